Source: an optimization exercise on an open RTL-to-GDS flow (aim: small area and a short achievable clock period). Production flows keep margins and buffers that such runs may drop. Where RTL was checked, it was by simulation tests only, not by an equivalence proof against the original. Order is by start time. A run may have started before the one above it ended, and the first run may already hold edits. Not every run is shown, and edits may drop behaviour that the tests do not exercise. No functional check of the RTL was part of runs 2 to 9, 11 to 15, 17, 20 and 27. No activity file was given, so power comes from the tool's default toggle rates.

--- flow/design.v ---
module Decoder_Unit(
    input wire [3:2] ALU_FUN,
    input CLK, RST,
    output reg Arith_Enable,
    output reg Logic_Enable,
    output reg CMP_Enable,
    output reg Shift_Enable
);
    always @(posedge CLK or negedge RST) begin
        if (!RST) begin         
            Arith_Enable <= 1'b0;
            Logic_Enable <= 1'b0;
            CMP_Enable <= 1'b0;
            Shift_Enable <= 1'b0; 
        end
        else begin
            case (ALU_FUN)
                2'b00: begin         
                    Arith_Enable <= 1'b1;
                    Logic_Enable <= 1'b0;
                    CMP_Enable <= 1'b0;
                    Shift_Enable <= 1'b0; 
                end
                2'b01: begin         
                    Arith_Enable <= 1'b0;
                    Logic_Enable <= 1'b1;
                    CMP_Enable <= 1'b0;
                    Shift_Enable <= 1'b0; 
                end
                2'b10: begin         
                    Arith_Enable <= 1'b0;
                    Logic_Enable <= 1'b0;
                    CMP_Enable <= 1'b1;
                    Shift_Enable <= 1'b0; 
                end
                2'b11: begin         
                    Arith_Enable <= 1'b0;
                    Logic_Enable <= 1'b0;
                    CMP_Enable <= 1'b0;
                    Shift_Enable <= 1'b1; 
                end
                default: begin
                    Arith_Enable <= 1'b0;
                    Logic_Enable <= 1'b0;
                    CMP_Enable <= 1'b0;
                    Shift_Enable <= 1'b0; 
                end
            endcase
        end
    end
endmodule
module ARITHMETIC_UNIT#(parameter inWidth=7,
                        parameter outWidth=15)
(
                input wire [inWidth:0] A,
                input wire [inWidth:0] B,
                input wire [1:0] ALU_FUN,
                input CLK,RST,
                input wire Arith_Enable,
                output reg [outWidth:0] Arith_OUT,
                output reg Carry_OUT,
                output reg Arith_Flag  
);
    wire [inWidth+1:0] Sum = A + B;
    always @(posedge CLK or negedge RST) begin
        if (!RST) begin
            Arith_OUT<= 16'd0;
            Carry_OUT<=1'b0;
            Arith_Flag<=1'b0;
        end
        else if (Arith_Enable==1'b1) begin
            case (ALU_FUN)
            2'b00: begin
                Arith_OUT<= A + B;
                Carry_OUT<= Sum[inWidth+1];
                Arith_Flag<=1;
             end
            2'b01:begin
                Arith_OUT<= A - B;
                Carry_OUT<= 1'b0;
                Arith_Flag<=1'b1;
            end
            2'b10:begin
                Arith_OUT<= A * B;
                Carry_OUT<= 1'b0;
                Arith_Flag<=1'b1;
            end
            2'b11: begin
                Arith_OUT<= (B == 0) ? 16'hFFFF : A / B;
                Carry_OUT<= 1'b0;
                Arith_Flag<=1'b1; 
            end
                default: begin
                    Arith_OUT<= 16'b0;
                    Carry_OUT<= 1'b0;
                    Arith_Flag<=1'b0;
                end
            endcase
        end
        else
                Arith_Flag<=1'b0; 
    end
endmodule
module LOGIC_UNIT#(parameter inWidth=7,
                   parameter outWidth=15)(
                input wire [inWidth:0] A,
                input wire [inWidth:0] B,
                input wire [1:0] ALU_FUN,
                input CLK,RST,
                input wire Logic_Enable,
                output reg [outWidth:0] Logic_OUT,
                output reg Logic_Flag  
);
    always @(posedge CLK or negedge RST) begin
        if (!RST) begin
            Logic_OUT<= 16'd0;
            Logic_Flag<=1'b0;
        end
        else if (Logic_Enable==1'b1) begin
            case (ALU_FUN)
            2'b00: begin
                Logic_OUT<= (A & B);
                Logic_Flag<=1'b1;
             end
            2'b01:begin
                Logic_OUT<= (A | B);
                Logic_Flag<=1'b1;
            end
            2'b10:begin
                Logic_OUT<= ~(A & B);
                Logic_Flag<=1'b1;
            end
            2'b11: begin
                Logic_OUT<= ~(A | B);
                Logic_Flag<=1'b1; 
            end
                default: begin
                    Logic_OUT<= 16'b0;
                    Logic_Flag<=1'b0;
                end
            endcase
        end
        else
            Logic_Flag<=1'b0; 
    end
endmodule
module CMP_UNIT#(parameter inWidth=7,
                 parameter outWidth=15)(
                input wire [inWidth:0] A,
                input wire [inWidth:0] B,
                input wire [1:0] ALU_FUN,
                input CLK,RST,
                input wire CMP_Enable,
                output reg [3 : 0] CMP_OUT,
                output reg CMP_Flag  
);
    always @(posedge CLK or negedge RST) begin
        if (!RST) begin
            CMP_OUT<= 16'd0;
            CMP_Flag<=1'b0;
        end
        else if (CMP_Enable==1'b1) begin
            case (ALU_FUN)
            2'b00: begin
                CMP_OUT<= 4'd0;
                CMP_Flag<=1'b1;
             end
            2'b01:begin
                CMP_Flag<=1'b1;
                CMP_OUT<=(A == B)? 4'd1 : 4'd0;
            end
            2'b10:begin
                CMP_Flag<=1'b1;
                CMP_OUT<=(A > B)? 4'd2 : 4'd0;
            end
            2'b11: begin
                CMP_Flag<=1'b1;
                CMP_OUT<=(A < B)? 4'd3 : 4'd0; 
            end
                default: begin
                    CMP_OUT<= 4'd0;
                    CMP_Flag<=1'b0;
                end
            endcase
        end
        else
            CMP_Flag<= 1'b0; 
    end
endmodule
module SHIFT_UNIT#(parameter Width=7,
                   parameter outWidth=15)(
                input wire [Width:0] A,
                input wire [Width:0] B,
                input wire [1:0] ALU_FUN,
                input CLK,RST,
                input wire Shift_Enable,
                output reg [outWidth:0] SHIFT_OUT,
                output reg SHIFT_Flag  
);
    always @(posedge CLK or negedge RST) begin
        if (!RST) begin
            SHIFT_OUT<= 16'd0;
            SHIFT_Flag<=1'b0;
        end
        else if (Shift_Enable==1'b1) begin
            case (ALU_FUN)
            2'b00: begin
                SHIFT_OUT<= (A >> 1);
                SHIFT_Flag<=1'b1;
             end
            2'b01:begin
                SHIFT_OUT<= (A << 1);
                SHIFT_Flag<=1'b1;
            end
            2'b10:begin
                SHIFT_OUT<= (B >> 1);
                SHIFT_Flag<=1'b1;
            end
            2'b11: begin
                SHIFT_OUT<= (B << 1);
                SHIFT_Flag<=1'b1; 
            end
                default: begin
                    SHIFT_OUT<= 16'd0;
                    SHIFT_Flag<=1'b0;
                end
            endcase
        end
        else
            SHIFT_Flag<=1'b0;
    end
endmodule
module ALU_TOP#(parameter inWidth = 8,
                parameter outWidth = 16)
(
    input wire [inWidth-1 : 0] A,B,
    input wire [3:0] ALU_FUN,
    input CLK, RST,
    output wire Arith_Enable,Logic_Enable,CMP_Enable,Shift_Enable,
    output wire [outWidth-1:0] Arith_OUT,
    output wire Carry_OUT,Arith_Flag,
    output wire [outWidth-1:0] Logic_OUT,
    output wire Logic_Flag,
    output wire [4-1:0] CMP_OUT,
    output wire CMP_Flag,
    output wire [outWidth-1:0] SHIFT_OUT,
    output wire SHIFT_Flag
);
Decoder_Unit u0 (
    .ALU_FUN(ALU_FUN[3:2]),
    .CLK(CLK),.RST(RST),
    .Arith_Enable(Arith_Enable),
    .Logic_Enable(Logic_Enable),
    .CMP_Enable(CMP_Enable),
    .Shift_Enable(Shift_Enable)
);
ARITHMETIC_UNIT u1 (
    .A(A), .B(B),
    .ALU_FUN(ALU_FUN [1:0]),
    .CLK(CLK),.RST(RST),
    .Arith_Enable(Arith_Enable),
    .Arith_OUT(Arith_OUT),
    .Carry_OUT (Carry_OUT),
    .Arith_Flag (Arith_Flag)
);
LOGIC_UNIT u2 (
    .A(A), .B(B),
    .ALU_FUN(ALU_FUN [1:0]),
    .CLK(CLK),.RST(RST),
    .Logic_Enable(Logic_Enable),
    .Logic_OUT(Logic_OUT),
    .Logic_Flag (Logic_Flag)
);
CMP_UNIT u3 (
    .A(A), .B(B),
    .ALU_FUN(ALU_FUN [1:0]),
    .CLK(CLK),.RST(RST),
    .CMP_Enable(CMP_Enable),
    .CMP_OUT(CMP_OUT),
    .CMP_Flag (CMP_Flag)
);
SHIFT_UNIT u4 (
    .A(A), .B(B),
    .ALU_FUN(ALU_FUN [1:0]),
    .CLK(CLK),.RST(RST),
    .Shift_Enable(Shift_Enable),
    .SHIFT_OUT(SHIFT_OUT),
    .SHIFT_Flag (SHIFT_Flag)
);
endmodule
--- flow/run.sh ---
#!/bin/bash
# synth_recipe.tcl (not shown) runs the flow's synth.tcl, then flattens the netlist and writes it again
# the make line also repeats each setting of config.mk as NAME=value (left out here)
make -C /OpenROAD-flow-scripts/flow DESIGN_CONFIG=/design/flow/config.mk WORK_HOME=/design/flow/orfs CLKGATE_MAP_FILE= SYNTH_SCRIPT=/design/flow/synth_recipe.tcl finish
--- flow/config.mk ---
export PLATFORM = sky130hd
export DESIGN_NAME = ALU_TOP
export DESIGN_NICKNAME = ALU_TOP
export VERILOG_FILES = /design/flow/design.v
export SDC_FILE = /design/flow/constraint.sdc
export NUM_CORES = 4
export LEC_CHECK = 0
export CAP_MARGIN = 20
export CORE_AREA = 10 10 170 170
export DIE_AREA = 0 0 180 180
export SLEW_MARGIN = 20
--- flow/constraint.sdc ---
create_clock -name core_clock -period 32.0 [get_ports {CLK}]
set_input_delay 6.4000 -clock core_clock [delete_from_list [all_inputs] [get_ports {CLK}]]
set_output_delay 6.4000 -clock core_clock [all_outputs]
set_load 0.01 [all_outputs]
==> summary.md, run 1 <==
| Metric | Value |
|---|---|
| Outcome | finished clean |
| Port Buf Inserts | 73 |
| Hold_ws | around 0.5 ns |
| Via Count | between 10000 and 15000 |
| Router iterations before antenna repair | 5 |
| DRT Wirelength | between 30000 and 40000 µm |
| Data arrival, critical path | just over 30 ns |
| Crit-path most repeated cell | o21a_1 |
| H-tree depth | 2 |
| Clock Latency Late Sink | about 0.29 ns |
| Yosys warns | 5 |
| Critical R2R Capture | u1.Arith_OUT[0] |
| M1 GR Usage | 0.2736 |
| WL per Instance | roughly 19 µm |
| Slowest CP cell | or4_1 |
| Post-route ant nets | 0 |
| Net switching power figure | roughly 0.65 mW |
| Launch point of the worst path | B[7] |
| Most used DFF post-synth | dfrtp_1 |
| Crit path launch type | input port |
| Share of the synthesized area in the top cell type | 0.1909 |
| CORE AREA | between 0.02 and 0.03 mm² |
| DRC viols | 0 |
| Yosys top cell by area | ha_1 |
| First-pass GRT wire length | approximately 54000 µm |
| GR Util All Layers | 0.2004 |
| Post-synth EDFFs | 0 |
| Tmin final | approximately 30 ns |
| Initial DRC count | ~690 |
| Clock Sinks | 45 |
| Largest net degree at the start of global routing | 55 |
| RD Place Congestion | 0.9592 |
| Final period utilization | 0.9507 |
| Clock transition at path regs | 0.06 ns |
| Area contributors post-synth | ha_1, dfrtp_1, fa_1, nor2_1, a21oi_1 |
| Max Buffers Root-to-Sink | 2 |
| Min-Delay Path Class | flop to flop |
| WP data required | 32.16 ns |
| Mean number of vias per cell | about 5.8 |
| Root buf cell | clkbuf_16 |
| Cells after synthesis | 1349 |
| Internal power | ~0.62 mW |
| CP endpoint kind | flop |
| Reg2reg setup slack | approximately 30 ns |
| Die X-Extent | 180 µm |
| Max Clk Rate | between 30 and 40 MHz |
| Total chip power | around 1.3 mW |
| Avg Inst Size Synth | slightly below 8 µm² |
| Most frequent cell after synthesis | ha_1 |
| Final instance area | between 0.01 and 0.015 mm² |
| Worst reg2reg path depth | 6 |
| Vias in the first global route | between 10000 and 15000 |
| Reg-to-reg startpoint | u0.Arith_Enable |
| Crit path kind | input port to flop |
| Total Nets Final | 1700 |
| Final Slew Violations | 0 |
| Final Hold Fails | 0 |
| IO Count | 83 |
| Worst Tran Pin Value | a little under 0.9 ns |
| Placed cells | around 1800 |
| Antenna violations before repair | 0 |
| Register area share after synthesis | 0.1054 |
| Die height | roughly 180 µm |
| Num CTS Buffers | 5 |
| Synth async-reset ratio | 1.000 |
| Total grt overflow | 0 |
| Yosys reg bits | 45 |
| Slew HR | 0.4069 |
| Final setup fails | 0 |
| Area growth, synth to finish | 19.37% |
| Initial Util | 0.4242 |
| Net Sw Frac | 0.5088 |
| Worst-path fanout max | 14 |
| Synthesized area | 0.01068 mm² |
| CTS tree | done |
| CTS Hold Buffers Added | 0 |
| # Max-Cap Violations | 0 |
| Sequential share of power | 0.058 |
| GRT Max-Usage Layer | met2 |
| Count of different cell masters after synthesis | 96 |
| Ant diodes | 0 |
| Power per Cell Area | ~100 mW/mm² |
| Post-Layout Cell Count | ~1800 |
| Fraction of layout cells with a size suffix above 1 | 0.1590 |
| Setup TNS Final | 0 ns |
| Row Count | a little under 60 |
| Clk_skew | about 0.005 ns |
| Peak supply drop | 0.1345 mV |
| Post-synth top cells | ha_1, nor2_1, inv_1 |
| Leak pwr | about 6 nW |
| GRT met3 Usage | 0.02149 |
| DIE AREA | around 0.032 mm² |
| Detailed Place HPWL | between 20000 and 30000 µm |
| Logic pwr share | 0.894 |
| Met2 Use GR | 0.3263 |
| Worst stage delay on the critical path | just over 0.6 ns |
| Timing endpoint of the critical path | u1.Arith_OUT[0] |
| Placed inst area | roughly 0.012 mm² |
| Clk network pwr share | 0.048 |
[power by group through the flow]
stage	Clock, mW	Sequential, mW	Combinational, mW
finish	0.0610	0.0741	1.14
CTS	0.0621	0.0743	1.04
floorplan	0	0.0789	0.793
detailed placement	0	0.0752	1.02
global route	0.0641	0.0755	1.26
global placement	0	0.0749	1.02
[layer usage]
layer / share of wire / vias up
met5: 0 / -
met4: 0.025 / 0
met3: 0.064 / 53
met2: 0.45 / 348
met1: 0.46 / 4928
li1: - / 5127
[kinds of logic (layout without fill, tap and decap cells)]
family,count (synthesis),in the layout,share of synthesized area
flops,45,45,0.1054
buf+inv,160,273,0.06465
compound gates,386,386,0.2402
simple gates,415,415,0.1880
other cells,1,17,0.0003510
fa+ha+maj,203,203,0.2640
mux,76,76,0.08573
xor+xnor,63,63,0.05165
[worst max-delay path, delay by kind of cell]
| family | cells | cell delay, ns |
|---|---|---|
| AOI/OAI and AO/OA | 66 | 11.54 |
| and+or+nand+nor | 33 | 5.04 |
| adders and majority gates | 13 | 3.68 |
| muxes | 9 | 2.54 |
| buffers and inverters | 7 | 1.34 |
[state kept, by name (all words and copies together), names as in the netlist]
name	count
u0.Arith_Enable	1
u0.CMP_Enable	1
u0.Logic_Enable	1
u0.Shift_Enable	1
u1.Arith_Flag	1
u1.Arith_OUT	16
u1.Carry_OUT	1
u2.Logic_Flag	1
u2.Logic_OUT	9
u3.CMP_Flag	1
u3.CMP_OUT	2
u4.SHIFT_Flag	1
u4.SHIFT_OUT	9
[what timing repair did]
| action | 4_1_cts | 5_1_grt |
|---|---|---|
| pin swaps | 0 | 18 |
| hold endpoints to repair | 0 | 0 |
| resized for setup | 8 | 65 |
| endpoints found under the setup margin | 1 | 2 |
| setup buffers | 1 | 21 |
[final cells by class]
| type | count | area (µm²) |
|---|---|---|
| clock buffer | 6 | 138.9 |
| clock inverter | 2 | 37.54 |
| fill | 2443 | 12430 |
| inverter | 105 | 397.9 |
| multi-input combinational | 1160 | 9251 |
| sequential | 45 | 1126 |
| tap | 330 | 412.9 |
| timing repair buffer | 160 | 1388 |
[layout by cell type, fill, tap and decap left out, types with 12 or more instances in the layout]
cell type	netlist	routed
mux2i_1	29	27
o21a_1	52	51
nand4_1	13	13
or2_2	13	12
nand2_1	96	94
or3_1	13	13
conb_1	1	17
buf_4	17	86
a21oi_1	94	85
dfrtp_1	45	45
nand2b_1	15	15
xnor2_1	46	46
ha_1	163	159
nor3_1	48	46
mux2_2	37	37
nor2_1	138	128
a21o_1	29	29
o21ai_0	82	73
clkdlybuf4s50_1	0	67
o211ai_1	21	21
xor2_1	17	17
inv_1	102	101
fa_1	38	38
[through the flow]
stage                       util  setup slack [ns]
after global placement    0.4812           -0.3250
after global routing      0.5064           -0.1421
after detailed placement  0.4812           -0.9105
after CTS                 0.4894           0.06024
after floorplan                -            0.1234
final                     0.5064             1.578
[how the worst min path moves through the flow]
stage / startpoint / cells past startpoint / endpoint / slack (ns)
after floorplan: u0.Arith_Enable / 0 / u1.Arith_Flag / 0.43
after global placement: u1.Arith_OUT[8] / 2 / u1.Arith_OUT[8] / 0.49
after CTS: u4.SHIFT_OUT[4] / 1 / u4.SHIFT_OUT[4] / 0.51
after global routing: u4.SHIFT_OUT[1] / 1 / u4.SHIFT_OUT[1] / 0.53
after detailed placement: u4.SHIFT_OUT[4] / 1 / u4.SHIFT_OUT[4] / 0.50
final: u4.SHIFT_OUT[4] / 1 / u4.SHIFT_OUT[4] / 0.51
==> inputs of run 2 (changes only) <==
==> flow/design.v (replaced) <==
module ALU_TOP #(parameter inWidth = 8,
                 parameter outWidth = 16)
(
    input wire [inWidth-1 : 0] A,B,
    input wire [3:0] ALU_FUN,
    input CLK, RST,
    output reg Arith_Enable,Logic_Enable,CMP_Enable,Shift_Enable,
    output wire [outWidth-1:0] Arith_OUT,
    output reg Carry_OUT,Arith_Flag,
    output wire [outWidth-1:0] Logic_OUT,
    output reg Logic_Flag,
    output wire [4-1:0] CMP_OUT,
    output reg CMP_Flag,
    output wire [outWidth-1:0] SHIFT_OUT,
    output reg SHIFT_Flag
);
    wire [1:0] op = ALU_FUN[1:0];
    wire       sub = op[0];
    wire [8:0] s   = {1'b0, A} + {1'b0, B ^ {8{sub}}} + {8'd0, sub};
    wire       borrow = ~s[8];
    wire [15:0] prod = A * B;
    wire [7:0] quo;
    wire [7:0] rem [0:8];
    assign rem[8] = A;
    genvar i;
    generate
        for (i = 7; i >= 0; i = i - 1) begin : div
            wire [8-i:0] d = {1'b0, rem[i+1][7:i]} - {1'b0, B[7-i:0]};
            wire bhz;
            if (i == 0) begin : top0
                assign bhz = 1'b1;
            end else begin : topn
                assign bhz = ~|B[7:8-i];
            end
            assign quo[i] = bhz & ~d[8-i];
            if (i == 0) begin : r0
                assign rem[i] = quo[i] ? d[7:0] : rem[i+1];
            end else begin : rn
                assign rem[i] = quo[i] ? {d[7-i:0], rem[i+1][i-1:0]} : rem[i+1];
            end
        end
    endgenerate
    wire bz = ~|B;
    reg [8:0] arith_lo;    
    reg [6:0] arith_hi;    
    always @* begin
        case (op)
            2'b00: begin arith_lo = s;               arith_hi = 7'd0;         end
            2'b01: begin arith_lo = {borrow, s[7:0]}; arith_hi = {7{borrow}}; end
            2'b10: begin arith_lo = prod[8:0];       arith_hi = prod[15:9];   end
            default: begin arith_lo = {bz, quo};     arith_hi = {7{bz}};      end
        endcase
    end
    reg [15:0] arith_q;
    always @(posedge CLK or negedge RST) begin
        if (!RST) begin
            arith_q   <= 16'd0;
            Carry_OUT <= 1'b0;
        end else if (Arith_Enable) begin
            arith_q   <= {arith_hi, arith_lo};
            Carry_OUT <= (op == 2'b00) & s[8];
        end
    end
    assign Arith_OUT = arith_q;
    reg [7:0] logic_lo;
    reg       logic_hi;
    wire [7:0] lres = (op[0] ? (A | B) : (A & B)) ^ {8{op[1]}};
    always @(posedge CLK or negedge RST) begin
        if (!RST) begin
            logic_lo <= 8'd0;
            logic_hi <= 1'b0;
        end else if (Logic_Enable) begin
            logic_lo <= lres;
            logic_hi <= op[1];
        end
    end
    assign Logic_OUT = {{8{logic_hi}}, logic_lo};
    reg [1:0] cmp_q;
    wire eq = (A == B);
    wire gt = (A > B);
    wire lt = ~eq & ~gt;
    always @(posedge CLK or negedge RST) begin
        if (!RST)
            cmp_q <= 2'd0;
        else if (CMP_Enable) begin
            cmp_q[0] <= (op == 2'b01) ? eq : (op == 2'b11) ? lt : 1'b0;
            cmp_q[1] <= (op == 2'b10) ? gt : (op == 2'b11) ? lt : 1'b0;
        end
    end
    assign CMP_OUT = {2'b00, cmp_q};
    reg  [8:0] shift_q;
    wire [7:0] sx = op[1] ? B : A;
    always @(posedge CLK or negedge RST) begin
        if (!RST)
            shift_q <= 9'd0;
        else if (Shift_Enable)
            shift_q <= op[0] ? {sx, 1'b0} : {2'b00, sx[7:1]};
    end
    assign SHIFT_OUT = {7'd0, shift_q};
    always @(posedge CLK or negedge RST) begin
        if (!RST) begin
            Arith_Enable <= 1'b0;
            Logic_Enable <= 1'b0;
            CMP_Enable   <= 1'b0;
            Shift_Enable <= 1'b0;
            Arith_Flag   <= 1'b0;
            Logic_Flag   <= 1'b0;
            CMP_Flag     <= 1'b0;
            SHIFT_Flag   <= 1'b0;
        end else begin
            Arith_Enable <= (ALU_FUN[3:2] == 2'b00);
            Logic_Enable <= (ALU_FUN[3:2] == 2'b01);
            CMP_Enable   <= (ALU_FUN[3:2] == 2'b10);
            Shift_Enable <= (ALU_FUN[3:2] == 2'b11);
            Arith_Flag   <= Arith_Enable;
            Logic_Flag   <= Logic_Enable;
            CMP_Flag     <= CMP_Enable;
            SHIFT_Flag   <= Shift_Enable;
        end
    end
endmodule
==> summary.md, run 2 <==
| Metric | Value |
|---|---|
| Avg Inst Size Synth | 8.865 µm² (+12%) |
| Reg2reg setup slack | 30.34 ns (-0.20 ns) |
| WP data required | 32.23 ns (+0.07 ns) |
| Cells after synthesis | 762 (-44%) |
| Launch point of the worst path | B[7] |
| DIE AREA | 0.03240 mm² (unchanged) |
| PostCTS Resize Cnt | 0 (-8) |
| Post-Layout Cell Count | 1148 (-37%) |
| DRT Wirelength | 19040 µm (-44%) |
| RD Place Congestion | 0.9043 (-5.7%) |
| Hold path cells | 0 (-1) |
| Min-Delay Path Class | flop to flop |
| Vias in the first global route | 5612 (-44%) |
| Post-synth top cells | ha_1, inv_1, nor2_1 |
| Max Clk Rate | 53.39 MHz (+62%) |
| Die height | 180 µm (unchanged) |
| GR Util All Layers | 0.1133 (-0.08705) |
| # Max-Cap Violations | 0 (unchanged) |
| Area contributors post-synth | ha_1, dfrtp_1, fa_1, inv_1, nor2_1 |
| Antenna violations before repair | 1 (+1) |
| Router iterations before antenna repair | 5 (unchanged) |
| Num CTS Buffers | 5 (unchanged) |
| Hold Path End | CMP_Flag |
| Initial Util | 0.2683 (-0.1560) |
| Clock transition at path regs | 0.07 ns (about the same) |
| First-pass GRT wire length | 30500 µm (-44%) |
| Worst Tran Pin Value | 0.6844 ns (-0.2052 ns) |
| Mean number of vias per cell | 4.834 (-16%) |
| Fraction of layout cells with a size suffix above 1 | 0.07099 (-0.08801) |
| Clk_skew | 0.003108 ns (-0.001906 ns) |
| Reg-to-reg startpoint | Arith_Enable |
| Crit-path most repeated cell | ha_1 |
| Peak supply drop | 0.02781 mV (-79%) |
| Largest registers | arith_q x16, shift_q x9, logic_lo x8 |
| Final setup fails | 0 (unchanged) |
| Slowest CP cell | clkdlybuf4s50_1 |
| Post-synth EDFFs | 0 (unchanged) |
| Power per Cell Area | 42.62 mW/mm² (-57%) |
| RSZ-0062 raised after global routing | false |
| Data arrival, critical path | 18.96 ns (-11.63 ns) |
| CTS tree | done |
| Clock Sinks | 45 (unchanged) |
| Critical R2R Capture | arith_q[15] |
| Worst setup margin | 13.27 ns (+11.69 ns) |
| Fillers | 2614 (+7.0%) |
| Largest delay contributor family on the critical path | compound AO/OA/AOI/OAI gates |
| Placed cells | 1138 (-36%) |
| Clock Latency Late Sink | 0.29 ns (about the same) |
| Yosys top cell by area | ha_1 |
| Synth async-reset ratio | 1.000 (unchanged) |
| Die X-Extent | 180 µm (unchanged) |
| Initial DRC count | 352 (-49%) |
| Port Buf Inserts | 73 (unchanged) |
| Largest net degree at the start of global routing | 52 (-5.5%) |
| Biggest register | arith_q |
| Final period utilization | 0.5854 (-0.3653) |
| CTS Hold Buffers Added | 0 (unchanged) |
| Fin util | 0.3134 (-0.1930) |
| Row Count | 58 (unchanged) |
| WL per Instance | 16.59 µm (-12%) |
| DRC viols | 0 (unchanged) |
| Yosys reg bits | 45 (unchanged) |
| Setup TNS Final | 0 ns (unchanged) |
| H-tree depth | 2 (unchanged) |
| Commonest non-fill, non-tap cell in the layout | ha_1 |
| Post-route ant nets | 0 (unchanged) |
| Final Slew Violations | 0 (unchanged) |
| Area growth, synth to finish | 16.84% |
| Max Buffers Root-to-Sink | 2 (unchanged) |
| Via Count | 5550 (-47%) |
| Hold_ws | 0.4967 ns (-0.009528 ns) |
| Total grt overflow | 0 (unchanged) |
| Register area share after synthesis | 0.1667 (+0.06129) |
| Worst reg2reg path depth | 4 (-2) |
| Slew HR | 0.5380 (+0.1310) |
| # Post-CTS Setup Buffers | 0 (-1) |
| IO Count | 83 (unchanged) |
| Root buf cell | clkbuf_16 |
| Count of different cell masters after synthesis | 72 (-25%) |
| Synthesized area | 0.006755 mm² (-37%) |
| Most frequent cells in the layout | ha_1, inv_1, nor2_1 |
| Max reg flops | 16 (unchanged) |
| Pre-CTS WS | 12.78 ns (+13.69 ns) |
| CP endpoint kind | flop |
| Worst-path fanout max | 13 (-1) |
| Crit path launch type | input port |
| Leak pwr | 3.699 nW (-38%) |
| WP buf/inv | 3 (-4) |
| Detailed Place HPWL | 15070 µm (-43%) |
| Crit path kind | input port to flop |
| Most used DFF post-synth | dfrtp_1 |
| Share of the synthesized area in the top cell type | 0.2000 (+0.009126) |
| Yosys warns | 1 (-4) |
| Total Nets Final | 989 (-42%) |
| CORE AREA | 0.02518 mm² (unchanged) |
| Most frequent cell after synthesis | ha_1 |
| Hold path startpoint | CMP_Enable |
| Outcome | finished clean |
| Final Hold Fails | 0 (unchanged) |
| Worst stage delay on the critical path | 0.71 ns (+0.10 ns) |
| Tmin final | 18.73 ns (-11.69 ns) |
[run 2: cell count changes after synthesis, moves of 38 or more]
cell,delta
ha_1,-55
a21oi_1,-61
o21ai_0,-58
nor3_1,-38
o21a_1,-41
nor2_1,-58
nand2_1,-40
[run 2: area by class of cell]
class	instances	area [µm²]	area share
multi-input cells	587	5065	0.6417
flip-flops and latches	45	1126	0.1427
repair buffers	79	768.2	0.09734
well taps	330	412.9	0.05231
inverters	98	367.9	0.04661
clock buffers	5	125.1	0.01585
clock inverters	3	25.02	0.003171
diodes	1	2.502	0.0003171
[run 2: where the power goes]
group | total (mW) | internal (mW) | switching, mW
Combinational | 0.210 | 0.0955 | 0.114
Sequential | 0.0743 | 0.0675 | 0.00677
Clock | 0.0525 | 0.0293 | 0.0231
[run 2: worst max path at each step]
| stage | endpoint | slack (ns) | cells past startpoint |
|---|---|---|---|
| 2_1_floorplan | arith_q[0] | 14.92 | 45 |
| 3_3_place_gp | arith_q[0] | 13.15 | 42 |
| 3_5_place_dp | arith_q[0] | 12.78 | 43 |
| 4_1_cts | arith_q[0] | 13.08 | 43 |
| 5_1_grt | arith_q[0] | 12.45 | 42 |
| 6_report | arith_q[0] | 13.27 | 42 |
[run 2: cell families after synthesis]
group,after synthesis,share of synthesized area
buf+inv,138,0.08798
flops,45,0.1667
fa+ha+maj,151,0.3275
mux,45,0.08428
xor+xnor,32,0.04149
simple gates,206,0.1419
other cells,1,0.0005551
compound gates,144,0.1497
[run 2: metal layers]
metal	up-vias	track usage	routed length, µm
li1	2695	-	-
met1	2664	0.1510	8742
met2	170	0.1836	8781
met3	21	0.02169	1254
met4	0	0.02911	264
met5	-	0	0
[run 2: metrics by stage]
step	total power [mW]	area, µm²
3_5_place_dp	0.2847	7730
3_3_place_gp	0.2823	7730
4_1_cts	0.3391	7880
6_report	0.3364	7893
2_1_floorplan	0.2166	6785
5_1_grt	0.3659	7890
==> inputs of run 3 (changes only) <==
--- a/flow/design.v
+++ b/flow/design.v
@@ -17,6 +17,46 @@
     wire [1:0] op = ALU_FUN[1:0];
-    wire       sub = op[0];
-    wire [8:0] s   = {1'b0, A} + {1'b0, B ^ {8{sub}}} + {8'd0, sub};
-    wire       borrow = ~s[8];
-    wire [15:0] prod = A * B;
+    wire       sub = ~Arith_Enable | op[0];
+    wire [7:0] bx  = B ^ {8{sub}};
+    wire [8:0] ac;
+    wire [8:0] s;
+    assign ac[0] = sub;
+    genvar i, j;
+    generate
+        for (i = 0; i < 8; i = i + 1) begin : addsub
+            assign s[i]    = A[i] ^ bx[i] ^ ac[i];
+            assign ac[i+1] = (A[i] & bx[i]) | (A[i] & ac[i]) | (bx[i] & ac[i]);
+        end
+    endgenerate
+    assign s[8] = ac[8];
+    wire borrow = ~s[8];
+    wire [15:0] nprod;
+    wire [7:0] ms [0:7];    
+    wire [7:0] mc [0:7];    
+    generate
+        for (j = 0; j < 8; j = j + 1) begin : mrow0
+            assign ms[0][j] = ~(A[j] & B[0]);
+            assign mc[0][j] = 1'b1;
+        end
+        for (i = 1; i < 8; i = i + 1) begin : mrow
+            for (j = 0; j < 8; j = j + 1) begin : mcell
+                wire a = ~(A[j] & B[i]);
+                wire b = (j == 7) ? 1'b1 : ms[i-1][(j == 7) ? 0 : j+1];
+                wire c = mc[i-1][j];
+                assign ms[i][j] = a ^ b ^ c;
+                assign mc[i][j] = (a & b) | (a & c) | (b & c);
+            end
+        end
+        for (i = 0; i < 8; i = i + 1) begin : mlow
+            assign nprod[i] = ms[i][0];
+        end
+        wire [8:0] fc;
+        assign fc[0] = 1'b1;
+        for (j = 0; j < 8; j = j + 1) begin : mfinal
+            wire x = (j == 7) ? 1'b1 : ms[7][(j == 7) ? 0 : j+1];
+            wire y = mc[7][j];
+            assign nprod[8+j] = x ^ y ^ fc[j];
+            assign fc[j+1]    = (x & y) | (x & fc[j]) | (y & fc[j]);
+        end
+    endgenerate
+    wire [15:0] prod = ~nprod;
     wire [7:0] quo;
@@ -24,3 +64,2 @@
     assign rem[8] = A;
-    genvar i;
     generate
@@ -78,5 +117,6 @@
     reg [1:0] cmp_q;
-    wire eq = (A == B);
-    wire gt = (A > B);
-    wire lt = ~eq & ~gt;
+    wire ge = s[8];
+    wire eq = ~|s[7:0];
+    wire gt = ge & ~eq;
+    wire lt = ~ge;
     always @(posedge CLK or negedge RST) begin
--- a/flow/config.mk
+++ b/flow/config.mk
@@ -7,2 +7,3 @@
 export LEC_CHECK = 0
+export ABC_AREA = 1
 export CAP_MARGIN = 20
==> summary.md, run 3 <==
| Metric | Value |
|---|---|
| Power per Cell Area | 41.46 mW/mm² (-2.7%) |
| Row Count | 58 (unchanged) |
| Post-route ant nets | 0 (unchanged) |
| Total grt overflow | 0 (unchanged) |
| DRC viols | 0 (unchanged) |
| Clock Sinks | 45 (unchanged) |
| Initial Util | 0.2292 (-0.03910) |
| Post-synth EDFFs | 0 (unchanged) |
| DIE AREA | 0.03240 mm² (unchanged) |
| Crit path kind | input port to flop |
| Max reg flops | 16 (unchanged) |
| # Post-CTS Setup Buffers | 0 (unchanged) |
| Post-synthesis mux area share | 0 (-0.08427) |
| Router iterations before antenna repair | 5 (unchanged) |
| Fraction of layout cells with a size suffix above 1 | 0.07206 (+0.001069) |
| Yosys warns | 1 (unchanged) |
| Clk_skew | 0.005283 ns (+0.002175 ns) |
| Most frequent cell after synthesis | nand2_1 |
| IO Count | 83 (unchanged) |
| Fin util | 0.2756 (-0.03786) |
| Yosys reg bits | 45 (unchanged) |
| Data arrival, critical path | 15.72 ns (-3.24 ns) |
| DRT Wirelength | 16690 µm (-12%) |
| Reg-to-reg startpoint | Arith_Enable |
| Register area share after synthesis | 0.1951 (+0.02845) |
| Antenna violations before repair | 0 (-1) |
| Vias in the first global route | 4929 (-12%) |
| WP buf/inv | 8 (+5) |
| Max Clk Rate | 64.32 MHz (+20%) |
| Die X-Extent | 180 µm (unchanged) |
| Peak supply drop | 0.02167 mV (-22%) |
| H-tree depth | 2 (unchanged) |
| Worst reg2reg path depth | 13 (+9) |
| Yosys top cell by area | fa_1 |
| Post-synthesis adder-cell area fraction | 0.3244 (-0.003097) |
| Detailed Place HPWL | 13320 µm (-12%) |
| Synth Area in Compound Gates | 0.1130 (-0.03669) |
| Synthesized area | 0.005771 mm² (-15%) |
| CP endpoint kind | flop |
| Final Hold Fails | 0 (unchanged) |
| Setup TNS Final | 0 ns (unchanged) |
| WL per Instance | 14.89 µm (-10%) |
| Die height | 180 µm (unchanged) |
| Largest delay contributor family on the critical path | simple AND/OR/NAND/NOR gates |
| Total Nets Final | 925 (-6.5%) |
| Hold path startpoint | Logic_Enable |
| Most frequent cells in the layout | nand2_1, inv_1, clkdlybuf4s50_1 |
| Worst-path fanout max | 12 (-1) |
| Pre-CTS WS | 16.17 ns (+3.393 ns) |
| Area share of and/or/nand/nor cells after synthesis | 0.2079 (+0.06606) |
| CTS tree | done |
| GR Util All Layers | 0.1008 (-0.01253) |
| Worst stage delay on the critical path | 0.76 ns (+0.05 ns) |
| Slowest CP cell | clkdlybuf4s50_1 |
| Synth async-reset ratio | 1.000 (unchanged) |
| Root buf cell | clkbuf_16 |
| Crit path launch type | input port |
| Worst setup margin | 16.45 ns (+3.183 ns) |
| Area contributors post-synth | fa_1, dfrtp_1, ha_1, nand2_1, inv_1 |
| Xor/xnor share of the synthesized area | 0.02884 (-0.01265) |
| # Max-Cap Violations | 0 (unchanged) |
| Port Buf Inserts | 73 (unchanged) |
| Leak pwr | 3.548 nW (-4.1%) |
| Outcome | finished clean |
| Mean number of vias per cell | 4.315 (-11%) |
| Hold Path End | Logic_Flag |
| Min-Delay Path Class | flop to flop |
| Cells after synthesis | 733 (-3.8%) |
| Reg2reg setup slack | 27.20 ns (-3.14 ns) |
| Avg Inst Size Synth | 7.872 µm² (-11%) |
| Max Buffers Root-to-Sink | 2 (unchanged) |
| PostCTS Resize Cnt | 0 (unchanged) |
| Largest net degree at the start of global routing | 46 (-12%) |
| Commonest non-fill, non-tap cell in the layout | nand2_1 |
| Share of the synthesized area in the top cell type | 0.2116 (+0.01158) |
| Final period utilization | 0.4859 (-0.09948) |
| Clock transition at path regs | 0.07 ns (about the same) |
| Count of different cell masters after synthesis | 46 (-36%) |
| Largest registers | arith_q x16, shift_q x9, logic_lo x8 |
| RSZ-0062 raised after global routing | false |
| Hold_ws | 0.4532 ns (-0.04344 ns) |
| Largest family of logic cells by synthesized area | adder cells |
| Ant diodes | 0 (-1) |
| Most used DFF post-synth | dfrtp_1 |
| Worst Tran Pin Value | 0.9342 ns (+0.2498 ns) |
| Slew HR | 0.3743 (-0.1636) |
| Hold path cells | 0 (unchanged) |
| CORE AREA | 0.02518 mm² (unchanged) |
| Num CTS Buffers | 5 (unchanged) |
| First-pass GRT wire length | 26860 µm (-12%) |
| Post-synth top cells | nand2_1, inv_1, fa_1 |
| CTS Hold Buffers Added | 0 (unchanged) |
| RD Place Congestion | 0.8837 (-2.3%) |
| WP data required | 32.17 ns (-0.06 ns) |
| Final Slew Violations | 0 (unchanged) |
| Crit-path most repeated cell | nand2_1 |
| Tmin final | 15.55 ns (-3.183 ns) |
| Via Count | 4837 (-13%) |
| Initial DRC count | 303 (-14%) |
| Critical R2R Capture | arith_q[8] |
| Biggest register | arith_q |
| Final setup fails | 0 (unchanged) |
| Clock Latency Late Sink | 0.29 ns (about the same) |
| Area growth, synth to finish | 20.25% |
## run 3: changes by cell type after synthesis, sizes merged, moves of 10 or more
cell	change
mux2	-19
ha	-56
nor2b	-16
nand3	+19
nor2	-37
inv	+40
fa	+18
o21ai	+10
xnor2	-11
mux2i	-20
nand2	+123
## run 3: per-layer routing
metal  vias up  track usage  wire length (µm)  part of all wire
met5         -            0                 0                 0
met4         0      0.02481               269             0.016
met3        22     0.009639               581             0.035
met2       103       0.1805              8617              0.52
met1      2352       0.1265              7221              0.43
li1       2360            -                 -                 -
## run 3: cells by family after synthesis
logic type,after synthesis
other,1
AOI/OAI and AO/OA,107
and+or+nand+nor,267
xor gates and xnor gates,19
buffers and inverters,181
adders and majority gates,113
DFF,45
## run 3: area by class of cell
cell class,count,area [µm²]
Clock buffer,6,138.9
Clock inverter,2,16.27
Fill cell,2707,18240
Inverter,142,533.0
Multi-Input combinational cell,515,3924
Sequential cell,45,1126
Tap cell,330,412.9
Timing Repair Buffer,81,788.3
## run 3: per-stage QoR
stage               instance area [µm²]  std cells  total power [mW]
finish                             6939       1121            0.2877
global route                       6939       1121            0.3163
CTS                                6937       1121            0.2918
detailed placement                 6782       1113            0.2345
global placement                   6782       1113            0.2314
floorplan                          5801        741            0.1794
## run 3: where the power goes
| part | switching (mW) | leakage (nW) | internal [mW] | total [mW] |
|---|---|---|---|---|
| clock network | 0.0248 | 0.0735 | 0.0315 | 0.0563 |
| logic | 0.0871 | 2.93 | 0.0708 | 0.158 |
| registers | 0.00719 | 0.548 | 0.0663 | 0.0735 |
| total | 0.119 | 3.55 | 0.169 | 0.288 |
## run 3: worst max path at each step
stage          startpoint          to  slack, ns  cells after the start
3_5_place_dp         B[4]  arith_q[0]      16.17                     55
3_3_place_gp         B[4]  arith_q[0]      16.41                     55
5_1_grt              B[4]  arith_q[0]      15.74                     57
4_1_cts              B[4]  arith_q[0]      16.45                     55
6_report             B[4]  arith_q[0]      16.45                     55
2_1_floorplan        A[7]  arith_q[0]      17.53                     58
==> inputs of run 4 (changes only) <==
--- a/flow/config.mk
+++ b/flow/config.mk
@@ -9,4 +9,4 @@
 export CAP_MARGIN = 20
-export CORE_AREA = 10 10 170 170
-export DIE_AREA = 0 0 180 180
+export CORE_MARGIN = 2
+export CORE_UTILIZATION = 60
 export SLEW_MARGIN = 20
==> summary.md, run 4 <==
| Metric | Value |
|---|---|
| Tmin final | 15.76 ns (+0.2087 ns) |
| Clock transition at path regs | 0.09 ns (+0.02 ns) |
| Total chip power | 0.2775 mW (-3.6%) |
| Net switching power figure | 0.1144 mW (-4.0%) |
| Max Clk Rate | 63.46 MHz (-1.3%) |
| Worst-path fanout max | 12 (unchanged) |
| Total Nets Final | 921 (-0.43%) |
| Final Slew Violations | 0 (unchanged) |
| Setup TNS Final | 0 ns (unchanged) |
| Worst setup margin | 16.24 ns (-0.2087 ns) |
| Num CTS Buffers | 5 (unchanged) |
| Yosys warns | 1 (unchanged) |
| Hold_ws | 0.4488 ns (-0.004440 ns) |
| Fillers | 783 (-71%) |
| Fraction of layout cells with a size suffix above 1 | 0.06734 (-0.004716) |
| RSZ-0062 raised after global routing | false |
| Placed cells | 908 (-18%) |
| Crit path launch type | input port |
| Router iterations before antenna repair | 5 (unchanged) |
| Net Sw Frac | 0.4122 (-0.001916) |
| Data arrival, critical path | 15.95 ns (+0.23 ns) |
| Most frequent cells in the layout | nand2_1, inv_1, clkdlybuf4s50_1 |
| Worst reg2reg path depth | 13 (unchanged) |
| Mean number of vias per cell | 5.349 (+24%) |
| Peak supply drop | 0.02674 mV (+23%) |
| WP data required | 32.19 ns (+0.02 ns) |
| Die height | 102.1 µm (-43%) |
| Synth async-reset ratio | 1.000 (unchanged) |
| First-pass GRT wire length | 23580 µm (-12%) |
| Internal power | 0.1631 mW (-3.2%) |
| CTS tree | done |
| Largest registers | arith_q x16, shift_q x9, logic_lo x8 |
| Initial Util | 0.6216 (+0.3924) |
| Clock Latency Late Sink | 0.30 ns (about the same) |
| Levels on crit path | 57 (+3.6%) |
| WP buf/inv | 8 (unchanged) |
| Yosys reg bits | 45 (unchanged) |
| Register area share after synthesis | 0.1951 (unchanged) |
| H-tree depth | 2 (unchanged) |
| Final period utilization | 0.4924 (+0.006522) |
| Synthesized area | 0.005771 mm² (unchanged) |
| Biggest register | arith_q |
| Worst Tran Pin Value | 0.8588 ns (-0.07538 ns) |
| Largest net degree at the start of global routing | 46 (unchanged) |
| Avg Inst Size Synth | 7.872 µm² (unchanged) |
| Die X-Extent | 102.1 µm (-43%) |
| Area growth, synth to finish | 14.77% |
| Detailed Place HPWL | 11210 µm (-16%) |
| Min-Delay Path Class | flop to flop |
| Post-synth EDFFs | 0 (unchanged) |
| Placed inst area | 0.006500 mm² (-4.2%) |
| DRT Wirelength | 14220 µm (-15%) |
| Post-synth top cells | nand2_1, inv_1, fa_1 |
| Critical R2R Capture | cmp_q[0] |
| Worst stage delay on the critical path | 0.84 ns (+0.08 ns) |
| CP endpoint kind | flop |
| Clock Sinks | 45 (unchanged) |
| Outcome | finished clean |
| Vias in the first global route | 4831 (-2.0%) |
| Leak pwr | 3.512 nW (-1.0%) |
| Commonest non-fill, non-tap cell in the layout | nand2_1 |
| Final instance area | 0.006623 mm² (-4.6%) |
| IO Count | 83 (unchanged) |
| Count of different cell masters after synthesis | 46 (unchanged) |
| Reg-to-reg startpoint | Arith_Enable |
| Slew HR | 0.4248 (+0.05049) |
| Final setup fails | 0 (unchanged) |
| Cells after synthesis | 733 (unchanged) |
| Hold path startpoint | Logic_Enable |
| Sequential share of power | 0.261 (+0.005) |
| Yosys top cell by area | fa_1 |
| Initial DRC count | 289 (-4.6%) |
| Ant diodes | 0 (unchanged) |
| Max reg flops | 16 (unchanged) |
| PostCTS Resize Cnt | 0 (unchanged) |
| Total grt overflow | 0 (unchanged) |
| CORE AREA | 0.009284 mm² (-63%) |
| Crit-path most repeated cell | nand2_1 |
| GR Util All Layers | 0.2911 (+0.1903) |
| Fin util | 0.7133 (+0.4378) |
| # Max-Cap Violations | 0 (unchanged) |
| Area contributors post-synth | fa_1, dfrtp_1, ha_1, nand2_1, inv_1 |
| Slowest CP cell | clkdlybuf4s50_1 |
| Post-Layout Cell Count | 916 (-18%) |
| Max Buffers Root-to-Sink | 2 (unchanged) |
| Root buf cell | clkbuf_8 |
| Share of the synthesized area in the top cell type | 0.2116 (unchanged) |
| Power per Cell Area | 41.90 mW/mm² (+1.1%) |
| CTS Hold Buffers Added | 0 (unchanged) |
| Port Buf Inserts | 73 (unchanged) |
| # Post-CTS Setup Buffers | 0 (unchanged) |
| Antenna violations before repair | 0 (unchanged) |
| Most frequent cell after synthesis | nand2_1 |
| Via Count | 4900 (+1.3%) |
| RD Place Congestion | 0.8932 (+1.1%) |
| DIE AREA | 0.01042 mm² (-68%) |
| Most used DFF post-synth | dfrtp_1 |
| Crit path kind | input port to flop |
| DRC viols | 0 (unchanged) |
| Logic pwr share | 0.571 (+0.022) |
| Pre-CTS WS | 16.04 ns (-0.1307 ns) |
| Final Hold Fails | 0 (unchanged) |
| WL per Instance | 15.52 µm (+4.2%) |
| Clk_skew | 0.005066 ns (-0.0002165 ns) |
| Clk network pwr share | 0.168 (-0.028) |
| Post-route ant nets | 0 (unchanged) |
| Reg2reg setup slack | 26.77 ns (-0.43 ns) |
| Largest delay contributor family on the critical path | simple AND/OR/NAND/NOR gates |
| Row Count | 35 (-40%) |
| Hold Path End | Logic_Flag |
| Hold path cells | 0 (unchanged) |
[run 4: final cells by class]
class / count / area (µm²) / area share
clock buffers: 6 / 82.58 / 0.01247
clock inverters: 2 / 37.54 / 0.005668
inverters: 142 / 533.0 / 0.08048
multi-input cells: 515 / 3924 / 0.5925
flip-flops and latches: 45 / 1126 / 0.1700
well taps: 129 / 161.4 / 0.02437
repair buffers: 77 / 758.2 / 0.1145
[run 4: kinds of logic after synthesis]
family,after synthesis,share of synthesized area
and+or+nand+nor,267,0.2079
buffers and inverters,181,0.1301
adders and majority gates,113,0.3244
AOI/OAI and AO/OA,107,0.1130
DFF,45,0.1951
xor gates and xnor gates,19,0.02884
other,1,0.0006499
[run 4: metal layers]
layer | track usage | vias to the layer above | share of wire
met1 | 0.4250 | 2326 | 0.47
met5 | 0 | - | 0
met2 | 0.4641 | 202 | 0.45
met4 | 0.08718 | 0 | 0.024
met3 | 0.02873 | 30 | 0.063
li1 | - | 2342 | -
[run 4: power by group through the flow]
stage | clock [mW] | sequential (mW) | combinational (mW)
floorplan | 0 | 0.0771 | 0.102
global placement | 0 | 0.0733 | 0.153
detailed placement | 0 | 0.0735 | 0.158
CTS | 0.0472 | 0.0724 | 0.159
global route | 0.0491 | 0.0735 | 0.180
finish | 0.0467 | 0.0724 | 0.158
[run 4: how the worst max path moves through the flow]
stage / slack [ns] / endpoint / startpoint
floorplan: 17.53 / arith_q[0] / A[7]
global placement: 16.54 / arith_q[0] / A[7]
CTS: 16.34 / arith_q[0] / A[7]
global route: 15.41 / arith_q[0] / A[7]
finish: 16.24 / arith_q[0] / A[7]
detailed placement: 16.04 / arith_q[0] / A[7]
[run 4: worst reg2reg max path: stages, from the launching register on]
cell and delay (ns):
dfrtp_1 0.84, nand2_1 0.45, xor2_1 0.27, fa_1 0.43, fa_1 0.39, fa_1 0.40
fa_1 0.41, fa_1 0.40, fa_1 0.40, fa_1 0.45, nor4_1 0.23, nand3_1 0.17
o21ai_0 0.18, o21a_1 0.14
==> inputs of run 5 (changes only) <==
==> flow/flow/run.sh (new file) <==
#!/bin/bash
# The standard layout, with the port buffers made of the smallest buffer cell
set -euo pipefail
bash standard.sh "BUFFER_PORTS_ARGS=-buffer_cell sky130_fd_sc_hd__buf_1" finish > flow_make.log 2>&1
==> flow/standard.sh (new file) <==
#!/bin/bash
# synth_recipe.tcl (not shown) runs the flow's synth.tcl, then flattens the netlist and writes it again
# the make line also repeats each setting of config.mk as NAME=value (left out here)
make -C /OpenROAD-flow-scripts/flow DESIGN_CONFIG=/design/flow/config.mk WORK_HOME=/design/flow/orfs CLKGATE_MAP_FILE= SYNTH_SCRIPT=/design/flow/synth_recipe.tcl "${@:-finish}"
--- a/flow/config.mk
+++ b/flow/config.mk
@@ -9,4 +9,4 @@
 export CAP_MARGIN = 20
-export CORE_MARGIN = 2
-export CORE_UTILIZATION = 60
+export CORE_AREA = 10 10 170 170
+export DIE_AREA = 0 0 180 180
 export SLEW_MARGIN = 20
removed: flow/run.sh
==> summary.md, run 5 <==
| Metric | Value |
|---|---|
| Tmin final | 15.20 ns (-0.5618 ns) |
| Slew HR | 0.3584 (-0.06642) |
| Largest net degree at the start of global routing | 46 (unchanged) |
| Worst Tran Pin Value | 0.9579 ns (+0.09916 ns) |
| Detailed Place HPWL | 13360 µm (+19%) |
| Final period utilization | 0.4748 (-0.01756) |
| First-pass GRT wire length | 26700 µm (+13%) |
| Post-route ant nets | 0 (unchanged) |
| Clock Latency Late Sink | 0.30 ns (about the same) |
| CTS Hold Buffers Added | 0 (unchanged) |
| WP data required | 32.18 ns (about the same) |
| CORE AREA | 0.02518 mm² (+170%) |
| Hold_ws | 0.4844 ns (+0.03564 ns) |
| RSZ-0062 raised after global routing | false |
| Post-synth EDFFs | 0 (unchanged) |
| Peak supply drop | 0.02759 mV (+3.2%) |
| Initial DRC count | 314 (+8.7%) |
| Fraction of layout cells with a size suffix above 1 | 0.07673 (+0.009385) |
| CTS tree | done |
| Router iterations before antenna repair | 5 (unchanged) |
| CP endpoint kind | flop |
| Reg2reg setup slack | 27.10 ns (+0.33 ns) |
| Vias in the first global route | 5095 (+5.5%) |
| Fin util | 0.2595 (-0.4539) |
| Pre-CTS WS | 16.54 ns (+0.4954 ns) |
| Largest registers | arith_q x16, shift_q x9, logic_lo x8 |
| Area growth, synth to finish | 13.23% |
| WL per Instance | 14.68 µm (-5.4%) |
| Final Slew Violations | 0 (unchanged) |
| Placed inst area | 0.006361 mm² (-2.1%) |
| Clk_skew | 0.01441 ns (+0.009348 ns) |
| Biggest register | arith_q |
| Critical R2R Capture | cmp_q[0] |
| Ant diodes | 0 (unchanged) |
| Area contributors post-synth | fa_1, dfrtp_1, ha_1, nand2_1, inv_1 |
| RD Place Congestion | 0.8902 (-0.34%) |
| Total chip power | 0.2794 mW (+0.70%) |
| Placed cells | 1117 (+23%) |
| H-tree depth | 2 (unchanged) |
| Worst stage delay on the critical path | 0.57 ns (-0.27 ns) |
| Worst-path fanout max | 12 (unchanged) |
| Crit path kind | input port to flop |
| Max reg flops | 16 (unchanged) |
| Initial Util | 0.2292 (-0.3924) |
| Outcome | finished clean |
| Port Buf Inserts | 73 (unchanged) |
| Synth async-reset ratio | 1.000 (unchanged) |
| Yosys top cell by area | fa_1 |
| Leak pwr | 3.387 nW (-3.6%) |
| Num CTS Buffers | 5 (unchanged) |
| Clock transition at path regs | 0.08 ns (about the same) |
| Hold path startpoint | Logic_Enable |
| Antenna violations before repair | 0 (unchanged) |
| Most used DFF post-synth | dfrtp_1 |
| DRC viols | 0 (unchanged) |
| Share of the synthesized area in the top cell type | 0.2116 (unchanged) |
| IO Count | 83 (unchanged) |
| Yosys warns | 1 (unchanged) |
| Max Buffers Root-to-Sink | 2 (unchanged) |
| Max Clk Rate | 65.81 MHz (+3.7%) |
| Power per Cell Area | 42.76 mW/mm² (+2.1%) |
| Worst reg2reg path depth | 14 (+1) |
| Die X-Extent | 180 µm (+76%) |
| Total Nets Final | 929 (+0.87%) |
| # Max-Cap Violations | 0 (unchanged) |
| Total grt overflow | 0 (unchanged) |
| Commonest non-fill, non-tap cell in the layout | nand2_1 |
| PostCTS Resize Cnt | 0 (unchanged) |
| Most frequent cells in the layout | nand2_1, inv_1, buf_1 |
| Via Count | 4849 (-1.0%) |
| Final setup fails | 0 (unchanged) |
| Cells after synthesis | 733 (unchanged) |
| Most frequent cell after synthesis | nand2_1 |
| Mean number of vias per cell | 4.310 (-19%) |
| Data arrival, critical path | 15.38 ns (-0.57 ns) |
| Row Count | 58 (+66%) |
| Crit path launch type | input port |
| Post-synth top cells | nand2_1, inv_1, fa_1 |
| Reg-to-reg startpoint | Arith_Enable |
| Crit-path most repeated cell | nand2_1 |
| GR Util All Layers | 0.09970 (-0.1914) |
| DRT Wirelength | 16510 µm (+16%) |
| Worst setup margin | 16.81 ns (+0.5618 ns) |
| Slowest CP cell | buf_1 |
| DIE AREA | 0.03240 mm² (+210%) |
| Yosys reg bits | 45 (unchanged) |
| Die height | 180 µm (+76%) |
| # Post-CTS Setup Buffers | 0 (unchanged) |
| Final Hold Fails | 0 (unchanged) |
| Post-Layout Cell Count | 1125 (+23%) |
| Min-Delay Path Class | flop to flop |
| Setup TNS Final | 0 ns (unchanged) |
| Synthesized area | 0.005771 mm² (unchanged) |
| Hold path cells | 0 (unchanged) |
| Final instance area | 0.006534 mm² (-1.3%) |
| Count of different cell masters after synthesis | 46 (unchanged) |
| Avg Inst Size Synth | 7.872 µm² (unchanged) |
| Register area share after synthesis | 0.1951 (unchanged) |
| Hold Path End | Logic_Flag |
| Root buf cell | clkbuf_16 |
| Clock Sinks | 45 (unchanged) |
## run 5: logic make-up after synthesis
family	share of synthesized area
AOI/OAI and AO/OA	0.1130
xor gates and xnor gates	0.02884
adders and majority gates	0.3244
and+or+nand+nor	0.2079
buffers and inverters	0.1301
DFF	0.1951
other	0.0006499
## run 5: worst max-delay path by stage
stage,from,slack (ns),depth (start not counted),endpoint
6_report,B[4],16.81,56,arith_q[0]
5_1_grt,B[3],16.01,57,arith_q[0]
4_1_cts,B[4],16.87,56,arith_q[0]
3_5_place_dp,B[4],16.54,56,arith_q[0]
3_3_place_gp,B[4],16.84,54,arith_q[0]
2_1_floorplan,A[7],17.53,58,arith_q[0]
## run 5: report_power, final
group / internal (mW) / total (mW) / switching, mW
clock: 0.0375 / 0.0631 / 0.0256
combinational: 0.0561 / 0.144 / 0.0877
sequential: 0.0663 / 0.0725 / 0.00620
## run 5: critical path, delay by kind of cell
family	cells	cell delay (ns)
adders and majority gates	7	2.35
AOI/OAI and AO/OA	16	2.26
and+or+nand+nor	26	2.94
buffers and inverters	7	1.38
## run 5: area by class of cell
| type | count | area (µm²) |
|---|---|---|
| Fill cell | 2718 | 18650 |
| Multi-Input combinational cell | 515 | 3924 |
| Sequential cell | 45 | 1126 |
| Inverter | 142 | 533.0 |
| Tap cell | 330 | 412.9 |
| Timing Repair Buffer | 85 | 365.4 |
| Clock buffer | 5 | 125.1 |
| Clock inverter | 3 | 47.55 |
## run 5: metal layers
layer	global-route usage	part of all wire	vias to the layer above
met5	0	0	-
li1	-	-	2375
met1	0.1185	0.42	2348
met3	0.01165	0.032	22
met2	0.1845	0.53	104
met4	0.02580	0.019	0
==> inputs of run 6 (changes only) <==
==> flow/run.sh (new file) <==
#!/bin/bash
# synth_recipe.tcl (not shown) runs the flow's synth.tcl, then flattens the netlist and writes it again
# the make line also repeats each setting of config.mk as NAME=value (left out here)
make -C /OpenROAD-flow-scripts/flow DESIGN_CONFIG=/design/flow/config.mk WORK_HOME=/design/flow/orfs CLKGATE_MAP_FILE= SYNTH_SCRIPT=/design/flow/synth_recipe.tcl finish
--- a/flow/config.mk
+++ b/flow/config.mk
@@ -10,2 +10,3 @@
 export CORE_AREA = 10 10 170 170
+export CTS_BUF_LIST = sky130_fd_sc_hd__clkbuf_2 sky130_fd_sc_hd__clkbuf_4 sky130_fd_sc_hd__clkbuf_8
 export DIE_AREA = 0 0 180 180
removed: flow/flow/run.sh
removed: flow/standard.sh
==> summary.md, run 6 <==
| Metric | Value |
|---|---|
| Final setup fails | 0 (unchanged) |
| First-pass GRT wire length | 26920 µm (+0.82%) |
| Detailed Place HPWL | 13320 µm (-0.24%) |
| Largest registers | arith_q x16, shift_q x9, logic_lo x8 |
| H-tree depth | 2 (unchanged) |
| Register area | 0.001126 mm² (unchanged) |
| Max Clk Rate | 64.44 MHz (-2.1%) |
| Root buf cell | clkbuf_8 |
| Fraction of layout cells with a size suffix above 1 | 0.07206 (-0.004669) |
| Total Nets Final | 925 (-0.43%) |
| Net Sw Frac | 0.4304 (+0.002876) |
| Clock transition at path regs | 0.10 ns (+0.02 ns) |
| Area contributors post-synth | fa_1, dfrtp_1, ha_1, nand2_1, inv_1 |
| # Post-CTS Setup Buffers | 0 (unchanged) |
| Ant diodes | 0 (unchanged) |
| Setup TNS Final | 0 ns (unchanged) |
| Data arrival, critical path | 15.71 ns (+0.33 ns) |
| Row Count | 58 (unchanged) |
| Crit path kind | input port to flop |
| CP endpoint kind | flop |
| Outcome | finished clean |
| PostCTS Resize Cnt | 0 (unchanged) |
| Clock Latency Late Sink | 0.31 ns (about the same) |
| Yosys reg bits | 45 (unchanged) |
| DIE AREA | 0.03240 mm² (unchanged) |
| WP data required | 32.19 ns (about the same) |
| Final Slew Violations | 0 (unchanged) |
| Min-Delay Path Class | flop to flop |
| Power per Cell Area | 39.50 mW/mm² (-7.6%) |
| CTS Hold Buffers Added | 0 (unchanged) |
| Vias in the first global route | 4907 (-3.7%) |
| Worst stage delay on the critical path | 0.77 ns (+0.20 ns) |
| Via Count | 4864 (+0.31%) |
| DRC viols | 0 (unchanged) |
| Count of different cell masters after synthesis | 46 (unchanged) |
| Crit path launch type | input port |
| Antenna violations before repair | 0 (unchanged) |
| Sequential share of power | 0.270 (+0.010) |
| Tmin final | 15.52 ns (+0.3223 ns) |
| DRT Wirelength | 16650 µm (+0.82%) |
| Area of the multi-input gates | 0.003924 mm² (unchanged) |
| Clock Sinks | 45 (unchanged) |
| # Max-Cap Violations | 0 (unchanged) |
| Register area share after synthesis | 0.1951 (unchanged) |
| WP buf/inv | 8 (+1) |
| Critical R2R Capture | cmp_q[0] |
| Final Hold Fails | 0 (unchanged) |
| Die height | 180 µm (unchanged) |
| Port Buf Inserts | 73 (unchanged) |
| Hold Path End | Logic_Flag |
| Clk_skew | 0.003914 ns (-0.01050 ns) |
| Post-route ant nets | 0 (unchanged) |
| IO Count | 83 (unchanged) |
| Largest delay contributor family on the critical path | simple AND/OR/NAND/NOR gates |
| Area growth, synth to finish | 19.28% |
| Total grt overflow | 0 (unchanged) |
| RSZ-0062 raised after global routing | false |
| Initial Util | 0.2292 (unchanged) |
| CORE AREA | 0.02518 mm² (unchanged) |
| Router iterations before antenna repair | 5 (unchanged) |
| Num CTS Buffers | 5 (unchanged) |
| Final period utilization | 0.4849 (+0.01007) |
| Reg-to-reg startpoint | Arith_Enable |
| GR Util All Layers | 0.1010 (+0.001266) |
| Fin util | 0.2733 (+0.01386) |
| Most frequent cells in the layout | nand2_1, inv_1, clkdlybuf4s50_1 |
| Net switching power figure | 0.1170 mW (-2.0%) |
| Reg2reg setup slack | 27.17 ns (+0.07 ns) |
| Logic pwr share | 0.580 (+0.065) |
| Placed cells | 1113 (-0.36%) |
| Mean number of vias per cell | 4.339 (+0.67%) |
| Crit-path most repeated cell | nand2_1 |
| Die X-Extent | 180 µm (unchanged) |
| RD Place Congestion | 0.8837 (-0.73%) |
| Hold path cells | 0 (unchanged) |
| Worst-path fanout max | 12 (unchanged) |
| Fillers | 2716 (-0.074%) |
| Avg Inst Size Synth | 7.872 µm² (unchanged) |
| Peak supply drop | 0.01919 mV (-30%) |
| Clk network pwr share | 0.150 (-0.076) |
| Most used DFF post-synth | dfrtp_1 |
| Slowest CP cell | clkdlybuf4s50_1 |
| Worst Tran Pin Value | 0.9535 ns (-0.004396 ns) |
| Biggest register | arith_q |
| Yosys warns | 1 (unchanged) |
| Post-Layout Cell Count | 1121 (-0.36%) |
| Internal power | 0.1549 mW (-3.2%) |
| Initial DRC count | 278 (-11%) |
| Post-synth EDFFs | 0 (unchanged) |
| Largest net degree at the start of global routing | 46 (unchanged) |
| Synthesized area | 0.005771 mm² (unchanged) |
| CTS tree | done |
| Synth async-reset ratio | 1.000 (unchanged) |
| Hold path startpoint | Logic_Enable |
| Commonest non-fill, non-tap cell in the layout | nand2_1 |
| Max reg flops | 16 (unchanged) |
| Yosys top cell by area | fa_1 |
| Slew HR | 0.3613 (+0.002944) |
| Max Buffers Root-to-Sink | 2 (unchanged) |
| Worst reg2reg path depth | 14 (unchanged) |
| Share of the synthesized area in the top cell type | 0.2116 (unchanged) |
| Most frequent cell after synthesis | nand2_1 |
| Leak pwr | 3.522 nW (+4.0%) |
| WL per Instance | 14.85 µm (+1.2%) |
| Cells after synthesis | 733 (unchanged) |
| Post-synth top cells | nand2_1, inv_1, fa_1 |
[run 6: cells by family (layout without fill, tap and decap cells)]
group,Yosys count,after routing,share of synthesized area
fa+ha+maj,113,113,0.3244
xor+xnor,19,19,0.02884
buf+inv,181,231,0.1301
simple gates,267,267,0.2079
compound gates,107,107,0.1130
other cells,1,9,0.0006499
flops,45,45,0.1951
[run 6: power by group through the flow]
stage	clock, mW	sequential, mW	combinational [mW]
3_3_place_gp	0	0.0746	0.157
3_5_place_dp	0	0.0747	0.160
6_report	0.0408	0.0734	0.158
5_1_grt	0.0439	0.0745	0.183
2_1_floorplan	0	0.0771	0.102
4_1_cts	0.0420	0.0737	0.161
[run 6: layout make-up]
type | count | area share
Multi-Input combinational cell | 515 | 0.5701
Sequential cell | 45 | 0.1636
Timing Repair Buffer | 81 | 0.1145
Inverter | 142 | 0.07744
Tap cell | 330 | 0.05999
Clock buffer | 6 | 0.01200
Clock inverter | 2 | 0.002363
[run 6: worst max path at each step]
stage	start	slack, ns	to	cells past startpoint
6_report	B[4]	16.48	arith_q[0]	55
5_1_grt	B[4]	15.77	arith_q[0]	57
4_1_cts	B[4]	16.47	arith_q[0]	55
2_1_floorplan	A[7]	17.53	arith_q[0]	58
3_3_place_gp	B[4]	16.41	arith_q[0]	55
3_5_place_dp	B[4]	16.17	arith_q[0]	55
[run 6: through the flow]
stage	cell area, µm²	total power [mW]	worst slack (ns)	hold slack (ns)
detailed placement	6782	0.2345	16.17	0.4390
CTS	6880	0.2764	16.47	0.4613
global placement	6782	0.2314	16.41	0.4374
floorplan	5801	0.1794	17.53	0.4330
global route	6883	0.3010	15.77	0.4838
finish	6883	0.2719	16.48	0.4658
[run 6: routing by layer]
metal,share of wire,vias up,GRT usage
met5,0,-,0
met4,0.017,0,0.02316
met3,0.041,20,0.01024
met2,0.52,130,0.1814
met1,0.42,2357,0.1265
li1,-,2357,-
==> inputs of run 7 (changes only) <==
==> flow/flow/run.sh (new file) <==
#!/bin/bash
# The standard layout, with the port buffers made of the smallest buffer
# cell, and timing repair asked for extra setup margin
set -euo pipefail
bash standard.sh "BUFFER_PORTS_ARGS=-buffer_cell sky130_fd_sc_hd__buf_1" SETUP_SLACK_MARGIN=19 finish > flow_make.log 2>&1
==> flow/standard.sh (new file) <==
#!/bin/bash
# synth_recipe.tcl (not shown) runs the flow's synth.tcl, then flattens the netlist and writes it again
# the make line also repeats each setting of config.mk as NAME=value (left out here)
make -C /OpenROAD-flow-scripts/flow DESIGN_CONFIG=/design/flow/config.mk WORK_HOME=/design/flow/orfs CLKGATE_MAP_FILE= SYNTH_SCRIPT=/design/flow/synth_recipe.tcl "${@:-finish}"
removed: flow/run.sh
==> summary.md, run 7 <==
| Metric | Value |
|---|---|
| Most frequent cell after synthesis | nand2_1 |
| Peak supply drop | 0.01963 mV (+2.3%) |
| Outcome | finished clean |
| # Max-Cap Violations | 0 (unchanged) |
| Clk_skew | 0.006869 ns (+0.002956 ns) |
| Crit path kind | input port to flop |
| DIE AREA | 0.03240 mm² (unchanged) |
| Yosys warns | 1 (unchanged) |
| Most used DFF post-synth | dfrtp_1 |
| Synth async-reset ratio | 1.000 (unchanged) |
| Die height | 180 µm (unchanged) |
| Final period utilization | 0.4311 (-0.05382) |
| Die X-Extent | 180 µm (unchanged) |
| Router iterations before antenna repair | 5 (unchanged) |
| Via Count | 5165 (+6.2%) |
| Post-Layout Cell Count | 1176 (+4.9%) |
| Clock Latency Late Sink | 0.32 ns (about the same) |
| Max Clk Rate | 72.49 MHz (+12%) |
| Slew HR | 0.4323 (+0.07096) |
| Total Nets Final | 980 (+5.9%) |
| Worst-path fanout max | 8 (-4) |
| Mean number of vias per cell | 4.392 (+1.2%) |
| Yosys reg bits | 45 (unchanged) |
| Worst stage delay on the critical path | 0.53 ns (-0.24 ns) |
| Row Count | 58 (unchanged) |
| Crit-path most repeated cell | nand2_1 |
| Count of different cell masters after synthesis | 46 (unchanged) |
| CP endpoint kind | flop |
| Final setup fails | 0 (unchanged) |
| Post-synth top cells | nand2_1, inv_1, fa_1 |
| Yosys top cell by area | fa_1 |
| Most frequent cells in the layout | nand2_1, inv_1, buf_1 |
| IO Count | 83 (unchanged) |
| Leak pwr | 3.649 nW (+3.6%) |
| WP buf/inv | 8 (unchanged) |
| CTS tree | done |
| Fraction of layout cells with a size suffix above 1 | 0.2293 (+0.1573) |
| Post-route ant nets | 0 (unchanged) |
| Total grt overflow | 0 (unchanged) |
| Root buf cell | clkbuf_8 |
| First-pass GRT wire length | 28510 µm (+5.9%) |
| Slowest CP cell | fa_2 |
| Initial Util | 0.2292 (unchanged) |
| Clock Sinks | 45 (unchanged) |
| Tmin final | 13.80 ns (-1.722 ns) |
| Max reg flops | 16 (unchanged) |
| Placed cells | 1115 (+0.18%) |
| CORE AREA | 0.02518 mm² (unchanged) |
| Area growth, synth to finish | 26.86% |
| GR Util All Layers | 0.1083 (+0.007365) |
| Power per Cell Area | 38.07 mW/mm² (-3.6%) |
| Final Slew Violations | 0 (unchanged) |
| Area contributors post-synth | fa_1, dfrtp_1, ha_1, nand2_1, inv_1 |
| Vias in the first global route | 5252 (+7.0%) |
| Ant diodes | 0 (unchanged) |
| Share of the synthesized area in the top cell type | 0.2116 (unchanged) |
| Post-synth EDFFs | 0 (unchanged) |
| Fillers | 2683 (-1.2%) |
| Worst Tran Pin Value | 0.8515 ns (-0.1020 ns) |
| Final Hold Fails | 0 (unchanged) |
| Synthesized area | 0.005771 mm² (unchanged) |
| Commonest non-fill, non-tap cell in the layout | nand2_1 |
| Antenna violations before repair | 0 (unchanged) |
| Avg Inst Size Synth | 7.872 µm² (unchanged) |
| Biggest register | arith_q |
| H-tree depth | 2 (unchanged) |
| Min-Delay Path Class | flop to flop |
| Largest registers | arith_q x16, shift_q x9, logic_lo x8 |
| Crit path launch type | input port |
| Largest net degree at the start of global routing | 46 (unchanged) |
| Cells after synthesis | 733 (unchanged) |
| DRT Wirelength | 18260 µm (+9.7%) |
| Register area share after synthesis | 0.1951 (unchanged) |
| Worst setup margin | 18.20 ns (+1.722 ns) |
| Port Buf Inserts | 73 (unchanged) |
| Largest delay contributor family on the critical path | simple AND/OR/NAND/NOR gates |
| Num CTS Buffers | 5 (unchanged) |
| Max Buffers Root-to-Sink | 2 (unchanged) |
| Detailed Place HPWL | 13420 µm (+0.73%) |
| DRC viols | 0 (unchanged) |
| Setup TNS Final | 0 ns (unchanged) |
| Data arrival, critical path | 14.01 ns (-1.70 ns) |
| WL per Instance | 15.53 µm (+4.5%) |
| WP data required | 32.21 ns (+0.02 ns) |
| RSZ-0062 raised after global routing | true |
| Initial DRC count | 352 (+27%) |
| RD Place Congestion | 0.8742 (-1.1%) |
| Pre-CTS WS | 17.00 ns (+0.8269 ns) |
| Clock transition at path regs | 0.10 ns (about the same) |
-- run 7: cell counts after synthesis --
No cell type changed its count.
-- run 7: routing by layer --
metal | global-route usage | part of all wire | vias to the layer above
met2 | 0.1885 | 0.50 | 129
met5 | 0 | 0 | -
li1 | - | - | 2476
met3 | 0.02550 | 0.062 | 19
met4 | 0.02316 | 0.013 | 0
met1 | 0.1326 | 0.42 | 2541
-- run 7: worst register-to-register path, stage by stage (launching register included) --
cell	delay, ns
dfrtp_1	0.89
nand2_1	0.48
xor2_1	0.28
fa_1	0.43
fa_1	0.41
fa_1	0.40
fa_1	0.39
fa_1	0.40
fa_1	0.40
fa_1	0.43
o21ai_0	0.22
a31oi_1	0.19
a21oi_1	0.26
-- run 7: final cells by class --
class / count / area (µm²) / share of cell area
Timing Repair inverter: 1 / 3.754 / 0.0005127
Clock buffer: 6 / 82.58 / 0.01128
Timing Repair Buffer: 135 / 793.3 / 0.1084
Inverter: 142 / 566.8 / 0.07742
Tap cell: 330 / 412.9 / 0.05640
Clock inverter: 2 / 16.27 / 0.002222
Sequential cell: 45 / 1126 / 0.1538
Multi-Input combinational cell: 515 / 4319 / 0.5900
-- run 7: cell families (layout without fill, tap and decap cells) --
family	Yosys count	count (layout)	share of synthesized area
flops	45	45	0.1951
xor+xnor	19	19	0.02884
fa+ha+maj	113	113	0.3244
buf+inv	181	286	0.1301
simple gates	267	267	0.2079
compound gates	107	107	0.1130
other cells	1	9	0.0006499
-- run 7: through the flow --
step           total power, mW  instance area (µm²)    util  hold WS (ns)
4_1_cts                 0.2754                 7206  0.2861        0.4577
3_3_place_gp            0.2209                 6538  0.2596        0.4286
6_report                0.2787                 7321  0.2907        0.4553
3_5_place_dp            0.2236                 6538  0.2596        0.4355
2_1_floorplan           0.1845                 6008       -        0.4330
5_1_grt                 0.3071                 7321  0.2907        0.4874
-- run 7: what timing repair did --
action,CTS,global route
pin swaps,52,12
setup endpoints to repair,2,4
resized for setup,61,22
cloned,1,0
buffers inserted,47,5
hold buffers,0,0
-- run 7: power by group --
group / internal, mW / switching, mW
registers: 0.0663 / 0.00681
logic: 0.0694 / 0.0952
clock network: 0.0178 / 0.0231
total: 0.154 / 0.125
-- run 7: worst paths after layout --
kind	cells past startpoint	end	start	slack [ns]
worst max-delay path	56	arith_q[0]	A[7]	18.20
worst min register to register	0	Logic_Flag	Logic_Enable	0.46
max in group asynchronous	2	shift_q[5]	RST	25.43
worst max register to register	12	arith_q[14]	Arith_Enable	26.76
min in group asynchronous	2	logic_lo[6]	RST	6.16
worst min-delay path	0	Logic_Flag	Logic_Enable	0.46
==> inputs of run 8 (changes only) <==
==> flow/flow/run.sh (replaced) <==
#!/bin/bash
# The standard layout, with the port buffers made of the smallest buffer
# cell, and timing repair asked for extra setup margin
set -euo pipefail
bash standard.sh "BUFFER_PORTS_ARGS=-buffer_cell sky130_fd_sc_hd__buf_1" SETUP_SLACK_MARGIN=17.5 finish > flow_make.log 2>&1
==> summary.md, run 8 <==
| Metric | Value |
|---|---|
| Die height | 180 µm (unchanged) |
| Final Hold Fails | 0 (unchanged) |
| Post-synth EDFFs | 0 (unchanged) |
| Final setup fails | 0 (unchanged) |
| Clock transition at path regs | 0.11 ns (about the same) |
| Min-Delay Path Class | flop to flop |
| Post-route ant nets | 0 (unchanged) |
| Root buf cell | clkbuf_8 |
| Ant diodes | 0 (unchanged) |
| Final Slew Violations | 0 (unchanged) |
| Reg-to-reg startpoint | Arith_Enable |
| Register area share after synthesis | 0.1951 (unchanged) |
| RD Place Congestion | 0.8902 (+1.8%) |
| GR Util All Layers | 0.1005 (-0.007821) |
| Share of the synthesized area in the top cell type | 0.2116 (unchanged) |
| Peak supply drop | 0.02364 mV (+20%) |
| Biggest register | arith_q |
| CP endpoint kind | flop |
| Largest net degree at the start of global routing | 46 (unchanged) |
| Num CTS Buffers | 5 (unchanged) |
| Synthesized area | 0.005771 mm² (unchanged) |
| Setup TNS Final | 0 ns (unchanged) |
| Synth async-reset ratio | 1.000 (unchanged) |
| Power per Cell Area | 38.70 mW/mm² (+1.7%) |
| Fraction of layout cells with a size suffix above 1 | 0.2064 (-0.02291) |
| Max Buffers Root-to-Sink | 2 (unchanged) |
| Port Buf Inserts | 73 (unchanged) |
| Hold_ws | 0.4825 ns (+0.02713 ns) |
| Row Count | 58 (unchanged) |
| WL per Instance | 15.18 µm (-2.3%) |
| Via Count | 5101 (-1.2%) |
| Post-synth top cells | nand2_1, inv_1, fa_1 |
| CTS Hold Buffers Added | 0 (unchanged) |
| Worst Tran Pin Value | 0.9657 ns (+0.1142 ns) |
| Router iterations before antenna repair | 5 (unchanged) |
| Area contributors post-synth | fa_1, dfrtp_1, ha_1, nand2_1, inv_1 |
| Commonest non-fill, non-tap cell in the layout | nand2_1 |
| Reg2reg setup slack | 27.11 ns (+0.35 ns) |
| DRC viols | 0 (unchanged) |
| Slowest CP cell | fa_2 |
| Vias in the first global route | 5096 (-3.0%) |
| H-tree depth | 2 (unchanged) |
| Fillers | 2645 (-1.4%) |
| # Max-Cap Violations | 0 (unchanged) |
| Largest delay contributor family on the critical path | compound AO/OA/AOI/OAI gates |
| Crit path launch type | input port |
| Worst setup margin | 17.82 ns (-0.3868 ns) |
| Initial DRC count | 324 (-8.0%) |
| Slew HR | 0.3532 (-0.07912) |
| Hold path startpoint | CMP_Enable |
| Antenna violations before repair | 0 (unchanged) |
| Die X-Extent | 180 µm (unchanged) |
| WP data required | 32.25 ns (+0.04 ns) |
| Crit path kind | input port to flop |
| DRT Wirelength | 17800 µm (-2.5%) |
| Clk_skew | 0.02473 ns (+0.01786 ns) |
| Pre-CTS WS | 16.54 ns (-0.4622 ns) |
| Final period utilization | 0.4432 (+0.01209) |
| Area growth, synth to finish | 26.02% |
| Yosys reg bits | 45 (unchanged) |
| CORE AREA | 0.02518 mm² (unchanged) |
| IO Count | 83 (unchanged) |
| Worst reg2reg path depth | 14 (+2) |
| Most frequent cell after synthesis | nand2_1 |
| Max reg flops | 16 (unchanged) |
| Data arrival, critical path | 14.43 ns (+0.42 ns) |
| Crit-path most repeated cell | nand2_1 |
| Leak pwr | 3.655 nW (+0.18%) |
| Hold path cells | 0 (unchanged) |
| Yosys top cell by area | fa_1 |
| Most frequent cells in the layout | nand2_1, inv_1, buf_1 |
| Clock Sinks | 45 (unchanged) |
| Clock Latency Late Sink | 0.32 ns (about the same) |
| Mean number of vias per cell | 4.349 (-0.99%) |
| Worst stage delay on the critical path | 0.35 ns (-0.18 ns) |
| Count of different cell masters after synthesis | 46 (unchanged) |
| WP buf/inv | 10 (+2) |
| First-pass GRT wire length | 26860 µm (-5.8%) |
| Max Clk Rate | 70.51 MHz (-2.7%) |
| Outcome | finished clean |
| Tmin final | 14.18 ns (+0.3868 ns) |
| Critical R2R Capture | cmp_q[0] |
| Most used DFF post-synth | dfrtp_1 |
| Yosys warns | 1 (unchanged) |
| Total Nets Final | 977 (-0.31%) |
| Cells after synthesis | 733 (unchanged) |
| Total grt overflow | 0 (unchanged) |
| CTS tree | done |
| Detailed Place HPWL | 13360 µm (-0.48%) |
| DIE AREA | 0.03240 mm² (unchanged) |
| RSZ-0062 raised after global routing | true |
| Worst-path fanout max | 14 (+6) |
| Hold Path End | CMP_Flag |
| Largest registers | arith_q x16, shift_q x9, logic_lo x8 |
| Initial Util | 0.2292 (unchanged) |
| Avg Inst Size Synth | 7.872 µm² (unchanged) |
-- run 8: cell types whose count changed in the layout (fill, tap and decap cells not counted), moves of 2 or more --
cell,before,now
ha_2,2,0
inv_1,120,122
fa_2,13,4
buf_4,57,53
ha_1,39,41
fa_1,48,57
a21oi_2,5,7
buf_6,5,7
inv_2,11,9
nand2_1,151,157
nand2_2,21,15
-- run 8: final cells by class --
type	count	area [µm²]	area share
clock inverter	3	47.55	0.006538
inverter	142	561.8	0.07725
timing repair buffer	133	773.2	0.1063
tap	330	412.9	0.05678
multi-input combinational	515	4282	0.5888
clock buffer	5	68.82	0.009463
sequential	45	1126	0.1549
-- run 8: logic make-up after synthesis --
| kind of cell | after synthesis | synth area share |
|---|---|---|
| other cells | 1 | 0.0006499 |
| simple gates | 267 | 0.2079 |
| buf+inv | 181 | 0.1301 |
| flops | 45 | 0.1951 |
| fa+ha+maj | 113 | 0.3244 |
| xor+xnor | 19 | 0.02884 |
| compound gates | 107 | 0.1130 |
-- run 8: worst register-to-register path: cells and delay by family (launching register included) --
kind            cells  cell delay [ns]
flops               1             0.35
xor+xnor            1             0.27
compound gates      2             0.33
buf+inv             1             0.29
simple gates        3             0.73
fa+ha+maj           7             2.88
-- run 8: how the worst max path moves through the flow --
stage / startpoint / end / slack (ns) / cells after the start
floorplan: A[7] / arith_q[0] / 17.53 / 58
finish: B[0] / arith_q[0] / 17.82 / 57
global placement: B[4] / arith_q[0] / 16.84 / 54
detailed placement: B[4] / arith_q[0] / 16.54 / 56
global route: A[7] / arith_q[0] / 17.35 / 59
CTS: A[7] / arith_q[0] / 17.52 / 59
-- run 8: timing repair --
action                                  in CTS  in global routing
pin swaps                                    5                 59
buffers inserted                             4                 44
endpoints found under the setup margin       1                  1
gates resized for setup                     19                 89
-- run 8: power by group --
group | internal (mW) | total (mW) | switching, mW
clock | 0.0239 | 0.0480 | 0.0241
combinational | 0.0663 | 0.161 | 0.0945
sequential | 0.0663 | 0.0726 | 0.00627
-- run 8: per-layer routing --
| layer | vias to the layer above | GRT usage | wire length, µm |
|---|---|---|---|
| li1 | 2464 | - | - |
| met3 | 15 | 0.01506 | 763 |
| met1 | 2506 | 0.1183 | 7292 |
| met5 | - | 0 | 0 |
| met4 | 0 | 0.02481 | 270 |
| met2 | 116 | 0.1856 | 9475 |
-- run 8: through the flow --
step	total power, mW	utilization	cells	instance area (µm²)
after CTS	0.2701	0.2602	1129	6551
after detailed placement	0.2198	0.2526	1117	6361
after global routing	0.3088	0.2888	1173	7272
after global placement	0.2166	0.2526	1117	6361
final	0.2814	0.2888	1173	7272
after floorplan	0.1794	-	741	5801
==> inputs of run 9 (changes only) <==
==> flow/flow/run.sh (replaced) <==
#!/bin/bash
# The standard layout (standard.sh, unchanged synthesis), with the port
# buffers made of the smallest buffer cell instead of a delay cell.
set -euo pipefail
bash standard.sh "BUFFER_PORTS_ARGS=-buffer_cell sky130_fd_sc_hd__buf_1" finish > flow_make.log 2>&1
==> summary.md, run 9 <==
| Metric | Value |
|---|---|
| Max reg flops | 16 (unchanged) |
| Final setup fails | 0 (unchanged) |
| Commonest non-fill, non-tap cell in the layout | nand2_1 |
| DRC viols | 0 (unchanged) |
| Clock transition at path regs | 0.11 ns (about the same) |
| Total grt overflow | 0 (unchanged) |
| Most used DFF post-synth | dfrtp_1 |
| Share of the synthesized area in the top cell type | 0.2116 (unchanged) |
| Fin util | 0.2572 (-0.03155) |
| Final period utilization | 0.4735 (+0.03035) |
| Largest registers | arith_q x16, shift_q x9, logic_lo x8 |
| Crit path kind | input port to flop |
| CTS Hold Buffers Added | 0 (unchanged) |
| Die height | 180 µm (unchanged) |
| H-tree depth | 2 (unchanged) |
| Outcome | finished clean |
| CTS tree | done |
| Yosys top cell by area | fa_1 |
| Detailed Place HPWL | 13360 µm (unchanged) |
| Router iterations before antenna repair | 5 (unchanged) |
| RD Place Congestion | 0.8902 (unchanged) |
| Most frequent cell after synthesis | nand2_1 |
| Yosys warns | 1 (unchanged) |
| Synth async-reset ratio | 1.000 (unchanged) |
| Yosys reg bits | 45 (unchanged) |
| Placed inst area | 0.006361 mm² (unchanged) |
| Slew HR | 0.3695 (+0.01635) |
| Num CTS Buffers | 5 (unchanged) |
| Pre-CTS WS | 16.54 ns (unchanged) |
| Row Count | 58 (unchanged) |
| Initial Util | 0.2292 (unchanged) |
| IO Count | 83 (unchanged) |
| Ant diodes | 0 (unchanged) |
| Net Sw Frac | 0.4458 (+0.002024) |
| Post-Layout Cell Count | 1125 (-4.1%) |
| Tmin final | 15.15 ns (+0.9713 ns) |
| Logic pwr share | 0.544 (-0.028) |
| # Max-Cap Violations | 0 (unchanged) |
| Total Nets Final | 929 (-4.9%) |
| WP data required | 32.21 ns (-0.04 ns) |
| Clock Latency Late Sink | 0.32 ns (about the same) |
| Slowest CP cell | buf_1 |
| Data arrival, critical path | 15.36 ns (+0.93 ns) |
| Clock Sinks | 45 (unchanged) |
| Crit path launch type | input port |
| First-pass GRT wire length | 26610 µm (-0.92%) |
| Worst Tran Pin Value | 0.9413 ns (-0.02441 ns) |
| Clk network pwr share | 0.181 (+0.011) |
| Antenna violations before repair | 0 (unchanged) |
| Clk_skew | 0.02459 ns (-0.0001446 ns) |
| RSZ-0062 raised after global routing | false |
| Synthesized area | 0.005771 mm² (unchanged) |
| # Post-CTS Setup Buffers | 0 (-4) |
| Biggest register | arith_q |
| Register area share after synthesis | 0.1951 (unchanged) |
| Min-Delay Path Class | flop to flop |
| Final Slew Violations | 0 (unchanged) |
| Worst-path fanout max | 12 (-2) |
| GR Util All Layers | 0.09941 (-0.001097) |
| Die X-Extent | 180 µm (unchanged) |
| DIE AREA | 0.03240 mm² (unchanged) |
| DRT Wirelength | 16450 µm (-7.6%) |
| Leak pwr | 3.361 nW (-8.0%) |
| Net switching power figure | 0.1176 mW (-5.8%) |
| Post-synth EDFFs | 0 (unchanged) |
| Sequential share of power | 0.275 (+0.017) |
| Area growth, synth to finish | 12.25% |
| Worst setup margin | 16.85 ns (-0.9713 ns) |
| Avg Inst Size Synth | 7.872 µm² (unchanged) |
| Root buf cell | clkbuf_8 |
| Max Clk Rate | 65.99 MHz (-6.4%) |
| Setup TNS Final | 0 ns (unchanged) |
| Mean number of vias per cell | 4.318 (-0.70%) |
| Post-route ant nets | 0 (unchanged) |
| Peak supply drop | 0.02287 mV (-3.2%) |
| Fraction of layout cells with a size suffix above 1 | 0.07673 (-0.1297) |
| Count of different cell masters after synthesis | 46 (unchanged) |
| Final instance area | 0.006477 mm² (-11%) |
| Placed cells | 1117 (unchanged) |
| CORE AREA | 0.02518 mm² (unchanged) |
| Worst stage delay on the critical path | 0.56 ns (+0.21 ns) |
| Port Buf Inserts | 73 (unchanged) |
| CP endpoint kind | flop |
| Crit-path most repeated cell | nand2_1 |
| Largest net degree at the start of global routing | 46 (unchanged) |
| Via Count | 4858 (-4.8%) |
| Final Hold Fails | 0 (unchanged) |
| Max Buffers Root-to-Sink | 2 (unchanged) |
| PostCTS Resize Cnt | 0 (-19) |
| Post-synth top cells | nand2_1, inv_1, fa_1 |
| Cells after synthesis | 733 (unchanged) |
| Initial DRC count | 286 (-12%) |
| Internal power | 0.1462 mW (-6.6%) |
| WL per Instance | 14.63 µm (-3.6%) |
| Most frequent cells in the layout | nand2_1, inv_1, buf_1 |
| Vias in the first global route | 5062 (-0.67%) |
| Power per Cell Area | 40.74 mW/mm² (+5.3%) |
| Area contributors post-synth | fa_1, dfrtp_1, ha_1, nand2_1, inv_1 |
[run 9: changes by cell type in the layout (fill, tap and decap cells not counted), sizes merged]
cell / previous run / this run
inv: 138 / 139
clkbuf: 7 / 6
buf: 131 / 84
clkinvlp: 1 / 0
[run 9: final timing paths]
path / startpoint / to / slack [ns] / cells past startpoint
max: B[4] / arith_q[0] / 16.85 / 56
min: CMP_Enable / CMP_Flag / 0.49 / 0
max reg2reg: Arith_Enable / cmp_q[0] / 27.11 / 14
min reg2reg: CMP_Enable / CMP_Flag / 0.49 / 0
max in group asynchronous: RST / shift_q[1] / 25.39 / 2
min in group asynchronous: RST / arith_q[13] / 6.16 / 2
[run 9: stage by stage]
step           hold WS (ns)  power (mW)
6_report             0.4874      0.2639
5_1_grt              0.5049      0.2920
4_1_cts              0.4874      0.2686
3_5_place_dp         0.4541      0.2198
3_3_place_gp         0.4413      0.2166
2_1_floorplan        0.4330      0.1794
[run 9: layer usage]
metal	global-route usage	vias to the layer above	part of all wire
li1	-	2377	-
met1	0.1187	2353	0.43
met2	0.1830	108	0.52
met3	0.01265	20	0.032
met4	0.02481	0	0.017
met5	0	-	0
[run 9: area by class of cell]
| class | instances | area (µm²) |
|---|---|---|
| Fill cell | 2726 | 18700 |
| Clock inverter | 3 | 47.55 |
| Multi-Input combinational cell | 515 | 3924 |
| Timing Repair Buffer | 85 | 365.4 |
| Clock buffer | 5 | 68.82 |
| Inverter | 142 | 533.0 |
| Sequential cell | 45 | 1126 |
| Tap cell | 330 | 412.9 |
[run 9: critical path, delay by kind of cell]
family,cells,cell delay [ns]
fa+ha+maj,7,2.35
compound gates,16,2.25
buf+inv,7,1.37
simple gates,26,2.94
[run 9: logic make-up after synthesis]
kind of cell	Yosys count	share of synthesized area
xor+xnor	19	0.02884
buf+inv	181	0.1301
fa+ha+maj	113	0.3244
compound gates	107	0.1130
simple gates	267	0.2079
flops	45	0.1951
other cells	1	0.0006499
[run 9: power groups by stage]
stage	registers [mW]	logic (mW)	clock network, mW
6_report	0.0725	0.144	0.0477
5_1_grt	0.0741	0.167	0.0512
4_1_cts	0.0727	0.147	0.0492
3_5_place_dp	0.0738	0.146	0
3_3_place_gp	0.0737	0.143	0
2_1_floorplan	0.0771	0.102	0
==> inputs of run 10 (changes only) <==
--- a/flow/design.v
+++ b/flow/design.v
@@ -1 +1,98 @@
+module FA (
+    input  wire a, b, c,
+    output wire s, co
+);
+    assign s  = a ^ b ^ c;
+    assign co = (a & b) | (a & c) | (b & c);
+endmodule
+module ADDSUB8 (
+    input  wire [7:0] A, B,
+    input  wire       sub,
+    output wire [8:0] s
+);
+    wire [7:0] bx = B ^ {8{sub}};
+    wire [8:0] c;
+    assign c[0] = sub;
+    genvar i;
+    generate
+        for (i = 0; i < 8; i = i + 1) begin : g
+            FA fa (.a(A[i]), .b(bx[i]), .c(c[i]), .s(s[i]), .co(c[i+1]));
+        end
+    endgenerate
+    assign s[8] = c[8];
+endmodule
+module MUL8 (
+    input  wire [7:0]  A, B,
+    output wire [15:0] P
+);
+    wire [15:0] np;
+    wire [7:0] ms [0:7];    
+    wire [7:0] mc [0:7];    
+    genvar i, j;
+    generate
+        for (j = 0; j < 8; j = j + 1) begin : r0
+            assign ms[0][j] = ~(A[j] & B[0]);
+            assign mc[0][j] = 1'b1;
+        end
+        for (i = 1; i < 8; i = i + 1) begin : r
+            for (j = 0; j < 8; j = j + 1) begin : c
+                wire a = ~(A[j] & B[i]);
+                if (j == 7) begin : ed
+                    assign ms[i][j] = ~(a ^ mc[i-1][j]);
+                    assign mc[i][j] = a | mc[i-1][j];
+                end else if (i == 1) begin : top
+                    assign ms[i][j] = ~(a ^ ms[i-1][j+1]);
+                    assign mc[i][j] = a | ms[i-1][j+1];
+                end else begin : full
+                    FA fa (.a(a), .b(ms[i-1][j+1]), .c(mc[i-1][j]), .s(ms[i][j]), .co(mc[i][j]));
+                end
+            end
+        end
+        for (i = 0; i < 8; i = i + 1) begin : lo
+            assign np[i] = ms[i][0];
+        end
+        wire [8:0] fc;
+        assign fc[0] = 1'b1;
+        for (j = 0; j < 8; j = j + 1) begin : f
+            if (j == 7) begin : last
+                assign np[15] = ~(mc[7][j] ^ fc[j]);
+            end else begin : mid
+                FA fa (.a(ms[7][j+1]), .b(mc[7][j]), .c(fc[j]), .s(np[8+j]), .co(fc[j+1]));
+            end
+        end
+    endgenerate
+    assign P = ~np;
+endmodule
+module DIV8 (
+    input  wire [7:0] A, B,
+    output wire [7:0] Q
+);
+    wire [9:0] b1 = {2'b00, B};
+    wire [9:0] b2 = {1'b0, B, 1'b0};
+    wire [9:0] b3 = b1 + b2;
+    wire [7:0] rem [0:4];
+    assign rem[4] = A;
+    genvar m;
+    generate
+        for (m = 3; m >= 0; m = m - 1) begin : s
+            localparam W = 8 - 2*m;            
+            wire [W-1:0] x = rem[m+1][7:2*m];
+            wire [W:0] d1 = {1'b0, x} - {1'b0, b1[W-1:0]};
+            wire [W:0] d2 = {1'b0, x} - {1'b0, b2[W-1:0]};
+            wire [W:0] d3 = {1'b0, x} - {1'b0, b3[W-1:0]};
+            wire c1, c2, c3;
+            if (W < 10) begin : hz
+                assign c1 = ~|b1[9:W] & ~d1[W];
+                assign c2 = ~|b2[9:W] & ~d2[W];
+                assign c3 = ~|b3[9:W] & ~d3[W];
+            end
+            assign Q[2*m+1] = c2;
+            assign Q[2*m]   = c3 | (c1 & ~c2);
+            if (m != 0) begin : r
+                wire [W-1:0] nx = c3 ? d3[W-1:0] : c2 ? d2[W-1:0] : c1 ? d1[W-1:0] : x;
+                assign rem[m] = {nx, rem[m+1][2*m-1:0]};
+            end
+        end
+    endgenerate
+endmodule
 module ALU_TOP #(parameter inWidth = 8,
@@ -18,65 +115,9 @@
     wire       sub = ~Arith_Enable | op[0];
-    wire [7:0] bx  = B ^ {8{sub}};
-    wire [8:0] ac;
     wire [8:0] s;
-    assign ac[0] = sub;
-    genvar i, j;
-    generate
-        for (i = 0; i < 8; i = i + 1) begin : addsub
-            assign s[i]    = A[i] ^ bx[i] ^ ac[i];
-            assign ac[i+1] = (A[i] & bx[i]) | (A[i] & ac[i]) | (bx[i] & ac[i]);
-        end
-    endgenerate
-    assign s[8] = ac[8];
+    ADDSUB8 u_addsub (.A(A), .B(B), .sub(sub), .s(s));
     wire borrow = ~s[8];
-    wire [15:0] nprod;
-    wire [7:0] ms [0:7];    
-    wire [7:0] mc [0:7];    
-    generate
-        for (j = 0; j < 8; j = j + 1) begin : mrow0
-            assign ms[0][j] = ~(A[j] & B[0]);
-            assign mc[0][j] = 1'b1;
-        end
-        for (i = 1; i < 8; i = i + 1) begin : mrow
-            for (j = 0; j < 8; j = j + 1) begin : mcell
-                wire a = ~(A[j] & B[i]);
-                wire b = (j == 7) ? 1'b1 : ms[i-1][(j == 7) ? 0 : j+1];
-                wire c = mc[i-1][j];
-                assign ms[i][j] = a ^ b ^ c;
-                assign mc[i][j] = (a & b) | (a & c) | (b & c);
-            end
-        end
-        for (i = 0; i < 8; i = i + 1) begin : mlow
-            assign nprod[i] = ms[i][0];
-        end
-        wire [8:0] fc;
-        assign fc[0] = 1'b1;
-        for (j = 0; j < 8; j = j + 1) begin : mfinal
-            wire x = (j == 7) ? 1'b1 : ms[7][(j == 7) ? 0 : j+1];
-            wire y = mc[7][j];
-            assign nprod[8+j] = x ^ y ^ fc[j];
-            assign fc[j+1]    = (x & y) | (x & fc[j]) | (y & fc[j]);
-        end
-    endgenerate
-    wire [15:0] prod = ~nprod;
+    wire [15:0] prod;
+    MUL8 u_mul (.A(A), .B(B), .P(prod));
     wire [7:0] quo;
-    wire [7:0] rem [0:8];
-    assign rem[8] = A;
-    generate
-        for (i = 7; i >= 0; i = i - 1) begin : div
-            wire [8-i:0] d = {1'b0, rem[i+1][7:i]} - {1'b0, B[7-i:0]};
-            wire bhz;
-            if (i == 0) begin : top0
-                assign bhz = 1'b1;
-            end else begin : topn
-                assign bhz = ~|B[7:8-i];
-            end
-            assign quo[i] = bhz & ~d[8-i];
-            if (i == 0) begin : r0
-                assign rem[i] = quo[i] ? d[7:0] : rem[i+1];
-            end else begin : rn
-                assign rem[i] = quo[i] ? {d[7-i:0], rem[i+1][i-1:0]} : rem[i+1];
-            end
-        end
-    endgenerate
+    DIV8 u_div (.A(A), .B(B), .Q(quo));
     wire bz = ~|B;
==> summary.md, run 10 <==
| Metric | Value |
|---|---|
| Outcome | finished clean |
| Worst setup margin | 18.80 ns (+1.952 ns) |
| Placed inst area | 0.007147 mm² (+12%) |
| Row Count | 58 (unchanged) |
| Vias in the first global route | 5784 (+14%) |
| Most frequent cell after synthesis | nand2_1 |
| Avg Inst Size Synth | 7.613 µm² (-3.3%) |
| Max Buffers Root-to-Sink | 2 (unchanged) |
| Setup TNS Final | 0 ns (unchanged) |
| Clk_skew | 0.01279 ns (-0.01180 ns) |
| GR Util All Layers | 0.1151 (+0.01570) |
| CORE AREA | 0.02518 mm² (unchanged) |
| WP data required | 32.21 ns (about the same) |
| Cells after synthesis | 864 (+18%) |
| Detailed Place HPWL | 15470 µm (+16%) |
| Initial Util | 0.2612 (+0.03205) |
| DIE AREA | 0.03240 mm² (unchanged) |
| CTS tree | done |
| Final instance area | 0.007246 mm² (+12%) |
| Router iterations before antenna repair | 5 (unchanged) |
| # Max-Cap Violations | 0 (unchanged) |
| Crit path launch type | input port |
| H-tree depth | 2 (unchanged) |
| Leak pwr | 3.867 nW (+15%) |
| Crit path kind | input port to flop |
| Post-route ant nets | 0 (unchanged) |
| Min-Delay Path Class | flop to flop |
| Synthesized area | 0.006578 mm² (+14%) |
| # Post-CTS Setup Buffers | 0 (unchanged) |
| Total chip power | 0.2747 mW (+4.1%) |
| Via Count | 5671 (+17%) |
| First-pass GRT wire length | 31140 µm (+17%) |
| Post-synth EDFFs | 0 (unchanged) |
| Yosys reg bits | 45 (unchanged) |
| Power per Cell Area | 37.91 mW/mm² (-6.9%) |
| Initial DRC count | 323 (+13%) |
| Die X-Extent | 180 µm (unchanged) |
| Post-synth top cells | nand2_1, inv_1, ha_1 |
| Worst-path fanout max | 16 (+4) |
| Clock Latency Late Sink | 0.32 ns (about the same) |
| Total grt overflow | 0 (unchanged) |
| Most used DFF post-synth | dfrtp_1 |
| DRC viols | 0 (unchanged) |
| Antenna violations before repair | 4 (+4) |
| WL per Instance | 15.02 µm (+2.7%) |
| Final Hold Fails | 0 (unchanged) |
| Largest registers | arith_q x16, shift_q x9, logic_lo x8 |
| Share of the synthesized area in the top cell type | 0.1917 (-0.01988) |
| Yosys top cell by area | fa_1 |
| Port Buf Inserts | 73 (unchanged) |
| Crit-path most repeated cell | nand2_1 |
| Yosys warns | 3 (+2) |
| Pre-CTS WS | 18.43 ns (+1.894 ns) |
| IO Count | 83 (unchanged) |
| Synth async-reset ratio | 1.000 (unchanged) |
| Commonest non-fill, non-tap cell in the layout | nand2_1 |
| Num CTS Buffers | 5 (unchanged) |
| Biggest register | arith_q |
| CP endpoint kind | flop |
| Peak supply drop | 0.02759 mV (+21%) |
| RSZ-0062 raised after global routing | false |
| DRT Wirelength | 18850 µm (+15%) |
| Fraction of layout cells with a size suffix above 1 | 0.03900 (-0.03773) |
| Most frequent cells in the layout | nand2_1, inv_1, ha_1 |
| Slew HR | 0.4038 (+0.03432) |
| Worst Tran Pin Value | 0.8942 ns (-0.04708 ns) |
| Count of different cell masters after synthesis | 44 (-4.3%) |
| Mean number of vias per cell | 4.519 (+4.6%) |
| Area contributors post-synth | fa_1, dfrtp_1, ha_1, nand2_1, inv_1 |
| Die height | 180 µm (unchanged) |
| Worst stage delay on the critical path | 0.65 ns (+0.09 ns) |
| Clock transition at path regs | 0.11 ns (about the same) |
| Data arrival, critical path | 13.41 ns (-1.95 ns) |
| RD Place Congestion | 0.9003 (+1.1%) |
| Tmin final | 13.20 ns (-1.952 ns) |
| Slowest CP cell | buf_1 |
| Final setup fails | 0 (unchanged) |
| Root buf cell | clkbuf_8 |
| CTS Hold Buffers Added | 0 (unchanged) |
| Largest net degree at the start of global routing | 46 (unchanged) |
| Register area share after synthesis | 0.1712 (-0.02394) |
| Total Nets Final | 1095 (+18%) |
| Area growth, synth to finish | 10.16% |
| Clock Sinks | 45 (unchanged) |
| Final Slew Violations | 0 (unchanged) |
| Max Clk Rate | 75.75 MHz (+15%) |
| Final period utilization | 0.4126 (-0.06099) |
| Max reg flops | 16 (unchanged) |
| PostCTS Resize Cnt | 0 (unchanged) |
run 10: cell count changes after synthesis, sizes merged, moves of 4 or more:
cell / previous run / this run
o21ai: 35 / 58
buf: 25 / 18
a21oi: 41 / 54
clkbuf: 14 / 19
and2: 6 / 2
or2: 9 / 2
ha: 52 / 88
inv: 137 / 163
nand2: 179 / 207
nor2: 43 / 50
nand3: 25 / 21
run 10: stage by stage:
| step | hold WS, ns | std cells | utilization |
|---|---|---|---|
| 2_1_floorplan | 0.4330 | 872 | - |
| 3_3_place_gp | 0.4225 | 1245 | 0.2837 |
| 3_5_place_dp | 0.4356 | 1245 | 0.2838 |
| 4_1_cts | 0.4659 | 1253 | 0.2875 |
| 5_1_grt | 0.4824 | 1253 | 0.2875 |
| 6_report | 0.4634 | 1255 | 0.2877 |
run 10: worst paths after layout:
path,from,cells past startpoint,end,slack (ns)
max,B[7],43,arith_q[0],18.80
min,Logic_Enable,0,Logic_Flag,0.46
max reg2reg,Arith_Enable,14,cmp_q[1],26.26
min reg2reg,Logic_Enable,0,Logic_Flag,0.46
max in group asynchronous,RST,1,arith_q[12],25.44
min in group asynchronous,RST,1,shift_q[5],6.11
run 10: cell type report:
class	instances	area (µm²)
inverter	169	635.6
timing repair buffer	80	330.3
fill	2761	17940
tap	330	412.9
antenna	2	5.005
clock inverter	3	25.02
sequential	45	1126
clock buffer	5	68.82
multi-input combinational	621	4642
run 10: report_power, final:
part	internal [mW]	switching, mW
Combinational	0.0629	0.101
Clock	0.0158	0.0223
Sequential	0.0664	0.00676
run 10: cell families after synthesis:
group,count (synthesis),synth area share
xor gates and xnor gates,22,0.03044
other,1,0.0005701
buffers and inverters,206,0.1276
AOI/OAI and AO/OA,148,0.1286
adders and majority gates,151,0.3591
DFF,45,0.1712
and+or+nand+nor,291,0.1824
run 10: critical path: cells and delay by family:
| family | cells | cell delay [ns] |
|---|---|---|
| buf+inv | 6 | 1.33 |
| compound gates | 20 | 2.75 |
| simple gates | 13 | 1.54 |
| fa+ha+maj | 4 | 1.37 |
run 10: per-layer routing:
| layer | routed length, µm | GRT usage | vias to the layer above |
|---|---|---|---|
| met4 | 308 | 0.02746 | 4 |
| li1 | - | - | 2806 |
| met2 | 8124 | 0.1801 | 161 |
| met5 | 16 | 0 | - |
| met1 | 8937 | 0.1551 | 2678 |
| met3 | 1465 | 0.02912 | 22 |
==> inputs of run 11 (changes only) <==
--- a/flow/design.v
+++ b/flow/design.v
@@ -27,39 +27,161 @@
 );
-    wire [15:0] np;
-    wire [7:0] ms [0:7];    
-    wire [7:0] mc [0:7];    
-    genvar i, j;
-    generate
-        for (j = 0; j < 8; j = j + 1) begin : r0
-            assign ms[0][j] = ~(A[j] & B[0]);
-            assign mc[0][j] = 1'b1;
-        end
-        for (i = 1; i < 8; i = i + 1) begin : r
-            for (j = 0; j < 8; j = j + 1) begin : c
-                wire a = ~(A[j] & B[i]);
-                if (j == 7) begin : ed
-                    assign ms[i][j] = ~(a ^ mc[i-1][j]);
-                    assign mc[i][j] = a | mc[i-1][j];
-                end else if (i == 1) begin : top
-                    assign ms[i][j] = ~(a ^ ms[i-1][j+1]);
-                    assign mc[i][j] = a | ms[i-1][j+1];
-                end else begin : full
-                    FA fa (.a(a), .b(ms[i-1][j+1]), .c(mc[i-1][j]), .s(ms[i][j]), .co(mc[i][j]));
-                end
-            end
-        end
-        for (i = 0; i < 8; i = i + 1) begin : lo
-            assign np[i] = ms[i][0];
-        end
-        wire [8:0] fc;
-        assign fc[0] = 1'b1;
-        for (j = 0; j < 8; j = j + 1) begin : f
-            if (j == 7) begin : last
-                assign np[15] = ~(mc[7][j] ^ fc[j]);
-            end else begin : mid
-                FA fa (.a(ms[7][j+1]), .b(mc[7][j]), .c(fc[j]), .s(np[8+j]), .co(fc[j+1]));
-            end
-        end
-    endgenerate
-    assign P = ~np;
+    wire pp0_0 = ~(A[0] & B[0]);
+    wire pp0_1 = ~(A[1] & B[0]);
+    wire pp0_2 = ~(A[2] & B[0]);
+    wire pp0_3 = ~(A[3] & B[0]);
+    wire pp0_4 = ~(A[4] & B[0]);
+    wire pp0_5 = ~(A[5] & B[0]);
+    wire pp0_6 = ~(A[6] & B[0]);
+    wire pp0_7 = ~(A[7] & B[0]);
+    wire pp1_0 = ~(A[0] & B[1]);
+    wire pp1_1 = ~(A[1] & B[1]);
+    wire pp1_2 = ~(A[2] & B[1]);
+    wire pp1_3 = ~(A[3] & B[1]);
+    wire pp1_4 = ~(A[4] & B[1]);
+    wire pp1_5 = ~(A[5] & B[1]);
+    wire pp1_6 = ~(A[6] & B[1]);
+    wire pp1_7 = ~(A[7] & B[1]);
+    wire pp2_0 = ~(A[0] & B[2]);
+    wire pp2_1 = ~(A[1] & B[2]);
+    wire pp2_2 = ~(A[2] & B[2]);
+    wire pp2_3 = ~(A[3] & B[2]);
+    wire pp2_4 = ~(A[4] & B[2]);
+    wire pp2_5 = ~(A[5] & B[2]);
+    wire pp2_6 = ~(A[6] & B[2]);
+    wire pp2_7 = ~(A[7] & B[2]);
+    wire pp3_0 = ~(A[0] & B[3]);
+    wire pp3_1 = ~(A[1] & B[3]);
+    wire pp3_2 = ~(A[2] & B[3]);
+    wire pp3_3 = ~(A[3] & B[3]);
+    wire pp3_4 = ~(A[4] & B[3]);
+    wire pp3_5 = ~(A[5] & B[3]);
+    wire pp3_6 = ~(A[6] & B[3]);
+    wire pp3_7 = ~(A[7] & B[3]);
+    wire pp4_0 = ~(A[0] & B[4]);
+    wire pp4_1 = ~(A[1] & B[4]);
+    wire pp4_2 = ~(A[2] & B[4]);
+    wire pp4_3 = ~(A[3] & B[4]);
+    wire pp4_4 = ~(A[4] & B[4]);
+    wire pp4_5 = ~(A[5] & B[4]);
+    wire pp4_6 = ~(A[6] & B[4]);
+    wire pp4_7 = ~(A[7] & B[4]);
+    wire pp5_0 = ~(A[0] & B[5]);
+    wire pp5_1 = ~(A[1] & B[5]);
+    wire pp5_2 = ~(A[2] & B[5]);
+    wire pp5_3 = ~(A[3] & B[5]);
+    wire pp5_4 = ~(A[4] & B[5]);
+    wire pp5_5 = ~(A[5] & B[5]);
+    wire pp5_6 = ~(A[6] & B[5]);
+    wire pp5_7 = ~(A[7] & B[5]);
+    wire pp6_0 = ~(A[0] & B[6]);
+    wire pp6_1 = ~(A[1] & B[6]);
+    wire pp6_2 = ~(A[2] & B[6]);
+    wire pp6_3 = ~(A[3] & B[6]);
+    wire pp6_4 = ~(A[4] & B[6]);
+    wire pp6_5 = ~(A[5] & B[6]);
+    wire pp6_6 = ~(A[6] & B[6]);
+    wire pp6_7 = ~(A[7] & B[6]);
+    wire pp7_0 = ~(A[0] & B[7]);
+    wire pp7_1 = ~(A[1] & B[7]);
+    wire pp7_2 = ~(A[2] & B[7]);
+    wire pp7_3 = ~(A[3] & B[7]);
+    wire pp7_4 = ~(A[4] & B[7]);
+    wire pp7_5 = ~(A[5] & B[7]);
+    wire pp7_6 = ~(A[6] & B[7]);
+    wire pp7_7 = ~(A[7] & B[7]);
+    wire s1, c2;
+    wire s3, c4;
+    wire s6, c7;
+    wire s8, c9;
+    wire s11, c12;
+    wire s13, c14;
+    wire s16, c17;
+    wire s18, c19;
+    wire s21, c22;
+    wire s23, c24;
+    wire s26, c27;
+    wire s29, c30;
+    wire s32, c33;
+    wire s35, c36;
+    wire s38, c39;
+    wire s41, c42;
+    wire s44, c45;
+    wire s47, c48;
+    wire s50, c51;
+    wire s53, c54;
+    wire s56, c57;
+    wire s58, c59;
+    wire s61, c62;
+    wire s64, c65;
+    wire s67, c68;
+    wire s70, c71;
+    wire s73, c74;
+    wire s76, c77;
+    wire s79, c80;
+    wire s82, c83;
+    wire s85, c86;
+    wire s87, c88;
+    wire s90, c91;
+    wire s93, c94;
+    wire s96, c97;
+    wire s99, c100;
+    wire s102, c103;
+    wire s105, c106;
+    wire s108, c109;
+    wire s111, c112;
+    wire s114, c115;
+    wire s117, c118;
+    assign s1 = ~(pp0_6 ^ pp1_5);
+    assign c2 = pp0_6 | pp1_5;
+    FA u5 (.a(pp0_7), .b(pp1_6), .c(pp2_5), .s(s3), .co(c4));
+    assign s6 = ~(pp3_4 ^ pp4_3);
+    assign c7 = pp3_4 | pp4_3;
+    FA u10 (.a(pp1_7), .b(pp2_6), .c(pp3_5), .s(s8), .co(c9));
+    assign s11 = ~(pp4_4 ^ pp5_3);
+    assign c12 = pp4_4 | pp5_3;
+    FA u15 (.a(pp2_7), .b(pp3_6), .c(pp4_5), .s(s13), .co(c14));
+    assign s16 = ~(pp0_4 ^ pp1_3);
+    assign c17 = pp0_4 | pp1_3;
+    FA u20 (.a(pp0_5), .b(pp1_4), .c(pp2_3), .s(s18), .co(c19));
+    assign s21 = ~(pp3_2 ^ pp4_1);
+    assign c22 = pp3_2 | pp4_1;
+    FA u25 (.a(s1), .b(pp2_4), .c(pp3_3), .s(s23), .co(c24));
+    FA u28 (.a(pp4_2), .b(pp5_1), .c(pp6_0), .s(s26), .co(c27));
+    FA u31 (.a(c2), .b(s3), .c(s6), .s(s29), .co(c30));
+    FA u34 (.a(pp5_2), .b(pp6_1), .c(pp7_0), .s(s32), .co(c33));
+    FA u37 (.a(c4), .b(c7), .c(s8), .s(s35), .co(c36));
+    FA u40 (.a(s11), .b(pp6_2), .c(pp7_1), .s(s38), .co(c39));
+    FA u43 (.a(c9), .b(c12), .c(s13), .s(s41), .co(c42));
+    FA u46 (.a(pp5_4), .b(pp6_3), .c(pp7_2), .s(s44), .co(c45));
+    FA u49 (.a(c14), .b(pp3_7), .c(pp4_6), .s(s47), .co(c48));
+    FA u52 (.a(pp5_5), .b(pp6_4), .c(pp7_3), .s(s50), .co(c51));
+    FA u55 (.a(pp4_7), .b(pp5_6), .c(pp6_5), .s(s53), .co(c54));
+    assign s56 = ~(pp0_3 ^ pp1_2);
+    assign c57 = pp0_3 | pp1_2;
+    FA u60 (.a(s16), .b(pp2_2), .c(pp3_1), .s(s58), .co(c59));
+    FA u63 (.a(c17), .b(s18), .c(s21), .s(s61), .co(c62));
+    FA u66 (.a(c19), .b(c22), .c(s23), .s(s64), .co(c65));
+    FA u69 (.a(c24), .b(c27), .c(s29), .s(s67), .co(c68));
+    FA u72 (.a(c30), .b(c33), .c(s35), .s(s70), .co(c71));
+    FA u75 (.a(c36), .b(c39), .c(s41), .s(s73), .co(c74));
+    FA u78 (.a(c42), .b(c45), .c(s47), .s(s76), .co(c77));
+    FA u81 (.a(c48), .b(c51), .c(s53), .s(s79), .co(c80));
+    FA u84 (.a(c54), .b(pp5_7), .c(pp6_6), .s(s82), .co(c83));
+    assign s85 = ~(pp0_2 ^ pp1_1);
+    assign c86 = pp0_2 | pp1_1;
+    FA u89 (.a(s56), .b(pp2_1), .c(pp3_0), .s(s87), .co(c88));
+    FA u92 (.a(c57), .b(s58), .c(pp4_0), .s(s90), .co(c91));
+    FA u95 (.a(c59), .b(s61), .c(pp5_0), .s(s93), .co(c94));
+    FA u98 (.a(c62), .b(s64), .c(s26), .s(s96), .co(c97));
+    FA u101 (.a(c65), .b(s67), .c(s32), .s(s99), .co(c100));
+    FA u104 (.a(c68), .b(s70), .c(s38), .s(s102), .co(c103));
+    FA u107 (.a(c71), .b(s73), .c(s44), .s(s105), .co(c106));
+    FA u110 (.a(c74), .b(s76), .c(s50), .s(s108), .co(c109));
+    FA u113 (.a(c77), .b(s79), .c(pp7_4), .s(s111), .co(c112));
+    FA u116 (.a(c80), .b(s82), .c(pp7_5), .s(s114), .co(c115));
+    FA u119 (.a(c83), .b(pp6_7), .c(pp7_6), .s(s117), .co(c118));
+    wire [15:0] x = {1'b1, c118, c115, c112, c109, c106, c103, c100, c97, c94, c91, c88, c86, s85, pp0_1, pp0_0};
+    wire [15:0] y = {1'b1, pp7_7, s117, s114, s111, s108, s105, s102, s99, s96, s93, s90, s87, pp2_0, pp1_0, 1'b1};
+    wire [16:0] t = {x, 1'b1} + {y, 1'b1};
+    assign P = ~t[16:1];
 endmodule
==> summary.md, run 11 <==
| Metric | Value |
|---|---|
| Clk_skew | 0.02205 ns (+0.009258 ns) |
| Row Count | 58 (unchanged) |
| Crit path launch type | input port |
| CORE AREA | 0.02518 mm² (unchanged) |
| Data arrival, critical path | 12.85 ns (-0.56 ns) |
| Largest net degree at the start of global routing | 46 (unchanged) |
| Register area share after synthesis | 0.1643 (-0.006877) |
| Antenna violations before repair | 2 (-2) |
| CTS Hold Buffers Added | 0 (unchanged) |
| Fin util | 0.3008 (+0.01307) |
| # Post-CTS Setup Buffers | 0 (unchanged) |
| Worst stage delay on the critical path | 0.57 ns (-0.08 ns) |
| Synthesized area | 0.006853 mm² (+4.2%) |
| Max reg flops | 16 (unchanged) |
| Power per Cell Area | 41.42 mW/mm² (+9.3%) |
| Port Buf Inserts | 73 (unchanged) |
| Total Nets Final | 1173 (+7.1%) |
| Yosys reg bits | 45 (unchanged) |
| Area growth, synth to finish | 10.53% |
| DIE AREA | 0.03240 mm² (unchanged) |
| Leak pwr | 3.975 nW (+2.8%) |
| Clock transition at path regs | 0.12 ns (about the same) |
| Clock Sinks | 45 (unchanged) |
| Tmin final | 12.63 ns (-0.5693 ns) |
| Share of the synthesized area in the top cell type | 0.1808 (-0.01099) |
| RD Place Congestion | 0.9204 (+2.2%) |
| Yosys top cell by area | ha_1 |
| # Max-Cap Violations | 0 (unchanged) |
| Largest registers | arith_q x16, shift_q x9, logic_lo x8 |
| DRT Wirelength | 20620 µm (+9.4%) |
| Initial DRC count | 436 (+35%) |
| Detailed Place HPWL | 16530 µm (+6.8%) |
| Min-Delay Path Class | flop to flop |
| CTS tree | done |
| Synth async-reset ratio | 1.000 (unchanged) |
| Most frequent cells in the layout | nand2_1, inv_1, ha_1 |
| Most used DFF post-synth | dfrtp_1 |
| PostCTS Resize Cnt | 0 (unchanged) |
| First-pass GRT wire length | 32690 µm (+5.0%) |
| Via Count | 6217 (+9.6%) |
| Final Slew Violations | 0 (unchanged) |
| Max Clk Rate | 79.16 MHz (+4.5%) |
| Cells after synthesis | 935 (+8.2%) |
| Router iterations before antenna repair | 5 (unchanged) |
| Post-route ant nets | 0 (unchanged) |
| Count of different cell masters after synthesis | 50 (+14%) |
| Num CTS Buffers | 5 (unchanged) |
| Largest delay contributor family on the critical path | compound AO/OA/AOI/OAI gates |
| Mean number of vias per cell | 4.664 (+3.2%) |
| Post-Layout Cell Count | 1333 (+6.2%) |
| Most frequent cell after synthesis | nand2_1 |
| Worst-path fanout max | 15 (-1) |
| Final Hold Fails | 0 (unchanged) |
| Total grt overflow | 0 (unchanged) |
| Final period utilization | 0.3948 (-0.01779) |
| GR Util All Layers | 0.1220 (+0.006874) |
| DRC viols | 0 (unchanged) |
| Die X-Extent | 180 µm (unchanged) |
| RSZ-0062 raised after global routing | false |
| Crit-path most repeated cell | nand2_1 |
| Post-synth top cells | nand2_1, inv_1, ha_1 |
| Area contributors post-synth | ha_1, dfrtp_1, fa_1, nand2_1, inv_1 |
| Worst setup margin | 19.37 ns (+0.5693 ns) |
| Setup TNS Final | 0 ns (unchanged) |
| Initial Util | 0.2721 (+0.01093) |
| Worst Tran Pin Value | 1.010 ns (+0.1156 ns) |
| Die height | 180 µm (unchanged) |
| WL per Instance | 15.47 µm (+3.0%) |
| IO Count | 83 (unchanged) |
| Fraction of layout cells with a size suffix above 1 | 0.04595 (+0.006951) |
| CP endpoint kind | flop |
| Fillers | 2728 (-1.2%) |
| H-tree depth | 2 (unchanged) |
| Commonest non-fill, non-tap cell in the layout | nand2_1 |
| Crit path kind | input port to flop |
| Slowest CP cell | fa_1 |
| WP buf/inv | 7 (+1) |
| WP data required | 32.22 ns (about the same) |
| Root buf cell | clkbuf_8 |
| Post-synth EDFFs | 0 (unchanged) |
| Max Buffers Root-to-Sink | 2 (unchanged) |
| Peak supply drop | 0.02602 mV (-5.7%) |
| Pre-CTS WS | 19.06 ns (+0.6308 ns) |
| Clock Latency Late Sink | 0.33 ns (about the same) |
| Avg Inst Size Synth | 7.329 µm² (-3.7%) |
| Final setup fails | 0 (unchanged) |
| Yosys warns | 2 (-1) |
| Slew HR | 0.3243 (-0.07956) |
| Placed cells | 1323 (+6.3%) |
| Biggest register | arith_q |
| Outcome | finished clean |
| Vias in the first global route | 6015 (+4.0%) |
[run 11: changes by cell type in the layout (fill, tap and decap cells not counted), sizes merged, moves of 8 or more]
| cell | previous run | this run |
|---|---|---|
| nand2 | 207 | 228 |
| nand3 | 21 | 42 |
| o21ai | 58 | 40 |
| nor2 | 50 | 62 |
| fa | 63 | 52 |
| ha | 88 | 99 |
| buf | 79 | 87 |
[run 11: power by group]
group          internal [mW]  switching, mW  leakage [nW]
logic                 0.0765          0.125          3.38
registers             0.0661        0.00630         0.549
clock network         0.0158         0.0238        0.0448
[run 11: path summary, 6_finish.rpt]
check                      cells after the start          from  slack (ns)          end
min reg2reg                                    0    CMP_Enable        0.49     CMP_Flag
max in group asynchronous                      2           RST       25.40   shift_q[6]
min                                            0    CMP_Enable        0.49     CMP_Flag
max                                           41          B[1]       19.37   arith_q[0]
max reg2reg                                   12  Arith_Enable       26.62  arith_q[12]
min in group asynchronous                      2           RST        6.15  arith_q[12]
[run 11: cell type report]
class | count | area, µm² | share of cell area
multi-input combinational | 688 | 4903 | 0.6473
clock inverter | 3 | 25.02 | 0.003304
inverter | 172 | 645.6 | 0.08523
sequential | 45 | 1126 | 0.1487
tap | 330 | 412.9 | 0.05451
clock buffer | 5 | 68.82 | 0.009085
timing repair buffer | 88 | 387.9 | 0.05121
antenna | 2 | 5.005 | 0.0006607
[run 11: stage by stage]
stage                     power [mW]  instance area (µm²)  hold WS (ns)
after floorplan               0.2219                 6883        0.4330
after global placement        0.2731                 7476        0.4469
after detailed placement      0.2751                 7476        0.4683
after CTS                     0.3158                 7570        0.4941
after global routing          0.3462                 7570        0.5136
final                         0.3137                 7575        0.4885
[run 11: logic make-up after synthesis]
logic type | Yosys count | share of synthesized area
AND/OR/NAND/NOR | 354 | 0.2186
other | 1 | 0.0005472
XOR/XNOR | 23 | 0.02940
flip-flops | 45 | 0.1643
buffers and inverters | 210 | 0.1245
adder cells (fa/ha/maj) | 151 | 0.3327
AO/OA/AOI/OAI | 151 | 0.1300
[run 11: routing by layer]
layer | routed length, µm | GRT usage
met2 | 9520 | 0.2022
met5 | 0 | 0
met3 | 1499 | 0.02390
met4 | 322 | 0.02646
met1 | 9274 | 0.1602
==> inputs of run 12 (changes only) <==
--- a/flow/config.mk
+++ b/flow/config.mk
@@ -13 +13,3 @@
 export SLEW_MARGIN = 20
+export SYNTH_HIERARCHICAL = 1
+export SYNTH_MINIMUM_KEEP_SIZE = 0
==> summary.md, run 12 <==
| Metric | Value |
|---|---|
| Outcome | finished clean |
| Total Nets Final | 1237 (+5.5%) |
| Internal power | 0.1745 mW (+10%) |
| Clock Latency Late Sink | 0.31 ns (-0.02 ns) |
| DRC viols | 0 (unchanged) |
| Die X-Extent | 180 µm (unchanged) |
| Net switching power figure | 0.1697 mW (+9.2%) |
| Most frequent cell after synthesis | nand2_1 |
| # Max-Cap Violations | 0 (unchanged) |
| Fin util | 0.3111 (+0.01028) |
| Clk_skew | 0.005674 ns (-0.01637 ns) |
| Post-synth top cells | nand2_1, inv_1, ha_1 |
| Biggest register | arith_q |
| RSZ-0062 raised after global routing | false |
| Clk network pwr share | 0.134 (+0.008) |
| Fraction of layout cells with a size suffix above 1 | 0.06395 (+0.01799) |
| CORE AREA | 0.02518 mm² (unchanged) |
| Leak pwr | 3.983 nW (+0.21%) |
| WP data required | 32.20 ns (-0.02 ns) |
| Yosys warns | 8 (+6) |
| Port Buf Inserts | 73 (unchanged) |
| Detailed Place HPWL | 15990 µm (-3.2%) |
| Max Clk Rate | 76.21 MHz (-3.7%) |
| Most used DFF post-synth | dfrtp_1 |
| Critical R2R Capture | cmp_q[1] |
| GR Util All Layers | 0.1254 (+0.003378) |
| Post-route ant nets | 0 (unchanged) |
| Hold path startpoint | CMP_Enable |
| Final Slew Violations | 0 (unchanged) |
| Initial Util | 0.2858 (+0.01371) |
| Peak supply drop | 0.01825 mV (-30%) |
| Power per Cell Area | 43.93 mW/mm² (+6.1%) |
| Area contributors post-synth | nand2_1, dfrtp_1, fa_1, ha_1, inv_1 |
| DIE AREA | 0.03240 mm² (unchanged) |
| Mean number of vias per cell | 4.700 (+0.78%) |
| Initial DRC count | 433 (-0.69%) |
| Reg-to-reg startpoint | Arith_Enable |
| DRT Wirelength | 20540 µm (-0.37%) |
| Final Hold Fails | 0 (unchanged) |
| PostCTS Resize Cnt | 0 (unchanged) |
| First-pass GRT wire length | 34420 µm (+5.3%) |
| Max reg flops | 16 (unchanged) |
| Worst reg2reg path depth | 17 (+5) |
| IO Count | 83 (unchanged) |
| Tmin final | 13.12 ns (+0.4896 ns) |
| Cells after synthesis | 1024 (+9.5%) |
| Count of different cell masters after synthesis | 52 (+4.0%) |
| # Post-CTS Setup Buffers | 0 (unchanged) |
| Die height | 180 µm (unchanged) |
| Commonest non-fill, non-tap cell in the layout | nand2_1 |
| Total grt overflow | 0 (unchanged) |
| Vias in the first global route | 6712 (+12%) |
| RD Place Congestion | 0.9167 (-0.40%) |
| Area growth, synth to finish | 8.830% |
| Sequential share of power | 0.210 (-0.021) |
| CP endpoint kind | flop |
| Net Sw Frac | 0.4930 (-0.002077) |
| Post-synth EDFFs | 0 (unchanged) |
| Row Count | 58 (unchanged) |
| Largest net degree at the start of global routing | 46 (unchanged) |
| Clock Sinks | 45 (unchanged) |
| Worst-path fanout max | 18 (+3) |
| Largest delay contributor family on the critical path | compound AO/OA/AOI/OAI gates |
| Clock transition at path regs | 0.10 ns (-0.02 ns) |
| Final period utilization | 0.4101 (+0.01530) |
| Worst stage delay on the critical path | 0.73 ns (+0.16 ns) |
| Share of the synthesized area in the top cell type | 0.1627 (-0.01806) |
| Final setup fails | 0 (unchanged) |
| Hold path cells | 0 (unchanged) |
| Root buf cell | clkbuf_8 |
| Min-Delay Path Class | flop to flop |
| CTS Hold Buffers Added | 0 (unchanged) |
| Pre-CTS WS | 18.64 ns (-0.4169 ns) |
| Via Count | 6623 (+6.5%) |
| Worst Tran Pin Value | 1.018 ns (+0.008605 ns) |
| Crit-path most repeated cell | nand2_1 |
| Router iterations before antenna repair | 5 (unchanged) |
| Yosys top cell by area | nand2_1 |
| Largest registers | arith_q x16, shift_q x9, logic_lo x8 |
| Synthesized area | 0.007198 mm² (+5.0%) |
| Num CTS Buffers | 5 (unchanged) |
| Most frequent cells in the layout | nand2_1, inv_1, ha_1 |
| Synth async-reset ratio | 1.000 (unchanged) |
| WL per Instance | 14.58 µm (-5.7%) |
| Setup TNS Final | 0 ns (unchanged) |
| Worst setup margin | 18.88 ns (-0.4896 ns) |
| WP buf/inv | 5 (-2) |
| Slowest CP cell | buf_1 |
| Hold Path End | CMP_Flag |
| Crit path kind | input port to flop |
| Logic pwr share | 0.656 (+0.013) |
| Antenna violations before repair | 0 (-2) |
| Slew HR | 0.3210 (-0.003249) |
| Ant diodes | 0 (-2) |
| Yosys reg bits | 45 (unchanged) |
| Max Buffers Root-to-Sink | 2 (unchanged) |
| Reg2reg setup slack | 26.85 ns (+0.23 ns) |
| Crit path launch type | input port |
| Data arrival, critical path | 13.32 ns (+0.47 ns) |
| Avg Inst Size Synth | 7.029 µm² (-4.1%) |
| CTS tree | done |
| Register area share after synthesis | 0.1564 (-0.007883) |
| H-tree depth | 2 (unchanged) |
==> run 12: cell types whose count changed after synthesis, sizes merged, moves of 3 or more <==
cell,previous run,this run
a21boi,1,8
a21oi,60,50
buf,19,31
ha,99,84
inv,167,150
nand2,228,327
nand3,42,55
nor2,62,88
o211ai,14,7
o21bai,4,7
or2,6,2
xor2,17,14
==> run 12: worst max-delay path by stage <==
stage          startpoint         end  slack (ns)  depth (start not counted)
4_1_cts              B[6]  arith_q[0]       18.96                         38
3_5_place_dp         B[6]  arith_q[0]       18.64                         38
2_1_floorplan        B[1]  arith_q[0]       20.20                         38
5_1_grt              B[6]  arith_q[0]       17.93                         40
3_3_place_gp         B[6]  arith_q[0]       18.87                         40
6_report             B[6]  arith_q[0]       18.88                         38
==> run 12: per-layer routing <==
metal | wire, µm | GRT usage | vias up
met5 | 0 | 0 | -
met2 | 9862 | 0.2159 | 153
li1 | - | - | 3299
met4 | 345 | 0.03109 | 0
met3 | 849 | 0.01225 | 26
met1 | 9483 | 0.1640 | 3145
==> run 12: power by group through the flow <==
stage	Combinational (mW)	Clock [mW]	Sequential, mW
after CTS	0.227	0.0468	0.0724
after detailed placement	0.226	0	0.0735
after floorplan	0.167	0	0.0770
after global placement	0.223	0	0.0734
final	0.226	0.0459	0.0724
after global routing	0.262	0.0486	0.0736
==> run 12: Yosys stat by module (local to each module, per instance) <==
module,flops+latches,times used,cells inside
ADDSUB8,0,1,35
ALU_TOP,45,1,314
FA,0,43,1
DIV8,0,1,363
MUL8,0,1,269
==> run 12: cell families after synthesis <==
logic type                 synth area share
buffers and inverters                0.1231
and+or+nand+nor                      0.2915
adders and majority gates            0.2934
DFF                                  0.1564
AOI/OAI and AO/OA                    0.1073
other                             0.0005210
xor gates and xnor gates            0.02781
==> run 12: worst reg2reg max path: stages, from the launching register on <==
cell	delay (ns)
dfrtp_1	0.40
buf_4	0.25
nand2_1	0.35
inv_2	0.15
nand2_1	0.09
nand2_1	0.07
fa_1	0.42
fa_1	0.40
fa_1	0.41
fa_1	0.41
fa_1	0.40
fa_1	0.39
fa_1	0.40
fa_1	0.46
nor2_1	0.10
nand2_1	0.08
o21ai_0	0.18
a21oi_1	0.09
==> run 12: layout make-up <==
type	count	area [µm²]
clock buffers	6	76.32
repair buffers	87	380.4
fillers	2736	17350
well taps	330	412.9
clock inverters	2	38.79
flip-flops and latches	45	1126
multi-input cells	786	5216
inverters	153	583.1
==> run 12: stage by stage <==
stage          power, mW  area (µm²)  hold WS (ns)  instances
3_3_place_gp      0.2967        7719        0.4389       1401
4_1_cts           0.3464        7834        0.4604       1409
5_1_grt           0.3840        7834        0.4873       1409
2_1_floorplan     0.2442        7228        0.4330       1032
3_5_place_dp      0.2993        7719        0.4410       1401
6_report          0.3442        7834        0.4586       1409
==> inputs of run 13 (changes only) <==
==> flow/flow/run.sh (replaced) <==
#!/bin/bash
set -euo pipefail
bash standard.sh "BUFFER_PORTS_ARGS=-buffer_cell sky130_fd_sc_hd__buf_1" SETUP_SLACK_MARGIN=19.6 SETUP_MOVE_SEQUENCE=sizeup,swap finish > flow_make.log 2>&1
--- a/flow/config.mk
+++ b/flow/config.mk
@@ -13,3 +13 @@
 export SLEW_MARGIN = 20
-export SYNTH_HIERARCHICAL = 1
-export SYNTH_MINIMUM_KEEP_SIZE = 0
==> summary.md, run 13 <==
| Metric | Value |
|---|---|
| RD Place Congestion | 0.9204 (+0.40%) |
| Internal power | 0.1627 mW (-6.8%) |
| Yosys warns | 2 (-6) |
| Worst stage delay on the critical path | 0.53 ns (-0.20 ns) |
| Hold Path End | cmp_q[0] |
| Met2 Use GR | 0.2012 (-0.01473) |
| Final Slew Violations | 0 (unchanged) |
| Post-synth top cells | nand2_1, inv_1, ha_1 |
| Slew HR | 0.3388 (+0.01775) |
| Root buf cell | clkbuf_8 |
| Reg2reg setup slack | 26.59 ns (-0.26 ns) |
| Clk network pwr share | 0.123 (-0.011) |
| Max Buffers Root-to-Sink | 2 (unchanged) |
| Area share of and/or/nand/nor cells after synthesis | 0.2186 (-0.07295) |
| Antenna violations before repair | 2 (+2) |
| Num CTS Buffers | 5 (unchanged) |
| Synth async-reset ratio | 1.000 (unchanged) |
| Clock Sinks | 45 (unchanged) |
| Clock transition at path regs | 0.11 ns (about the same) |
| Synthesized area | 0.006853 mm² (-4.8%) |
| Worst reg2reg path depth | 12 (-5) |
| Clk_skew | 0.02044 ns (+0.01476 ns) |
| Die X-Extent | 180 µm (unchanged) |
| Die height | 180 µm (unchanged) |
| Leak pwr | 3.991 nW (+0.20%) |
| Hold path cells | 1 (+1) |
| Router iterations before antenna repair | 4 (-1) |
| Detailed Place HPWL | 16530 µm (+3.3%) |
| Outcome | finished clean |
| Most frequent cells in the layout | nand2_1, inv_1, ha_1 |
| Min-Delay Path Class | flop to flop |
| Post-synthesis mux area share | 0 (unchanged) |
| IO Count | 83 (unchanged) |
| DRC viols | 0 (unchanged) |
| Largest registers | arith_q x16, shift_q x9, logic_lo x8 |
| Data arrival, critical path | 12.35 ns (-0.97 ns) |
| DIE AREA | 0.03240 mm² (unchanged) |
| Crit path launch type | input port |
| Worst-path fanout max | 14 (-4) |
| GRT Max-Usage Layer | met2 |
| Final Hold Fails | 0 (unchanged) |
| Total grt overflow | 0 (unchanged) |
| WL per Instance | 15.74 µm (+8.0%) |
| CP endpoint kind | flop |
| Clock Latency Late Sink | 0.33 ns (+0.02 ns) |
| Avg Inst Size Synth | 7.329 µm² (+4.3%) |
| Area growth, synth to finish | 15.06% |
| Worst Tran Pin Value | 0.9882 ns (-0.03028 ns) |
| Post-Layout Cell Count | 1333 (-5.4%) |
| Largest delay contributor family on the critical path | compound AO/OA/AOI/OAI gates |
| Largest net degree at the start of global routing | 46 (unchanged) |
| Total Nets Final | 1173 (-5.2%) |
| WP data required | 32.21 ns (about the same) |
| # Max-Cap Violations | 0 (unchanged) |
| Net Sw Frac | 0.4939 (+0.0009613) |
| H-tree depth | 2 (unchanged) |
| Fraction of layout cells with a size suffix above 1 | 0.08991 (+0.02596) |
| RSZ-0062 raised after global routing | true |
| Logic pwr share | 0.652 (-0.004) |
| Post-route ant nets | 0 (unchanged) |
| WP buf/inv | 7 (+2) |
| DRT Wirelength | 20980 µm (+2.1%) |
| Largest family of logic cells by synthesized area | adder cells |
| Peak supply drop | 0.02606 mV (+43%) |
| Yosys top cell by area | ha_1 |
| Sequential share of power | 0.225 (+0.015) |
| Via Count | 6233 (-5.9%) |
| M1 GR Usage | 0.1603 (-0.003693) |
| Biggest register | arith_q |
| First-pass GRT wire length | 32640 µm (-5.2%) |
| Net switching power figure | 0.1588 mW (-6.4%) |
| Final setup fails | 0 (unchanged) |
| Critical R2R Capture | arith_q[12] |
| Crit-path most repeated cell | nand2_1 |
| CORE AREA | 0.02518 mm² (unchanged) |
| Row Count | 58 (unchanged) |
| Initial Util | 0.2721 (-0.01371) |
| Power per Cell Area | 40.78 mW/mm² (-7.2%) |
| Crit path kind | input port to flop |
| Register area share after synthesis | 0.1643 (+0.007883) |
| Yosys reg bits | 45 (unchanged) |
| Share of the synthesized area in the top cell type | 0.1808 (+0.01806) |
| Vias in the first global route | 6012 (-10%) |
| Synth Area in Compound Gates | 0.1300 (+0.02275) |
| Max Clk Rate | 82.39 MHz (+8.1%) |
| Tmin final | 12.14 ns (-0.9848 ns) |
| Final period utilization | 0.3793 (-0.03077) |
| Slowest CP cell | fa_2 |
| Most used DFF post-synth | dfrtp_1 |
| CTS Hold Buffers Added | 0 (unchanged) |
| Most frequent cell after synthesis | nand2_1 |
| Reg-to-reg startpoint | Arith_Enable |
| Initial DRC count | 467 (+7.9%) |
| Commonest non-fill, non-tap cell in the layout | nand2_1 |
| Area contributors post-synth | ha_1, dfrtp_1, fa_1, nand2_1, inv_1 |
| Port Buf Inserts | 73 (unchanged) |
| GR Util All Layers | 0.1219 (-0.003504) |
| Post-synth EDFFs | 0 (unchanged) |
| Count of different cell masters after synthesis | 50 (-3.8%) |
| # Post-CTS Setup Buffers | 0 (unchanged) |
| Xor/xnor share of the synthesized area | 0.02940 (+0.001584) |
| Setup TNS Final | 0 ns (unchanged) |
| GRT met3 Usage | 0.02390 (+0.01165) |
| Placed cells | 1323 (-5.6%) |
| Max reg flops | 16 (unchanged) |
| Hold path startpoint | cmp_q[0] |
| CTS tree | done |
| Cells after synthesis | 935 (-8.7%) |
| Post-synthesis adder-cell area fraction | 0.3327 (+0.03925) |
| Mean number of vias per cell | 4.676 (-0.52%) |
==> run 13: cell types whose count changed in the layout (fill, tap and decap cells not counted), sizes merged, moves of 7 or more <==
cell    change
a21oi      +10
nand2      -99
ha         +15
nor2       -26
o211ai      +7
inv        +15
a21boi      -7
nand3      -13
==> run 13: final cells by class <==
type | instances | area [µm²]
antenna | 2 | 5.005
clock buffer | 5 | 68.82
clock inverter | 3 | 25.02
fill | 2695 | 17300
inverter | 172 | 659.4
multi-input combinational | 688 | 5189
sequential | 45 | 1126
tap | 330 | 412.9
timing repair buffer | 88 | 399.1
==> run 13: what timing repair did <==
action / CTS / global route
gates resized for setup: 7 / 49
pin swaps: 0 / 14
endpoints found under the setup margin: 2 / 2
==> run 13: through the flow <==
stage               hold WS, ns  instance area [µm²]  setup slack, ns  power [mW]  utilization
global route             0.5136                 7880            19.41      0.3545       0.3129
floorplan                0.4330                 6883            20.05      0.2219            -
detailed placement       0.4683                 7476            19.06      0.2751       0.2969
CTS                      0.4941                 7595            19.60      0.3163       0.3016
finish                   0.4937                 7885            19.86      0.3215       0.3131
global placement         0.4469                 7476            19.22      0.2731       0.2969
==> run 13: routing by layer <==
layer  share of wire  vias to the layer above
li1                -                     3082
met1            0.45                     2944
met2            0.47                      182
met3           0.067                       25
met4           0.017                        0
met5               0                        -
==> run 13: cell families (layout without fill, tap and decap cells) <==
kind of cell | Yosys count | count (layout)
and+or+nand+nor | 354 | 354
buffers and inverters | 210 | 268
adders and majority gates | 151 | 151
AOI/OAI and AO/OA | 151 | 151
DFF | 45 | 45
xor gates and xnor gates | 23 | 23
other | 1 | 11
==> run 13: power groups by stage <==
stage	Clock (mW)	Sequential, mW	Combinational (mW)
CTS	0.0409	0.0725	0.203
finish	0.0396	0.0724	0.210
detailed placement	0	0.0735	0.202
global route	0.0430	0.0736	0.238
global placement	0	0.0735	0.200
floorplan	0	0.0767	0.145
==> run 13: how the worst max path moves through the flow <==
stage	startpoint	endpoint	slack, ns	cells past startpoint
detailed placement	B[1]	arith_q[0]	19.06	40
global placement	B[1]	arith_q[0]	19.22	40
global route	B[2]	arith_q[0]	19.41	44
CTS	B[1]	arith_q[0]	19.60	40
floorplan	B[1]	arith_q[0]	20.05	37
finish	B[2]	arith_q[0]	19.86	40
==> inputs of run 14 (changes only) <==
==> flow/flow/run.sh (replaced) <==
#!/bin/bash
set -euo pipefail
bash standard.sh "BUFFER_PORTS_ARGS=-buffer_cell sky130_fd_sc_hd__buf_1" SETUP_SLACK_MARGIN=20.5 SETUP_MOVE_SEQUENCE=sizeup,swap finish > flow_make.log 2>&1
==> summary.md, run 14 <==
| Metric | Value |
|---|---|
| Yosys top cell by area | ha_1 |
| Leak pwr | 4.051 nW (+1.5%) |
| Total Nets Final | 1171 (-0.17%) |
| Vias in the first global route | 6188 (+2.9%) |
| GRT met3 Usage | 0.01667 (-0.007229) |
| Port Buf Inserts | 73 (unchanged) |
| Register area share after synthesis | 0.1643 (unchanged) |
| Worst-path fanout max | 15 (+1) |
| Power per Cell Area | 41.57 mW/mm² (+2.0%) |
| Yosys reg bits | 45 (unchanged) |
| Crit path kind | input port to flop |
| # Max-Cap Violations | 0 (unchanged) |
| Worst Tran Pin Value | 0.7746 ns (-0.2136 ns) |
| Crit-path most repeated cell | nand2_2 |
| GRT Max-Usage Layer | met2 |
| Post-synth top cells | nand2_1, inv_1, ha_1 |
| Row Count | 58 (unchanged) |
| Initial Util | 0.2721 (unchanged) |
| Peak supply drop | 0.02166 mV (-17%) |
| Post-synthesis mux area share | 0 (unchanged) |
| Data arrival, critical path | 12.06 ns (-0.29 ns) |
| Router iterations before antenna repair | 8 (+4) |
| Most frequent cells in the layout | nand2_1, inv_1, ha_1 |
| Area of the multi-input gates | 0.005413 mm² (+4.3%) |
| Largest family of logic cells by synthesized area | adder cells |
| Clock Sinks | 45 (unchanged) |
| CTS Hold Buffers Added | 0 (unchanged) |
| Area contributors post-synth | ha_1, dfrtp_1, fa_1, nand2_1, inv_1 |
| Clock Latency Late Sink | 0.32 ns (about the same) |
| WP data required | 32.19 ns (-0.02 ns) |
| Biggest register | arith_q |
| Clock transition at path regs | 0.10 ns (about the same) |
| Largest net degree at the start of global routing | 46 (unchanged) |
| Max reg flops | 16 (unchanged) |
| Fillers | 2661 (-1.3%) |
| Fraction of layout cells with a size suffix above 1 | 0.1311 (+0.04122) |
| Final Hold Fails | 0 (unchanged) |
| Largest registers | arith_q x16, shift_q x9, logic_lo x8 |
| Post-synthesis adder-cell area fraction | 0.3327 (unchanged) |
| Area growth, synth to finish | 19.57% |
| Setup TNS Final | 0 ns (unchanged) |
| Min-Delay Path Class | flop to flop |
| Most frequent cell after synthesis | nand2_1 |
| GR Util All Layers | 0.1300 (+0.008184) |
| Yosys warns | 2 (unchanged) |
| Post-synth EDFFs | 0 (unchanged) |
| Die height | 180 µm (unchanged) |
| Mean number of vias per cell | 4.732 (+1.2%) |
| Total grt overflow | 0 (unchanged) |
| Met2 Use GR | 0.2058 (+0.004613) |
| Initial DRC count | 487 (+4.3%) |
| Register area | 0.001126 mm² (unchanged) |
| Hold path cells | 0 (-1) |
| Xor/xnor share of the synthesized area | 0.02940 (unchanged) |
| Synth Area in Compound Gates | 0.1300 (unchanged) |
| CTS tree | done |
| WL per Instance | 16.29 µm (+3.5%) |
| Synthesized area | 0.006853 mm² (unchanged) |
| Clk_skew | 0.01245 ns (-0.007985 ns) |
| Final Slew Violations | 0 (unchanged) |
| Synth async-reset ratio | 1.000 (unchanged) |
| Tmin final | 11.87 ns (-0.2654 ns) |
| First-pass GRT wire length | 34620 µm (+6.1%) |
| Antenna violations before repair | 0 (-2) |
| Final period utilization | 0.3710 (-0.008294) |
| IO Count | 83 (unchanged) |
| Via Count | 6289 (+0.90%) |
| Ant diodes | 0 (-2) |
| Post-route ant nets | 0 (unchanged) |
| Area share of and/or/nand/nor cells after synthesis | 0.2186 (unchanged) |
| Slowest CP cell | fa_1 |
| Most used DFF post-synth | dfrtp_1 |
| Avg Inst Size Synth | 7.329 µm² (unchanged) |
| CP endpoint kind | flop |
| DRT Wirelength | 21640 µm (+3.2%) |
| Root buf cell | clkbuf_8 |
| Count of different cell masters after synthesis | 50 (unchanged) |
| Die X-Extent | 180 µm (unchanged) |
| Final setup fails | 0 (unchanged) |
| RSZ-0062 raised after global routing | true |
| Slew HR | 0.4836 (+0.1448) |
| H-tree depth | 2 (unchanged) |
| Max Buffers Root-to-Sink | 2 (unchanged) |
| Num CTS Buffers | 5 (unchanged) |
| Max Clk Rate | 84.23 MHz (+2.2%) |
| Detailed Place HPWL | 17110 µm (+3.5%) |
| Crit path launch type | input port |
| Fin util | 0.3254 (+0.01227) |
| Outcome | finished clean |
| Cells after synthesis | 935 (unchanged) |
| Worst reg2reg path depth | 12 (unchanged) |
| M1 GR Usage | 0.1832 (+0.02291) |
| Share of the synthesized area in the top cell type | 0.1808 (unchanged) |
| Commonest non-fill, non-tap cell in the layout | nand2_1 |
| RD Place Congestion | 0.9210 (about the same) |
| # Post-CTS Setup Buffers | 0 (unchanged) |
| DRC viols | 0 (unchanged) |
| Worst stage delay on the critical path | 0.46 ns (-0.07 ns) |
| CORE AREA | 0.02518 mm² (unchanged) |
| DIE AREA | 0.03240 mm² (unchanged) |
[run 14: cell counts after synthesis]
Identical to the previous run, type by type.
[run 14: worst paths after layout]
path / start / slack, ns / endpoint
worst max-delay path: B[1] / 20.13 / arith_q[0]
worst min-delay path: Logic_Enable / 0.47 / Logic_Flag
worst max register to register: Arith_Enable / 26.75 / arith_q[9]
worst min register to register: Logic_Enable / 0.47 / Logic_Flag
max in group asynchronous: RST / 25.41 / logic_hi
min in group asynchronous: RST / 6.16 / arith_q[8]
[run 14: metal layers]
layer,vias to the layer above,part of all wire
met5,-,0
met4,0,0.015
met3,19,0.064
met2,204,0.45
met1,2981,0.47
li1,3085,-
[run 14: cell type report]
class / count / area share
clock buffers: 6 / 0.009314
multi-input cells: 688 / 0.6606
well taps: 330 / 0.05039
repair buffers: 86 / 0.05589
clock inverters: 2 / 0.004734
inverters: 172 / 0.08169
flip-flops and latches: 45 / 0.1374
[run 14: repair_timing]
action                                  in CTS  in global routing
pin swaps                                   26                 28
endpoints found under the setup margin       2                  2
resized for setup                           69                 49
[run 14: worst max-delay path, delay by kind of cell]
family                   cells  cell delay (ns)
AO/OA/AOI/OAI               14             1.90
adder cells (fa/ha/maj)      5             1.66
buffers and inverters        6             0.74
AND/OR/NAND/NOR             10             1.35
[run 14: where the power goes]
group | switching, mW | leakage, nW | internal (mW)
Combinational | 0.135 | 3.44 | 0.0869
Sequential | 0.00634 | 0.549 | 0.0661
Clock | 0.0220 | 0.0588 | 0.0243
Total | 0.163 | 4.05 | 0.177
[run 14: through the flow]
stage / instances / instance area, µm² / total power [mW] / hold WS [ns] / setup slack, ns
4_1_cts: 1329 / 7990 / 0.3356 / 0.4755 / 20.16
2_1_floorplan: 943 / 6989 / 0.2242 / 0.4330 / 20.52
6_report: 1329 / 8194 / 0.3407 / 0.4685 / 20.13
5_1_grt: 1329 / 8194 / 0.3763 / 0.4994 / 19.76
3_3_place_gp: 1321 / 7555 / 0.2766 / 0.4471 / 19.21
3_5_place_dp: 1321 / 7555 / 0.2793 / 0.4549 / 19.00
[run 14: cells by family (layout without fill, tap and decap cells)]
kind of cell / count (synthesis) / count (layout)
xor+xnor: 23 / 23
other cells: 1 / 9
flops: 45 / 45
simple gates: 354 / 354
buf+inv: 210 / 266
fa+ha+maj: 151 / 151
compound gates: 151 / 151
==> inputs of run 15 (changes only) <==
==> flow/design.v (replaced) <==
module ALU_TOP #(parameter inWidth = 8,
                 parameter outWidth = 16)
(
    input wire [inWidth-1 : 0] A,B,
    input wire [3:0] ALU_FUN,
    input CLK, RST,
    output reg Arith_Enable,Logic_Enable,CMP_Enable,Shift_Enable,
    output wire [outWidth-1:0] Arith_OUT,
    output reg Carry_OUT,Arith_Flag,
    output wire [outWidth-1:0] Logic_OUT,
    output reg Logic_Flag,
    output wire [4-1:0] CMP_OUT,
    output reg CMP_Flag,
    output wire [outWidth-1:0] SHIFT_OUT,
    output reg SHIFT_Flag
);
    wire [1:0] op = ALU_FUN[1:0];
    wire       sub = ~Arith_Enable | op[0];
    wire [7:0] bx  = B ^ {8{sub}};
    wire [8:0] ac;
    wire [8:0] s;
    assign ac[0] = sub;
    genvar i, j;
    generate
        for (i = 0; i < 8; i = i + 1) begin : addsub
            assign s[i]    = A[i] ^ bx[i] ^ ac[i];
            assign ac[i+1] = (A[i] & bx[i]) | (A[i] & ac[i]) | (bx[i] & ac[i]);
        end
    endgenerate
    assign s[8] = ac[8];
    wire borrow = ~s[8];
    wire [15:0] nprod;
    wire [7:0] ms [0:7];    
    wire [7:0] mc [0:7];    
    generate
        for (j = 0; j < 8; j = j + 1) begin : mrow0
            assign ms[0][j] = ~(A[j] & B[0]);
            assign mc[0][j] = 1'b1;
        end
        for (i = 1; i < 8; i = i + 1) begin : mrow
            for (j = 0; j < 8; j = j + 1) begin : mcell
                wire a = ~(A[j] & B[i]);
                wire b = (j == 7) ? 1'b1 : ms[i-1][(j == 7) ? 0 : j+1];
                wire c = mc[i-1][j];
                assign ms[i][j] = a ^ b ^ c;
                assign mc[i][j] = (a & b) | (a & c) | (b & c);
            end
        end
        for (i = 0; i < 8; i = i + 1) begin : mlow
            assign nprod[i] = ms[i][0];
        end
        wire [8:0] fc;
        assign fc[0] = 1'b1;
        for (j = 0; j < 8; j = j + 1) begin : mfinal
            wire x = (j == 7) ? 1'b1 : ms[7][(j == 7) ? 0 : j+1];
            wire y = mc[7][j];
            assign nprod[8+j] = x ^ y ^ fc[j];
            assign fc[j+1]    = (x & y) | (x & fc[j]) | (y & fc[j]);
        end
    endgenerate
    wire [15:0] prod = ~nprod;
    wire [7:0] quo;
    wire [7:0] rem [1:8];
    assign rem[8] = A;
    generate
        for (i = 7; i >= 0; i = i - 1) begin : div
            localparam W = 8 - i;
            wire [W-1:0] x = rem[i+1][7:i];
            wire [W-1:0] y = ~B[W-1:0];
            wire [W:0]   c;
            wire [W-1:0] d;
            assign c[0] = 1'b1;
            for (j = 0; j < W; j = j + 1) begin : dbit
                assign d[j]   = x[j] ^ y[j] ^ c[j];
                assign c[j+1] = (x[j] & y[j]) | (x[j] & c[j]) | (y[j] & c[j]);
            end
            if (i == 0) begin : last
                assign quo[0] = c[W];
            end else begin : mid
                assign quo[i] = c[W] & ~|B[7:W];
                assign rem[i] = {quo[i] ? d : x, rem[i+1][i-1:0]};
            end
        end
    endgenerate
    wire bz = ~|B;
    reg [8:0] arith_lo;    
    reg [6:0] arith_hi;    
    always @* begin
        case (op)
            2'b00: begin arith_lo = s;               arith_hi = 7'd0;         end
            2'b01: begin arith_lo = {borrow, s[7:0]}; arith_hi = {7{borrow}}; end
            2'b10: begin arith_lo = prod[8:0];       arith_hi = prod[15:9];   end
            default: begin arith_lo = {bz, quo};     arith_hi = {7{bz}};      end
        endcase
    end
    reg [15:0] arith_q;
    always @(posedge CLK or negedge RST) begin
        if (!RST) begin
            arith_q   <= 16'd0;
            Carry_OUT <= 1'b0;
        end else if (Arith_Enable) begin
            arith_q   <= {arith_hi, arith_lo};
            Carry_OUT <= (op == 2'b00) & s[8];
        end
    end
    assign Arith_OUT = arith_q;
    reg [7:0] logic_lo;
    reg       logic_hi;
    wire [7:0] lres = (op[0] ? (A | B) : (A & B)) ^ {8{op[1]}};
    always @(posedge CLK or negedge RST) begin
        if (!RST) begin
            logic_lo <= 8'd0;
            logic_hi <= 1'b0;
        end else if (Logic_Enable) begin
            logic_lo <= lres;
            logic_hi <= op[1];
        end
    end
    assign Logic_OUT = {{8{logic_hi}}, logic_lo};
    reg [1:0] cmp_q;
    wire ge = s[8];
    wire eq = ~|s[7:0];
    wire gt = ge & ~eq;
    wire lt = ~ge;
    always @(posedge CLK or negedge RST) begin
        if (!RST)
            cmp_q <= 2'd0;
        else if (CMP_Enable) begin
            cmp_q[0] <= (op == 2'b01) ? eq : (op == 2'b11) ? lt : 1'b0;
            cmp_q[1] <= (op == 2'b10) ? gt : (op == 2'b11) ? lt : 1'b0;
        end
    end
    assign CMP_OUT = {2'b00, cmp_q};
    reg  [8:0] shift_q;
    wire [7:0] sx = op[1] ? B : A;
    always @(posedge CLK or negedge RST) begin
        if (!RST)
            shift_q <= 9'd0;
        else if (Shift_Enable)
            shift_q <= op[0] ? {sx, 1'b0} : {2'b00, sx[7:1]};
    end
    assign SHIFT_OUT = {7'd0, shift_q};
    always @(posedge CLK or negedge RST) begin
        if (!RST) begin
            Arith_Enable <= 1'b0;
            Logic_Enable <= 1'b0;
            CMP_Enable   <= 1'b0;
            Shift_Enable <= 1'b0;
            Arith_Flag   <= 1'b0;
            Logic_Flag   <= 1'b0;
            CMP_Flag     <= 1'b0;
            SHIFT_Flag   <= 1'b0;
        end else begin
            Arith_Enable <= (ALU_FUN[3:2] == 2'b00);
            Logic_Enable <= (ALU_FUN[3:2] == 2'b01);
            CMP_Enable   <= (ALU_FUN[3:2] == 2'b10);
            Shift_Enable <= (ALU_FUN[3:2] == 2'b11);
            Arith_Flag   <= Arith_Enable;
            Logic_Flag   <= Logic_Enable;
            CMP_Flag     <= CMP_Enable;
            SHIFT_Flag   <= Shift_Enable;
        end
    end
endmodule
==> flow/flow/run.sh (replaced) <==
#!/bin/bash
# The standard layout (standard.sh) with two changes:
#  - synthesis leaves adders to ABC instead of mapping them to the library's
#    full/half-adder cells (ADDER_MAP_FILE empty); registers are unchanged;
#  - the port buffers are the smallest buffer cell instead of a delay cell.
# Each tool's full output is in flow_make.log and orfs/logs/.
set -euo pipefail
bash standard.sh ADDER_MAP_FILE= "BUFFER_PORTS_ARGS=-buffer_cell sky130_fd_sc_hd__buf_1" finish > flow_make.log 2>&1
==> summary.md, run 15 <==
| Metric | Value |
|---|---|
| Outcome | finished clean |
| Leak pwr | 3.207 nW (-21%) |
| Clock transition at path regs | 0.09 ns (about the same) |
| Setup TNS Final | 0 ns (unchanged) |
| Peak supply drop | 0.02469 mV (+14%) |
| Detailed Place HPWL | 15110 µm (-12%) |
| Router iterations before antenna repair | 5 (-3) |
| Crit path kind | input port to flop |
| Placed inst area | 0.006296 mm² (-17%) |
| Avg Inst Size Synth | 5.899 µm² (-20%) |
| Final period utilization | 0.3812 (+0.01021) |
| Min-Delay Path Class | flop to flop |
| Slew HR | 0.2708 (-0.2128) |
| Largest registers | arith_q x16, shift_q x9, logic_lo x8 |
| Via Count | 6167 (-1.9%) |
| Most frequent cells in the layout | nand2_1, inv_1, nor2_1 |
| Yosys warns | 1 (-1) |
| Largest net degree at the start of global routing | 46 (unchanged) |
| DIE AREA | 0.03240 mm² (unchanged) |
| Slowest CP cell | buf_1 |
| RSZ-0062 raised after global routing | false |
| Antenna violations before repair | 1 (+1) |
| Fin util | 0.2537 (-0.07175) |
| Crit-path most repeated cell | nand2_2 |
| Worst Tran Pin Value | 1.094 ns (+0.3192 ns) |
| H-tree depth | 2 (unchanged) |
| DRT Wirelength | 19170 µm (-11%) |
| Final Slew Violations | 0 (unchanged) |
| Hold path startpoint | Logic_Enable |
| Ant diodes | 0 (unchanged) |
| CTS tree | done |
| Reg-to-reg startpoint | Arith_Enable |
| WP buf/inv | 5 (-1) |
| Worst stage delay on the critical path | 0.79 ns (+0.33 ns) |
| Yosys reg bits | 45 (unchanged) |
| Share of the synthesized area in the top cell type | 0.2271 (+0.04635) |
| Fraction of layout cells with a size suffix above 1 | 0.09188 (-0.03925) |
| Total Nets Final | 1055 (-9.9%) |
| Cells after synthesis | 989 (+5.8%) |
| Hold Path End | Logic_Flag |
| Clock Sinks | 45 (unchanged) |
| Num CTS Buffers | 5 (unchanged) |
| Reg2reg setup slack | 28.55 ns (+1.80 ns) |
| Synth async-reset ratio | 1.000 (unchanged) |
| WP data required | 32.24 ns (+0.05 ns) |
| CP endpoint kind | flop |
| Crit path launch type | input port |
| IO Count | 83 (unchanged) |
| Data arrival, critical path | 12.44 ns (+0.38 ns) |
| Die X-Extent | 180 µm (unchanged) |
| GR Util All Layers | 0.1153 (-0.01470) |
| RD Place Congestion | 0.9314 (+1.1%) |
| Initial DRC count | 470 (-3.5%) |
| Area contributors post-synth | nand2_1, dfrtp_1, inv_1, xor2_1, nand3_1 |
| # Max-Cap Violations | 0 (unchanged) |
| CORE AREA | 0.02518 mm² (unchanged) |
| Final setup fails | 0 (unchanged) |
| Biggest register | arith_q |
| Port Buf Inserts | 73 (unchanged) |
| Commonest non-fill, non-tap cell in the layout | nand2_1 |
| Worst-path fanout max | 16 (+1) |
| Synthesized area | 0.005834 mm² (-15%) |
| Die height | 180 µm (unchanged) |
| Post-route ant nets | 0 (unchanged) |
| Mean number of vias per cell | 4.521 (-4.5%) |
| First-pass GRT wire length | 31150 µm (-10%) |
| Most used DFF post-synth | dfrtp_1 |
| Hold path cells | 0 (unchanged) |
| Vias in the first global route | 5875 (-5.1%) |
| Initial Util | 0.2317 (-0.04045) |
| Clock Latency Late Sink | 0.30 ns (-0.02 ns) |
| Tmin final | 12.20 ns (+0.3268 ns) |
| Fillers | 2864 (+7.6%) |
| PostCTS Resize Cnt | 0 (-100%) |
| Final instance area | 0.006387 mm² (-22%) |
| Root buf cell | clkbuf_8 |
| Row Count | 58 (unchanged) |
| WL per Instance | 14.06 µm (-14%) |
| Count of different cell masters after synthesis | 54 (+8.0%) |
| Area growth, synth to finish | 9.479% |
| Max Clk Rate | 81.98 MHz (-2.7%) |
| Most frequent cell after synthesis | nand2_1 |
| Register area share after synthesis | 0.1930 (+0.02869) |
| # Post-CTS Setup Buffers | 0 (unchanged) |
| Max Buffers Root-to-Sink | 2 (unchanged) |
| Total grt overflow | 0 (unchanged) |
| Critical R2R Capture | arith_q[8] |
| Post-synth top cells | nand2_1, inv_1, nor2_1 |
| Clk_skew | 0.007996 ns (-0.004458 ns) |
| Largest delay contributor family on the critical path | simple AND/OR/NAND/NOR gates |
| DRC viols | 0 (unchanged) |
| Worst reg2reg path depth | 21 (+9) |
| Power per Cell Area | 39.37 mW/mm² (-5.3%) |
| Yosys top cell by area | nand2_1 |
| Final Hold Fails | 0 (unchanged) |
| CTS Hold Buffers Added | 0 (unchanged) |
| Max reg flops | 16 (unchanged) |
| Post-synth EDFFs | 0 (unchanged) |
## run 15: worst max-delay path by stage
stage | start | slack, ns | end | cells past startpoint
global placement | B[7] | 19.68 | arith_q[0] | 61
detailed placement | B[7] | 19.54 | arith_q[0] | 61
CTS | B[7] | 19.85 | arith_q[0] | 61
finish | B[7] | 19.80 | arith_q[0] | 59
global route | B[7] | 19.08 | arith_q[0] | 61
floorplan | B[4] | 21.02 | arith_q[0] | 59
## run 15: where the power goes
part           switching (mW)  total [mW]  internal, mW
Clock                  0.0203      0.0366        0.0163
Combinational          0.0934       0.144        0.0508
Sequential            0.00526      0.0707        0.0654
Total                   0.119       0.251         0.132
## run 15: routing by layer
layer / wire, µm / share of wire / vias up / track usage
met5: 13 / 0.00068 / - / 0
met4: 172 / 0.0090 / 2 / 0.02117
met3: 1323 / 0.069 / 10 / 0.02169
met2: 8133 / 0.42 / 186 / 0.1799
met1: 9529 / 0.50 / 2755 / 0.1620
li1: - / - / 3214 / -
## run 15: cell type report
type                       count  area [µm²]  area share
clock inverter                 2       15.01    0.002351
multi-input combinational    789        3985      0.6239
timing repair buffer          83       350.3     0.05485
sequential                    45        1126      0.1763
tap                          330       412.9     0.06464
inverter                     109       421.7     0.06601
clock buffer                   6       76.32     0.01195
## run 15: metrics by stage
step	instances	setup slack, ns	hold WS, ns	total power, mW
floorplan	997	21.02	0.4330	0.1847
global placement	1356	19.68	0.4168	0.2143
detailed placement	1356	19.54	0.4347	0.2160
CTS	1364	19.85	0.4551	0.2523
global route	1364	19.08	0.4652	0.2783
finish	1364	19.80	0.4439	0.2515
## run 15: logic make-up after synthesis
logic type / synth area share
xor gates and xnor gates: 0.09457
and+or+nand+nor: 0.4210
buffers and inverters: 0.1291
muxes: 0.001716
DFF: 0.1930
AOI/OAI and AO/OA: 0.1600
other: 0.0006427
==> inputs of run 16 (changes only) <==
--- a/flow/design.v
+++ b/flow/design.v
@@ -1 +1,228 @@
+module FA (
+    input  wire a, b, c,
+    output wire s, co
+);
+    assign s  = a ^ b ^ c;
+    assign co = (a & b) | (a & c) | (b & c);
+endmodule
+module ADDSUB8 (
+    input  wire [7:0] A, B,
+    input  wire       sub,
+    output wire [8:0] s
+);
+    wire [7:0] bx = B ^ {8{sub}};
+    wire [8:0] c;
+    assign c[0] = sub;
+    genvar i;
+    generate
+        for (i = 0; i < 8; i = i + 1) begin : g
+            FA fa (.a(A[i]), .b(bx[i]), .c(c[i]), .s(s[i]), .co(c[i+1]));
+        end
+    endgenerate
+    assign s[8] = c[8];
+endmodule
+module MUL8 (
+    input  wire [7:0]  A, B,
+    output wire [15:0] P
+);
+    wire pp0_0 = ~(A[0] & B[0]);
+    wire pp0_1 = ~(A[1] & B[0]);
+    wire pp0_2 = ~(A[2] & B[0]);
+    wire pp0_3 = ~(A[3] & B[0]);
+    wire pp0_4 = ~(A[4] & B[0]);
+    wire pp0_5 = ~(A[5] & B[0]);
+    wire pp0_6 = ~(A[6] & B[0]);
+    wire pp0_7 = ~(A[7] & B[0]);
+    wire pp1_0 = ~(A[0] & B[1]);
+    wire pp1_1 = ~(A[1] & B[1]);
+    wire pp1_2 = ~(A[2] & B[1]);
+    wire pp1_3 = ~(A[3] & B[1]);
+    wire pp1_4 = ~(A[4] & B[1]);
+    wire pp1_5 = ~(A[5] & B[1]);
+    wire pp1_6 = ~(A[6] & B[1]);
+    wire pp1_7 = ~(A[7] & B[1]);
+    wire pp2_0 = ~(A[0] & B[2]);
+    wire pp2_1 = ~(A[1] & B[2]);
+    wire pp2_2 = ~(A[2] & B[2]);
+    wire pp2_3 = ~(A[3] & B[2]);
+    wire pp2_4 = ~(A[4] & B[2]);
+    wire pp2_5 = ~(A[5] & B[2]);
+    wire pp2_6 = ~(A[6] & B[2]);
+    wire pp2_7 = ~(A[7] & B[2]);
+    wire pp3_0 = ~(A[0] & B[3]);
+    wire pp3_1 = ~(A[1] & B[3]);
+    wire pp3_2 = ~(A[2] & B[3]);
+    wire pp3_3 = ~(A[3] & B[3]);
+    wire pp3_4 = ~(A[4] & B[3]);
+    wire pp3_5 = ~(A[5] & B[3]);
+    wire pp3_6 = ~(A[6] & B[3]);
+    wire pp3_7 = ~(A[7] & B[3]);
+    wire pp4_0 = ~(A[0] & B[4]);
+    wire pp4_1 = ~(A[1] & B[4]);
+    wire pp4_2 = ~(A[2] & B[4]);
+    wire pp4_3 = ~(A[3] & B[4]);
+    wire pp4_4 = ~(A[4] & B[4]);
+    wire pp4_5 = ~(A[5] & B[4]);
+    wire pp4_6 = ~(A[6] & B[4]);
+    wire pp4_7 = ~(A[7] & B[4]);
+    wire pp5_0 = ~(A[0] & B[5]);
+    wire pp5_1 = ~(A[1] & B[5]);
+    wire pp5_2 = ~(A[2] & B[5]);
+    wire pp5_3 = ~(A[3] & B[5]);
+    wire pp5_4 = ~(A[4] & B[5]);
+    wire pp5_5 = ~(A[5] & B[5]);
+    wire pp5_6 = ~(A[6] & B[5]);
+    wire pp5_7 = ~(A[7] & B[5]);
+    wire pp6_0 = ~(A[0] & B[6]);
+    wire pp6_1 = ~(A[1] & B[6]);
+    wire pp6_2 = ~(A[2] & B[6]);
+    wire pp6_3 = ~(A[3] & B[6]);
+    wire pp6_4 = ~(A[4] & B[6]);
+    wire pp6_5 = ~(A[5] & B[6]);
+    wire pp6_6 = ~(A[6] & B[6]);
+    wire pp6_7 = ~(A[7] & B[6]);
+    wire pp7_0 = ~(A[0] & B[7]);
+    wire pp7_1 = ~(A[1] & B[7]);
+    wire pp7_2 = ~(A[2] & B[7]);
+    wire pp7_3 = ~(A[3] & B[7]);
+    wire pp7_4 = ~(A[4] & B[7]);
+    wire pp7_5 = ~(A[5] & B[7]);
+    wire pp7_6 = ~(A[6] & B[7]);
+    wire pp7_7 = ~(A[7] & B[7]);
+    wire s1, c2;
+    wire s3, c4;
+    wire s6, c7;
+    wire s8, c9;
+    wire s11, c12;
+    wire s13, c14;
+    wire s16, c17;
+    wire s18, c19;
+    wire s21, c22;
+    wire s23, c24;
+    wire s26, c27;
+    wire s29, c30;
+    wire s32, c33;
+    wire s35, c36;
+    wire s38, c39;
+    wire s41, c42;
+    wire s44, c45;
+    wire s47, c48;
+    wire s50, c51;
+    wire s53, c54;
+    wire s56, c57;
+    wire s58, c59;
+    wire s61, c62;
+    wire s64, c65;
+    wire s67, c68;
+    wire s70, c71;
+    wire s73, c74;
+    wire s76, c77;
+    wire s79, c80;
+    wire s82, c83;
+    wire s85, c86;
+    wire s87, c88;
+    wire s90, c91;
+    wire s93, c94;
+    wire s96, c97;
+    wire s99, c100;
+    wire s102, c103;
+    wire s105, c106;
+    wire s108, c109;
+    wire s111, c112;
+    wire s114, c115;
+    wire s117, c118;
+    assign s1 = ~(pp0_6 ^ pp1_5);
+    assign c2 = pp0_6 | pp1_5;
+    FA u5 (.a(pp0_7), .b(pp1_6), .c(pp2_5), .s(s3), .co(c4));
+    assign s6 = ~(pp3_4 ^ pp4_3);
+    assign c7 = pp3_4 | pp4_3;
+    FA u10 (.a(pp1_7), .b(pp2_6), .c(pp3_5), .s(s8), .co(c9));
+    assign s11 = ~(pp4_4 ^ pp5_3);
+    assign c12 = pp4_4 | pp5_3;
+    FA u15 (.a(pp2_7), .b(pp3_6), .c(pp4_5), .s(s13), .co(c14));
+    assign s16 = ~(pp0_4 ^ pp1_3);
+    assign c17 = pp0_4 | pp1_3;
+    FA u20 (.a(pp0_5), .b(pp1_4), .c(pp2_3), .s(s18), .co(c19));
+    assign s21 = ~(pp3_2 ^ pp4_1);
+    assign c22 = pp3_2 | pp4_1;
+    FA u25 (.a(s1), .b(pp2_4), .c(pp3_3), .s(s23), .co(c24));
+    FA u28 (.a(pp4_2), .b(pp5_1), .c(pp6_0), .s(s26), .co(c27));
+    FA u31 (.a(c2), .b(s3), .c(s6), .s(s29), .co(c30));
+    FA u34 (.a(pp5_2), .b(pp6_1), .c(pp7_0), .s(s32), .co(c33));
+    FA u37 (.a(c4), .b(c7), .c(s8), .s(s35), .co(c36));
+    FA u40 (.a(s11), .b(pp6_2), .c(pp7_1), .s(s38), .co(c39));
+    FA u43 (.a(c9), .b(c12), .c(s13), .s(s41), .co(c42));
+    FA u46 (.a(pp5_4), .b(pp6_3), .c(pp7_2), .s(s44), .co(c45));
+    FA u49 (.a(c14), .b(pp3_7), .c(pp4_6), .s(s47), .co(c48));
+    FA u52 (.a(pp5_5), .b(pp6_4), .c(pp7_3), .s(s50), .co(c51));
+    FA u55 (.a(pp4_7), .b(pp5_6), .c(pp6_5), .s(s53), .co(c54));
+    assign s56 = ~(pp0_3 ^ pp1_2);
+    assign c57 = pp0_3 | pp1_2;
+    FA u60 (.a(s16), .b(pp2_2), .c(pp3_1), .s(s58), .co(c59));
+    FA u63 (.a(c17), .b(s18), .c(s21), .s(s61), .co(c62));
+    FA u66 (.a(c19), .b(c22), .c(s23), .s(s64), .co(c65));
+    FA u69 (.a(c24), .b(c27), .c(s29), .s(s67), .co(c68));
+    FA u72 (.a(c30), .b(c33), .c(s35), .s(s70), .co(c71));
+    FA u75 (.a(c36), .b(c39), .c(s41), .s(s73), .co(c74));
+    FA u78 (.a(c42), .b(c45), .c(s47), .s(s76), .co(c77));
+    FA u81 (.a(c48), .b(c51), .c(s53), .s(s79), .co(c80));
+    FA u84 (.a(c54), .b(pp5_7), .c(pp6_6), .s(s82), .co(c83));
+    assign s85 = ~(pp0_2 ^ pp1_1);
+    assign c86 = pp0_2 | pp1_1;
+    FA u89 (.a(s56), .b(pp2_1), .c(pp3_0), .s(s87), .co(c88));
+    FA u92 (.a(c57), .b(s58), .c(pp4_0), .s(s90), .co(c91));
+    FA u95 (.a(c59), .b(s61), .c(pp5_0), .s(s93), .co(c94));
+    FA u98 (.a(c62), .b(s64), .c(s26), .s(s96), .co(c97));
+    FA u101 (.a(c65), .b(s67), .c(s32), .s(s99), .co(c100));
+    FA u104 (.a(c68), .b(s70), .c(s38), .s(s102), .co(c103));
+    FA u107 (.a(c71), .b(s73), .c(s44), .s(s105), .co(c106));
+    FA u110 (.a(c74), .b(s76), .c(s50), .s(s108), .co(c109));
+    FA u113 (.a(c77), .b(s79), .c(pp7_4), .s(s111), .co(c112));
+    FA u116 (.a(c80), .b(s82), .c(pp7_5), .s(s114), .co(c115));
+    FA u119 (.a(c83), .b(pp6_7), .c(pp7_6), .s(s117), .co(c118));
+    wire [15:0] x = {1'b1, c118, c115, c112, c109, c106, c103, c100, c97, c94, c91, c88, c86, s85, pp0_1, pp0_0};
+    wire [15:0] y = {1'b1, pp7_7, s117, s114, s111, s108, s105, s102, s99, s96, s93, s90, s87, pp2_0, pp1_0, 1'b1};
+    wire [16:0] fc;
+    wire [15:0] ns;
+    assign fc[0] = 1'b1;
+    genvar k;
+    generate
+        for (k = 0; k < 16; k = k + 1) begin : cpa
+            FA fa (.a(x[k]), .b(y[k]), .c(fc[k]), .s(ns[k]), .co(fc[k+1]));
+        end
+    endgenerate
+    assign P = ~ns;
+endmodule
+module DIV8 (
+    input  wire [7:0] A, B,
+    output wire [7:0] Q
+);
+    wire [9:0] b1 = {2'b00, B};
+    wire [9:0] b2 = {1'b0, B, 1'b0};
+    wire [9:0] b3 = b1 + b2;
+    wire [7:0] rem [0:4];
+    assign rem[4] = A;
+    genvar m;
+    generate
+        for (m = 3; m >= 0; m = m - 1) begin : s
+            localparam W = 8 - 2*m;            
+            wire [W-1:0] x = rem[m+1][7:2*m];
+            wire [W:0] d1 = {1'b0, x} - {1'b0, b1[W-1:0]};
+            wire [W:0] d2 = {1'b0, x} - {1'b0, b2[W-1:0]};
+            wire [W:0] d3 = {1'b0, x} - {1'b0, b3[W-1:0]};
+            wire c1, c2, c3;
+            if (W < 10) begin : hz
+                assign c1 = ~|b1[9:W] & ~d1[W];
+                assign c2 = ~|b2[9:W] & ~d2[W];
+                assign c3 = ~|b3[9:W] & ~d3[W];
+            end
+            assign Q[2*m+1] = c2;
+            assign Q[2*m]   = c3 | (c1 & ~c2);
+            if (m != 0) begin : r
+                wire [W-1:0] nx = c3 ? d3[W-1:0] : c2 ? d2[W-1:0] : c1 ? d1[W-1:0] : x;
+                assign rem[m] = {nx, rem[m+1][2*m-1:0]};
+            end
+        end
+    endgenerate
+endmodule
 module ALU_TOP #(parameter inWidth = 8,
@@ -18,68 +245,9 @@
     wire       sub = ~Arith_Enable | op[0];
-    wire [7:0] bx  = B ^ {8{sub}};
-    wire [8:0] ac;
     wire [8:0] s;
-    assign ac[0] = sub;
-    genvar i, j;
-    generate
-        for (i = 0; i < 8; i = i + 1) begin : addsub
-            assign s[i]    = A[i] ^ bx[i] ^ ac[i];
-            assign ac[i+1] = (A[i] & bx[i]) | (A[i] & ac[i]) | (bx[i] & ac[i]);
-        end
-    endgenerate
-    assign s[8] = ac[8];
+    ADDSUB8 u_addsub (.A(A), .B(B), .sub(sub), .s(s));
     wire borrow = ~s[8];
-    wire [15:0] nprod;
-    wire [7:0] ms [0:7];    
-    wire [7:0] mc [0:7];    
-    generate
-        for (j = 0; j < 8; j = j + 1) begin : mrow0
-            assign ms[0][j] = ~(A[j] & B[0]);
-            assign mc[0][j] = 1'b1;
-        end
-        for (i = 1; i < 8; i = i + 1) begin : mrow
-            for (j = 0; j < 8; j = j + 1) begin : mcell
-                wire a = ~(A[j] & B[i]);
-                wire b = (j == 7) ? 1'b1 : ms[i-1][(j == 7) ? 0 : j+1];
-                wire c = mc[i-1][j];
-                assign ms[i][j] = a ^ b ^ c;
-                assign mc[i][j] = (a & b) | (a & c) | (b & c);
-            end
-        end
-        for (i = 0; i < 8; i = i + 1) begin : mlow
-            assign nprod[i] = ms[i][0];
-        end
-        wire [8:0] fc;
-        assign fc[0] = 1'b1;
-        for (j = 0; j < 8; j = j + 1) begin : mfinal
-            wire x = (j == 7) ? 1'b1 : ms[7][(j == 7) ? 0 : j+1];
-            wire y = mc[7][j];
-            assign nprod[8+j] = x ^ y ^ fc[j];
-            assign fc[j+1]    = (x & y) | (x & fc[j]) | (y & fc[j]);
-        end
-    endgenerate
-    wire [15:0] prod = ~nprod;
+    wire [15:0] prod;
+    MUL8 u_mul (.A(A), .B(B), .P(prod));
     wire [7:0] quo;
-    wire [7:0] rem [1:8];
-    assign rem[8] = A;
-    generate
-        for (i = 7; i >= 0; i = i - 1) begin : div
-            localparam W = 8 - i;
-            wire [W-1:0] x = rem[i+1][7:i];
-            wire [W-1:0] y = ~B[W-1:0];
-            wire [W:0]   c;
-            wire [W-1:0] d;
-            assign c[0] = 1'b1;
-            for (j = 0; j < W; j = j + 1) begin : dbit
-                assign d[j]   = x[j] ^ y[j] ^ c[j];
-                assign c[j+1] = (x[j] & y[j]) | (x[j] & c[j]) | (y[j] & c[j]);
-            end
-            if (i == 0) begin : last
-                assign quo[0] = c[W];
-            end else begin : mid
-                assign quo[i] = c[W] & ~|B[7:W];
-                assign rem[i] = {quo[i] ? d : x, rem[i+1][i-1:0]};
-            end
-        end
-    endgenerate
+    DIV8 u_div (.A(A), .B(B), .Q(quo));
     wire bz = ~|B;
==> summary.md, run 16 <==
| Metric | Value |
|---|---|
| RSZ-0062 raised after global routing | false |
| Slowest CP cell | buf_4 |
| Antenna violations before repair | 0 (-1) |
| Worst-path fanout max | 20 (+4) |
| Router iterations before antenna repair | 5 (unchanged) |
| # Post-CTS Setup Buffers | 0 (unchanged) |
| Area contributors post-synth | nand2_1, dfrtp_1, inv_1, xor2_1, nor2_1 |
| Die X-Extent | 180 µm (unchanged) |
| CP endpoint kind | flop |
| Yosys reg bits | 45 (unchanged) |
| Most frequent cells in the layout | nand2_1, inv_1, nor2_1 |
| Data arrival, critical path | 10.55 ns (-1.89 ns) |
| Crit path kind | input port to flop |
| DIE AREA | 0.03240 mm² (unchanged) |
| Min-Delay Path Class | flop to flop |
| Worst stage delay on the critical path | 0.27 ns (-0.52 ns) |
| Die height | 180 µm (unchanged) |
| WP data required | 32.26 ns (+0.02 ns) |
| Cells after synthesis | 1118 (+13%) |
| Detailed Place HPWL | 16920 µm (+12%) |
| Clk network pwr share | 0.152 (+0.006) |
| Largest net degree at the start of global routing | 46 (unchanged) |
| Power per Cell Area | 35.25 mW/mm² (-10%) |
| GR Util All Layers | 0.1238 (+0.008435) |
| Root buf cell | clkbuf_8 |
| Max Buffers Root-to-Sink | 2 (unchanged) |
| Worst Tran Pin Value | 0.8243 ns (-0.2695 ns) |
| # Max-Cap Violations | 0 (unchanged) |
| Final instance area | 0.007079 mm² (+11%) |
| Clock Sinks | 45 (unchanged) |
| Share of the synthesized area in the top cell type | 0.2225 (-0.004564) |
| Initial DRC count | 616 (+31%) |
| Crit path launch type | input port |
| Fraction of layout cells with a size suffix above 1 | 0.1035 (+0.01163) |
| Max reg flops | 16 (unchanged) |
| PostCTS Resize Cnt | 0 (unchanged) |
| Yosys warns | 2 (+1) |
| Clock transition at path regs | 0.10 ns (about the same) |
| Biggest register | arith_q |
| Row Count | 58 (unchanged) |
| Commonest non-fill, non-tap cell in the layout | nand2_1 |
| Ant diodes | 0 (unchanged) |
| CTS Hold Buffers Added | 0 (unchanged) |
| Leak pwr | 3.651 nW (+14%) |
| Clk_skew | 0.01107 ns (+0.003075 ns) |
| Setup TNS Final | 0 ns (unchanged) |
| CORE AREA | 0.02518 mm² (unchanged) |
| Logic pwr share | 0.564 (-0.009) |
| Yosys top cell by area | nand2_1 |
| Initial Util | 0.2579 (+0.02619) |
| Total grt overflow | 0 (unchanged) |
| Vias in the first global route | 6521 (+11%) |
| Final period utilization | 0.3218 (-0.05938) |
| Peak supply drop | 0.02096 mV (-15%) |
| Outcome | finished clean |
| Final Hold Fails | 0 (unchanged) |
| Post-Layout Cell Count | 1499 (+9.9%) |
| DRC viols | 0 (unchanged) |
| Internal power | 0.1275 mW (-3.7%) |
| Hold_ws | 0.4456 ns (+0.001655 ns) |
| DRT Wirelength | 20890 µm (+9.0%) |
| Post-synth EDFFs | 0 (unchanged) |
| Fin util | 0.2811 (+0.02748) |
| Via Count | 7054 (+14%) |
| Largest registers | arith_q x16, shift_q x9, logic_lo x8 |
| WP buf/inv | 4 (-1) |
| Port Buf Inserts | 73 (unchanged) |
| Area growth, synth to finish | 9.017% |
| WL per Instance | 13.94 µm (-0.84%) |
| Final setup fails | 0 (unchanged) |
| Net switching power figure | 0.1220 mW (+2.5%) |
| First-pass GRT wire length | 33960 µm (+9.0%) |
| H-tree depth | 2 (unchanged) |
| Total Nets Final | 1190 (+13%) |
| Slew HR | 0.4484 (+0.1777) |
| Tmin final | 10.30 ns (-1.900 ns) |
| Most used DFF post-synth | dfrtp_1 |
| Synthesized area | 0.006494 mm² (+11%) |
| Clock Latency Late Sink | 0.31 ns (about the same) |
| Most frequent cell after synthesis | nand2_1 |
| Post-route ant nets | 0 (unchanged) |
| Placed inst area | 0.006985 mm² (+11%) |
| Count of different cell masters after synthesis | 56 (+3.7%) |
| Final Slew Violations | 0 (unchanged) |
| Mean number of vias per cell | 4.706 (+4.1%) |
| Num CTS Buffers | 5 (unchanged) |
| Largest delay contributor family on the critical path | simple AND/OR/NAND/NOR gates |
| Post-synth top cells | nand2_1, inv_1, nor2_1 |
| Max Clk Rate | 97.10 MHz (+18%) |
| RD Place Congestion | 0.9406 (+0.99%) |
| Sequential share of power | 0.284 (+0.003) |
| Synth async-reset ratio | 1.000 (unchanged) |
| Placed cells | 1491 (+10%) |
| Net Sw Frac | 0.4889 (+0.01564) |
| CTS tree | done |
| Crit-path most repeated cell | nand2_1 |
| Register area share after synthesis | 0.1734 (-0.01960) |
| IO Count | 83 (unchanged) |
| Avg Inst Size Synth | 5.808 µm² (-1.5%) |
[run 16: cell types whose count changed after synthesis, sizes merged, moves of 5 or more]
cell,delta
xnor2,-11
buf,+6
nand2,+46
xor2,+15
a21boi,+10
o21ai,+39
nor2,+23
clkbuf,-9
nand3b,-5
inv,+27
a22oi,+5
[run 16: cell type report]
type,count,area [µm²]
fill,2840,18100
multi-input combinational,895,4564
sequential,45,1126
inverter,135,509.2
tap,330,412.9
timing repair buffer,86,372.9
clock buffer,5,68.82
clock inverter,3,25.02
[run 16: final timing paths]
kind                         startpoint           to  slack (ns)  cells after the start
min in group asynchronous           RST  logic_lo[7]        6.17                      2
max in group asynchronous           RST  logic_lo[1]       25.43                      2
hold reg to reg            Logic_Enable   Logic_Flag        0.45                      0
hold / removal             Logic_Enable   Logic_Flag        0.45                      0
setup / recovery                   B[0]   arith_q[0]       21.70                     40
setup reg to reg           Arith_Enable   arith_q[7]       27.82                     18
[run 16: logic make-up after synthesis]
logic type	count (synthesis)	synth area share
AO/OA/AOI/OAI	190	0.1723
XOR/XNOR	67	0.09268
adder cells (fa/ha/maj)	2	0.003083
AND/OR/NAND/NOR	627	0.4297
other	1	0.0005775
flip-flops	45	0.1734
buffers and inverters	186	0.1283
[run 16: worst register-to-register path, cell delays in order (launching register included)]
cell     delay [ns]
dfrtp_1        0.86
inv_1          0.42
nor2_1         0.74
xor2_1         0.16
or2_2          0.33
nand2_1        0.10
nand2_1        0.06
nand2_1        0.10
nand2_1        0.06
nand2_1        0.09
nand2_1        0.05
nand2_1        0.09
nand2_1        0.06
nand2_1        0.10
nand2_1        0.06
nand2_1        0.09
xor2_1         0.23
o21ai_0        0.11
o32a_1         0.36
[run 16: power groups by stage]
stage | registers [mW] | logic, mW | clock network, mW
final | 0.0709 | 0.141 | 0.0379
after global routing | 0.0723 | 0.161 | 0.0412
after CTS | 0.0710 | 0.141 | 0.0396
after detailed placement | 0.0721 | 0.141 | 0
after global placement | 0.0719 | 0.139 | 0
after floorplan | 0.0751 | 0.104 | 0
[run 16: routing by layer]
layer	share of wire	global-route usage
met1	0.48	0.1758
met2	0.43	0.1902
met3	0.078	0.02369
met4	0.0094	0.02316
met5	0	0
[run 16: through the flow]
stage               power [mW]  setup slack, ns
global route            0.2745            21.22
CTS                     0.2518            21.75
global placement        0.2113            21.43
detailed placement      0.2128            21.45
finish                  0.2495            21.70
floorplan               0.1794            22.56
==> inputs of run 17 (changes only) <==
--- a/flow/design.v
+++ b/flow/design.v
@@ -184,12 +184,4 @@
     wire [15:0] y = {1'b1, pp7_7, s117, s114, s111, s108, s105, s102, s99, s96, s93, s90, s87, pp2_0, pp1_0, 1'b1};
-    wire [16:0] fc;
-    wire [15:0] ns;
-    assign fc[0] = 1'b1;
-    genvar k;
-    generate
-        for (k = 0; k < 16; k = k + 1) begin : cpa
-            FA fa (.a(x[k]), .b(y[k]), .c(fc[k]), .s(ns[k]), .co(fc[k+1]));
-        end
-    endgenerate
-    assign P = ~ns;
+    wire [16:0] t = {x, 1'b1} + {y, 1'b1};
+    assign P = ~t[16:1];
 endmodule
@@ -209,5 +201,5 @@
             wire [W-1:0] x = rem[m+1][7:2*m];
-            wire [W:0] d1 = {1'b0, x} - {1'b0, b1[W-1:0]};
-            wire [W:0] d2 = {1'b0, x} - {1'b0, b2[W-1:0]};
-            wire [W:0] d3 = {1'b0, x} - {1'b0, b3[W-1:0]};
+            wire [W:0] d1; RSUB #(W) u1 (.x(x), .y(b1[W-1:0]), .d(d1));
+            wire [W:0] d2; RSUB #(W) u2 (.x(x), .y(b2[W-1:0]), .d(d2));
+            wire [W:0] d3; RSUB #(W) u3 (.x(x), .y(b3[W-1:0]), .d(d3));
             wire c1, c2, c3;
@@ -227,2 +219,17 @@
 endmodule
+module RSUB #(parameter W = 2) (
+    input  wire [W-1:0] x, y,
+    output wire [W:0]   d
+);
+    wire [W:0] c;
+    assign c[0] = 1'b1;
+    genvar j;
+    generate
+        for (j = 0; j < W; j = j + 1) begin : b
+            assign d[j]   = x[j] ^ ~y[j] ^ c[j];
+            assign c[j+1] = (x[j] & ~y[j]) | (x[j] & c[j]) | (~y[j] & c[j]);
+        end
+    endgenerate
+    assign d[W] = ~c[W];
+endmodule
 module ALU_TOP #(parameter inWidth = 8,
==> summary.md, run 17 <==
| Metric | Value |
|---|---|
| Worst-path fanout max | 16 (-20%) |
| Final Hold Fails | 0 (unchanged) |
| Area growth, synth to finish | 9.266% |
| Mean number of vias per cell | 4.663 (-0.92%) |
| Timing endpoint of the critical path | arith_q[0] |
| Leak pwr | 3.580 nW (-1.9%) |
| Peak supply drop | 0.02727 mV (+30%) |
| Synthesized area | 0.006360 mm² (-2.1%) |
| Largest registers | arith_q x16, shift_q x9, logic_lo x8 |
| RSZ-0062 raised after global routing | false |
| Final period utilization | 0.3339 (+0.01213) |
| Launch point of the worst path | B[3] |
| Port Buf Inserts | 73 (unchanged) |
| Net Sw Frac | 0.4648 (-0.02406) |
| Num CTS Buffers | 5 (unchanged) |
| Min-Delay Path Class | flop to flop |
| Data arrival, critical path | 10.92 ns (+0.37 ns) |
| Most frequent cells in the layout | nand2_1, inv_1, nor2_1 |
| Tmin final | 10.69 ns (+0.3882 ns) |
| Router iterations before antenna repair | 5 (unchanged) |
| Detailed Place HPWL | 17070 µm (+0.88%) |
| Max reg flops | 16 (unchanged) |
| Post-synth EDFFs | 0 (unchanged) |
| Final Slew Violations | 0 (unchanged) |
| Die height | 180 µm (unchanged) |
| Max Clk Rate | 93.58 MHz (-3.6%) |
| Slew HR | 0.2920 (-0.1564) |
| CORE AREA | 0.02518 mm² (unchanged) |
| CTS Hold Buffers Added | 0 (unchanged) |
| Largest net degree at the start of global routing | 46 (unchanged) |
| H-tree depth | 2 (unchanged) |
| Total Nets Final | 1173 (-1.4%) |
| Clk_skew | 0.007313 ns (-0.003758 ns) |
| IO Count | 83 (unchanged) |
| CP endpoint kind | flop |
| Synth async-reset ratio | 1.000 (unchanged) |
| Avg Inst Size Synth | 5.756 µm² (-0.91%) |
| # Post-CTS Setup Buffers | 0 (unchanged) |
| Yosys warns | 2 (unchanged) |
| Crit-path most repeated cell | nand2_1 |
| Clk network pwr share | 0.170 (+0.018) |
| GR Util All Layers | 0.1283 (+0.004490) |
| Setup TNS Final | 0 ns (unchanged) |
| Critical R2R Capture | cmp_q[1] |
| Most frequent cell after synthesis | nand2_1 |
| Worst stage delay on the critical path | 0.72 ns (+0.45 ns) |
| Internal power | 0.1423 mW (+12%) |
| Max Buffers Root-to-Sink | 2 (unchanged) |
| Worst reg2reg path depth | 20 (+2) |
| Yosys top cell by area | nand2_1 |
| Post-synth top cells | nand2_1, inv_1, nor2_1 |
| First-pass GRT wire length | 34440 µm (+1.4%) |
| Reg-to-reg startpoint | Arith_Enable |
| Post-route ant nets | 0 (unchanged) |
| Total grt overflow | 0 (unchanged) |
| Clock transition at path regs | 0.09 ns (about the same) |
| Via Count | 6910 (-2.0%) |
| CTS tree | done |
| Slowest CP cell | buf_1 |
| Sequential share of power | 0.270 (-0.014) |
| Outcome | finished clean |
| Final setup fails | 0 (unchanged) |
| Share of the synthesized area in the top cell type | 0.2249 (+0.002324) |
| Initial DRC count | 519 (-16%) |
| RD Place Congestion | 0.9046 (-3.8%) |
| Yosys reg bits | 45 (unchanged) |
| Vias in the first global route | 6334 (-2.9%) |
| Register area share after synthesis | 0.1771 (+0.003650) |
| Area contributors post-synth | nand2_1, dfrtp_1, xor2_1, inv_1, nor2_1 |
| DRC viols | 0 (unchanged) |
| Clock Sinks | 45 (unchanged) |
| Reg2reg setup slack | 27.62 ns (-0.20 ns) |
| Antenna violations before repair | 2 (+2) |
| Crit path kind | input port to flop |
| Count of different cell masters after synthesis | 53 (-5.4%) |
| Fraction of layout cells with a size suffix above 1 | 0.09635 (-0.007153) |
| DIE AREA | 0.03240 mm² (unchanged) |
| Placed inst area | 0.006829 mm² (-2.2%) |
| Initial Util | 0.2526 (-0.005316) |
| Die X-Extent | 180 µm (unchanged) |
| Row Count | 58 (unchanged) |
| Crit path launch type | input port |
| Most used DFF post-synth | dfrtp_1 |
| Commonest non-fill, non-tap cell in the layout | nand2_1 |
| Cells after synthesis | 1105 (-1.2%) |
| Final instance area | 0.006949 mm² (-1.8%) |
| WP data required | 32.24 ns (-0.02 ns) |
| PostCTS Resize Cnt | 0 (unchanged) |
| Net switching power figure | 0.1236 mW (+1.3%) |
| Power per Cell Area | 38.27 mW/mm² (+8.6%) |
| Root buf cell | clkbuf_8 |
| Clock Latency Late Sink | 0.30 ns (about the same) |
| Worst Tran Pin Value | 1.062 ns (+0.2376 ns) |
| # Max-Cap Violations | 0 (unchanged) |
| Biggest register | arith_q |
| DRT Wirelength | 21550 µm (+3.1%) |
| WL per Instance | 14.54 µm (+4.3%) |
| Logic pwr share | 0.560 (-0.004) |
| Ant diodes | 0 (unchanged) |
## run 17: changes by cell type in the layout (fill, tap and decap cells not counted), moves of 6 or more
cell      delta
a21boi_0     -8
xor2_1      +10
nand2_2      -8
o21ai_0     -15
nand3_1      +7
a22oi_1      -6
or2_2        +8
o211ai_1     +8
## run 17: cells by family (layout without fill, tap and decap cells)
kind of cell | after synthesis | after routing | share of synthesized area
XOR/XNOR | 73 | 73 | 0.1017
flip-flops | 45 | 45 | 0.1771
buffers and inverters | 181 | 220 | 0.1265
AND/OR/NAND/NOR | 634 | 634 | 0.4322
AO/OA/AOI/OAI | 171 | 171 | 0.1619
other | 1 | 9 | 0.0005896
## run 17: area by class of cell
cell class / count / area [µm²]
Fill cell: 2824 / 18230
Multi-Input combinational cell: 887 / 4459
Sequential cell: 45 / 1126
Inverter: 130 / 488.0
Tap cell: 330 / 412.9
Timing Repair Buffer: 82 / 342.8
Clock buffer: 7 / 90.09
Clock inverter: 1 / 30.03
## run 17: power by group through the flow
stage	Sequential (mW)	Combinational [mW]	Clock [mW]
floorplan	0.0755	0.112	0
global placement	0.0728	0.148	0
detailed placement	0.0730	0.149	0
CTS	0.0719	0.149	0.0466
global route	0.0731	0.171	0.0480
finish	0.0718	0.149	0.0451
## run 17: worst min path at each step
stage                             from          to  slack (ns)  cells past startpoint
after floorplan           Logic_Enable  Logic_Flag        0.45                      0
after global placement    Logic_Enable  Logic_Flag        0.41                      0
after detailed placement  Logic_Enable  Logic_Flag        0.43                      0
after CTS                 Logic_Enable  Logic_Flag        0.45                      0
after global routing      Logic_Enable  Logic_Flag        0.47                      0
final                     Logic_Enable  Logic_Flag        0.44                      0
## run 17: per-stage QoR
step	worst slack [ns]	util	power, mW	std cells	hold WS (ns)
6_report	21.31	0.2760	0.2659	1482	0.4399
3_3_place_gp	21.11	0.2712	0.2208	1474	0.4102
5_1_grt	20.84	0.2760	0.2923	1482	0.4659
2_1_floorplan	22.71	-	0.1876	1113	0.4534
4_1_cts	21.29	0.2760	0.2679	1482	0.4475
3_5_place_dp	20.99	0.2712	0.2220	1474	0.4308
## run 17: critical path: cells and delay by family
family	cells	cell delay, ns
AND/OR/NAND/NOR	25	2.40
AO/OA/AOI/OAI	2	0.25
buffers and inverters	5	1.58
XOR/XNOR	1	0.29
## run 17: layer usage
metal | part of all wire | vias to the layer above | wire length (µm) | GRT usage
li1 | - | 3566 | - | -
met1 | 0.46 | 3087 | 9912 | 0.1772
met2 | 0.44 | 239 | 9422 | 0.2006
met3 | 0.091 | 14 | 1970 | 0.02791
met4 | 0.0097 | 4 | 210 | 0.02448
met5 | 0.0016 | - | 34 | 0
==> inputs of run 18 (changes only) <==
--- a/flow/design.v
+++ b/flow/design.v
@@ -184,4 +184,12 @@
     wire [15:0] y = {1'b1, pp7_7, s117, s114, s111, s108, s105, s102, s99, s96, s93, s90, s87, pp2_0, pp1_0, 1'b1};
-    wire [16:0] t = {x, 1'b1} + {y, 1'b1};
-    assign P = ~t[16:1];
+    wire [16:0] fc;
+    wire [15:0] ns;
+    assign fc[0] = 1'b1;
+    genvar k;
+    generate
+        for (k = 0; k < 16; k = k + 1) begin : cpa
+            FA fa (.a(x[k]), .b(y[k]), .c(fc[k]), .s(ns[k]), .co(fc[k+1]));
+        end
+    endgenerate
+    assign P = ~ns;
 endmodule
@@ -201,5 +209,5 @@
             wire [W-1:0] x = rem[m+1][7:2*m];
-            wire [W:0] d1; RSUB #(W) u1 (.x(x), .y(b1[W-1:0]), .d(d1));
-            wire [W:0] d2; RSUB #(W) u2 (.x(x), .y(b2[W-1:0]), .d(d2));
-            wire [W:0] d3; RSUB #(W) u3 (.x(x), .y(b3[W-1:0]), .d(d3));
+            wire [W:0] d1 = {1'b0, x} - {1'b0, b1[W-1:0]};
+            wire [W:0] d2 = {1'b0, x} - {1'b0, b2[W-1:0]};
+            wire [W:0] d3 = {1'b0, x} - {1'b0, b3[W-1:0]};
             wire c1, c2, c3;
@@ -219,17 +227,2 @@
 endmodule
-module RSUB #(parameter W = 2) (
-    input  wire [W-1:0] x, y,
-    output wire [W:0]   d
-);
-    wire [W:0] c;
-    assign c[0] = 1'b1;
-    genvar j;
-    generate
-        for (j = 0; j < W; j = j + 1) begin : b
-            assign d[j]   = x[j] ^ ~y[j] ^ c[j];
-            assign c[j+1] = (x[j] & ~y[j]) | (x[j] & c[j]) | (~y[j] & c[j]);
-        end
-    endgenerate
-    assign d[W] = ~c[W];
-endmodule
 module ALU_TOP #(parameter inWidth = 8,
==> flow/flow/run.sh (replaced) <==
#!/bin/bash
set -euo pipefail
here=$(cd "$(dirname "$0")" && pwd)
bash standard.sh ADDER_MAP_FILE= "SYNTH_SCRIPT=$here/synth.tcl" \
  "BUFFER_PORTS_ARGS=-buffer_cell sky130_fd_sc_hd__buf_1" finish > flow_make.log 2>&1
==> flow/flow/abc.script (new file) <==
strash
&get -n
&deepsyn -T 20
&put
dch
map -B 0.9
topo
stime -c
buffer -c
upsize -c
dnsize -c
==> flow/flow/synth.tcl (new file) <==
proc synth {args} { yosys synth -nofsm -noshare {*}$args }
proc abc {args} {
  set i [lsearch -exact $args -script]
  if {$i >= 0} {
    lset args [expr {$i + 1}] [file join [file dirname [info script]] abc.script]
  }
  yosys abc {*}$args
}
source $::env(SCRIPTS_DIR)/synth.tcl
# left out here: clear keep_hierarchy, flatten, clean up, hide names made inside functions, write 1_2_yosys.v
==> summary.md, run 18 <==
| Metric | Value |
|---|---|
| Fail Step | 1_2_yosys |
| Log Error | ERROR: ABC script did not complete successfully |
| Outcome | did not finish |
| Yosys warns | 2 (unchanged) |
==> inputs of run 19 (changes only) <==
--- a/flow/flow/synth.tcl
+++ b/flow/flow/synth.tcl
@@ -1,2 +1,3 @@
 proc synth {args} { yosys synth -nofsm -noshare {*}$args }
+set ::flow_abc_script [file join [file dirname [file normalize [info script]]] abc.script]
 proc abc {args} {
@@ -4,3 +5,3 @@
   if {$i >= 0} {
-    lset args [expr {$i + 1}] [file join [file dirname [info script]] abc.script]
+    lset args [expr {$i + 1}] $::flow_abc_script
   }
==> summary.md, run 19 <==
| Metric | Value |
|---|---|
| Worst stage delay on the critical path | approximately 0.67 ns |
| Slew HR | 0.3772 |
| Final Hold Fails | 0 |
| # Max-Cap Violations | 0 |
| Worst setup margin | between 20 and 25 ns |
| Synthesized area | ~0.0060 mm² |
| Pre-CTS WS | 21.69 ns |
| Detailed Place HPWL | 15990 µm |
| Worst Tran Pin Value | slightly above 0.9 ns |
| Placed cells | between 1000 and 1500 |
| CTS Hold Buffers Added | 0 |
| Post-Layout Cell Count | approximately 1400 |
| Yosys reg bits | 45 |
| Outcome | finished clean |
| DRC viols | 0 |
| Clock Sinks | between 40 and 50 |
| Fin util | 0.2630 |
| Num CTS Buffers | 5 |
| Data arrival, critical path | 10.24 ns |
| Crit path launch type | input port |
| Avg Inst Size Synth | roughly 6 µm² |
| Most frequent cells in the layout | nand2_1, inv_1, nand3_1 |
| Vias in the first global route | 6320 |
| Clock Latency Late Sink | between 0.3 and 0.4 ns |
| Peak supply drop | approximately 0.018 mV |
| IO Count | between 80 and 90 |
| Initial Util | 0.2373 |
| WP data required | between 30 and 40 ns |
| Die X-Extent | 180 µm |
| Slowest CP cell | buf_1 |
| First-pass GRT wire length | 33260 µm |
| Final Slew Violations | 0 |
| Biggest register | arith_q |
| CP endpoint kind | flop |
| Die height | around 180 µm |
| Clock transition at path regs | approximately 0.09 ns |
| WL per Instance | about 15 µm |
| GR Util All Layers | 0.1223 |
| Yosys top cell by area | nand2_1 |
| DIE AREA | ~0.032 mm² |
| Total Nets Final | approximately 1100 |
| Commonest non-fill, non-tap cell in the layout | nand2_1 |
| Root buf cell | clkbuf_8 |
| Mean number of vias per cell | ~4.8 |
| Ant diodes | 0 |
| RD Place Congestion | ~0.90 |
| Min-Delay Path Class | flop to flop |
| Final period utilization | 0.3140 |
| Power per Cell Area | 40.26 mW/mm² |
| Yosys warns | 2 (unchanged) |
| Post-synth EDFFs | 0 |
| Setup TNS Final | 0 ns |
| Count of different cell masters after synthesis | 52 |
| # Post-CTS Setup Buffers | 0 |
| Area growth, synth to finish | 10.82% |
| Total grt overflow | 0 |
| Row Count | 58 |
| Fillers | about 2900 |
| Leak pwr | 3.300 nW |
| Port Buf Inserts | between 70 and 80 |
| PostCTS Resize Cnt | 0 |
| CTS tree | done |
| Share of the synthesized area in the top cell type | 0.2123 |
| Post-synth top cells | nand2_1, inv_1, nand3_1 |
| Clk_skew | between 0.009 and 0.01 ns |
| H-tree depth | 2 |
| Register area share after synthesis | 0.1884 |
| Final setup fails | 0 |
| Tmin final | between 10 and 15 ns |
| Max Buffers Root-to-Sink | 2 |
| Crit-path most repeated cell | nand2_1 |
| Crit path kind | input port to flop |
| Post-route ant nets | 0 |
| Synth async-reset ratio | 1.000 |
| Max Clk Rate | approximately 100 MHz |
| Via Count | between 6000 and 7000 |
| Most used DFF post-synth | dfrtp_1 |
| DRT Wirelength | 20440 µm |
| Area contributors post-synth | nand2_1, dfrtp_1, nand3_1, xor2_1, inv_1 |
| Cells after synthesis | ~1000 |
| Most frequent cell after synthesis | nand2_1 |
| Largest registers | arith_q x16, shift_q x9, logic_lo x8 |
| RSZ-0062 raised after global routing | false |
| Router iterations before antenna repair | 5 |
| Worst-path fanout max | 15 |
| CORE AREA | between 0.02 and 0.03 mm² |
| Fraction of layout cells with a size suffix above 1 | 0.09962 |
| Antenna violations before repair | 0 |
| Initial DRC count | slightly above 500 |
| Max reg flops | 16 |
| Largest net degree at the start of global routing | 46 |
| Total chip power | 0.2667 mW |
[run 19: kinds of logic after synthesis]
group,synth area share
adders and majority gates,0.01675
buffers and inverters,0.1181
and+or+nand+nor,0.4242
muxes,0.001884
AOI/OAI and AO/OA,0.1541
xor gates and xnor gates,0.09590
DFF,0.1884
other,0.0006275
[run 19: metrics by stage]
step	area, µm²	hold slack, ns
global placement	6506	0.4250
finish	6623	0.4513
CTS	6623	0.4495
detailed placement	6506	0.4265
floorplan	6006	0.4601
global route	6623	0.4718
[run 19: worst paths after layout]
check,start,endpoint,slack (ns),depth (start not counted)
max,A[2],arith_q[15],21.95,30
min,Logic_Enable,Logic_Flag,0.45,0
max reg2reg,Arith_Enable,arith_q[14],27.46,27
min reg2reg,Logic_Enable,Logic_Flag,0.45,0
max in group asynchronous,RST,logic_lo[6],25.44,2
min in group asynchronous,RST,arith_q[5],6.17,2
[run 19: worst max-delay path: cells and delay by family]
| family | cells | cell delay [ns] |
|---|---|---|
| and+or+nand+nor | 25 | 2.37 |
| buffers and inverters | 2 | 0.94 |
| AOI/OAI and AO/OA | 3 | 0.52 |
[run 19: layout make-up]
class / count / area, µm² / share of cell area
clock buffers: 5 / 68.82 / 0.01039
repair buffers: 88 / 387.9 / 0.05857
well taps: 330 / 412.9 / 0.06235
inverters: 108 / 405.4 / 0.06121
flip-flops and latches: 45 / 1126 / 0.1700
clock inverters: 3 / 47.55 / 0.007179
multi-input cells: 805 / 4174 / 0.6303
[run 19: power by group]
group          switching [mW]  internal [mW]
Clock                  0.0219         0.0238
Sequential            0.00614         0.0657
Combinational          0.0970         0.0520
Total                   0.125          0.142
[run 19: metal layers]
metal | routed length [µm] | GRT usage | vias up
li1 | - | - | 3327
met1 | 8684 | 0.1517 | 3047
met2 | 9859 | 0.2106 | 223
met3 | 1282 | 0.02048 | 41
met4 | 614 | 0.03837 | 0
met5 | 0 | 0 | -
==> inputs of run 20 (changes only) <==
==> flow/design.v (replaced) <==
module FA (
    input  wire a, b, c,
    output wire s, co
);
    assign s  = a ^ b ^ c;
    assign co = (a & b) | (a & c) | (b & c);
endmodule
module ADDSUB8 (
    input  wire [7:0] A, B,
    input  wire       sub,
    output wire [8:0] s
);
    wire [7:0] bx = B ^ {8{sub}};
    wire [8:0] c;
    assign c[0] = sub;
    genvar i;
    generate
        for (i = 0; i < 8; i = i + 1) begin : g
            FA fa (.a(A[i]), .b(bx[i]), .c(c[i]), .s(s[i]), .co(c[i+1]));
        end
    endgenerate
    assign s[8] = c[8];
endmodule
module MUL8 (
    input  wire [7:0]  A, B,
    output wire [15:0] P
);
    assign P = A * B;
endmodule
module DIV8 (
    input  wire [7:0] A, B,
    output wire [7:0] Q
);
    wire [9:0] b1 = {2'b00, B};
    wire [9:0] b2 = {1'b0, B, 1'b0};
    wire [9:0] b3 = b1 + b2;
    wire [7:0] rem [0:4];
    assign rem[4] = A;
    genvar m;
    generate
        for (m = 3; m >= 0; m = m - 1) begin : s
            localparam W = 8 - 2*m;            
            wire [W-1:0] x = rem[m+1][7:2*m];
            wire [W:0] d1 = {1'b0, x} - {1'b0, b1[W-1:0]};
            wire [W:0] d2 = {1'b0, x} - {1'b0, b2[W-1:0]};
            wire [W:0] d3 = {1'b0, x} - {1'b0, b3[W-1:0]};
            wire c1, c2, c3;
            if (W < 10) begin : hz
                assign c1 = ~|b1[9:W] & ~d1[W];
                assign c2 = ~|b2[9:W] & ~d2[W];
                assign c3 = ~|b3[9:W] & ~d3[W];
            end
            assign Q[2*m+1] = c2;
            assign Q[2*m]   = c3 | (c1 & ~c2);
            if (m != 0) begin : r
                wire [W-1:0] nx = c3 ? d3[W-1:0] : c2 ? d2[W-1:0] : c1 ? d1[W-1:0] : x;
                assign rem[m] = {nx, rem[m+1][2*m-1:0]};
            end
        end
    endgenerate
endmodule
module ALU_TOP #(parameter inWidth = 8,
                 parameter outWidth = 16)
(
    input wire [inWidth-1 : 0] A,B,
    input wire [3:0] ALU_FUN,
    input CLK, RST,
    output reg Arith_Enable,Logic_Enable,CMP_Enable,Shift_Enable,
    output wire [outWidth-1:0] Arith_OUT,
    output reg Carry_OUT,Arith_Flag,
    output wire [outWidth-1:0] Logic_OUT,
    output reg Logic_Flag,
    output wire [4-1:0] CMP_OUT,
    output reg CMP_Flag,
    output wire [outWidth-1:0] SHIFT_OUT,
    output reg SHIFT_Flag
);
    wire [1:0] op = ALU_FUN[1:0];
    wire       sub = ~Arith_Enable | op[0];
    wire [8:0] s;
    ADDSUB8 u_addsub (.A(A), .B(B), .sub(sub), .s(s));
    wire borrow = ~s[8];
    wire [15:0] prod;
    MUL8 u_mul (.A(A), .B(B), .P(prod));
    wire [7:0] quo;
    DIV8 u_div (.A(A), .B(B), .Q(quo));
    wire bz = ~|B;
    reg [8:0] arith_lo;    
    reg [6:0] arith_hi;    
    always @* begin
        case (op)
            2'b00: begin arith_lo = s;               arith_hi = 7'd0;         end
            2'b01: begin arith_lo = {borrow, s[7:0]}; arith_hi = {7{borrow}}; end
            2'b10: begin arith_lo = prod[8:0];       arith_hi = prod[15:9];   end
            default: begin arith_lo = {bz, quo};     arith_hi = {7{bz}};      end
        endcase
    end
    reg [15:0] arith_q;
    always @(posedge CLK or negedge RST) begin
        if (!RST) begin
            arith_q   <= 16'd0;
            Carry_OUT <= 1'b0;
        end else if (Arith_Enable) begin
            arith_q   <= {arith_hi, arith_lo};
            Carry_OUT <= (op == 2'b00) & s[8];
        end
    end
    assign Arith_OUT = arith_q;
    reg [7:0] logic_lo;
    reg       logic_hi;
    wire [7:0] lres = (op[0] ? (A | B) : (A & B)) ^ {8{op[1]}};
    always @(posedge CLK or negedge RST) begin
        if (!RST) begin
            logic_lo <= 8'd0;
            logic_hi <= 1'b0;
        end else if (Logic_Enable) begin
            logic_lo <= lres;
            logic_hi <= op[1];
        end
    end
    assign Logic_OUT = {{8{logic_hi}}, logic_lo};
    reg [1:0] cmp_q;
    wire ge = s[8];
    wire eq = ~|s[7:0];
    wire gt = ge & ~eq;
    wire lt = ~ge;
    always @(posedge CLK or negedge RST) begin
        if (!RST)
            cmp_q <= 2'd0;
        else if (CMP_Enable) begin
            cmp_q[0] <= (op == 2'b01) ? eq : (op == 2'b11) ? lt : 1'b0;
            cmp_q[1] <= (op == 2'b10) ? gt : (op == 2'b11) ? lt : 1'b0;
        end
    end
    assign CMP_OUT = {2'b00, cmp_q};
    reg  [8:0] shift_q;
    wire [7:0] sx = op[1] ? B : A;
    always @(posedge CLK or negedge RST) begin
        if (!RST)
            shift_q <= 9'd0;
        else if (Shift_Enable)
            shift_q <= op[0] ? {sx, 1'b0} : {2'b00, sx[7:1]};
    end
    assign SHIFT_OUT = {7'd0, shift_q};
    always @(posedge CLK or negedge RST) begin
        if (!RST) begin
            Arith_Enable <= 1'b0;
            Logic_Enable <= 1'b0;
            CMP_Enable   <= 1'b0;
            Shift_Enable <= 1'b0;
            Arith_Flag   <= 1'b0;
            Logic_Flag   <= 1'b0;
            CMP_Flag     <= 1'b0;
            SHIFT_Flag   <= 1'b0;
        end else begin
            Arith_Enable <= (ALU_FUN[3:2] == 2'b00);
            Logic_Enable <= (ALU_FUN[3:2] == 2'b01);
            CMP_Enable   <= (ALU_FUN[3:2] == 2'b10);
            Shift_Enable <= (ALU_FUN[3:2] == 2'b11);
            Arith_Flag   <= Arith_Enable;
            Logic_Flag   <= Logic_Enable;
            CMP_Flag     <= CMP_Enable;
            SHIFT_Flag   <= Shift_Enable;
        end
    end
endmodule
==> summary.md, run 20 <==
| Metric | Value |
|---|---|
| Final instance area | 0.006539 mm² (-1.3%) |
| Via Count | 6737 (+1.5%) |
| Count of different cell masters after synthesis | 53 (+1.9%) |
| Share of the synthesized area in the top cell type | 0.2045 (-0.007810) |
| Max Buffers Root-to-Sink | 2 (unchanged) |
| Total Nets Final | 1072 (-0.28%) |
| Register area share after synthesis | 0.1911 (+0.002681) |
| GR Util All Layers | 0.1337 (+0.01137) |
| CTS Hold Buffers Added | 0 (unchanged) |
| PostCTS Resize Cnt | 0 (unchanged) |
| Clk_skew | 0.01204 ns (+0.002329 ns) |
| # Post-CTS Setup Buffers | 0 (unchanged) |
| Area contributors post-synth | nand2_1, dfrtp_1, nand3_1, inv_1, xor2_1 |
| Leak pwr | 3.124 nW (-5.3%) |
| Num CTS Buffers | 5 (unchanged) |
| Initial DRC count | 705 (+40%) |
| IO Count | 83 (unchanged) |
| WL per Instance | 16.17 µm (+9.5%) |
| Most frequent cells in the layout | nand2_1, inv_1, nand3_1 |
| Clock Sinks | 45 (unchanged) |
| H-tree depth | 2 (unchanged) |
| DIE AREA | 0.03240 mm² (unchanged) |
| Mean number of vias per cell | 4.875 (+1.6%) |
| Die X-Extent | 180 µm (unchanged) |
| Total chip power | 0.2701 mW (+1.3%) |
| Total grt overflow | 0 (unchanged) |
| Crit path launch type | input port |
| Final Hold Fails | 0 (unchanged) |
| Synth async-reset ratio | 1.000 (unchanged) |
| Clock transition at path regs | 0.10 ns (about the same) |
| Crit path kind | input port to flop |
| Most frequent cell after synthesis | nand2_1 |
| Area growth, synth to finish | 10.98% |
| Most used DFF post-synth | dfrtp_1 |
| Max Clk Rate | 96.93 MHz (-2.6%) |
| Fraction of layout cells with a size suffix above 1 | 0.08183 (-0.01779) |
| Vias in the first global route | 6472 (+2.4%) |
| Detailed Place HPWL | 17270 µm (+8.0%) |
| Commonest non-fill, non-tap cell in the layout | nand2_1 |
| Initial Util | 0.2340 (-0.003329) |
| Clock Latency Late Sink | 0.33 ns (+0.02 ns) |
| Router iterations before antenna repair | 5 (unchanged) |
| Fin util | 0.2597 (-0.003329) |
| Final Slew Violations | 0 (unchanged) |
| Cells after synthesis | 996 (unchanged) |
| Row Count | 58 (unchanged) |
| Yosys reg bits | 45 (unchanged) |
| CORE AREA | 0.02518 mm² (unchanged) |
| Largest registers | arith_q x16, shift_q x9, logic_lo x8 |
| Largest net degree at the start of global routing | 46 (unchanged) |
| Crit-path most repeated cell | nand2_2 |
| Port Buf Inserts | 73 (unchanged) |
| Avg Inst Size Synth | 5.916 µm² (-1.4%) |
| RSZ-0062 raised after global routing | false |
| Outcome | finished clean |
| Post-route ant nets | 0 (unchanged) |
| Post-synth EDFFs | 0 (unchanged) |
| Max reg flops | 16 (unchanged) |
| Slew HR | 0.4212 (+0.04403) |
| Min-Delay Path Class | flop to flop |
| Antenna violations before repair | 1 (+1) |
| Reg2reg setup slack | 27.93 ns (+0.47 ns) |
| Final setup fails | 0 (unchanged) |
| Worst Tran Pin Value | 0.8682 ns (-0.06605 ns) |
| First-pass GRT wire length | 35800 µm (+7.7%) |
| Tmin final | 10.32 ns (+0.2684 ns) |
| WP data required | 32.18 ns (-0.02 ns) |
| Setup TNS Final | 0 ns (unchanged) |
| RD Place Congestion | 0.9344 (+3.8%) |
| Peak supply drop | 0.02203 mV (+25%) |
| Root buf cell | clkbuf_8 |
| Hold_ws | 0.4383 ns (-0.01299 ns) |
| Yosys warns | 2 (unchanged) |
| Placed inst area | 0.006420 mm² (-1.3%) |
| Die height | 180 µm (unchanged) |
| Worst stage delay on the critical path | 0.60 ns (-0.07 ns) |
| DRC viols | 0 (unchanged) |
| DRT Wirelength | 22350 µm (+9.3%) |
| Slowest CP cell | buf_1 |
| Yosys top cell by area | nand2_1 |
| # Max-Cap Violations | 0 (unchanged) |
| Final period utilization | 0.3224 (+0.008387) |
| Biggest register | arith_q |
| Synthesized area | 0.005892 mm² (-1.4%) |
| Power per Cell Area | 41.31 mW/mm² (+2.6%) |
| Worst-path fanout max | 13 (-2) |
| Data arrival, critical path | 10.50 ns (+0.26 ns) |
| Post-synth top cells | nand2_1, inv_1, nand3_1 |
| CTS tree | done |
| CP endpoint kind | flop |
## run 20: cell types whose count changed in the layout (fill, tap and decap cells not counted), moves of 6 or more
cell / change
nand3_1: +11
a21oi_1: +26
nand2_1: -17
o2111ai_1: +9
xor2_1: -9
o22ai_1: +6
## run 20: path summary, 6_finish.rpt
kind,startpoint,to,cells past startpoint
worst max-delay path,A[2],arith_q[15],33
worst min-delay path,Logic_Enable,Logic_Flag,0
worst max register to register,Arith_Enable,arith_q[8],19
min in group asynchronous,RST,arith_q[9],2
worst min register to register,Logic_Enable,Logic_Flag,0
max in group asynchronous,RST,shift_q[3],2
## run 20: metal layers
metal | up-vias | part of all wire | GRT usage
li1 | 3369 | - | -
met1 | 3054 | 0.44 | 0.1675
met2 | 257 | 0.46 | 0.2228
met3 | 57 | 0.071 | 0.02390
met4 | 0 | 0.033 | 0.05127
met5 | - | 0 | 0
## run 20: worst max-delay path: cells and delay by family
| kind | cells | cell delay [ns] |
|---|---|---|
| simple gates | 19 | 1.44 |
| buf+inv | 6 | 1.24 |
| compound gates | 6 | 0.98 |
| xor+xnor | 2 | 0.42 |
## run 20: layout make-up
class                   instances  area, µm²
repair buffers                 89      395.4
inverters                     105      394.1
clock inverters                 3      47.55
clock buffers                   5      68.82
multi-input cells             804       4091
diodes                          1      2.502
flip-flops and latches         45       1126
fillers                      2877      18640
well taps                     330      412.9
## run 20: stage by stage
stage / worst slack [ns] / instances
floorplan: 22.68 / 1004
global placement: 21.47 / 1373
detailed placement: 21.38 / 1373
CTS: 21.73 / 1381
global route: 21.15 / 1381
finish: 21.68 / 1382
## run 20: power breakdown
group / switching [mW] / internal, mW / leakage [nW]
Clock: 0.0233 / 0.0239 / 0.0592
Combinational: 0.0992 / 0.0515 / 2.52
Sequential: 0.00648 / 0.0658 / 0.542
## run 20: logic make-up after synthesis
family	Yosys count	share of synthesized area
flip-flops	45	0.1911
adder cells (fa/ha/maj)	5	0.008495
other	1	0.0006365
AND/OR/NAND/NOR	554	0.4092
buffers and inverters	155	0.1196
AO/OA/AOI/OAI	183	0.1896
XOR/XNOR	53	0.08134
==> inputs of run 21 (changes only) <==
==> flow/design.v: back to that of run 16 <==
--- a/flow/config.mk
+++ b/flow/config.mk
@@ -9,5 +9,6 @@
 export CAP_MARGIN = 20
-export CORE_AREA = 10 10 170 170
+export CORE_MARGIN = 2
+export CORE_UTILIZATION = 50
 export CTS_BUF_LIST = sky130_fd_sc_hd__clkbuf_2 sky130_fd_sc_hd__clkbuf_4 sky130_fd_sc_hd__clkbuf_8
-export DIE_AREA = 0 0 180 180
+export PLACE_DENSITY = 0.75
 export SLEW_MARGIN = 20
==> summary.md, run 21 <==
| Metric | Value |
|---|---|
| Outcome | finished clean |
| Yosys top cell by area | nand2_1 |
| Power per Cell Area | 42.65 mW/mm² (+3.2%) |
| Hold path startpoint | Logic_Enable |
| Worst-path fanout max | 20 (+7) |
| Antenna violations before repair | 0 (-1) |
| Biggest register | arith_q |
| Crit-path most repeated cell | nand2_1 |
| First-pass GRT wire length | 30200 µm (-16%) |
| Share of the synthesized area in the top cell type | 0.2123 (+0.007810) |
| Avg Inst Size Synth | 6.000 µm² (+1.4%) |
| Slowest CP cell | buf_4 |
| Min-Delay Path Class | flop to flop |
| Placed inst area | 0.006265 mm² (-2.4%) |
| Initial Util | 0.5167 (+0.2827) |
| CORE AREA | 0.01156 mm² (-54%) |
| Fillers | 1230 (-57%) |
| Worst Tran Pin Value | 0.9321 ns (+0.06389 ns) |
| Clock transition at path regs | 0.09 ns (about the same) |
| Synthesized area | 0.005976 mm² (+1.4%) |
| Detailed Place HPWL | 14010 µm (-19%) |
| WP data required | 32.21 ns (+0.03 ns) |
| Total Nets Final | 1074 (+0.19%) |
| DRT Wirelength | 18490 µm (-17%) |
| Num CTS Buffers | 5 (unchanged) |
| Fraction of layout cells with a size suffix above 1 | 0.09877 (+0.01694) |
| Worst setup margin | 21.92 ns (+0.2364 ns) |
| Count of different cell masters after synthesis | 52 (-1.9%) |
| Total grt overflow | 0 (unchanged) |
| Post-route ant nets | 0 (unchanged) |
| Cells after synthesis | 996 (unchanged) |
| Die X-Extent | 113.3 µm (-37%) |
| Final period utilization | 0.3150 (-0.007387) |
| DIE AREA | 0.01284 mm² (-60%) |
| DRC viols | 0 (unchanged) |
| Synth async-reset ratio | 1.000 (unchanged) |
| Post-synth top cells | nand2_1, inv_1, nand3_1 |
| Hold_ws | 0.4504 ns (+0.01209 ns) |
| Leak pwr | 3.305 nW (+5.8%) |
| PostCTS Resize Cnt | 0 (unchanged) |
| IO Count | 83 (unchanged) |
| Area contributors post-synth | nand2_1, dfrtp_1, nand3_1, xor2_1, inv_1 |
| CP endpoint kind | flop |
| Vias in the first global route | 6178 (-4.5%) |
| Max Buffers Root-to-Sink | 2 (unchanged) |
| Ant diodes | 0 (-1) |
| Crit path launch type | input port |
| Register area share after synthesis | 0.1884 (-0.002681) |
| RD Place Congestion | 0.9976 (+6.8%) |
| Clk_skew | 0.006763 ns (-0.005275 ns) |
| Max reg flops | 16 (unchanged) |
| Fin util | 0.5536 (+0.2939) |
| Yosys warns | 2 (unchanged) |
| Launch point of the worst path | B[2] |
| Peak supply drop | 0.02821 mV (+28%) |
| Final setup fails | 0 (unchanged) |
| Area growth, synth to finish | 7.140% |
| Commonest non-fill, non-tap cell in the layout | nand2_1 |
| Largest net degree at the start of global routing | 46 (unchanged) |
| Initial DRC count | 558 (-21%) |
| Port Buf Inserts | 73 (unchanged) |
| Reg-to-reg startpoint | Arith_Enable |
| GR Util All Layers | 0.2907 (+0.1570) |
| H-tree depth | 2 (unchanged) |
| CTS tree | done |
| Most used DFF post-synth | dfrtp_1 |
| Most frequent cell after synthesis | nand2_1 |
| Data arrival, critical path | 10.29 ns (-0.21 ns) |
| RSZ-0062 raised after global routing | false |
| Via Count | 6690 (-0.70%) |
| Clock Sinks | 45 (unchanged) |
| Die height | 113.3 µm (-37%) |
| Crit path kind | input port to flop |
| Clock Latency Late Sink | 0.31 ns (-0.02 ns) |
| Final Hold Fails | 0 (unchanged) |
| Row Count | 39 (-33%) |
| CTS Hold Buffers Added | 0 (unchanged) |
| Post-synth EDFFs | 0 (unchanged) |
| WL per Instance | 15.46 µm (-4.4%) |
| Worst stage delay on the critical path | 0.27 ns (-0.33 ns) |
| Most frequent cells in the layout | nand2_1, inv_1, nand3_1 |
| # Post-CTS Setup Buffers | 0 (unchanged) |
| # Max-Cap Violations | 0 (unchanged) |
| Root buf cell | clkbuf_8 |
| Final instance area | 0.006402 mm² (-2.1%) |
| Tmin final | 10.08 ns (-0.2364 ns) |
| Router iterations before antenna repair | 5 (unchanged) |
| Max Clk Rate | 99.21 MHz (+2.3%) |
| Final Slew Violations | 0 (unchanged) |
| Setup TNS Final | 0 ns (unchanged) |
| Slew HR | 0.3786 (-0.04259) |
| Largest registers | arith_q x16, shift_q x9, logic_lo x8 |
| Mean number of vias per cell | 5.594 (+15%) |
| Pre-CTS WS | 21.72 ns (+0.3354 ns) |
| Yosys reg bits | 45 (unchanged) |
==> run 21: final timing paths <==
kind | end | cells past startpoint | slack [ns]
worst min register to register | Logic_Flag | 0 | 0.45
worst max register to register | arith_q[11] | 28 | 27.53
max in group asynchronous | shift_q[6] | 2 | 25.45
worst min-delay path | Logic_Flag | 0 | 0.45
worst max-delay path | arith_q[0] | 37 | 21.92
min in group asynchronous | arith_q[10] | 2 | 6.16
==> run 21: area by class of cell <==
class	count	area, µm²	area share
flip-flops and latches	45	1126	0.1759
inverters	108	405.4	0.06332
well taps	143	178.9	0.02795
repair buffers	87	380.4	0.05941
multi-input cells	805	4174	0.6519
clock buffers	5	68.82	0.01075
clock inverters	3	68.82	0.01075
==> run 21: metal layers <==
metal / vias to the layer above / GRT usage / routed length, µm
met5: - / 0 / 0
met4: 0 / 0.08943 / 550
met3: 46 / 0.04071 / 1324
met2: 281 / 0.4910 / 8581
met1: 3036 / 0.3860 / 8029
li1: 3327 / - / -
==> run 21: stage by stage <==
step           power, mW  std cells
2_1_floorplan     0.1875       1004
3_3_place_gp      0.2176       1188
3_5_place_dp      0.2193       1188
4_1_cts           0.2725       1196
5_1_grt           0.2970       1196
6_report          0.2731       1196
==> run 21: kinds of logic after synthesis <==
| logic type | after synthesis | synth area share |
|---|---|---|
| AO/OA/AOI/OAI | 150 | 0.1541 |
| XOR/XNOR | 62 | 0.09590 |
| adder cells (fa/ha/maj) | 10 | 0.01675 |
| buffers and inverters | 154 | 0.1181 |
| flip-flops | 45 | 0.1884 |
| multiplexers | 1 | 0.001884 |
| other | 1 | 0.0006275 |
| AND/OR/NAND/NOR | 573 | 0.4242 |
==> run 21: where the power goes <==
| group | total, mW | internal, mW | switching (mW) | leakage [nW] |
|---|---|---|---|---|
| sequential | 0.0716 | 0.0657 | 0.00591 | 0.542 |
| clock | 0.0531 | 0.0314 | 0.0217 | 0.0687 |
| combinational | 0.148 | 0.0519 | 0.0964 | 2.69 |
==> run 21: critical path: cells and delay by family <==
family                 cells  cell delay (ns)
buffers and inverters      4             0.62
and+or+nand+nor           30             2.80
AOI/OAI and AO/OA          3             0.43
==> inputs of run 22 (changes only) <==
==> flow/flow/run.sh (replaced) <==
#!/bin/bash
set -euo pipefail
here=$(cd "$(dirname "$0")" && pwd)
bash standard.sh ADDER_MAP_FILE= "SYNTH_SCRIPT=$here/synth.tcl" \
  "PRE_GLOBAL_PLACE_TCL=$here/ports.tcl" finish > flow_make.log 2>&1
==> flow/flow/ports.tcl (new file) <==
# PRE_GLOBAL_PLACE hook: buffer every port as the standard flow does, but
# choose the cells: buf_4 on the inputs (they fan out widely), buf_1 on the
# outputs (each drives just its port). The standard buffer_ports call is
# then skipped.
if { $::env(GPL_TIMING_DRIVEN) } {
  remove_buffers
}
buffer_ports -inputs -buffer_cell sky130_fd_sc_hd__buf_4
buffer_ports -outputs -buffer_cell sky130_fd_sc_hd__buf_1
set ::env(DONT_BUFFER_PORTS) 1
--- a/flow/config.mk
+++ b/flow/config.mk
@@ -9,6 +9,5 @@
 export CAP_MARGIN = 20
-export CORE_MARGIN = 2
-export CORE_UTILIZATION = 50
+export CORE_AREA = 10 10 170 170
 export CTS_BUF_LIST = sky130_fd_sc_hd__clkbuf_2 sky130_fd_sc_hd__clkbuf_4 sky130_fd_sc_hd__clkbuf_8
-export PLACE_DENSITY = 0.75
+export DIE_AREA = 0 0 180 180
 export SLEW_MARGIN = 20
==> summary.md, run 22 <==
| Metric | Value |
|---|---|
| IO Count | 83 (unchanged) |
| # Post-CTS Setup Buffers | 0 (unchanged) |
| Clk_skew | 0.01165 ns (+0.004883 ns) |
| DR top layer | met4 |
| Final instance area | 0.006252 mm² (-2.3%) |
| PostCTS Resize Cnt | 0 (unchanged) |
| Clock Latency Late Sink | 0.31 ns (about the same) |
| Num CTS Buffers | 5 (unchanged) |
| Setup TNS Final | 0 ns (unchanged) |
| Share of the synthesized area in the top cell type | 0.2123 (unchanged) |
| Crit-path most repeated cell | nand2_1 |
| Most frequent cells in the layout | nand2_1, inv_1, nand3_1 |
| DRT Wirelength | 21020 µm (+14%) |
| CORE AREA | 0.02518 mm² (+120%) |
| Largest registers | arith_q x16, shift_q x9, logic_lo x8 |
| Clock Sinks | 45 (unchanged) |
| DRC viols | 0 (unchanged) |
| Outcome | finished clean |
| Cells after synthesis | 996 (unchanged) |
| Row Count | 58 (+49%) |
| Area growth, synth to finish | 4.627% |
| Biggest register | arith_q |
| Yosys reg bits | 45 (unchanged) |
| Avg Inst Size Synth | 6.000 µm² (unchanged) |
| Most frequent cell after synthesis | nand2_1 |
| Worst stage delay on the critical path | 0.29 ns (+0.02 ns) |
| Min-Delay Path Class | flop to flop |
| Final period utilization | 0.3068 (-0.008188) |
| Root buf cell | clkbuf_8 |
| Detailed Place HPWL | 16600 µm (+19%) |
| CTS tree | done |
| Initial Util | 0.2373 (-0.2794) |
| Yosys top cell by area | nand2_1 |
| Hold path cells | 0 (unchanged) |
| CTS Hold Buffers Added | 0 (unchanged) |
| Final Hold Fails | 0 (unchanged) |
| Slowest CP cell | inv_2 |
| Max reg flops | 16 (unchanged) |
| Fin util | 0.2483 (-0.3053) |
| Post-synth top cells | nand2_1, inv_1, nand3_1 |
| GR Util All Layers | 0.1222 (-0.1685) |
| Worst-path fanout max | 20 (unchanged) |
| RSZ-0062 raised after global routing | false |
| Die height | 180 µm (+59%) |
| Peak supply drop | 0.02456 mV (-13%) |
| DIE AREA | 0.03240 mm² (+150%) |
| Total grt overflow | 0 (unchanged) |
| Leak pwr | 3.150 nW (-4.7%) |
| RD Place Congestion | 0.9499 (-4.8%) |
| Antenna violations before repair | 0 (unchanged) |
| Slew HR | 0.4608 (+0.08224) |
| Post-route ant nets | 0 (unchanged) |
| Via Count | 6389 (-4.5%) |
| Reg-to-reg startpoint | Arith_Enable |
| WL met3 | 1741 µm (+31%) |
| Area contributors post-synth | nand2_1, dfrtp_1, nand3_1, xor2_1, inv_1 |
| Worst reg2reg path depth | 29 (+3.6%) |
| Most used DFF post-synth | dfrtp_1 |
| Largest delay contributor family on the critical path | simple AND/OR/NAND/NOR gates |
| Crit path kind | input port to flop |
| Fillers | 2860 (+130%) |
| Register area | 0.001126 mm² (unchanged) |
| Routed wl met2 | 10470 µm (+22%) |
| WP data required | 32.20 ns (about the same) |
| First-pass GRT wire length | 32920 µm (+9.0%) |
| Initial DRC count | 470 (-16%) |
| Max Clk Rate | 101.9 MHz (+2.7%) |
| # Max-Cap Violations | 0 (unchanged) |
| Placed inst area | 0.006133 mm² (-2.1%) |
| Vias in the first global route | 5937 (-3.9%) |
| Area of the multi-input gates | 0.004174 mm² (unchanged) |
| Final Slew Violations | 0 (unchanged) |
| WL per Instance | 16.19 µm (+4.8%) |
| Register area share after synthesis | 0.1884 (unchanged) |
| Largest net degree at the start of global routing | 46 (unchanged) |
| Final setup fails | 0 (unchanged) |
| Router iterations before antenna repair | 5 (unchanged) |
| Ant diodes | 0 (unchanged) |
| Die X-Extent | 180 µm (+59%) |
| WP buf/inv | 3 (-1) |
| CP endpoint kind | flop |
| Synthesized area | 0.005976 mm² (unchanged) |
| Fraction of layout cells with a size suffix above 1 | 0.09401 (-0.004757) |
| Clock transition at path regs | 0.10 ns (about the same) |
| Reg2reg setup slack | 27.75 ns (+0.22 ns) |
| Port Buf Inserts | 73 (unchanged) |
| Crit path launch type | input port |
| Mean number of vias per cell | 4.922 (-12%) |
| Post-synth EDFFs | 0 (unchanged) |
| Count of different cell masters after synthesis | 52 (unchanged) |
| Worst Tran Pin Value | 0.8058 ns (-0.1263 ns) |
| Hold path startpoint | Logic_Enable |
| Data arrival, critical path | 10.02 ns (-0.27 ns) |
| H-tree depth | 2 (unchanged) |
| Total Nets Final | 989 (-7.9%) |
| Wl on met1 | 8351 µm (+4.0%) |
| Hold_ws | 0.5281 ns (+0.07770 ns) |
| Commonest non-fill, non-tap cell in the layout | nand2_1 |
| Synth async-reset ratio | 1.000 (unchanged) |
| Critical R2R Capture | arith_q[11] |
| Hold Path End | Logic_Flag |
| Power per Cell Area | 40.36 mW/mm² (-5.4%) |
| Yosys warns | 2 (unchanged) |
| Tmin final | 9.818 ns (-0.2620 ns) |
| Max Buffers Root-to-Sink | 2 (unchanged) |
[run 22: cell counts after synthesis]
No cell type changed its count.
[run 22: area by class of cell]
cell class              instances  area share
well taps                     330     0.06604
flip-flops and latches         45      0.1801
repair buffers                  2    0.002401
clock inverters                 3    0.008005
multi-input cells             805      0.6676
inverters                     108     0.06484
clock buffers                   5     0.01101
[run 22: metal layers]
metal	up-vias	global-route usage
li1	3148	-
met1	2985	0.1390
met4	0	0.03076
met2	223	0.2210
met3	33	0.03193
met5	-	0
[run 22: worst reg2reg max path, delay by kind of cell (launching register included)]
kind                      cells  cell delay (ns)
buffers and inverters         5             0.72
DFF                           1             0.42
xor gates and xnor gates      1             0.08
AOI/OAI and AO/OA             6             0.98
and+or+nand+nor              17             1.97
[run 22: stage by stage]
stage | power (mW) | setup WS [ns] | cells
6_report | 0.2523 | 22.18 | 1298
2_1_floorplan | 0.1875 | 22.75 | 1004
5_1_grt | 0.2755 | 21.81 | 1298
4_1_cts | 0.2546 | 22.31 | 1298
3_5_place_dp | 0.2072 | 21.98 | 1290
3_3_place_gp | 0.2063 | 21.94 | 1290
[run 22: how the worst max path moves through the flow]
stage / cells past startpoint / start / slack (ns) / to
finish: 34 / B[2] / 22.18 / arith_q[0]
global route: 37 / B[2] / 21.81 / arith_q[0]
CTS: 34 / B[2] / 22.31 / arith_q[0]
detailed placement: 34 / B[2] / 21.98 / arith_q[0]
global placement: 34 / B[2] / 21.94 / arith_q[0]
floorplan: 37 / B[5] / 22.75 / arith_q[0]
[run 22: cell families (layout without fill, tap and decap cells)]
family | count (synthesis) | in the layout | share of synthesized area
mux | 1 | 1 | 0.001884
flops | 45 | 45 | 0.1884
compound gates | 150 | 150 | 0.1541
other cells | 1 | 9 | 0.0006275
simple gates | 573 | 573 | 0.4242
fa+ha+maj | 10 | 10 | 0.01675
xor+xnor | 62 | 62 | 0.09590
buf+inv | 154 | 118 | 0.1181
[run 22: report_power, final]
part / switching [mW] / total (mW) / leakage (nW) / internal [mW]
logic: 0.0804 / 0.127 / 2.55 / 0.0466
registers: 0.0133 / 0.0790 / 0.542 / 0.0657
clock network: 0.0223 / 0.0463 / 0.0603 / 0.0240
==> inputs of run 23 (changes only) <==
==> flow/flow/run.sh (replaced) <==
#!/bin/bash
set -euo pipefail
here=$(cd "$(dirname "$0")" && pwd)
bash standard.sh ADDER_MAP_FILE= "SYNTH_SCRIPT=$here/synth.tcl" \
  "PRE_GLOBAL_PLACE_TCL=$here/ports.tcl" "POST_GLOBAL_PLACE_TCL=$here/ports_post.tcl" finish > flow_make.log 2>&1
--- a/flow/flow/ports.tcl
+++ b/flow/flow/ports.tcl
@@ -3,3 +3,5 @@
 # outputs (each drives just its port). The standard buffer_ports call is
-# then skipped.
+# then skipped. The standard script's remove_buffers (timing-driven mode)
+# runs here first, and the new port buffers are kept out of its reach with
+# dont_touch until global placement is done (flow/ports_post.tcl).
 if { $::env(GPL_TIMING_DRIVEN) } {
@@ -7,4 +9,14 @@
 }
+set flow_insts_before [dict create]
+foreach inst [[ord::get_db_block] getInsts] { dict set flow_insts_before [$inst getName] 1 }
 buffer_ports -inputs -buffer_cell sky130_fd_sc_hd__buf_4
 buffer_ports -outputs -buffer_cell sky130_fd_sc_hd__buf_1
+set ::flow_port_buffers {}
+foreach inst [[ord::get_db_block] getInsts] {
+  if { ![dict exists $flow_insts_before [$inst getName]] } {
+    lappend ::flow_port_buffers [$inst getName]
+  }
+}
+puts "flow: [llength $::flow_port_buffers] port buffers"
+set_dont_touch [get_cells $::flow_port_buffers]
 set ::env(DONT_BUFFER_PORTS) 1
==> flow/flow/ports_post.tcl (new file) <==
# POST_GLOBAL_PLACE hook: release the port buffers (see flow/ports.tcl)
if { [info exists ::flow_port_buffers] } {
  unset_dont_touch [get_cells $::flow_port_buffers]
}
==> summary.md, run 23 <==
| Metric | Value |
|---|---|
| Outcome | finished clean |
| First-pass GRT wire length | 32940 µm (about the same) |
| Register area share after synthesis | 0.1884 (unchanged) |
| Final setup fails | 0 (unchanged) |
| Avg Inst Size Synth | 6.000 µm² (unchanged) |
| Power per Cell Area | 40.45 mW/mm² (+0.22%) |
| DRC viols | 0 (unchanged) |
| Clock transition at path regs | 0.10 ns (about the same) |
| Area of the multi-input gates | 0.004174 mm² (unchanged) |
| Final Hold Fails | 0 (unchanged) |
| Synth async-reset ratio | 1.000 (unchanged) |
| Router iterations before antenna repair | 5 (unchanged) |
| Crit-path most repeated cell | nand2_1 |
| Vias in the first global route | 6330 (+6.6%) |
| DIE AREA | 0.03240 mm² (unchanged) |
| Die X-Extent | 180 µm (unchanged) |
| CTS Hold Buffers Added | 0 (unchanged) |
| Crit path launch type | input port |
| Fraction of layout cells with a size suffix above 1 | 0.1067 (+0.01272) |
| Data arrival, critical path | 10.34 ns (+0.32 ns) |
| Clock Sinks | 45 (unchanged) |
| Largest registers | arith_q x16, shift_q x9, logic_lo x8 |
| Post-synthesis mux area share | 0.001884 (unchanged) |
| Die height | 180 µm (unchanged) |
| Worst stage delay on the critical path | 0.31 ns (+0.02 ns) |
| Max reg flops | 16 (unchanged) |
| Root buf cell | clkbuf_8 |
| Detailed Place HPWL | 16240 µm (-2.2%) |
| Max Clk Rate | 98.55 MHz (-3.2%) |
| Xor/xnor share of the synthesized area | 0.09590 (unchanged) |
| Worst-path fanout max | 20 (unchanged) |
| Synthesized area | 0.005976 mm² (unchanged) |
| Slowest CP cell | inv_2 |
| Worst Tran Pin Value | 0.8851 ns (+0.07930 ns) |
| Largest net degree at the start of global routing | 46 (unchanged) |
| Cells after synthesis | 996 (unchanged) |
| Num CTS Buffers | 5 (unchanged) |
| Area growth, synth to finish | 10.36% |
| IO Count | 83 (unchanged) |
| Post-route ant nets | 0 (unchanged) |
| GR Util All Layers | 0.1210 (-0.001192) |
| Biggest register | arith_q |
| Slew HR | 0.4100 (-0.05089) |
| PostCTS Resize Cnt | 0 (unchanged) |
| Commonest non-fill, non-tap cell in the layout | nand2_1 |
| Clk_skew | 0.01383 ns (+0.002183 ns) |
| Row Count | 58 (unchanged) |
| Yosys reg bits | 45 (unchanged) |
| Tmin final | 10.15 ns (+0.3293 ns) |
| RSZ-0062 raised after global routing | false |
| Most used DFF post-synth | dfrtp_1 |
| Post-synthesis adder-cell area fraction | 0.01675 (unchanged) |
| Final period utilization | 0.3171 (+0.01029) |
| WL per Instance | 15.03 µm (-7.2%) |
| # Max-Cap Violations | 0 (unchanged) |
| Antenna violations before repair | 0 (unchanged) |
| Total grt overflow | 0 (unchanged) |
| Leak pwr | 3.306 nW (+5.0%) |
| Pre-CTS WS | 21.63 ns (-0.3500 ns) |
| H-tree depth | 2 (unchanged) |
| Setup TNS Final | 0 ns (unchanged) |
| Total Nets Final | 1061 (+7.3%) |
| Share of the synthesized area in the top cell type | 0.2123 (unchanged) |
| Largest family of logic cells by synthesized area | simple AND/OR/NAND/NOR gates |
| Synth Area in Compound Gates | 0.1541 (unchanged) |
| CTS tree | done |
| Final Slew Violations | 0 (unchanged) |
| CP endpoint kind | flop |
| Area share of and/or/nand/nor cells after synthesis | 0.4242 (unchanged) |
| Crit path kind | input port to flop |
| Area contributors post-synth | nand2_1, dfrtp_1, nand3_1, xor2_1, inv_1 |
| Peak supply drop | 0.02236 mV (-9.0%) |
| Min-Delay Path Class | flop to flop |
| Fillers | 2846 (-0.49%) |
| Initial DRC count | 495 (+5.3%) |
| Initial Util | 0.2373 (unchanged) |
| # Post-CTS Setup Buffers | 0 (unchanged) |
| Ant diodes | 0 (unchanged) |
| Most frequent cells in the layout | nand2_1, inv_1, nand3_1 |
| Count of different cell masters after synthesis | 52 (unchanged) |
| WP data required | 32.19 ns (about the same) |
| Yosys warns | 2 (unchanged) |
| Yosys top cell by area | nand2_1 |
| Worst setup margin | 21.85 ns (-0.3293 ns) |
| Register area | 0.001126 mm² (unchanged) |
| Port Buf Inserts | 73 (unchanged) |
| Most frequent cell after synthesis | nand2_1 |
| Post-synth EDFFs | 0 (unchanged) |
| CORE AREA | 0.02518 mm² (unchanged) |
| Post-synth top cells | nand2_1, inv_1, nand3_1 |
| DRT Wirelength | 20590 µm (-2.0%) |
| Mean number of vias per cell | 4.800 (-2.5%) |
| Via Count | 6576 (+2.9%) |
| Clock Latency Late Sink | 0.31 ns (about the same) |
| Max Buffers Root-to-Sink | 2 (unchanged) |
-- run 23: changes by cell type in the layout (fill, tap and decap cells not counted) --
cell / delta
inv_6: +2
clkinv_4: -1
inv_8: -1
buf_4: +20
buf_1: +52
-- run 23: kinds of logic after synthesis --
kind of cell,after synthesis
AND/OR/NAND/NOR,573
buffers and inverters,154
AO/OA/AOI/OAI,150
XOR/XNOR,62
flip-flops,45
adder cells (fa/ha/maj),10
other,1
multiplexers,1
-- run 23: power by group --
part	leakage, nW	switching [mW]	internal, mW
Combinational	2.71	0.0979	0.0520
Sequential	0.542	0.00603	0.0657
Clock	0.0591	0.0212	0.0238
Total	3.31	0.125	0.142
-- run 23: critical path, delay by kind of cell --
kind / cells / cell delay [ns]
buffers and inverters: 4 / 0.79
AOI/OAI and AO/OA: 3 / 0.50
and+or+nand+nor: 26 / 2.62
-- run 23: layer usage --
layer,global-route usage,share of wire
met3,0.01787,0.059
met2,0.2129,0.48
met4,0.04466,0.032
met1,0.1453,0.43
met5,0,0
-- run 23: layout make-up --
cell class              instances  area share
clock inverters                 3    0.007209
multi-input cells             805      0.6329
clock buffers                   5     0.01043
flip-flops and latches         45      0.1707
well taps                     330     0.06261
repair buffers                 74     0.05464
inverters                     108     0.06147
-- run 23: worst paths after layout --
kind / from / slack (ns) / cells after the start / endpoint
setup reg to reg: Arith_Enable / 27.53 / 28 / arith_q[14]
max in group asynchronous: RST / 25.53 / 1 / arith_q[3]
hold reg to reg: Logic_Enable / 0.44 / 0 / Logic_Flag
min in group asynchronous: RST / 6.08 / 1 / logic_lo[1]
hold / removal: Logic_Enable / 0.44 / 0 / Logic_Flag
setup / recovery: B[2] / 21.85 / 33 / arith_q[0]
-- run 23: stage by stage --
stage	power (mW)	util	cells	area [µm²]	hold WS, ns
final	0.2668	0.2619	1370	6595	0.4380
after global routing	0.2931	0.2619	1370	6595	0.4583
after CTS	0.2688	0.2619	1370	6595	0.4434
after detailed placement	0.2228	0.2573	1362	6479	0.4201
after global placement	0.2215	0.2573	1362	6479	0.4238
after floorplan	0.1875	-	1004	6006	0.4601
==> inputs of run 24 (changes only) <==
==> flow/flow/run.sh (replaced) <==
#!/bin/bash
set -euo pipefail
here=$(cd "$(dirname "$0")" && pwd)
bash standard.sh ADDER_MAP_FILE= "SYNTH_SCRIPT=$here/synth.tcl" \
  "PRE_GLOBAL_PLACE_TCL=$here/ports.tcl" "POST_GLOBAL_PLACE_TCL=$here/ports_post.tcl" SETUP_SLACK_MARGIN=22.4 SETUP_MOVE_SEQUENCE=sizeup,swap finish > flow_make.log 2>&1
==> summary.md, run 24 <==
| Metric | Value |
|---|---|
| Worst stage delay on the critical path | 0.22 ns (-0.09 ns) |
| Clock Sinks | 45 (unchanged) |
| Initial Util | 0.2373 (unchanged) |
| Clock transition at path regs | 0.10 ns (about the same) |
| CORE AREA | 0.02518 mm² (unchanged) |
| Vias in the first global route | 6363 (+0.52%) |
| Max Buffers Root-to-Sink | 2 (unchanged) |
| Synth async-reset ratio | 1.000 (unchanged) |
| Crit path kind | input port to flop |
| Share of the synthesized area in the top cell type | 0.2123 (unchanged) |
| CTS tree | done |
| Total grt overflow | 0 (unchanged) |
| First-pass GRT wire length | 33030 µm (+0.27%) |
| Largest registers | arith_q x16, shift_q x9, logic_lo x8 |
| Count of different cell masters after synthesis | 52 (unchanged) |
| WL per Instance | 15.37 µm (+2.3%) |
| Crit path launch type | input port |
| Via Count | 6653 (+1.2%) |
| Data arrival, critical path | 9.81 ns (-0.53 ns) |
| Most frequent cells in the layout | nand2_1, inv_1, nor2_1 |
| Worst-path fanout max | 24 (+20%) |
| DRC viols | 0 (unchanged) |
| Slew HR | 0.4061 (-0.003812) |
| Tmin final | 9.620 ns (-0.5274 ns) |
| Initial DRC count | 429 (-13%) |
| Largest net degree at the start of global routing | 46 (unchanged) |
| Post-route ant nets | 0 (unchanged) |
| Most used DFF post-synth | dfrtp_1 |
| Power per Cell Area | 38.89 mW/mm² (-3.9%) |
| Most frequent cell after synthesis | nand2_1 |
| Outcome | finished clean |
| Worst reg2reg path depth | 28 (unchanged) |
| Leak pwr | 3.461 nW (+4.7%) |
| DRT Wirelength | 21060 µm (+2.3%) |
| Die height | 180 µm (unchanged) |
| Post-synth EDFFs | 0 (unchanged) |
| RSZ-0062 raised after global routing | true |
| Cells after synthesis | 996 (unchanged) |
| Setup TNS Final | 0 ns (unchanged) |
| Worst Tran Pin Value | 0.8908 ns (+0.005719 ns) |
| Area growth, synth to finish | 22.76% |
| Root buf cell | clkbuf_8 |
| Yosys top cell by area | nand2_1 |
| Peak supply drop | 0.02238 mV (+0.13%) |
| Biggest register | arith_q |
| Final period utilization | 0.3006 (-0.01648) |
| Port Buf Inserts | 73 (unchanged) |
| Crit-path most repeated cell | nand2_1 |
| Detailed Place HPWL | 16240 µm (unchanged) |
| Hold path cells | 0 (unchanged) |
| Register area share after synthesis | 0.1884 (unchanged) |
| Area contributors post-synth | nand2_1, dfrtp_1, nand3_1, xor2_1, inv_1 |
| Yosys reg bits | 45 (unchanged) |
| IO Count | 83 (unchanged) |
| Clock Latency Late Sink | 0.31 ns (about the same) |
| Fraction of layout cells with a size suffix above 1 | 0.2106 (+0.1038) |
| Final Slew Violations | 0 (unchanged) |
| CP endpoint kind | flop |
| Ant diodes | 0 (unchanged) |
| GR Util All Layers | 0.1212 (+0.0002520) |
| Antenna violations before repair | 0 (unchanged) |
| Final Hold Fails | 0 (unchanged) |
| Avg Inst Size Synth | 6.000 µm² (unchanged) |
| Total Nets Final | 1061 (unchanged) |
| Router iterations before antenna repair | 5 (unchanged) |
| Total chip power | 0.2853 mW (+6.9%) |
| WP data required | 32.19 ns (about the same) |
| # Max-Cap Violations | 0 (unchanged) |
| Post-synth top cells | nand2_1, inv_1, nand3_1 |
| Max reg flops | 16 (unchanged) |
| Commonest non-fill, non-tap cell in the layout | nand2_1 |
| Clk_skew | 0.01287 ns (-0.0009547 ns) |
| Die X-Extent | 180 µm (unchanged) |
| Slowest CP cell | o21ai_1 |
| Min-Delay Path Class | flop to flop |
| CTS Hold Buffers Added | 0 (unchanged) |
| Synthesized area | 0.005976 mm² (unchanged) |
| Num CTS Buffers | 5 (unchanged) |
| H-tree depth | 2 (unchanged) |
| Row Count | 58 (unchanged) |
| DIE AREA | 0.03240 mm² (unchanged) |
| Final setup fails | 0 (unchanged) |
| Max Clk Rate | 104.0 MHz (+5.5%) |
| Yosys warns | 2 (unchanged) |
| Mean number of vias per cell | 4.856 (+1.2%) |
run 24: cell counts after synthesis:
Identical to the previous run, type by type.
run 24: what timing repair did:
action / in CTS / in global routing
setup endpoints to repair: 4 / 13
gates cloned: 0 / 0
pin swaps: 8 / 67
resized for setup: 36 / 150
buffers inserted: 0 / 0
run 24: layer usage:
layer,vias up,routed length (µm),global-route usage
met5,-,0,0
met3,44,1199,0.01888
met4,0,690,0.04466
met2,193,10320,0.2141
li1,3301,-,-
met1,3115,8849,0.1445
run 24: layout make-up:
cell class,instances,area [µm²]
Fill cell,2780,17850
Clock buffer,5,68.82
Sequential cell,45,1126
Timing Repair Buffer,74,466.7
Multi-Input combinational cell,805,4762
Tap cell,330,412.9
Inverter,108,451.7
Clock inverter,3,47.55
run 24: worst max-delay path, delay by kind of cell:
kind                   cells  cell delay [ns]
AO/OA/AOI/OAI              3             0.43
buffers and inverters      5             0.70
AND/OR/NAND/NOR           25             2.27
run 24: through the flow:
stage | instances | instance area (µm²) | util | worst slack (ns) | hold WS [ns]
after floorplan | 1004 | 6006 | - | 22.75 | 0.4601
after global placement | 1362 | 6479 | 0.2573 | 21.56 | 0.4238
after detailed placement | 1362 | 6479 | 0.2573 | 21.63 | 0.4201
after CTS | 1370 | 6721 | 0.2669 | 22.39 | 0.4434
after global routing | 1370 | 7336 | 0.2913 | 22.09 | 0.4583
final | 1370 | 7336 | 0.2913 | 22.38 | 0.4377
run 24: path summary, 6_finish.rpt:
kind	startpoint	end	slack, ns
max	B[1]	arith_q[0]	22.38
min	Logic_Enable	Logic_Flag	0.44
max reg2reg	Arith_Enable	arith_q[8]	27.69
min reg2reg	Logic_Enable	Logic_Flag	0.44
max in group asynchronous	RST	arith_q[3]	25.52
min in group asynchronous	RST	logic_lo[4]	6.09
run 24: cells by family after synthesis:
family / share of synthesized area
other: 0.0006275
AND/OR/NAND/NOR: 0.4242
multiplexers: 0.001884
flip-flops: 0.1884
adder cells (fa/ha/maj): 0.01675
XOR/XNOR: 0.09590
buffers and inverters: 0.1181
AO/OA/AOI/OAI: 0.1541
run 24: where the power goes:
part / total, mW / leakage [nW] / internal (mW) / switching (mW)
combinational: 0.168 / 2.86 / 0.0604 / 0.108
clock: 0.0451 / 0.0591 / 0.0238 / 0.0212
sequential: 0.0718 / 0.542 / 0.0657 / 0.00607
==> inputs of run 25 (changes only) <==
==> flow/flow/run.sh (replaced) <==
#!/bin/bash
set -euo pipefail
here=$(cd "$(dirname "$0")" && pwd)
bash standard.sh ADDER_MAP_FILE= "SYNTH_SCRIPT=$here/synth.tcl" \
  "BUFFER_PORTS_ARGS=-buffer_cell sky130_fd_sc_hd__buf_1" ABC_LOAD_IN_FF=12 finish > flow_make.log 2>&1
removed: flow/flow/ports.tcl
removed: flow/flow/ports_post.tcl
==> summary.md, run 25 <==
| Metric | Value |
|---|---|
| Data arrival, critical path | 10.38 ns (+0.57 ns) |
| Vias in the first global route | 6220 (-2.2%) |
| Detailed Place HPWL | 16290 µm (+0.32%) |
| Die X-Extent | 180 µm (unchanged) |
| DRT Wirelength | 20590 µm (-2.2%) |
| Initial DRC count | 586 (+37%) |
| Cells after synthesis | 996 (unchanged) |
| CP endpoint kind | flop |
| Fraction of layout cells with a size suffix above 1 | 0.1188 (-0.09176) |
| Port Buf Inserts | 73 (unchanged) |
| Final setup fails | 0 (unchanged) |
| Register area share after synthesis | 0.1846 (-0.003865) |
| Yosys warns | 2 (unchanged) |
| Worst stage delay on the critical path | 0.57 ns (+0.35 ns) |
| Via Count | 6540 (-1.7%) |
| Worst-path fanout max | 12 (-50%) |
| Ant diodes | 0 (unchanged) |
| Post-synth top cells | nand2_1, inv_1, nor2_1 |
| Worst Tran Pin Value | 0.8881 ns (-0.002726 ns) |
| Total grt overflow | 0 (unchanged) |
| Die height | 180 µm (unchanged) |
| Num CTS Buffers | 5 (unchanged) |
| Post-Layout Cell Count | 1382 (+0.88%) |
| Launch point of the worst path | A[7] |
| Yosys reg bits | 45 (unchanged) |
| Share of the synthesized area in the top cell type | 0.2030 (-0.009276) |
| Clk_skew | 0.009808 ns (-0.003067 ns) |
| Clock transition at path regs | 0.10 ns (about the same) |
| Synth async-reset ratio | 1.000 (unchanged) |
| Most used DFF post-synth | dfrtp_1 |
| GR Util All Layers | 0.1203 (-0.0009255) |
| Net switching power figure | 0.1268 mW (-6.3%) |
| CORE AREA | 0.02518 mm² (unchanged) |
| # Max-Cap Violations | 0 (unchanged) |
| Logic pwr share | 0.570 (-0.020) |
| Register area | 0.001126 mm² (unchanged) |
| Placed cells | 1374 (+0.88%) |
| Tmin final | 10.16 ns (+0.5418 ns) |
| Final Slew Violations | 0 (unchanged) |
| Hold path startpoint | Logic_Enable |
| Min-Delay Path Class | flop to flop |
| CTS Hold Buffers Added | 0 (unchanged) |
| Mean number of vias per cell | 4.732 (-2.6%) |
| Initial Util | 0.2423 (+0.004969) |
| Net Sw Frac | 0.4695 (-0.004808) |
| Clk network pwr share | 0.165 (+0.007) |
| DIE AREA | 0.03240 mm² (unchanged) |
| Root buf cell | clkbuf_8 |
| Synthesized area | 0.006101 mm² (+2.1%) |
| Outcome | finished clean |
| Biggest register | arith_q |
| Max Buffers Root-to-Sink | 2 (unchanged) |
| Slew HR | 0.4080 (+0.001817) |
| Slowest CP cell | buf_1 |
| PostCTS Resize Cnt | 0 (-100%) |
| Sequential share of power | 0.265 (+0.013) |
| Count of different cell masters after synthesis | 56 (+7.7%) |
| Max reg flops | 16 (unchanged) |
| Peak supply drop | 0.02486 mV (+11%) |
| Crit-path most repeated cell | nand2_1 |
| WP data required | 32.22 ns (+0.03 ns) |
| Power per Cell Area | 40.20 mW/mm² (+3.4%) |
| RD Place Congestion | between 0.9 and 1 |
| DRC viols | 0 (unchanged) |
| IO Count | 83 (unchanged) |
| Avg Inst Size Synth | 6.125 µm² (+2.1%) |
| First-pass GRT wire length | 32630 µm (-1.2%) |
| Crit path launch type | input port |
| Final period utilization | 0.3176 (+0.01693) |
| WL per Instance | 14.90 µm (-3.1%) |
| WP buf/inv | 3 (-2) |
| Area of the multi-input gates | 0.004287 mm² (-10%) |
| Yosys top cell by area | nand2_1 |
| Leak pwr | 3.336 nW (-3.6%) |
| Clock Latency Late Sink | 0.30 ns (about the same) |
| Router iterations before antenna repair | 5 (unchanged) |
| Setup TNS Final | 0 ns (unchanged) |
| Crit path kind | input port to flop |
| Area growth, synth to finish | 10.17% |
| RSZ-0062 raised after global routing | false |
| # Post-CTS Setup Buffers | 0 (unchanged) |
| Most frequent cell after synthesis | nand2_1 |
| Reg-to-reg startpoint | Arith_Enable |
| Commonest non-fill, non-tap cell in the layout | nand2_1 |
| Most frequent cells in the layout | nand2_1, inv_1, nor2_1 |
| Area contributors post-synth | nand2_1, dfrtp_1, xor2_1, nand3_1, inv_1 |
| Total Nets Final | 1073 (+1.1%) |
| Internal power | 0.1433 mW (-4.4%) |
| Post-synth EDFFs | 0 (unchanged) |
| H-tree depth | 2 (unchanged) |
| Largest registers | arith_q x16, shift_q x9, logic_lo x8 |
| Fillers | 2860 (+2.9%) |
| Row Count | 58 (unchanged) |
| Largest net degree at the start of global routing | 46 (unchanged) |
| Largest delay contributor family on the critical path | simple AND/OR/NAND/NOR gates |
| Clock Sinks | 45 (unchanged) |
| Final Hold Fails | 0 (unchanged) |
| Post-route ant nets | 0 (unchanged) |
| Antenna violations before repair | 0 (unchanged) |
| Max Clk Rate | 98.41 MHz (-5.3%) |
| CTS tree | done |
[run 25: changes by cell type after synthesis, sizes merged]
cell    delta
buf        +3
clkbuf     -3
[run 25: cell type report]
type | count | area share
clock buffer | 5 | 0.01024
multi-input combinational | 805 | 0.6378
inverter | 108 | 0.06031
clock inverter | 3 | 0.007074
tap | 330 | 0.06143
timing repair buffer | 86 | 0.05566
sequential | 45 | 0.1675
[run 25: power groups by stage]
stage	logic (mW)	clock network, mW	registers, mW
3_5_place_dp	0.154	0	0.0728
3_3_place_gp	0.152	0	0.0726
4_1_cts	0.155	0.0460	0.0717
5_1_grt	0.174	0.0485	0.0728
6_report	0.154	0.0445	0.0716
2_1_floorplan	0.116	0	0.0761
[run 25: worst reg2reg max path, delay by kind of cell (launching register included)]
| family | cells | cell delay (ns) |
|---|---|---|
| AO/OA/AOI/OAI | 6 | 0.87 |
| AND/OR/NAND/NOR | 17 | 1.87 |
| XOR/XNOR | 1 | 0.10 |
| buffers and inverters | 5 | 0.74 |
| flip-flops | 1 | 0.37 |
[run 25: final timing paths]
| check | endpoint | slack [ns] | cells after the start |
|---|---|---|---|
| min in group asynchronous | logic_lo[2] | 6.17 | 2 |
| worst min register to register | Logic_Flag | 0.44 | 0 |
| worst max-delay path | arith_q[1] | 21.84 | 33 |
| worst min-delay path | Logic_Flag | 0.44 | 0 |
| worst max register to register | arith_q[8] | 27.95 | 29 |
| max in group asynchronous | shift_q[1] | 25.45 | 2 |
[run 25: cell families (layout without fill, tap and decap cells)]
kind of cell               count (synthesis)  in the layout  share of synthesized area
adders and majority gates                 10             10                    0.01641
AOI/OAI and AO/OA                        150            150                     0.1571
buffers and inverters                    154            202                     0.1177
DFF                                       45             45                     0.1846
muxes                                      1              1                   0.001846
other                                      1              9                  0.0006147
xor gates and xnor gates                  62             62                    0.09516
and+or+nand+nor                          573            573                     0.4266
[run 25: routing by layer]
| layer | GRT usage | vias to the layer above | routed length, µm |
|---|---|---|---|
| li1 | - | 3319 | - |
| met1 | 0.1493 | 3002 | 8974 |
| met4 | 0.03407 | 0 | 533 |
| met2 | 0.2104 | 184 | 9836 |
| met3 | 0.01787 | 35 | 1241 |
| met5 | 0 | - | 0 |
[run 25: stage by stage]
stage          total power [mW]  worst slack (ns)    util  hold slack (ns)  instance area [µm²]
2_1_floorplan            0.1920             22.75       -           0.4601                 6131
3_3_place_gp             0.2250             21.36  0.2622           0.4325                 6604
3_5_place_dp             0.2269             21.30  0.2622           0.4257                 6604
4_1_cts                  0.2724             21.62  0.2669           0.4486                 6720
5_1_grt                  0.2954             21.49  0.2669           0.4883                 6721
6_report                 0.2702             21.84  0.2669           0.4442                 6721
==> inputs of run 26 (changes only) <==
==> flow/flow/run.sh (replaced) <==
#!/bin/bash
set -euo pipefail
here=$(cd "$(dirname "$0")" && pwd)
bash standard.sh ADDER_MAP_FILE= "SYNTH_SCRIPT=$here/synth.tcl" \
  "BUFFER_PORTS_ARGS=-buffer_cell sky130_fd_sc_hd__buf_1" finish > flow_make.log 2>&1
--- a/flow/config.mk
+++ b/flow/config.mk
@@ -10,3 +10,5 @@
 export CORE_AREA = 10 10 170 170
-export CTS_BUF_LIST = sky130_fd_sc_hd__clkbuf_2 sky130_fd_sc_hd__clkbuf_4 sky130_fd_sc_hd__clkbuf_8
+export CTS_BUF_LIST = sky130_fd_sc_hd__clkbuf_8
+export CTS_CLUSTER_DIAMETER = 250
+export CTS_CLUSTER_SIZE = 25
 export DIE_AREA = 0 0 180 180
==> summary.md, run 26 <==
| Metric | Value |
|---|---|
| Most frequent cell after synthesis | nand2_1 |
| Initial DRC count | 504 (-14%) |
| Die height | 180 µm (unchanged) |
| Register area share after synthesis | 0.1884 (+0.003865) |
| Total grt overflow | 0 (unchanged) |
| Worst-path fanout max | 15 (+3) |
| Outcome | finished clean |
| Biggest register | arith_q |
| Worst stage delay on the critical path | 0.67 ns (+0.10 ns) |
| Yosys reg bits | 45 (unchanged) |
| Clock Sinks | 45 (unchanged) |
| Post-route ant nets | 0 (unchanged) |
| Antenna violations before repair | 0 (unchanged) |
| Clock Latency Late Sink | 0.31 ns (about the same) |
| RSZ-0062 raised after global routing | false |
| Cells after synthesis | 996 (unchanged) |
| WP data required | 32.20 ns (-0.02 ns) |
| Slew HR | 0.3772 (-0.03080) |
| PostCTS Resize Cnt | 0 (unchanged) |
| Total Nets Final | 1075 (+0.19%) |
| First-pass GRT wire length | 33260 µm (+1.9%) |
| Clock transition at path regs | 0.09 ns (about the same) |
| Final instance area | 0.006623 mm² (-1.5%) |
| Via Count | 6638 (+1.5%) |
| GR Util All Layers | 0.1223 (+0.002007) |
| Crit path launch type | input port |
| Synthesized area | 0.005976 mm² (-2.1%) |
| Final setup fails | 0 (unchanged) |
| Initial Util | 0.2373 (-0.004969) |
| Vias in the first global route | 6320 (+1.6%) |
| Count of different cell masters after synthesis | 52 (-7.1%) |
| CTS tree | done |
| Crit-path most repeated cell | nand2_1 |
| Clk_skew | 0.009708 ns (-0.00009920 ns) |
| Final Hold Fails | 0 (unchanged) |
| DRT Wirelength | 20440 µm (-0.71%) |
| Avg Inst Size Synth | 6.000 µm² (-2.1%) |
| Synth async-reset ratio | 1.000 (unchanged) |
| Tmin final | 10.05 ns (-0.1137 ns) |
| Area growth, synth to finish | 10.82% |
| Post-synth EDFFs | 0 (unchanged) |
| Die X-Extent | 180 µm (unchanged) |
| WL per Instance | 14.77 µm (-0.85%) |
| CTS Hold Buffers Added | 0 (unchanged) |
| Commonest non-fill, non-tap cell in the layout | nand2_1 |
| Router iterations before antenna repair | 5 (unchanged) |
| Placed inst area | 0.006506 mm² (-1.5%) |
| Power per Cell Area | 40.26 mW/mm² (+0.17%) |
| Most frequent cells in the layout | nand2_1, inv_1, nand3_1 |
| DRC viols | 0 (unchanged) |
| # Post-CTS Setup Buffers | 0 (unchanged) |
| Num CTS Buffers | 5 (unchanged) |
| Final period utilization | 0.3140 (-0.003553) |
| Slowest CP cell | buf_1 |
| H-tree depth | 2 (unchanged) |
| Data arrival, critical path | 10.24 ns (-0.14 ns) |
| Min-Delay Path Class | flop to flop |
| Most used DFF post-synth | dfrtp_1 |
| Mean number of vias per cell | 4.796 (+1.4%) |
| Leak pwr | 3.300 nW (-1.1%) |
| # Max-Cap Violations | 0 (unchanged) |
| Post-synth top cells | nand2_1, inv_1, nand3_1 |
| Largest net degree at the start of global routing | 46 (unchanged) |
| Max reg flops | 16 (unchanged) |
| RD Place Congestion | 0.9004 (-2.9%) |
| Total chip power | 0.2667 mW (-1.3%) |
| Area contributors post-synth | nand2_1, dfrtp_1, nand3_1, xor2_1, inv_1 |
| Max Clk Rate | 99.52 MHz (+1.1%) |
| Yosys top cell by area | nand2_1 |
| Crit path kind | input port to flop |
| CORE AREA | 0.02518 mm² (unchanged) |
| Row Count | 58 (unchanged) |
| Hold_ws | 0.4513 ns (+0.007061 ns) |
| Share of the synthesized area in the top cell type | 0.2123 (+0.009276) |
| Worst Tran Pin Value | 0.9343 ns (+0.04619 ns) |
| Peak supply drop | 0.01762 mV (-29%) |
| DIE AREA | 0.03240 mm² (unchanged) |
| Final Slew Violations | 0 (unchanged) |
| Port Buf Inserts | 73 (unchanged) |
| Root buf cell | clkbuf_8 |
| Yosys warns | 2 (unchanged) |
| Setup TNS Final | 0 ns (unchanged) |
| Detailed Place HPWL | 15990 µm (-1.8%) |
| Largest registers | arith_q x16, shift_q x9, logic_lo x8 |
| IO Count | 83 (unchanged) |
| CP endpoint kind | flop |
| Ant diodes | 0 (unchanged) |
| Max Buffers Root-to-Sink | 2 (unchanged) |
| Fraction of layout cells with a size suffix above 1 | 0.09962 (-0.01920) |
run 26: metrics by stage:
step	setup slack (ns)	util	instances
final	21.95	0.2630	1384
after global routing	21.48	0.2630	1384
after CTS	22.00	0.2630	1384
after detailed placement	21.69	0.2584	1376
after global placement	21.75	0.2584	1376
after floorplan	22.75	-	1004
run 26: power breakdown:
part           internal [mW]  leakage (nW)  switching, mW
Clock                 0.0238        0.0591         0.0219
Combinational         0.0520          2.70         0.0970
Sequential            0.0657         0.542        0.00614
run 26: critical path, delay by kind of cell:
kind | cells | cell delay [ns]
simple gates | 25 | 2.37
buf+inv | 2 | 0.94
compound gates | 3 | 0.52
run 26: metal layers:
| layer | wire length [µm] | global-route usage | vias to the layer above |
|---|---|---|---|
| met5 | 0 | 0 | - |
| met2 | 9859 | 0.2106 | 223 |
| met3 | 1282 | 0.02048 | 41 |
| met1 | 8684 | 0.1517 | 3047 |
| li1 | - | - | 3327 |
| met4 | 614 | 0.03837 | 0 |
run 26: cells by family after synthesis:
kind of cell / after synthesis / synth area share
and+or+nand+nor: 573 / 0.4242
xor gates and xnor gates: 62 / 0.09590
AOI/OAI and AO/OA: 150 / 0.1541
DFF: 45 / 0.1884
other: 1 / 0.0006275
buffers and inverters: 154 / 0.1181
adders and majority gates: 10 / 0.01675
muxes: 1 / 0.001884
run 26: path summary, 6_finish.rpt:
kind                               from           to  slack (ns)  cells past startpoint
hold / removal             Logic_Enable   Logic_Flag        0.45                      0
setup / recovery                   A[2]  arith_q[15]       21.95                     30
min in group asynchronous           RST   arith_q[5]        6.17                      2
max in group asynchronous           RST  logic_lo[6]       25.44                      2
hold reg to reg            Logic_Enable   Logic_Flag        0.45                      0
setup reg to reg           Arith_Enable  arith_q[14]       27.46                     27
run 26: layout make-up:
type                    count  area (µm²)
well taps                 330       412.9
clock buffers               5       68.82
repair buffers             88       387.9
inverters                 108       405.4
multi-input cells         805        4174
flip-flops and latches     45        1126
clock inverters             3       47.55
fillers                  2868       18560
==> inputs of run 27 (changes only) <==
--- a/flow/design.v
+++ b/flow/design.v
@@ -184,12 +184,4 @@
     wire [15:0] y = {1'b1, pp7_7, s117, s114, s111, s108, s105, s102, s99, s96, s93, s90, s87, pp2_0, pp1_0, 1'b1};
-    wire [16:0] fc;
-    wire [15:0] ns;
-    assign fc[0] = 1'b1;
-    genvar k;
-    generate
-        for (k = 0; k < 16; k = k + 1) begin : cpa
-            FA fa (.a(x[k]), .b(y[k]), .c(fc[k]), .s(ns[k]), .co(fc[k+1]));
-        end
-    endgenerate
-    assign P = ~ns;
+    wire [16:0] t = {x, 1'b1} + {y, 1'b1};
+    assign P = ~t[16:1];
 endmodule
@@ -209,5 +201,5 @@
             wire [W-1:0] x = rem[m+1][7:2*m];
-            wire [W:0] d1 = {1'b0, x} - {1'b0, b1[W-1:0]};
-            wire [W:0] d2 = {1'b0, x} - {1'b0, b2[W-1:0]};
-            wire [W:0] d3 = {1'b0, x} - {1'b0, b3[W-1:0]};
+            wire [W:0] d1; RSUB #(W) u1 (.x(x), .y(b1[W-1:0]), .d(d1));
+            wire [W:0] d2; RSUB #(W) u2 (.x(x), .y(b2[W-1:0]), .d(d2));
+            wire [W:0] d3; RSUB #(W) u3 (.x(x), .y(b3[W-1:0]), .d(d3));
             wire c1, c2, c3;
@@ -227,2 +219,17 @@
 endmodule
+module RSUB #(parameter W = 2) (
+    input  wire [W-1:0] x, y,
+    output wire [W:0]   d
+);
+    wire [W:0] c;
+    assign c[0] = 1'b1;
+    genvar j;
+    generate
+        for (j = 0; j < W; j = j + 1) begin : b
+            assign d[j]   = x[j] ^ ~y[j] ^ c[j];
+            assign c[j+1] = (x[j] & ~y[j]) | (x[j] & c[j]) | (~y[j] & c[j]);
+        end
+    endgenerate
+    assign d[W] = ~c[W];
+endmodule
 module ALU_TOP #(parameter inWidth = 8,
--- a/flow/config.mk
+++ b/flow/config.mk
@@ -10,5 +10,3 @@
 export CORE_AREA = 10 10 170 170
-export CTS_BUF_LIST = sky130_fd_sc_hd__clkbuf_8
-export CTS_CLUSTER_DIAMETER = 250
-export CTS_CLUSTER_SIZE = 25
+export CTS_BUF_LIST = sky130_fd_sc_hd__clkbuf_2 sky130_fd_sc_hd__clkbuf_4 sky130_fd_sc_hd__clkbuf_8
 export DIE_AREA = 0 0 180 180
==> summary.md, run 27 <==
| Metric | Value |
|---|---|
| Outcome | finished clean |
| Share of the synthesized area in the top cell type | 0.2143 (+0.001974) |
| DRT Wirelength | 21470 µm (+5.0%) |
| Initial DRC count | 585 (+16%) |
| PostCTS Resize Cnt | 0 (unchanged) |
| # Post-CTS Setup Buffers | 0 (unchanged) |
| Die X-Extent | 180 µm (unchanged) |
| Post-synth top cells | nand2_1, inv_1, nand3_1 |
| DIE AREA | 0.03240 mm² (unchanged) |
| Avg Inst Size Synth | 5.946 µm² (-0.90%) |
| Total grt overflow | 0 (unchanged) |
| Slew HR | 0.3141 (-0.06304) |
| Biggest register | arith_q |
| Hold path startpoint | Logic_Enable |
| Yosys top cell by area | nand2_1 |
| Commonest non-fill, non-tap cell in the layout | nand2_1 |
| CTS tree | done |
| Power per Cell Area | 38.74 mW/mm² (-3.8%) |
| Row Count | 58 (unchanged) |
| RSZ-0062 raised after global routing | false |
| Mean number of vias per cell | 4.787 (-0.19%) |
| Clk_skew | 0.008022 ns (-0.001687 ns) |
| Post-route ant nets | 0 (unchanged) |
| Root buf cell | clkbuf_8 |
| Synthesized area | 0.006183 mm² (+3.5%) |
| Critical R2R Capture | arith_q[10] |
| Worst reg2reg path depth | 24 (-11%) |
| IO Count | 83 (unchanged) |
| Total Nets Final | 1113 (+3.5%) |
| Crit path launch type | input port |
| H-tree depth | 2 (unchanged) |
| Register area share after synthesis | 0.1821 (-0.006330) |
| First-pass GRT wire length | 33900 µm (+1.9%) |
| Yosys reg bits | 45 (unchanged) |
| Synth async-reset ratio | 1.000 (unchanged) |
| Worst Tran Pin Value | 1.029 ns (+0.09456 ns) |
| Max reg flops | 16 (unchanged) |
| Most used DFF post-synth | dfrtp_1 |
| Clock Latency Late Sink | 0.31 ns (about the same) |
| Post-synth EDFFs | 0 (unchanged) |
| Count of different cell masters after synthesis | 63 (+21%) |
| WP data required | 32.25 ns (+0.05 ns) |
| Total chip power | 0.2619 mW (-1.8%) |
| Setup TNS Final | 0 ns (unchanged) |
| CTS Hold Buffers Added | 0 (unchanged) |
| Fillers | 2820 (-1.7%) |
| Clock Sinks | 45 (unchanged) |
| Vias in the first global route | 6320 (unchanged) |
| Reg-to-reg startpoint | Arith_Enable |
| Max Clk Rate | 99.65 MHz (+0.12%) |
| Cells after synthesis | 1040 (+4.4%) |
| Via Count | 6807 (+2.5%) |
| DRC viols | 0 (unchanged) |
| Ant diodes | 0 (unchanged) |
| Die height | 180 µm (unchanged) |
| Clock transition at path regs | 0.10 ns (about the same) |
| # Max-Cap Violations | 0 (unchanged) |
| Fin util | 0.2685 (+0.005515) |
| Tmin final | 10.04 ns (-0.01250 ns) |
| Final setup fails | 0 (unchanged) |
| Hold Path End | Logic_Flag |
| Post-Layout Cell Count | 1422 (+2.7%) |
| Area contributors post-synth | nand2_1, dfrtp_1, nand3_1, inv_1, nor2_1 |
| Fraction of layout cells with a size suffix above 1 | 0.09341 (-0.006214) |
| Min-Delay Path Class | flop to flop |
| Launch point of the worst path | A[6] |
| Most frequent cells in the layout | nand2_1, inv_1, nand3_1 |
| Reg2reg setup slack | 27.98 ns (+0.52 ns) |
| Final Hold Fails | 0 (unchanged) |
| Initial Util | 0.2456 (+0.008248) |
| Num CTS Buffers | 5 (unchanged) |
| WL per Instance | 15.10 µm (+2.2%) |
| Placed cells | 1414 (+2.8%) |
| Most frequent cell after synthesis | nand2_1 |
| Worst-path fanout max | 15 (unchanged) |
| Final period utilization | 0.3136 (-0.0003906) |
| Router iterations before antenna repair | 7 (+2) |
| Hold path cells | 0 (unchanged) |
| Final Slew Violations | 0 (unchanged) |
| Antenna violations before repair | 1 (+1) |
| Largest net degree at the start of global routing | 46 (unchanged) |
| Leak pwr | 3.394 nW (+2.8%) |
| Data arrival, critical path | 10.28 ns (+0.04 ns) |
| Detailed Place HPWL | 16650 µm (+4.1%) |
| GR Util All Layers | 0.1262 (+0.003859) |
| Peak supply drop | 0.01962 mV (+11%) |
| Crit path kind | input port to flop |
| RD Place Congestion | 0.9550 (+6.1%) |
| CP endpoint kind | flop |
| Largest registers | arith_q x16, shift_q x9, logic_lo x8 |
| CORE AREA | 0.02518 mm² (unchanged) |
| Yosys warns | 2 (unchanged) |
| Max Buffers Root-to-Sink | 2 (unchanged) |
| Port Buf Inserts | 73 (unchanged) |
| Area growth, synth to finish | 9.348% |
==> run 27: logic make-up (layout without fill, tap and decap cells) <==
kind of cell	Yosys count	after routing	share of synthesized area
AND/OR/NAND/NOR	608	608	0.4389
AO/OA/AOI/OAI	155	155	0.1554
buffers and inverters	175	219	0.1362
flip-flops	45	45	0.1821
other	1	9	0.0006065
XOR/XNOR	48	48	0.07345
adder cells (fa/ha/maj)	8	8	0.01336
==> run 27: stage by stage <==
stage	worst slack (ns)	hold slack [ns]	instance area [µm²]
after floorplan	22.81	0.4330	6213
after global placement	21.81	0.4093	6643
after CTS	22.03	0.4426	6761
final	21.96	0.4425	6761
after global routing	21.51	0.4584	6761
after detailed placement	21.73	0.4185	6643
==> run 27: power breakdown <==
group | internal [mW] | switching [mW]
sequential | 0.0654 | 0.00572
combinational | 0.0494 | 0.0948
clock | 0.0240 | 0.0226
total | 0.139 | 0.123
==> run 27: worst max-delay path by stage <==
stage / endpoint / slack (ns) / cells past startpoint
after CTS: arith_q[14] / 22.03 / 27
final: arith_q[14] / 21.96 / 27
after detailed placement: arith_q[14] / 21.73 / 28
after floorplan: arith_q[10] / 22.81 / 23
after global placement: arith_q[14] / 21.81 / 28
after global routing: arith_q[14] / 21.51 / 31
==> run 27: layer usage <==
layer,GRT usage,up-vias,share of wire
li1,-,3426,-
met1,0.1501,3143,0.42
met2,0.2228,200,0.49
met3,0.02691,36,0.069
met4,0.03573,2,0.025
met5,0,-,0.00061
==> run 27: worst max-delay path, stage by stage <==
cell and delay, ns:
buf_1 0.74, inv_1 0.28, o21ai_1 0.28, nand3b_1 0.13, o211ai_1 0.16, nand2_1 0.10, or2_1 0.24, nand2_1 0.08
xor2_1 0.21, nand3_1 0.15, nand3_1 0.15, nand2_1 0.08, inv_1 0.07, nand2_2 0.06, nand2_1 0.06, nand2_1 0.08
nand2_2 0.09, nand2_2 0.06, nand3_2 0.07, nand2_2 0.07, nand2_2 0.07, nand3_2 0.09, nand3_2 0.08, nand3b_1 0.12
nand3_1 0.11, nand3_1 0.09, a21oi_2 0.13
==> run 27: area by class of cell <==
class / instances / area [µm²] / area share
inverters: 122 / 462.9 / 0.06847
flip-flops and latches: 45 / 1126 / 0.1665
clock inverters: 3 / 50.05 / 0.007402
clock buffers: 5 / 68.82 / 0.01018
repair buffers: 89 / 395.4 / 0.05848
well taps: 330 / 412.9 / 0.06107
multi-input cells: 828 / 4245 / 0.6279
==> inputs of run 28 (changes only) <==
--- a/flow/design.v
+++ b/flow/design.v
@@ -184,4 +184,12 @@
     wire [15:0] y = {1'b1, pp7_7, s117, s114, s111, s108, s105, s102, s99, s96, s93, s90, s87, pp2_0, pp1_0, 1'b1};
-    wire [16:0] t = {x, 1'b1} + {y, 1'b1};
-    assign P = ~t[16:1];
+    wire [16:0] fc;
+    wire [15:0] ns;
+    assign fc[0] = 1'b1;
+    genvar k;
+    generate
+        for (k = 0; k < 16; k = k + 1) begin : cpa
+            FA fa (.a(x[k]), .b(y[k]), .c(fc[k]), .s(ns[k]), .co(fc[k+1]));
+        end
+    endgenerate
+    assign P = ~ns;
 endmodule
@@ -201,5 +209,5 @@
             wire [W-1:0] x = rem[m+1][7:2*m];
-            wire [W:0] d1; RSUB #(W) u1 (.x(x), .y(b1[W-1:0]), .d(d1));
-            wire [W:0] d2; RSUB #(W) u2 (.x(x), .y(b2[W-1:0]), .d(d2));
-            wire [W:0] d3; RSUB #(W) u3 (.x(x), .y(b3[W-1:0]), .d(d3));
+            wire [W:0] d1 = {1'b0, x} - {1'b0, b1[W-1:0]};
+            wire [W:0] d2 = {1'b0, x} - {1'b0, b2[W-1:0]};
+            wire [W:0] d3 = {1'b0, x} - {1'b0, b3[W-1:0]};
             wire c1, c2, c3;
@@ -219,17 +227,2 @@
 endmodule
-module RSUB #(parameter W = 2) (
-    input  wire [W-1:0] x, y,
-    output wire [W:0]   d
-);
-    wire [W:0] c;
-    assign c[0] = 1'b1;
-    genvar j;
-    generate
-        for (j = 0; j < W; j = j + 1) begin : b
-            assign d[j]   = x[j] ^ ~y[j] ^ c[j];
-            assign c[j+1] = (x[j] & ~y[j]) | (x[j] & c[j]) | (~y[j] & c[j]);
-        end
-    endgenerate
-    assign d[W] = ~c[W];
-endmodule
 module ALU_TOP #(parameter inWidth = 8,
==> flow/flow/abc.script (replaced) <==
strash
&get -n
&deepsyn -T 20
&put
dch
map -B 0.9
topo
stime -c
upsize -c
dnsize -c
==> summary.md, run 28 <==
| Metric | Value |
|---|---|
| Synthesized area | 0.005821 mm² (-5.9%) |
| Port Buf Inserts | 73 (unchanged) |
| H-tree depth | 2 (unchanged) |
| Final Slew Violations | 0 (unchanged) |
| Antenna violations before repair | 0 (-1) |
| Outcome | finished clean |
| Fillers | 2874 (+1.9%) |
| Fraction of layout cells with a size suffix above 1 | 0.1128 (+0.01939) |
| IO Count | 83 (unchanged) |
| Leak pwr | 3.032 nW (-11%) |
| Total grt overflow | 0 (unchanged) |
| Area growth, synth to finish | 13.87% |
| Slowest CP cell | nor2_1 |
| Peak supply drop | 0.01705 mV (-13%) |
| # Max-Cap Violations | 0 (unchanged) |
| Worst Tran Pin Value | 0.8493 ns (-0.1796 ns) |
| Row Count | 58 (unchanged) |
| Mean number of vias per cell | 4.773 (-0.30%) |
| Largest registers | arith_q x16, shift_q x9, logic_lo x8 |
| # Post-CTS Setup Buffers | 0 (unchanged) |
| Logic pwr share | 0.580 (+0.029) |
| Clock Sinks | 45 (unchanged) |
| CP endpoint kind | flop |
| Final Hold Fails | 0 (unchanged) |
| Detailed Place HPWL | 16090 µm (-3.4%) |
| Clock transition at path regs | 0.09 ns (about the same) |
| Most used DFF post-synth | dfrtp_1 |
| Initial DRC count | 435 (-26%) |
| Post-synth top cells | nand2_1, clkinv_1, nand3_1 |
| RD Place Congestion | 0.9323 (-2.4%) |
| First-pass GRT wire length | 32850 µm (-3.1%) |
| CTS tree | done |
| Max Clk Rate | 97.92 MHz (-1.7%) |
| Via Count | 6610 (-2.9%) |
| Total chip power | 0.2617 mW (about the same) |
| Net switching power figure | 0.1261 mW (+2.4%) |
| Root buf cell | clkbuf_8 |
| Largest delay contributor family on the critical path | simple AND/OR/NAND/NOR gates |
| DRC viols | 0 (unchanged) |
| Biggest register | arith_q |
| Yosys top cell by area | nand2_1 |
| Clock Latency Late Sink | 0.30 ns (about the same) |
| Register area share after synthesis | 0.1935 (+0.01135) |
| Synth async-reset ratio | 1.000 (unchanged) |
| Setup TNS Final | 0 ns (unchanged) |
| Final period utilization | 0.3192 (+0.005538) |
| Tmin final | 10.21 ns (+0.1772 ns) |
| Crit path kind | input port to flop |
| Yosys reg bits | 45 (unchanged) |
| DRT Wirelength | 20600 µm (-4.0%) |
| WP data required | 32.19 ns (-0.06 ns) |
| Crit path launch type | input port |
| PostCTS Resize Cnt | 0 (unchanged) |
| Sequential share of power | 0.274 (+0.002) |
| Die X-Extent | 180 µm (unchanged) |
| Clk network pwr share | 0.146 (-0.032) |
| Net Sw Frac | 0.4817 (+0.01164) |
| Final setup fails | 0 (unchanged) |
| Commonest non-fill, non-tap cell in the layout | nand2_1 |
| Worst-path fanout max | 14 (-1) |
| Slew HR | 0.4338 (+0.1197) |
| Max Buffers Root-to-Sink | 2 (unchanged) |
| Crit-path most repeated cell | nand2_1 |
| WL per Instance | 14.87 µm (-1.5%) |
| CTS Hold Buffers Added | 0 (unchanged) |
| Data arrival, critical path | 10.41 ns (+0.13 ns) |
| RSZ-0062 raised after global routing | false |
| Yosys warns | 2 (unchanged) |
| Vias in the first global route | 6154 (-2.6%) |
| Die height | 180 µm (unchanged) |
| Most frequent cell after synthesis | nand2_1 |
| DIE AREA | 0.03240 mm² (unchanged) |
| GR Util All Layers | 0.1219 (-0.004269) |
| Total Nets Final | 1076 (-3.3%) |
| Ant diodes | 0 (unchanged) |
| Post-synth EDFFs | 0 (unchanged) |
| Worst stage delay on the critical path | 0.39 ns (-0.35 ns) |
| WP buf/inv | 4 (+1) |
| Share of the synthesized area in the top cell type | 0.2154 (+0.001106) |
| Count of different cell masters after synthesis | 49 (-22%) |
| Max reg flops | 16 (unchanged) |
| Min-Delay Path Class | flop to flop |
| Cells after synthesis | 967 (-7.0%) |
| Num CTS Buffers | 5 (unchanged) |
| Router iterations before antenna repair | 5 (-2) |
| Post-route ant nets | 0 (unchanged) |
| Power per Cell Area | 39.49 mW/mm² (+1.9%) |
| Initial Util | 0.2311 (-0.01441) |
| Area contributors post-synth | nand2_1, dfrtp_1, nand3_1, xor2_1, clkinv_1 |
| Avg Inst Size Synth | 6.019 µm² (+1.2%) |
| Largest net degree at the start of global routing | 46 (unchanged) |
| Internal power | 0.1357 mW (-2.3%) |
| Most frequent cells in the layout | nand2_1, clkinv_1, nand3_1 |
| CORE AREA | 0.02518 mm² (unchanged) |
| Clk_skew | 0.007374 ns (-0.0006477 ns) |
run 28: cell types whose count changed in the layout (fill, tap and decap cells not counted), moves of 8 or more:
cell / change
a21oi_1: -11
clkinv_1: +77
inv_1: -101
inv_2: +10
nand2_1: -19
nand3_1: -13
nand3b_1: -8
o211ai_1: -8
xor2_1: +11
run 28: logic make-up (layout without fill, tap and decap cells):
| logic type | after synthesis | in the layout | share of synthesized area |
|---|---|---|---|
| and+or+nand+nor | 573 | 573 | 0.4409 |
| AOI/OAI and AO/OA | 150 | 150 | 0.1589 |
| adders and majority gates | 10 | 10 | 0.01720 |
| muxes | 1 | 1 | 0.001935 |
| DFF | 45 | 45 | 0.1935 |
| buffers and inverters | 125 | 205 | 0.09243 |
| other | 1 | 9 | 0.0006443 |
| xor gates and xnor gates | 62 | 62 | 0.09458 |
run 28: per-stage QoR:
step	std cells	hold WS (ns)	instance area [µm²]	worst slack, ns	utilization
final	1385	0.4449	6628	21.79	0.2632
after global routing	1385	0.4742	6628	21.26	0.2632
after CTS	1385	0.4472	6628	21.86	0.2632
after detailed placement	1377	0.4164	6531	21.54	0.2594
after global placement	1377	0.4147	6531	21.68	0.2594
after floorplan	975	0.4601	5851	22.69	-
run 28: power by group through the flow:
stage | Clock [mW] | Sequential [mW] | Combinational, mW
after detailed placement | 0 | 0.0729 | 0.151
after CTS | 0.0391 | 0.0718 | 0.152
after floorplan | 0 | 0.0763 | 0.107
after global routing | 0.0427 | 0.0729 | 0.171
final | 0.0383 | 0.0717 | 0.152
after global placement | 0 | 0.0729 | 0.150
run 28: worst paths after layout:
check / cells after the start / to / slack [ns] / from
setup / recovery: 37 / arith_q[0] / 21.79 / B[7]
hold / removal: 0 / Logic_Flag / 0.44 / Logic_Enable
setup reg to reg: 29 / arith_q[14] / 28.05 / Arith_Enable
hold reg to reg: 0 / Logic_Flag / 0.44 / Logic_Enable
max in group asynchronous: 2 / logic_hi / 25.42 / RST
min in group asynchronous: 2 / arith_q[9] / 6.15 / RST
run 28: routing by layer:
| metal | share of wire | track usage | routed length (µm) | vias up |
|---|---|---|---|---|
| met2 | 0.48 | 0.2106 | 9929 | 202 |
| met4 | 0.015 | 0.02580 | 309 | 0 |
| met1 | 0.45 | 0.1555 | 9209 | 3056 |
| li1 | - | - | - | 3331 |
| met5 | 0 | 0 | 0 | - |
| met3 | 0.056 | 0.01968 | 1153 | 21 |
run 28: layout make-up:
class | count | area [µm²] | share of cell area
Multi-Input combinational cell | 805 | 4187 | 0.6317
Sequential cell | 45 | 1126 | 0.1699
Timing Repair Buffer | 89 | 395.4 | 0.05966
Clock buffer | 6 | 82.58 | 0.01246
Clock inverter | 2 | 13.76 | 0.002077
Inverter | 108 | 410.4 | 0.06192
Tap cell | 330 | 412.9 | 0.06230
==> inputs of run 29 (changes only) <==
==> flow/flow/abc.script (replaced) <==
strash
&get -n
&deepsyn -T 20
&put
dch
map -B 0.9
topo
stime -c
buffer -c
upsize -c
dnsize -c
--- a/flow/config.mk
+++ b/flow/config.mk
@@ -12,2 +12,3 @@
 export DIE_AREA = 0 0 180 180
+export GPL_TIMING_DRIVEN = 0
 export SLEW_MARGIN = 20
==> summary.md, run 29 <==
| Metric | Value |
|---|---|
| Largest registers | arith_q x16, shift_q x9, logic_lo x8 |
| Fraction of layout cells with a size suffix above 1 | 0.1165 (+0.003655) |
| Max Buffers Root-to-Sink | 2 (unchanged) |
| CORE AREA | 0.02518 mm² (unchanged) |
| Final setup fails | 0 (unchanged) |
| Share of the synthesized area in the top cell type | 0.2123 (-0.003080) |
| Crit-path most repeated cell | nand2_1 |
| Largest net degree at the start of global routing | 29 (-37%) |
| Final Slew Violations | 0 (unchanged) |
| Post-synth EDFFs | 0 (unchanged) |
| Die height | 180 µm (unchanged) |
| Hold_ws | 0.4501 ns (+0.005203 ns) |
| Row Count | 58 (unchanged) |
| Clk_skew | 0.01566 ns (+0.008286 ns) |
| WP data required | 32.19 ns (about the same) |
| Commonest non-fill, non-tap cell in the layout | nand2_1 |
| IO Count | 83 (unchanged) |
| First-pass GRT wire length | 33190 µm (+1.0%) |
| Most used DFF post-synth | dfrtp_1 |
| Leak pwr | 3.420 nW (+13%) |
| Levels on crit path | 35 (-5.4%) |
| CTS Hold Buffers Added | 0 (unchanged) |
| Via Count | 6665 (+0.83%) |
| Slowest CP cell | nor2_2 |
| Synth async-reset ratio | 1.000 (unchanged) |
| Initial Util | 0.2373 (+0.006161) |
| Yosys reg bits | 45 (unchanged) |
| Total Nets Final | 1103 (+2.5%) |
| Initial DRC count | 508 (+17%) |
| Power per Cell Area | 39.73 mW/mm² (+0.60%) |
| Min-Delay Path Class | flop to flop |
| CP endpoint kind | flop |
| Final period utilization | 0.3164 (-0.002788) |
| Worst Tran Pin Value | 0.8680 ns (+0.01876 ns) |
| DRC viols | 0 (unchanged) |
| Fillers | 2846 (-0.97%) |
| Most frequent cell after synthesis | nand2_1 |
| Avg Inst Size Synth | 6.000 µm² (-0.32%) |
| Biggest register | arith_q |
| Yosys top cell by area | nand2_1 |
| H-tree depth | 2 (unchanged) |
| WL per Instance | 14.99 µm (+0.81%) |
| # Post-CTS Setup Buffers | 0 (unchanged) |
| Clock Latency Late Sink | 0.31 ns (about the same) |
| Crit path launch type | input port |
| Die X-Extent | 180 µm (unchanged) |
| Router iterations before antenna repair | 6 (+1) |
| Max reg flops | 16 (unchanged) |
| Worst stage delay on the critical path | 0.33 ns (-0.06 ns) |
| Area growth, synth to finish | 14.09% |
| Register area share after synthesis | 0.1884 (-0.005023) |
| Detailed Place HPWL | 17060 µm (+6.0%) |
| Post-route ant nets | 0 (unchanged) |
| Most frequent cells in the layout | nand2_1, inv_1, nand3_1 |
| RSZ-0062 raised after global routing | false |
| Final Hold Fails | 0 (unchanged) |
| Setup TNS Final | 0 ns (unchanged) |
| Clock Sinks | 45 (unchanged) |
| Yosys warns | 2 (unchanged) |
| GR Util All Layers | 0.1238 (+0.001874) |
| Reg2reg setup slack | 28.14 ns (+0.09 ns) |
| Synthesized area | 0.005976 mm² (+2.7%) |
| Total grt overflow | 0 (unchanged) |
| Max Clk Rate | 98.78 MHz (+0.88%) |
| # Max-Cap Violations | 0 (unchanged) |
| Timing endpoint of the critical path | arith_q[0] |
| Worst reg2reg path depth | 28 (-3.4%) |
| RD Place Congestion | 0.9020 (-3.3%) |
| Reg-to-reg startpoint | Arith_Enable |
| Launch point of the worst path | B[6] |
| Root buf cell | clkbuf_8 |
| Port Buf Inserts | 69 (-5.5%) |
| DIE AREA | 0.03240 mm² (unchanged) |
| Post-synth top cells | nand2_1, inv_1, nand3_1 |
| Antenna violations before repair | 2 (+2) |
| Vias in the first global route | 6210 (+0.91%) |
| Worst-path fanout max | 7 (-7) |
| Area contributors post-synth | nand2_1, dfrtp_1, nand3_1, xor2_1, inv_1 |
| Critical R2R Capture | arith_q[10] |
| Num CTS Buffers | 5 (unchanged) |
| Data arrival, critical path | 10.31 ns (-0.10 ns) |
| CTS tree | done |
| WP buf/inv | 1 (-3) |
| Cells after synthesis | 996 (+3.0%) |
| PostCTS Resize Cnt | 0 (unchanged) |
| DRT Wirelength | 21190 µm (+2.8%) |
| Tmin final | 10.12 ns (-0.08920 ns) |
| Clock transition at path regs | 0.10 ns (about the same) |
| Slew HR | 0.4213 (-0.01250) |
| Outcome | finished clean |
| Crit path kind | input port to flop |
| Peak supply drop | 0.01836 mV (+7.6%) |
| Mean number of vias per cell | 4.717 (-1.2%) |
| Largest delay contributor family on the critical path | simple AND/OR/NAND/NOR gates |
| Count of different cell masters after synthesis | 52 (+6.1%) |
-- run 29: changes by cell type in the layout (fill, tap and decap cells not counted), moves of 4 or more --
cell / previous run / this run
buf_1: 72 / 68
buf_2: 0 / 10
buf_4: 16 / 21
buf_6: 0 / 5
clkbuf_1: 0 / 11
clkinv_1: 79 / 3
inv_1: 7 / 92
inv_2: 20 / 13
nand2_1: 334 / 338
-- run 29: per-stage QoR --
stage	power, mW	cells	area [µm²]	util	worst slack [ns]
2_1_floorplan	0.1875	1004	6006	-	22.75
3_3_place_gp	0.2240	1403	6678	0.2652	21.66
3_5_place_dp	0.2268	1404	6699	0.2660	21.68
4_1_cts	0.2722	1412	6815	0.2706	21.99
5_1_grt	0.2959	1413	6818	0.2707	21.46
6_report	0.2709	1413	6818	0.2707	21.88
-- run 29: worst min-delay path by stage --
stage	from	endpoint	slack, ns	cells past startpoint
floorplan	Logic_Enable	Logic_Flag	0.46	0
global placement	Logic_Enable	Logic_Flag	0.43	0
detailed placement	Logic_Enable	Logic_Flag	0.43	0
CTS	Logic_Enable	Logic_Flag	0.45	0
global route	Logic_Enable	Logic_Flag	0.47	0
finish	Logic_Enable	Logic_Flag	0.45	0
-- run 29: cells by family (layout without fill, tap and decap cells) --
group	after synthesis	in the layout	synth area share
compound gates	150	150	0.1541
mux	1	1	0.001884
simple gates	573	573	0.4242
buf+inv	154	232	0.1181
flops	45	45	0.1884
fa+ha+maj	10	10	0.01675
xor+xnor	62	62	0.09590
other cells	1	10	0.0006275
-- run 29: layout make-up --
type | instances | area, µm² | area share
Clock inverter | 3 | 47.55 | 0.006974
Timing Repair Buffer | 70 | 280.3 | 0.04111
Clock buffer | 5 | 68.82 | 0.01009
Antenna cell | 1 | 2.502 | 0.0003670
Multi-Input combinational cell | 805 | 4174 | 0.6122
Buffer | 46 | 300.3 | 0.04404
Sequential cell | 45 | 1126 | 0.1652
Tap cell | 330 | 412.9 | 0.06056
Inverter | 108 | 405.4 | 0.05946
-- run 29: metal layers --
layer,wire (µm),GRT usage,vias to the layer above
met5,20,0,-
met4,489,0.03341,2
met3,1284,0.02470,41
met2,10290,0.2199,188
met1,9104,0.1476,3047
li1,-,-,3387
-- run 29: power by group --
part / total, mW / internal [mW] / switching [mW]
clock network: 0.0450 / 0.0238 / 0.0212
registers: 0.0716 / 0.0658 / 0.00583
logic: 0.154 / 0.0547 / 0.0996
total: 0.271 / 0.144 / 0.127
==> inputs of run 30 (changes only) <==
==> flow/flow/abc.script (replaced) <==
strash
&get -n
&deepsyn -T 20
&put
dch
map -B 0.9
topo
stime -c
buffer -c
upsize -c -D 3000
dnsize -c -D 3000
--- a/flow/config.mk
+++ b/flow/config.mk
@@ -12,3 +12,2 @@
 export DIE_AREA = 0 0 180 180
-export GPL_TIMING_DRIVEN = 0
 export SLEW_MARGIN = 20
==> summary.md, run 30 <==
| Metric | Value |
|---|---|
| H-tree depth | 2 (unchanged) |
| Worst stage delay on the critical path | 0.32 ns (about the same) |
| Hold Path End | Logic_Flag |
| Max Clk Rate | 96.92 MHz (-1.9%) |
| Net Sw Frac | 0.4829 (+0.01561) |
| Share of the synthesized area in the top cell type | 0.2193 (+0.007030) |
| Yosys top cell by area | nand2_1 |
| DRT Wirelength | 20610 µm (-2.7%) |
| Slowest CP cell | inv_1 |
| Router iterations before antenna repair | 6 (unchanged) |
| Mean number of vias per cell | 4.750 (+0.70%) |
| PostCTS Resize Cnt | 0 (unchanged) |
| WP data required | 32.20 ns (about the same) |
| Cells after synthesis | 996 (unchanged) |
| Die height | 180 µm (unchanged) |
| Die X-Extent | 180 µm (unchanged) |
| Most frequent cell after synthesis | nand2_1 |
| Worst reg2reg path depth | 28 (unchanged) |
| Clock Sinks | 45 (unchanged) |
| Final Slew Violations | 0 (unchanged) |
| Area contributors post-synth | nand2_1, dfrtp_1, nand3_1, xor2_1, inv_1 |
| Post-synth EDFFs | 0 (unchanged) |
| Yosys reg bits | 45 (unchanged) |
| GR Util All Layers | 0.1218 (-0.001971) |
| Critical R2R Capture | arith_q[15] |
| Clk network pwr share | 0.148 (-0.018) |
| Min-Delay Path Class | flop to flop |
| Synth async-reset ratio | 1.000 (unchanged) |
| DIE AREA | 0.03240 mm² (unchanged) |
| Antenna violations before repair | 0 (-2) |
| Count of different cell masters after synthesis | 52 (unchanged) |
| Hold path startpoint | Logic_Enable |
| Fraction of layout cells with a size suffix above 1 | 0.07400 (-0.04245) |
| Post-route ant nets | 0 (unchanged) |
| Area growth, synth to finish | 10.73% |
| Post-synth top cells | nand2_1, inv_1, nand3_1 |
| Wl on met1 | 8843 µm (-2.9%) |
| Total grt overflow | 0 (unchanged) |
| Final setup fails | 0 (unchanged) |
| Most used DFF post-synth | dfrtp_1 |
| Area of the multi-input gates | 0.004093 mm² (-1.9%) |
| Crit-path most repeated cell | nand2_1 |
| IO Count | 83 (unchanged) |
| Largest net degree at the start of global routing | 46 (+59%) |
| Internal power | 0.1324 mW (-8.2%) |
| Reg2reg setup slack | 27.57 ns (-0.57 ns) |
| Worst Tran Pin Value | 0.8570 ns (-0.01102 ns) |
| Hold_ws | 0.4420 ns (-0.008123 ns) |
| Reg-to-reg startpoint | Arith_Enable |
| Synthesized area | 0.005887 mm² (-1.5%) |
| Worst setup margin | 21.68 ns (-0.1938 ns) |
| Final Hold Fails | 0 (unchanged) |
| Tmin final | 10.32 ns (+0.1938 ns) |
| Total Nets Final | 1075 (-2.5%) |
| Data arrival, critical path | 10.51 ns (+0.20 ns) |
| Crit path kind | input port to flop |
| Routed wl met2 | 9811 µm (-4.6%) |
| Net switching power figure | 0.1237 mW (-2.3%) |
| Clock transition at path regs | 0.10 ns (about the same) |
| Biggest register | arith_q |
| CP endpoint kind | flop |
| Sequential share of power | 0.281 (+0.017) |
| CTS Hold Buffers Added | 0 (unchanged) |
| Detailed Place HPWL | 16170 µm (-5.2%) |
| Register area | 0.001126 mm² (unchanged) |
| Initial Util | 0.2338 (-0.003528) |
| Crit path launch type | input port |
| Yosys warns | 2 (unchanged) |
| DRC viols | 0 (unchanged) |
| Setup TNS Final | 0 ns (unchanged) |
| Fillers | 2866 (+0.70%) |
| CORE AREA | 0.02518 mm² (unchanged) |
| CTS tree | done |
| Initial DRC count | 444 (-13%) |
| Vias in the first global route | 6351 (+2.3%) |
| Clk_skew | 0.01824 ns (+0.002582 ns) |
| RSZ-0062 raised after global routing | false |
| Logic pwr share | 0.571 (about the same) |
| Num CTS Buffers | 5 (unchanged) |
| Leak pwr | 3.271 nW (-4.3%) |
| Avg Inst Size Synth | 5.911 µm² (-1.5%) |
| Hold path cells | 0 (unchanged) |
| Register area share after synthesis | 0.1913 (+0.002844) |
| Root buf cell | clkbuf_8 |
| Largest registers | arith_q x16, shift_q x9, logic_lo x8 |
| Placed inst area | 0.006425 mm² (-4.1%) |
| Max Buffers Root-to-Sink | 2 (unchanged) |
| Clock Latency Late Sink | 0.32 ns (about the same) |
| Via Count | 6574 (-1.4%) |
| Pre-CTS WS | 21.41 ns (-0.2671 ns) |
| Peak supply drop | 0.01889 mV (+2.9%) |
| Final period utilization | 0.3224 (+0.006056) |
| Ant diodes | 0 (-1) |
| Port Buf Inserts | 73 (+5.8%) |
| Total chip power | 0.2561 mW (-5.5%) |
| Most frequent cells in the layout | nand2_1, inv_1, nand3_1 |
| WL per Instance | 14.89 µm (-0.67%) |
| Slew HR | 0.4287 (+0.007344) |
| Worst-path fanout max | 20 (+13) |
| Power per Cell Area | 39.29 mW/mm² (-1.1%) |
| Max reg flops | 16 (unchanged) |
| Row Count | 58 (unchanged) |
| DR top layer | met4 |
| RD Place Congestion | 0.9522 (+5.6%) |
| Commonest non-fill, non-tap cell in the layout | nand2_1 |
| # Post-CTS Setup Buffers | 0 (unchanged) |
| Final instance area | 0.006519 mm² (-4.4%) |
| WL met3 | 1283 µm (about the same) |
| First-pass GRT wire length | 33010 µm (-0.54%) |
| # Max-Cap Violations | 0 (unchanged) |
| Outcome | finished clean |
[run 30: cells by family after synthesis]
logic type      Yosys count  share of synthesized area
fa+ha+maj                10                    0.01700
simple gates            573                     0.4213
compound gates          150                     0.1532
other cells               1                  0.0006370
mux                       1                   0.001913
xor+xnor                 62                    0.09607
buf+inv                 154                     0.1186
flops                    45                     0.1913
[run 30: critical path: cells and delay by family]
| kind | cells | cell delay, ns |
|---|---|---|
| AOI/OAI and AO/OA | 4 | 0.60 |
| and+or+nand+nor | 28 | 2.84 |
| buffers and inverters | 3 | 0.64 |
[run 30: per-layer routing]
metal,global-route usage,up-vias
li1,-,3319
met1,0.1465,2974
met2,0.2100,234
met3,0.02490,47
met4,0.04300,0
met5,0,-
[run 30: worst max-delay path by stage]
stage | cells after the start | endpoint | start | slack [ns]
floorplan | 27 | arith_q[12] | A[0] | 22.73
global placement | 34 | arith_q[0] | B[2] | 21.41
detailed placement | 34 | arith_q[0] | B[2] | 21.41
CTS | 34 | arith_q[0] | B[2] | 21.75
global route | 38 | arith_q[0] | B[2] | 21.14
finish | 35 | arith_q[0] | B[2] | 21.68
[run 30: final cells by class]
type | instances | share of cell area
multi-input combinational | 805 | 0.6278
timing repair buffer | 88 | 0.05950
clock inverter | 3 | 0.003839
clock buffer | 5 | 0.01056
sequential | 45 | 0.1727
inverter | 108 | 0.06219
tap | 330 | 0.06334
[run 30: per-stage QoR]
stage,std cells,utilization
finish,1384,0.2589
global route,1384,0.2589
CTS,1384,0.2589
detailed placement,1376,0.2551
global placement,1376,0.2551
floorplan,1004,-
[run 30: power by group through the flow]
stage	sequential, mW	combinational (mW)	clock [mW]
global route	0.0734	0.166	0.0414
finish	0.0719	0.146	0.0380
detailed placement	0.0733	0.146	0
global placement	0.0729	0.145	0
CTS	0.0722	0.147	0.0387
floorplan	0.0761	0.109	0
==> inputs of run 31 (changes only) <==
==> flow/flow/abc.script (replaced) <==
strash
&get -n
&deepsyn -T 20
&put
dch
map -B 0.9
topo
stime -c
buffer -c
upsize -c
dnsize -c
--- a/flow/config.mk
+++ b/flow/config.mk
@@ -9,5 +9,6 @@
 export CAP_MARGIN = 20
-export CORE_AREA = 10 10 170 170
+export CORE_MARGIN = 2
+export CORE_UTILIZATION = 70
 export CTS_BUF_LIST = sky130_fd_sc_hd__clkbuf_2 sky130_fd_sc_hd__clkbuf_4 sky130_fd_sc_hd__clkbuf_8
-export DIE_AREA = 0 0 180 180
+export PLACE_DENSITY = 0.9
 export SLEW_MARGIN = 20
==> summary.md, run 31 <==
| Metric | Value |
|---|---|
| Outcome | finished clean |
| Synthesized area | 0.005976 mm² (+1.5%) |
| Max Buffers Root-to-Sink | 2 (unchanged) |
| Die X-Extent | 96.40 µm (-46%) |
| Slowest CP cell | buf_1 |
| Register area share after synthesis | 0.1884 (-0.002844) |
| Post-synth top cells | nand2_1, inv_1, nand3_1 |
| Crit path kind | input port to flop |
| Reg-to-reg startpoint | Arith_Enable |
| Worst stage delay on the critical path | 0.69 ns (+0.37 ns) |
| Max Clk Rate | 97.29 MHz (+0.38%) |
| Largest registers | arith_q x16, shift_q x9, logic_lo x8 |
| Fraction of layout cells with a size suffix above 1 | 0.09619 (+0.02219) |
| Total Nets Final | 1071 (-0.37%) |
| Biggest register | arith_q |
| Area contributors post-synth | nand2_1, dfrtp_1, nand3_1, xor2_1, inv_1 |
| Most frequent cells in the layout | nand2_1, inv_1, nand3_1 |
| Tmin final | 10.28 ns (-0.03910 ns) |
| Commonest non-fill, non-tap cell in the layout | nand2_1 |
| Max reg flops | 16 (unchanged) |
| RSZ-0062 raised after global routing | false |
| Cells after synthesis | 996 (unchanged) |
| DRT Wirelength | 18430 µm (-11%) |
| Peak supply drop | 0.03312 mV (+75%) |
| Router iterations before antenna repair | 6 (unchanged) |
| WP buf/inv | 1 (-2) |
| PostCTS Resize Cnt | 0 (unchanged) |
| # Post-CTS Setup Buffers | 0 (unchanged) |
| CTS Hold Buffers Added | 0 (unchanged) |
| Final setup fails | 0 (unchanged) |
| Yosys reg bits | 45 (unchanged) |
| Post-route ant nets | 0 (unchanged) |
| Avg Inst Size Synth | 6.000 µm² (+1.5%) |
| Crit path launch type | input port |
| CP endpoint kind | flop |
| WP data required | 32.20 ns (about the same) |
| Initial DRC count | 636 (+43%) |
| Clock Sinks | 45 (unchanged) |
| CORE AREA | 0.008258 mm² (-67%) |
| Count of different cell masters after synthesis | 52 (unchanged) |
| First-pass GRT wire length | 29160 µm (-12%) |
| Total chip power | 0.2606 mW (+1.7%) |
| Most used DFF post-synth | dfrtp_1 |
| Final period utilization | 0.3212 (-0.001222) |
| DIE AREA | 0.009292 mm² (-71%) |
| WL per Instance | 15.96 µm (+7.1%) |
| Via Count | 6876 (+4.6%) |
| Timing endpoint of the critical path | arith_q[0] |
| CTS tree | done |
| Pre-CTS WS | 21.53 ns (+0.1188 ns) |
| Final Slew Violations | 0 (unchanged) |
| Slew HR | 0.3623 (-0.06638) |
| Fin util | 0.7615 (+0.5026) |
| Mean number of vias per cell | 5.953 (+25%) |
| Levels on crit path | 36 (+2.9%) |
| # Max-Cap Violations | 0 (unchanged) |
| Detailed Place HPWL | 13770 µm (-15%) |
| Synth async-reset ratio | 1.000 (unchanged) |
| Root buf cell | clkbuf_8 |
| Critical R2R Capture | arith_q[14] |
| Worst Tran Pin Value | 0.9566 ns (+0.09958 ns) |
| Most frequent cell after synthesis | nand2_1 |
| Crit-path most repeated cell | nand2_1 |
| Fillers | 724 (-75%) |
| Port Buf Inserts | 73 (unchanged) |
| DRC viols | 0 (unchanged) |
| Clock Latency Late Sink | 0.31 ns (about the same) |
| Power per Cell Area | 41.43 mW/mm² (+5.5%) |
| Ant diodes | 0 (unchanged) |
| Clk_skew | 0.004351 ns (-0.01389 ns) |
| Reg2reg setup slack | 27.45 ns (-0.12 ns) |
| Die height | 96.40 µm (-46%) |
| Leak pwr | 3.266 nW (-0.14%) |
| Worst-path fanout max | 19 (-5.0%) |
| Initial Util | 0.7236 (+0.4899) |
| H-tree depth | 2 (unchanged) |
| Share of the synthesized area in the top cell type | 0.2123 (-0.007030) |
| Data arrival, critical path | 10.48 ns (-0.03 ns) |
| Final Hold Fails | 0 (unchanged) |
| Vias in the first global route | 6237 (-1.8%) |
| Post-synth EDFFs | 0 (unchanged) |
| IO Count | 83 (unchanged) |
| Largest delay contributor family on the critical path | simple AND/OR/NAND/NOR gates |
| Yosys warns | 2 (unchanged) |
| Area growth, synth to finish | 5.234% |
| Row Count | 33 (-43%) |
| Largest net degree at the start of global routing | 46 (unchanged) |
| Clock transition at path regs | 0.09 ns (about the same) |
| Num CTS Buffers | 5 (unchanged) |
| Yosys top cell by area | nand2_1 |
| Worst setup margin | 21.72 ns (+0.03910 ns) |
| RD Place Congestion | 1.016 (+6.7%) |
| Launch point of the worst path | B[4] |
| Total grt overflow | 0 (unchanged) |
| GR Util All Layers | 0.4038 (+0.2820) |
| Setup TNS Final | 0 ns (unchanged) |
| Antenna violations before repair | 0 (unchanged) |
| Min-Delay Path Class | flop to flop |
| Worst reg2reg path depth | 28 (unchanged) |
run 31: changes by cell type after synthesis, sizes merged:
| cell | previous run | this run |
|---|---|---|
| clkbuf | 9 | 11 |
| buf | 37 | 35 |
run 31: cell type report:
class                   instances  area, µm²  share of cell area
clock buffers                   5      68.82             0.01094
clock inverters                 3      25.02            0.003979
inverters                     108      405.4             0.06446
multi-input cells             805       4174              0.6637
flip-flops and latches         45       1126              0.1791
well taps                     105      131.4             0.02089
repair buffers                 84      357.8             0.05690
run 31: worst min path at each step:
stage                 start          to  slack (ns)  cells past startpoint
2_1_floorplan  Logic_Enable  Logic_Flag        0.46                      0
3_3_place_gp   Logic_Enable  Logic_Flag        0.43                      0
3_5_place_dp   Logic_Enable  Logic_Flag        0.45                      0
4_1_cts        Logic_Enable  Logic_Flag        0.47                      0
5_1_grt          CMP_Enable    CMP_Flag        0.50                      0
6_report       Logic_Enable  Logic_Flag        0.48                      0
run 31: per-layer routing:
| layer | track usage | wire length (µm) | vias up |
|---|---|---|---|
| met5 | 0 | 0 | - |
| met4 | 0.2089 | 966 | 0 |
| met3 | 0.06051 | 1776 | 82 |
| met2 | 0.6620 | 8452 | 404 |
| met1 | 0.5158 | 7235 | 3073 |
| li1 | - | - | 3317 |
run 31: power by group:
part           leakage, nW  switching [mW]  internal (mW)
clock network       0.0447          0.0220         0.0158
registers            0.542         0.00617         0.0657
logic                 2.68          0.0992         0.0516
total                 3.27           0.127          0.133
run 31: logic make-up after synthesis:
kind of cell,Yosys count,share of synthesized area
xor+xnor,62,0.09590
compound gates,150,0.1541
fa+ha+maj,10,0.01675
other cells,1,0.0006275
simple gates,573,0.4242
buf+inv,154,0.1181
mux,1,0.001884
flops,45,0.1884
run 31: through the flow:
stage	hold WS (ns)	instance area, µm²	cells
3_3_place_gp	0.4287	6195	1147
3_5_place_dp	0.4452	6195	1147
4_1_cts	0.4701	6289	1155
2_1_floorplan	0.4601	6006	1004
6_report	0.4770	6289	1155
5_1_grt	0.4955	6289	1155

==> what the ideal ports hide <==
Ports are ideal in the flow. The routed layouts listed here were re-timed in OpenROAD.
Step 1 (the two cells are an assumption about what drives the block):
set clk [get_ports {CLK}]
set_driving_cell -lib_cell sky130_fd_sc_hd__clkbuf_16 $clk
set_driving_cell -lib_cell sky130_fd_sc_hd__buf_2 [delete_from_list [all_inputs] $clk]
Step 2 adds t to the input delays and takes it off the output delays; t is the mean of the earliest and latest rising clock arrival at the registers after step 1. Input paths then give back, and output paths get back, about the clock's delay inside the block.
Three values: no drivers, after step 1, after step 2; two values: the first two.
run	shift t [ns]	setup slack, ns	slew at the worst register clock pin (ns)
run 1	0.327	1.578 / 1.586 / 1.259	0.07 / 0.07
run 2	0.333	13.269 / 13.275 / 12.943	0.07 / 0.07
run 3	0.329	16.452 / 16.462 / 16.133	0.07 / 0.07
run 4	0.328	16.243 / 16.244 / 15.916	0.09 / 0.09
run 5	0.331	16.805 / 16.804 / 16.474	0.08 / 0.08
run 6	0.342	16.483 / 16.488 / 16.146	0.10 / 0.10
run 7	0.351	18.205 / 18.203 / 17.852	0.10 / 0.10
run 8	0.347	17.818 / 17.825 / 17.478	0.11 / 0.11
run 9	0.346	16.847 / 16.843 / 16.497	0.11 / 0.11
run 10	0.343	18.798 / 18.780 / 18.437	0.11 / 0.11
run 11	0.357	19.368 / 19.381 / 19.024	0.12 / 0.12
run 12	0.340	18.878 / 18.866 / 18.526	0.10 / 0.10
run 13	0.357	19.863 / 19.843 / 19.486	0.11 / 0.11
run 14	0.343	20.128 / 20.121 / 19.778	0.10 / 0.10
run 15	0.334	19.802 / 19.792 / 19.458	0.09 / 0.09
run 16	0.340	21.702 / 21.703 / 21.363	0.10 / 0.10
run 17	0.332	21.314 / 21.306 / 20.975	0.09 / 0.09
run 19	0.339	21.952 / 21.949 / 21.610	0.10 / 0.10
run 20	0.358	21.684 / 21.672 / 21.314	0.10 / 0.10
run 21	0.342	21.920 / 21.928 / 21.586	0.09 / 0.09
run 22	0.336	22.182 / 21.680 / 21.344	0.10 / 0.10
run 23	0.332	21.853 / 21.850 / 21.518	0.10 / 0.10
run 24	0.331	22.380 / 22.312 / 21.981	0.10 / 0.10
run 25	0.327	21.838 / 21.807 / 21.480	0.10 / 0.10
run 26	0.339	21.952 / 21.949 / 21.610	0.10 / 0.10
run 27	0.333	21.964 / 21.942 / 21.609	0.10 / 0.10
run 28	0.336	21.787 / 21.792 / 21.457	0.09 / 0.09
run 29	0.331	21.876 / 21.880 / 21.549	0.10 / 0.10
run 30	0.341	21.683 / 21.664 / 21.323	0.10 / 0.10
run 31	0.333	21.722 / 21.723 / 21.390	0.09 / 0.09
After both steps setup and hold are still met in every run listed. For run 22, which loses most, drivers alone change the setup slack by -0.502 ns; drivers and shift together by -0.838 ns.
